This is an optimization exercise on Yosys and OpenROAD, whose aim is small area, not a production implementation. RTL that was checked went through simulation tests only; none was proved equivalent to the original. Runs are listed by start time; runs that overlapped did not see each other's results, and the first one shown may already differ from the original design. Some runs may be left out. An edit can pass the tests and still lose a function that they never use. The RTL of runs 1 and 13 was laid out without a check of its function.

[design.v]
`timescale 1ns / 1ps
module xbip_dsp48_macro_0 (
    input wire                 CLK,
    input wire                 CE,
    input wire signed  [7:0]   A,
    input wire signed  [7:0]   B,
    input wire signed  [30:0]  C,
    output wire signed [31:0]  P
);
assign P = A * B + C;
endmodule
`timescale 1ns / 1ps
module MAC(
    input wire rstn_i,
    input wire clk_i,
    input wire dsp_enable_i,
    input wire dsp_valid_i,
    input wire signed [7:0] dsp_input_i,
    input wire signed [7:0] dsp_weight_i,
    output wire valid_o_d,
    output reg done_o,
    output wire signed [31:0] dsp_output_o
);
reg signed [30:0] partial_sum;     
reg signed [31:0] dsp_output;
wire signed [31:0] dsp_temp;
wire dsp_valid_o;
reg [1:0] dsp_valid_delay;
assign dsp_output_o = dsp_output;
assign dsp_valid_o = dsp_valid_delay[0];
assign valid_o_d = dsp_valid_delay[1];
always @(posedge clk_i or negedge rstn_i) begin
    if (!rstn_i) begin
        partial_sum <= 0;
    end else if (valid_o_d) begin
        partial_sum <= 0;
    end else begin
        partial_sum <= $signed ({dsp_temp[31],dsp_temp[29:0]});
    end 
end
always @(posedge clk_i or negedge rstn_i) begin
    if (!rstn_i) begin
        dsp_valid_delay <=0;
    end
    else begin
        dsp_valid_delay[0] <= dsp_valid_i;
        dsp_valid_delay[1] <= dsp_valid_delay[0];
    end
end
always @(posedge clk_i or negedge rstn_i) begin    
    if(!rstn_i) begin
        dsp_output <= 0;
        done_o <= 0;
    end
    else if (dsp_valid_o) begin
        dsp_output <= dsp_temp;
        done_o <= 1;
    end
    else begin
        dsp_output <=0;
        done_o <= 0;
    end
end 
xbip_dsp48_macro_0 DSP_for_MAC (
    .CLK(clk_i),              
    .CE(dsp_enable_i),        
    .A(dsp_input_i),          
    .B(dsp_weight_i),         
    .C(partial_sum),          
    .P(dsp_temp)              
);
endmodule
module Quantize
#(
    parameter WIDTH_INPUT       = 32, 
    parameter WIDTH_OUTPUT      = 8,
    parameter NUM_CALCULATE     = 8,
    parameter SCALIING_FACTOR   = 2408, 
    parameter QUANTIZE_BIT      = 8
)
(
    input wire                              clk_i,           
    input wire                              rstn_i,          
    input wire                              i_q_en,          
    input wire signed   [WIDTH_INPUT-1:0]   din_i,           
    output wire signed  [WIDTH_OUTPUT-1:0]  o_qout,          
    output wire                             o_qvalid,        
    output wire                             done_o           
);
    localparam LOCAL_COUNTER = $clog2(NUM_CALCULATE);  
    reg         [LOCAL_COUNTER-1:0] rCnt;                
    reg signed  [WIDTH_INPUT-1:0]   rScaled;             
    reg signed  [WIDTH_OUTPUT-1:0]  rClipped;            
    reg     rEn_delay;                                   
    reg     q_valid;                                     
    reg     q_done;                                      
    always @(posedge clk_i) begin
        if (!rstn_i) begin
            rEn_delay <= 0;                        
        end else begin
            rEn_delay <= i_q_en;                   
        end
    end
    always @(posedge clk_i or negedge rstn_i) begin
        if (!rstn_i) begin
            rScaled <= 0;                           
        end else if(din_i >= 0) begin
            rScaled <= (din_i + SCALIING_FACTOR / 2) / SCALIING_FACTOR;  
        end else begin
            rScaled <= (din_i - SCALIING_FACTOR / 2) / SCALIING_FACTOR;  
        end
    end
    always @(posedge clk_i) begin
        if (!rstn_i) begin
            q_valid <= 0;                          
            q_done  <= 0;                          
        end else if (rEn_delay) begin
            q_valid <= 1;                          
        end else if (rCnt == NUM_CALCULATE-2) begin
            q_done  <= 1;                           
        end else if (rCnt == NUM_CALCULATE-1) begin
            q_done  <= 0;                           
            q_valid <= 0;                          
        end
    end
    always @(posedge clk_i) begin
        if (!rstn_i) begin
            rCnt    <= 0;                              
        end else if(q_valid) begin
            rCnt <= rCnt + 1;                       
        end else begin
            rCnt <= 0;                              
        end
    end
    always @(posedge clk_i or negedge rstn_i) begin
        if (!rstn_i) begin
            rClipped <= 0;                          
        end else if (q_valid | rEn_delay) begin
            case(rScaled[QUANTIZE_BIT:QUANTIZE_BIT-1])
                2'b01:  begin
                    rClipped <= {(QUANTIZE_BIT-1){1'b1}};  
                end
                2'b10:  begin
                    rClipped <= {1'b1,{(QUANTIZE_BIT-1){1'b0}}};  
                end
                default:    begin
                    rClipped <= rScaled[QUANTIZE_BIT-1:0];  
                end
            endcase
        end else begin
            rClipped <= 0;                          
        end
    end    
    assign o_qvalid = q_valid;                     
    assign done_o   = q_done;                        
    assign o_qout   = rClipped;                      
endmodule
module Dequantize
#(
    parameter WIDTH_INPUT       = 32,
    parameter WIDTH_OUTPUT      = 32,
    parameter SCALIING_FACTOR_X = 2408,   
    parameter SCALIING_FACTOR_Y = 134,    
    parameter NUM_COUNTER_BIT   = 3,
    parameter NUM_CALCULATE     = 4
)
(
    input wire  clk_i,                               
    input wire  rstn_i,                              
    input wire signed   [WIDTH_INPUT-1:0]   din_i,   
    input wire  valid_i,                             
    output wire valid_o,                             
    output wire done_o,                              
    output wire signed  [WIDTH_OUTPUT-1:0]  dout_o   
);
    reg         [NUM_COUNTER_BIT-1:0]   rCnt;            
    reg signed  [WIDTH_OUTPUT-1:0]      rScaled;         
    reg         q_done;                                  
    reg [1:0]   valid_delay;                             
    always @(posedge clk_i or negedge rstn_i) begin
        if (!rstn_i) begin
            rScaled <= 0;
        end else begin
            rScaled <= din_i * SCALIING_FACTOR_X * SCALIING_FACTOR_Y; 
        end
    end
    always @(posedge clk_i or negedge rstn_i) begin
        if (!rstn_i) begin
            q_done <= 0;
        end else if (rCnt == NUM_CALCULATE-2) begin
            q_done <= 1;
        end else if (rCnt == NUM_CALCULATE-1) begin
            q_done <= 0;
        end
    end
    always @(posedge clk_i or negedge rstn_i) begin
        if (!rstn_i) begin
            rCnt <= 0;
        end else if (valid_o) begin
            rCnt <= rCnt + 1;
        end else begin
            rCnt <= 0;
        end
    end
    always @(posedge clk_i or negedge rstn_i) begin
        if (!rstn_i) begin
            valid_delay <= 0;
        end else begin
            valid_delay[0] <= valid_i;
            valid_delay[1] <= valid_delay[0];
        end
    end
    assign done_o = q_done;
    assign valid_o = valid_delay[1];
    assign dout_o = rScaled;
endmodule
module top(
    input wire                  clk_i,           
    input wire                  rstn_i,          
    input wire                  start_i,         
    input wire signed   [31:0]  vector_x_i,      
    input wire signed   [31:0]  quant_w_i,       
    output wire                 done_o,          
    output wire signed  [31:0]  dout_o           
);
wire quantize_done;                        
wire dequantize_done;                      
wire signed [7:0]   quantized_data;          
wire signed [31:0]  mac_out [3:0];           
reg signed  [31:0]  mac_o [3:0];             
wire valid;                                
wire mac_done;                             
wire [3:0] mac_done_w;                     
assign mac_done = mac_done_w[0];
reg q_valid;                               
reg [31:0] q_in;                           
Quantize #(
    .WIDTH_INPUT(32), 
    .WIDTH_OUTPUT(8),
    .NUM_CALCULATE(8),                     
    .SCALIING_FACTOR(2408),                
    .QUANTIZE_BIT(8) 
) quantize_inst (
    .clk_i(clk_i),                         
    .rstn_i(rstn_i),                       
    .i_q_en(start_i),                      
    .din_i(vector_x_i),                    
    .o_qout(quantized_data),               
    .o_qvalid(valid),                      
    .done_o(quantize_done)                 
);
genvar i;
generate 
    for (i = 0; i < 4; i = i + 1) begin : mac_gen
        MAC mymac(
            .clk_i(clk_i),                 
            .rstn_i(rstn_i),               
            .dsp_enable_i(valid),          
            .dsp_valid_i(quantize_done),   
            .dsp_input_i(quantized_data),  
            .dsp_weight_i(quant_w_i[32-1-8*i:32-8*(i+1)]),  
            .done_o(mac_done_w[i]),        
            .dsp_output_o(mac_out[i])      
        );
        always @(posedge clk_i or negedge rstn_i) begin
            if (!rstn_i) begin
                mac_o[i] <= 0;             
            end else if (mac_done) begin
                mac_o[i] <= mac_out[i];    
            end
        end
    end
endgenerate
Dequantize #(
    .WIDTH_INPUT(32),                      
    .WIDTH_OUTPUT(32), 
    .SCALIING_FACTOR_X(2408), 
    .SCALIING_FACTOR_Y(134),
    .NUM_COUNTER_BIT(3),                   
    .NUM_CALCULATE(4) 
) dequantize_inst (
    .clk_i(clk_i),                         
    .rstn_i(rstn_i),                       
    .din_i(q_in),                          
    .valid_i(q_valid),                     
    .done_o(dequantize_done),              
    .dout_o(dout_o)                        
);
reg [1:0] qCnt;                            
always @(posedge clk_i or negedge rstn_i) begin
    if (!rstn_i) begin
        qCnt <= 0;                         
    end else if (q_valid) begin
        qCnt <= qCnt + 1;                  
    end
end
always @(posedge clk_i or negedge rstn_i) begin
    if (!rstn_i) begin
        q_valid <= 0;                      
    end else if (mac_done) begin
        q_valid <= 1;                      
    end else if (qCnt == 3) begin
        q_valid <= 0;                      
    end
end
always @(posedge clk_i or negedge rstn_i) begin
    if (!rstn_i) begin
        q_in <= 0;                         
    end else if (q_valid) begin
        q_in <= mac_o[qCnt];               
    end else begin
        q_in <= 0;                         
    end
end
assign done_o = dequantize_done ? 1 : 0;   
endmodule
[run.sh]
#!/bin/bash
# synth_recipe.tcl (not shown) runs the flow's synth.tcl, then flattens the netlist and writes it again
# the make line also repeats each setting of config.mk as NAME=value (left out here)
make -C /OpenROAD-flow-scripts/flow DESIGN_CONFIG=/design/flow/config.mk WORK_HOME=/design/flow/orfs CLKGATE_MAP_FILE= SYNTH_SCRIPT=/design/flow/synth_recipe.tcl finish
[config.mk]
export PLATFORM = sky130hd
export DESIGN_NAME = top
export DESIGN_NICKNAME = top
export VERILOG_FILES = /design/flow/design.v
export SDC_FILE = /design/flow/constraint.sdc
export NUM_CORES = 4
export LEC_CHECK = 0
export CAP_MARGIN = 20
export CORE_MARGIN = 2
export CORE_UTILIZATION = 40
export SLEW_MARGIN = 20
[constraint.sdc]
create_clock -name core_clock -period 33.0 [get_ports {clk_i}]
set_input_delay 6.6000 -clock core_clock [delete_from_list [all_inputs] [get_ports {clk_i}]]
set_output_delay 6.6000 -clock core_clock [all_outputs]
set_load 0.01 [all_outputs]
==> metrics.md, run 1 <==
| Metric | Value |
|---|---|
| Vias in the first global route | `34830` |
| Maximum number of pins on one net before global-route repair | `158` |
| Cell mode on critical path | `a21oi_1` |
| Die Y | `341.3 µm` |
| Clock skew | `0.03388 ns` |
| WL final | `101.8 mm` |
| Synth top area cells | `dfrtp_1 23%, fa_1 14%, ha_1 12%` |
| Initial Util | `0.4039` |
| Cell taking the most area after synthesis | `dfrtp_1` |
| Initial DRC Count | `1976` |
| 1st-pass router iterations | `8` |
| Mapped Area | `45500 µm²` |
| Die W | `341.3 µm` |
| DP HPWL | `78.92 mm` |
| Total CTS buffers | `46` |
| CTS tree | `done` |
| Ys Warns | `6` |
| Hold Crit Depth | `0` |
| Final net count | `5696` |
| Max FO, Critical Path | `25` |
| Setup slack, reg-to-reg | `24.47 ns` |
| Post-synth ARST share | `0.9859` |
| Final hold vios | `0` |
| Syn Area/Cell | `9.354 µm²` |
| Hold Path Class | `register to register` |
| Status | `complete, no violations` |
| Critical Path Start Type | `input pin` |
| Critical Path Stages | `81` |
| Seq/Total Area, Yosys | `0.2337` |
| Period utilization | `0.9345` |
| H-tree levels | `2` |
| Slowest cell on crit path | `a311oi_4` |
| Row cnt | `123` |
| Pins Over Slew Limit | `0` |
| Clk buf depth | `3` |
| Data required, critical path | `33.46 ns` |
| Postcts setup bufs | `0` |
| Post-layout util | `0.4403` |
| Worst path bufs/invs | `4` |
| Top-area cell type share of the netlist area | `0.2310` |
| Post-synthesis register bit count | `426` |
| Clock latency on the worst-skew pair | `0.59 ns` |
| Synth unique cells | `144` |
| Arrival @ worst endpoint | `31.30 ns` |
| Slew margin rel. | `0.2710` |
| Initial antenna violation count | `0` |
| Cells after Synth | `4864` |
| Area growth, synth to finish | `9.029%` |
| Commonest non-fill, non-tap cells in the layout | `516 x inv_1, 441 x ha_1, 418 x dfrtp_1` |
| Primary FF master, synth | `dfrtp_1` |
| Vias | `34440` |
| Core Box Area | `112700 µm²` |
| GRT Residual Overflow | `0` |
| ANT nets after route | `0` |
| Post-DR vias/cell | `5.367` |
| Cells on worst reg2reg path | `40` |
| I/O Buffers | `95` |
| Max incr delay on CP | `0.61 ns` |
| Gr usage total | `0.1752` |
| Clk slew on worst S/H paths | `0.06 ns` |
| Drt drc | `0` |
| Final setup viols | `0` |
| Placer Congestion | `0.8650` |
| DIE AREA | `116500 µm²` |
| Fmax | `0.03243 GHz` |
| Setup Crit Path Kind | `input pin to register` |
| I/O pins | `100` |
| CTS sink count | `426` |
| DR WL/cell | `15.86 µm` |
| Minimum clock period | `30.84 ns` |
| Commonest non-fill, non-tap cell in the layout | `inv_1` |
| EDFF count, synth | `0` |
| CTS root buf | `clkbuf_16` |
| Setup TNS | `0 ns` |
| Share of layout cells above drive strength 1 | `0.07771` |
| First-pass GRT wire length | `172.3 mm` |
| Max Cap Violations | `0` |
| Worst Max-Slew Pin Slew | `1.094 ns` |
| Final-layout fill cell count | `10950` |
| RSZ-0062 raised after global routing | `no` |
| Critical path endpoint category | `register` |
| Top delay family on crit path | `compound AO/OA/AOI/OAI gates` |
## logic make-up after synthesis
kind of cell,count (synthesis),share of synthesized area
compound gates,1110,0.1733
fa+ha+maj,757,0.2584
buf+inv,686,0.05913
other cells,1,0.00008242
xor+xnor,383,0.07615
simple gates,1317,0.1546
flops,426,0.2337
mux,184,0.04469
## Yosys cell counts, types with 119 or more instances
cell        n
inv_1     516
ha_1      442
dfrtp_1   420
and2_1    318
fa_1      307
nand2_1   307
a21oi_1   306
xnor2_1   264
nor2_1    200
o21bai_1  159
mux2_2    130
o21ai_0   128
nor2b_1   124
clkbuf_1  119
## final cells by class
cell class,count,area [µm²],area share
multi-input cells,3755,32260,0.6503
flip-flops and latches,426,10640,0.2144
inverters,516,1937,0.03905
well taps,1500,1877,0.03784
clock buffers,64,1370,0.02762
repair buffers,135,1269,0.02558
clock inverters,20,256.5,0.005171
diodes,1,2.502,0.00005045
## through the flow
step                      hold WS, ns  area [µm²]  setup slack (ns)  cells
after detailed placement       0.3364       47920            0.9744   6332
after floorplan                0.3288       45510             6.447   4867
final                          0.3460       49600             2.162   6417
after global routing           0.3555       49600            0.1203   6416
after CTS                      0.3461       49540             1.494   6416
after global placement         0.3318       47920             1.611   6332
## worst paths after layout
path | endpoint | startpoint
hold / removal | mac_gen[3].mymac.dsp_valid_delay[0] | quantize_inst.q_done
setup reg to reg | dequantize_inst.rScaled[31] | q_in[3]
setup / recovery | quantize_inst.rScaled[8] | vector_x_i[31]
hold reg to reg | mac_gen[3].mymac.dsp_valid_delay[0] | quantize_inst.q_done
max in group asynchronous | mac_gen[2].mymac.partial_sum[8] | rstn_i
min in group asynchronous | dequantize_inst.rScaled[26] | rstn_i
## repair_timing
| item | in CTS | in global routing |
|---|---|---|
| resized for setup | 0 | 9 |
| endpoints found under the setup margin | 0 | 9 |
| hold buffers | 0 | 0 |
## layer usage
layer	GRT usage	routed length, µm	vias up
li1	-	-	16860
met1	0.2333	46380	16900
met2	0.3063	50010	553
met3	0.01667	3191	129
met4	0.04112	2205	0
met5	0	0	-
## flip-flops by register name (all words and copies together), names as in the netlist, 3 cells and up
signal	cells
mac_gen.mymac.dsp_output	112
mac_gen.mymac.partial_sum	112
mac_o	112
dequantize_inst.rScaled	28
q_in	28
quantize_inst.rScaled	9
quantize_inst.rClipped	8
dequantize_inst.rCnt	3
quantize_inst.rCnt	3
Power of run 1 is left out: the tool's default activity adds up to more than one toggle a clock period on the data nets, which glitch-free logic cannot reach.
==> inputs of run 2 (changes only) <==
==> design.v (replaced) <==
module FA (input wire a, input wire b, input wire c, output wire s, output wire co);
assign s = a ^ b ^ c;
assign co = (a & b) | (a & c) | (b & c);
endmodule
module HA (input wire a, input wire b, output wire s, output wire co);
assign s = a ^ b;
assign co = a & b;
endmodule
module XOR2 (input wire a, input wire b, output wire y);
assign y = a ^ b;
endmodule
module Quantize (
    input  wire [31:0] din_i,
    output wire [7:0]  q_o
);
wire [31:0] x = din_i;
wire [9:0] V;
wire [7:0] W;
wire [5:0] r43;
wire [2:0] tA, tB, t, u;
wire [3:0] tsum;
wire c;
wire [8:0] D, U73, s9;
wire q1s;
wire q1c;
wire q2s;
wire q2c;
wire q3s;
wire q3c;
wire q4s;
wire q4c;
wire q5s;
wire q5c;
wire q6s;
wire q6c;
wire q7s;
wire q7c;
wire q8s;
wire q8c;
wire q9;
wire q10;
wire q11s;
wire q11c;
wire q12s;
wire q12c;
wire q13s;
wire q13c;
wire q14;
wire q15;
wire q16s;
wire q16c;
wire q17s;
wire q17c;
wire q18s;
wire q18c;
wire q19;
wire q20;
wire q21s;
wire q21c;
wire q22s;
wire q22c;
wire q23s;
wire q23c;
wire q24;
wire q25;
wire q26s;
wire q26c;
wire q27s;
wire q27c;
wire q28s;
wire q28c;
wire q29;
wire q30;
wire q31s;
wire q31c;
wire q32;
wire q33;
wire q34s;
wire q34c;
wire q35;
wire q36;
wire q37s;
wire q37c;
wire q38s;
wire q38c;
wire q39s;
wire q39c;
wire q40s;
wire q40c;
wire q41;
wire q42;
wire q43s;
wire q43c;
wire q44s;
wire q44c;
wire q45s;
wire q45c;
wire q46s;
wire q46c;
wire q47s;
wire q47c;
wire q48s;
wire q48c;
wire q49s;
wire q49c;
wire q50s;
wire q50c;
wire q51s;
wire q51c;
wire q52s;
wire q52c;
wire q53s;
wire q53c;
wire q54s;
wire q54c;
wire q55s;
wire q55c;
wire q56s;
wire q56c;
wire q57s;
wire q57c;
wire q58s;
wire q58c;
wire q59s;
wire q59c;
wire q60s;
wire q60c;
wire q61s;
wire q61c;
wire q62s;
wire q62c;
wire q63s;
wire q63c;
wire q64s;
wire q64c;
wire q65s;
wire q65c;
wire q66s;
wire q66c;
wire q67s;
wire q67c;
wire q68s;
wire q68c;
wire q69s;
wire q69c;
wire q70s;
wire q70c;
wire q71s;
wire q71c;
wire q72s;
wire q72c;
wire q73s;
wire q73c;
wire q74s;
wire q74c;
wire q75;
wire q76;
wire q77s;
wire q77c;
wire q78s;
wire q78c;
wire q79s;
wire q79c;
wire q80s;
wire q80c;
wire q81s;
wire q81c;
wire q82;
wire q83;
wire q84;
wire q85;
wire q86;
wire q87s;
wire q87c;
wire q88s;
wire q88c;
wire q89s;
wire q89c;
wire q90s;
wire q90c;
wire q91s;
wire q91c;
wire q92s;
wire q92c;
wire q93s;
wire q93c;
wire q94s;
wire q94c;
wire q95s;
wire q95c;
wire q96s;
wire q96c;
wire q97s;
wire q97c;
wire q98s;
wire q98c;
wire q99s;
wire q99c;
wire q100s;
wire q100c;
wire q101s;
wire q101c;
wire q102s;
wire q102c;
wire q103s;
wire q103c;
wire q104;
wire q105;
wire q106;
wire q107;
wire q108;
wire q109;
wire q110;
wire q111;
wire q112;
wire q113;
FA uq1 (.a(x[10]), .b(x[24]), .c(x[31]), .s(q1s), .co(q1c));
FA uq2 (.a(x[3]), .b(x[17]), .c(~q1s), .s(q2s), .co(q2c));
FA uq3 (.a(x[11]), .b(x[25]), .c(q1c), .s(q3s), .co(q3c));
FA uq4 (.a(x[4]), .b(x[18]), .c(q2c), .s(q4s), .co(q4c));
FA uq5 (.a(~q3s), .b(q2s), .c(q4s), .s(q5s), .co(q5c));
FA uq6 (.a(x[12]), .b(x[26]), .c(q3c), .s(q6s), .co(q6c));
FA uq7 (.a(x[5]), .b(x[19]), .c(q4c), .s(q7s), .co(q7c));
FA uq8 (.a(q5c), .b(q7s), .c(q5s), .s(q8s), .co(q8c));
XOR2 uq9 (.a(q6s), .b(q8s), .y(q9));
assign q10 = ~q6s & q8s;
FA uq11 (.a(x[13]), .b(x[27]), .c(q6c), .s(q11s), .co(q11c));
FA uq12 (.a(x[6]), .b(x[20]), .c(q7c), .s(q12s), .co(q12c));
FA uq13 (.a(q12s), .b(q8c), .c(q10), .s(q13s), .co(q13c));
XOR2 uq14 (.a(q11s), .b(q13s), .y(q14));
assign q15 = ~q11s & q13s;
FA uq16 (.a(x[14]), .b(x[28]), .c(q11c), .s(q16s), .co(q16c));
FA uq17 (.a(x[7]), .b(x[21]), .c(q12c), .s(q17s), .co(q17c));
FA uq18 (.a(q17s), .b(q13c), .c(q15), .s(q18s), .co(q18c));
XOR2 uq19 (.a(q16s), .b(q18s), .y(q19));
assign q20 = ~q16s & q18s;
FA uq21 (.a(x[15]), .b(x[29]), .c(q16c), .s(q21s), .co(q21c));
FA uq22 (.a(x[8]), .b(x[22]), .c(q17c), .s(q22s), .co(q22c));
FA uq23 (.a(q22s), .b(q18c), .c(q20), .s(q23s), .co(q23c));
XOR2 uq24 (.a(q21s), .b(q23s), .y(q24));
assign q25 = ~q21s & q23s;
FA uq26 (.a(x[16]), .b(x[30]), .c(q21c), .s(q26s), .co(q26c));
FA uq27 (.a(x[9]), .b(x[23]), .c(q22c), .s(q27s), .co(q27c));
FA uq28 (.a(q27s), .b(q23c), .c(q25), .s(q28s), .co(q28c));
XOR2 uq29 (.a(q26s), .b(q28s), .y(q29));
assign q30 = ~q26s & q28s;
FA uq31 (.a(q27c), .b(q28c), .c(q30), .s(q31s), .co(q31c));
XOR2 uq32 (.a(q26c), .b(q31s), .y(q32));
assign q33 = ~q26c & q31s;
HA uq34 (.a(q31c), .b(q33), .s(q34s), .co(q34c));
assign V = {q34c, q34s, ~q32, ~q29, ~q24, ~q19, ~q14, ~q9, ~q5s, ~q2s};
XOR2 uq35 (.a(V[0]), .b(V[7]), .y(q35));
assign q36 = V[0] & ~V[7];
FA uq37 (.a(V[1]), .b(~V[8]), .c(q36), .s(q37s), .co(q37c));
FA uq38 (.a(V[2]), .b(~V[9]), .c(q37c), .s(q38s), .co(q38c));
FA uq39 (.a(V[3]), .b(q38c), .c(q38s), .s(q39s), .co(q39c));
HA uq40 (.a(V[4]), .b(q39c), .s(q40s), .co(q40c));
XOR2 uq41 (.a(V[5]), .b(q40c), .y(q41));
assign q42 = V[5] | q40c;
HA uq43 (.a(V[6]), .b(q42), .s(q43s), .co(q43c));
assign W = {q43c, q43s, ~q41, q40s, q39s, ~q38s, q37s, ~q35};
assign r43 = (W >= 8'd129) ? W - 8'd129 : (W >= 8'd86) ? W - 8'd86 : (W >= 8'd43) ? W - 8'd43 : W;
FA uq44 (.a(x[3]), .b(x[6]), .c(x[9]), .s(q44s), .co(q44c));
FA uq45 (.a(x[12]), .b(x[15]), .c(x[18]), .s(q45s), .co(q45c));
FA uq46 (.a(x[21]), .b(x[24]), .c(x[27]), .s(q46s), .co(q46c));
FA uq47 (.a(x[30]), .b(x[31]), .c(q44s), .s(q47s), .co(q47c));
FA uq48 (.a(q45s), .b(q46s), .c(q47s), .s(q48s), .co(q48c));
FA uq49 (.a(r43[0]), .b(r43[3]), .c(~q48s), .s(q49s), .co(q49c));
FA uq50 (.a(x[4]), .b(x[7]), .c(x[10]), .s(q50s), .co(q50c));
FA uq51 (.a(x[13]), .b(x[16]), .c(x[19]), .s(q51s), .co(q51c));
FA uq52 (.a(x[22]), .b(x[25]), .c(x[28]), .s(q52s), .co(q52c));
FA uq53 (.a(q44c), .b(q45c), .c(q46c), .s(q53s), .co(q53c));
FA uq54 (.a(q50s), .b(q51s), .c(q52s), .s(q54s), .co(q54c));
FA uq55 (.a(q47c), .b(q53s), .c(q54s), .s(q55s), .co(q55c));
FA uq56 (.a(r43[1]), .b(r43[4]), .c(q49c), .s(q56s), .co(q56c));
FA uq57 (.a(q48c), .b(q55s), .c(~q56s), .s(q57s), .co(q57c));
FA uq58 (.a(x[5]), .b(x[8]), .c(x[11]), .s(q58s), .co(q58c));
FA uq59 (.a(x[14]), .b(x[17]), .c(x[20]), .s(q59s), .co(q59c));
FA uq60 (.a(x[23]), .b(x[26]), .c(x[29]), .s(q60s), .co(q60c));
FA uq61 (.a(x[31]), .b(q50c), .c(q51c), .s(q61s), .co(q61c));
FA uq62 (.a(q52c), .b(q58s), .c(q59s), .s(q62s), .co(q62c));
FA uq63 (.a(q60s), .b(q53c), .c(q54c), .s(q63s), .co(q63c));
FA uq64 (.a(q61s), .b(q62s), .c(q55c), .s(q64s), .co(q64c));
FA uq65 (.a(r43[2]), .b(r43[5]), .c(q56c), .s(q65s), .co(q65c));
FA uq66 (.a(q63s), .b(q64s), .c(q57c), .s(q66s), .co(q66c));
FA uq67 (.a(q58c), .b(q59c), .c(q60c), .s(q67s), .co(q67c));
FA uq68 (.a(q61c), .b(q62c), .c(q67s), .s(q68s), .co(q68c));
FA uq69 (.a(q63c), .b(q68s), .c(q64c), .s(q69s), .co(q69c));
FA uq70 (.a(q49s), .b(~q69s), .c(q65c), .s(q70s), .co(q70c));
FA uq71 (.a(q67c), .b(q68c), .c(q69c), .s(q71s), .co(q71c));
FA uq72 (.a(q71s), .b(q57s), .c(~q70c), .s(q72s), .co(q72c));
FA uq73 (.a(q71c), .b(q66s), .c(q72c), .s(q73s), .co(q73c));
FA uq74 (.a(q66c), .b(~q70s), .c(q73c), .s(q74s), .co(q74c));
assign tA = {~q65s, q72s, q74s};
assign tB = {q73s, q74c, 1'b0};
assign tsum = tA + tB;
assign t = tsum % 4'd7;
assign c = (t >= 3'd4) | ((t == 3'd3) & ((r43 >= 6'd22) | ((r43 == 6'd21) & x[2] & (~x[31] | x[1] | x[0]))));
assign u = c ? t + 3'd1 : t;
XOR2 uq75 (.a(x[3]), .b(r43[0]), .y(q75));
assign q76 = x[3] | ~r43[0];
FA uq77 (.a(x[4]), .b(~r43[1]), .c(q76), .s(q77s), .co(q77c));
FA uq78 (.a(x[5]), .b(~r43[2]), .c(q77c), .s(q78s), .co(q78c));
FA uq79 (.a(x[6]), .b(~r43[3]), .c(q78c), .s(q79s), .co(q79c));
FA uq80 (.a(x[7]), .b(~r43[4]), .c(q79c), .s(q80s), .co(q80c));
FA uq81 (.a(x[8]), .b(~r43[5]), .c(q80c), .s(q81s), .co(q81c));
XOR2 uq82 (.a(x[9]), .b(q81c), .y(q82));
assign q83 = x[9] | q81c;
XOR2 uq84 (.a(x[10]), .b(q83), .y(q84));
assign q85 = x[10] | q83;
XOR2 uq86 (.a(x[11]), .b(q85), .y(q86));
assign D = {~q86, ~q84, ~q82, q81s, q80s, q79s, q78s, q77s, q75};
assign U73 = {{6{u[2]}}, u} * 9'd73;
HA uq87 (.a(U73[0]), .b(q75), .s(q87s), .co(q87c));
FA uq88 (.a(U73[1]), .b(q87c), .c(q77s), .s(q88s), .co(q88c));
FA uq89 (.a(U73[2]), .b(q75), .c(q78s), .s(q89s), .co(q89c));
HA uq90 (.a(q88c), .b(q89s), .s(q90s), .co(q90c));
FA uq91 (.a(U73[3]), .b(q77s), .c(q79s), .s(q91s), .co(q91c));
FA uq92 (.a(q89c), .b(q90c), .c(q91s), .s(q92s), .co(q92c));
FA uq93 (.a(U73[4]), .b(q78s), .c(q80s), .s(q93s), .co(q93c));
FA uq94 (.a(q91c), .b(q92c), .c(q93s), .s(q94s), .co(q94c));
FA uq95 (.a(U73[5]), .b(q75), .c(q79s), .s(q95s), .co(q95c));
FA uq96 (.a(q95s), .b(q81s), .c(q93c), .s(q96s), .co(q96c));
HA uq97 (.a(q94c), .b(q96s), .s(q97s), .co(q97c));
FA uq98 (.a(U73[6]), .b(q77s), .c(q80s), .s(q98s), .co(q98c));
FA uq99 (.a(q95c), .b(q98s), .c(q96c), .s(q99s), .co(q99c));
FA uq100 (.a(~q82), .b(q97c), .c(q99s), .s(q100s), .co(q100c));
FA uq101 (.a(U73[7]), .b(q75), .c(q78s), .s(q101s), .co(q101c));
FA uq102 (.a(q101s), .b(q81s), .c(q98c), .s(q102s), .co(q102c));
FA uq103 (.a(q102s), .b(q99c), .c(q100c), .s(q103s), .co(q103c));
XOR2 uq104 (.a(q84), .b(q103s), .y(q104));
assign q105 = ~q84 & q103s;
XOR2 uq106 (.a(U73[8]), .b(q77s), .y(q106));
XOR2 uq107 (.a(q106), .b(q79s), .y(q107));
XOR2 uq108 (.a(q107), .b(q101c), .y(q108));
XOR2 uq109 (.a(q108), .b(q82), .y(q109));
XOR2 uq110 (.a(q109), .b(q102c), .y(q110));
XOR2 uq111 (.a(q110), .b(q86), .y(q111));
XOR2 uq112 (.a(q111), .b(q103c), .y(q112));
XOR2 uq113 (.a(q112), .b(q105), .y(q113));
assign s9 = {q113, ~q104, q100s, q97s, q94s, q92s, q90s, q88s, q87s};
wire sat = s9[8] ^ s9[7];
wire [7:0] qn = {s9[8], sat ? {7{s9[7]}} : s9[6:0]};
wire wp = ~x[31] & (&x[30:11]) & (x[10:0] >= 11'd844);
wire wn = x[31] & ~(|x[30:11]) & (x[10:0] < 11'd1204);
wire [7:0] qw = x[31] ? ((x[10:0] >= 11'd852) ? 8'd164 : 8'd163) : ((x[10:0] > 11'd1196) ? 8'd93 : 8'd92);
assign q_o = (wp | wn) ? qw : qn;
endmodule
module top(
    input  wire         clk_i,
    input  wire         rstn_i,
    input  wire         start_i,
    input  wire [31:0]  vector_x_i,
    input  wire [31:0]  quant_w_i,
    output wire         done_o,
    output wire [31:0]  dout_o
);
reg [4:0] cnt;
always @(posedge clk_i or negedge rstn_i) begin
    if (!rstn_i)           cnt <= 5'd0;
    else if (cnt == 5'd0)  cnt <= {4'd0, start_i};
    else if (cnt == 5'd17) cnt <= 5'd0;
    else                   cnt <= cnt + 5'd1;
end
wire [7:0] q;
Quantize quantize_inst (.din_i(vector_x_i), .q_o(q));
wire qen = (cnt == 5'd0) ? start_i : (cnt <= 5'd8);
reg [7:0] q1, q2;
always @(posedge clk_i) begin
    q1 <= qen ? q : 8'd0;
    q2 <= q1;
end
wire clr = (cnt == 5'd2);
wire [7:0] w0 = quant_w_i[31:24], w1 = quant_w_i[23:16], w2 = quant_w_i[15:8], w3 = quant_w_i[7:0];
reg [18:0] acc0, acc1, acc2, acc3;
wire [18:0] a0 = clr ? 19'd134398 : acc0;
wire [18:0] v0 = acc0 ^ 19'd254;    
wire [18:0] a1 = clr ? 19'd101886 : acc1;
wire [18:0] v1 = acc1 ^ 19'd254;    
wire [18:0] a2 = clr ? 19'd69374 : acc2;
wire [18:0] v2 = acc2 ^ 19'd254;    
wire [18:0] a3 = clr ? 19'd36862 : acc3;
wire [18:0] v3 = acc3 ^ 19'd254;    
wire t1s;
wire t1c;
wire t2s;
wire t2c;
wire t3;
wire t4;
wire t5s;
wire t5c;
wire t6s;
wire t6c;
wire t7;
wire t8;
wire t9s;
wire t9c;
wire t10s;
wire t10c;
wire t11s;
wire t11c;
wire t12;
wire t13;
wire t14s;
wire t14c;
wire t15s;
wire t15c;
wire t16s;
wire t16c;
wire t17s;
wire t17c;
wire t18;
wire t19;
wire t20s;
wire t20c;
wire t21s;
wire t21c;
wire t22s;
wire t22c;
wire t23s;
wire t23c;
wire t24s;
wire t24c;
wire t25;
wire t26;
wire t27s;
wire t27c;
wire t28s;
wire t28c;
wire t29s;
wire t29c;
wire t30s;
wire t30c;
wire t31s;
wire t31c;
wire t32s;
wire t32c;
wire t33;
wire t34;
wire t35s;
wire t35c;
wire t36s;
wire t36c;
wire t37s;
wire t37c;
wire t38s;
wire t38c;
wire t39s;
wire t39c;
wire t40s;
wire t40c;
wire t41s;
wire t41c;
wire t42;
wire t43;
wire t44s;
wire t44c;
wire t45s;
wire t45c;
wire t46s;
wire t46c;
wire t47s;
wire t47c;
wire t48s;
wire t48c;
wire t49s;
wire t49c;
wire t50s;
wire t50c;
wire t51;
wire t52;
wire t53s;
wire t53c;
wire t54s;
wire t54c;
wire t55s;
wire t55c;
wire t56s;
wire t56c;
wire t57s;
wire t57c;
wire t58s;
wire t58c;
wire t59s;
wire t59c;
wire t60s;
wire t60c;
wire t61s;
wire t61c;
wire t62s;
wire t62c;
wire t63s;
wire t63c;
wire t64s;
wire t64c;
wire t65s;
wire t65c;
wire t66s;
wire t66c;
wire t67s;
wire t67c;
wire t68s;
wire t68c;
wire t69s;
wire t69c;
wire t70s;
wire t70c;
wire t71s;
wire t71c;
wire t72s;
wire t72c;
wire t73s;
wire t73c;
wire t74s;
wire t74c;
wire t75s;
wire t75c;
wire t76s;
wire t76c;
wire t77s;
wire t77c;
wire t78s;
wire t78c;
wire t79s;
wire t79c;
wire t80s;
wire t80c;
wire t81s;
wire t81c;
wire t82s;
wire t82c;
wire t83;
wire t84s;
wire t84c;
wire t85s;
wire t85c;
wire t86;
wire t87;
wire t88s;
wire t88c;
wire t89s;
wire t89c;
wire t90;
wire t91;
wire t92s;
wire t92c;
wire t93s;
wire t93c;
wire t94s;
wire t94c;
wire t95;
wire t96;
wire t97s;
wire t97c;
wire t98s;
wire t98c;
wire t99s;
wire t99c;
wire t100s;
wire t100c;
wire t101;
wire t102;
wire t103s;
wire t103c;
wire t104s;
wire t104c;
wire t105s;
wire t105c;
wire t106s;
wire t106c;
wire t107s;
wire t107c;
wire t108;
wire t109;
wire t110s;
wire t110c;
wire t111s;
wire t111c;
wire t112s;
wire t112c;
wire t113s;
wire t113c;
wire t114s;
wire t114c;
wire t115s;
wire t115c;
wire t116;
wire t117;
wire t118s;
wire t118c;
wire t119s;
wire t119c;
wire t120s;
wire t120c;
wire t121s;
wire t121c;
wire t122s;
wire t122c;
wire t123s;
wire t123c;
wire t124s;
wire t124c;
wire t125;
wire t126;
wire t127s;
wire t127c;
wire t128s;
wire t128c;
wire t129s;
wire t129c;
wire t130s;
wire t130c;
wire t131s;
wire t131c;
wire t132s;
wire t132c;
wire t133s;
wire t133c;
wire t134;
wire t135;
wire t136s;
wire t136c;
wire t137s;
wire t137c;
wire t138s;
wire t138c;
wire t139s;
wire t139c;
wire t140s;
wire t140c;
wire t141s;
wire t141c;
wire t142s;
wire t142c;
wire t143s;
wire t143c;
wire t144s;
wire t144c;
wire t145s;
wire t145c;
wire t146s;
wire t146c;
wire t147s;
wire t147c;
wire t148s;
wire t148c;
wire t149s;
wire t149c;
wire t150s;
wire t150c;
wire t151s;
wire t151c;
wire t152s;
wire t152c;
wire t153s;
wire t153c;
wire t154s;
wire t154c;
wire t155s;
wire t155c;
wire t156s;
wire t156c;
wire t157s;
wire t157c;
wire t158s;
wire t158c;
wire t159s;
wire t159c;
wire t160s;
wire t160c;
wire t161s;
wire t161c;
wire t162s;
wire t162c;
wire t163s;
wire t163c;
wire t164s;
wire t164c;
wire t165s;
wire t165c;
wire t166;
wire t167s;
wire t167c;
wire t168s;
wire t168c;
wire t169;
wire t170;
wire t171s;
wire t171c;
wire t172s;
wire t172c;
wire t173;
wire t174;
wire t175s;
wire t175c;
wire t176s;
wire t176c;
wire t177s;
wire t177c;
wire t178;
wire t179;
wire t180s;
wire t180c;
wire t181s;
wire t181c;
wire t182s;
wire t182c;
wire t183s;
wire t183c;
wire t184;
wire t185;
wire t186s;
wire t186c;
wire t187s;
wire t187c;
wire t188s;
wire t188c;
wire t189s;
wire t189c;
wire t190s;
wire t190c;
wire t191;
wire t192;
wire t193s;
wire t193c;
wire t194s;
wire t194c;
wire t195s;
wire t195c;
wire t196s;
wire t196c;
wire t197s;
wire t197c;
wire t198s;
wire t198c;
wire t199;
wire t200;
wire t201s;
wire t201c;
wire t202s;
wire t202c;
wire t203s;
wire t203c;
wire t204s;
wire t204c;
wire t205s;
wire t205c;
wire t206s;
wire t206c;
wire t207s;
wire t207c;
wire t208;
wire t209;
wire t210s;
wire t210c;
wire t211s;
wire t211c;
wire t212s;
wire t212c;
wire t213s;
wire t213c;
wire t214s;
wire t214c;
wire t215s;
wire t215c;
wire t216s;
wire t216c;
wire t217;
wire t218;
wire t219s;
wire t219c;
wire t220s;
wire t220c;
wire t221s;
wire t221c;
wire t222s;
wire t222c;
wire t223s;
wire t223c;
wire t224s;
wire t224c;
wire t225s;
wire t225c;
wire t226s;
wire t226c;
wire t227s;
wire t227c;
wire t228s;
wire t228c;
wire t229s;
wire t229c;
wire t230s;
wire t230c;
wire t231s;
wire t231c;
wire t232s;
wire t232c;
wire t233s;
wire t233c;
wire t234s;
wire t234c;
wire t235s;
wire t235c;
wire t236s;
wire t236c;
wire t237s;
wire t237c;
wire t238s;
wire t238c;
wire t239s;
wire t239c;
wire t240s;
wire t240c;
wire t241s;
wire t241c;
wire t242s;
wire t242c;
wire t243s;
wire t243c;
wire t244s;
wire t244c;
wire t245s;
wire t245c;
wire t246s;
wire t246c;
wire t247s;
wire t247c;
wire t248s;
wire t248c;
wire t249;
wire t250s;
wire t250c;
wire t251s;
wire t251c;
wire t252;
wire t253;
wire t254s;
wire t254c;
wire t255s;
wire t255c;
wire t256;
wire t257;
wire t258s;
wire t258c;
wire t259s;
wire t259c;
wire t260s;
wire t260c;
wire t261;
wire t262;
wire t263s;
wire t263c;
wire t264s;
wire t264c;
wire t265s;
wire t265c;
wire t266s;
wire t266c;
wire t267;
wire t268;
wire t269s;
wire t269c;
wire t270s;
wire t270c;
wire t271s;
wire t271c;
wire t272s;
wire t272c;
wire t273s;
wire t273c;
wire t274;
wire t275;
wire t276s;
wire t276c;
wire t277s;
wire t277c;
wire t278s;
wire t278c;
wire t279s;
wire t279c;
wire t280s;
wire t280c;
wire t281s;
wire t281c;
wire t282;
wire t283;
wire t284s;
wire t284c;
wire t285s;
wire t285c;
wire t286s;
wire t286c;
wire t287s;
wire t287c;
wire t288s;
wire t288c;
wire t289s;
wire t289c;
wire t290s;
wire t290c;
wire t291;
wire t292;
wire t293s;
wire t293c;
wire t294s;
wire t294c;
wire t295s;
wire t295c;
wire t296s;
wire t296c;
wire t297s;
wire t297c;
wire t298s;
wire t298c;
wire t299s;
wire t299c;
wire t300;
wire t301;
wire t302s;
wire t302c;
wire t303s;
wire t303c;
wire t304s;
wire t304c;
wire t305s;
wire t305c;
wire t306s;
wire t306c;
wire t307s;
wire t307c;
wire t308s;
wire t308c;
wire t309s;
wire t309c;
wire t310s;
wire t310c;
wire t311s;
wire t311c;
wire t312s;
wire t312c;
wire t313s;
wire t313c;
wire t314s;
wire t314c;
wire t315s;
wire t315c;
wire t316s;
wire t316c;
wire t317s;
wire t317c;
wire t318s;
wire t318c;
wire t319s;
wire t319c;
wire t320s;
wire t320c;
wire t321s;
wire t321c;
wire t322s;
wire t322c;
wire t323s;
wire t323c;
wire t324s;
wire t324c;
wire t325s;
wire t325c;
wire t326s;
wire t326c;
wire t327s;
wire t327c;
wire t328s;
wire t328c;
wire t329s;
wire t329c;
wire t330s;
wire t330c;
wire t331s;
wire t331c;
wire t332;
HA ut1 (.a((q2[0] & w0[0])), .b(a0[0]), .s(t1s), .co(t1c));
FA ut2 (.a(~(q2[0] & w0[1])), .b(~(q2[1] & w0[0])), .c(a0[1]), .s(t2s), .co(t2c));
XOR2 ut3 (.a(t1c), .b(t2s), .y(t3));
assign t4 = t1c & ~t2s;
FA ut5 (.a(~(q2[0] & w0[2])), .b(~(q2[1] & w0[1])), .c(~(q2[2] & w0[0])), .s(t5s), .co(t5c));
FA ut6 (.a(a0[2]), .b(t2c), .c(t5s), .s(t6s), .co(t6c));
XOR2 ut7 (.a(t4), .b(t6s), .y(t7));
assign t8 = t4 & ~t6s;
FA ut9 (.a(~(q2[0] & w0[3])), .b(~(q2[1] & w0[2])), .c(~(q2[2] & w0[1])), .s(t9s), .co(t9c));
FA ut10 (.a(~(q2[3] & w0[0])), .b(a0[3]), .c(t5c), .s(t10s), .co(t10c));
FA ut11 (.a(t9s), .b(t6c), .c(t10s), .s(t11s), .co(t11c));
XOR2 ut12 (.a(t8), .b(t11s), .y(t12));
assign t13 = t8 & ~t11s;
FA ut14 (.a(~(q2[0] & w0[4])), .b(~(q2[1] & w0[3])), .c(~(q2[2] & w0[2])), .s(t14s), .co(t14c));
FA ut15 (.a(~(q2[3] & w0[1])), .b(~(q2[4] & w0[0])), .c(a0[4]), .s(t15s), .co(t15c));
FA ut16 (.a(t9c), .b(t14s), .c(t15s), .s(t16s), .co(t16c));
FA ut17 (.a(t10c), .b(t16s), .c(t11c), .s(t17s), .co(t17c));
XOR2 ut18 (.a(t13), .b(t17s), .y(t18));
assign t19 = t13 & ~t17s;
FA ut20 (.a(~(q2[0] & w0[5])), .b(~(q2[1] & w0[4])), .c(~(q2[2] & w0[3])), .s(t20s), .co(t20c));
FA ut21 (.a(~(q2[3] & w0[2])), .b(~(q2[4] & w0[1])), .c(~(q2[5] & w0[0])), .s(t21s), .co(t21c));
FA ut22 (.a(a0[5]), .b(t14c), .c(t15c), .s(t22s), .co(t22c));
FA ut23 (.a(t20s), .b(t21s), .c(t16c), .s(t23s), .co(t23c));
FA ut24 (.a(t22s), .b(t23s), .c(t17c), .s(t24s), .co(t24c));
XOR2 ut25 (.a(t19), .b(t24s), .y(t25));
assign t26 = t19 & ~t24s;
FA ut27 (.a(~(q2[0] & w0[6])), .b(~(q2[1] & w0[5])), .c(~(q2[2] & w0[4])), .s(t27s), .co(t27c));
FA ut28 (.a(~(q2[3] & w0[3])), .b(~(q2[4] & w0[2])), .c(~(q2[5] & w0[1])), .s(t28s), .co(t28c));
FA ut29 (.a(~(q2[6] & w0[0])), .b(a0[6]), .c(t20c), .s(t29s), .co(t29c));
FA ut30 (.a(t21c), .b(t27s), .c(t28s), .s(t30s), .co(t30c));
FA ut31 (.a(t22c), .b(t29s), .c(t30s), .s(t31s), .co(t31c));
FA ut32 (.a(t23c), .b(t31s), .c(t24c), .s(t32s), .co(t32c));
XOR2 ut33 (.a(t26), .b(t32s), .y(t33));
assign t34 = t26 & ~t32s;
FA ut35 (.a(~(q2[1] & w0[6])), .b(~(q2[2] & w0[5])), .c(~(q2[3] & w0[4])), .s(t35s), .co(t35c));
FA ut36 (.a(~(q2[4] & w0[3])), .b(~(q2[5] & w0[2])), .c(~(q2[6] & w0[1])), .s(t36s), .co(t36c));
FA ut37 (.a(a0[7]), .b(t27c), .c(t28c), .s(t37s), .co(t37c));
FA ut38 (.a(t35s), .b(t36s), .c(t29c), .s(t38s), .co(t38c));
FA ut39 (.a(t30c), .b(t37s), .c(t38s), .s(t39s), .co(t39c));
FA ut40 (.a(t31c), .b(t39s), .c(t32c), .s(t40s), .co(t40c));
FA ut41 (.a(~(q2[0] & w0[7])), .b(~(q2[7] & w0[0])), .c(t34), .s(t41s), .co(t41c));
XOR2 ut42 (.a(t40s), .b(t41s), .y(t42));
assign t43 = ~t40s & t41s;
FA ut44 (.a(~(q2[1] & w0[7])), .b(~(q2[7] & w0[1])), .c(a0[8]), .s(t44s), .co(t44c));
FA ut45 (.a(~(q2[2] & w0[6])), .b(~(q2[3] & w0[5])), .c(~(q2[4] & w0[4])), .s(t45s), .co(t45c));
FA ut46 (.a(~(q2[5] & w0[3])), .b(~(q2[6] & w0[2])), .c(t35c), .s(t46s), .co(t46c));
FA ut47 (.a(t36c), .b(t45s), .c(t37c), .s(t47s), .co(t47c));
FA ut48 (.a(t46s), .b(t38c), .c(t47s), .s(t48s), .co(t48c));
FA ut49 (.a(t39c), .b(t48s), .c(t40c), .s(t49s), .co(t49c));
FA ut50 (.a(t44s), .b(t41c), .c(t43), .s(t50s), .co(t50c));
XOR2 ut51 (.a(t49s), .b(t50s), .y(t51));
assign t52 = ~t49s & t50s;
FA ut53 (.a(~(q2[2] & w0[7])), .b(~(q2[7] & w0[2])), .c(a0[9]), .s(t53s), .co(t53c));
FA ut54 (.a(~(q2[3] & w0[6])), .b(~(q2[4] & w0[5])), .c(~(q2[5] & w0[4])), .s(t54s), .co(t54c));
FA ut55 (.a(~(q2[6] & w0[3])), .b(t45c), .c(t54s), .s(t55s), .co(t55c));
FA ut56 (.a(t46c), .b(t55s), .c(t47c), .s(t56s), .co(t56c));
FA ut57 (.a(t48c), .b(t56s), .c(t49c), .s(t57s), .co(t57c));
FA ut58 (.a(t44c), .b(t53s), .c(t50c), .s(t58s), .co(t58c));
FA ut59 (.a(~t57s), .b(t52), .c(t58s), .s(t59s), .co(t59c));
FA ut60 (.a(~(q2[3] & w0[7])), .b(~(q2[7] & w0[3])), .c(a0[10]), .s(t60s), .co(t60c));
FA ut61 (.a(~(q2[4] & w0[6])), .b(~(q2[5] & w0[5])), .c(~(q2[6] & w0[4])), .s(t61s), .co(t61c));
FA ut62 (.a(t54c), .b(t61s), .c(t55c), .s(t62s), .co(t62c));
FA ut63 (.a(t62s), .b(t56c), .c(t57c), .s(t63s), .co(t63c));
FA ut64 (.a(t53c), .b(t60s), .c(t58c), .s(t64s), .co(t64c));
FA ut65 (.a(~t63s), .b(t59c), .c(t64s), .s(t65s), .co(t65c));
FA ut66 (.a(~(q2[4] & w0[7])), .b(~(q2[7] & w0[4])), .c(a0[11]), .s(t66s), .co(t66c));
FA ut67 (.a(~(q2[5] & w0[6])), .b(~(q2[6] & w0[5])), .c(t61c), .s(t67s), .co(t67c));
FA ut68 (.a(t67s), .b(t62c), .c(t63c), .s(t68s), .co(t68c));
FA ut69 (.a(t60c), .b(t66s), .c(t64c), .s(t69s), .co(t69c));
FA ut70 (.a(~t68s), .b(t65c), .c(t69s), .s(t70s), .co(t70c));
FA ut71 (.a(~(q2[5] & w0[7])), .b(~(q2[7] & w0[5])), .c(a0[12]), .s(t71s), .co(t71c));
FA ut72 (.a(~(q2[6] & w0[6])), .b(t67c), .c(t68c), .s(t72s), .co(t72c));
FA ut73 (.a(t66c), .b(t71s), .c(t69c), .s(t73s), .co(t73c));
FA ut74 (.a(~t72s), .b(t70c), .c(t73s), .s(t74s), .co(t74c));
FA ut75 (.a(~(q2[6] & w0[7])), .b(~(q2[7] & w0[6])), .c(a0[13]), .s(t75s), .co(t75c));
FA ut76 (.a(t71c), .b(t75s), .c(t73c), .s(t76s), .co(t76c));
FA ut77 (.a(~t72c), .b(t74c), .c(t76s), .s(t77s), .co(t77c));
FA ut78 (.a(a0[14]), .b(t75c), .c(t76c), .s(t78s), .co(t78c));
FA ut79 (.a((q2[7] & w0[7])), .b(t77c), .c(t78s), .s(t79s), .co(t79c));
FA ut80 (.a(a0[15]), .b(t78c), .c(t79c), .s(t80s), .co(t80c));
HA ut81 (.a(a0[16]), .b(t80c), .s(t81s), .co(t81c));
HA ut82 (.a(a0[17]), .b(t81c), .s(t82s), .co(t82c));
XOR2 ut83 (.a(a0[18]), .b(t82c), .y(t83));
HA ut84 (.a((q2[0] & w1[0])), .b(a1[0]), .s(t84s), .co(t84c));
FA ut85 (.a(~(q2[0] & w1[1])), .b(~(q2[1] & w1[0])), .c(a1[1]), .s(t85s), .co(t85c));
XOR2 ut86 (.a(t84c), .b(t85s), .y(t86));
assign t87 = t84c & ~t85s;
FA ut88 (.a(~(q2[0] & w1[2])), .b(~(q2[1] & w1[1])), .c(~(q2[2] & w1[0])), .s(t88s), .co(t88c));
FA ut89 (.a(a1[2]), .b(t85c), .c(t88s), .s(t89s), .co(t89c));
XOR2 ut90 (.a(t87), .b(t89s), .y(t90));
assign t91 = t87 & ~t89s;
FA ut92 (.a(~(q2[0] & w1[3])), .b(~(q2[1] & w1[2])), .c(~(q2[2] & w1[1])), .s(t92s), .co(t92c));
FA ut93 (.a(~(q2[3] & w1[0])), .b(a1[3]), .c(t88c), .s(t93s), .co(t93c));
FA ut94 (.a(t92s), .b(t89c), .c(t93s), .s(t94s), .co(t94c));
XOR2 ut95 (.a(t91), .b(t94s), .y(t95));
assign t96 = t91 & ~t94s;
FA ut97 (.a(~(q2[0] & w1[4])), .b(~(q2[1] & w1[3])), .c(~(q2[2] & w1[2])), .s(t97s), .co(t97c));
FA ut98 (.a(~(q2[3] & w1[1])), .b(~(q2[4] & w1[0])), .c(a1[4]), .s(t98s), .co(t98c));
FA ut99 (.a(t92c), .b(t97s), .c(t98s), .s(t99s), .co(t99c));
FA ut100 (.a(t93c), .b(t99s), .c(t94c), .s(t100s), .co(t100c));
XOR2 ut101 (.a(t96), .b(t100s), .y(t101));
assign t102 = t96 & ~t100s;
FA ut103 (.a(~(q2[0] & w1[5])), .b(~(q2[1] & w1[4])), .c(~(q2[2] & w1[3])), .s(t103s), .co(t103c));
FA ut104 (.a(~(q2[3] & w1[2])), .b(~(q2[4] & w1[1])), .c(~(q2[5] & w1[0])), .s(t104s), .co(t104c));
FA ut105 (.a(a1[5]), .b(t97c), .c(t98c), .s(t105s), .co(t105c));
FA ut106 (.a(t103s), .b(t104s), .c(t99c), .s(t106s), .co(t106c));
FA ut107 (.a(t105s), .b(t106s), .c(t100c), .s(t107s), .co(t107c));
XOR2 ut108 (.a(t102), .b(t107s), .y(t108));
assign t109 = t102 & ~t107s;
FA ut110 (.a(~(q2[0] & w1[6])), .b(~(q2[1] & w1[5])), .c(~(q2[2] & w1[4])), .s(t110s), .co(t110c));
FA ut111 (.a(~(q2[3] & w1[3])), .b(~(q2[4] & w1[2])), .c(~(q2[5] & w1[1])), .s(t111s), .co(t111c));
FA ut112 (.a(~(q2[6] & w1[0])), .b(a1[6]), .c(t103c), .s(t112s), .co(t112c));
FA ut113 (.a(t104c), .b(t110s), .c(t111s), .s(t113s), .co(t113c));
FA ut114 (.a(t105c), .b(t112s), .c(t113s), .s(t114s), .co(t114c));
FA ut115 (.a(t106c), .b(t114s), .c(t107c), .s(t115s), .co(t115c));
XOR2 ut116 (.a(t109), .b(t115s), .y(t116));
assign t117 = t109 & ~t115s;
FA ut118 (.a(~(q2[1] & w1[6])), .b(~(q2[2] & w1[5])), .c(~(q2[3] & w1[4])), .s(t118s), .co(t118c));
FA ut119 (.a(~(q2[4] & w1[3])), .b(~(q2[5] & w1[2])), .c(~(q2[6] & w1[1])), .s(t119s), .co(t119c));
FA ut120 (.a(a1[7]), .b(t110c), .c(t111c), .s(t120s), .co(t120c));
FA ut121 (.a(t118s), .b(t119s), .c(t112c), .s(t121s), .co(t121c));
FA ut122 (.a(t113c), .b(t120s), .c(t121s), .s(t122s), .co(t122c));
FA ut123 (.a(t114c), .b(t122s), .c(t115c), .s(t123s), .co(t123c));
FA ut124 (.a(~(q2[0] & w1[7])), .b(~(q2[7] & w1[0])), .c(t117), .s(t124s), .co(t124c));
XOR2 ut125 (.a(t123s), .b(t124s), .y(t125));
assign t126 = ~t123s & t124s;
FA ut127 (.a(~(q2[1] & w1[7])), .b(~(q2[7] & w1[1])), .c(a1[8]), .s(t127s), .co(t127c));
FA ut128 (.a(~(q2[2] & w1[6])), .b(~(q2[3] & w1[5])), .c(~(q2[4] & w1[4])), .s(t128s), .co(t128c));
FA ut129 (.a(~(q2[5] & w1[3])), .b(~(q2[6] & w1[2])), .c(t118c), .s(t129s), .co(t129c));
FA ut130 (.a(t119c), .b(t128s), .c(t120c), .s(t130s), .co(t130c));
FA ut131 (.a(t129s), .b(t121c), .c(t130s), .s(t131s), .co(t131c));
FA ut132 (.a(t122c), .b(t131s), .c(t123c), .s(t132s), .co(t132c));
FA ut133 (.a(t127s), .b(t124c), .c(t126), .s(t133s), .co(t133c));
XOR2 ut134 (.a(t132s), .b(t133s), .y(t134));
assign t135 = ~t132s & t133s;
FA ut136 (.a(~(q2[2] & w1[7])), .b(~(q2[7] & w1[2])), .c(a1[9]), .s(t136s), .co(t136c));
FA ut137 (.a(~(q2[3] & w1[6])), .b(~(q2[4] & w1[5])), .c(~(q2[5] & w1[4])), .s(t137s), .co(t137c));
FA ut138 (.a(~(q2[6] & w1[3])), .b(t128c), .c(t137s), .s(t138s), .co(t138c));
FA ut139 (.a(t129c), .b(t138s), .c(t130c), .s(t139s), .co(t139c));
FA ut140 (.a(t131c), .b(t139s), .c(t132c), .s(t140s), .co(t140c));
FA ut141 (.a(t127c), .b(t136s), .c(t133c), .s(t141s), .co(t141c));
FA ut142 (.a(~t140s), .b(t135), .c(t141s), .s(t142s), .co(t142c));
FA ut143 (.a(~(q2[3] & w1[7])), .b(~(q2[7] & w1[3])), .c(a1[10]), .s(t143s), .co(t143c));
FA ut144 (.a(~(q2[4] & w1[6])), .b(~(q2[5] & w1[5])), .c(~(q2[6] & w1[4])), .s(t144s), .co(t144c));
FA ut145 (.a(t137c), .b(t144s), .c(t138c), .s(t145s), .co(t145c));
FA ut146 (.a(t145s), .b(t139c), .c(t140c), .s(t146s), .co(t146c));
FA ut147 (.a(t136c), .b(t143s), .c(t141c), .s(t147s), .co(t147c));
FA ut148 (.a(~t146s), .b(t142c), .c(t147s), .s(t148s), .co(t148c));
FA ut149 (.a(~(q2[4] & w1[7])), .b(~(q2[7] & w1[4])), .c(a1[11]), .s(t149s), .co(t149c));
FA ut150 (.a(~(q2[5] & w1[6])), .b(~(q2[6] & w1[5])), .c(t144c), .s(t150s), .co(t150c));
FA ut151 (.a(t150s), .b(t145c), .c(t146c), .s(t151s), .co(t151c));
FA ut152 (.a(t143c), .b(t149s), .c(t147c), .s(t152s), .co(t152c));
FA ut153 (.a(~t151s), .b(t148c), .c(t152s), .s(t153s), .co(t153c));
FA ut154 (.a(~(q2[5] & w1[7])), .b(~(q2[7] & w1[5])), .c(a1[12]), .s(t154s), .co(t154c));
FA ut155 (.a(~(q2[6] & w1[6])), .b(t150c), .c(t151c), .s(t155s), .co(t155c));
FA ut156 (.a(t149c), .b(t154s), .c(t152c), .s(t156s), .co(t156c));
FA ut157 (.a(~t155s), .b(t153c), .c(t156s), .s(t157s), .co(t157c));
FA ut158 (.a(~(q2[6] & w1[7])), .b(~(q2[7] & w1[6])), .c(a1[13]), .s(t158s), .co(t158c));
FA ut159 (.a(t154c), .b(t158s), .c(t156c), .s(t159s), .co(t159c));
FA ut160 (.a(~t155c), .b(t157c), .c(t159s), .s(t160s), .co(t160c));
FA ut161 (.a(a1[14]), .b(t158c), .c(t159c), .s(t161s), .co(t161c));
FA ut162 (.a((q2[7] & w1[7])), .b(t160c), .c(t161s), .s(t162s), .co(t162c));
FA ut163 (.a(a1[15]), .b(t161c), .c(t162c), .s(t163s), .co(t163c));
HA ut164 (.a(a1[16]), .b(t163c), .s(t164s), .co(t164c));
HA ut165 (.a(a1[17]), .b(t164c), .s(t165s), .co(t165c));
XOR2 ut166 (.a(a1[18]), .b(t165c), .y(t166));
HA ut167 (.a((q2[0] & w2[0])), .b(a2[0]), .s(t167s), .co(t167c));
FA ut168 (.a(~(q2[0] & w2[1])), .b(~(q2[1] & w2[0])), .c(a2[1]), .s(t168s), .co(t168c));
XOR2 ut169 (.a(t167c), .b(t168s), .y(t169));
assign t170 = t167c & ~t168s;
FA ut171 (.a(~(q2[0] & w2[2])), .b(~(q2[1] & w2[1])), .c(~(q2[2] & w2[0])), .s(t171s), .co(t171c));
FA ut172 (.a(a2[2]), .b(t168c), .c(t171s), .s(t172s), .co(t172c));
XOR2 ut173 (.a(t170), .b(t172s), .y(t173));
assign t174 = t170 & ~t172s;
FA ut175 (.a(~(q2[0] & w2[3])), .b(~(q2[1] & w2[2])), .c(~(q2[2] & w2[1])), .s(t175s), .co(t175c));
FA ut176 (.a(~(q2[3] & w2[0])), .b(a2[3]), .c(t171c), .s(t176s), .co(t176c));
FA ut177 (.a(t175s), .b(t172c), .c(t176s), .s(t177s), .co(t177c));
XOR2 ut178 (.a(t174), .b(t177s), .y(t178));
assign t179 = t174 & ~t177s;
FA ut180 (.a(~(q2[0] & w2[4])), .b(~(q2[1] & w2[3])), .c(~(q2[2] & w2[2])), .s(t180s), .co(t180c));
FA ut181 (.a(~(q2[3] & w2[1])), .b(~(q2[4] & w2[0])), .c(a2[4]), .s(t181s), .co(t181c));
FA ut182 (.a(t175c), .b(t180s), .c(t181s), .s(t182s), .co(t182c));
FA ut183 (.a(t176c), .b(t182s), .c(t177c), .s(t183s), .co(t183c));
XOR2 ut184 (.a(t179), .b(t183s), .y(t184));
assign t185 = t179 & ~t183s;
FA ut186 (.a(~(q2[0] & w2[5])), .b(~(q2[1] & w2[4])), .c(~(q2[2] & w2[3])), .s(t186s), .co(t186c));
FA ut187 (.a(~(q2[3] & w2[2])), .b(~(q2[4] & w2[1])), .c(~(q2[5] & w2[0])), .s(t187s), .co(t187c));
FA ut188 (.a(a2[5]), .b(t180c), .c(t181c), .s(t188s), .co(t188c));
FA ut189 (.a(t186s), .b(t187s), .c(t182c), .s(t189s), .co(t189c));
FA ut190 (.a(t188s), .b(t189s), .c(t183c), .s(t190s), .co(t190c));
XOR2 ut191 (.a(t185), .b(t190s), .y(t191));
assign t192 = t185 & ~t190s;
FA ut193 (.a(~(q2[0] & w2[6])), .b(~(q2[1] & w2[5])), .c(~(q2[2] & w2[4])), .s(t193s), .co(t193c));
FA ut194 (.a(~(q2[3] & w2[3])), .b(~(q2[4] & w2[2])), .c(~(q2[5] & w2[1])), .s(t194s), .co(t194c));
FA ut195 (.a(~(q2[6] & w2[0])), .b(a2[6]), .c(t186c), .s(t195s), .co(t195c));
FA ut196 (.a(t187c), .b(t193s), .c(t194s), .s(t196s), .co(t196c));
FA ut197 (.a(t188c), .b(t195s), .c(t196s), .s(t197s), .co(t197c));
FA ut198 (.a(t189c), .b(t197s), .c(t190c), .s(t198s), .co(t198c));
XOR2 ut199 (.a(t192), .b(t198s), .y(t199));
assign t200 = t192 & ~t198s;
FA ut201 (.a(~(q2[1] & w2[6])), .b(~(q2[2] & w2[5])), .c(~(q2[3] & w2[4])), .s(t201s), .co(t201c));
FA ut202 (.a(~(q2[4] & w2[3])), .b(~(q2[5] & w2[2])), .c(~(q2[6] & w2[1])), .s(t202s), .co(t202c));
FA ut203 (.a(a2[7]), .b(t193c), .c(t194c), .s(t203s), .co(t203c));
FA ut204 (.a(t201s), .b(t202s), .c(t195c), .s(t204s), .co(t204c));
FA ut205 (.a(t196c), .b(t203s), .c(t204s), .s(t205s), .co(t205c));
FA ut206 (.a(t197c), .b(t205s), .c(t198c), .s(t206s), .co(t206c));
FA ut207 (.a(~(q2[0] & w2[7])), .b(~(q2[7] & w2[0])), .c(t200), .s(t207s), .co(t207c));
XOR2 ut208 (.a(t206s), .b(t207s), .y(t208));
assign t209 = ~t206s & t207s;
FA ut210 (.a(~(q2[1] & w2[7])), .b(~(q2[7] & w2[1])), .c(a2[8]), .s(t210s), .co(t210c));
FA ut211 (.a(~(q2[2] & w2[6])), .b(~(q2[3] & w2[5])), .c(~(q2[4] & w2[4])), .s(t211s), .co(t211c));
FA ut212 (.a(~(q2[5] & w2[3])), .b(~(q2[6] & w2[2])), .c(t201c), .s(t212s), .co(t212c));
FA ut213 (.a(t202c), .b(t211s), .c(t203c), .s(t213s), .co(t213c));
FA ut214 (.a(t212s), .b(t204c), .c(t213s), .s(t214s), .co(t214c));
FA ut215 (.a(t205c), .b(t214s), .c(t206c), .s(t215s), .co(t215c));
FA ut216 (.a(t210s), .b(t207c), .c(t209), .s(t216s), .co(t216c));
XOR2 ut217 (.a(t215s), .b(t216s), .y(t217));
assign t218 = ~t215s & t216s;
FA ut219 (.a(~(q2[2] & w2[7])), .b(~(q2[7] & w2[2])), .c(a2[9]), .s(t219s), .co(t219c));
FA ut220 (.a(~(q2[3] & w2[6])), .b(~(q2[4] & w2[5])), .c(~(q2[5] & w2[4])), .s(t220s), .co(t220c));
FA ut221 (.a(~(q2[6] & w2[3])), .b(t211c), .c(t220s), .s(t221s), .co(t221c));
FA ut222 (.a(t212c), .b(t221s), .c(t213c), .s(t222s), .co(t222c));
FA ut223 (.a(t214c), .b(t222s), .c(t215c), .s(t223s), .co(t223c));
FA ut224 (.a(t210c), .b(t219s), .c(t216c), .s(t224s), .co(t224c));
FA ut225 (.a(~t223s), .b(t218), .c(t224s), .s(t225s), .co(t225c));
FA ut226 (.a(~(q2[3] & w2[7])), .b(~(q2[7] & w2[3])), .c(a2[10]), .s(t226s), .co(t226c));
FA ut227 (.a(~(q2[4] & w2[6])), .b(~(q2[5] & w2[5])), .c(~(q2[6] & w2[4])), .s(t227s), .co(t227c));
FA ut228 (.a(t220c), .b(t227s), .c(t221c), .s(t228s), .co(t228c));
FA ut229 (.a(t228s), .b(t222c), .c(t223c), .s(t229s), .co(t229c));
FA ut230 (.a(t219c), .b(t226s), .c(t224c), .s(t230s), .co(t230c));
FA ut231 (.a(~t229s), .b(t225c), .c(t230s), .s(t231s), .co(t231c));
FA ut232 (.a(~(q2[4] & w2[7])), .b(~(q2[7] & w2[4])), .c(a2[11]), .s(t232s), .co(t232c));
FA ut233 (.a(~(q2[5] & w2[6])), .b(~(q2[6] & w2[5])), .c(t227c), .s(t233s), .co(t233c));
FA ut234 (.a(t233s), .b(t228c), .c(t229c), .s(t234s), .co(t234c));
FA ut235 (.a(t226c), .b(t232s), .c(t230c), .s(t235s), .co(t235c));
FA ut236 (.a(~t234s), .b(t231c), .c(t235s), .s(t236s), .co(t236c));
FA ut237 (.a(~(q2[5] & w2[7])), .b(~(q2[7] & w2[5])), .c(a2[12]), .s(t237s), .co(t237c));
FA ut238 (.a(~(q2[6] & w2[6])), .b(t233c), .c(t234c), .s(t238s), .co(t238c));
FA ut239 (.a(t232c), .b(t237s), .c(t235c), .s(t239s), .co(t239c));
FA ut240 (.a(~t238s), .b(t236c), .c(t239s), .s(t240s), .co(t240c));
FA ut241 (.a(~(q2[6] & w2[7])), .b(~(q2[7] & w2[6])), .c(a2[13]), .s(t241s), .co(t241c));
FA ut242 (.a(t237c), .b(t241s), .c(t239c), .s(t242s), .co(t242c));
FA ut243 (.a(~t238c), .b(t240c), .c(t242s), .s(t243s), .co(t243c));
FA ut244 (.a(a2[14]), .b(t241c), .c(t242c), .s(t244s), .co(t244c));
FA ut245 (.a((q2[7] & w2[7])), .b(t243c), .c(t244s), .s(t245s), .co(t245c));
FA ut246 (.a(a2[15]), .b(t244c), .c(t245c), .s(t246s), .co(t246c));
HA ut247 (.a(a2[16]), .b(t246c), .s(t247s), .co(t247c));
HA ut248 (.a(a2[17]), .b(t247c), .s(t248s), .co(t248c));
XOR2 ut249 (.a(a2[18]), .b(t248c), .y(t249));
HA ut250 (.a((q2[0] & w3[0])), .b(a3[0]), .s(t250s), .co(t250c));
FA ut251 (.a(~(q2[0] & w3[1])), .b(~(q2[1] & w3[0])), .c(a3[1]), .s(t251s), .co(t251c));
XOR2 ut252 (.a(t250c), .b(t251s), .y(t252));
assign t253 = t250c & ~t251s;
FA ut254 (.a(~(q2[0] & w3[2])), .b(~(q2[1] & w3[1])), .c(~(q2[2] & w3[0])), .s(t254s), .co(t254c));
FA ut255 (.a(a3[2]), .b(t251c), .c(t254s), .s(t255s), .co(t255c));
XOR2 ut256 (.a(t253), .b(t255s), .y(t256));
assign t257 = t253 & ~t255s;
FA ut258 (.a(~(q2[0] & w3[3])), .b(~(q2[1] & w3[2])), .c(~(q2[2] & w3[1])), .s(t258s), .co(t258c));
FA ut259 (.a(~(q2[3] & w3[0])), .b(a3[3]), .c(t254c), .s(t259s), .co(t259c));
FA ut260 (.a(t258s), .b(t255c), .c(t259s), .s(t260s), .co(t260c));
XOR2 ut261 (.a(t257), .b(t260s), .y(t261));
assign t262 = t257 & ~t260s;
FA ut263 (.a(~(q2[0] & w3[4])), .b(~(q2[1] & w3[3])), .c(~(q2[2] & w3[2])), .s(t263s), .co(t263c));
FA ut264 (.a(~(q2[3] & w3[1])), .b(~(q2[4] & w3[0])), .c(a3[4]), .s(t264s), .co(t264c));
FA ut265 (.a(t258c), .b(t263s), .c(t264s), .s(t265s), .co(t265c));
FA ut266 (.a(t259c), .b(t265s), .c(t260c), .s(t266s), .co(t266c));
XOR2 ut267 (.a(t262), .b(t266s), .y(t267));
assign t268 = t262 & ~t266s;
FA ut269 (.a(~(q2[0] & w3[5])), .b(~(q2[1] & w3[4])), .c(~(q2[2] & w3[3])), .s(t269s), .co(t269c));
FA ut270 (.a(~(q2[3] & w3[2])), .b(~(q2[4] & w3[1])), .c(~(q2[5] & w3[0])), .s(t270s), .co(t270c));
FA ut271 (.a(a3[5]), .b(t263c), .c(t264c), .s(t271s), .co(t271c));
FA ut272 (.a(t269s), .b(t270s), .c(t265c), .s(t272s), .co(t272c));
FA ut273 (.a(t271s), .b(t272s), .c(t266c), .s(t273s), .co(t273c));
XOR2 ut274 (.a(t268), .b(t273s), .y(t274));
assign t275 = t268 & ~t273s;
FA ut276 (.a(~(q2[0] & w3[6])), .b(~(q2[1] & w3[5])), .c(~(q2[2] & w3[4])), .s(t276s), .co(t276c));
FA ut277 (.a(~(q2[3] & w3[3])), .b(~(q2[4] & w3[2])), .c(~(q2[5] & w3[1])), .s(t277s), .co(t277c));
FA ut278 (.a(~(q2[6] & w3[0])), .b(a3[6]), .c(t269c), .s(t278s), .co(t278c));
FA ut279 (.a(t270c), .b(t276s), .c(t277s), .s(t279s), .co(t279c));
FA ut280 (.a(t271c), .b(t278s), .c(t279s), .s(t280s), .co(t280c));
FA ut281 (.a(t272c), .b(t280s), .c(t273c), .s(t281s), .co(t281c));
XOR2 ut282 (.a(t275), .b(t281s), .y(t282));
assign t283 = t275 & ~t281s;
FA ut284 (.a(~(q2[1] & w3[6])), .b(~(q2[2] & w3[5])), .c(~(q2[3] & w3[4])), .s(t284s), .co(t284c));
FA ut285 (.a(~(q2[4] & w3[3])), .b(~(q2[5] & w3[2])), .c(~(q2[6] & w3[1])), .s(t285s), .co(t285c));
FA ut286 (.a(a3[7]), .b(t276c), .c(t277c), .s(t286s), .co(t286c));
FA ut287 (.a(t284s), .b(t285s), .c(t278c), .s(t287s), .co(t287c));
FA ut288 (.a(t279c), .b(t286s), .c(t287s), .s(t288s), .co(t288c));
FA ut289 (.a(t280c), .b(t288s), .c(t281c), .s(t289s), .co(t289c));
FA ut290 (.a(~(q2[0] & w3[7])), .b(~(q2[7] & w3[0])), .c(t283), .s(t290s), .co(t290c));
XOR2 ut291 (.a(t289s), .b(t290s), .y(t291));
assign t292 = ~t289s & t290s;
FA ut293 (.a(~(q2[1] & w3[7])), .b(~(q2[7] & w3[1])), .c(a3[8]), .s(t293s), .co(t293c));
FA ut294 (.a(~(q2[2] & w3[6])), .b(~(q2[3] & w3[5])), .c(~(q2[4] & w3[4])), .s(t294s), .co(t294c));
FA ut295 (.a(~(q2[5] & w3[3])), .b(~(q2[6] & w3[2])), .c(t284c), .s(t295s), .co(t295c));
FA ut296 (.a(t285c), .b(t294s), .c(t286c), .s(t296s), .co(t296c));
FA ut297 (.a(t295s), .b(t287c), .c(t296s), .s(t297s), .co(t297c));
FA ut298 (.a(t288c), .b(t297s), .c(t289c), .s(t298s), .co(t298c));
FA ut299 (.a(t293s), .b(t290c), .c(t292), .s(t299s), .co(t299c));
XOR2 ut300 (.a(t298s), .b(t299s), .y(t300));
assign t301 = ~t298s & t299s;
FA ut302 (.a(~(q2[2] & w3[7])), .b(~(q2[7] & w3[2])), .c(a3[9]), .s(t302s), .co(t302c));
FA ut303 (.a(~(q2[3] & w3[6])), .b(~(q2[4] & w3[5])), .c(~(q2[5] & w3[4])), .s(t303s), .co(t303c));
FA ut304 (.a(~(q2[6] & w3[3])), .b(t294c), .c(t303s), .s(t304s), .co(t304c));
FA ut305 (.a(t295c), .b(t304s), .c(t296c), .s(t305s), .co(t305c));
FA ut306 (.a(t297c), .b(t305s), .c(t298c), .s(t306s), .co(t306c));
FA ut307 (.a(t293c), .b(t302s), .c(t299c), .s(t307s), .co(t307c));
FA ut308 (.a(~t306s), .b(t301), .c(t307s), .s(t308s), .co(t308c));
FA ut309 (.a(~(q2[3] & w3[7])), .b(~(q2[7] & w3[3])), .c(a3[10]), .s(t309s), .co(t309c));
FA ut310 (.a(~(q2[4] & w3[6])), .b(~(q2[5] & w3[5])), .c(~(q2[6] & w3[4])), .s(t310s), .co(t310c));
FA ut311 (.a(t303c), .b(t310s), .c(t304c), .s(t311s), .co(t311c));
FA ut312 (.a(t311s), .b(t305c), .c(t306c), .s(t312s), .co(t312c));
FA ut313 (.a(t302c), .b(t309s), .c(t307c), .s(t313s), .co(t313c));
FA ut314 (.a(~t312s), .b(t308c), .c(t313s), .s(t314s), .co(t314c));
FA ut315 (.a(~(q2[4] & w3[7])), .b(~(q2[7] & w3[4])), .c(a3[11]), .s(t315s), .co(t315c));
FA ut316 (.a(~(q2[5] & w3[6])), .b(~(q2[6] & w3[5])), .c(t310c), .s(t316s), .co(t316c));
FA ut317 (.a(t316s), .b(t311c), .c(t312c), .s(t317s), .co(t317c));
FA ut318 (.a(t309c), .b(t315s), .c(t313c), .s(t318s), .co(t318c));
FA ut319 (.a(~t317s), .b(t314c), .c(t318s), .s(t319s), .co(t319c));
FA ut320 (.a(~(q2[5] & w3[7])), .b(~(q2[7] & w3[5])), .c(a3[12]), .s(t320s), .co(t320c));
FA ut321 (.a(~(q2[6] & w3[6])), .b(t316c), .c(t317c), .s(t321s), .co(t321c));
FA ut322 (.a(t315c), .b(t320s), .c(t318c), .s(t322s), .co(t322c));
FA ut323 (.a(~t321s), .b(t319c), .c(t322s), .s(t323s), .co(t323c));
FA ut324 (.a(~(q2[6] & w3[7])), .b(~(q2[7] & w3[6])), .c(a3[13]), .s(t324s), .co(t324c));
FA ut325 (.a(t320c), .b(t324s), .c(t322c), .s(t325s), .co(t325c));
FA ut326 (.a(~t321c), .b(t323c), .c(t325s), .s(t326s), .co(t326c));
FA ut327 (.a(a3[14]), .b(t324c), .c(t325c), .s(t327s), .co(t327c));
FA ut328 (.a((q2[7] & w3[7])), .b(t326c), .c(t327s), .s(t328s), .co(t328c));
FA ut329 (.a(a3[15]), .b(t327c), .c(t328c), .s(t329s), .co(t329c));
HA ut330 (.a(a3[16]), .b(t329c), .s(t330s), .co(t330c));
HA ut331 (.a(a3[17]), .b(t330c), .s(t331s), .co(t331c));
XOR2 ut332 (.a(a3[18]), .b(t331c), .y(t332));
always @(posedge clk_i) acc0 <= {t83, t82s, t81s, t80s, t79s, t77s, t74s, t70s, t65s, t59s, ~t51, t42, t33, t25, t18, t12, t7, t3, t1s};
always @(posedge clk_i) acc1 <= {t166, t165s, t164s, t163s, t162s, t160s, t157s, t153s, t148s, t142s, ~t134, t125, t116, t108, t101, t95, t90, t86, t84s};
always @(posedge clk_i) acc2 <= {t249, t248s, t247s, t246s, t245s, t243s, t240s, t236s, t231s, t225s, ~t217, t208, t199, t191, t184, t178, t173, t169, t167s};
always @(posedge clk_i) acc3 <= {t332, t331s, t330s, t329s, t328s, t326s, t323s, t319s, t314s, t308s, ~t300, t291, t282, t274, t267, t261, t256, t252, t250s};
wire s0 = (cnt == 5'd14), s1 = (cnt == 5'd15), s2 = (cnt == 5'd16), s3 = (cnt == 5'd17);
wire [18:0] m = ({19{s0}} & v0) | ({19{s1}} & v1) | ({19{s2}} & v2) | ({19{s3}} & v3);
wire d1s;
wire d1c;
wire d2s;
wire d2c;
wire d3s;
wire d3c;
wire d4s;
wire d4c;
wire d5s;
wire d5c;
wire d6s;
wire d6c;
wire d7;
wire d8;
wire d9s;
wire d9c;
wire d10s;
wire d10c;
wire d11s;
wire d11c;
wire d12s;
wire d12c;
wire d13;
wire d14;
wire d15s;
wire d15c;
wire d16s;
wire d16c;
wire d17s;
wire d17c;
wire d18s;
wire d18c;
wire d19s;
wire d19c;
wire d20s;
wire d20c;
wire d21s;
wire d21c;
wire d22s;
wire d22c;
wire d23s;
wire d23c;
wire d24s;
wire d24c;
wire d25s;
wire d25c;
wire d26s;
wire d26c;
wire d27;
wire d28;
wire d29s;
wire d29c;
wire d30s;
wire d30c;
wire d31s;
wire d31c;
wire d32s;
wire d32c;
wire d33s;
wire d33c;
wire d34s;
wire d34c;
wire d35s;
wire d35c;
wire d36s;
wire d36c;
wire d37;
wire d38;
wire d39s;
wire d39c;
wire d40s;
wire d40c;
wire d41s;
wire d41c;
wire d42s;
wire d42c;
wire d43s;
wire d43c;
wire d44s;
wire d44c;
wire d45s;
wire d45c;
wire d46s;
wire d46c;
wire d47s;
wire d47c;
wire d48s;
wire d48c;
wire d49s;
wire d49c;
wire d50s;
wire d50c;
wire d51s;
wire d51c;
wire d52s;
wire d52c;
wire d53s;
wire d53c;
wire d54s;
wire d54c;
wire d55s;
wire d55c;
wire d56s;
wire d56c;
wire d57s;
wire d57c;
wire d58s;
wire d58c;
wire d59s;
wire d59c;
wire d60s;
wire d60c;
wire d61s;
wire d61c;
wire d62s;
wire d62c;
wire d63s;
wire d63c;
wire d64s;
wire d64c;
wire d65s;
wire d65c;
wire d66s;
wire d66c;
wire d67s;
wire d67c;
wire d68s;
wire d68c;
wire d69s;
wire d69c;
wire d70s;
wire d70c;
wire d71s;
wire d71c;
wire d72s;
wire d72c;
wire d73s;
wire d73c;
wire d74s;
wire d74c;
wire d75s;
wire d75c;
wire d76s;
wire d76c;
wire d77s;
wire d77c;
wire d78s;
wire d78c;
wire d79s;
wire d79c;
wire d80s;
wire d80c;
wire d81s;
wire d81c;
wire d82s;
wire d82c;
wire d83s;
wire d83c;
wire d84s;
wire d84c;
wire d85s;
wire d85c;
wire d86s;
wire d86c;
wire d87s;
wire d87c;
wire d88s;
wire d88c;
wire d89s;
wire d89c;
wire d90s;
wire d90c;
wire d91s;
wire d91c;
wire d92;
wire d93;
wire d94;
wire d95;
HA ud1 (.a(~m[1]), .b(~m[0]), .s(d1s), .co(d1c));
HA ud2 (.a(~m[2]), .b(d1c), .s(d2s), .co(d2c));
FA ud3 (.a(m[0]), .b(~m[3]), .c(d2c), .s(d3s), .co(d3c));
FA ud4 (.a(m[1]), .b(~m[4]), .c(d3c), .s(d4s), .co(d4c));
FA ud5 (.a(m[2]), .b(~m[5]), .c(d4c), .s(d5s), .co(d5c));
FA ud6 (.a(m[0]), .b(~m[3]), .c(m[6]), .s(d6s), .co(d6c));
XOR2 ud7 (.a(d6s), .b(d5c), .y(d7));
assign d8 = ~d6s | d5c;
FA ud9 (.a(m[1]), .b(~m[4]), .c(m[7]), .s(d9s), .co(d9c));
FA ud10 (.a(d6c), .b(d9s), .c(~d8), .s(d10s), .co(d10c));
FA ud11 (.a(m[0]), .b(m[2]), .c(~m[5]), .s(d11s), .co(d11c));
FA ud12 (.a(m[8]), .b(d9c), .c(d11s), .s(d12s), .co(d12c));
XOR2 ud13 (.a(d12s), .b(d10c), .y(d13));
assign d14 = ~d12s | ~d10c;
FA ud15 (.a(m[1]), .b(m[3]), .c(~m[6]), .s(d15s), .co(d15c));
FA ud16 (.a(m[9]), .b(d11c), .c(d15s), .s(d16s), .co(d16c));
FA ud17 (.a(d12c), .b(d16s), .c(~d14), .s(d17s), .co(d17c));
FA ud18 (.a(m[2]), .b(m[4]), .c(~m[7]), .s(d18s), .co(d18c));
FA ud19 (.a(m[10]), .b(d15c), .c(d18s), .s(d19s), .co(d19c));
FA ud20 (.a(d16c), .b(d19s), .c(d17c), .s(d20s), .co(d20c));
FA ud21 (.a(m[3]), .b(m[5]), .c(~m[8]), .s(d21s), .co(d21c));
FA ud22 (.a(m[11]), .b(d18c), .c(d21s), .s(d22s), .co(d22c));
FA ud23 (.a(d19c), .b(d22s), .c(d20c), .s(d23s), .co(d23c));
FA ud24 (.a(~m[0]), .b(m[4]), .c(m[6]), .s(d24s), .co(d24c));
FA ud25 (.a(~m[9]), .b(m[12]), .c(d21c), .s(d25s), .co(d25c));
FA ud26 (.a(d24s), .b(d22c), .c(d25s), .s(d26s), .co(d26c));
XOR2 ud27 (.a(d26s), .b(d23c), .y(d27));
assign d28 = ~d26s & ~d23c;
FA ud29 (.a(~m[1]), .b(m[5]), .c(m[7]), .s(d29s), .co(d29c));
FA ud30 (.a(~m[10]), .b(m[13]), .c(d24c), .s(d30s), .co(d30c));
FA ud31 (.a(d29s), .b(d25c), .c(d30s), .s(d31s), .co(d31c));
FA ud32 (.a(d26c), .b(d31s), .c(~d28), .s(d32s), .co(d32c));
FA ud33 (.a(~m[0]), .b(~m[2]), .c(m[6]), .s(d33s), .co(d33c));
FA ud34 (.a(m[8]), .b(~m[11]), .c(m[14]), .s(d34s), .co(d34c));
FA ud35 (.a(d29c), .b(d33s), .c(d34s), .s(d35s), .co(d35c));
FA ud36 (.a(d30c), .b(d35s), .c(d31c), .s(d36s), .co(d36c));
XOR2 ud37 (.a(d36s), .b(d32c), .y(d37));
assign d38 = ~d36s & ~d32c;
FA ud39 (.a(~m[1]), .b(~m[3]), .c(m[7]), .s(d39s), .co(d39c));
FA ud40 (.a(m[9]), .b(~m[12]), .c(m[15]), .s(d40s), .co(d40c));
FA ud41 (.a(d33c), .b(d34c), .c(d39s), .s(d41s), .co(d41c));
FA ud42 (.a(d40s), .b(d35c), .c(d41s), .s(d42s), .co(d42c));
FA ud43 (.a(d42s), .b(d36c), .c(~d38), .s(d43s), .co(d43c));
FA ud44 (.a(~m[2]), .b(~m[4]), .c(m[8]), .s(d44s), .co(d44c));
FA ud45 (.a(m[10]), .b(~m[13]), .c(m[16]), .s(d45s), .co(d45c));
FA ud46 (.a(d39c), .b(d40c), .c(d44s), .s(d46s), .co(d46c));
FA ud47 (.a(d45s), .b(d41c), .c(d46s), .s(d47s), .co(d47c));
FA ud48 (.a(d42c), .b(d47s), .c(d43c), .s(d48s), .co(d48c));
FA ud49 (.a(~m[3]), .b(~m[5]), .c(m[9]), .s(d49s), .co(d49c));
FA ud50 (.a(m[11]), .b(~m[14]), .c(m[17]), .s(d50s), .co(d50c));
FA ud51 (.a(d44c), .b(d45c), .c(d49s), .s(d51s), .co(d51c));
FA ud52 (.a(d50s), .b(d46c), .c(d51s), .s(d52s), .co(d52c));
FA ud53 (.a(d47c), .b(d52s), .c(d48c), .s(d53s), .co(d53c));
FA ud54 (.a(~m[4]), .b(~m[6]), .c(m[10]), .s(d54s), .co(d54c));
FA ud55 (.a(m[12]), .b(~m[15]), .c(~m[18]), .s(d55s), .co(d55c));
FA ud56 (.a(d49c), .b(d50c), .c(d54s), .s(d56s), .co(d56c));
FA ud57 (.a(d55s), .b(d51c), .c(d56s), .s(d57s), .co(d57c));
FA ud58 (.a(d52c), .b(d57s), .c(d53c), .s(d58s), .co(d58c));
FA ud59 (.a(~m[5]), .b(~m[7]), .c(m[11]), .s(d59s), .co(d59c));
FA ud60 (.a(m[13]), .b(~m[16]), .c(d54c), .s(d60s), .co(d60c));
FA ud61 (.a(d55c), .b(d59s), .c(d56c), .s(d61s), .co(d61c));
FA ud62 (.a(d60s), .b(d57c), .c(d61s), .s(d62s), .co(d62c));
FA ud63 (.a(d62s), .b(d58c), .c(d58s), .s(d63s), .co(d63c));
FA ud64 (.a(~m[6]), .b(~m[8]), .c(m[12]), .s(d64s), .co(d64c));
FA ud65 (.a(m[14]), .b(~m[17]), .c(d59c), .s(d65s), .co(d65c));
FA ud66 (.a(d64s), .b(d60c), .c(d65s), .s(d66s), .co(d66c));
FA ud67 (.a(d61c), .b(d66s), .c(d62c), .s(d67s), .co(d67c));
FA ud68 (.a(d67s), .b(d63c), .c(d63s), .s(d68s), .co(d68c));
FA ud69 (.a(~m[7]), .b(~m[9]), .c(m[13]), .s(d69s), .co(d69c));
FA ud70 (.a(m[15]), .b(m[18]), .c(d64c), .s(d70s), .co(d70c));
FA ud71 (.a(d69s), .b(d65c), .c(d70s), .s(d71s), .co(d71c));
FA ud72 (.a(d66c), .b(d71s), .c(d67c), .s(d72s), .co(d72c));
FA ud73 (.a(d72s), .b(d68c), .c(d68s), .s(d73s), .co(d73c));
FA ud74 (.a(~m[8]), .b(~m[10]), .c(m[14]), .s(d74s), .co(d74c));
FA ud75 (.a(m[16]), .b(d69c), .c(d74s), .s(d75s), .co(d75c));
FA ud76 (.a(d70c), .b(d75s), .c(d71c), .s(d76s), .co(d76c));
FA ud77 (.a(d76s), .b(d72c), .c(d73c), .s(d77s), .co(d77c));
FA ud78 (.a(~m[9]), .b(~m[11]), .c(m[15]), .s(d78s), .co(d78c));
FA ud79 (.a(m[17]), .b(d74c), .c(d78s), .s(d79s), .co(d79c));
FA ud80 (.a(d75c), .b(d79s), .c(d76c), .s(d80s), .co(d80c));
FA ud81 (.a(d80s), .b(d77c), .c(d77s), .s(d81s), .co(d81c));
FA ud82 (.a(~m[10]), .b(~m[12]), .c(m[16]), .s(d82s), .co(d82c));
FA ud83 (.a(~m[18]), .b(d78c), .c(d82s), .s(d83s), .co(d83c));
FA ud84 (.a(d79c), .b(d83s), .c(d80c), .s(d84s), .co(d84c));
FA ud85 (.a(d84s), .b(d81c), .c(d81s), .s(d85s), .co(d85c));
FA ud86 (.a(~m[11]), .b(~m[13]), .c(m[17]), .s(d86s), .co(d86c));
FA ud87 (.a(d82c), .b(d86s), .c(d83c), .s(d87s), .co(d87c));
FA ud88 (.a(d87s), .b(d84c), .c(d85c), .s(d88s), .co(d88c));
FA ud89 (.a(~m[12]), .b(~m[14]), .c(~m[18]), .s(d89s), .co(d89c));
FA ud90 (.a(d86c), .b(d89s), .c(d87c), .s(d90s), .co(d90c));
FA ud91 (.a(d90s), .b(d88c), .c(d88s), .s(d91s), .co(d91c));
XOR2 ud92 (.a(m[13]), .b(m[15]), .y(d92));
XOR2 ud93 (.a(d92), .b(d89c), .y(d93));
XOR2 ud94 (.a(d93), .b(d90c), .y(d94));
XOR2 ud95 (.a(d94), .b(d91c), .y(d95));
assign dout_o = {d95, ~d91s, d88s, ~d85s, d81s, d77s, ~d73s, d68s, d63s, d58s, ~d53s, ~d48s, ~d43s, d37, ~d32s, d27, ~d23s, ~d20s, ~d17s, ~d13, ~d10s, d7, d5s, d4s, d3s, d2s, d1s, m[0], 4'b0000};
assign done_o = s3;
endmodule
--- a/config.mk
+++ b/config.mk
@@ -9,3 +9,5 @@
 export CORE_MARGIN = 2
 export CORE_UTILIZATION = 40
 export SLEW_MARGIN = 20
+export SYNTH_HIERARCHICAL = 1
+export SYNTH_MINIMUM_KEEP_SIZE = 0
==> run 2 against run 1 <==
  * Utilization is 0.29 points higher
  * Routed wire length is 63% lower
  * Worst setup slack better by 3.3 ns
  * Final area is 65% lower
  * Flip-flop and latch count is 329 lower
  * Count of clock-buffer cells in the layout is 54 lower
  * Final cell count is 69% lower
  * Hold slack worse by 0.019 ns
  * Die area is 65% lower
  * Highest routed layer unchanged
==> metrics.md, run 2 <==
| Metric | Value |
|---|---|
| Fmax | `0.03628 GHz` |
| Initial antenna violation count | `0` |
| Cells after Synth | `1472` |
| EDFF count, synth | `0` |
| CTS tree | `done` |
| DIE AREA | `40900 µm²` |
| Vias | `10350` |
| Reg2reg end | `acc1[18]` |
| Core Box Area | `38740 µm²` |
| Post-Layout Cell Count | `2010` |
| Critical path endpoint category | `register` |
| Critical Path Start Type | `input pin` |
| Cell mode on critical path | `fa_1` |
| Count leader, synth | `fa_1` |
| Synth top area cells | `fa_1 52%, dfxtp_1 12%, nand2_1 6.8%` |
| Final-layout fill cell count | `3645` |
| Vias in the first global route | `11440` |
| Syn Area/Cell | `10.68 µm²` |
| Data required, critical path | `33.25 ns` |
| Final net count | `2006` |
| Post-synthesis register bit count | `97` |
| Placer Congestion | `0.9212` |
| Commonest non-fill, non-tap cell in the layout | `fa_1` |
| Setup slack, reg-to-reg | `23.22 ns` |
| Clock latency on the worst-skew pair | `0.36 ns` |
| Max incr delay on CP | `0.66 ns` |
| Share of layout cells above drive strength 1 | `0.06099` |
| Critical path startpoint | `vector_x_i[10]` |
| ANT nets after route | `0` |
| 1st-pass router iterations | `8` |
| Ys Warns | `7` |
| Area growth, synth to finish | `9.234%` |
| CTS Hold Bufs | `0` |
| Maximum number of pins on one net before global-route repair | `58` |
| Drt drc | `0` |
| Postcts setup bufs | `0` |
| Pins Over Slew Limit | `0` |
| Max FO, Critical Path | `13` |
| Crit path to | `q1[0]` |
| Arrival @ worst endpoint | `27.81 ns` |
| Die W | `202.2 µm` |
| Worst Max-Slew Pin Slew | `1.028 ns` |
| Max Cap Violations | `0` |
| Post-CTS sizing | `0` |
| Setup TNS | `0 ns` |
| GRT Residual Overflow | `0` |
| I/O Buffers | `95` |
| Slew margin rel. | `0.3093` |
| Mapped Area | `15720 µm²` |
| Initial Util | `0.4057` |
| Cell taking the most area after synthesis | `fa_1` |
| WL final | `37.46 mm` |
| Post-DR vias/cell | `5.149` |
| Commonest non-fill, non-tap cells in the layout | `409 x fa_1, 284 x nand2_1, 95 x clkdlybuf4s50_1` |
| Initial DRC Count | `607` |
| Final setup viols | `0` |
| Top-area cell type share of the netlist area | `0.5209` |
| Clk slew on worst S/H paths | `0.07 ns` |
| Minimum clock period | `27.56 ns` |
| Primary FF master, synth | `dfxtp_1` |
| Final hold vios | `0` |
| DR WL/cell | `18.64 µm` |
| I/O pins | `100` |
| Worst r2r src | `cnt[0]` |
| CTS root buf | `clkbuf_16` |
| Post-synth ARST share | `0.05155` |
| Commonest cells in the netlist | `409 x fa_1, 284 x nand2_1, 92 x dfxtp_1` |
| Hold Path Class | `register to register` |
| Seq/Total Area, Yosys | `0.1251` |
| Synth unique cells | `81` |
| Period utilization | `0.8352` |
| Status | `complete, no violations` |
| Clock skew | `0.01309 ns` |
| Row cnt | `72` |
| Slowest cell on crit path | `fa_1` |
| First-pass GRT wire length | `61.23 mm` |
| RSZ-0062 raised after global routing | `no` |
| Ant. Diodes | `0` |
| Gr usage total | `0.1912` |
| Setup Crit Path Kind | `input pin to register` |
| Clk buf depth | `2` |
| H-tree levels | `3` |
| Total CTS buffers | `9` |
| Die Y | `202.2 µm` |
| Cells on worst reg2reg path | `26` |
| DP HPWL | `30.35 mm` |
| CTS sink count | `97` |
| Dpl cells | `1994` |
-- run 2: cell count changes after synthesis, sizes merged, moves of 132 or more --
cell	change
o21ai	-163
inv	-422
xnor2	-261
ha	-399
and2	-286
mux2	-132
nor2	-162
a21oi	-308
o21bai	-155
dfrtp	-415
-- run 2: through the flow --
stage                     worst slack [ns]    util  hold slack, ns  instance area, µm²
final                                5.439  0.4432          0.3268               17170
after global routing                 4.125  0.4432          0.3331               17170
after CTS                            5.453  0.4432          0.3284               17170
after detailed placement             5.132  0.4359          0.3128               16880
after global placement               5.593  0.4359          0.3133               16880
after floorplan                      7.243       -          0.3096               15730
-- run 2: cell families after synthesis --
logic type      count (synthesis)  share of synthesized area
compound gates                 98                    0.04904
flops                          97                     0.1251
mux                             4                   0.002945
simple gates                  544                     0.1674
buf+inv                       197                    0.05509
xor+xnor                       73                    0.04116
fa+ha+maj                     458                     0.5590
other cells                     1                  0.0002386
-- run 2: cell type report --
cell class                 count  area [µm²]  area share
timing repair buffer         103        1011     0.05888
clock buffer                  10       229.0     0.01334
multi-input combinational   1181       12900      0.7512
clock inverter                 6       56.30    0.003279
tap                          518       648.1     0.03775
inverter                      95       359.1     0.02092
sequential                    97        1968      0.1146
-- run 2: worst max-delay path, delay by kind of cell --
family	cells	cell delay, ns
adders and majority gates	36	14.46
buffers and inverters	8	1.12
muxes	1	0.41
AOI/OAI and AO/OA	8	1.87
and+or+nand+nor	14	2.61
xor gates and xnor gates	2	0.72
-- run 2: modules after synthesis, one instance, submodules excluded --
module    flip-flops and latches  cells  area [µm²]  times used
Quantize                       0    252        1732           1
HA                             0      1       12.51          20
XOR2                           0      1       8.758          65
FA                             0      1       20.02         407
top                           97    728        5019           1
-- run 2: layer usage --
layer	GRT usage	vias to the layer above	routed length, µm
met3	0.03064	20	1824
met4	0.02815	0	369
met5	0	-	0
met1	0.2659	5453	16910
met2	0.3234	242	18350
li1	-	4634	-
-- run 2: how the worst min path moves through the flow --
stage | to | startpoint | cells after the start
floorplan | q2[0] | q1[0] | 0
global placement | q2[6] | q1[6] | 0
detailed placement | q2[4] | q1[4] | 0
CTS | q2[1] | q1[1] | 0
global route | q2[0] | q1[0] | 0
finish | q2[1] | q1[1] | 0
Power of run 2 is left out for the same reason.
==> inputs of run 3 (changes only) <==
==> design.v (replaced) <==
module FA (input wire a, input wire b, input wire c, output wire s, output wire co);
assign s = a ^ b ^ c;
assign co = (a & b) | (a & c) | (b & c);
endmodule
module HA (input wire a, input wire b, output wire s, output wire co);
assign s = a ^ b;
assign co = a & b;
endmodule
module XOR2 (input wire a, input wire b, output wire y);
assign y = a ^ b;
endmodule
module Quantize (
    input  wire [31:0] din_i,
    output wire [7:0]  q_o
);
wire [31:0] x = din_i;
wire e = x[2] & (~x[31] | x[1] | x[0]);
wire [9:0] V;
wire [7:0] W;
wire [1:0] m;
wire [2:0] tA, tB, tz;
wire [3:0] ts;
wire t7 = &tz;
wire [8:0] D, s9;
wire q1s;
wire q1c;
wire q2s;
wire q2c;
wire q3;
wire q4;
wire q5s;
wire q5c;
wire q6s;
wire q6c;
wire q7s;
wire q7c;
wire q8s;
wire q8c;
wire q9s;
wire q9c;
wire q10s;
wire q10c;
wire q11s;
wire q11c;
wire q12s;
wire q12c;
wire q13s;
wire q13c;
wire q14s;
wire q14c;
wire q15s;
wire q15c;
wire q16s;
wire q16c;
wire q17;
wire q18;
wire q19s;
wire q19c;
wire q20s;
wire q20c;
wire q21s;
wire q21c;
wire q22;
wire q23;
wire q24s;
wire q24c;
wire q25s;
wire q25c;
wire q26s;
wire q26c;
wire q27;
wire q28;
wire q29s;
wire q29c;
wire q30;
wire q31;
wire q32s;
wire q32c;
wire q33;
wire q34;
wire q35s;
wire q35c;
wire q36s;
wire q36c;
wire q37s;
wire q37c;
wire q38s;
wire q38c;
wire q39;
wire q40;
wire q41s;
wire q41c;
wire q42s;
wire q42c;
wire q43s;
wire q43c;
wire q44s;
wire q44c;
wire q45s;
wire q45c;
wire q46s;
wire q46c;
wire q47s;
wire q47c;
wire q48s;
wire q48c;
wire q49s;
wire q49c;
wire q50s;
wire q50c;
wire q51s;
wire q51c;
wire q52s;
wire q52c;
wire q53s;
wire q53c;
wire q54s;
wire q54c;
wire q55s;
wire q55c;
wire q56s;
wire q56c;
wire q57s;
wire q57c;
wire q58s;
wire q58c;
wire q59s;
wire q59c;
wire q60s;
wire q60c;
wire q61s;
wire q61c;
wire q62s;
wire q62c;
wire q63s;
wire q63c;
wire q64s;
wire q64c;
wire q65s;
wire q65c;
wire q66s;
wire q66c;
wire q67s;
wire q67c;
wire q68s;
wire q68c;
wire q69s;
wire q69c;
wire q70s;
wire q70c;
wire q71s;
wire q71c;
wire q72s;
wire q72c;
wire q73s;
wire q73c;
wire q74s;
wire q74c;
wire q75s;
wire q75c;
wire q76s;
wire q76c;
wire q77s;
wire q77c;
wire q78s;
wire q78c;
wire q79s;
wire q79c;
wire q80;
wire q81;
wire q82s;
wire q82c;
wire q83;
wire q84;
wire q85s;
wire q85c;
wire q86;
wire q87;
wire q88s;
wire q88c;
wire q89;
wire q90;
wire q91s;
wire q91c;
wire q92;
wire q93;
wire q94s;
wire q94c;
wire q95;
wire q96;
wire q97s;
wire q97c;
wire q98;
wire q99;
wire q100;
wire q101;
wire q102s;
wire q102c;
wire q103;
wire q104;
wire q105s;
wire q105c;
wire q106s;
wire q106c;
wire q107s;
wire q107c;
wire q108s;
wire q108c;
wire q109s;
wire q109c;
wire q110s;
wire q110c;
wire q111s;
wire q111c;
wire q112s;
wire q112c;
wire q113s;
wire q113c;
wire q114s;
wire q114c;
wire q115s;
wire q115c;
wire q116s;
wire q116c;
wire q117s;
wire q117c;
wire q118s;
wire q118c;
wire q119s;
wire q119c;
wire q120s;
wire q120c;
wire q121s;
wire q121c;
wire q122s;
wire q122c;
wire q123s;
wire q123c;
wire q124s;
wire q124c;
wire q125s;
wire q125c;
wire q126;
wire q127;
wire q128;
wire q129;
wire q130;
wire q131;
wire q132;
wire q133;
wire q134;
wire q135;
wire q136;
FA uq1 (.a(x[3]), .b(x[17]), .c(e), .s(q1s), .co(q1c));
FA uq2 (.a(x[10]), .b(x[24]), .c(x[31]), .s(q2s), .co(q2c));
XOR2 uq3 (.a(q1s), .b(q2s), .y(q3));
assign q4 = q1s & ~q2s;
FA uq5 (.a(x[4]), .b(x[18]), .c(q1c), .s(q5s), .co(q5c));
FA uq6 (.a(x[11]), .b(x[25]), .c(q2c), .s(q6s), .co(q6c));
FA uq7 (.a(q4), .b(q5s), .c(~q6s), .s(q7s), .co(q7c));
FA uq8 (.a(x[5]), .b(x[19]), .c(q5c), .s(q8s), .co(q8c));
FA uq9 (.a(x[12]), .b(x[26]), .c(q6c), .s(q9s), .co(q9c));
FA uq10 (.a(q7c), .b(q8s), .c(~q9s), .s(q10s), .co(q10c));
FA uq11 (.a(x[6]), .b(x[20]), .c(q8c), .s(q11s), .co(q11c));
FA uq12 (.a(x[13]), .b(x[27]), .c(q9c), .s(q12s), .co(q12c));
FA uq13 (.a(q10c), .b(q11s), .c(~q12s), .s(q13s), .co(q13c));
FA uq14 (.a(x[7]), .b(x[21]), .c(q11c), .s(q14s), .co(q14c));
FA uq15 (.a(x[14]), .b(x[28]), .c(q12c), .s(q15s), .co(q15c));
FA uq16 (.a(q13c), .b(q14s), .c(q13s), .s(q16s), .co(q16c));
XOR2 uq17 (.a(q15s), .b(q16s), .y(q17));
assign q18 = ~q15s | q16s;
FA uq19 (.a(x[8]), .b(x[22]), .c(q14c), .s(q19s), .co(q19c));
FA uq20 (.a(x[15]), .b(x[29]), .c(q15c), .s(q20s), .co(q20c));
FA uq21 (.a(q19s), .b(q16c), .c(q18), .s(q21s), .co(q21c));
XOR2 uq22 (.a(q20s), .b(q21s), .y(q22));
assign q23 = ~q20s & q21s;
FA uq24 (.a(x[9]), .b(x[23]), .c(q19c), .s(q24s), .co(q24c));
FA uq25 (.a(x[16]), .b(x[30]), .c(q20c), .s(q25s), .co(q25c));
FA uq26 (.a(q24s), .b(q21c), .c(q23), .s(q26s), .co(q26c));
XOR2 uq27 (.a(q25s), .b(q26s), .y(q27));
assign q28 = ~q25s & q26s;
FA uq29 (.a(q24c), .b(q26c), .c(q28), .s(q29s), .co(q29c));
XOR2 uq30 (.a(q25c), .b(q29s), .y(q30));
assign q31 = ~q25c & q29s;
HA uq32 (.a(q29c), .b(q31), .s(q32s), .co(q32c));
assign V = {q32c, q32s, ~q30, ~q27, ~q22, q17, ~q13s, q10s, q7s, ~q3};
XOR2 uq33 (.a(V[0]), .b(V[7]), .y(q33));
assign q34 = V[0] & ~V[7];
FA uq35 (.a(V[1]), .b(~V[8]), .c(q34), .s(q35s), .co(q35c));
FA uq36 (.a(V[2]), .b(~V[9]), .c(q35c), .s(q36s), .co(q36c));
FA uq37 (.a(V[3]), .b(q36c), .c(q36s), .s(q37s), .co(q37c));
HA uq38 (.a(V[4]), .b(q37c), .s(q38s), .co(q38c));
XOR2 uq39 (.a(V[5]), .b(q38c), .y(q39));
assign q40 = V[5] | q38c;
HA uq41 (.a(V[6]), .b(q40), .s(q41s), .co(q41c));
assign W = {q41c, q41s, ~q39, q38s, q37s, ~q36s, q35s, ~q33};
assign m = {W >= 8'd86, (W >= 8'd43 && W < 8'd86) || W >= 8'd129};
FA uq42 (.a(x[3]), .b(x[6]), .c(x[9]), .s(q42s), .co(q42c));
FA uq43 (.a(x[12]), .b(x[15]), .c(x[18]), .s(q43s), .co(q43c));
FA uq44 (.a(x[21]), .b(x[24]), .c(x[27]), .s(q44s), .co(q44c));
FA uq45 (.a(x[30]), .b(x[31]), .c(e), .s(q45s), .co(q45c));
FA uq46 (.a(q42s), .b(q43s), .c(q44s), .s(q46s), .co(q46c));
FA uq47 (.a(W[0]), .b(W[3]), .c(W[6]), .s(q47s), .co(q47c));
FA uq48 (.a(q45s), .b(q46s), .c(m[0]), .s(q48s), .co(q48c));
FA uq49 (.a(x[4]), .b(x[7]), .c(x[10]), .s(q49s), .co(q49c));
FA uq50 (.a(x[13]), .b(x[16]), .c(x[19]), .s(q50s), .co(q50c));
FA uq51 (.a(x[22]), .b(x[25]), .c(x[28]), .s(q51s), .co(q51c));
FA uq52 (.a(q42c), .b(q43c), .c(q44c), .s(q52s), .co(q52c));
FA uq53 (.a(q45c), .b(q49s), .c(q50s), .s(q53s), .co(q53c));
FA uq54 (.a(q51s), .b(q46c), .c(q52s), .s(q54s), .co(q54c));
FA uq55 (.a(W[1]), .b(W[4]), .c(W[7]), .s(q55s), .co(q55c));
FA uq56 (.a(q53s), .b(m[1]), .c(q54s), .s(q56s), .co(q56c));
FA uq57 (.a(q47c), .b(q55s), .c(~q48c), .s(q57s), .co(q57c));
FA uq58 (.a(x[5]), .b(x[8]), .c(x[11]), .s(q58s), .co(q58c));
FA uq59 (.a(x[14]), .b(x[17]), .c(x[20]), .s(q59s), .co(q59c));
FA uq60 (.a(x[23]), .b(x[26]), .c(x[29]), .s(q60s), .co(q60c));
FA uq61 (.a(x[31]), .b(q49c), .c(q50c), .s(q61s), .co(q61c));
FA uq62 (.a(q51c), .b(q58s), .c(q59s), .s(q62s), .co(q62c));
FA uq63 (.a(q60s), .b(q52c), .c(q53c), .s(q63s), .co(q63c));
FA uq64 (.a(q61s), .b(q62s), .c(q54c), .s(q64s), .co(q64c));
FA uq65 (.a(W[2]), .b(W[5]), .c(q55c), .s(q65s), .co(q65c));
FA uq66 (.a(q63s), .b(q56c), .c(q64s), .s(q66s), .co(q66c));
FA uq67 (.a(q65s), .b(q57c), .c(~q66s), .s(q67s), .co(q67c));
FA uq68 (.a(q58c), .b(q59c), .c(q60c), .s(q68s), .co(q68c));
FA uq69 (.a(q61c), .b(q62c), .c(q68s), .s(q69s), .co(q69c));
FA uq70 (.a(q63c), .b(q69s), .c(q64c), .s(q70s), .co(q70c));
FA uq71 (.a(q48s), .b(q66c), .c(q70s), .s(q71s), .co(q71c));
FA uq72 (.a(q47s), .b(q65c), .c(q67c), .s(q72s), .co(q72c));
FA uq73 (.a(q68c), .b(q69c), .c(q56s), .s(q73s), .co(q73c));
FA uq74 (.a(q70c), .b(q73s), .c(q71c), .s(q74s), .co(q74c));
FA uq75 (.a(q57s), .b(q72c), .c(~q74s), .s(q75s), .co(q75c));
FA uq76 (.a(q73c), .b(~q67s), .c(q74c), .s(q76s), .co(q76c));
FA uq77 (.a(q71s), .b(~q72s), .c(q76c), .s(q77s), .co(q77c));
assign tA = {~q75c, ~q75s, q77s};
assign tB = {q76s, q77c, 1'b0};
assign ts = tA + tB;
assign tz = ts[2:0] + ts[3];    
FA uq78 (.a(x[3]), .b(e), .c(~W[0]), .s(q78s), .co(q78c));
FA uq79 (.a(x[4]), .b(q78c), .c(q78s), .s(q79s), .co(q79c));
XOR2 uq80 (.a(W[1]), .b(q79s), .y(q80));
assign q81 = ~W[1] | q79s;
FA uq82 (.a(x[5]), .b(q79c), .c(q81), .s(q82s), .co(q82c));
XOR2 uq83 (.a(W[2]), .b(q82s), .y(q83));
assign q84 = ~W[2] | q82s;
FA uq85 (.a(x[6]), .b(q82c), .c(q84), .s(q85s), .co(q85c));
XOR2 uq86 (.a(W[3]), .b(q85s), .y(q86));
assign q87 = ~W[3] & q85s;
FA uq88 (.a(x[7]), .b(q85c), .c(q87), .s(q88s), .co(q88c));
XOR2 uq89 (.a(W[4]), .b(q88s), .y(q89));
assign q90 = ~W[4] | q88s;
FA uq91 (.a(x[8]), .b(q88c), .c(q90), .s(q91s), .co(q91c));
XOR2 uq92 (.a(W[5]), .b(q91s), .y(q92));
assign q93 = ~W[5] & q91s;
FA uq94 (.a(x[9]), .b(q91c), .c(q93), .s(q94s), .co(q94c));
XOR2 uq95 (.a(W[6]), .b(q94s), .y(q95));
assign q96 = ~W[6] & q94s;
FA uq97 (.a(x[10]), .b(q94c), .c(q96), .s(q97s), .co(q97c));
XOR2 uq98 (.a(W[7]), .b(q97s), .y(q98));
assign q99 = ~W[7] | q97s;
XOR2 uq100 (.a(x[11]), .b(q97c), .y(q100));
XOR2 uq101 (.a(q100), .b(q99), .y(q101));
assign D = {~q101, q98, ~q95, ~q92, q89, ~q86, q83, q80, ~q78s};
FA uq102 (.a(q78s), .b(m[0]), .c(~tz[0]), .s(q102s), .co(q102c));
XOR2 uq103 (.a(t7), .b(q102s), .y(q103));
assign q104 = t7 | ~q102s;
FA uq105 (.a(q80), .b(tz[1]), .c(q104), .s(q105s), .co(q105c));
FA uq106 (.a(m[1]), .b(q102c), .c(~q105s), .s(q106s), .co(q106c));
FA uq107 (.a(q83), .b(tz[2]), .c(q105c), .s(q107s), .co(q107c));
FA uq108 (.a(q78s), .b(q106c), .c(~q107s), .s(q108s), .co(q108c));
FA uq109 (.a(q80), .b(tz[0]), .c(q107c), .s(q109s), .co(q109c));
FA uq110 (.a(m[0]), .b(q86), .c(q108c), .s(q110s), .co(q110c));
FA uq111 (.a(~q109s), .b(q108s), .c(q110s), .s(q111s), .co(q111c));
FA uq112 (.a(q83), .b(tz[1]), .c(q89), .s(q112s), .co(q112c));
FA uq113 (.a(m[1]), .b(q110c), .c(q111c), .s(q113s), .co(q113c));
FA uq114 (.a(q109c), .b(q112s), .c(~q113s), .s(q114s), .co(q114c));
FA uq115 (.a(q78s), .b(q86), .c(q92), .s(q115s), .co(q115c));
FA uq116 (.a(tz[2]), .b(q112c), .c(q114c), .s(q116s), .co(q116c));
FA uq117 (.a(q115s), .b(q113c), .c(~q116s), .s(q117s), .co(q117c));
FA uq118 (.a(q80), .b(tz[0]), .c(q89), .s(q118s), .co(q118c));
FA uq119 (.a(m[0]), .b(q115c), .c(q95), .s(q119s), .co(q119c));
FA uq120 (.a(q119s), .b(q117c), .c(q117s), .s(q120s), .co(q120c));
FA uq121 (.a(q118s), .b(q116c), .c(~q120s), .s(q121s), .co(q121c));
FA uq122 (.a(q83), .b(tz[1]), .c(q118c), .s(q122s), .co(q122c));
FA uq123 (.a(q78s), .b(m[1]), .c(q92), .s(q123s), .co(q123c));
FA uq124 (.a(q123s), .b(q119c), .c(q120c), .s(q124s), .co(q124c));
FA uq125 (.a(q122s), .b(q98), .c(q121c), .s(q125s), .co(q125c));
XOR2 uq126 (.a(q124s), .b(q125s), .y(q126));
assign q127 = ~q124s & q125s;
XOR2 uq128 (.a(q80), .b(tz[2]), .y(q128));
XOR2 uq129 (.a(q128), .b(q86), .y(q129));
XOR2 uq130 (.a(q129), .b(q122c), .y(q130));
XOR2 uq131 (.a(q130), .b(q123c), .y(q131));
XOR2 uq132 (.a(q131), .b(q95), .y(q132));
XOR2 uq133 (.a(q132), .b(q101), .y(q133));
XOR2 uq134 (.a(q133), .b(q124c), .y(q134));
XOR2 uq135 (.a(q134), .b(q125c), .y(q135));
XOR2 uq136 (.a(q135), .b(q127), .y(q136));
assign s9 = {q136, ~q126, q121s, q117s, q114s, ~q111s, q108s, ~q106s, q103};
wire sat = s9[8] ^ s9[7];
wire [7:0] qn = {s9[8], sat ? {7{s9[7]}} : s9[6:0]};
wire wp = ~x[31] & (&x[30:11]) & (x[10:0] >= 11'd844);
wire wn = x[31] & ~(|x[30:11]) & (x[10:0] < 11'd1204);
wire [7:0] qw = x[31] ? ((x[10:0] >= 11'd852) ? 8'd164 : 8'd163) : ((x[10:0] > 11'd1196) ? 8'd93 : 8'd92);
assign q_o = (wp | wn) ? qw : qn;
endmodule
module top(
    input  wire         clk_i,
    input  wire         rstn_i,
    input  wire         start_i,
    input  wire [31:0]  vector_x_i,
    input  wire [31:0]  quant_w_i,
    output wire         done_o,
    output wire [31:0]  dout_o
);
reg [4:0] cnt;
always @(posedge clk_i or negedge rstn_i) begin
    if (!rstn_i)           cnt <= 5'd0;
    else if (cnt == 5'd0)  cnt <= {4'd0, start_i};
    else if (cnt == 5'd17) cnt <= 5'd0;
    else                   cnt <= cnt + 5'd1;
end
wire [7:0] q;
Quantize quantize_inst (.din_i(vector_x_i), .q_o(q));
wire qen = (cnt == 5'd0) ? start_i : (cnt <= 5'd8);
reg [7:0] q1, q2;
always @(posedge clk_i) begin
    q1 <= qen ? q : 8'd0;
    q2 <= q1;
end
wire clr = (cnt == 5'd2);
wire [7:0] w0 = quant_w_i[31:24], w1 = quant_w_i[23:16], w2 = quant_w_i[15:8], w3 = quant_w_i[7:0];
reg [18:0] acc0, acc1, acc2, acc3;
wire [8:0] qx = {q2, 1'b0};
wire bo0 = qx[1] ^ qx[0], bo1 = qx[3] ^ qx[2], bo2 = qx[5] ^ qx[4], bo3 = qx[7] ^ qx[6];
wire bt0 = (qx[2] & ~qx[1] & ~qx[0]) | (~qx[2] & qx[1] & qx[0]);
wire bt1 = (qx[4] & ~qx[3] & ~qx[2]) | (~qx[4] & qx[3] & qx[2]);
wire bt2 = (qx[6] & ~qx[5] & ~qx[4]) | (~qx[6] & qx[5] & qx[4]);
wire bt3 = (qx[8] & ~qx[7] & ~qx[6]) | (~qx[8] & qx[7] & qx[6]);
wire bn0 = qx[2] & ~(qx[1] & qx[0]), bn1 = qx[4] & ~(qx[3] & qx[2]);
wire bn2 = qx[6] & ~(qx[5] & qx[4]), bn3 = qx[8] & ~(qx[7] & qx[6]);
wire [18:0] a0 = clr ? 19'd272888 : acc0;
wire [18:0] v0 = acc0 ^ 19'd11768;    
wire [18:0] a1 = clr ? 19'd230136 : acc1;
wire [18:0] v1 = acc1 ^ 19'd11768;    
wire [18:0] a2 = clr ? 19'd227320 : acc2;
wire [18:0] v2 = acc2 ^ 19'd11768;    
wire [18:0] a3 = clr ? 19'd207096 : acc3;
wire [18:0] v3 = acc3 ^ 19'd11768;    
wire xw0_0_0;
wire xw0_0_1;
wire xw0_0_2;
wire xw0_0_3;
wire xw0_0_4;
wire xw0_0_5;
wire xw0_0_6;
wire xw0_0_7;
wire xw0_1_0;
wire xw0_1_1;
wire xw0_1_2;
wire xw0_1_3;
wire xw0_1_4;
wire xw0_1_5;
wire xw0_1_6;
wire xw0_1_7;
wire xw0_2_0;
wire xw0_2_1;
wire xw0_2_2;
wire xw0_2_3;
wire xw0_2_4;
wire xw0_2_5;
wire xw0_2_6;
wire xw0_2_7;
wire xw0_3_0;
wire xw0_3_1;
wire xw0_3_2;
wire xw0_3_3;
wire xw0_3_4;
wire xw0_3_5;
wire xw0_3_6;
wire xw0_3_7;
wire t1s;
wire t1c;
wire t2s;
wire t2c;
wire t3s;
wire t3c;
wire t4s;
wire t4c;
wire t5s;
wire t5c;
wire t6s;
wire t6c;
wire t7s;
wire t7c;
wire t8s;
wire t8c;
wire t9s;
wire t9c;
wire t10s;
wire t10c;
wire t11s;
wire t11c;
wire t12s;
wire t12c;
wire t13s;
wire t13c;
wire t14s;
wire t14c;
wire t15s;
wire t15c;
wire t16s;
wire t16c;
wire t17s;
wire t17c;
wire t18s;
wire t18c;
wire t19s;
wire t19c;
wire t20s;
wire t20c;
wire t21s;
wire t21c;
wire t22s;
wire t22c;
wire t23s;
wire t23c;
wire t24s;
wire t24c;
wire t25s;
wire t25c;
wire t26s;
wire t26c;
wire t27s;
wire t27c;
wire t28;
wire t29;
wire t30s;
wire t30c;
wire t31s;
wire t31c;
wire t32s;
wire t32c;
wire t33;
wire t34;
wire t35s;
wire t35c;
wire t36s;
wire t36c;
wire t37s;
wire t37c;
wire t38s;
wire t38c;
wire t39s;
wire t39c;
wire t40;
wire t41;
wire t42s;
wire t42c;
wire t43s;
wire t43c;
wire t44s;
wire t44c;
wire t45;
wire t46;
wire t47s;
wire t47c;
wire t48s;
wire t48c;
wire t49s;
wire t49c;
wire t50;
wire xw1_0_0;
wire xw1_0_1;
wire xw1_0_2;
wire xw1_0_3;
wire xw1_0_4;
wire xw1_0_5;
wire xw1_0_6;
wire xw1_0_7;
wire xw1_1_0;
wire xw1_1_1;
wire xw1_1_2;
wire xw1_1_3;
wire xw1_1_4;
wire xw1_1_5;
wire xw1_1_6;
wire xw1_1_7;
wire xw1_2_0;
wire xw1_2_1;
wire xw1_2_2;
wire xw1_2_3;
wire xw1_2_4;
wire xw1_2_5;
wire xw1_2_6;
wire xw1_2_7;
wire xw1_3_0;
wire xw1_3_1;
wire xw1_3_2;
wire xw1_3_3;
wire xw1_3_4;
wire xw1_3_5;
wire xw1_3_6;
wire xw1_3_7;
wire t51s;
wire t51c;
wire t52s;
wire t52c;
wire t53s;
wire t53c;
wire t54s;
wire t54c;
wire t55s;
wire t55c;
wire t56s;
wire t56c;
wire t57s;
wire t57c;
wire t58s;
wire t58c;
wire t59s;
wire t59c;
wire t60s;
wire t60c;
wire t61s;
wire t61c;
wire t62s;
wire t62c;
wire t63s;
wire t63c;
wire t64s;
wire t64c;
wire t65s;
wire t65c;
wire t66s;
wire t66c;
wire t67s;
wire t67c;
wire t68s;
wire t68c;
wire t69s;
wire t69c;
wire t70s;
wire t70c;
wire t71s;
wire t71c;
wire t72s;
wire t72c;
wire t73s;
wire t73c;
wire t74s;
wire t74c;
wire t75s;
wire t75c;
wire t76s;
wire t76c;
wire t77s;
wire t77c;
wire t78;
wire t79;
wire t80s;
wire t80c;
wire t81s;
wire t81c;
wire t82s;
wire t82c;
wire t83;
wire t84;
wire t85s;
wire t85c;
wire t86s;
wire t86c;
wire t87s;
wire t87c;
wire t88s;
wire t88c;
wire t89s;
wire t89c;
wire t90;
wire t91;
wire t92s;
wire t92c;
wire t93s;
wire t93c;
wire t94s;
wire t94c;
wire t95;
wire t96;
wire t97s;
wire t97c;
wire t98s;
wire t98c;
wire t99s;
wire t99c;
wire t100;
wire xw2_0_0;
wire xw2_0_1;
wire xw2_0_2;
wire xw2_0_3;
wire xw2_0_4;
wire xw2_0_5;
wire xw2_0_6;
wire xw2_0_7;
wire xw2_1_0;
wire xw2_1_1;
wire xw2_1_2;
wire xw2_1_3;
wire xw2_1_4;
wire xw2_1_5;
wire xw2_1_6;
wire xw2_1_7;
wire xw2_2_0;
wire xw2_2_1;
wire xw2_2_2;
wire xw2_2_3;
wire xw2_2_4;
wire xw2_2_5;
wire xw2_2_6;
wire xw2_2_7;
wire xw2_3_0;
wire xw2_3_1;
wire xw2_3_2;
wire xw2_3_3;
wire xw2_3_4;
wire xw2_3_5;
wire xw2_3_6;
wire xw2_3_7;
wire t101s;
wire t101c;
wire t102s;
wire t102c;
wire t103s;
wire t103c;
wire t104s;
wire t104c;
wire t105s;
wire t105c;
wire t106s;
wire t106c;
wire t107s;
wire t107c;
wire t108s;
wire t108c;
wire t109s;
wire t109c;
wire t110s;
wire t110c;
wire t111s;
wire t111c;
wire t112s;
wire t112c;
wire t113s;
wire t113c;
wire t114s;
wire t114c;
wire t115s;
wire t115c;
wire t116s;
wire t116c;
wire t117s;
wire t117c;
wire t118s;
wire t118c;
wire t119s;
wire t119c;
wire t120s;
wire t120c;
wire t121s;
wire t121c;
wire t122s;
wire t122c;
wire t123s;
wire t123c;
wire t124s;
wire t124c;
wire t125s;
wire t125c;
wire t126s;
wire t126c;
wire t127s;
wire t127c;
wire t128;
wire t129;
wire t130s;
wire t130c;
wire t131s;
wire t131c;
wire t132s;
wire t132c;
wire t133;
wire t134;
wire t135s;
wire t135c;
wire t136s;
wire t136c;
wire t137s;
wire t137c;
wire t138s;
wire t138c;
wire t139s;
wire t139c;
wire t140;
wire t141;
wire t142s;
wire t142c;
wire t143s;
wire t143c;
wire t144s;
wire t144c;
wire t145;
wire t146;
wire t147s;
wire t147c;
wire t148s;
wire t148c;
wire t149s;
wire t149c;
wire t150;
wire xw3_0_0;
wire xw3_0_1;
wire xw3_0_2;
wire xw3_0_3;
wire xw3_0_4;
wire xw3_0_5;
wire xw3_0_6;
wire xw3_0_7;
wire xw3_1_0;
wire xw3_1_1;
wire xw3_1_2;
wire xw3_1_3;
wire xw3_1_4;
wire xw3_1_5;
wire xw3_1_6;
wire xw3_1_7;
wire xw3_2_0;
wire xw3_2_1;
wire xw3_2_2;
wire xw3_2_3;
wire xw3_2_4;
wire xw3_2_5;
wire xw3_2_6;
wire xw3_2_7;
wire xw3_3_0;
wire xw3_3_1;
wire xw3_3_2;
wire xw3_3_3;
wire xw3_3_4;
wire xw3_3_5;
wire xw3_3_6;
wire xw3_3_7;
wire t151s;
wire t151c;
wire t152s;
wire t152c;
wire t153s;
wire t153c;
wire t154s;
wire t154c;
wire t155s;
wire t155c;
wire t156s;
wire t156c;
wire t157s;
wire t157c;
wire t158s;
wire t158c;
wire t159s;
wire t159c;
wire t160s;
wire t160c;
wire t161s;
wire t161c;
wire t162s;
wire t162c;
wire t163s;
wire t163c;
wire t164s;
wire t164c;
wire t165s;
wire t165c;
wire t166s;
wire t166c;
wire t167s;
wire t167c;
wire t168s;
wire t168c;
wire t169s;
wire t169c;
wire t170s;
wire t170c;
wire t171s;
wire t171c;
wire t172s;
wire t172c;
wire t173s;
wire t173c;
wire t174s;
wire t174c;
wire t175s;
wire t175c;
wire t176s;
wire t176c;
wire t177s;
wire t177c;
wire t178;
wire t179;
wire t180s;
wire t180c;
wire t181s;
wire t181c;
wire t182s;
wire t182c;
wire t183;
wire t184;
wire t185s;
wire t185c;
wire t186s;
wire t186c;
wire t187s;
wire t187c;
wire t188s;
wire t188c;
wire t189s;
wire t189c;
wire t190;
wire t191;
wire t192s;
wire t192c;
wire t193s;
wire t193c;
wire t194s;
wire t194c;
wire t195;
wire t196;
wire t197s;
wire t197c;
wire t198s;
wire t198c;
wire t199s;
wire t199c;
wire t200;
XOR2 uxw0_0_0 (.a(w0[0]), .b(bn0), .y(xw0_0_0));
XOR2 uxw0_0_1 (.a(w0[1]), .b(bn0), .y(xw0_0_1));
XOR2 uxw0_0_2 (.a(w0[2]), .b(bn0), .y(xw0_0_2));
XOR2 uxw0_0_3 (.a(w0[3]), .b(bn0), .y(xw0_0_3));
XOR2 uxw0_0_4 (.a(w0[4]), .b(bn0), .y(xw0_0_4));
XOR2 uxw0_0_5 (.a(w0[5]), .b(bn0), .y(xw0_0_5));
XOR2 uxw0_0_6 (.a(w0[6]), .b(bn0), .y(xw0_0_6));
XOR2 uxw0_0_7 (.a(w0[7]), .b(bn0), .y(xw0_0_7));
XOR2 uxw0_1_0 (.a(w0[0]), .b(bn1), .y(xw0_1_0));
XOR2 uxw0_1_1 (.a(w0[1]), .b(bn1), .y(xw0_1_1));
XOR2 uxw0_1_2 (.a(w0[2]), .b(bn1), .y(xw0_1_2));
XOR2 uxw0_1_3 (.a(w0[3]), .b(bn1), .y(xw0_1_3));
XOR2 uxw0_1_4 (.a(w0[4]), .b(bn1), .y(xw0_1_4));
XOR2 uxw0_1_5 (.a(w0[5]), .b(bn1), .y(xw0_1_5));
XOR2 uxw0_1_6 (.a(w0[6]), .b(bn1), .y(xw0_1_6));
XOR2 uxw0_1_7 (.a(w0[7]), .b(bn1), .y(xw0_1_7));
XOR2 uxw0_2_0 (.a(w0[0]), .b(bn2), .y(xw0_2_0));
XOR2 uxw0_2_1 (.a(w0[1]), .b(bn2), .y(xw0_2_1));
XOR2 uxw0_2_2 (.a(w0[2]), .b(bn2), .y(xw0_2_2));
XOR2 uxw0_2_3 (.a(w0[3]), .b(bn2), .y(xw0_2_3));
XOR2 uxw0_2_4 (.a(w0[4]), .b(bn2), .y(xw0_2_4));
XOR2 uxw0_2_5 (.a(w0[5]), .b(bn2), .y(xw0_2_5));
XOR2 uxw0_2_6 (.a(w0[6]), .b(bn2), .y(xw0_2_6));
XOR2 uxw0_2_7 (.a(w0[7]), .b(bn2), .y(xw0_2_7));
XOR2 uxw0_3_0 (.a(w0[0]), .b(bn3), .y(xw0_3_0));
XOR2 uxw0_3_1 (.a(w0[1]), .b(bn3), .y(xw0_3_1));
XOR2 uxw0_3_2 (.a(w0[2]), .b(bn3), .y(xw0_3_2));
XOR2 uxw0_3_3 (.a(w0[3]), .b(bn3), .y(xw0_3_3));
XOR2 uxw0_3_4 (.a(w0[4]), .b(bn3), .y(xw0_3_4));
XOR2 uxw0_3_5 (.a(w0[5]), .b(bn3), .y(xw0_3_5));
XOR2 uxw0_3_6 (.a(w0[6]), .b(bn3), .y(xw0_3_6));
XOR2 uxw0_3_7 (.a(w0[7]), .b(bn3), .y(xw0_3_7));
FA ut1 (.a(((bo0 & xw0_0_0) | (bt0 & bn0))), .b(bn0), .c(a0[0]), .s(t1s), .co(t1c));
FA ut2 (.a(((bo0 & xw0_0_1) | (bt0 & xw0_0_0))), .b(a0[1]), .c(t1c), .s(t2s), .co(t2c));
FA ut3 (.a(~((bo0 & xw0_0_2) | (bt0 & xw0_0_1))), .b(~((bo1 & xw0_1_0) | (bt1 & bn1))), .c(~a0[2]), .s(t3s), .co(t3c));
FA ut4 (.a(bn1), .b(~t3s), .c(t2c), .s(t4s), .co(t4c));
FA ut5 (.a(~((bo0 & xw0_0_3) | (bt0 & xw0_0_2))), .b(~((bo1 & xw0_1_1) | (bt1 & xw0_1_0))), .c(t3c), .s(t5s), .co(t5c));
FA ut6 (.a(a0[3]), .b(t5s), .c(~t4c), .s(t6s), .co(t6c));
FA ut7 (.a(~((bo0 & xw0_0_4) | (bt0 & xw0_0_3))), .b(~((bo1 & xw0_1_2) | (bt1 & xw0_1_1))), .c(~((bo2 & xw0_2_0) | (bt2 & bn2))), .s(t7s), .co(t7c));
FA ut8 (.a(t7s), .b(t5c), .c(t6c), .s(t8s), .co(t8c));
FA ut9 (.a(~bn2), .b(a0[4]), .c(t8s), .s(t9s), .co(t9c));
FA ut10 (.a(~((bo0 & xw0_0_5) | (bt0 & xw0_0_4))), .b(~((bo1 & xw0_1_3) | (bt1 & xw0_1_2))), .c(~((bo2 & xw0_2_1) | (bt2 & xw0_2_0))), .s(t10s), .co(t10c));
FA ut11 (.a(t7c), .b(t10s), .c(t8c), .s(t11s), .co(t11c));
FA ut12 (.a(a0[5]), .b(t9c), .c(t11s), .s(t12s), .co(t12c));
FA ut13 (.a(~((bo0 & xw0_0_6) | (bt0 & xw0_0_5))), .b(~((bo1 & xw0_1_4) | (bt1 & xw0_1_3))), .c(~((bo2 & xw0_2_2) | (bt2 & xw0_2_1))), .s(t13s), .co(t13c));
FA ut14 (.a(~((bo3 & xw0_3_0) | (bt3 & bn3))), .b(t10c), .c(t13s), .s(t14s), .co(t14c));
FA ut15 (.a(t14s), .b(t11c), .c(t12c), .s(t15s), .co(t15c));
FA ut16 (.a(~bn3), .b(a0[6]), .c(t15s), .s(t16s), .co(t16c));
FA ut17 (.a(~((bo0 & xw0_0_7) | (bt0 & xw0_0_6))), .b(~((bo1 & xw0_1_5) | (bt1 & xw0_1_4))), .c(~((bo2 & xw0_2_3) | (bt2 & xw0_2_2))), .s(t17s), .co(t17c));
FA ut18 (.a(~((bo3 & xw0_3_1) | (bt3 & xw0_3_0))), .b(t13c), .c(t17s), .s(t18s), .co(t18c));
FA ut19 (.a(t14c), .b(t18s), .c(t15c), .s(t19s), .co(t19c));
FA ut20 (.a(a0[7]), .b(t16c), .c(t19s), .s(t20s), .co(t20c));
FA ut21 (.a(((bo0 | bt0) & xw0_0_7)), .b(~((bo1 & xw0_1_6) | (bt1 & xw0_1_5))), .c(~((bo2 & xw0_2_4) | (bt2 & xw0_2_3))), .s(t21s), .co(t21c));
FA ut22 (.a(~((bo3 & xw0_3_2) | (bt3 & xw0_3_1))), .b(t17c), .c(t21s), .s(t22s), .co(t22c));
FA ut23 (.a(t18c), .b(t22s), .c(t19c), .s(t23s), .co(t23c));
FA ut24 (.a(a0[8]), .b(t20c), .c(t23s), .s(t24s), .co(t24c));
FA ut25 (.a(~((bo1 & xw0_1_7) | (bt1 & xw0_1_6))), .b(~((bo2 & xw0_2_5) | (bt2 & xw0_2_4))), .c(~((bo3 & xw0_3_3) | (bt3 & xw0_3_2))), .s(t25s), .co(t25c));
FA ut26 (.a(~a0[9]), .b(t21c), .c(t25s), .s(t26s), .co(t26c));
FA ut27 (.a(t22c), .b(t26s), .c(t23c), .s(t27s), .co(t27c));
XOR2 ut28 (.a(t24c), .b(t27s), .y(t28));
assign t29 = ~t24c & ~t27s;
FA ut30 (.a(((bo1 | bt1) & xw0_1_7)), .b(~((bo2 & xw0_2_6) | (bt2 & xw0_2_5))), .c(~((bo3 & xw0_3_4) | (bt3 & xw0_3_3))), .s(t30s), .co(t30c));
FA ut31 (.a(t25c), .b(t30s), .c(t26c), .s(t31s), .co(t31c));
FA ut32 (.a(a0[10]), .b(t31s), .c(t27c), .s(t32s), .co(t32c));
XOR2 ut33 (.a(t29), .b(t32s), .y(t33));
assign t34 = t29 & ~t32s;
FA ut35 (.a(~((bo2 & xw0_2_7) | (bt2 & xw0_2_6))), .b(~((bo3 & xw0_3_5) | (bt3 & xw0_3_4))), .c(t30c), .s(t35s), .co(t35c));
FA ut36 (.a(t35s), .b(t31c), .c(t32c), .s(t36s), .co(t36c));
FA ut37 (.a(a0[11]), .b(~t34), .c(t36s), .s(t37s), .co(t37c));
FA ut38 (.a(((bo2 | bt2) & xw0_2_7)), .b(~((bo3 & xw0_3_6) | (bt3 & xw0_3_5))), .c(~a0[12]), .s(t38s), .co(t38c));
FA ut39 (.a(t38s), .b(t35c), .c(t36c), .s(t39s), .co(t39c));
XOR2 ut40 (.a(t37c), .b(t39s), .y(t40));
assign t41 = ~t37c & ~t39s;
FA ut42 (.a(~((bo3 & xw0_3_7) | (bt3 & xw0_3_6))), .b(t38c), .c(t39c), .s(t42s), .co(t42c));
FA ut43 (.a(a0[13]), .b(~t41), .c(t42s), .s(t43s), .co(t43c));
FA ut44 (.a(((bo3 | bt3) & xw0_3_7)), .b(~a0[14]), .c(t42c), .s(t44s), .co(t44c));
XOR2 ut45 (.a(t43c), .b(t44s), .y(t45));
assign t46 = ~t43c & ~t44s;
FA ut47 (.a(a0[15]), .b(~t44c), .c(t46), .s(t47s), .co(t47c));
HA ut48 (.a(a0[16]), .b(t47c), .s(t48s), .co(t48c));
HA ut49 (.a(a0[17]), .b(t48c), .s(t49s), .co(t49c));
XOR2 ut50 (.a(a0[18]), .b(t49c), .y(t50));
XOR2 uxw1_0_0 (.a(w1[0]), .b(bn0), .y(xw1_0_0));
XOR2 uxw1_0_1 (.a(w1[1]), .b(bn0), .y(xw1_0_1));
XOR2 uxw1_0_2 (.a(w1[2]), .b(bn0), .y(xw1_0_2));
XOR2 uxw1_0_3 (.a(w1[3]), .b(bn0), .y(xw1_0_3));
XOR2 uxw1_0_4 (.a(w1[4]), .b(bn0), .y(xw1_0_4));
XOR2 uxw1_0_5 (.a(w1[5]), .b(bn0), .y(xw1_0_5));
XOR2 uxw1_0_6 (.a(w1[6]), .b(bn0), .y(xw1_0_6));
XOR2 uxw1_0_7 (.a(w1[7]), .b(bn0), .y(xw1_0_7));
XOR2 uxw1_1_0 (.a(w1[0]), .b(bn1), .y(xw1_1_0));
XOR2 uxw1_1_1 (.a(w1[1]), .b(bn1), .y(xw1_1_1));
XOR2 uxw1_1_2 (.a(w1[2]), .b(bn1), .y(xw1_1_2));
XOR2 uxw1_1_3 (.a(w1[3]), .b(bn1), .y(xw1_1_3));
XOR2 uxw1_1_4 (.a(w1[4]), .b(bn1), .y(xw1_1_4));
XOR2 uxw1_1_5 (.a(w1[5]), .b(bn1), .y(xw1_1_5));
XOR2 uxw1_1_6 (.a(w1[6]), .b(bn1), .y(xw1_1_6));
XOR2 uxw1_1_7 (.a(w1[7]), .b(bn1), .y(xw1_1_7));
XOR2 uxw1_2_0 (.a(w1[0]), .b(bn2), .y(xw1_2_0));
XOR2 uxw1_2_1 (.a(w1[1]), .b(bn2), .y(xw1_2_1));
XOR2 uxw1_2_2 (.a(w1[2]), .b(bn2), .y(xw1_2_2));
XOR2 uxw1_2_3 (.a(w1[3]), .b(bn2), .y(xw1_2_3));
XOR2 uxw1_2_4 (.a(w1[4]), .b(bn2), .y(xw1_2_4));
XOR2 uxw1_2_5 (.a(w1[5]), .b(bn2), .y(xw1_2_5));
XOR2 uxw1_2_6 (.a(w1[6]), .b(bn2), .y(xw1_2_6));
XOR2 uxw1_2_7 (.a(w1[7]), .b(bn2), .y(xw1_2_7));
XOR2 uxw1_3_0 (.a(w1[0]), .b(bn3), .y(xw1_3_0));
XOR2 uxw1_3_1 (.a(w1[1]), .b(bn3), .y(xw1_3_1));
XOR2 uxw1_3_2 (.a(w1[2]), .b(bn3), .y(xw1_3_2));
XOR2 uxw1_3_3 (.a(w1[3]), .b(bn3), .y(xw1_3_3));
XOR2 uxw1_3_4 (.a(w1[4]), .b(bn3), .y(xw1_3_4));
XOR2 uxw1_3_5 (.a(w1[5]), .b(bn3), .y(xw1_3_5));
XOR2 uxw1_3_6 (.a(w1[6]), .b(bn3), .y(xw1_3_6));
XOR2 uxw1_3_7 (.a(w1[7]), .b(bn3), .y(xw1_3_7));
FA ut51 (.a(((bo0 & xw1_0_0) | (bt0 & bn0))), .b(bn0), .c(a1[0]), .s(t51s), .co(t51c));
FA ut52 (.a(((bo0 & xw1_0_1) | (bt0 & xw1_0_0))), .b(a1[1]), .c(t51c), .s(t52s), .co(t52c));
FA ut53 (.a(~((bo0 & xw1_0_2) | (bt0 & xw1_0_1))), .b(~((bo1 & xw1_1_0) | (bt1 & bn1))), .c(~a1[2]), .s(t53s), .co(t53c));
FA ut54 (.a(bn1), .b(~t53s), .c(t52c), .s(t54s), .co(t54c));
FA ut55 (.a(~((bo0 & xw1_0_3) | (bt0 & xw1_0_2))), .b(~((bo1 & xw1_1_1) | (bt1 & xw1_1_0))), .c(t53c), .s(t55s), .co(t55c));
FA ut56 (.a(a1[3]), .b(t55s), .c(~t54c), .s(t56s), .co(t56c));
FA ut57 (.a(~((bo0 & xw1_0_4) | (bt0 & xw1_0_3))), .b(~((bo1 & xw1_1_2) | (bt1 & xw1_1_1))), .c(~((bo2 & xw1_2_0) | (bt2 & bn2))), .s(t57s), .co(t57c));
FA ut58 (.a(t57s), .b(t55c), .c(t56c), .s(t58s), .co(t58c));
FA ut59 (.a(~bn2), .b(a1[4]), .c(t58s), .s(t59s), .co(t59c));
FA ut60 (.a(~((bo0 & xw1_0_5) | (bt0 & xw1_0_4))), .b(~((bo1 & xw1_1_3) | (bt1 & xw1_1_2))), .c(~((bo2 & xw1_2_1) | (bt2 & xw1_2_0))), .s(t60s), .co(t60c));
FA ut61 (.a(t57c), .b(t60s), .c(t58c), .s(t61s), .co(t61c));
FA ut62 (.a(a1[5]), .b(t59c), .c(t61s), .s(t62s), .co(t62c));
FA ut63 (.a(~((bo0 & xw1_0_6) | (bt0 & xw1_0_5))), .b(~((bo1 & xw1_1_4) | (bt1 & xw1_1_3))), .c(~((bo2 & xw1_2_2) | (bt2 & xw1_2_1))), .s(t63s), .co(t63c));
FA ut64 (.a(~((bo3 & xw1_3_0) | (bt3 & bn3))), .b(t60c), .c(t63s), .s(t64s), .co(t64c));
FA ut65 (.a(t64s), .b(t61c), .c(t62c), .s(t65s), .co(t65c));
FA ut66 (.a(~bn3), .b(a1[6]), .c(t65s), .s(t66s), .co(t66c));
FA ut67 (.a(~((bo0 & xw1_0_7) | (bt0 & xw1_0_6))), .b(~((bo1 & xw1_1_5) | (bt1 & xw1_1_4))), .c(~((bo2 & xw1_2_3) | (bt2 & xw1_2_2))), .s(t67s), .co(t67c));
FA ut68 (.a(~((bo3 & xw1_3_1) | (bt3 & xw1_3_0))), .b(t63c), .c(t67s), .s(t68s), .co(t68c));
FA ut69 (.a(t64c), .b(t68s), .c(t65c), .s(t69s), .co(t69c));
FA ut70 (.a(a1[7]), .b(t66c), .c(t69s), .s(t70s), .co(t70c));
FA ut71 (.a(((bo0 | bt0) & xw1_0_7)), .b(~((bo1 & xw1_1_6) | (bt1 & xw1_1_5))), .c(~((bo2 & xw1_2_4) | (bt2 & xw1_2_3))), .s(t71s), .co(t71c));
FA ut72 (.a(~((bo3 & xw1_3_2) | (bt3 & xw1_3_1))), .b(t67c), .c(t71s), .s(t72s), .co(t72c));
FA ut73 (.a(t68c), .b(t72s), .c(t69c), .s(t73s), .co(t73c));
FA ut74 (.a(a1[8]), .b(t70c), .c(t73s), .s(t74s), .co(t74c));
FA ut75 (.a(~((bo1 & xw1_1_7) | (bt1 & xw1_1_6))), .b(~((bo2 & xw1_2_5) | (bt2 & xw1_2_4))), .c(~((bo3 & xw1_3_3) | (bt3 & xw1_3_2))), .s(t75s), .co(t75c));
FA ut76 (.a(~a1[9]), .b(t71c), .c(t75s), .s(t76s), .co(t76c));
FA ut77 (.a(t72c), .b(t76s), .c(t73c), .s(t77s), .co(t77c));
XOR2 ut78 (.a(t74c), .b(t77s), .y(t78));
assign t79 = ~t74c & ~t77s;
FA ut80 (.a(((bo1 | bt1) & xw1_1_7)), .b(~((bo2 & xw1_2_6) | (bt2 & xw1_2_5))), .c(~((bo3 & xw1_3_4) | (bt3 & xw1_3_3))), .s(t80s), .co(t80c));
FA ut81 (.a(t75c), .b(t80s), .c(t76c), .s(t81s), .co(t81c));
FA ut82 (.a(a1[10]), .b(t81s), .c(t77c), .s(t82s), .co(t82c));
XOR2 ut83 (.a(t79), .b(t82s), .y(t83));
assign t84 = t79 & ~t82s;
FA ut85 (.a(~((bo2 & xw1_2_7) | (bt2 & xw1_2_6))), .b(~((bo3 & xw1_3_5) | (bt3 & xw1_3_4))), .c(t80c), .s(t85s), .co(t85c));
FA ut86 (.a(t85s), .b(t81c), .c(t82c), .s(t86s), .co(t86c));
FA ut87 (.a(a1[11]), .b(~t84), .c(t86s), .s(t87s), .co(t87c));
FA ut88 (.a(((bo2 | bt2) & xw1_2_7)), .b(~((bo3 & xw1_3_6) | (bt3 & xw1_3_5))), .c(~a1[12]), .s(t88s), .co(t88c));
FA ut89 (.a(t88s), .b(t85c), .c(t86c), .s(t89s), .co(t89c));
XOR2 ut90 (.a(t87c), .b(t89s), .y(t90));
assign t91 = ~t87c & ~t89s;
FA ut92 (.a(~((bo3 & xw1_3_7) | (bt3 & xw1_3_6))), .b(t88c), .c(t89c), .s(t92s), .co(t92c));
FA ut93 (.a(a1[13]), .b(~t91), .c(t92s), .s(t93s), .co(t93c));
FA ut94 (.a(((bo3 | bt3) & xw1_3_7)), .b(~a1[14]), .c(t92c), .s(t94s), .co(t94c));
XOR2 ut95 (.a(t93c), .b(t94s), .y(t95));
assign t96 = ~t93c & ~t94s;
FA ut97 (.a(a1[15]), .b(~t94c), .c(t96), .s(t97s), .co(t97c));
HA ut98 (.a(a1[16]), .b(t97c), .s(t98s), .co(t98c));
HA ut99 (.a(a1[17]), .b(t98c), .s(t99s), .co(t99c));
XOR2 ut100 (.a(a1[18]), .b(t99c), .y(t100));
XOR2 uxw2_0_0 (.a(w2[0]), .b(bn0), .y(xw2_0_0));
XOR2 uxw2_0_1 (.a(w2[1]), .b(bn0), .y(xw2_0_1));
XOR2 uxw2_0_2 (.a(w2[2]), .b(bn0), .y(xw2_0_2));
XOR2 uxw2_0_3 (.a(w2[3]), .b(bn0), .y(xw2_0_3));
XOR2 uxw2_0_4 (.a(w2[4]), .b(bn0), .y(xw2_0_4));
XOR2 uxw2_0_5 (.a(w2[5]), .b(bn0), .y(xw2_0_5));
XOR2 uxw2_0_6 (.a(w2[6]), .b(bn0), .y(xw2_0_6));
XOR2 uxw2_0_7 (.a(w2[7]), .b(bn0), .y(xw2_0_7));
XOR2 uxw2_1_0 (.a(w2[0]), .b(bn1), .y(xw2_1_0));
XOR2 uxw2_1_1 (.a(w2[1]), .b(bn1), .y(xw2_1_1));
XOR2 uxw2_1_2 (.a(w2[2]), .b(bn1), .y(xw2_1_2));
XOR2 uxw2_1_3 (.a(w2[3]), .b(bn1), .y(xw2_1_3));
XOR2 uxw2_1_4 (.a(w2[4]), .b(bn1), .y(xw2_1_4));
XOR2 uxw2_1_5 (.a(w2[5]), .b(bn1), .y(xw2_1_5));
XOR2 uxw2_1_6 (.a(w2[6]), .b(bn1), .y(xw2_1_6));
XOR2 uxw2_1_7 (.a(w2[7]), .b(bn1), .y(xw2_1_7));
XOR2 uxw2_2_0 (.a(w2[0]), .b(bn2), .y(xw2_2_0));
XOR2 uxw2_2_1 (.a(w2[1]), .b(bn2), .y(xw2_2_1));
XOR2 uxw2_2_2 (.a(w2[2]), .b(bn2), .y(xw2_2_2));
XOR2 uxw2_2_3 (.a(w2[3]), .b(bn2), .y(xw2_2_3));
XOR2 uxw2_2_4 (.a(w2[4]), .b(bn2), .y(xw2_2_4));
XOR2 uxw2_2_5 (.a(w2[5]), .b(bn2), .y(xw2_2_5));
XOR2 uxw2_2_6 (.a(w2[6]), .b(bn2), .y(xw2_2_6));
XOR2 uxw2_2_7 (.a(w2[7]), .b(bn2), .y(xw2_2_7));
XOR2 uxw2_3_0 (.a(w2[0]), .b(bn3), .y(xw2_3_0));
XOR2 uxw2_3_1 (.a(w2[1]), .b(bn3), .y(xw2_3_1));
XOR2 uxw2_3_2 (.a(w2[2]), .b(bn3), .y(xw2_3_2));
XOR2 uxw2_3_3 (.a(w2[3]), .b(bn3), .y(xw2_3_3));
XOR2 uxw2_3_4 (.a(w2[4]), .b(bn3), .y(xw2_3_4));
XOR2 uxw2_3_5 (.a(w2[5]), .b(bn3), .y(xw2_3_5));
XOR2 uxw2_3_6 (.a(w2[6]), .b(bn3), .y(xw2_3_6));
XOR2 uxw2_3_7 (.a(w2[7]), .b(bn3), .y(xw2_3_7));
FA ut101 (.a(((bo0 & xw2_0_0) | (bt0 & bn0))), .b(bn0), .c(a2[0]), .s(t101s), .co(t101c));
FA ut102 (.a(((bo0 & xw2_0_1) | (bt0 & xw2_0_0))), .b(a2[1]), .c(t101c), .s(t102s), .co(t102c));
FA ut103 (.a(~((bo0 & xw2_0_2) | (bt0 & xw2_0_1))), .b(~((bo1 & xw2_1_0) | (bt1 & bn1))), .c(~a2[2]), .s(t103s), .co(t103c));
FA ut104 (.a(bn1), .b(~t103s), .c(t102c), .s(t104s), .co(t104c));
FA ut105 (.a(~((bo0 & xw2_0_3) | (bt0 & xw2_0_2))), .b(~((bo1 & xw2_1_1) | (bt1 & xw2_1_0))), .c(t103c), .s(t105s), .co(t105c));
FA ut106 (.a(a2[3]), .b(t105s), .c(~t104c), .s(t106s), .co(t106c));
FA ut107 (.a(~((bo0 & xw2_0_4) | (bt0 & xw2_0_3))), .b(~((bo1 & xw2_1_2) | (bt1 & xw2_1_1))), .c(~((bo2 & xw2_2_0) | (bt2 & bn2))), .s(t107s), .co(t107c));
FA ut108 (.a(t107s), .b(t105c), .c(t106c), .s(t108s), .co(t108c));
FA ut109 (.a(~bn2), .b(a2[4]), .c(t108s), .s(t109s), .co(t109c));
FA ut110 (.a(~((bo0 & xw2_0_5) | (bt0 & xw2_0_4))), .b(~((bo1 & xw2_1_3) | (bt1 & xw2_1_2))), .c(~((bo2 & xw2_2_1) | (bt2 & xw2_2_0))), .s(t110s), .co(t110c));
FA ut111 (.a(t107c), .b(t110s), .c(t108c), .s(t111s), .co(t111c));
FA ut112 (.a(a2[5]), .b(t109c), .c(t111s), .s(t112s), .co(t112c));
FA ut113 (.a(~((bo0 & xw2_0_6) | (bt0 & xw2_0_5))), .b(~((bo1 & xw2_1_4) | (bt1 & xw2_1_3))), .c(~((bo2 & xw2_2_2) | (bt2 & xw2_2_1))), .s(t113s), .co(t113c));
FA ut114 (.a(~((bo3 & xw2_3_0) | (bt3 & bn3))), .b(t110c), .c(t113s), .s(t114s), .co(t114c));
FA ut115 (.a(t114s), .b(t111c), .c(t112c), .s(t115s), .co(t115c));
FA ut116 (.a(~bn3), .b(a2[6]), .c(t115s), .s(t116s), .co(t116c));
FA ut117 (.a(~((bo0 & xw2_0_7) | (bt0 & xw2_0_6))), .b(~((bo1 & xw2_1_5) | (bt1 & xw2_1_4))), .c(~((bo2 & xw2_2_3) | (bt2 & xw2_2_2))), .s(t117s), .co(t117c));
FA ut118 (.a(~((bo3 & xw2_3_1) | (bt3 & xw2_3_0))), .b(t113c), .c(t117s), .s(t118s), .co(t118c));
FA ut119 (.a(t114c), .b(t118s), .c(t115c), .s(t119s), .co(t119c));
FA ut120 (.a(a2[7]), .b(t116c), .c(t119s), .s(t120s), .co(t120c));
FA ut121 (.a(((bo0 | bt0) & xw2_0_7)), .b(~((bo1 & xw2_1_6) | (bt1 & xw2_1_5))), .c(~((bo2 & xw2_2_4) | (bt2 & xw2_2_3))), .s(t121s), .co(t121c));
FA ut122 (.a(~((bo3 & xw2_3_2) | (bt3 & xw2_3_1))), .b(t117c), .c(t121s), .s(t122s), .co(t122c));
FA ut123 (.a(t118c), .b(t122s), .c(t119c), .s(t123s), .co(t123c));
FA ut124 (.a(a2[8]), .b(t120c), .c(t123s), .s(t124s), .co(t124c));
FA ut125 (.a(~((bo1 & xw2_1_7) | (bt1 & xw2_1_6))), .b(~((bo2 & xw2_2_5) | (bt2 & xw2_2_4))), .c(~((bo3 & xw2_3_3) | (bt3 & xw2_3_2))), .s(t125s), .co(t125c));
FA ut126 (.a(~a2[9]), .b(t121c), .c(t125s), .s(t126s), .co(t126c));
FA ut127 (.a(t122c), .b(t126s), .c(t123c), .s(t127s), .co(t127c));
XOR2 ut128 (.a(t124c), .b(t127s), .y(t128));
assign t129 = ~t124c & ~t127s;
FA ut130 (.a(((bo1 | bt1) & xw2_1_7)), .b(~((bo2 & xw2_2_6) | (bt2 & xw2_2_5))), .c(~((bo3 & xw2_3_4) | (bt3 & xw2_3_3))), .s(t130s), .co(t130c));
FA ut131 (.a(t125c), .b(t130s), .c(t126c), .s(t131s), .co(t131c));
FA ut132 (.a(a2[10]), .b(t131s), .c(t127c), .s(t132s), .co(t132c));
XOR2 ut133 (.a(t129), .b(t132s), .y(t133));
assign t134 = t129 & ~t132s;
FA ut135 (.a(~((bo2 & xw2_2_7) | (bt2 & xw2_2_6))), .b(~((bo3 & xw2_3_5) | (bt3 & xw2_3_4))), .c(t130c), .s(t135s), .co(t135c));
FA ut136 (.a(t135s), .b(t131c), .c(t132c), .s(t136s), .co(t136c));
FA ut137 (.a(a2[11]), .b(~t134), .c(t136s), .s(t137s), .co(t137c));
FA ut138 (.a(((bo2 | bt2) & xw2_2_7)), .b(~((bo3 & xw2_3_6) | (bt3 & xw2_3_5))), .c(~a2[12]), .s(t138s), .co(t138c));
FA ut139 (.a(t138s), .b(t135c), .c(t136c), .s(t139s), .co(t139c));
XOR2 ut140 (.a(t137c), .b(t139s), .y(t140));
assign t141 = ~t137c & ~t139s;
FA ut142 (.a(~((bo3 & xw2_3_7) | (bt3 & xw2_3_6))), .b(t138c), .c(t139c), .s(t142s), .co(t142c));
FA ut143 (.a(a2[13]), .b(~t141), .c(t142s), .s(t143s), .co(t143c));
FA ut144 (.a(((bo3 | bt3) & xw2_3_7)), .b(~a2[14]), .c(t142c), .s(t144s), .co(t144c));
XOR2 ut145 (.a(t143c), .b(t144s), .y(t145));
assign t146 = ~t143c & ~t144s;
FA ut147 (.a(a2[15]), .b(~t144c), .c(t146), .s(t147s), .co(t147c));
HA ut148 (.a(a2[16]), .b(t147c), .s(t148s), .co(t148c));
HA ut149 (.a(a2[17]), .b(t148c), .s(t149s), .co(t149c));
XOR2 ut150 (.a(a2[18]), .b(t149c), .y(t150));
XOR2 uxw3_0_0 (.a(w3[0]), .b(bn0), .y(xw3_0_0));
XOR2 uxw3_0_1 (.a(w3[1]), .b(bn0), .y(xw3_0_1));
XOR2 uxw3_0_2 (.a(w3[2]), .b(bn0), .y(xw3_0_2));
XOR2 uxw3_0_3 (.a(w3[3]), .b(bn0), .y(xw3_0_3));
XOR2 uxw3_0_4 (.a(w3[4]), .b(bn0), .y(xw3_0_4));
XOR2 uxw3_0_5 (.a(w3[5]), .b(bn0), .y(xw3_0_5));
XOR2 uxw3_0_6 (.a(w3[6]), .b(bn0), .y(xw3_0_6));
XOR2 uxw3_0_7 (.a(w3[7]), .b(bn0), .y(xw3_0_7));
XOR2 uxw3_1_0 (.a(w3[0]), .b(bn1), .y(xw3_1_0));
XOR2 uxw3_1_1 (.a(w3[1]), .b(bn1), .y(xw3_1_1));
XOR2 uxw3_1_2 (.a(w3[2]), .b(bn1), .y(xw3_1_2));
XOR2 uxw3_1_3 (.a(w3[3]), .b(bn1), .y(xw3_1_3));
XOR2 uxw3_1_4 (.a(w3[4]), .b(bn1), .y(xw3_1_4));
XOR2 uxw3_1_5 (.a(w3[5]), .b(bn1), .y(xw3_1_5));
XOR2 uxw3_1_6 (.a(w3[6]), .b(bn1), .y(xw3_1_6));
XOR2 uxw3_1_7 (.a(w3[7]), .b(bn1), .y(xw3_1_7));
XOR2 uxw3_2_0 (.a(w3[0]), .b(bn2), .y(xw3_2_0));
XOR2 uxw3_2_1 (.a(w3[1]), .b(bn2), .y(xw3_2_1));
XOR2 uxw3_2_2 (.a(w3[2]), .b(bn2), .y(xw3_2_2));
XOR2 uxw3_2_3 (.a(w3[3]), .b(bn2), .y(xw3_2_3));
XOR2 uxw3_2_4 (.a(w3[4]), .b(bn2), .y(xw3_2_4));
XOR2 uxw3_2_5 (.a(w3[5]), .b(bn2), .y(xw3_2_5));
XOR2 uxw3_2_6 (.a(w3[6]), .b(bn2), .y(xw3_2_6));
XOR2 uxw3_2_7 (.a(w3[7]), .b(bn2), .y(xw3_2_7));
XOR2 uxw3_3_0 (.a(w3[0]), .b(bn3), .y(xw3_3_0));
XOR2 uxw3_3_1 (.a(w3[1]), .b(bn3), .y(xw3_3_1));
XOR2 uxw3_3_2 (.a(w3[2]), .b(bn3), .y(xw3_3_2));
XOR2 uxw3_3_3 (.a(w3[3]), .b(bn3), .y(xw3_3_3));
XOR2 uxw3_3_4 (.a(w3[4]), .b(bn3), .y(xw3_3_4));
XOR2 uxw3_3_5 (.a(w3[5]), .b(bn3), .y(xw3_3_5));
XOR2 uxw3_3_6 (.a(w3[6]), .b(bn3), .y(xw3_3_6));
XOR2 uxw3_3_7 (.a(w3[7]), .b(bn3), .y(xw3_3_7));
FA ut151 (.a(((bo0 & xw3_0_0) | (bt0 & bn0))), .b(bn0), .c(a3[0]), .s(t151s), .co(t151c));
FA ut152 (.a(((bo0 & xw3_0_1) | (bt0 & xw3_0_0))), .b(a3[1]), .c(t151c), .s(t152s), .co(t152c));
FA ut153 (.a(~((bo0 & xw3_0_2) | (bt0 & xw3_0_1))), .b(~((bo1 & xw3_1_0) | (bt1 & bn1))), .c(~a3[2]), .s(t153s), .co(t153c));
FA ut154 (.a(bn1), .b(~t153s), .c(t152c), .s(t154s), .co(t154c));
FA ut155 (.a(~((bo0 & xw3_0_3) | (bt0 & xw3_0_2))), .b(~((bo1 & xw3_1_1) | (bt1 & xw3_1_0))), .c(t153c), .s(t155s), .co(t155c));
FA ut156 (.a(a3[3]), .b(t155s), .c(~t154c), .s(t156s), .co(t156c));
FA ut157 (.a(~((bo0 & xw3_0_4) | (bt0 & xw3_0_3))), .b(~((bo1 & xw3_1_2) | (bt1 & xw3_1_1))), .c(~((bo2 & xw3_2_0) | (bt2 & bn2))), .s(t157s), .co(t157c));
FA ut158 (.a(t157s), .b(t155c), .c(t156c), .s(t158s), .co(t158c));
FA ut159 (.a(~bn2), .b(a3[4]), .c(t158s), .s(t159s), .co(t159c));
FA ut160 (.a(~((bo0 & xw3_0_5) | (bt0 & xw3_0_4))), .b(~((bo1 & xw3_1_3) | (bt1 & xw3_1_2))), .c(~((bo2 & xw3_2_1) | (bt2 & xw3_2_0))), .s(t160s), .co(t160c));
FA ut161 (.a(t157c), .b(t160s), .c(t158c), .s(t161s), .co(t161c));
FA ut162 (.a(a3[5]), .b(t159c), .c(t161s), .s(t162s), .co(t162c));
FA ut163 (.a(~((bo0 & xw3_0_6) | (bt0 & xw3_0_5))), .b(~((bo1 & xw3_1_4) | (bt1 & xw3_1_3))), .c(~((bo2 & xw3_2_2) | (bt2 & xw3_2_1))), .s(t163s), .co(t163c));
FA ut164 (.a(~((bo3 & xw3_3_0) | (bt3 & bn3))), .b(t160c), .c(t163s), .s(t164s), .co(t164c));
FA ut165 (.a(t164s), .b(t161c), .c(t162c), .s(t165s), .co(t165c));
FA ut166 (.a(~bn3), .b(a3[6]), .c(t165s), .s(t166s), .co(t166c));
FA ut167 (.a(~((bo0 & xw3_0_7) | (bt0 & xw3_0_6))), .b(~((bo1 & xw3_1_5) | (bt1 & xw3_1_4))), .c(~((bo2 & xw3_2_3) | (bt2 & xw3_2_2))), .s(t167s), .co(t167c));
FA ut168 (.a(~((bo3 & xw3_3_1) | (bt3 & xw3_3_0))), .b(t163c), .c(t167s), .s(t168s), .co(t168c));
FA ut169 (.a(t164c), .b(t168s), .c(t165c), .s(t169s), .co(t169c));
FA ut170 (.a(a3[7]), .b(t166c), .c(t169s), .s(t170s), .co(t170c));
FA ut171 (.a(((bo0 | bt0) & xw3_0_7)), .b(~((bo1 & xw3_1_6) | (bt1 & xw3_1_5))), .c(~((bo2 & xw3_2_4) | (bt2 & xw3_2_3))), .s(t171s), .co(t171c));
FA ut172 (.a(~((bo3 & xw3_3_2) | (bt3 & xw3_3_1))), .b(t167c), .c(t171s), .s(t172s), .co(t172c));
FA ut173 (.a(t168c), .b(t172s), .c(t169c), .s(t173s), .co(t173c));
FA ut174 (.a(a3[8]), .b(t170c), .c(t173s), .s(t174s), .co(t174c));
FA ut175 (.a(~((bo1 & xw3_1_7) | (bt1 & xw3_1_6))), .b(~((bo2 & xw3_2_5) | (bt2 & xw3_2_4))), .c(~((bo3 & xw3_3_3) | (bt3 & xw3_3_2))), .s(t175s), .co(t175c));
FA ut176 (.a(~a3[9]), .b(t171c), .c(t175s), .s(t176s), .co(t176c));
FA ut177 (.a(t172c), .b(t176s), .c(t173c), .s(t177s), .co(t177c));
XOR2 ut178 (.a(t174c), .b(t177s), .y(t178));
assign t179 = ~t174c & ~t177s;
FA ut180 (.a(((bo1 | bt1) & xw3_1_7)), .b(~((bo2 & xw3_2_6) | (bt2 & xw3_2_5))), .c(~((bo3 & xw3_3_4) | (bt3 & xw3_3_3))), .s(t180s), .co(t180c));
FA ut181 (.a(t175c), .b(t180s), .c(t176c), .s(t181s), .co(t181c));
FA ut182 (.a(a3[10]), .b(t181s), .c(t177c), .s(t182s), .co(t182c));
XOR2 ut183 (.a(t179), .b(t182s), .y(t183));
assign t184 = t179 & ~t182s;
FA ut185 (.a(~((bo2 & xw3_2_7) | (bt2 & xw3_2_6))), .b(~((bo3 & xw3_3_5) | (bt3 & xw3_3_4))), .c(t180c), .s(t185s), .co(t185c));
FA ut186 (.a(t185s), .b(t181c), .c(t182c), .s(t186s), .co(t186c));
FA ut187 (.a(a3[11]), .b(~t184), .c(t186s), .s(t187s), .co(t187c));
FA ut188 (.a(((bo2 | bt2) & xw3_2_7)), .b(~((bo3 & xw3_3_6) | (bt3 & xw3_3_5))), .c(~a3[12]), .s(t188s), .co(t188c));
FA ut189 (.a(t188s), .b(t185c), .c(t186c), .s(t189s), .co(t189c));
XOR2 ut190 (.a(t187c), .b(t189s), .y(t190));
assign t191 = ~t187c & ~t189s;
FA ut192 (.a(~((bo3 & xw3_3_7) | (bt3 & xw3_3_6))), .b(t188c), .c(t189c), .s(t192s), .co(t192c));
FA ut193 (.a(a3[13]), .b(~t191), .c(t192s), .s(t193s), .co(t193c));
FA ut194 (.a(((bo3 | bt3) & xw3_3_7)), .b(~a3[14]), .c(t192c), .s(t194s), .co(t194c));
XOR2 ut195 (.a(t193c), .b(t194s), .y(t195));
assign t196 = ~t193c & ~t194s;
FA ut197 (.a(a3[15]), .b(~t194c), .c(t196), .s(t197s), .co(t197c));
HA ut198 (.a(a3[16]), .b(t197c), .s(t198s), .co(t198c));
HA ut199 (.a(a3[17]), .b(t198c), .s(t199s), .co(t199c));
XOR2 ut200 (.a(a3[18]), .b(t199c), .y(t200));
always @(posedge clk_i) acc0 <= {t50, t49s, t48s, t47s, t45, t43s, t40, t37s, t33, t28, t24s, t20s, t16s, t12s, t9s, t6s, t4s, t2s, t1s};
always @(posedge clk_i) acc1 <= {t100, t99s, t98s, t97s, t95, t93s, t90, t87s, t83, t78, t74s, t70s, t66s, t62s, t59s, t56s, t54s, t52s, t51s};
always @(posedge clk_i) acc2 <= {t150, t149s, t148s, t147s, t145, t143s, t140, t137s, t133, t128, t124s, t120s, t116s, t112s, t109s, t106s, t104s, t102s, t101s};
always @(posedge clk_i) acc3 <= {t200, t199s, t198s, t197s, t195, t193s, t190, t187s, t183, t178, t174s, t170s, t166s, t162s, t159s, t156s, t154s, t152s, t151s};
wire s0 = (cnt == 5'd14), s1 = (cnt == 5'd15), s2 = (cnt == 5'd16), s3 = (cnt == 5'd17);
wire [18:0] m = ({19{s0}} & v0) | ({19{s1}} & v1) | ({19{s2}} & v2) | ({19{s3}} & v3);
wire d1s;
wire d1c;
wire d2s;
wire d2c;
wire d3s;
wire d3c;
wire d4s;
wire d4c;
wire d5s;
wire d5c;
wire d6s;
wire d6c;
wire d7;
wire d8;
wire d9s;
wire d9c;
wire d10s;
wire d10c;
wire d11s;
wire d11c;
wire d12s;
wire d12c;
wire d13;
wire d14;
wire d15s;
wire d15c;
wire d16s;
wire d16c;
wire d17s;
wire d17c;
wire d18s;
wire d18c;
wire d19s;
wire d19c;
wire d20s;
wire d20c;
wire d21s;
wire d21c;
wire d22s;
wire d22c;
wire d23s;
wire d23c;
wire d24s;
wire d24c;
wire d25s;
wire d25c;
wire d26s;
wire d26c;
wire d27;
wire d28;
wire d29s;
wire d29c;
wire d30s;
wire d30c;
wire d31s;
wire d31c;
wire d32s;
wire d32c;
wire d33s;
wire d33c;
wire d34s;
wire d34c;
wire d35s;
wire d35c;
wire d36s;
wire d36c;
wire d37;
wire d38;
wire d39s;
wire d39c;
wire d40s;
wire d40c;
wire d41s;
wire d41c;
wire d42s;
wire d42c;
wire d43s;
wire d43c;
wire d44s;
wire d44c;
wire d45s;
wire d45c;
wire d46s;
wire d46c;
wire d47s;
wire d47c;
wire d48s;
wire d48c;
wire d49s;
wire d49c;
wire d50s;
wire d50c;
wire d51s;
wire d51c;
wire d52s;
wire d52c;
wire d53s;
wire d53c;
wire d54s;
wire d54c;
wire d55s;
wire d55c;
wire d56s;
wire d56c;
wire d57s;
wire d57c;
wire d58s;
wire d58c;
wire d59s;
wire d59c;
wire d60s;
wire d60c;
wire d61s;
wire d61c;
wire d62s;
wire d62c;
wire d63s;
wire d63c;
wire d64s;
wire d64c;
wire d65s;
wire d65c;
wire d66s;
wire d66c;
wire d67s;
wire d67c;
wire d68s;
wire d68c;
wire d69s;
wire d69c;
wire d70s;
wire d70c;
wire d71s;
wire d71c;
wire d72s;
wire d72c;
wire d73s;
wire d73c;
wire d74s;
wire d74c;
wire d75s;
wire d75c;
wire d76s;
wire d76c;
wire d77s;
wire d77c;
wire d78s;
wire d78c;
wire d79s;
wire d79c;
wire d80s;
wire d80c;
wire d81s;
wire d81c;
wire d82s;
wire d82c;
wire d83s;
wire d83c;
wire d84s;
wire d84c;
wire d85s;
wire d85c;
wire d86s;
wire d86c;
wire d87s;
wire d87c;
wire d88s;
wire d88c;
wire d89s;
wire d89c;
wire d90s;
wire d90c;
wire d91s;
wire d91c;
wire d92;
wire d93;
wire d94;
wire d95;
HA ud1 (.a(~m[1]), .b(~m[0]), .s(d1s), .co(d1c));
HA ud2 (.a(~m[2]), .b(d1c), .s(d2s), .co(d2c));
FA ud3 (.a(m[0]), .b(~m[3]), .c(d2c), .s(d3s), .co(d3c));
FA ud4 (.a(m[1]), .b(~m[4]), .c(d3c), .s(d4s), .co(d4c));
FA ud5 (.a(m[2]), .b(~m[5]), .c(d4c), .s(d5s), .co(d5c));
FA ud6 (.a(m[0]), .b(~m[3]), .c(m[6]), .s(d6s), .co(d6c));
XOR2 ud7 (.a(d6s), .b(d5c), .y(d7));
assign d8 = ~d6s | d5c;
FA ud9 (.a(m[1]), .b(~m[4]), .c(m[7]), .s(d9s), .co(d9c));
FA ud10 (.a(d6c), .b(d9s), .c(~d8), .s(d10s), .co(d10c));
FA ud11 (.a(m[0]), .b(m[2]), .c(~m[5]), .s(d11s), .co(d11c));
FA ud12 (.a(m[8]), .b(d9c), .c(d11s), .s(d12s), .co(d12c));
XOR2 ud13 (.a(d12s), .b(d10c), .y(d13));
assign d14 = ~d12s | ~d10c;
FA ud15 (.a(m[1]), .b(m[3]), .c(~m[6]), .s(d15s), .co(d15c));
FA ud16 (.a(m[9]), .b(d11c), .c(d15s), .s(d16s), .co(d16c));
FA ud17 (.a(d12c), .b(d16s), .c(~d14), .s(d17s), .co(d17c));
FA ud18 (.a(m[2]), .b(m[4]), .c(~m[7]), .s(d18s), .co(d18c));
FA ud19 (.a(m[10]), .b(d15c), .c(d18s), .s(d19s), .co(d19c));
FA ud20 (.a(d16c), .b(d19s), .c(d17c), .s(d20s), .co(d20c));
FA ud21 (.a(m[3]), .b(m[5]), .c(~m[8]), .s(d21s), .co(d21c));
FA ud22 (.a(m[11]), .b(d18c), .c(d21s), .s(d22s), .co(d22c));
FA ud23 (.a(d19c), .b(d22s), .c(d20c), .s(d23s), .co(d23c));
FA ud24 (.a(~m[0]), .b(m[4]), .c(m[6]), .s(d24s), .co(d24c));
FA ud25 (.a(~m[9]), .b(m[12]), .c(d21c), .s(d25s), .co(d25c));
FA ud26 (.a(d24s), .b(d22c), .c(d25s), .s(d26s), .co(d26c));
XOR2 ud27 (.a(d26s), .b(d23c), .y(d27));
assign d28 = ~d26s & ~d23c;
FA ud29 (.a(~m[1]), .b(m[5]), .c(m[7]), .s(d29s), .co(d29c));
FA ud30 (.a(~m[10]), .b(m[13]), .c(d24c), .s(d30s), .co(d30c));
FA ud31 (.a(d29s), .b(d25c), .c(d30s), .s(d31s), .co(d31c));
FA ud32 (.a(d26c), .b(d31s), .c(~d28), .s(d32s), .co(d32c));
FA ud33 (.a(~m[0]), .b(~m[2]), .c(m[6]), .s(d33s), .co(d33c));
FA ud34 (.a(m[8]), .b(~m[11]), .c(m[14]), .s(d34s), .co(d34c));
FA ud35 (.a(d29c), .b(d33s), .c(d34s), .s(d35s), .co(d35c));
FA ud36 (.a(d30c), .b(d35s), .c(d31c), .s(d36s), .co(d36c));
XOR2 ud37 (.a(d36s), .b(d32c), .y(d37));
assign d38 = ~d36s & ~d32c;
FA ud39 (.a(~m[1]), .b(~m[3]), .c(m[7]), .s(d39s), .co(d39c));
FA ud40 (.a(m[9]), .b(~m[12]), .c(m[15]), .s(d40s), .co(d40c));
FA ud41 (.a(d33c), .b(d34c), .c(d39s), .s(d41s), .co(d41c));
FA ud42 (.a(d40s), .b(d35c), .c(d41s), .s(d42s), .co(d42c));
FA ud43 (.a(d42s), .b(d36c), .c(~d38), .s(d43s), .co(d43c));
FA ud44 (.a(~m[2]), .b(~m[4]), .c(m[8]), .s(d44s), .co(d44c));
FA ud45 (.a(m[10]), .b(~m[13]), .c(m[16]), .s(d45s), .co(d45c));
FA ud46 (.a(d39c), .b(d40c), .c(d44s), .s(d46s), .co(d46c));
FA ud47 (.a(d45s), .b(d41c), .c(d46s), .s(d47s), .co(d47c));
FA ud48 (.a(d42c), .b(d47s), .c(d43c), .s(d48s), .co(d48c));
FA ud49 (.a(~m[3]), .b(~m[5]), .c(m[9]), .s(d49s), .co(d49c));
FA ud50 (.a(m[11]), .b(~m[14]), .c(m[17]), .s(d50s), .co(d50c));
FA ud51 (.a(d44c), .b(d45c), .c(d49s), .s(d51s), .co(d51c));
FA ud52 (.a(d50s), .b(d46c), .c(d51s), .s(d52s), .co(d52c));
FA ud53 (.a(d47c), .b(d52s), .c(d48c), .s(d53s), .co(d53c));
FA ud54 (.a(~m[4]), .b(~m[6]), .c(m[10]), .s(d54s), .co(d54c));
FA ud55 (.a(m[12]), .b(~m[15]), .c(~m[18]), .s(d55s), .co(d55c));
FA ud56 (.a(d49c), .b(d50c), .c(d54s), .s(d56s), .co(d56c));
FA ud57 (.a(d55s), .b(d51c), .c(d56s), .s(d57s), .co(d57c));
FA ud58 (.a(d52c), .b(d57s), .c(d53c), .s(d58s), .co(d58c));
FA ud59 (.a(~m[5]), .b(~m[7]), .c(m[11]), .s(d59s), .co(d59c));
FA ud60 (.a(m[13]), .b(~m[16]), .c(d54c), .s(d60s), .co(d60c));
FA ud61 (.a(d55c), .b(d59s), .c(d56c), .s(d61s), .co(d61c));
FA ud62 (.a(d60s), .b(d57c), .c(d61s), .s(d62s), .co(d62c));
FA ud63 (.a(d62s), .b(d58c), .c(d58s), .s(d63s), .co(d63c));
FA ud64 (.a(~m[6]), .b(~m[8]), .c(m[12]), .s(d64s), .co(d64c));
FA ud65 (.a(m[14]), .b(~m[17]), .c(d59c), .s(d65s), .co(d65c));
FA ud66 (.a(d64s), .b(d60c), .c(d65s), .s(d66s), .co(d66c));
FA ud67 (.a(d61c), .b(d66s), .c(d62c), .s(d67s), .co(d67c));
FA ud68 (.a(d67s), .b(d63c), .c(d63s), .s(d68s), .co(d68c));
FA ud69 (.a(~m[7]), .b(~m[9]), .c(m[13]), .s(d69s), .co(d69c));
FA ud70 (.a(m[15]), .b(m[18]), .c(d64c), .s(d70s), .co(d70c));
FA ud71 (.a(d69s), .b(d65c), .c(d70s), .s(d71s), .co(d71c));
FA ud72 (.a(d66c), .b(d71s), .c(d67c), .s(d72s), .co(d72c));
FA ud73 (.a(d72s), .b(d68c), .c(d68s), .s(d73s), .co(d73c));
FA ud74 (.a(~m[8]), .b(~m[10]), .c(m[14]), .s(d74s), .co(d74c));
FA ud75 (.a(m[16]), .b(d69c), .c(d74s), .s(d75s), .co(d75c));
FA ud76 (.a(d70c), .b(d75s), .c(d71c), .s(d76s), .co(d76c));
FA ud77 (.a(d76s), .b(d72c), .c(d73c), .s(d77s), .co(d77c));
FA ud78 (.a(~m[9]), .b(~m[11]), .c(m[15]), .s(d78s), .co(d78c));
FA ud79 (.a(m[17]), .b(d74c), .c(d78s), .s(d79s), .co(d79c));
FA ud80 (.a(d75c), .b(d79s), .c(d76c), .s(d80s), .co(d80c));
FA ud81 (.a(d80s), .b(d77c), .c(d77s), .s(d81s), .co(d81c));
FA ud82 (.a(~m[10]), .b(~m[12]), .c(m[16]), .s(d82s), .co(d82c));
FA ud83 (.a(~m[18]), .b(d78c), .c(d82s), .s(d83s), .co(d83c));
FA ud84 (.a(d79c), .b(d83s), .c(d80c), .s(d84s), .co(d84c));
FA ud85 (.a(d84s), .b(d81c), .c(d81s), .s(d85s), .co(d85c));
FA ud86 (.a(~m[11]), .b(~m[13]), .c(m[17]), .s(d86s), .co(d86c));
FA ud87 (.a(d82c), .b(d86s), .c(d83c), .s(d87s), .co(d87c));
FA ud88 (.a(d87s), .b(d84c), .c(d85c), .s(d88s), .co(d88c));
FA ud89 (.a(~m[12]), .b(~m[14]), .c(~m[18]), .s(d89s), .co(d89c));
FA ud90 (.a(d86c), .b(d89s), .c(d87c), .s(d90s), .co(d90c));
FA ud91 (.a(d90s), .b(d88c), .c(d88s), .s(d91s), .co(d91c));
XOR2 ud92 (.a(m[13]), .b(m[15]), .y(d92));
XOR2 ud93 (.a(d92), .b(d89c), .y(d93));
XOR2 ud94 (.a(d93), .b(d90c), .y(d94));
XOR2 ud95 (.a(d94), .b(d91c), .y(d95));
assign dout_o = {d95, ~d91s, d88s, ~d85s, d81s, d77s, ~d73s, d68s, d63s, d58s, ~d53s, ~d48s, ~d43s, d37, ~d32s, d27, ~d23s, ~d20s, ~d17s, ~d13, ~d10s, d7, d5s, d4s, d3s, d2s, d1s, m[0], 4'b0000};
assign done_o = s3;
endmodule
==> flow/run.sh (new file) <==
#!/bin/bash
# The standard layout (standard.sh, unchanged synthesis), with one difference:
# the port buffers that global placement inserts are buf_1 cells.
set -euo pipefail
bash standard.sh 'BUFFER_PORTS_ARGS=-buffer_cell sky130_fd_sc_hd__buf_1' finish > flow.log 2>&1
==> standard.sh (new file) <==
#!/bin/bash
# synth_recipe.tcl (not shown) runs the flow's synth.tcl, then flattens the netlist and writes it again
# the make line also repeats each setting of config.mk as NAME=value (left out here)
make -C /OpenROAD-flow-scripts/flow DESIGN_CONFIG=/design/flow/config.mk WORK_HOME=/design/flow/orfs CLKGATE_MAP_FILE= SYNTH_SCRIPT=/design/flow/synth_recipe.tcl "${@:-finish}"
removed: run.sh
==> run 3 against run 2 <==
  * Via count is 8.6% lower
  * Global-route usage is 0.20 points higher
  * Utilization is 0.62 points lower
  * Clock skew hardly changed
  * Sequential share of layout area is 1.6 points higher
  * Hold slack better by 0.0030 ns
  * Critical path depth is 7 lower
  * Highest routed layer unchanged
  * Synthesized area is 11% lower
==> metrics.md, run 3 <==
| Metric | Value |
|---|---|
| WL final | `34.12 mm` |
| Die W | `191.2 µm` |
| Max Cap Violations | `0` |
| Post-DR vias/cell | `5.407` |
| Hold Path Class | `register to register` |
| Placer Congestion | `0.8781` |
| Worst Max-Slew Pin Slew | `1.150 ns` |
| Critical Path Stages | `62` |
| Max incr delay on CP | `0.60 ns` |
| RSZ-0062 raised after global routing | `no` |
| CTS sink count | `97` |
| Cell mode on critical path | `fa_1` |
| DR WL/cell | `19.50 µm` |
| Max FO, Critical Path | `9` |
| Cells on worst reg2reg path | `25` |
| Die Y | `191.2 µm` |
| Initial antenna violation count | `0` |
| Critical Path Start Type | `input pin` |
| Cell taking the most area after synthesis | `fa_1` |
| Commonest cells in the netlist | `328 x fa_1, 183 x xor2_1, 108 x a22oi_1` |
| Clk slew on worst S/H paths | `0.08 ns` |
| Total CTS buffers | `9` |
| Data required, critical path | `33.24 ns` |
| Count leader, synth | `fa_1` |
| Core Box Area | `34540 µm²` |
| Slew margin rel. | `0.2316` |
| Cells after Synth | `1229` |
| Synth top area cells | `fa_1 47%, dfxtp_1 13%, xor2_1 11%` |
| Drt drc | `0` |
| Area growth, synth to finish | `7.694%` |
| Synth unique cells | `61` |
| GRT Residual Overflow | `0` |
| ANT nets after route | `0` |
| Post-synthesis register bit count | `97` |
| Gr usage total | `0.1933` |
| Status | `complete, no violations` |
| Period utilization | `0.7840` |
| Fmax | `0.03865 GHz` |
| Initial DRC Count | `676` |
| Setup TNS | `0 ns` |
| Arrival @ worst endpoint | `26.12 ns` |
| Final hold vios | `0` |
| CTS tree | `done` |
| Initial Util | `0.4058` |
| Postcts setup bufs | `0` |
| Vias in the first global route | `10240` |
| Minimum clock period | `25.87 ns` |
| Final setup viols | `0` |
| Hold_ws | `0.3298 ns` |
| Ys Warns | `7` |
| Setup Crit Path Kind | `input pin to register` |
| Post-synth ARST share | `0.05155` |
| Top-area cell type share of the netlist area | `0.4684` |
| Maximum number of pins on one net before global-route repair | `43` |
| CTS Hold Bufs | `0` |
| DIE AREA | `36560 µm²` |
| I/O Buffers | `95` |
| Pins Over Slew Limit | `0` |
| Primary FF master, synth | `dfxtp_1` |
| Final-layout fill cell count | `3355` |
| Clock latency on the worst-skew pair | `0.36 ns` |
| First-pass GRT wire length | `54.74 mm` |
| Top delay family on crit path | `adder cells` |
| Syn Area/Cell | `11.41 µm²` |
| Mapped Area | `14020 µm²` |
| I/O pins | `100` |
| Commonest non-fill, non-tap cell in the layout | `fa_1` |
| 1st-pass router iterations | `5` |
| Row cnt | `68` |
| Critical path endpoint category | `register` |
| CTS root buf | `clkbuf_16` |
| Slowest cell on crit path | `fa_1` |
| Hold Crit Depth | `0` |
| Vias | `9462` |
| Seq/Total Area, Yosys | `0.1403` |
| EDFF count, synth | `0` |
| Post-CTS sizing | `0` |
| DP HPWL | `28.21 mm` |
| Final net count | `1709` |
| Clk buf depth | `2` |
| H-tree levels | `3` |
| Worst path bufs/invs | `11` |
| Clock skew | `0.01297 ns` |
| Commonest non-fill, non-tap cells in the layout | `328 x fa_1, 183 x xor2_1, 108 x a22oi_1` |
| Share of layout cells above drive strength 1 | `0.04324` |
| Ant. Diodes | `0` |
[run 3: changes by cell type in the layout (fill, tap and decap cells not counted), sizes merged, moves of 35 or more]
| cell | delta |
|---|---|
| nand2 | -244 |
| xor2 | +115 |
| a22oi | +108 |
| buf | +104 |
| clkdlybuf4s50 | -95 |
| fa | -81 |
| or2 | -42 |
| nand2b | +35 |
[run 3: cells by family (layout without fill, tap and decap cells)]
kind of cell               count (synthesis)  after routing  share of synthesized area
AOI/OAI and AO/OA                        202            202                     0.1051
adders and majority gates                355            355                     0.4920
and+or+nand+nor                          255            255                     0.1017
DFF                                       97             97                     0.1403
buffers and inverters                    131            194                    0.04302
muxes                                      3              3                   0.002142
other                                      1              4                  0.0002675
xor gates and xnor gates                 185            185                     0.1156
[run 3: layer usage]
layer,share of wire,GRT usage
met4,0.015,0.03905
met2,0.49,0.3248
met5,0,0
met3,0.047,0.02130
met1,0.45,0.2712
[run 3: path summary, 6_finish.rpt]
kind | start | end | slack, ns
max | vector_x_i[31] | q1[5] | 7.13
min | q1[1] | q2[1] | 0.33
max reg2reg | q2[1] | acc1[18] | 23.31
min reg2reg | q1[1] | q2[1] | 0.33
max in group asynchronous | rstn_i | cnt[0] | 26.73
min in group asynchronous | rstn_i | cnt[2] | 6.07
[run 3: area by class of cell]
type | count | area (µm²) | area share
Tap cell | 455 | 569.3 | 0.03771
Clock inverter | 6 | 78.83 | 0.005221
Clock buffer | 10 | 239.0 | 0.01583
Multi-Input combinational cell | 1004 | 11510 | 0.7622
Timing Repair Buffer | 112 | 484.2 | 0.03207
Sequential cell | 97 | 1968 | 0.1304
Inverter | 66 | 250.2 | 0.01658
[run 3: modules after synthesis (local to each module, per instance)]
module | times used | cell area [µm²]
Quantize | 1 | 778.2
HA | 13 | 12.51
FA | 327 | 20.02
top | 1 | 4928
XOR2 | 183 | 8.758
[run 3: per-stage QoR]
| stage | area, µm² | instances | utilization | worst slack, ns |
|---|---|---|---|---|
| 2_1_floorplan | 14030 | 1232 | - | 8.023 |
| 3_3_place_gp | 14780 | 1734 | 0.4278 | 7.124 |
| 3_5_place_dp | 14780 | 1734 | 0.4278 | 6.635 |
| 4_1_cts | 15100 | 1750 | 0.4370 | 7.028 |
| 5_1_grt | 15100 | 1750 | 0.4370 | 6.277 |
| 6_report | 15100 | 1750 | 0.4370 | 7.127 |
Power of run 3 is left out for the same reason.
==> inputs of run 4 (changes only) <==
--- a/config.mk
+++ b/config.mk
@@ -8,6 +8,7 @@
 export CAP_MARGIN = 20
 export CORE_MARGIN = 2
 export CORE_UTILIZATION = 40
+export CTS_BUF_LIST = sky130_fd_sc_hd__clkbuf_8
 export SLEW_MARGIN = 20
 export SYNTH_HIERARCHICAL = 1
 export SYNTH_MINIMUM_KEEP_SIZE = 0
==> run 4 against run 3 <==
  * Still clean on timing, DRC and antenna
  * First-iteration DRC count down 2.1%
  * Hold slack better by 0.0043 ns
  * Critical path type unchanged
  * Sequential share of layout area up 0.088 points
  * Highest routed layer unchanged
  * Largest cell class unchanged
  * Via count down 0.21%
==> metrics.md, run 4 <==
| Metric | Value |
|---|---|
| Commonest cells in the netlist | `328 x fa_1, 183 x xor2_1, 108 x a22oi_1` |
| 1st-pass router iterations | `6` |
| Final hold vios | `0` |
| Synth unique cells | `61` |
| Xor-xnor portion of the synthesized cell area | `0.1156` |
| Setup slack, reg-to-reg | `23.32 ns` |
| Slew margin rel. | `0.2294` |
| Total CTS buffers | `9` |
| Final-layout fill cell count | `3367` |
| CTS tree | `done` |
| DR WL/cell | `19.49 µm` |
| Placer Congestion | `0.8781` |
| H-tree levels | `3` |
| Initial DRC Count | `662` |
| Cells after Synth | `1229` |
| Cell mode on critical path | `fa_1` |
| Max FO, Critical Path | `9` |
| Mapped Area | `14020 µm²` |
| Pins Over Slew Limit | `0` |
| Setup Crit Path Kind | `input pin to register` |
| First-pass GRT wire length | `54.83 mm` |
| Ys Warns | `7` |
| Cell taking the most area after synthesis | `fa_1` |
| Vias in the first global route | `10210` |
| Count leader, synth | `fa_1` |
| Status | `complete, no violations` |
| Max Cap Violations | `0` |
| I/O Buffers | `95` |
| EDFF count, synth | `0` |
| Top-area cell type share of the netlist area | `0.4684` |
| WL met3 | `1.717 mm` |
| Slowest cell on crit path | `fa_1` |
| Seq/Total Area, Yosys | `0.1403` |
| Die W | `191.2 µm` |
| Die Y | `191.2 µm` |
| Worst Max-Slew Pin Slew | `1.153 ns` |
| Post-CTS sizing | `0` |
| Gr usage total | `0.1935` |
| GRT Residual Overflow | `0` |
| Post-Route M1 WL | `15.22 mm` |
| Data required, critical path | `33.28 ns` |
| Max incr delay on CP | `0.60 ns` |
| Post-synthesis register bit count | `97` |
| Minimum clock period | `25.85 ns` |
| Final net count | `1709` |
| ANT nets after route | `0` |
| Commonest non-fill, non-tap cells in the layout | `328 x fa_1, 183 x xor2_1, 108 x a22oi_1` |
| Worst path bufs/invs | `11` |
| Initial Util | `0.4058` |
| Top delay family on crit path | `adder cells` |
| Row cnt | `68` |
| RSZ-0062 raised after global routing | `no` |
| Synth Area in Compound Gates | `0.1051` |
| Final setup viols | `0` |
| Clk buf depth | `2` |
| Clock latency on the worst-skew pair | `0.39 ns` |
| Multiplexer share of the synthesized area | `0.002142` |
| Synth Area in Simple Gates | `0.1017` |
| DP HPWL | `28.21 mm` |
| Commonest non-fill, non-tap cell in the layout | `fa_1` |
| Post-Synth Adder-Cell Area | `0.4920` |
| Core Box Area | `34540 µm²` |
| I/O pins | `100` |
| Syn Area/Cell | `11.41 µm²` |
| Post-synth ARST share | `0.05155` |
| Post-DR vias/cell | `5.395` |
| Highest metal used | `met4` |
| Arrival @ worst endpoint | `26.14 ns` |
| CTS sink count | `97` |
| Fmax | `0.03868 GHz` |
| Initial antenna violation count | `0` |
| Hold Path Class | `register to register` |
| Routed met2 length | `16.77 mm` |
| Drt drc | `0` |
| Maximum number of pins on one net before global-route repair | `43` |
| Period utilization | `0.7834` |
| Ant. Diodes | `0` |
| Critical Path Start Type | `input pin` |
| CTS root buf | `clkbuf_8` |
| Vias | `9442` |
| DIE AREA | `36560 µm²` |
| Postcts setup bufs | `0` |
| Setup TNS | `0 ns` |
| CTS Hold Bufs | `0` |
| Primary FF master, synth | `dfxtp_1` |
| WL final | `34.10 mm` |
| Clock skew | `0.01059 ns` |
| Clk slew on worst S/H paths | `0.10 ns` |
| Share of layout cells above drive strength 1 | `0.04324` |
| Area growth, synth to finish | `6.970%` |
| Synth top area cells | `fa_1 47%, dfxtp_1 13%, xor2_1 11%` |
| Critical path endpoint category | `register` |
| Main combinational cell family by area after synthesis | `adder cells` |
## run 4: stage by stage
stage	cells	cell area, µm²	utilization	setup WS [ns]	hold WS (ns)
2_1_floorplan	1232	14030	-	8.023	0.3096
6_report	1750	15000	0.4341	7.147	0.3341
4_1_cts	1750	15000	0.4341	7.076	0.3384
3_3_place_gp	1734	14780	0.4278	7.124	0.3111
5_1_grt	1750	15000	0.4341	6.326	0.3487
3_5_place_dp	1734	14780	0.4278	6.635	0.3150
## run 4: cell families (layout without fill, tap and decap cells)
family | count (synthesis) | in the layout
buffers and inverters | 131 | 194
and+or+nand+nor | 255 | 255
adders and majority gates | 355 | 355
other | 1 | 4
AOI/OAI and AO/OA | 202 | 202
xor gates and xnor gates | 185 | 185
muxes | 3 | 3
DFF | 97 | 97
## run 4: worst reg2reg max path: cells and delay by family (launching register included)
family	cells	cell delay (ns)
xor gates and xnor gates	1	0.15
and+or+nand+nor	3	1.10
DFF	1	0.32
AOI/OAI and AO/OA	1	0.16
buffers and inverters	1	0.31
adders and majority gates	19	7.53
## run 4: metal layers
layer / GRT usage / vias up
met5: 0 / -
met4: 0.03905 / 0
met3: 0.02111 / 32
met2: 0.3262 / 298
met1: 0.2707 / 4920
li1: - / 4192
## run 4: final cells by class
type                    count  area [µm²]  share of cell area
inverters                  66       250.2             0.01669
flip-flops and latches     97        1968              0.1312
repair buffers            112       484.2             0.03229
clock inverters             6       78.83            0.005257
clock buffers              10       137.6            0.009178
multi-input cells        1004       11510              0.7674
well taps                 455       569.3             0.03796
## run 4: modules after synthesis, one instance, submodules excluded
module,flip-flops and latches,cells inside,cell area [µm²],copies in the design
FA,0,1,20.02,327
HA,0,1,12.51,13
Quantize,0,129,778.2,1
XOR2,0,1,8.758,183
top,97,577,4928,1
## run 4: path summary, 6_finish.rpt
kind                                  to      startpoint  cells past startpoint
max in group asynchronous         cnt[4]          rstn_i                      1
worst max register to register  acc1[18]           q2[1]                     25
worst min-delay path               q2[1]           q1[1]                      0
worst max-delay path               q1[5]  vector_x_i[31]                     62
worst min register to register     q2[1]           q1[1]                      0
min in group asynchronous         cnt[3]          rstn_i                      1
Power of run 4 is left out for the same reason.
==> inputs of run 5 (changes only) <==
--- a/design.v
+++ b/design.v
@@ -15,13 +15,12 @@
 );
 wire [31:0] x = din_i;
 wire e = x[2] & (~x[31] | x[1] | x[0]);
-wire [9:0] V;
 wire [7:0] W;
 wire [1:0] m;
 wire [2:0] tA, tB, tz;
 wire [3:0] ts;
 wire t7 = &tz;
-wire [8:0] D, s9;
+wire [8:0] s9;
 wire q1s;
 wire q1c;
 wire q2s;
@@ -88,10 +87,8 @@
 wire q38c;
 wire q39;
 wire q40;
-wire q41s;
-wire q41c;
-wire q42s;
-wire q42c;
+wire q41;
+wire q42;
 wire q43s;
 wire q43c;
 wire q44s;
@@ -166,28 +163,30 @@
 wire q78c;
 wire q79s;
 wire q79c;
-wire q80;
+wire q80s;
+wire q80c;
 wire q81;
-wire q82s;
-wire q82c;
-wire q83;
+wire q82;
+wire q83s;
+wire q83c;
 wire q84;
-wire q85s;
-wire q85c;
-wire q86;
+wire q85;
+wire q86s;
+wire q86c;
 wire q87;
-wire q88s;
-wire q88c;
-wire q89;
+wire q88;
+wire q89s;
+wire q89c;
 wire q90;
-wire q91s;
-wire q91c;
-wire q92;
+wire q91;
+wire q92s;
+wire q92c;
 wire q93;
-wire q94s;
-wire q94c;
-wire q95;
-wire q96;
+wire q94;
+wire q95s;
+wire q95c;
+wire q96s;
+wire q96c;
 wire q97s;
 wire q97c;
 wire q98;
@@ -283,119 +282,117 @@
 XOR2 uq30 (.a(q25c), .b(q29s), .y(q30));
 assign q31 = ~q25c & q29s;
 HA uq32 (.a(q29c), .b(q31), .s(q32s), .co(q32c));
-assign V = {q32c, q32s, ~q30, ~q27, ~q22, q17, ~q13s, q10s, q7s, ~q3};
-XOR2 uq33 (.a(V[0]), .b(V[7]), .y(q33));
-assign q34 = V[0] & ~V[7];
-FA uq35 (.a(V[1]), .b(~V[8]), .c(q34), .s(q35s), .co(q35c));
-FA uq36 (.a(V[2]), .b(~V[9]), .c(q35c), .s(q36s), .co(q36c));
-FA uq37 (.a(V[3]), .b(q36c), .c(q36s), .s(q37s), .co(q37c));
-HA uq38 (.a(V[4]), .b(q37c), .s(q38s), .co(q38c));
-XOR2 uq39 (.a(V[5]), .b(q38c), .y(q39));
-assign q40 = V[5] | q38c;
-HA uq41 (.a(V[6]), .b(q40), .s(q41s), .co(q41c));
-assign W = {q41c, q41s, ~q39, q38s, q37s, ~q36s, q35s, ~q33};
+XOR2 uq33 (.a(q3), .b(q30), .y(q33));
+assign q34 = ~q3 & q30;
+FA uq35 (.a(q7s), .b(~q32s), .c(q34), .s(q35s), .co(q35c));
+FA uq36 (.a(q10s), .b(~q32c), .c(q35c), .s(q36s), .co(q36c));
+FA uq37 (.a(~q13s), .b(q36c), .c(q36s), .s(q37s), .co(q37c));
+HA uq38 (.a(q17), .b(q37c), .s(q38s), .co(q38c));
+XOR2 uq39 (.a(q22), .b(q38c), .y(q39));
+assign q40 = ~q22 | q38c;
+XOR2 uq41 (.a(q27), .b(q40), .y(q41));
+assign q42 = ~q27 & q40;
+assign W = {q42, ~q41, q39, q38s, q37s, ~q36s, q35s, ~q33};
 assign m = {W >= 8'd86, (W >= 8'd43 && W < 8'd86) || W >= 8'd129};
-FA uq42 (.a(x[3]), .b(x[6]), .c(x[9]), .s(q42s), .co(q42c));
-FA uq43 (.a(x[12]), .b(x[15]), .c(x[18]), .s(q43s), .co(q43c));
-FA uq44 (.a(x[21]), .b(x[24]), .c(x[27]), .s(q44s), .co(q44c));
-FA uq45 (.a(x[30]), .b(x[31]), .c(e), .s(q45s), .co(q45c));
-FA uq46 (.a(q42s), .b(q43s), .c(q44s), .s(q46s), .co(q46c));
-FA uq47 (.a(W[0]), .b(W[3]), .c(W[6]), .s(q47s), .co(q47c));
-FA uq48 (.a(q45s), .b(q46s), .c(m[0]), .s(q48s), .co(q48c));
-FA uq49 (.a(x[4]), .b(x[7]), .c(x[10]), .s(q49s), .co(q49c));
-FA uq50 (.a(x[13]), .b(x[16]), .c(x[19]), .s(q50s), .co(q50c));
-FA uq51 (.a(x[22]), .b(x[25]), .c(x[28]), .s(q51s), .co(q51c));
-FA uq52 (.a(q42c), .b(q43c), .c(q44c), .s(q52s), .co(q52c));
-FA uq53 (.a(q45c), .b(q49s), .c(q50s), .s(q53s), .co(q53c));
-FA uq54 (.a(q51s), .b(q46c), .c(q52s), .s(q54s), .co(q54c));
-FA uq55 (.a(W[1]), .b(W[4]), .c(W[7]), .s(q55s), .co(q55c));
-FA uq56 (.a(q53s), .b(m[1]), .c(q54s), .s(q56s), .co(q56c));
-FA uq57 (.a(q47c), .b(q55s), .c(~q48c), .s(q57s), .co(q57c));
-FA uq58 (.a(x[5]), .b(x[8]), .c(x[11]), .s(q58s), .co(q58c));
-FA uq59 (.a(x[14]), .b(x[17]), .c(x[20]), .s(q59s), .co(q59c));
-FA uq60 (.a(x[23]), .b(x[26]), .c(x[29]), .s(q60s), .co(q60c));
-FA uq61 (.a(x[31]), .b(q49c), .c(q50c), .s(q61s), .co(q61c));
-FA uq62 (.a(q51c), .b(q58s), .c(q59s), .s(q62s), .co(q62c));
-FA uq63 (.a(q60s), .b(q52c), .c(q53c), .s(q63s), .co(q63c));
-FA uq64 (.a(q61s), .b(q62s), .c(q54c), .s(q64s), .co(q64c));
-FA uq65 (.a(W[2]), .b(W[5]), .c(q55c), .s(q65s), .co(q65c));
-FA uq66 (.a(q63s), .b(q56c), .c(q64s), .s(q66s), .co(q66c));
-FA uq67 (.a(q65s), .b(q57c), .c(~q66s), .s(q67s), .co(q67c));
-FA uq68 (.a(q58c), .b(q59c), .c(q60c), .s(q68s), .co(q68c));
-FA uq69 (.a(q61c), .b(q62c), .c(q68s), .s(q69s), .co(q69c));
-FA uq70 (.a(q63c), .b(q69s), .c(q64c), .s(q70s), .co(q70c));
-FA uq71 (.a(q48s), .b(q66c), .c(q70s), .s(q71s), .co(q71c));
-FA uq72 (.a(q47s), .b(q65c), .c(q67c), .s(q72s), .co(q72c));
-FA uq73 (.a(q68c), .b(q69c), .c(q56s), .s(q73s), .co(q73c));
-FA uq74 (.a(q70c), .b(q73s), .c(q71c), .s(q74s), .co(q74c));
-FA uq75 (.a(q57s), .b(q72c), .c(~q74s), .s(q75s), .co(q75c));
-FA uq76 (.a(q73c), .b(~q67s), .c(q74c), .s(q76s), .co(q76c));
-FA uq77 (.a(q71s), .b(~q72s), .c(q76c), .s(q77s), .co(q77c));
-assign tA = {~q75c, ~q75s, q77s};
-assign tB = {q76s, q77c, 1'b0};
+FA uq43 (.a(x[3]), .b(x[6]), .c(x[9]), .s(q43s), .co(q43c));
+FA uq44 (.a(x[12]), .b(x[15]), .c(x[18]), .s(q44s), .co(q44c));
+FA uq45 (.a(x[21]), .b(x[24]), .c(x[27]), .s(q45s), .co(q45c));
+FA uq46 (.a(x[30]), .b(x[31]), .c(e), .s(q46s), .co(q46c));
+FA uq47 (.a(q43s), .b(q44s), .c(q45s), .s(q47s), .co(q47c));
+FA uq48 (.a(q46s), .b(q47s), .c(m[0]), .s(q48s), .co(q48c));
+FA uq49 (.a(q48s), .b(q33), .c(q41), .s(q49s), .co(q49c));
+FA uq50 (.a(x[4]), .b(x[7]), .c(x[10]), .s(q50s), .co(q50c));
+FA uq51 (.a(x[13]), .b(x[16]), .c(x[19]), .s(q51s), .co(q51c));
+FA uq52 (.a(x[22]), .b(x[25]), .c(x[28]), .s(q52s), .co(q52c));
+FA uq53 (.a(q43c), .b(q44c), .c(q45c), .s(q53s), .co(q53c));
+FA uq54 (.a(q46c), .b(q50s), .c(q51s), .s(q54s), .co(q54c));
+FA uq55 (.a(q52s), .b(q47c), .c(q53s), .s(q55s), .co(q55c));
+FA uq56 (.a(q54s), .b(m[1]), .c(q55s), .s(q56s), .co(q56c));
+FA uq57 (.a(q35s), .b(q38s), .c(q42), .s(q57s), .co(q57c));
+FA uq58 (.a(q48c), .b(q56s), .c(q49c), .s(q58s), .co(q58c));
+FA uq59 (.a(x[5]), .b(x[8]), .c(x[11]), .s(q59s), .co(q59c));
+FA uq60 (.a(x[14]), .b(x[17]), .c(x[20]), .s(q60s), .co(q60c));
+FA uq61 (.a(x[23]), .b(x[26]), .c(x[29]), .s(q61s), .co(q61c));
+FA uq62 (.a(x[31]), .b(q50c), .c(q51c), .s(q62s), .co(q62c));
+FA uq63 (.a(q52c), .b(q59s), .c(q60s), .s(q63s), .co(q63c));
+FA uq64 (.a(q61s), .b(q53c), .c(q54c), .s(q64s), .co(q64c));
+FA uq65 (.a(q62s), .b(q63s), .c(q55c), .s(q65s), .co(q65c));
+FA uq66 (.a(q64s), .b(q56c), .c(q65s), .s(q66s), .co(q66c));
+FA uq67 (.a(q66s), .b(q36s), .c(q58c), .s(q67s), .co(q67c));
+FA uq68 (.a(q39), .b(q57c), .c(~q67s), .s(q68s), .co(q68c));
+FA uq69 (.a(q59c), .b(q60c), .c(q61c), .s(q69s), .co(q69c));
+FA uq70 (.a(q62c), .b(q63c), .c(q69s), .s(q70s), .co(q70c));
+FA uq71 (.a(q64c), .b(q70s), .c(q65c), .s(q71s), .co(q71c));
+FA uq72 (.a(q66c), .b(q71s), .c(q49s), .s(q72s), .co(q72c));
+FA uq73 (.a(~q37s), .b(q72s), .c(q67c), .s(q73s), .co(q73c));
+FA uq74 (.a(q69c), .b(q70c), .c(q71c), .s(q74s), .co(q74c));
+FA uq75 (.a(q74s), .b(q58s), .c(q72c), .s(q75s), .co(q75c));
+FA uq76 (.a(~q57s), .b(q75s), .c(q73c), .s(q76s), .co(q76c));
+FA uq77 (.a(q74c), .b(q75c), .c(q76c), .s(q77s), .co(q77c));
+FA uq78 (.a(~q68c), .b(q73s), .c(q77c), .s(q78s), .co(q78c));
+assign tA = {~q68s, q76s, q78s};
+assign tB = {q77s, q78c, 1'b0};
 assign ts = tA + tB;
 assign tz = ts[2:0] + ts[3];    
-FA uq78 (.a(x[3]), .b(e), .c(~W[0]), .s(q78s), .co(q78c));
-FA uq79 (.a(x[4]), .b(q78c), .c(q78s), .s(q79s), .co(q79c));
-XOR2 uq80 (.a(W[1]), .b(q79s), .y(q80));
-assign q81 = ~W[1] | q79s;
-FA uq82 (.a(x[5]), .b(q79c), .c(q81), .s(q82s), .co(q82c));
-XOR2 uq83 (.a(W[2]), .b(q82s), .y(q83));
-assign q84 = ~W[2] | q82s;
-FA uq85 (.a(x[6]), .b(q82c), .c(q84), .s(q85s), .co(q85c));
-XOR2 uq86 (.a(W[3]), .b(q85s), .y(q86));
-assign q87 = ~W[3] & q85s;
-FA uq88 (.a(x[7]), .b(q85c), .c(q87), .s(q88s), .co(q88c));
-XOR2 uq89 (.a(W[4]), .b(q88s), .y(q89));
-assign q90 = ~W[4] | q88s;
-FA uq91 (.a(x[8]), .b(q88c), .c(q90), .s(q91s), .co(q91c));
-XOR2 uq92 (.a(W[5]), .b(q91s), .y(q92));
-assign q93 = ~W[5] & q91s;
-FA uq94 (.a(x[9]), .b(q91c), .c(q93), .s(q94s), .co(q94c));
-XOR2 uq95 (.a(W[6]), .b(q94s), .y(q95));
-assign q96 = ~W[6] & q94s;
-FA uq97 (.a(x[10]), .b(q94c), .c(q96), .s(q97s), .co(q97c));
-XOR2 uq98 (.a(W[7]), .b(q97s), .y(q98));
-assign q99 = ~W[7] | q97s;
+FA uq79 (.a(x[3]), .b(e), .c(q33), .s(q79s), .co(q79c));
+FA uq80 (.a(x[4]), .b(q79c), .c(q79s), .s(q80s), .co(q80c));
+XOR2 uq81 (.a(q35s), .b(q80s), .y(q81));
+assign q82 = ~q35s | q80s;
+FA uq83 (.a(x[5]), .b(q36s), .c(q80c), .s(q83s), .co(q83c));
+XOR2 uq84 (.a(q82), .b(q83s), .y(q84));
+assign q85 = q82 | q83s;
+FA uq86 (.a(x[6]), .b(q83c), .c(q85), .s(q86s), .co(q86c));
+XOR2 uq87 (.a(q37s), .b(q86s), .y(q87));
+assign q88 = ~q37s & q86s;
+FA uq89 (.a(x[7]), .b(q86c), .c(q88), .s(q89s), .co(q89c));
+XOR2 uq90 (.a(q38s), .b(q89s), .y(q90));
+assign q91 = ~q38s | q89s;
+FA uq92 (.a(x[8]), .b(q89c), .c(q91), .s(q92s), .co(q92c));
+XOR2 uq93 (.a(q39), .b(q92s), .y(q93));
+assign q94 = ~q39 & q92s;
+FA uq95 (.a(x[9]), .b(q41), .c(q92c), .s(q95s), .co(q95c));
+HA uq96 (.a(q94), .b(q95s), .s(q96s), .co(q96c));
+FA uq97 (.a(x[10]), .b(q95c), .c(q96c), .s(q97s), .co(q97c));
+XOR2 uq98 (.a(q42), .b(q97s), .y(q98));
+assign q99 = ~q42 | q97s;
 XOR2 uq100 (.a(x[11]), .b(q97c), .y(q100));
 XOR2 uq101 (.a(q100), .b(q99), .y(q101));
-assign D = {~q101, q98, ~q95, ~q92, q89, ~q86, q83, q80, ~q78s};
-FA uq102 (.a(q78s), .b(m[0]), .c(~tz[0]), .s(q102s), .co(q102c));
-XOR2 uq103 (.a(t7), .b(q102s), .y(q103));
-assign q104 = t7 | ~q102s;
-FA uq105 (.a(q80), .b(tz[1]), .c(q104), .s(q105s), .co(q105c));
-FA uq106 (.a(m[1]), .b(q102c), .c(~q105s), .s(q106s), .co(q106c));
-FA uq107 (.a(q83), .b(tz[2]), .c(q105c), .s(q107s), .co(q107c));
-FA uq108 (.a(q78s), .b(q106c), .c(~q107s), .s(q108s), .co(q108c));
-FA uq109 (.a(q80), .b(tz[0]), .c(q107c), .s(q109s), .co(q109c));
-FA uq110 (.a(m[0]), .b(q86), .c(q108c), .s(q110s), .co(q110c));
+FA uq102 (.a(~m[0]), .b(tz[0]), .c(t7), .s(q102s), .co(q102c));
+XOR2 uq103 (.a(q102s), .b(q79s), .y(q103));
+assign q104 = q102s | ~q79s;
+FA uq105 (.a(tz[1]), .b(q102c), .c(q104), .s(q105s), .co(q105c));
+FA uq106 (.a(~m[1]), .b(q81), .c(q105s), .s(q106s), .co(q106c));
+FA uq107 (.a(tz[2]), .b(q105c), .c(q106c), .s(q107s), .co(q107c));
+FA uq108 (.a(q79s), .b(q84), .c(~q107s), .s(q108s), .co(q108c));
+FA uq109 (.a(tz[0]), .b(q81), .c(q107c), .s(q109s), .co(q109c));
+FA uq110 (.a(m[0]), .b(q87), .c(q108c), .s(q110s), .co(q110c));
 FA uq111 (.a(~q109s), .b(q108s), .c(q110s), .s(q111s), .co(q111c));
-FA uq112 (.a(q83), .b(tz[1]), .c(q89), .s(q112s), .co(q112c));
-FA uq113 (.a(m[1]), .b(q110c), .c(q111c), .s(q113s), .co(q113c));
-FA uq114 (.a(q109c), .b(q112s), .c(~q113s), .s(q114s), .co(q114c));
-FA uq115 (.a(q78s), .b(q86), .c(q92), .s(q115s), .co(q115c));
-FA uq116 (.a(tz[2]), .b(q112c), .c(q114c), .s(q116s), .co(q116c));
-FA uq117 (.a(q115s), .b(q113c), .c(~q116s), .s(q117s), .co(q117c));
-FA uq118 (.a(q80), .b(tz[0]), .c(q89), .s(q118s), .co(q118c));
-FA uq119 (.a(m[0]), .b(q115c), .c(q95), .s(q119s), .co(q119c));
-FA uq120 (.a(q119s), .b(q117c), .c(q117s), .s(q120s), .co(q120c));
-FA uq121 (.a(q118s), .b(q116c), .c(~q120s), .s(q121s), .co(q121c));
-FA uq122 (.a(q83), .b(tz[1]), .c(q118c), .s(q122s), .co(q122c));
-FA uq123 (.a(q78s), .b(m[1]), .c(q92), .s(q123s), .co(q123c));
-FA uq124 (.a(q123s), .b(q119c), .c(q120c), .s(q124s), .co(q124c));
-FA uq125 (.a(q122s), .b(q98), .c(q121c), .s(q125s), .co(q125c));
-XOR2 uq126 (.a(q124s), .b(q125s), .y(q126));
-assign q127 = ~q124s & q125s;
-XOR2 uq128 (.a(q80), .b(tz[2]), .y(q128));
-XOR2 uq129 (.a(q128), .b(q86), .y(q129));
-XOR2 uq130 (.a(q129), .b(q122c), .y(q130));
-XOR2 uq131 (.a(q130), .b(q123c), .y(q131));
-XOR2 uq132 (.a(q131), .b(q95), .y(q132));
+FA uq112 (.a(m[1]), .b(q84), .c(q110c), .s(q112s), .co(q112c));
+FA uq113 (.a(tz[1]), .b(q109c), .c(q90), .s(q113s), .co(q113c));
+FA uq114 (.a(q111c), .b(q112s), .c(~q113s), .s(q114s), .co(q114c));
+FA uq115 (.a(q79s), .b(q87), .c(q112c), .s(q115s), .co(q115c));
+FA uq116 (.a(q115s), .b(q93), .c(q114c), .s(q116s), .co(q116c));
+FA uq117 (.a(tz[2]), .b(q113c), .c(~q116s), .s(q117s), .co(q117c));
+FA uq118 (.a(tz[0]), .b(q81), .c(q90), .s(q118s), .co(q118c));
+FA uq119 (.a(m[0]), .b(q115c), .c(q116c), .s(q119s), .co(q119c));
+FA uq120 (.a(q118s), .b(q96s), .c(q117c), .s(q120s), .co(q120c));
+FA uq121 (.a(~q119s), .b(q117s), .c(q120s), .s(q121s), .co(q121c));
+FA uq122 (.a(m[1]), .b(q79s), .c(q84), .s(q122s), .co(q122c));
+FA uq123 (.a(q122s), .b(q93), .c(q119c), .s(q123s), .co(q123c));
+FA uq124 (.a(tz[1]), .b(q118c), .c(q98), .s(q124s), .co(q124c));
+FA uq125 (.a(q120c), .b(q124s), .c(q121c), .s(q125s), .co(q125c));
+XOR2 uq126 (.a(q123s), .b(q125s), .y(q126));
+assign q127 = ~q123s & q125s;
+XOR2 uq128 (.a(tz[2]), .b(q81), .y(q128));
+XOR2 uq129 (.a(q128), .b(q122c), .y(q129));
+XOR2 uq130 (.a(q129), .b(q87), .y(q130));
+XOR2 uq131 (.a(q130), .b(q96s), .y(q131));
+XOR2 uq132 (.a(q131), .b(q123c), .y(q132));
 XOR2 uq133 (.a(q132), .b(q101), .y(q133));
 XOR2 uq134 (.a(q133), .b(q124c), .y(q134));
 XOR2 uq135 (.a(q134), .b(q125c), .y(q135));
 XOR2 uq136 (.a(q135), .b(q127), .y(q136));
-assign s9 = {q136, ~q126, q121s, q117s, q114s, ~q111s, q108s, ~q106s, q103};
+assign s9 = {~q136, ~q126, q121s, ~q117s, ~q114s, ~q111s, q108s, q106s, q103};
 wire sat = s9[8] ^ s9[7];
 wire [7:0] qn = {s9[8], sat ? {7{s9[7]}} : s9[6:0]};
 wire wp = ~x[31] & (&x[30:11]) & (x[10:0] >= 11'd844);
--- a/config.mk
+++ b/config.mk
@@ -8,7 +8,7 @@
 export CAP_MARGIN = 20
 export CORE_MARGIN = 2
 export CORE_UTILIZATION = 40
-export CTS_BUF_LIST = sky130_fd_sc_hd__clkbuf_8
+export CTS_BUF_LIST = sky130_fd_sc_hd__clkbuf_4 sky130_fd_sc_hd__clkbuf_8
 export SLEW_MARGIN = 20
 export SYNTH_HIERARCHICAL = 1
 export SYNTH_MINIMUM_KEEP_SIZE = 0
==> run 5 against run 4 <==
  * Still clean
  * Non-clock buffer count down 3
  * Utilization down 0.18 points
  * Sequential share of layout area up 0.055 points
  * Synthesized area about the same
==> metrics.md, run 5 <==
| Metric | Value |
|---|---|
| Status | `complete, no violations` |
| Fmax | `0.03651 GHz` |
| Core Box Area | `34540 µm²` |
| Initial DRC Count | `654` |
| Worst Max-Slew Pin Slew | `1.002 ns` |
| 1st-pass router iterations | `5` |
| Initial Util | `0.4057` |
| Final hold vios | `0` |
| CTS tree | `done` |
| DP HPWL | `28.69 mm` |
| FF/Latch Area | `1968 µm²` |
| Slew margin rel. | `0.3268` |
| Post-synthesis register bit count | `97` |
| Cell mode on critical path | `fa_1` |
| Synth Area in Compound Gates | `0.1058` |
| WL final | `34.65 mm` |
| Clk slew on worst S/H paths | `0.09 ns` |
| Cells after Synth | `1218` |
| Hold Path Class | `register to register` |
| Setup TNS | `0 ns` |
| Minimum clock period | `27.39 ns` |
| Total CTS buffers | `9` |
| Placer Congestion | `0.8926` |
| Synth top area cells | `fa_1 47%, dfxtp_1 13%, xor2_1 11%` |
| Commonest cells in the netlist | `328 x fa_1, 183 x xor2_1, 108 x a22oi_1` |
| Critical path endpoint category | `register` |
| Drt drc | `0` |
| Arrival @ worst endpoint | `27.73 ns` |
| Max incr delay on CP | `0.59 ns` |
| Ant. Diodes | `0` |
| Pins Over Slew Limit | `0` |
| Primary FF master, synth | `dfxtp_1` |
| Critical Path Start Type | `input pin` |
| Area growth, synth to finish | `6.563%` |
| Die Y | `191.2 µm` |
| Xor-xnor portion of the synthesized cell area | `0.1156` |
| CTS sink count | `97` |
| ANT nets after route | `0` |
| Post-Synth Adder-Cell Area | `0.4929` |
| Data required, critical path | `33.34 ns` |
| Final net count | `1695` |
| Final setup viols | `0` |
| Max FO, Critical Path | `7` |
| Vias | `9311` |
| Multiplexer share of the synthesized area | `0.003571` |
| Post-DR vias/cell | `5.363` |
| Max Cap Violations | `0` |
| Post-synth ARST share | `0.05155` |
| Period utilization | `0.8301` |
| Count leader, synth | `fa_1` |
| Postcts setup bufs | `0` |
| Top-area cell type share of the netlist area | `0.4686` |
| Cell taking the most area after synthesis | `fa_1` |
| Final-layout fill cell count | `3351` |
| I/O Buffers | `95` |
| EDFF count, synth | `0` |
| Gr usage total | `0.1968` |
| CTS root buf | `clkbuf_8` |
| Post-CTS sizing | `0` |
| Ys Warns | `7` |
| Setup Crit Path Kind | `input pin to register` |
| DR WL/cell | `19.96 µm` |
| Clk buf depth | `2` |
| Vias in the first global route | `10060` |
| Area of the multi-input gates | `11540 µm²` |
| CTS Hold Bufs | `0` |
| Initial antenna violation count | `1` |
| Setup slack, reg-to-reg | `23.34 ns` |
| DIE AREA | `36550 µm²` |
| Commonest non-fill, non-tap cell in the layout | `fa_1` |
| Commonest non-fill, non-tap cells in the layout | `328 x fa_1, 183 x xor2_1, 108 x a22oi_1` |
| First-pass GRT wire length | `55.41 mm` |
| Maximum number of pins on one net before global-route repair | `50` |
| Syn Area/Cell | `11.51 µm²` |
| GRT Residual Overflow | `0` |
| Synth unique cells | `64` |
| Row cnt | `68` |
| Mapped Area | `14010 µm²` |
| Clock skew | `0.01682 ns` |
| RSZ-0062 raised after global routing | `no` |
| Share of layout cells above drive strength 1 | `0.04606` |
| Seq/Total Area, Yosys | `0.1404` |
| Synth Area in Simple Gates | `0.1007` |
| H-tree levels | `3` |
| Die W | `191.2 µm` |
| Main combinational cell family by area after synthesis | `adder cells` |
| Clock latency on the worst-skew pair | `0.40 ns` |
| I/O pins | `100` |
| Slowest cell on crit path | `fa_1` |
-- run 5: worst paths after layout --
kind | start | endpoint | cells past startpoint
setup / recovery | vector_x_i[31] | q1[3] | 66
hold / removal | q1[1] | q2[1] | 0
setup reg to reg | q2[1] | acc3[18] | 26
hold reg to reg | q1[1] | q2[1] | 0
max in group asynchronous | rstn_i | cnt[2] | 1
min in group asynchronous | rstn_i | cnt[3] | 1
-- run 5: modules after synthesis, one instance, submodules excluded --
module	area (µm²)	copies in the design	flops+latches
Quantize	772.0	1	0
XOR2	8.758	183	0
HA	12.51	13	0
FA	20.02	327	0
top	4930	1	97
-- run 5: through the flow --
stage	hold slack [ns]	cell area (µm²)	std cells	utilization	setup WS, ns
2_1_floorplan	0.3096	14020	1221	-	6.643
3_5_place_dp	0.3127	14750	1720	0.4270	5.092
6_report	0.3320	14930	1736	0.4323	5.608
3_3_place_gp	0.3135	14750	1720	0.4270	5.502
5_1_grt	0.3437	14930	1736	0.4323	4.476
4_1_cts	0.3322	14920	1736	0.4320	5.533
-- run 5: logic make-up (layout without fill, tap and decap cells) --
kind of cell / after synthesis / after routing
fa+ha+maj: 356 / 356
simple gates: 254 / 254
compound gates: 199 / 199
xor+xnor: 185 / 185
buf+inv: 122 / 182
flops: 97 / 97
mux: 4 / 4
other cells: 1 / 4
-- run 5: layout make-up --
cell class / instances / area share
multi-input cells: 1002 / 0.7730
inverters: 57 / 0.01450
repair buffers: 109 / 0.03092
well taps: 455 / 0.03812
clock buffers: 10 / 0.008798
clock inverters: 6 / 0.002849
flip-flops and latches: 97 / 0.1318
-- run 5: worst max-delay path, delay by kind of cell --
kind	cells	cell delay (ns)
and+or+nand+nor	10	1.81
adders and majority gates	40	16.18
AOI/OAI and AO/OA	5	0.97
buffers and inverters	8	0.80
xor gates and xnor gates	3	1.36
-- run 5: per-layer routing --
layer	up-vias	GRT usage	share of wire
met5	-	0	0.00029
met2	298	0.3232	0.48
met1	4830	0.2766	0.45
met3	42	0.02791	0.057
li1	4139	-	-
met4	2	0.04527	0.016
Power of run 5 is left out for the same reason.
==> inputs of run 6 (changes only) <==
--- a/config.mk
+++ b/config.mk
@@ -8,7 +8,7 @@
 export CAP_MARGIN = 20
 export CORE_MARGIN = 2
 export CORE_UTILIZATION = 40
-export CTS_BUF_LIST = sky130_fd_sc_hd__clkbuf_4 sky130_fd_sc_hd__clkbuf_8
+export CTS_BUF_LIST = sky130_fd_sc_hd__clkbuf_8
 export SLEW_MARGIN = 20
 export SYNTH_HIERARCHICAL = 1
 export SYNTH_MINIMUM_KEEP_SIZE = 0
==> run 6 against run 5 <==
  * Critical path depth unchanged
  * Register-to-register slack is essentially flat
  * Flip-flop and latch count unchanged
  * Final cell count unchanged
  * First-iteration DRC count up 7.2%
  * Hold slack lost 0.00073 ns
  * Worst setup slack improved by 0.012 ns
  * Sequential share of layout area about the same
  * Via count decreased by 0.37%
  * Non-clock buffer count unchanged
==> metrics.md, run 6 <==
| Metric | Value |
|---|---|
| Critical path endpoint category | `register` |
| Reg2reg end | `acc3[18]` |
| Cells on worst reg2reg path | `26` |
| Seq/Total Area, Yosys | `0.1404` |
| Syn Area/Cell | `11.51 µm²` |
| Commonest non-fill, non-tap cells in the layout | `328 x fa_1, 183 x xor2_1, 108 x a22oi_1` |
| Area growth, synth to finish | `6.536%` |
| Mapped Area | `14010 µm²` |
| Die Y | `191.2 µm` |
| 1st-pass router iterations | `5` |
| Post-CTS sizing | `0` |
| CTS root buf | `clkbuf_8` |
| Vias in the first global route | `10050` |
| Hold Path Class | `register to register` |
| Arrival @ worst endpoint | `27.72 ns` |
| Status | `complete, no violations` |
| Final-layout fill cell count | `3352` |
| Worst Max-Slew Pin Slew | `0.9765 ns` |
| Final hold vios | `0` |
| Clock latency on the worst-skew pair | `0.40 ns` |
| Pins Over Slew Limit | `0` |
| Final setup viols | `0` |
| Clk buf depth | `2` |
| EDFF count, synth | `0` |
| DIE AREA | `36550 µm²` |
| Maximum number of pins on one net before global-route repair | `50` |
| Setup Crit Path Kind | `input pin to register` |
| Share of layout cells above drive strength 1 | `0.04528` |
| Post-synthesis register bit count | `97` |
| DP HPWL | `28.69 mm` |
| Cell mode on critical path | `fa_1` |
| GRT Residual Overflow | `0` |
| Setup slack, reg-to-reg | `23.33 ns` |
| Synth top area cells | `fa_1 47%, dfxtp_1 13%, xor2_1 11%` |
| Hold path start | `q1[1]` |
| Top-area cell type share of the netlist area | `0.4686` |
| Synth unique cells | `64` |
| Setup TNS | `0 ns` |
| Commonest non-fill, non-tap cell in the layout | `fa_1` |
| Count leader, synth | `fa_1` |
| I/O pins | `100` |
| Crit path to | `q1[3]` |
| Cell taking the most area after synthesis | `fa_1` |
| RSZ-0062 raised after global routing | `no` |
| WL final | `34.58 mm` |
| Max Cap Violations | `0` |
| Initial antenna violation count | `1` |
| I/O Buffers | `95` |
| Gr usage total | `0.1967` |
| Die W | `191.2 µm` |
| Clock skew | `0.01419 ns` |
| CTS sink count | `97` |
| Fmax | `0.03652 GHz` |
| Post-synth ARST share | `0.05155` |
| Ant. Diodes | `0` |
| Placer Congestion | `0.8926` |
| Initial Util | `0.4057` |
| Minimum clock period | `27.38 ns` |
| First-pass GRT wire length | `55.37 mm` |
| Total CTS buffers | `9` |
| Critical path startpoint | `vector_x_i[31]` |
| Commonest cells in the netlist | `328 x fa_1, 183 x xor2_1, 108 x a22oi_1` |
| Hold Crit Depth | `0` |
| Primary FF master, synth | `dfxtp_1` |
| Data required, critical path | `33.34 ns` |
| Worst r2r src | `q2[1]` |
| Core Box Area | `34540 µm²` |
| Slew margin rel. | `0.3440` |
| Ys Warns | `7` |
| Cells after Synth | `1218` |
| Max FO, Critical Path | `7` |
| Row cnt | `68` |
| FF/Latch Area | `1968 µm²` |
| Post-DR vias/cell | `5.344` |
| H-tree levels | `3` |
| Initial DRC Count | `701` |
| DR WL/cell | `19.92 µm` |
| ANT nets after route | `0` |
| Max incr delay on CP | `0.59 ns` |
| Vias | `9277` |
| Area of the multi-input gates | `11540 µm²` |
| Clk slew on worst S/H paths | `0.09 ns` |
| Period utilization | `0.8297` |
| Final net count | `1695` |
| CTS tree | `done` |
| Postcts setup bufs | `0` |
| Slowest cell on crit path | `fa_1` |
| Critical Path Start Type | `input pin` |
| CTS Hold Bufs | `0` |
| Drt drc | `0` |
[run 6: cell type report]
cell class / instances / share of cell area
sequential: 97 / 0.1318
multi-input combinational: 1002 / 0.7732
tap: 455 / 0.03813
clock buffer: 9 / 0.008297
clock inverter: 7 / 0.003101
inverter: 57 / 0.01450
timing repair buffer: 109 / 0.03093
[run 6: per-module statistics from Yosys (local to each module, per instance)]
module | cell area (µm²) | times used | cells
top | 4930 | 1 | 577
Quantize | 772.0 | 1 | 118
FA | 20.02 | 327 | 1
HA | 12.51 | 13 | 1
XOR2 | 8.758 | 183 | 1
[run 6: worst max-delay path, delay by kind of cell]
kind | cells | cell delay [ns]
adders and majority gates | 40 | 16.18
buffers and inverters | 8 | 0.80
xor gates and xnor gates | 3 | 1.35
AOI/OAI and AO/OA | 5 | 0.97
and+or+nand+nor | 10 | 1.79
[run 6: how the worst min path moves through the flow]
stage                        to  slack (ns)
final                     q2[1]        0.33
after detailed placement  q2[1]        0.31
after global placement    q2[1]        0.31
after CTS                 q2[1]        0.33
after global routing      q2[1]        0.34
after floorplan           q2[0]        0.31
[run 6: logic make-up after synthesis]
logic type                 Yosys count  synth area share
xor gates and xnor gates           185            0.1156
DFF                                 97            0.1404
muxes                                4          0.003572
buffers and inverters              122           0.04080
adders and majority gates          356            0.4929
and+or+nand+nor                    254            0.1007
AOI/OAI and AO/OA                  199            0.1058
other                                1         0.0002676
[run 6: metal layers]
metal	global-route usage	vias up	wire [µm]
met5	0	-	10
met4	0.04527	2	557
met3	0.02791	36	1944
met2	0.3229	294	16480
met1	0.2764	4806	15590
li1	-	4139	-
[run 6: through the flow]
stage | utilization | std cells | hold WS [ns] | setup WS [ns] | area (µm²)
2_1_floorplan | - | 1221 | 0.3096 | 6.643 | 14020
3_3_place_gp | 0.4270 | 1720 | 0.3135 | 5.502 | 14750
3_5_place_dp | 0.4270 | 1720 | 0.3127 | 5.092 | 14750
4_1_cts | 0.4319 | 1736 | 0.3322 | 5.533 | 14920
5_1_grt | 0.4322 | 1736 | 0.3437 | 4.476 | 14930
6_report | 0.4322 | 1736 | 0.3313 | 5.620 | 14930
Power of run 6 is left out for the same reason.
==> inputs of run 7 (changes only) <==
==> flow/run.sh (replaced) <==
#!/bin/bash
# The standard layout (standard.sh, unchanged synthesis), with two differences:
# the port buffers that global placement inserts are buf_1 cells, and the buffers
# that synthesis (abc) inserted are taken out at floorplan (repair_design puts back
# whatever slew and capacitance need).
set -euo pipefail
bash standard.sh 'BUFFER_PORTS_ARGS=-buffer_cell sky130_fd_sc_hd__buf_1' REMOVE_ABC_BUFFERS=1 finish > flow.log 2>&1
--- a/config.mk
+++ b/config.mk
@@ -8,7 +8,7 @@
 export CAP_MARGIN = 20
 export CORE_MARGIN = 2
 export CORE_UTILIZATION = 40
-export CTS_BUF_LIST = sky130_fd_sc_hd__clkbuf_8
+export CTS_BUF_LIST = sky130_fd_sc_hd__clkbuf_4 sky130_fd_sc_hd__clkbuf_8
 export SLEW_MARGIN = 20
 export SYNTH_HIERARCHICAL = 1
 export SYNTH_MINIMUM_KEEP_SIZE = 0
==> run 7 against run 6 <==
  * Utilization is 0.12 points higher
  * Register-to-register slack improved by 0.04 ns
  * Fmax is 0.75% lower
  * Routed wire length down 3.5%
  * Hold slack got worse by 0.0053 ns
  * Final area grew 0.29%
  * Critical path type unchanged
  * Final cell count rose by 0.12%
  * Flip-flop and latch count did not move
  * Die area did not move
  * Worst setup slack worse by 0.21 ns
  * Critical path depth unchanged
  * Global-route usage is 0.54 points lower
==> metrics.md, run 7 <==
| Metric | Value |
|---|---|
| Cell taking the most area after synthesis | `fa_1` |
| Minimum clock period | `27.59 ns` |
| Commonest non-fill, non-tap cell in the layout | `fa_1` |
| Area growth, synth to finish | `6.840%` |
| Syn Area/Cell | `11.51 µm²` |
| Final hold vios | `0` |
| First-pass GRT wire length | `54.19 mm` |
| H-tree levels | `3` |
| Seq/Total Area, Yosys | `0.1404` |
| Initial antenna violation count | `0` |
| Final net count | `1696` |
| Cells after Synth | `1218` |
| ANT nets after route | `0` |
| Core Box Area | `34540 µm²` |
| Clock skew | `0.01449 ns` |
| Slew margin rel. | `0.2800` |
| Postcts setup bufs | `0` |
| Die Y | `191.2 µm` |
| Setup Crit Path Kind | `input pin to register` |
| Worst Max-Slew Pin Slew | `1.072 ns` |
| Max incr delay on CP | `0.59 ns` |
| Share of layout cells above drive strength 1 | `0.04602` |
| Cell mode on critical path | `fa_1` |
| Final setup viols | `0` |
| Vias | `9286` |
| Synth top area cells | `fa_1 47%, dfxtp_1 13%, xor2_1 11%` |
| Post-CTS sizing | `0` |
| I/O Buffers | `95` |
| CTS tree | `done` |
| Clk slew on worst S/H paths | `0.11 ns` |
| Post-synthesis register bit count | `97` |
| Max Cap Violations | `0` |
| Critical path endpoint category | `register` |
| Fmax | `0.03625 GHz` |
| Gr usage total | `0.1913` |
| Total CTS buffers | `9` |
| Data required, critical path | `33.32 ns` |
| Max FO, Critical Path | `7` |
| Post-synth ARST share | `0.05155` |
| Arrival @ worst endpoint | `27.91 ns` |
| Slowest cell on crit path | `fa_1` |
| Die W | `191.2 µm` |
| Status | `complete, no violations` |
| Synth unique cells | `64` |
| Primary FF master, synth | `dfxtp_1` |
| Clock latency on the worst-skew pair | `0.38 ns` |
| CTS sink count | `97` |
| Post-DR vias/cell | `5.343` |
| Row cnt | `68` |
| Placer Congestion | `0.8901` |
| Initial DRC Count | `662` |
| Vias in the first global route | `10230` |
| Pins Over Slew Limit | `0` |
| CTS Hold Bufs | `0` |
| Period utilization | `0.8359` |
| Commonest non-fill, non-tap cells in the layout | `328 x fa_1, 183 x xor2_1, 108 x a22oi_1` |
| DIE AREA | `36550 µm²` |
| RSZ-0062 raised after global routing | `no` |
| Clk buf depth | `2` |
| Count leader, synth | `fa_1` |
| Hold Path Class | `register to register` |
| Commonest cells in the netlist | `328 x fa_1, 183 x xor2_1, 108 x a22oi_1` |
| Maximum number of pins on one net before global-route repair | `43` |
| Post-layout util | `0.4334` |
| Drt drc | `0` |
| Mapped Area | `14010 µm²` |
| DR WL/cell | `19.19 µm` |
| Setup TNS | `0 ns` |
| I/O pins | `100` |
| Critical Path Start Type | `input pin` |
| Initial Util | `0.4057` |
| EDFF count, synth | `0` |
| GRT Residual Overflow | `0` |
| Ys Warns | `7` |
| CTS root buf | `clkbuf_8` |
| Top-area cell type share of the netlist area | `0.4686` |
| 1st-pass router iterations | `8` |
| DP HPWL | `27.38 mm` |
| WL final | `33.36 mm` |
[run 7: worst max-delay path: cells and delay by family]
| kind | cells | cell delay [ns] |
|---|---|---|
| xor gates and xnor gates | 3 | 1.36 |
| AOI/OAI and AO/OA | 5 | 1.02 |
| and+or+nand+nor | 10 | 1.85 |
| adders and majority gates | 40 | 16.24 |
| buffers and inverters | 8 | 0.83 |
[run 7: through the flow]
step | std cells | setup slack (ns) | cell area [µm²] | hold slack, ns
floorplan | 1156 | 6.643 | 13670 | 0.3096
global placement | 1721 | 5.642 | 14760 | 0.3132
detailed placement | 1721 | 4.995 | 14760 | 0.3121
CTS | 1737 | 5.415 | 14960 | 0.3278
global route | 1737 | 4.426 | 14970 | 0.3308
finish | 1738 | 5.414 | 14970 | 0.3260
[run 7: logic make-up after synthesis]
logic type,synth area share
AO/OA/AOI/OAI,0.1058
XOR/XNOR,0.1156
adder cells (fa/ha/maj),0.4929
flip-flops,0.1404
buffers and inverters,0.04080
multiplexers,0.003572
other,0.0002676
AND/OR/NAND/NOR,0.1007
[run 7: final timing paths]
check                          startpoint       end  slack [ns]  depth (start not counted)
max in group asynchronous          rstn_i    cnt[4]       26.76                          1
hold reg to reg                     q1[3]     q2[3]        0.33                          0
hold / removal                      q1[3]     q2[3]        0.33                          0
setup / recovery           vector_x_i[31]     q1[4]        5.41                         66
min in group asynchronous          rstn_i    cnt[1]        6.04                          1
setup reg to reg                    q2[1]  acc0[18]       23.37                         26
[run 7: per-layer routing]
layer	GRT usage	wire length [µm]
met1	0.2678	15170
met2	0.3229	16230
met3	0.01652	1398
met4	0.04497	551
met5	0	0
[run 7: cell type report]
| type | instances | area [µm²] |
|---|---|---|
| well taps | 455 | 569.3 |
| multi-input cells | 1002 | 11540 |
| inverters | 57 | 216.5 |
| diodes | 1 | 2.502 |
| clock buffers | 9 | 123.9 |
| clock inverters | 7 | 83.83 |
| flip-flops and latches | 97 | 1968 |
| fillers | 3355 | 19570 |
| repair buffers | 110 | 469.2 |
[run 7: modules after synthesis (local to each module, per instance)]
module	flops+latches	cells inside	copies in the design
HA	0	1	13
Quantize	0	118	1
top	97	577	1
FA	0	1	327
XOR2	0	1	183
Power of run 7 is left out for the same reason.
==> inputs of run 8 (changes only) <==
--- a/design.v
+++ b/design.v
@@ -11,6 +11,7 @@
 endmodule
 module Quantize (
     input  wire [31:0] din_i,
+    input  wire        en_i,      
     output wire [7:0]  q_o
 );
 wire [31:0] x = din_i;
@@ -398,7 +399,7 @@
 wire wp = ~x[31] & (&x[30:11]) & (x[10:0] >= 11'd844);
 wire wn = x[31] & ~(|x[30:11]) & (x[10:0] < 11'd1204);
 wire [7:0] qw = x[31] ? ((x[10:0] >= 11'd852) ? 8'd164 : 8'd163) : ((x[10:0] > 11'd1196) ? 8'd93 : 8'd92);
-assign q_o = (wp | wn) ? qw : qn;
+assign q_o = ~en_i ? 8'd0 : (wp | wn) ? qw : qn;
 endmodule
 module top(
     input  wire         clk_i,
@@ -417,11 +418,11 @@
     else                   cnt <= cnt + 5'd1;
 end
 wire [7:0] q;
-Quantize quantize_inst (.din_i(vector_x_i), .q_o(q));
 wire qen = (cnt == 5'd0) ? start_i : (cnt <= 5'd8);
+Quantize quantize_inst (.din_i(vector_x_i), .en_i(qen), .q_o(q));
 reg [7:0] q1, q2;
 always @(posedge clk_i) begin
-    q1 <= qen ? q : 8'd0;
+    q1 <= q;
     q2 <= q1;
 end
 wire clr = (cnt == 5'd2);
@@ -1281,8 +1282,10 @@
 wire d5c;
 wire d6s;
 wire d6c;
-wire d7;
-wire d8;
+wire d7s;
+wire d7c;
+wire d8s;
+wire d8c;
 wire d9s;
 wire d9c;
 wire d10s;
@@ -1291,12 +1294,13 @@
 wire d11c;
 wire d12s;
 wire d12c;
-wire d13;
-wire d14;
+wire d13s;
+wire d13c;
+wire d14s;
+wire d14c;
 wire d15s;
 wire d15c;
-wire d16s;
-wire d16c;
+wire d16;
 wire d17s;
 wire d17c;
 wire d18s;
@@ -1317,8 +1321,10 @@
 wire d25c;
 wire d26s;
 wire d26c;
-wire d27;
-wire d28;
+wire d27s;
+wire d27c;
+wire d28s;
+wire d28c;
 wire d29s;
 wire d29c;
 wire d30s;
@@ -1333,10 +1339,10 @@
 wire d34c;
 wire d35s;
 wire d35c;
-wire d36s;
-wire d36c;
+wire d36;
 wire d37;
-wire d38;
+wire d38s;
+wire d38c;
 wire d39s;
 wire d39c;
 wire d40s;
@@ -1347,10 +1353,8 @@
 wire d42c;
 wire d43s;
 wire d43c;
-wire d44s;
-wire d44c;
-wire d45s;
-wire d45c;
+wire d44;
+wire d45;
 wire d46s;
 wire d46c;
 wire d47s;
@@ -1417,10 +1421,8 @@
 wire d77c;
 wire d78s;
 wire d78c;
-wire d79s;
-wire d79c;
-wire d80s;
-wire d80c;
+wire d79;
+wire d80;
 wire d81s;
 wire d81c;
 wire d82s;
@@ -1439,109 +1441,104 @@
 wire d88c;
 wire d89s;
 wire d89c;
-wire d90s;
-wire d90c;
-wire d91s;
-wire d91c;
-wire d92;
+wire d90;
+wire d91;
+wire d92s;
+wire d92c;
 wire d93;
-wire d94;
-wire d95;
-HA ud1 (.a(~m[1]), .b(~m[0]), .s(d1s), .co(d1c));
-HA ud2 (.a(~m[2]), .b(d1c), .s(d2s), .co(d2c));
-FA ud3 (.a(m[0]), .b(~m[3]), .c(d2c), .s(d3s), .co(d3c));
-FA ud4 (.a(m[1]), .b(~m[4]), .c(d3c), .s(d4s), .co(d4c));
-FA ud5 (.a(m[2]), .b(~m[5]), .c(d4c), .s(d5s), .co(d5c));
-FA ud6 (.a(m[0]), .b(~m[3]), .c(m[6]), .s(d6s), .co(d6c));
-XOR2 ud7 (.a(d6s), .b(d5c), .y(d7));
-assign d8 = ~d6s | d5c;
-FA ud9 (.a(m[1]), .b(~m[4]), .c(m[7]), .s(d9s), .co(d9c));
-FA ud10 (.a(d6c), .b(d9s), .c(~d8), .s(d10s), .co(d10c));
-FA ud11 (.a(m[0]), .b(m[2]), .c(~m[5]), .s(d11s), .co(d11c));
-FA ud12 (.a(m[8]), .b(d9c), .c(d11s), .s(d12s), .co(d12c));
-XOR2 ud13 (.a(d12s), .b(d10c), .y(d13));
-assign d14 = ~d12s | ~d10c;
-FA ud15 (.a(m[1]), .b(m[3]), .c(~m[6]), .s(d15s), .co(d15c));
-FA ud16 (.a(m[9]), .b(d11c), .c(d15s), .s(d16s), .co(d16c));
-FA ud17 (.a(d12c), .b(d16s), .c(~d14), .s(d17s), .co(d17c));
-FA ud18 (.a(m[2]), .b(m[4]), .c(~m[7]), .s(d18s), .co(d18c));
-FA ud19 (.a(m[10]), .b(d15c), .c(d18s), .s(d19s), .co(d19c));
-FA ud20 (.a(d16c), .b(d19s), .c(d17c), .s(d20s), .co(d20c));
-FA ud21 (.a(m[3]), .b(m[5]), .c(~m[8]), .s(d21s), .co(d21c));
-FA ud22 (.a(m[11]), .b(d18c), .c(d21s), .s(d22s), .co(d22c));
-FA ud23 (.a(d19c), .b(d22s), .c(d20c), .s(d23s), .co(d23c));
-FA ud24 (.a(~m[0]), .b(m[4]), .c(m[6]), .s(d24s), .co(d24c));
-FA ud25 (.a(~m[9]), .b(m[12]), .c(d21c), .s(d25s), .co(d25c));
-FA ud26 (.a(d24s), .b(d22c), .c(d25s), .s(d26s), .co(d26c));
-XOR2 ud27 (.a(d26s), .b(d23c), .y(d27));
-assign d28 = ~d26s & ~d23c;
-FA ud29 (.a(~m[1]), .b(m[5]), .c(m[7]), .s(d29s), .co(d29c));
-FA ud30 (.a(~m[10]), .b(m[13]), .c(d24c), .s(d30s), .co(d30c));
-FA ud31 (.a(d29s), .b(d25c), .c(d30s), .s(d31s), .co(d31c));
-FA ud32 (.a(d26c), .b(d31s), .c(~d28), .s(d32s), .co(d32c));
-FA ud33 (.a(~m[0]), .b(~m[2]), .c(m[6]), .s(d33s), .co(d33c));
-FA ud34 (.a(m[8]), .b(~m[11]), .c(m[14]), .s(d34s), .co(d34c));
-FA ud35 (.a(d29c), .b(d33s), .c(d34s), .s(d35s), .co(d35c));
-FA ud36 (.a(d30c), .b(d35s), .c(d31c), .s(d36s), .co(d36c));
-XOR2 ud37 (.a(d36s), .b(d32c), .y(d37));
-assign d38 = ~d36s & ~d32c;
-FA ud39 (.a(~m[1]), .b(~m[3]), .c(m[7]), .s(d39s), .co(d39c));
-FA ud40 (.a(m[9]), .b(~m[12]), .c(m[15]), .s(d40s), .co(d40c));
-FA ud41 (.a(d33c), .b(d34c), .c(d39s), .s(d41s), .co(d41c));
-FA ud42 (.a(d40s), .b(d35c), .c(d41s), .s(d42s), .co(d42c));
-FA ud43 (.a(d42s), .b(d36c), .c(~d38), .s(d43s), .co(d43c));
-FA ud44 (.a(~m[2]), .b(~m[4]), .c(m[8]), .s(d44s), .co(d44c));
-FA ud45 (.a(m[10]), .b(~m[13]), .c(m[16]), .s(d45s), .co(d45c));
-FA ud46 (.a(d39c), .b(d40c), .c(d44s), .s(d46s), .co(d46c));
-FA ud47 (.a(d45s), .b(d41c), .c(d46s), .s(d47s), .co(d47c));
-FA ud48 (.a(d42c), .b(d47s), .c(d43c), .s(d48s), .co(d48c));
-FA ud49 (.a(~m[3]), .b(~m[5]), .c(m[9]), .s(d49s), .co(d49c));
-FA ud50 (.a(m[11]), .b(~m[14]), .c(m[17]), .s(d50s), .co(d50c));
-FA ud51 (.a(d44c), .b(d45c), .c(d49s), .s(d51s), .co(d51c));
-FA ud52 (.a(d50s), .b(d46c), .c(d51s), .s(d52s), .co(d52c));
-FA ud53 (.a(d47c), .b(d52s), .c(d48c), .s(d53s), .co(d53c));
-FA ud54 (.a(~m[4]), .b(~m[6]), .c(m[10]), .s(d54s), .co(d54c));
-FA ud55 (.a(m[12]), .b(~m[15]), .c(~m[18]), .s(d55s), .co(d55c));
-FA ud56 (.a(d49c), .b(d50c), .c(d54s), .s(d56s), .co(d56c));
-FA ud57 (.a(d55s), .b(d51c), .c(d56s), .s(d57s), .co(d57c));
-FA ud58 (.a(d52c), .b(d57s), .c(d53c), .s(d58s), .co(d58c));
-FA ud59 (.a(~m[5]), .b(~m[7]), .c(m[11]), .s(d59s), .co(d59c));
-FA ud60 (.a(m[13]), .b(~m[16]), .c(d54c), .s(d60s), .co(d60c));
-FA ud61 (.a(d55c), .b(d59s), .c(d56c), .s(d61s), .co(d61c));
-FA ud62 (.a(d60s), .b(d57c), .c(d61s), .s(d62s), .co(d62c));
-FA ud63 (.a(d62s), .b(d58c), .c(d58s), .s(d63s), .co(d63c));
-FA ud64 (.a(~m[6]), .b(~m[8]), .c(m[12]), .s(d64s), .co(d64c));
-FA ud65 (.a(m[14]), .b(~m[17]), .c(d59c), .s(d65s), .co(d65c));
-FA ud66 (.a(d64s), .b(d60c), .c(d65s), .s(d66s), .co(d66c));
-FA ud67 (.a(d61c), .b(d66s), .c(d62c), .s(d67s), .co(d67c));
-FA ud68 (.a(d67s), .b(d63c), .c(d63s), .s(d68s), .co(d68c));
-FA ud69 (.a(~m[7]), .b(~m[9]), .c(m[13]), .s(d69s), .co(d69c));
-FA ud70 (.a(m[15]), .b(m[18]), .c(d64c), .s(d70s), .co(d70c));
-FA ud71 (.a(d69s), .b(d65c), .c(d70s), .s(d71s), .co(d71c));
-FA ud72 (.a(d66c), .b(d71s), .c(d67c), .s(d72s), .co(d72c));
-FA ud73 (.a(d72s), .b(d68c), .c(d68s), .s(d73s), .co(d73c));
-FA ud74 (.a(~m[8]), .b(~m[10]), .c(m[14]), .s(d74s), .co(d74c));
-FA ud75 (.a(m[16]), .b(d69c), .c(d74s), .s(d75s), .co(d75c));
-FA ud76 (.a(d70c), .b(d75s), .c(d71c), .s(d76s), .co(d76c));
-FA ud77 (.a(d76s), .b(d72c), .c(d73c), .s(d77s), .co(d77c));
-FA ud78 (.a(~m[9]), .b(~m[11]), .c(m[15]), .s(d78s), .co(d78c));
-FA ud79 (.a(m[17]), .b(d74c), .c(d78s), .s(d79s), .co(d79c));
-FA ud80 (.a(d75c), .b(d79s), .c(d76c), .s(d80s), .co(d80c));
-FA ud81 (.a(d80s), .b(d77c), .c(d77s), .s(d81s), .co(d81c));
-FA ud82 (.a(~m[10]), .b(~m[12]), .c(m[16]), .s(d82s), .co(d82c));
-FA ud83 (.a(~m[18]), .b(d78c), .c(d82s), .s(d83s), .co(d83c));
-FA ud84 (.a(d79c), .b(d83s), .c(d80c), .s(d84s), .co(d84c));
-FA ud85 (.a(d84s), .b(d81c), .c(d81s), .s(d85s), .co(d85c));
-FA ud86 (.a(~m[11]), .b(~m[13]), .c(m[17]), .s(d86s), .co(d86c));
-FA ud87 (.a(d82c), .b(d86s), .c(d83c), .s(d87s), .co(d87c));
-FA ud88 (.a(d87s), .b(d84c), .c(d85c), .s(d88s), .co(d88c));
-FA ud89 (.a(~m[12]), .b(~m[14]), .c(~m[18]), .s(d89s), .co(d89c));
-FA ud90 (.a(d86c), .b(d89s), .c(d87c), .s(d90s), .co(d90c));
-FA ud91 (.a(d90s), .b(d88c), .c(d88s), .s(d91s), .co(d91c));
-XOR2 ud92 (.a(m[13]), .b(m[15]), .y(d92));
-XOR2 ud93 (.a(d92), .b(d89c), .y(d93));
-XOR2 ud94 (.a(d93), .b(d90c), .y(d94));
-XOR2 ud95 (.a(d94), .b(d91c), .y(d95));
-assign dout_o = {d95, ~d91s, d88s, ~d85s, d81s, d77s, ~d73s, d68s, d63s, d58s, ~d53s, ~d48s, ~d43s, d37, ~d32s, d27, ~d23s, ~d20s, ~d17s, ~d13, ~d10s, d7, d5s, d4s, d3s, d2s, d1s, m[0], 4'b0000};
+HA ud1 (.a(m[0]), .b(~m[6]), .s(d1s), .co(d1c));
+FA ud2 (.a(m[1]), .b(~m[7]), .c(d1c), .s(d2s), .co(d2c));
+FA ud3 (.a(m[2]), .b(~m[8]), .c(d2c), .s(d3s), .co(d3c));
+FA ud4 (.a(m[3]), .b(~m[9]), .c(d3c), .s(d4s), .co(d4c));
+FA ud5 (.a(m[4]), .b(~m[10]), .c(d4c), .s(d5s), .co(d5c));
+FA ud6 (.a(m[5]), .b(~m[11]), .c(d5c), .s(d6s), .co(d6c));
+FA ud7 (.a(m[6]), .b(~m[12]), .c(d6c), .s(d7s), .co(d7c));
+FA ud8 (.a(m[7]), .b(~m[13]), .c(d7c), .s(d8s), .co(d8c));
+FA ud9 (.a(m[8]), .b(~m[14]), .c(d8c), .s(d9s), .co(d9c));
+FA ud10 (.a(m[9]), .b(~m[15]), .c(d9c), .s(d10s), .co(d10c));
+FA ud11 (.a(m[10]), .b(~m[16]), .c(d10c), .s(d11s), .co(d11c));
+FA ud12 (.a(m[11]), .b(~m[17]), .c(d11c), .s(d12s), .co(d12c));
+FA ud13 (.a(m[12]), .b(m[18]), .c(d12c), .s(d13s), .co(d13c));
+HA ud14 (.a(m[13]), .b(d13c), .s(d14s), .co(d14c));
+HA ud15 (.a(m[14]), .b(d14c), .s(d15s), .co(d15c));
+XOR2 ud16 (.a(m[15]), .b(d15c), .y(d16));
+HA ud17 (.a(~m[2]), .b(~m[0]), .s(d17s), .co(d17c));
+FA ud18 (.a(~m[3]), .b(~m[1]), .c(d17c), .s(d18s), .co(d18c));
+FA ud19 (.a(~m[4]), .b(~m[2]), .c(d18c), .s(d19s), .co(d19c));
+FA ud20 (.a(~m[5]), .b(~m[3]), .c(d19c), .s(d20s), .co(d20c));
+FA ud21 (.a(~m[4]), .b(d1s), .c(d20c), .s(d21s), .co(d21c));
+FA ud22 (.a(~m[5]), .b(d2s), .c(d21c), .s(d22s), .co(d22c));
+FA ud23 (.a(d1s), .b(d3s), .c(d22c), .s(d23s), .co(d23c));
+FA ud24 (.a(d2s), .b(d4s), .c(d23c), .s(d24s), .co(d24c));
+FA ud25 (.a(d3s), .b(d5s), .c(d24c), .s(d25s), .co(d25c));
+FA ud26 (.a(d4s), .b(d6s), .c(d25c), .s(d26s), .co(d26c));
+FA ud27 (.a(d5s), .b(d7s), .c(d26c), .s(d27s), .co(d27c));
+FA ud28 (.a(d6s), .b(d8s), .c(d27c), .s(d28s), .co(d28c));
+FA ud29 (.a(d7s), .b(d9s), .c(d28c), .s(d29s), .co(d29c));
+FA ud30 (.a(d8s), .b(d10s), .c(d29c), .s(d30s), .co(d30c));
+FA ud31 (.a(d9s), .b(d11s), .c(d30c), .s(d31s), .co(d31c));
+FA ud32 (.a(d10s), .b(d12s), .c(d31c), .s(d32s), .co(d32c));
+FA ud33 (.a(d11s), .b(d13s), .c(d32c), .s(d33s), .co(d33c));
+FA ud34 (.a(d12s), .b(d14s), .c(d33c), .s(d34s), .co(d34c));
+FA ud35 (.a(d13s), .b(d15s), .c(d34c), .s(d35s), .co(d35c));
+XOR2 ud36 (.a(d14s), .b(d16), .y(d36));
+XOR2 ud37 (.a(d36), .b(d35c), .y(d37));
+HA ud38 (.a(~m[1]), .b(~m[0]), .s(d38s), .co(d38c));
+HA ud39 (.a(~m[2]), .b(d38c), .s(d39s), .co(d39c));
+FA ud40 (.a(m[0]), .b(~m[3]), .c(d39c), .s(d40s), .co(d40c));
+FA ud41 (.a(m[1]), .b(~m[4]), .c(d40c), .s(d41s), .co(d41c));
+FA ud42 (.a(m[2]), .b(~m[5]), .c(d41c), .s(d42s), .co(d42c));
+FA ud43 (.a(~m[0]), .b(m[3]), .c(~m[6]), .s(d43s), .co(d43c));
+XOR2 ud44 (.a(d43s), .b(d42c), .y(d44));
+assign d45 = d43s | d42c;
+FA ud46 (.a(~m[1]), .b(m[4]), .c(~m[7]), .s(d46s), .co(d46c));
+FA ud47 (.a(d43c), .b(d46s), .c(d45), .s(d47s), .co(d47c));
+FA ud48 (.a(m[5]), .b(~m[8]), .c(d17s), .s(d48s), .co(d48c));
+FA ud49 (.a(d46c), .b(d48s), .c(d47c), .s(d49s), .co(d49c));
+FA ud50 (.a(m[6]), .b(~m[9]), .c(d48c), .s(d50s), .co(d50c));
+FA ud51 (.a(d18s), .b(d50s), .c(d49c), .s(d51s), .co(d51c));
+HA ud52 (.a(d49s), .b(d51s), .s(d52s), .co(d52c));
+FA ud53 (.a(m[7]), .b(~m[10]), .c(d50c), .s(d53s), .co(d53c));
+FA ud54 (.a(d19s), .b(d53s), .c(d51c), .s(d54s), .co(d54c));
+HA ud55 (.a(d52c), .b(d54s), .s(d55s), .co(d55c));
+FA ud56 (.a(m[8]), .b(~m[11]), .c(d53c), .s(d56s), .co(d56c));
+FA ud57 (.a(d20s), .b(d56s), .c(d54c), .s(d57s), .co(d57c));
+HA ud58 (.a(d55c), .b(d57s), .s(d58s), .co(d58c));
+FA ud59 (.a(m[9]), .b(~m[12]), .c(d56c), .s(d59s), .co(d59c));
+FA ud60 (.a(d21s), .b(d59s), .c(d57c), .s(d60s), .co(d60c));
+HA ud61 (.a(d58c), .b(d60s), .s(d61s), .co(d61c));
+FA ud62 (.a(m[10]), .b(~m[13]), .c(d59c), .s(d62s), .co(d62c));
+FA ud63 (.a(d22s), .b(d62s), .c(d60c), .s(d63s), .co(d63c));
+HA ud64 (.a(d61c), .b(d63s), .s(d64s), .co(d64c));
+FA ud65 (.a(m[11]), .b(~m[14]), .c(d62c), .s(d65s), .co(d65c));
+FA ud66 (.a(d23s), .b(d65s), .c(d63c), .s(d66s), .co(d66c));
+HA ud67 (.a(d64c), .b(d66s), .s(d67s), .co(d67c));
+FA ud68 (.a(m[12]), .b(~m[15]), .c(d65c), .s(d68s), .co(d68c));
+FA ud69 (.a(d24s), .b(d68s), .c(d66c), .s(d69s), .co(d69c));
+HA ud70 (.a(d67c), .b(d69s), .s(d70s), .co(d70c));
+FA ud71 (.a(m[13]), .b(~m[16]), .c(d68c), .s(d71s), .co(d71c));
+FA ud72 (.a(d25s), .b(d71s), .c(d69c), .s(d72s), .co(d72c));
+HA ud73 (.a(d70c), .b(d72s), .s(d73s), .co(d73c));
+FA ud74 (.a(m[14]), .b(~m[17]), .c(d71c), .s(d74s), .co(d74c));
+FA ud75 (.a(d26s), .b(d74s), .c(d72c), .s(d75s), .co(d75c));
+HA ud76 (.a(d73c), .b(d75s), .s(d76s), .co(d76c));
+FA ud77 (.a(m[15]), .b(m[18]), .c(d74c), .s(d77s), .co(d77c));
+FA ud78 (.a(d27s), .b(d77s), .c(d75c), .s(d78s), .co(d78c));
+XOR2 ud79 (.a(d76c), .b(d78s), .y(d79));
+assign d80 = d76c | d78s;
+FA ud81 (.a(m[16]), .b(d77c), .c(d28s), .s(d81s), .co(d81c));
+FA ud82 (.a(d81s), .b(d78c), .c(d80), .s(d82s), .co(d82c));
+FA ud83 (.a(m[17]), .b(d29s), .c(d81c), .s(d83s), .co(d83c));
+FA ud84 (.a(d83s), .b(d82c), .c(d82s), .s(d84s), .co(d84c));
+FA ud85 (.a(~m[18]), .b(d30s), .c(d83c), .s(d85s), .co(d85c));
+FA ud86 (.a(d85s), .b(d84c), .c(d84s), .s(d86s), .co(d86c));
+FA ud87 (.a(d31s), .b(d85c), .c(d86c), .s(d87s), .co(d87c));
+FA ud88 (.a(d32s), .b(d87c), .c(d87s), .s(d88s), .co(d88c));
+FA ud89 (.a(d33s), .b(d88c), .c(d88s), .s(d89s), .co(d89c));
+XOR2 ud90 (.a(d34s), .b(d89c), .y(d90));
+assign d91 = d34s | d89c;
+HA ud92 (.a(d35s), .b(d91), .s(d92s), .co(d92c));
+XOR2 ud93 (.a(d37), .b(d92c), .y(d93));
+assign dout_o = {~d93, d92s, ~d90, d89s, ~d88s, ~d87s, d86s, ~d84s, ~d82s, ~d79, d76s, d73s, d70s, d67s, d64s, d61s, d58s, d55s, d52s, ~d49s, d47s, ~d44, d42s, d41s, d40s, d39s, d38s, m[0], 4'b0000};
 assign done_o = s3;
 endmodule
==> flow/run.sh (replaced) <==
#!/bin/bash
# The standard layout (standard.sh, unchanged synthesis), with one difference:
# the port buffers that global placement inserts are buf_1 cells.
set -euo pipefail
bash standard.sh 'BUFFER_PORTS_ARGS=-buffer_cell sky130_fd_sc_hd__buf_1' finish > flow.log 2>&1
==> run 8 against run 7 <==
  * Final area shrank 1.4%
  * Count of clock-buffer cells in the layout is the same
  * Highest routed layer unchanged
  * Fmax grew 0.81%
  * Final cell count shrank 0.46%
  * Worst setup slack gained 0.22 ns
  * Clock skew grew 0.0055 ns
  * Critical path depth shrank 1
  * Routed wire length shrank 0.44%
  * Via count shrank 0.24%
  * First-iteration DRC count shrank 0.30%
==> metrics.md, run 8 <==
| Metric | Value |
|---|---|
| Vias | `9264` |
| Area growth, synth to finish | `6.859%` |
| Row cnt | `68` |
| Commonest non-fill, non-tap cells in the layout | `314 x fa_1, 182 x xor2_1, 108 x a22oi_1` |
| H-tree levels | `3` |
| Postcts setup bufs | `0` |
| DIE AREA | `36030 µm²` |
| Pins Over Slew Limit | `0` |
| Initial antenna violation count | `0` |
| Post-DR vias/cell | `5.355` |
| Setup Crit Path Kind | `input pin to register` |
| Vias in the first global route | `10030` |
| Mapped Area | `13810 µm²` |
| Commonest cells in the netlist | `314 x fa_1, 182 x xor2_1, 108 x a22oi_1` |
| Initial DRC Count | `660` |
| Maximum number of pins on one net before global-route repair | `43` |
| Count leader, synth | `fa_1` |
| Arrival @ worst endpoint | `27.69 ns` |
| RSZ-0062 raised after global routing | `no` |
| Max Cap Violations | `0` |
| WL final | `33.21 mm` |
| Commonest non-fill, non-tap cell in the layout | `fa_1` |
| GRT Residual Overflow | `0` |
| Core Box Area | `34290 µm²` |
| Primary FF master, synth | `dfxtp_1` |
| Gr usage total | `0.1914` |
| Drt drc | `0` |
| Ys Warns | `7` |
| I/O Buffers | `95` |
| Minimum clock period | `27.36 ns` |
| Setup TNS | `0 ns` |
| Post-synth ARST share | `0.05155` |
| Data required, critical path | `33.33 ns` |
| Post-CTS sizing | `0` |
| Slowest cell on crit path | `fa_1` |
| Clock latency on the worst-skew pair | `0.40 ns` |
| EDFF count, synth | `0` |
| Syn Area/Cell | `11.38 µm²` |
| Share of layout cells above drive strength 1 | `0.04314` |
| Placer Congestion | `0.8720` |
| DR WL/cell | `19.19 µm` |
| Top-area cell type share of the netlist area | `0.4552` |
| Post-layout util | `0.4304` |
| Hold Path Class | `register to register` |
| Hold_ws | `0.3335 ns` |
| Clk slew on worst S/H paths | `0.11 ns` |
| Ant. Diodes | `0` |
| Seq/Total Area, Yosys | `0.1424` |
| Die W | `189.8 µm` |
| Max incr delay on CP | `0.59 ns` |
| CTS Hold Bufs | `0` |
| Initial Util | `0.4028` |
| Fmax | `0.03655 GHz` |
| Post-synthesis register bit count | `97` |
| Cell mode on critical path | `fa_1` |
| DP HPWL | `27.26 mm` |
| Critical Path Start Type | `input pin` |
| ANT nets after route | `0` |
| Clk buf depth | `2` |
| Die Y | `189.8 µm` |
| Total CTS buffers | `9` |
| Synth unique cells | `58` |
| Cell taking the most area after synthesis | `fa_1` |
| Worst Max-Slew Pin Slew | `1.072 ns` |
| Final net count | `1689` |
| Period utilization | `0.8292` |
| Synth top area cells | `fa_1 46%, dfxtp_1 13%, xor2_1 12%` |
| I/O pins | `100` |
| Final setup viols | `0` |
| 1st-pass router iterations | `5` |
| Final hold vios | `0` |
| Status | `complete, no violations` |
| Critical path endpoint category | `register` |
| Slew margin rel. | `0.2836` |
| CTS tree | `done` |
| CTS root buf | `clkbuf_8` |
| Clock skew | `0.01995 ns` |
| Cells after Synth | `1214` |
| First-pass GRT wire length | `53.88 mm` |
| Max FO, Critical Path | `8` |
| CTS sink count | `97` |
-- run 8: cell types whose count changed in the layout (fill, tap and decap cells not counted), sizes merged, moves of 4 or more --
| cell | before | now |
|---|---|---|
| a21o | 4 | 8 |
| and2 | 44 | 36 |
| fa | 328 | 314 |
| ha | 24 | 38 |
| nand3 | 4 | 8 |
-- run 8: path summary, 6_finish.rpt --
check                               startpoint  endpoint  slack [ns]  depth (start not counted)
max in group asynchronous               rstn_i    cnt[2]       26.75                          1
worst max register to register           q2[1]  acc1[18]       22.77                         26
worst min register to register           q1[1]     q2[1]        0.33                          0
worst max-delay path            vector_x_i[31]     q1[4]        5.64                         65
worst min-delay path                     q1[1]     q2[1]        0.33                          0
min in group asynchronous               rstn_i    cnt[4]        6.04                          1
-- run 8: layout make-up --
cell class                 instances  area, µm²
clock buffer                       9      123.9
clock inverter                     7      86.33
fill                            3278      19530
inverter                          56      210.2
multi-input combinational        996      11330
sequential                        97       1968
tap                              455      569.3
timing repair buffer             110      469.2
-- run 8: cells by family (layout without fill, tap and decap cells) --
kind of cell	count (synthesis)	count (layout)	synth area share
simple gates	246	246	0.09704
fa+ha+maj	355	355	0.4918
xor+xnor	184	184	0.1167
mux	2	2	0.001450
compound gates	205	205	0.1085
other cells	1	4	0.0002716
buf+inv	124	182	0.04177
flops	97	97	0.1424
-- run 8: critical path: cells and delay by family --
kind,cells,cell delay (ns)
adder cells (fa/ha/maj),40,16.32
AND/OR/NAND/NOR,8,1.48
XOR/XNOR,3,1.24
AO/OA/AOI/OAI,5,1.10
buffers and inverters,9,0.96
-- run 8: layer usage --
layer / GRT usage / share of wire / up-vias
met5: 0 / 0 / -
met4: 0.04979 / 0.015 / 0
met3: 0.02730 / 0.056 / 43
met2: 0.3147 / 0.48 / 277
met1: 0.2672 / 0.45 / 4799
li1: - / - / 4145
-- run 8: Yosys stat by module (local to each module, per instance) --
module / cell area, µm² / cells inside
FA: 20.02 / 1
HA: 12.51 / 1
Quantize: 747.0 / 124
XOR2: 8.758 / 1
top: 4865 / 568
-- run 8: stage by stage --
stage / setup slack, ns / instance area [µm²] / cells
2_1_floorplan: 6.780 / 13820 / 1217
6_report: 5.637 / 14760 / 1730
4_1_cts: 5.611 / 14760 / 1730
3_5_place_dp: 5.171 / 14550 / 1714
5_1_grt: 4.581 / 14760 / 1730
3_3_place_gp: 5.623 / 14550 / 1714
Power of run 8 is left out for the same reason.
==> inputs of run 9 (changes only) <==
==> flow/run.sh (replaced) <==
#!/bin/bash
# The standard layout (standard.sh, unchanged synthesis), with two differences:
# the port buffers that global placement inserts are buf_1 cells, and clock tree
# synthesis adds no dummy loads.
set -euo pipefail
bash standard.sh 'BUFFER_PORTS_ARGS=-buffer_cell sky130_fd_sc_hd__buf_1' \
  'CTS_ARGS=-sink_clustering_enable -repair_clock_nets -buf_list {sky130_fd_sc_hd__clkbuf_4 sky130_fd_sc_hd__clkbuf_8} -dont_use_dummy_load' \
  finish > flow.log 2>&1
==> run 9 against run 8 <==
  * Register-to-register slack got worse by 0.07 ns
  * Critical endpoint unchanged
  * Final area is 0.57% lower
  * Synthesized cell count unchanged
  * Clock skew increased by 0.015 ns
  * Flip-flop and latch count unchanged
  * Count of clock-buffer cells in the layout did not move
  * Final cell count fell by 0.35%
  * Highest routed layer unchanged
  * Routed wire length decreased by 0.25%
  * Fmax about the same
  * Largest cell class unchanged
  * Synthesized area unchanged
==> metrics.md, run 9 <==
| Metric | Value |
|---|---|
| Status | `complete, no violations` |
| Vias | `9279` |
| Initial Util | `0.4028` |
| Final hold vios | `0` |
| Initial antenna violation count | `0` |
| FF/Latch Area | `1968 µm²` |
| I/O Buffers | `95` |
| Postcts setup bufs | `0` |
| Synth top area cells | `fa_1 46%, dfxtp_1 13%, xor2_1 12%` |
| EDFF count, synth | `0` |
| Cells after Synth | `1214` |
| Vias in the first global route | `10040` |
| Synth unique cells | `58` |
| Area of the multi-input gates | `11330 µm²` |
| Core Box Area | `34290 µm²` |
| Data required, critical path | `33.33 ns` |
| Seq/Total Area, Yosys | `0.1424` |
| Clk buf depth | `2` |
| Top-area cell type share of the netlist area | `0.4552` |
| Area growth, synth to finish | `6.252%` |
| Clock skew | `0.03520 ns` |
| CTS tree | `done` |
| Final-layout fill cell count | `3281` |
| Primary FF master, synth | `dfxtp_1` |
| Max FO, Critical Path | `8` |
| GRT Residual Overflow | `0` |
| Final net count | `1689` |
| Worst Max-Slew Pin Slew | `1.149 ns` |
| H-tree levels | `3` |
| DIE AREA | `36030 µm²` |
| DR WL/cell | `19.21 µm` |
| First-pass GRT wire length | `53.88 mm` |
| Final setup viols | `0` |
| Setup slack, reg-to-reg | `22.70 ns` |
| CTS Hold Bufs | `0` |
| Arrival @ worst endpoint | `27.70 ns` |
| Max Cap Violations | `0` |
| Placer Congestion | `0.8720` |
| Gr usage total | `0.1912` |
| Fmax | `0.03653 GHz` |
| Setup TNS | `0 ns` |
| Post-synthesis register bit count | `97` |
| Die W | `189.8 µm` |
| Hold Path Class | `register to register` |
| WL final | `33.13 mm` |
| Mapped Area | `13810 µm²` |
| I/O pins | `100` |
| Total CTS buffers | `9` |
| Critical path endpoint category | `register` |
| Cell mode on critical path | `fa_1` |
| Clk slew on worst S/H paths | `0.11 ns` |
| Clock latency on the worst-skew pair | `0.39 ns` |
| Drt drc | `0` |
| CTS sink count | `97` |
| Row cnt | `68` |
| Count leader, synth | `fa_1` |
| RSZ-0062 raised after global routing | `no` |
| Commonest non-fill, non-tap cells in the layout | `314 x fa_1, 182 x xor2_1, 108 x a22oi_1` |
| Slowest cell on crit path | `fa_1` |
| Commonest non-fill, non-tap cell in the layout | `fa_1` |
| Commonest cells in the netlist | `314 x fa_1, 182 x xor2_1, 108 x a22oi_1` |
| ANT nets after route | `0` |
| Share of layout cells above drive strength 1 | `0.03785` |
| Post-CTS sizing | `0` |
| DP HPWL | `27.26 mm` |
| Post-DR vias/cell | `5.382` |
| Post-synth ARST share | `0.05155` |
| Cell taking the most area after synthesis | `fa_1` |
| Critical Path Start Type | `input pin` |
| 1st-pass router iterations | `5` |
| Slew margin rel. | `0.2326` |
| Maximum number of pins on one net before global-route repair | `43` |
| Pins Over Slew Limit | `0` |
| CTS root buf | `clkbuf_8` |
| Ys Warns | `7` |
| Minimum clock period | `27.37 ns` |
| Setup Crit Path Kind | `input pin to register` |
| Syn Area/Cell | `11.38 µm²` |
| Max incr delay on CP | `0.59 ns` |
| Period utilization | `0.8295` |
| Initial DRC Count | `593` |
| Die Y | `189.8 µm` |
-- run 9: routing by layer --
layer | vias to the layer above | routed length (µm) | global-route usage
met5 | - | 0 | 0
met4 | 0 | 563 | 0.04621
met3 | 49 | 1794 | 0.02841
met2 | 310 | 15670 | 0.3143
met1 | 4789 | 15100 | 0.2677
li1 | 4131 | - | -
-- run 9: modules after synthesis (local to each module, per instance) --
module | copies in the design | cells
top | 1 | 568
Quantize | 1 | 124
FA | 313 | 1
HA | 27 | 1
XOR2 | 182 | 1
-- run 9: worst max-delay path, delay by kind of cell --
kind	cells	cell delay (ns)
fa+ha+maj	40	16.33
simple gates	8	1.48
xor+xnor	3	1.24
compound gates	5	1.09
buf+inv	9	0.96
-- run 9: final timing paths --
path                       cells past startpoint      startpoint       end
hold / removal                                 0           q1[7]     q2[7]
min in group asynchronous                      1          rstn_i    cnt[4]
setup reg to reg                              26           q2[1]  acc1[18]
hold reg to reg                                0           q1[7]     q2[7]
max in group asynchronous                      1          rstn_i    cnt[2]
setup / recovery                              65  vector_x_i[31]     q1[4]
-- run 9: logic make-up after synthesis --
logic type,count (synthesis),share of synthesized area
buf+inv,124,0.04177
simple gates,246,0.09704
mux,2,0.001450
xor+xnor,184,0.1167
other cells,1,0.0002716
flops,97,0.1424
compound gates,205,0.1085
fa+ha+maj,355,0.4918
-- run 9: final cells by class --
class / instances / area share
well taps: 455 / 0.03880
clock buffers: 9 / 0.008442
multi-input cells: 996 / 0.7721
flip-flops and latches: 97 / 0.1341
diodes: 1 / 0.0001705
inverters: 56 / 0.01433
repair buffers: 110 / 0.03198
-- run 9: stage by stage --
step	utilization	area, µm²	worst slack, ns	std cells	hold slack [ns]
finish	0.4279	14670	5.626	1724	0.3331
global route	0.4279	14670	4.562	1723	0.3411
CTS	0.4279	14670	5.610	1723	0.3363
detailed placement	0.4242	14550	5.171	1714	0.3157
global placement	0.4242	14550	5.623	1714	0.3144
floorplan	-	13820	6.780	1217	0.3096
Power of run 9 is left out for the same reason.
==> inputs of run 10 (changes only) <==
--- a/config.mk
+++ b/config.mk
@@ -7,8 +7,8 @@
 export LEC_CHECK = 0
 export CAP_MARGIN = 20
 export CORE_MARGIN = 2
-export CORE_UTILIZATION = 40
-export CTS_BUF_LIST = sky130_fd_sc_hd__clkbuf_4 sky130_fd_sc_hd__clkbuf_8
+export CORE_UTILIZATION = 65
+export PLACE_DENSITY = 0.75
 export SLEW_MARGIN = 20
 export SYNTH_HIERARCHICAL = 1
 export SYNTH_MINIMUM_KEEP_SIZE = 0
==> run 10 against run 9 <==
  * Synthesized area did not move
  * Critical path depth did not move
  * Still clean on timing, DRC and antenna
  * Worst setup slack got worse by 0.014 ns
  * Critical endpoint is now q1[3]
  * First-iteration DRC count rose by 23%
  * Largest cell class unchanged
  * Count of clock-buffer cells in the layout did not move
  * Final area fell by 1.6%
  * Final cell count fell by 10%
  * Non-clock buffer count did not move
  * Synthesized cell count did not move
  * Fmax barely moved
==> metrics.md, run 10 <==
| Metric | Value |
|---|---|
| Hold path start | `q1[1]` |
| Max incr delay on CP | `0.60 ns` |
| Total CTS buffers | `9` |
| Cells after Synth | `1214` |
| Setup slack, reg-to-reg | `22.93 ns` |
| ANT nets after route | `0` |
| Postcts setup bufs | `0` |
| Clk slew on worst S/H paths | `0.10 ns` |
| Final hold vios | `0` |
| Post-DR vias/cell | `6.084` |
| Critical path startpoint | `vector_x_i[31]` |
| Clock skew | `0.02466 ns` |
| Post-synthesis register bit count | `97` |
| Drt drc | `0` |
| Top-area cell type share of the netlist area | `0.4552` |
| First-pass GRT wire length | `50.66 mm` |
| Count leader, synth | `fa_1` |
| Post-CTS sizing | `0` |
| Seq/Total Area, Yosys | `0.1424` |
| Reg2reg end | `acc0[18]` |
| CTS tree | `done` |
| EDFF count, synth | `0` |
| Critical Path Start Type | `input pin` |
| I/O Buffers | `95` |
| Vias in the first global route | `9968` |
| Setup Crit Path Kind | `input pin to register` |
| GRT Residual Overflow | `0` |
| Final setup viols | `0` |
| Primary FF master, synth | `dfxtp_1` |
| Initial antenna violation count | `0` |
| DIE AREA | `22430 µm²` |
| DP HPWL | `25.73 mm` |
| Data required, critical path | `33.31 ns` |
| Hold Crit Depth | `0` |
| Hold Path Class | `register to register` |
| 1st-pass router iterations | `5` |
| Cells on worst reg2reg path | `26` |
| Commonest non-fill, non-tap cell in the layout | `fa_1` |
| Period utilization | `0.8300` |
| Placer Congestion | `0.9179` |
| Pins Over Slew Limit | `0` |
| H-tree levels | `3` |
| Ys Warns | `7` |
| Worst Max-Slew Pin Slew | `0.8180 ns` |
| Ant. Diodes | `0` |
| CTS Hold Bufs | `0` |
| CTS root buf | `clkbuf_8` |
| Synth top area cells | `fa_1 46%, dfxtp_1 13%, xor2_1 12%` |
| Final-layout fill cell count | `1632` |
| Fmax | `0.03651 GHz` |
| Initial DRC Count | `732` |
| Synth unique cells | `58` |
| Max FO, Critical Path | `8` |
| DR WL/cell | `20.30 µm` |
| Clock latency on the worst-skew pair | `0.38 ns` |
| Arrival @ worst endpoint | `27.70 ns` |
| Share of layout cells above drive strength 1 | `0.03785` |
| Setup TNS | `0 ns` |
| Mapped Area | `13810 µm²` |
| Syn Area/Cell | `11.38 µm²` |
| Maximum number of pins on one net before global-route repair | `50` |
| Slew margin rel. | `0.4535` |
| RSZ-0062 raised after global routing | `no` |
| Cell mode on critical path | `fa_1` |
| Top delay family on crit path | `adder cells` |
| FF/Latch Area | `1968 µm²` |
| CTS sink count | `97` |
| Vias | `9387` |
| Status | `complete, no violations` |
| Critical path endpoint category | `register` |
| Worst r2r src | `q2[1]` |
| Core Box Area | `20960 µm²` |
| Minimum clock period | `27.39 ns` |
| Commonest non-fill, non-tap cells in the layout | `314 x fa_1, 182 x xor2_1, 108 x a22oi_1` |
| Cell taking the most area after synthesis | `fa_1` |
| Max Cap Violations | `0` |
| Final net count | `1689` |
| Die W | `149.8 µm` |
| Die Y | `149.8 µm` |
| Slowest cell on crit path | `fa_1` |
| Worst path bufs/invs | `9` |
| Area of the multi-input gates | `11330 µm²` |
| Initial Util | `0.6590` |
| Commonest cells in the netlist | `314 x fa_1, 182 x xor2_1, 108 x a22oi_1` |
| WHS Endpoint | `q2[1]` |
| Area growth, synth to finish | `4.585%` |
| Clk buf depth | `2` |
| I/O pins | `100` |
| Row cnt | `53` |
| Gr usage total | `0.2967` |
| WL final | `31.33 mm` |
| Post-synth ARST share | `0.05155` |
run 10: cell count changes in the layout (fill, tap and decap cells not counted):
cell	change
buf_2	+1
buf_4	-1
diode_2	-1
run 10: worst max path at each step:
| stage | end | cells after the start |
|---|---|---|
| 2_1_floorplan | q1[3] | 65 |
| 3_5_place_dp | q1[3] | 65 |
| 5_1_grt | q1[3] | 65 |
| 6_report | q1[3] | 65 |
| 3_3_place_gp | q1[3] | 65 |
| 4_1_cts | q1[3] | 65 |
run 10: per-stage QoR:
step | worst slack [ns] | area (µm²) | hold slack (ns) | utilization | std cells
final | 5.612 | 14440 | 0.3323 | 0.6892 | 1543
after global routing | 4.588 | 14440 | 0.3397 | 0.6892 | 1543
after CTS | 5.657 | 14440 | 0.3341 | 0.6890 | 1542
after detailed placement | 5.246 | 14310 | 0.3145 | 0.6831 | 1533
after global placement | 5.698 | 14310 | 0.3132 | 0.6831 | 1533
after floorplan | 6.780 | 13820 | 0.3096 | - | 1217
run 10: Yosys stat by module, one instance, submodules excluded:
module,flip-flops and latches,cells,area [µm²]
top,97,568,4865
XOR2,0,1,8.758
FA,0,1,20.02
Quantize,0,124,747.0
HA,0,1,12.51
run 10: final cells by class:
| type | instances | area share |
|---|---|---|
| clock buffer | 9 | 0.008577 |
| inverter | 56 | 0.01455 |
| tap | 275 | 0.02382 |
| sequential | 97 | 0.1363 |
| multi-input combinational | 996 | 0.7845 |
| timing repair buffer | 110 | 0.03231 |
run 10: cell families (layout without fill, tap and decap cells):
group	after synthesis	after routing	synth area share
flip-flops	97	97	0.1424
XOR/XNOR	184	184	0.1167
other	1	4	0.0002716
adder cells (fa/ha/maj)	355	355	0.4918
buffers and inverters	124	175	0.04177
AND/OR/NAND/NOR	246	246	0.09704
AO/OA/AOI/OAI	205	205	0.1085
multiplexers	2	2	0.001450
run 10: routing by layer:
metal	global-route usage	wire length [µm]	vias up
met5	0	0	-
met4	0.07547	586	0
met3	0.04909	2308	47
met2	0.4874	15070	415
met1	0.4179	13360	4776
li1	-	-	4149
Power of run 10 is left out for the same reason.
==> inputs of run 11 (changes only) <==
==> flow/run.sh (replaced) <==
#!/bin/bash
# The standard layout (standard.sh, unchanged synthesis), with three differences:
# the port buffers that global placement inserts are buf_1 cells, cells on paths with
# slack to spare are sized down after global placement (flow/recover.tcl), and clock
# tree synthesis adds no dummy loads.
set -euo pipefail
bash standard.sh 'BUFFER_PORTS_ARGS=-buffer_cell sky130_fd_sc_hd__buf_1' \
  "POST_GLOBAL_PLACE_TCL=$PWD/flow/recover.tcl" \
  'CTS_ARGS=-sink_clustering_enable -repair_clock_nets -buf_list {sky130_fd_sc_hd__clkbuf_4 sky130_fd_sc_hd__clkbuf_8} -dont_use_dummy_load' \
  finish > flow.log 2>&1
==> flow/recover.tcl (new file) <==
# After global placement: size down cells on paths with slack to spare
# (repair_timing's power recovery), before repair_design and detailed placement.
repair_timing -recover_power 100 -verbose
--- a/config.mk
+++ b/config.mk
@@ -7,8 +7,8 @@
 export LEC_CHECK = 0
 export CAP_MARGIN = 20
 export CORE_MARGIN = 2
-export CORE_UTILIZATION = 65
-export PLACE_DENSITY = 0.75
+export CORE_UTILIZATION = 40
+export CTS_BUF_LIST = sky130_fd_sc_hd__clkbuf_4 sky130_fd_sc_hd__clkbuf_8
 export SLEW_MARGIN = 20
 export SYNTH_HIERARCHICAL = 1
 export SYNTH_MINIMUM_KEEP_SIZE = 0
==> run 11 against run 10 <==
  * Still clean on timing, DRC and antenna
  * Hold slack got worse by 0.025 ns
  * Sequential share of layout area decreased by 0.21 points
  * Utilization decreased by 26 points
  * Routed wire length increased by 5.8%
  * Flip-flop and latch count unchanged
  * Final cell count increased by 12%
  * Synthesized cell count unchanged
  * Global-route usage decreased by 11 points
  * First-iteration DRC count decreased by 2.2%
  * Register-to-register slack got worse by 0.16 ns
  * Critical path type unchanged
  * Largest cell class unchanged
==> metrics.md, run 11 <==
| Metric | Value |
|---|---|
| Critical path endpoint category | `register` |
| Maximum number of pins on one net before global-route repair | `43` |
| DP HPWL | `27.26 mm` |
| Die Y | `189.8 µm` |
| Primary FF master, synth | `dfxtp_1` |
| Setup slack, reg-to-reg | `22.77 ns` |
| DR WL/cell | `19.23 µm` |
| First-pass GRT wire length | `54.15 mm` |
| H-tree levels | `3` |
| Max Cap Violations | `0` |
| Clock latency on the worst-skew pair | `0.38 ns` |
| Synth top area cells | `fa_1 46%, dfxtp_1 13%, xor2_1 12%` |
| ANT nets after route | `0` |
| Post-CTS sizing | `0` |
| Initial DRC Count | `716` |
| Post-Layout Cell Count | `1724` |
| Critical Path Start Type | `input pin` |
| Seq/Total Area, Yosys | `0.1424` |
| Count leader, synth | `fa_1` |
| Clock skew | `0.03154 ns` |
| Fmax | `0.03651 GHz` |
| Slowest cell on crit path | `fa_1` |
| DIE AREA | `36030 µm²` |
| Dpl cells | `1714` |
| Clk slew on worst S/H paths | `0.10 ns` |
| Hold path start | `q1[2]` |
| I/O pins | `100` |
| CTS sink count | `97` |
| Max incr delay on CP | `0.60 ns` |
| Final hold vios | `0` |
| Cells on worst reg2reg path | `26` |
| Total CTS buffers | `9` |
| Minimum clock period | `27.39 ns` |
| WL final | `33.15 mm` |
| CTS tree | `done` |
| Gr usage total | `0.1917` |
| Area growth, synth to finish | `6.215%` |
| Worst Max-Slew Pin Slew | `1.083 ns` |
| Period utilization | `0.8300` |
| Share of layout cells above drive strength 1 | `0.03628` |
| Initial Util | `0.4028` |
| Post-synthesis register bit count | `97` |
| Setup TNS | `0 ns` |
| Setup Crit Path Kind | `input pin to register` |
| Core Box Area | `34290 µm²` |
| Cell taking the most area after synthesis | `fa_1` |
| Slew margin rel. | `0.2762` |
| Mapped Area | `13810 µm²` |
| Final net count | `1689` |
| Post-synth ARST share | `0.05155` |
| Cell mode on critical path | `fa_1` |
| Post-layout util | `0.4278` |
| RSZ-0062 raised after global routing | `no` |
| GRT Residual Overflow | `0` |
| Hold Path Class | `register to register` |
| Arrival @ worst endpoint | `27.71 ns` |
| Top-area cell type share of the netlist area | `0.4552` |
| Vias | `9283` |
| Vias in the first global route | `10000` |
| EDFF count, synth | `0` |
| Clk buf depth | `2` |
| Worst r2r src | `q2[1]` |
| Row cnt | `68` |
| Status | `complete, no violations` |
| 1st-pass router iterations | `6` |
| Ys Warns | `7` |
| Final setup viols | `0` |
| Data required, critical path | `33.32 ns` |
| Postcts setup bufs | `0` |
| Cells after Synth | `1214` |
| Hold Crit Depth | `0` |
| Drt drc | `0` |
| Max FO, Critical Path | `8` |
| I/O Buffers | `95` |
| CTS root buf | `clkbuf_8` |
| DP Area | `14540 µm²` |
| Initial antenna violation count | `0` |
| Commonest cells in the netlist | `314 x fa_1, 182 x xor2_1, 108 x a22oi_1` |
| WHS Endpoint | `q2[2]` |
| Syn Area/Cell | `11.38 µm²` |
| Commonest non-fill, non-tap cells in the layout | `314 x fa_1, 182 x xor2_1, 108 x a22oi_1` |
| Commonest non-fill, non-tap cell in the layout | `fa_1` |
| Post-DR vias/cell | `5.385` |
| Final instance area | `14670 µm²` |
| Pins Over Slew Limit | `0` |
| Synth unique cells | `58` |
| Die W | `189.8 µm` |
| Reg2reg end | `acc1[18]` |
| CTS Hold Bufs | `0` |
run 11: final cells by class:
| cell class | instances | area, µm² |
|---|---|---|
| Sequential cell | 97 | 1968 |
| Clock buffer | 9 | 123.9 |
| Fill cell | 3285 | 19620 |
| Inverter | 56 | 210.2 |
| Antenna cell | 1 | 2.502 |
| Tap cell | 455 | 569.3 |
| Multi-Input combinational cell | 996 | 11320 |
| Timing Repair Buffer | 110 | 469.2 |
run 11: kinds of logic (layout without fill, tap and decap cells):
| group | Yosys count | after routing | synth area share |
|---|---|---|---|
| AOI/OAI and AO/OA | 205 | 205 | 0.1085 |
| xor gates and xnor gates | 184 | 184 | 0.1167 |
| adders and majority gates | 355 | 355 | 0.4918 |
| buffers and inverters | 124 | 175 | 0.04177 |
| DFF | 97 | 97 | 0.1424 |
| muxes | 2 | 2 | 0.001450 |
| other | 1 | 5 | 0.0002716 |
| and+or+nand+nor | 246 | 246 | 0.09704 |
run 11: worst max-delay path by stage:
stage,start,end,slack [ns],depth (start not counted)
2_1_floorplan,vector_x_i[0],q1[3],6.78,65
3_3_place_gp,vector_x_i[31],q1[4],5.62,65
3_5_place_dp,vector_x_i[31],q1[4],5.16,65
4_1_cts,vector_x_i[31],q1[4],5.61,65
5_1_grt,vector_x_i[31],q1[1],4.49,66
6_report,vector_x_i[31],q1[5],5.61,65
run 11: layer usage:
layer	share of wire	wire, µm	GRT usage
met1	0.45	15060	0.2739
met2	0.47	15570	0.3143
met3	0.059	1941	0.02324
met4	0.017	580	0.04264
met5	0	0	0
run 11: modules after synthesis, one instance, submodules excluded:
module | copies in the design | cell area, µm²
FA | 313 | 20.02
HA | 27 | 12.51
Quantize | 1 | 747.0
XOR2 | 182 | 8.758
top | 1 | 4865
run 11: critical path: cells and delay by family:
kind	cells	cell delay (ns)
AOI/OAI and AO/OA	5	1.14
xor gates and xnor gates	3	1.24
and+or+nand+nor	8	1.46
adders and majority gates	40	16.32
buffers and inverters	9	0.95
run 11: metrics by stage:
stage / hold slack, ns / worst slack [ns]
final: 0.3078 / 5.610
after global routing: 0.3262 / 4.491
after CTS: 0.3090 / 5.609
after detailed placement: 0.3184 / 5.160
after global placement: 0.3144 / 5.623
after floorplan: 0.3096 / 6.780
Power of run 11 is left out for the same reason.
==> inputs of run 12 (changes only) <==
--- a/design.v
+++ b/design.v
@@ -9,6 +9,9 @@
 module XOR2 (input wire a, input wire b, output wire y);
 assign y = a ^ b;
 endmodule
+module XNOR2 (input wire a, input wire b, output wire y);
+assign y = ~(a ^ b);
+endmodule
 module Quantize (
     input  wire [31:0] din_i,
     input  wire        en_i,      
@@ -18,9 +21,8 @@
 wire e = x[2] & (~x[31] | x[1] | x[0]);
 wire [7:0] W;
 wire [1:0] m;
-wire [2:0] tA, tB, tz;
+wire [2:0] tA, tB, v;
 wire [3:0] ts;
-wire t7 = &tz;
 wire [8:0] s9;
 wire q1s;
 wire q1c;
@@ -90,10 +92,8 @@
 wire q40;
 wire q41;
 wire q42;
-wire q43s;
-wire q43c;
-wire q44s;
-wire q44c;
+wire q43;
+wire q44;
 wire q45s;
 wire q45c;
 wire q46s;
@@ -102,10 +102,8 @@
 wire q47c;
 wire q48s;
 wire q48c;
-wire q49s;
-wire q49c;
-wire q50s;
-wire q50c;
+wire q49;
+wire q50;
 wire q51s;
 wire q51c;
 wire q52s;
@@ -166,48 +164,59 @@
 wire q79c;
 wire q80s;
 wire q80c;
-wire q81;
-wire q82;
+wire q81s;
+wire q81c;
+wire q82s;
+wire q82c;
 wire q83s;
 wire q83c;
-wire q84;
-wire q85;
+wire q84s;
+wire q84c;
+wire q85s;
+wire q85c;
 wire q86s;
 wire q86c;
-wire q87;
-wire q88;
+wire q87s;
+wire q87c;
+wire q88s;
+wire q88c;
 wire q89s;
 wire q89c;
 wire q90;
-wire q91;
+wire q91s;
+wire q91c;
 wire q92s;
 wire q92c;
-wire q93;
-wire q94;
+wire q93s;
+wire q93c;
+wire q94s;
+wire q94c;
 wire q95s;
 wire q95c;
 wire q96s;
 wire q96c;
-wire q97s;
-wire q97c;
+wire q97;
 wire q98;
-wire q99;
-wire q100;
-wire q101;
+wire q99s;
+wire q99c;
+wire q100s;
+wire q100c;
+wire q101s;
+wire q101c;
 wire q102s;
 wire q102c;
-wire q103;
-wire q104;
+wire q103s;
+wire q103c;
+wire q104s;
+wire q104c;
 wire q105s;
 wire q105c;
 wire q106s;
 wire q106c;
 wire q107s;
 wire q107c;
-wire q108s;
-wire q108c;
-wire q109s;
-wire q109c;
+wire q108;
+wire q109;
 wire q110s;
 wire q110c;
 wire q111s;
@@ -216,41 +225,15 @@
 wire q112c;
 wire q113s;
 wire q113c;
-wire q114s;
-wire q114c;
-wire q115s;
-wire q115c;
-wire q116s;
-wire q116c;
-wire q117s;
-wire q117c;
-wire q118s;
-wire q118c;
-wire q119s;
-wire q119c;
-wire q120s;
-wire q120c;
-wire q121s;
-wire q121c;
-wire q122s;
-wire q122c;
-wire q123s;
-wire q123c;
-wire q124s;
-wire q124c;
-wire q125s;
-wire q125c;
-wire q126;
-wire q127;
-wire q128;
-wire q129;
-wire q130;
-wire q131;
-wire q132;
-wire q133;
-wire q134;
-wire q135;
-wire q136;
+wire q114;
+wire q115;
+wire q116;
+wire q117;
+wire q118;
+wire q119;
+wire q120;
+wire q121;
+wire q122;
 FA uq1 (.a(x[3]), .b(x[17]), .c(e), .s(q1s), .co(q1c));
 FA uq2 (.a(x[10]), .b(x[24]), .c(x[31]), .s(q2s), .co(q2c));
 XOR2 uq3 (.a(q1s), .b(q2s), .y(q3));
@@ -295,105 +278,91 @@
 assign q42 = ~q27 & q40;
 assign W = {q42, ~q41, q39, q38s, q37s, ~q36s, q35s, ~q33};
 assign m = {W >= 8'd86, (W >= 8'd43 && W < 8'd86) || W >= 8'd129};
-FA uq43 (.a(x[3]), .b(x[6]), .c(x[9]), .s(q43s), .co(q43c));
-FA uq44 (.a(x[12]), .b(x[15]), .c(x[18]), .s(q44s), .co(q44c));
-FA uq45 (.a(x[21]), .b(x[24]), .c(x[27]), .s(q45s), .co(q45c));
-FA uq46 (.a(x[30]), .b(x[31]), .c(e), .s(q46s), .co(q46c));
-FA uq47 (.a(q43s), .b(q44s), .c(q45s), .s(q47s), .co(q47c));
-FA uq48 (.a(q46s), .b(q47s), .c(m[0]), .s(q48s), .co(q48c));
-FA uq49 (.a(q48s), .b(q33), .c(q41), .s(q49s), .co(q49c));
-FA uq50 (.a(x[4]), .b(x[7]), .c(x[10]), .s(q50s), .co(q50c));
-FA uq51 (.a(x[13]), .b(x[16]), .c(x[19]), .s(q51s), .co(q51c));
-FA uq52 (.a(x[22]), .b(x[25]), .c(x[28]), .s(q52s), .co(q52c));
-FA uq53 (.a(q43c), .b(q44c), .c(q45c), .s(q53s), .co(q53c));
-FA uq54 (.a(q46c), .b(q50s), .c(q51s), .s(q54s), .co(q54c));
-FA uq55 (.a(q52s), .b(q47c), .c(q53s), .s(q55s), .co(q55c));
-FA uq56 (.a(q54s), .b(m[1]), .c(q55s), .s(q56s), .co(q56c));
-FA uq57 (.a(q35s), .b(q38s), .c(q42), .s(q57s), .co(q57c));
-FA uq58 (.a(q48c), .b(q56s), .c(q49c), .s(q58s), .co(q58c));
-FA uq59 (.a(x[5]), .b(x[8]), .c(x[11]), .s(q59s), .co(q59c));
-FA uq60 (.a(x[14]), .b(x[17]), .c(x[20]), .s(q60s), .co(q60c));
-FA uq61 (.a(x[23]), .b(x[26]), .c(x[29]), .s(q61s), .co(q61c));
-FA uq62 (.a(x[31]), .b(q50c), .c(q51c), .s(q62s), .co(q62c));
-FA uq63 (.a(q52c), .b(q59s), .c(q60s), .s(q63s), .co(q63c));
-FA uq64 (.a(q61s), .b(q53c), .c(q54c), .s(q64s), .co(q64c));
-FA uq65 (.a(q62s), .b(q63s), .c(q55c), .s(q65s), .co(q65c));
-FA uq66 (.a(q64s), .b(q56c), .c(q65s), .s(q66s), .co(q66c));
-FA uq67 (.a(q66s), .b(q36s), .c(q58c), .s(q67s), .co(q67c));
-FA uq68 (.a(q39), .b(q57c), .c(~q67s), .s(q68s), .co(q68c));
-FA uq69 (.a(q59c), .b(q60c), .c(q61c), .s(q69s), .co(q69c));
-FA uq70 (.a(q62c), .b(q63c), .c(q69s), .s(q70s), .co(q70c));
-FA uq71 (.a(q64c), .b(q70s), .c(q65c), .s(q71s), .co(q71c));
-FA uq72 (.a(q66c), .b(q71s), .c(q49s), .s(q72s), .co(q72c));
-FA uq73 (.a(~q37s), .b(q72s), .c(q67c), .s(q73s), .co(q73c));
-FA uq74 (.a(q69c), .b(q70c), .c(q71c), .s(q74s), .co(q74c));
-FA uq75 (.a(q74s), .b(q58s), .c(q72c), .s(q75s), .co(q75c));
-FA uq76 (.a(~q57s), .b(q75s), .c(q73c), .s(q76s), .co(q76c));
-FA uq77 (.a(q74c), .b(q75c), .c(q76c), .s(q77s), .co(q77c));
-FA uq78 (.a(~q68c), .b(q73s), .c(q77c), .s(q78s), .co(q78c));
-assign tA = {~q68s, q76s, q78s};
-assign tB = {q77s, q78c, 1'b0};
+XOR2 uq43 (.a(m[0]), .b(q33), .y(q43));
+assign q44 = m[0] & ~q33;
+FA uq45 (.a(m[1]), .b(q44), .c(q35s), .s(q45s), .co(q45c));
+FA uq46 (.a(m[0]), .b(~q36s), .c(q45c), .s(q46s), .co(q46c));
+FA uq47 (.a(m[1]), .b(q46c), .c(q37s), .s(q47s), .co(q47c));
+FA uq48 (.a(m[0]), .b(q38s), .c(q47c), .s(q48s), .co(q48c));
+XOR2 uq49 (.a(m[1]), .b(q39), .y(q49));
+XOR2 uq50 (.a(q49), .b(q48c), .y(q50));
+FA uq51 (.a(x[3]), .b(x[6]), .c(x[9]), .s(q51s), .co(q51c));
+FA uq52 (.a(x[12]), .b(x[15]), .c(x[18]), .s(q52s), .co(q52c));
+FA uq53 (.a(x[21]), .b(x[24]), .c(x[27]), .s(q53s), .co(q53c));
+FA uq54 (.a(x[30]), .b(x[31]), .c(e), .s(q54s), .co(q54c));
+FA uq55 (.a(q51s), .b(q52s), .c(q53s), .s(q55s), .co(q55c));
+FA uq56 (.a(q54s), .b(q55s), .c(q43), .s(q56s), .co(q56c));
+FA uq57 (.a(x[4]), .b(x[7]), .c(x[10]), .s(q57s), .co(q57c));
+FA uq58 (.a(x[13]), .b(x[16]), .c(x[19]), .s(q58s), .co(q58c));
+FA uq59 (.a(x[22]), .b(x[25]), .c(x[28]), .s(q59s), .co(q59c));
+FA uq60 (.a(q51c), .b(q52c), .c(q53c), .s(q60s), .co(q60c));
+FA uq61 (.a(q54c), .b(q57s), .c(q58s), .s(q61s), .co(q61c));
+FA uq62 (.a(q59s), .b(q55c), .c(q60s), .s(q62s), .co(q62c));
+FA uq63 (.a(q61s), .b(q62s), .c(q56c), .s(q63s), .co(q63c));
+FA uq64 (.a(q45s), .b(~q63s), .c(q48s), .s(q64s), .co(q64c));
+FA uq65 (.a(x[5]), .b(x[8]), .c(x[11]), .s(q65s), .co(q65c));
+FA uq66 (.a(x[14]), .b(x[17]), .c(x[20]), .s(q66s), .co(q66c));
+FA uq67 (.a(x[23]), .b(x[26]), .c(x[29]), .s(q67s), .co(q67c));
+FA uq68 (.a(x[31]), .b(q57c), .c(q58c), .s(q68s), .co(q68c));
+FA uq69 (.a(q59c), .b(q65s), .c(q66s), .s(q69s), .co(q69c));
+FA uq70 (.a(q67s), .b(q60c), .c(q61c), .s(q70s), .co(q70c));
+FA uq71 (.a(q68s), .b(q69s), .c(q62c), .s(q71s), .co(q71c));
+FA uq72 (.a(q70s), .b(q71s), .c(q63c), .s(q72s), .co(q72c));
+FA uq73 (.a(q46s), .b(q50), .c(q64c), .s(q73s), .co(q73c));
+FA uq74 (.a(q65c), .b(q66c), .c(q67c), .s(q74s), .co(q74c));
+FA uq75 (.a(q68c), .b(q69c), .c(q74s), .s(q75s), .co(q75c));
+FA uq76 (.a(q70c), .b(q75s), .c(q71c), .s(q76s), .co(q76c));
+FA uq77 (.a(q76s), .b(q56s), .c(q72c), .s(q77s), .co(q77c));
+FA uq78 (.a(q47s), .b(~q77s), .c(q73c), .s(q78s), .co(q78c));
+FA uq79 (.a(q74c), .b(q75c), .c(q76c), .s(q79s), .co(q79c));
+FA uq80 (.a(q79s), .b(q77c), .c(~q64s), .s(q80s), .co(q80c));
+FA uq81 (.a(q79c), .b(q72s), .c(q80c), .s(q81s), .co(q81c));
+assign tA = {~q73s, ~q78c, ~q78s};
+assign tB = {q81s, q80s, q81c};
 assign ts = tA + tB;
-assign tz = ts[2:0] + ts[3];    
-FA uq79 (.a(x[3]), .b(e), .c(q33), .s(q79s), .co(q79c));
-FA uq80 (.a(x[4]), .b(q79c), .c(q79s), .s(q80s), .co(q80c));
-XOR2 uq81 (.a(q35s), .b(q80s), .y(q81));
-assign q82 = ~q35s | q80s;
-FA uq83 (.a(x[5]), .b(q36s), .c(q80c), .s(q83s), .co(q83c));
-XOR2 uq84 (.a(q82), .b(q83s), .y(q84));
-assign q85 = q82 | q83s;
-FA uq86 (.a(x[6]), .b(q83c), .c(q85), .s(q86s), .co(q86c));
-XOR2 uq87 (.a(q37s), .b(q86s), .y(q87));
-assign q88 = ~q37s & q86s;
-FA uq89 (.a(x[7]), .b(q86c), .c(q88), .s(q89s), .co(q89c));
-XOR2 uq90 (.a(q38s), .b(q89s), .y(q90));
-assign q91 = ~q38s | q89s;
-FA uq92 (.a(x[8]), .b(q89c), .c(q91), .s(q92s), .co(q92c));
-XOR2 uq93 (.a(q39), .b(q92s), .y(q93));
-assign q94 = ~q39 & q92s;
-FA uq95 (.a(x[9]), .b(q41), .c(q92c), .s(q95s), .co(q95c));
-HA uq96 (.a(q94), .b(q95s), .s(q96s), .co(q96c));
-FA uq97 (.a(x[10]), .b(q95c), .c(q96c), .s(q97s), .co(q97c));
-XOR2 uq98 (.a(q42), .b(q97s), .y(q98));
-assign q99 = ~q42 | q97s;
-XOR2 uq100 (.a(x[11]), .b(q97c), .y(q100));
-XOR2 uq101 (.a(q100), .b(q99), .y(q101));
-FA uq102 (.a(~m[0]), .b(tz[0]), .c(t7), .s(q102s), .co(q102c));
-XOR2 uq103 (.a(q102s), .b(q79s), .y(q103));
-assign q104 = q102s | ~q79s;
-FA uq105 (.a(tz[1]), .b(q102c), .c(q104), .s(q105s), .co(q105c));
-FA uq106 (.a(~m[1]), .b(q81), .c(q105s), .s(q106s), .co(q106c));
-FA uq107 (.a(tz[2]), .b(q105c), .c(q106c), .s(q107s), .co(q107c));
-FA uq108 (.a(q79s), .b(q84), .c(~q107s), .s(q108s), .co(q108c));
-FA uq109 (.a(tz[0]), .b(q81), .c(q107c), .s(q109s), .co(q109c));
-FA uq110 (.a(m[0]), .b(q87), .c(q108c), .s(q110s), .co(q110c));
-FA uq111 (.a(~q109s), .b(q108s), .c(q110s), .s(q111s), .co(q111c));
-FA uq112 (.a(m[1]), .b(q84), .c(q110c), .s(q112s), .co(q112c));
-FA uq113 (.a(tz[1]), .b(q109c), .c(q90), .s(q113s), .co(q113c));
-FA uq114 (.a(q111c), .b(q112s), .c(~q113s), .s(q114s), .co(q114c));
-FA uq115 (.a(q79s), .b(q87), .c(q112c), .s(q115s), .co(q115c));
-FA uq116 (.a(q115s), .b(q93), .c(q114c), .s(q116s), .co(q116c));
-FA uq117 (.a(tz[2]), .b(q113c), .c(~q116s), .s(q117s), .co(q117c));
-FA uq118 (.a(tz[0]), .b(q81), .c(q90), .s(q118s), .co(q118c));
-FA uq119 (.a(m[0]), .b(q115c), .c(q116c), .s(q119s), .co(q119c));
-FA uq120 (.a(q118s), .b(q96s), .c(q117c), .s(q120s), .co(q120c));
-FA uq121 (.a(~q119s), .b(q117s), .c(q120s), .s(q121s), .co(q121c));
-FA uq122 (.a(m[1]), .b(q79s), .c(q84), .s(q122s), .co(q122c));
-FA uq123 (.a(q122s), .b(q93), .c(q119c), .s(q123s), .co(q123c));
-FA uq124 (.a(tz[1]), .b(q118c), .c(q98), .s(q124s), .co(q124c));
-FA uq125 (.a(q120c), .b(q124s), .c(q121c), .s(q125s), .co(q125c));
-XOR2 uq126 (.a(q123s), .b(q125s), .y(q126));
-assign q127 = ~q123s & q125s;
-XOR2 uq128 (.a(tz[2]), .b(q81), .y(q128));
-XOR2 uq129 (.a(q128), .b(q122c), .y(q129));
-XOR2 uq130 (.a(q129), .b(q87), .y(q130));
-XOR2 uq131 (.a(q130), .b(q96s), .y(q131));
-XOR2 uq132 (.a(q131), .b(q123c), .y(q132));
-XOR2 uq133 (.a(q132), .b(q101), .y(q133));
-XOR2 uq134 (.a(q133), .b(q124c), .y(q134));
-XOR2 uq135 (.a(q134), .b(q125c), .y(q135));
-XOR2 uq136 (.a(q135), .b(q127), .y(q136));
-assign s9 = {~q136, ~q126, q121s, ~q117s, ~q114s, ~q111s, q108s, q106s, q103};
+assign v = ts[2:0] + ts[3];    
+FA uq82 (.a(x[3]), .b(e), .c(q43), .s(q82s), .co(q82c));
+FA uq83 (.a(x[4]), .b(q82c), .c(~q45s), .s(q83s), .co(q83c));
+FA uq84 (.a(x[5]), .b(~q46s), .c(q83c), .s(q84s), .co(q84c));
+FA uq85 (.a(x[6]), .b(q84c), .c(~q47s), .s(q85s), .co(q85c));
+FA uq86 (.a(x[7]), .b(~q48s), .c(q85c), .s(q86s), .co(q86c));
+FA uq87 (.a(x[8]), .b(~q50), .c(q86c), .s(q87s), .co(q87c));
+HA uq88 (.a(x[9]), .b(q87c), .s(q88s), .co(q88c));
+HA uq89 (.a(x[10]), .b(q88c), .s(q89s), .co(q89c));
+XOR2 uq90 (.a(x[11]), .b(q89c), .y(q90));
+FA uq91 (.a(v[0]), .b(v[2]), .c(q82s), .s(q91s), .co(q91c));
+FA uq92 (.a(v[1]), .b(q91c), .c(q83s), .s(q92s), .co(q92c));
+FA uq93 (.a(v[2]), .b(q82s), .c(q84s), .s(q93s), .co(q93c));
+FA uq94 (.a(q92c), .b(q92s), .c(q93s), .s(q94s), .co(q94c));
+FA uq95 (.a(v[0]), .b(q83s), .c(q93c), .s(q95s), .co(q95c));
+FA uq96 (.a(q85s), .b(q94c), .c(q95s), .s(q96s), .co(q96c));
+XOR2 uq97 (.a(q94s), .b(q96s), .y(q97));
+assign q98 = q94s | q96s;
+FA uq99 (.a(v[1]), .b(q84s), .c(q95c), .s(q99s), .co(q99c));
+FA uq100 (.a(q86s), .b(q96c), .c(q99s), .s(q100s), .co(q100c));
+HA uq101 (.a(q98), .b(q100s), .s(q101s), .co(q101c));
+FA uq102 (.a(v[2]), .b(q82s), .c(q85s), .s(q102s), .co(q102c));
+FA uq103 (.a(q102s), .b(q99c), .c(q87s), .s(q103s), .co(q103c));
+FA uq104 (.a(q100c), .b(q103s), .c(q101c), .s(q104s), .co(q104c));
+FA uq105 (.a(v[0]), .b(q83s), .c(q86s), .s(q105s), .co(q105c));
+FA uq106 (.a(q102c), .b(q88s), .c(q105s), .s(q106s), .co(q106c));
+FA uq107 (.a(q103c), .b(q106s), .c(q104c), .s(q107s), .co(q107c));
+XOR2 uq108 (.a(q104s), .b(q107s), .y(q108));
+assign q109 = q104s | q107s;
+FA uq110 (.a(v[1]), .b(q82s), .c(q84s), .s(q110s), .co(q110c));
+FA uq111 (.a(q110s), .b(q87s), .c(q105c), .s(q111s), .co(q111c));
+FA uq112 (.a(q89s), .b(q106c), .c(q111s), .s(q112s), .co(q112c));
+FA uq113 (.a(q112s), .b(q107c), .c(q109), .s(q113s), .co(q113c));
+XOR2 uq114 (.a(v[2]), .b(q83s), .y(q114));
+XOR2 uq115 (.a(q114), .b(q110c), .y(q115));
+XOR2 uq116 (.a(q115), .b(q85s), .y(q116));
+XOR2 uq117 (.a(q116), .b(q88s), .y(q117));
+XOR2 uq118 (.a(q117), .b(q111c), .y(q118));
+XOR2 uq119 (.a(q118), .b(q90), .y(q119));
+XOR2 uq120 (.a(q119), .b(q112c), .y(q120));
+XOR2 uq121 (.a(q120), .b(q113c), .y(q121));
+XOR2 uq122 (.a(q121), .b(q113s), .y(q122));
+assign s9 = {q122, ~q113s, ~q108, ~q104s, q101s, ~q97, ~q94s, ~q92s, q91s};
 wire sat = s9[8] ^ s9[7];
 wire [7:0] qn = {s9[8], sat ? {7{s9[7]}} : s9[6:0]};
 wire wp = ~x[31] & (&x[30:11]) & (x[10:0] >= 11'd844);
==> flow/run.sh (replaced) <==
#!/bin/bash
# The standard layout (standard.sh, unchanged synthesis), with two differences:
# the port buffers that global placement inserts are buf_1 cells, and clock tree
# synthesis adds no dummy loads.
set -euo pipefail
bash standard.sh 'BUFFER_PORTS_ARGS=-buffer_cell sky130_fd_sc_hd__buf_1' \
  'CTS_ARGS=-sink_clustering_enable -repair_clock_nets -buf_list {sky130_fd_sc_hd__clkbuf_4 sky130_fd_sc_hd__clkbuf_8} -dont_use_dummy_load' \
  finish > flow.log 2>&1
removed: flow/recover.tcl
==> run 12 against run 11 <==
  * Still clean on timing, DRC and antenna
  * Non-clock buffer count grew 1
  * Final cell count shrank 1.0%
  * Flip-flop and latch count is the same
  * Via count shrank 0.87%
  * Utilization grew 0.49 points
  * Sequential share of layout area grew 0.11 points
  * Synthesized area shrank 0.94%
  * Global-route usage grew 0.32 points
  * Synthesized cell count shrank 0.91%
  * Final area shrank 0.84%
  * Clock skew grew 0.0033 ns
  * Critical endpoint unchanged
==> metrics.md, run 12 <==
| Metric | Value |
|---|---|
| Status | `complete, no violations` |
| Vias | `9202` |
| Worst Max-Slew Pin Slew | `1.236 ns` |
| Die W | `188.9 µm` |
| Arrival @ worst endpoint | `24.97 ns` |
| Placer Congestion | `0.8664` |
| Die Y | `188.9 µm` |
| Setup TNS | `0 ns` |
| Syn Area/Cell | `11.37 µm²` |
| Data required, critical path | `33.29 ns` |
| Share of layout cells above drive strength 1 | `0.04061` |
| Clk buf depth | `2` |
| Synth Area in Simple Gates | `0.09641` |
| Global routing usage on met3 | `0.02799` |
| Max Cap Violations | `0` |
| Final hold vios | `0` |
| Post-CTS sizing | `0` |
| Clock skew | `0.03486 ns` |
| 1st-pass router iterations | `5` |
| EDFF count, synth | `0` |
| Mapped Area | `13680 µm²` |
| Critical Path Start Type | `input pin` |
| Top delay family on crit path | `adder cells` |
| Top-area cell type share of the netlist area | `0.4493` |
| Maximum number of pins on one net before global-route repair | `44` |
| CTS sink count | `97` |
| I/O Buffers | `95` |
| Cell mode on critical path | `fa_1` |
| Initial DRC Count | `635` |
| Pins Over Slew Limit | `0` |
| Max incr delay on CP | `0.72 ns` |
| CTS Hold Bufs | `0` |
| Fmax | `0.04051 GHz` |
| Commonest cells in the netlist | `307 x fa_1, 178 x xor2_1, 108 x a22oi_1` |
| Period utilization | `0.7480` |
| Critical path endpoint category | `register` |
| GRT Residual Overflow | `0` |
| Worst path bufs/invs | `4` |
| I/O pins | `100` |
| Final setup viols | `0` |
| Clock latency on the worst-skew pair | `0.38 ns` |
| Final net count | `1674` |
| Vias in the first global route | `9981` |
| Minimum clock period | `24.68 ns` |
| Xor-xnor portion of the synthesized cell area | `0.1159` |
| Postcts setup bufs | `0` |
| ANT nets after route | `0` |
| Synth top area cells | `fa_1 45%, dfxtp_1 13%, xor2_1 11%` |
| Post-synth ARST share | `0.05155` |
| Cells after Synth | `1203` |
| Clk slew on worst S/H paths | `0.10 ns` |
| H-tree levels | `3` |
| Met1 Resource Use GR | `0.2808` |
| Area growth, synth to finish | `6.329%` |
| Main combinational cell family by area after synthesis | `adder cells` |
| CTS root buf | `clkbuf_8` |
| Post-DR vias/cell | `5.394` |
| Post-synthesis register bit count | `97` |
| Hold Path Class | `register to register` |
| Drt drc | `0` |
| Slowest cell on crit path | `fa_1` |
| Met2 Use GR | `0.3138` |
| WL final | `33.43 mm` |
| Multiplexer share of the synthesized area | `0.002927` |
| DR WL/cell | `19.59 µm` |
| CTS tree | `done` |
| First-pass GRT wire length | `54.68 mm` |
| RSZ-0062 raised after global routing | `no` |
| Commonest non-fill, non-tap cells in the layout | `307 x fa_1, 178 x xor2_1, 108 x a22oi_1` |
| Synth unique cells | `58` |
| DIE AREA | `35690 µm²` |
| Post-Synth Adder-Cell Area | `0.4899` |
| Slew margin rel. | `0.1694` |
| Primary FF master, synth | `dfxtp_1` |
| Total CTS buffers | `9` |
| DP HPWL | `27.19 mm` |
| Gr usage total | `0.1949` |
| Initial Util | `0.4069` |
| Cell taking the most area after synthesis | `fa_1` |
| Setup Crit Path Kind | `input pin to register` |
| Synth Area in Compound Gates | `0.1089` |
| Commonest non-fill, non-tap cell in the layout | `fa_1` |
| Seq/Total Area, Yosys | `0.1438` |
| Ys Warns | `7` |
| Count leader, synth | `fa_1` |
| Initial antenna violation count | `1` |
| Max FO, Critical Path | `12` |
| Row cnt | `67` |
| Top Usage Layer GRT | `met2` |
| Core Box Area | `33620 µm²` |
[run 12: kinds of logic (layout without fill, tap and decap cells)]
family	after synthesis	after routing
AND/OR/NAND/NOR	242	242
XOR/XNOR	181	181
multiplexers	4	4
other	1	6
AO/OA/AOI/OAI	203	203
flip-flops	97	97
adder cells (fa/ha/maj)	352	352
buffers and inverters	123	173
[run 12: routing by layer]
| metal | vias to the layer above | routed length, µm |
|---|---|---|
| li1 | 4118 | - |
| met1 | 4773 | 15770 |
| met2 | 283 | 15410 |
| met3 | 28 | 1759 |
| met4 | 0 | 481 |
| met5 | - | 0 |
[run 12: final cells by class]
cell class,count,area [µm²]
diodes,2,5.005
multi-input cells,986,11210
inverters,53,198.9
repair buffers,111,476.7
flip-flops and latches,97,1968
fillers,3210,19070
clock buffers,9,123.9
well taps,448,560.5
[run 12: Yosys stat by module (local to each module, per instance)]
module,copies in the design,flip-flops and latches,cells inside
Quantize,1,0,122
FA,306,0,1
XOR2,178,0,1
HA,29,0,1
top,1,97,568
[run 12: final timing paths]
kind | start | endpoint | slack (ns) | cells after the start
setup / recovery | vector_x_i[31] | q1[5] | 8.32 | 57
min in group asynchronous | rstn_i | cnt[3] | 6.04 | 1
setup reg to reg | q2[1] | acc3[18] | 23.23 | 27
hold reg to reg | q1[2] | q2[2] | 0.34 | 0
max in group asynchronous | rstn_i | cnt[4] | 26.72 | 1
hold / removal | q1[2] | q2[2] | 0.34 | 0
[run 12: metrics by stage]
stage               setup WS, ns  std cells  utilization  instance area (µm²)  hold slack (ns)
finish                     8.317       1706       0.4327                14550           0.3356
global route               7.439       1705       0.4326                14540           0.3418
global placement           8.309       1695       0.4287                14410           0.3135
floorplan                  9.416       1206            -                13690           0.3096
CTS                        8.228       1704       0.4324                14530           0.3384
detailed placement         7.813       1695       0.4287                14410           0.3128
Power of run 12 is left out for the same reason.
==> inputs of run 13 (changes only) <==
--- a/design.v
+++ b/design.v
@@ -23,6 +23,7 @@
 wire [1:0] m;
 wire [2:0] tA, tB, v;
 wire [3:0] ts;
+wire v6 = v[2] & v[1];
 wire [8:0] s9;
 wire q1s;
 wire q1c;
@@ -182,29 +183,27 @@
 wire q88c;
 wire q89s;
 wire q89c;
-wire q90;
-wire q91s;
-wire q91c;
+wire q90s;
+wire q90c;
+wire q91;
 wire q92s;
 wire q92c;
 wire q93s;
 wire q93c;
 wire q94s;
 wire q94c;
-wire q95s;
-wire q95c;
-wire q96s;
-wire q96c;
-wire q97;
-wire q98;
+wire q95;
+wire q96;
+wire q97s;
+wire q97c;
+wire q98s;
+wire q98c;
 wire q99s;
 wire q99c;
 wire q100s;
 wire q100c;
-wire q101s;
-wire q101c;
-wire q102s;
-wire q102c;
+wire q101;
+wire q102;
 wire q103s;
 wire q103c;
 wire q104s;
@@ -215,16 +214,17 @@
 wire q106c;
 wire q107s;
 wire q107c;
-wire q108;
-wire q109;
+wire q108s;
+wire q108c;
+wire q109s;
+wire q109c;
 wire q110s;
 wire q110c;
 wire q111s;
 wire q111c;
 wire q112s;
 wire q112c;
-wire q113s;
-wire q113c;
+wire q113;
 wire q114;
 wire q115;
 wire q116;
@@ -232,8 +232,6 @@
 wire q118;
 wire q119;
 wire q120;
-wire q121;
-wire q122;
 FA uq1 (.a(x[3]), .b(x[17]), .c(e), .s(q1s), .co(q1c));
 FA uq2 (.a(x[10]), .b(x[24]), .c(x[31]), .s(q2s), .co(q2c));
 XOR2 uq3 (.a(q1s), .b(q2s), .y(q3));
@@ -289,80 +287,78 @@
 FA uq51 (.a(x[3]), .b(x[6]), .c(x[9]), .s(q51s), .co(q51c));
 FA uq52 (.a(x[12]), .b(x[15]), .c(x[18]), .s(q52s), .co(q52c));
 FA uq53 (.a(x[21]), .b(x[24]), .c(x[27]), .s(q53s), .co(q53c));
-FA uq54 (.a(x[30]), .b(x[31]), .c(e), .s(q54s), .co(q54c));
-FA uq55 (.a(q51s), .b(q52s), .c(q53s), .s(q55s), .co(q55c));
-FA uq56 (.a(q54s), .b(q55s), .c(q43), .s(q56s), .co(q56c));
+FA uq54 (.a(x[30]), .b(e), .c(q51s), .s(q54s), .co(q54c));
+FA uq55 (.a(q52s), .b(q53s), .c(q54s), .s(q55s), .co(q55c));
+FA uq56 (.a(q55s), .b(q43), .c(~q47s), .s(q56s), .co(q56c));
 FA uq57 (.a(x[4]), .b(x[7]), .c(x[10]), .s(q57s), .co(q57c));
 FA uq58 (.a(x[13]), .b(x[16]), .c(x[19]), .s(q58s), .co(q58c));
 FA uq59 (.a(x[22]), .b(x[25]), .c(x[28]), .s(q59s), .co(q59c));
 FA uq60 (.a(q51c), .b(q52c), .c(q53c), .s(q60s), .co(q60c));
-FA uq61 (.a(q54c), .b(q57s), .c(q58s), .s(q61s), .co(q61c));
-FA uq62 (.a(q59s), .b(q55c), .c(q60s), .s(q62s), .co(q62c));
-FA uq63 (.a(q61s), .b(q62s), .c(q56c), .s(q63s), .co(q63c));
-FA uq64 (.a(q45s), .b(~q63s), .c(q48s), .s(q64s), .co(q64c));
+FA uq61 (.a(q57s), .b(q58s), .c(q59s), .s(q61s), .co(q61c));
+FA uq62 (.a(q54c), .b(q60s), .c(q61s), .s(q62s), .co(q62c));
+FA uq63 (.a(x[31]), .b(q45s), .c(q48s), .s(q63s), .co(q63c));
+FA uq64 (.a(q55c), .b(q62s), .c(q56c), .s(q64s), .co(q64c));
 FA uq65 (.a(x[5]), .b(x[8]), .c(x[11]), .s(q65s), .co(q65c));
 FA uq66 (.a(x[14]), .b(x[17]), .c(x[20]), .s(q66s), .co(q66c));
 FA uq67 (.a(x[23]), .b(x[26]), .c(x[29]), .s(q67s), .co(q67c));
-FA uq68 (.a(x[31]), .b(q57c), .c(q58c), .s(q68s), .co(q68c));
-FA uq69 (.a(q59c), .b(q65s), .c(q66s), .s(q69s), .co(q69c));
-FA uq70 (.a(q67s), .b(q60c), .c(q61c), .s(q70s), .co(q70c));
-FA uq71 (.a(q68s), .b(q69s), .c(q62c), .s(q71s), .co(q71c));
-FA uq72 (.a(q70s), .b(q71s), .c(q63c), .s(q72s), .co(q72c));
-FA uq73 (.a(q46s), .b(q50), .c(q64c), .s(q73s), .co(q73c));
+FA uq68 (.a(q57c), .b(q58c), .c(q59c), .s(q68s), .co(q68c));
+FA uq69 (.a(q65s), .b(q66s), .c(q67s), .s(q69s), .co(q69c));
+FA uq70 (.a(q60c), .b(q61c), .c(q68s), .s(q70s), .co(q70c));
+FA uq71 (.a(q69s), .b(q62c), .c(q70s), .s(q71s), .co(q71c));
+FA uq72 (.a(q46s), .b(q50), .c(q63c), .s(q72s), .co(q72c));
+FA uq73 (.a(q71s), .b(q64c), .c(~q72s), .s(q73s), .co(q73c));
 FA uq74 (.a(q65c), .b(q66c), .c(q67c), .s(q74s), .co(q74c));
 FA uq75 (.a(q68c), .b(q69c), .c(q74s), .s(q75s), .co(q75c));
 FA uq76 (.a(q70c), .b(q75s), .c(q71c), .s(q76s), .co(q76c));
-FA uq77 (.a(q76s), .b(q56s), .c(q72c), .s(q77s), .co(q77c));
-FA uq78 (.a(q47s), .b(~q77s), .c(q73c), .s(q78s), .co(q78c));
-FA uq79 (.a(q74c), .b(q75c), .c(q76c), .s(q79s), .co(q79c));
-FA uq80 (.a(q79s), .b(q77c), .c(~q64s), .s(q80s), .co(q80c));
-FA uq81 (.a(q79c), .b(q72s), .c(q80c), .s(q81s), .co(q81c));
-assign tA = {~q73s, ~q78c, ~q78s};
-assign tB = {q81s, q80s, q81c};
+FA uq77 (.a(q76s), .b(q56s), .c(q73c), .s(q77s), .co(q77c));
+FA uq78 (.a(q74c), .b(q75c), .c(q76c), .s(q78s), .co(q78c));
+FA uq79 (.a(q78s), .b(q64s), .c(q77c), .s(q79s), .co(q79c));
+FA uq80 (.a(q78c), .b(q73s), .c(q79c), .s(q80s), .co(q80c));
+FA uq81 (.a(~q72c), .b(q77s), .c(q80c), .s(q81s), .co(q81c));
+FA uq82 (.a(~q63s), .b(q79s), .c(q81c), .s(q82s), .co(q82c));
+assign tA = {q80s, q82s, q81s};
+assign tB = {q82c, 1'b0, 1'b0};
 assign ts = tA + tB;
 assign v = ts[2:0] + ts[3];    
-FA uq82 (.a(x[3]), .b(e), .c(q43), .s(q82s), .co(q82c));
-FA uq83 (.a(x[4]), .b(q82c), .c(~q45s), .s(q83s), .co(q83c));
-FA uq84 (.a(x[5]), .b(~q46s), .c(q83c), .s(q84s), .co(q84c));
-FA uq85 (.a(x[6]), .b(q84c), .c(~q47s), .s(q85s), .co(q85c));
-FA uq86 (.a(x[7]), .b(~q48s), .c(q85c), .s(q86s), .co(q86c));
-FA uq87 (.a(x[8]), .b(~q50), .c(q86c), .s(q87s), .co(q87c));
-HA uq88 (.a(x[9]), .b(q87c), .s(q88s), .co(q88c));
-HA uq89 (.a(x[10]), .b(q88c), .s(q89s), .co(q89c));
-XOR2 uq90 (.a(x[11]), .b(q89c), .y(q90));
-FA uq91 (.a(v[0]), .b(v[2]), .c(q82s), .s(q91s), .co(q91c));
-FA uq92 (.a(v[1]), .b(q91c), .c(q83s), .s(q92s), .co(q92c));
-FA uq93 (.a(v[2]), .b(q82s), .c(q84s), .s(q93s), .co(q93c));
-FA uq94 (.a(q92c), .b(q92s), .c(q93s), .s(q94s), .co(q94c));
-FA uq95 (.a(v[0]), .b(q83s), .c(q93c), .s(q95s), .co(q95c));
-FA uq96 (.a(q85s), .b(q94c), .c(q95s), .s(q96s), .co(q96c));
-XOR2 uq97 (.a(q94s), .b(q96s), .y(q97));
-assign q98 = q94s | q96s;
-FA uq99 (.a(v[1]), .b(q84s), .c(q95c), .s(q99s), .co(q99c));
-FA uq100 (.a(q86s), .b(q96c), .c(q99s), .s(q100s), .co(q100c));
-HA uq101 (.a(q98), .b(q100s), .s(q101s), .co(q101c));
-FA uq102 (.a(v[2]), .b(q82s), .c(q85s), .s(q102s), .co(q102c));
-FA uq103 (.a(q102s), .b(q99c), .c(q87s), .s(q103s), .co(q103c));
-FA uq104 (.a(q100c), .b(q103s), .c(q101c), .s(q104s), .co(q104c));
-FA uq105 (.a(v[0]), .b(q83s), .c(q86s), .s(q105s), .co(q105c));
-FA uq106 (.a(q102c), .b(q88s), .c(q105s), .s(q106s), .co(q106c));
-FA uq107 (.a(q103c), .b(q106s), .c(q104c), .s(q107s), .co(q107c));
-XOR2 uq108 (.a(q104s), .b(q107s), .y(q108));
-assign q109 = q104s | q107s;
-FA uq110 (.a(v[1]), .b(q82s), .c(q84s), .s(q110s), .co(q110c));
-FA uq111 (.a(q110s), .b(q87s), .c(q105c), .s(q111s), .co(q111c));
-FA uq112 (.a(q89s), .b(q106c), .c(q111s), .s(q112s), .co(q112c));
-FA uq113 (.a(q112s), .b(q107c), .c(q109), .s(q113s), .co(q113c));
-XOR2 uq114 (.a(v[2]), .b(q83s), .y(q114));
-XOR2 uq115 (.a(q114), .b(q110c), .y(q115));
-XOR2 uq116 (.a(q115), .b(q85s), .y(q116));
-XOR2 uq117 (.a(q116), .b(q88s), .y(q117));
-XOR2 uq118 (.a(q117), .b(q111c), .y(q118));
-XOR2 uq119 (.a(q118), .b(q90), .y(q119));
+FA uq83 (.a(x[3]), .b(e), .c(q43), .s(q83s), .co(q83c));
+FA uq84 (.a(x[4]), .b(q83c), .c(~q45s), .s(q84s), .co(q84c));
+FA uq85 (.a(x[5]), .b(~q46s), .c(q84c), .s(q85s), .co(q85c));
+FA uq86 (.a(x[6]), .b(q85c), .c(~q47s), .s(q86s), .co(q86c));
+FA uq87 (.a(x[7]), .b(~q48s), .c(q86c), .s(q87s), .co(q87c));
+FA uq88 (.a(x[8]), .b(~q50), .c(q87c), .s(q88s), .co(q88c));
+HA uq89 (.a(x[9]), .b(q88c), .s(q89s), .co(q89c));
+HA uq90 (.a(x[10]), .b(q89c), .s(q90s), .co(q90c));
+XOR2 uq91 (.a(x[11]), .b(q90c), .y(q91));
+FA uq92 (.a(v[0]), .b(v6), .c(q83s), .s(q92s), .co(q92c));
+FA uq93 (.a(v[1]), .b(q92c), .c(q84s), .s(q93s), .co(q93c));
+FA uq94 (.a(v[2]), .b(q83s), .c(q85s), .s(q94s), .co(q94c));
+XOR2 uq95 (.a(q93c), .b(q94s), .y(q95));
+assign q96 = q93c | q94s;
+FA uq97 (.a(v[0]), .b(q84s), .c(q94c), .s(q97s), .co(q97c));
+FA uq98 (.a(q86s), .b(q96), .c(q97s), .s(q98s), .co(q98c));
+FA uq99 (.a(v[1]), .b(q85s), .c(q97c), .s(q99s), .co(q99c));
+FA uq100 (.a(q87s), .b(q98c), .c(q99s), .s(q100s), .co(q100c));
+XOR2 uq101 (.a(q98s), .b(q100s), .y(q101));
+assign q102 = q98s | q100s;
+FA uq103 (.a(v[2]), .b(q83s), .c(q86s), .s(q103s), .co(q103c));
+FA uq104 (.a(q103s), .b(q99c), .c(q88s), .s(q104s), .co(q104c));
+FA uq105 (.a(q100c), .b(q104s), .c(q102), .s(q105s), .co(q105c));
+FA uq106 (.a(v[0]), .b(q84s), .c(q87s), .s(q106s), .co(q106c));
+FA uq107 (.a(q103c), .b(q89s), .c(q106s), .s(q107s), .co(q107c));
+FA uq108 (.a(q104c), .b(q107s), .c(q105c), .s(q108s), .co(q108c));
+FA uq109 (.a(v[1]), .b(q83s), .c(q85s), .s(q109s), .co(q109c));
+FA uq110 (.a(q109s), .b(q88s), .c(q106c), .s(q110s), .co(q110c));
+FA uq111 (.a(q90s), .b(q107c), .c(q110s), .s(q111s), .co(q111c));
+FA uq112 (.a(q111s), .b(q108c), .c(q108s), .s(q112s), .co(q112c));
+XOR2 uq113 (.a(v[2]), .b(q84s), .y(q113));
+XOR2 uq114 (.a(q113), .b(q109c), .y(q114));
+XOR2 uq115 (.a(q114), .b(q86s), .y(q115));
+XOR2 uq116 (.a(q115), .b(q89s), .y(q116));
+XOR2 uq117 (.a(q116), .b(q110c), .y(q117));
+XOR2 uq118 (.a(q117), .b(q91), .y(q118));
+XOR2 uq119 (.a(q118), .b(q111c), .y(q119));
 XOR2 uq120 (.a(q119), .b(q112c), .y(q120));
-XOR2 uq121 (.a(q120), .b(q113c), .y(q121));
-XOR2 uq122 (.a(q121), .b(q113s), .y(q122));
-assign s9 = {q122, ~q113s, ~q108, ~q104s, q101s, ~q97, ~q94s, ~q92s, q91s};
+assign s9 = {q120, q112s, ~q108s, q105s, ~q101, ~q98s, ~q95, q93s, q92s};
 wire sat = s9[8] ^ s9[7];
 wire [7:0] qn = {s9[8], sat ? {7{s9[7]}} : s9[6:0]};
 wire wp = ~x[31] & (&x[30:11]) & (x[10:0] >= 11'd844);
==> run 13 against run 12 <==
  * Worst setup slack worse by 1.2 ns
  * Synthesized cell count down 1.0%
  * Hold slack worse by 0.0012 ns
  * Register-to-register slack better by 0.11 ns
  * Still clean
==> metrics.md, run 13 <==
| Metric | Value |
|---|---|
| CTS Hold Bufs | `0` |
| WL final | `32.44 mm` |
| Die Y | `188.3 µm` |
| Clk buf depth | `2` |
| Postcts setup bufs | `0` |
| Post-synthesis register bit count | `97` |
| Fmax | `0.03864 GHz` |
| Commonest non-fill, non-tap cell in the layout | `fa_1` |
| Worst Max-Slew Pin Slew | `1.086 ns` |
| Max incr delay on CP | `0.59 ns` |
| EDFF count, synth | `0` |
| Period utilization | `0.7843` |
| Minimum clock period | `25.88 ns` |
| Slowest cell on crit path | `fa_1` |
| 1st-pass router iterations | `6` |
| Cell taking the most area after synthesis | `fa_1` |
| ANT nets after route | `0` |
| Final hold vios | `0` |
| WL met3 | `1.196 mm` |
| Critical Path Start Type | `input pin` |
| Drt drc | `0` |
| CTS sink count | `97` |
| Core Box Area | `33530 µm²` |
| DR WL/cell | `19.16 µm` |
| Highest metal used | `met4` |
| Critical path endpoint category | `register` |
| DIE AREA | `35470 µm²` |
| Setup TNS | `0 ns` |
| I/O pins | `100` |
| Final net count | `1658` |
| Commonest non-fill, non-tap cells in the layout | `306 x fa_1, 178 x xor2_1, 108 x a22oi_1` |
| Top-area cell type share of the netlist area | `0.4507` |
| Die W | `188.3 µm` |
| RSZ-0062 raised after global routing | `no` |
| Max Cap Violations | `0` |
| Vias | `8966` |
| GRT Residual Overflow | `0` |
| Clk slew on worst S/H paths | `0.11 ns` |
| Dpl cells | `1683` |
| Clock latency on the worst-skew pair | `0.39 ns` |
| Initial antenna violation count | `0` |
| Post-layout util | `0.4309` |
| Share of layout cells above drive strength 1 | `0.04100` |
| H-tree levels | `3` |
| Pins Over Slew Limit | `0` |
| Post-Route M1 WL | `15.44 mm` |
| Primary FF master, synth | `dfxtp_1` |
| Row cnt | `67` |
| Slew margin rel. | `0.2707` |
| CTS root buf | `clkbuf_8` |
| Ys Warns | `7` |
| Post-Layout Cell Count | `1693` |
| Arrival @ worst endpoint | `26.18 ns` |
| Data required, critical path | `33.29 ns` |
| Routed met2 length | `15.27 mm` |
| Synth top area cells | `fa_1 45%, dfxtp_1 14%, xor2_1 11%` |
| Maximum number of pins on one net before global-route repair | `54` |
| Clock skew | `0.03792 ns` |
| CTS tree | `done` |
| Cells after Synth | `1191` |
| Placer Congestion | `0.8820` |
| DP HPWL | `26.91 mm` |
| Status | `complete, no violations` |
| Count leader, synth | `fa_1` |
| Final setup viols | `0` |
| Vias in the first global route | `9629` |
| Post-CTS sizing | `0` |
| Initial Util | `0.4053` |
| Gr usage total | `0.1884` |
| Syn Area/Cell | `11.41 µm²` |
| Hold Path Class | `register to register` |
| Post-synth ARST share | `0.05155` |
| Seq/Total Area, Yosys | `0.1447` |
| Setup Crit Path Kind | `input pin to register` |
| Commonest cells in the netlist | `306 x fa_1, 178 x xor2_1, 108 x a22oi_1` |
| Max FO, Critical Path | `10` |
| Area growth, synth to finish | `6.316%` |
| I/O Buffers | `95` |
| Total CTS buffers | `9` |
| Cell mode on critical path | `fa_1` |
| Post-DR vias/cell | `5.296` |
| Initial DRC Count | `697` |
| First-pass GRT wire length | `52.51 mm` |
| Synth unique cells | `61` |
| Mapped Area | `13590 µm²` |
==> run 13: path summary, 6_finish.rpt <==
path | endpoint | cells past startpoint | start | slack (ns)
setup / recovery | q1[5] | 59 | vector_x_i[31] | 7.12
hold / removal | q2[3] | 0 | q1[3] | 0.33
setup reg to reg | acc3[18] | 27 | q2[1] | 23.34
hold reg to reg | q2[3] | 0 | q1[3] | 0.33
max in group asynchronous | cnt[4] | 1 | rstn_i | 26.71
min in group asynchronous | cnt[3] | 1 | rstn_i | 6.05
==> run 13: cells by family after synthesis <==
family | synth area share
simple gates | 0.09823
other cells | 0.0002759
fa+ha+maj | 0.4889
xor+xnor | 0.1154
mux | 0.002946
flops | 0.1447
compound gates | 0.1093
buf+inv | 0.04032
==> run 13: Yosys stat by module, one instance, submodules excluded <==
module,flip-flops and latches,cells,cell area [µm²],times used
FA,0,1,20.02,306
Quantize,0,112,701.9,1
top,97,568,4862,1
XOR2,0,1,8.758,177
HA,0,1,12.51,28
==> run 13: metrics by stage <==
step	hold slack (ns)	cell area, µm²	worst slack [ns]
after detailed placement	0.3121	14320	6.643
final	0.3343	14450	7.118
after floorplan	0.3096	13600	8.217
after CTS	0.3361	14440	7.113
after global routing	0.3375	14450	6.262
after global placement	0.3113	14320	7.165
==> run 13: area by class of cell <==
class                      instances  area [µm²]
timing repair buffer             110       469.2
multi-input combinational        981       11150
tap                              448       560.5
fill                            3236       19080
clock buffer                       9       123.9
sequential                        97        1968
inverter                          47       176.4
antenna                            1       2.502
==> run 13: critical path: cells and delay by family <==
family                   cells  cell delay [ns]
XOR/XNOR                     3             1.07
buffers and inverters        5             0.69
AND/OR/NAND/NOR             10             1.81
AO/OA/AOI/OAI                4             1.02
adder cells (fa/ha/maj)     37            14.94
==> run 13: metal layers <==
metal / global-route usage / vias up
li1: - / 4078
met1: 0.2724 / 4581
met2: 0.3090 / 264
met3: 0.01714 / 43
met4: 0.04297 / 0
met5: 0 / -
Power of run 13 is left out for the same reason.
==> inputs of run 14 (changes only) <==
--- a/design.v
+++ b/design.v
@@ -55,20 +55,22 @@
 wire q15c;
 wire q16s;
 wire q16c;
-wire q17;
-wire q18;
+wire q17s;
+wire q17c;
+wire q18s;
+wire q18c;
 wire q19s;
 wire q19c;
 wire q20s;
 wire q20c;
 wire q21s;
 wire q21c;
-wire q22;
-wire q23;
-wire q24s;
-wire q24c;
-wire q25s;
-wire q25c;
+wire q22s;
+wire q22c;
+wire q23s;
+wire q23c;
+wire q24;
+wire q25;
 wire q26s;
 wire q26c;
 wire q27;
@@ -79,22 +81,26 @@
 wire q31;
 wire q32s;
 wire q32c;
-wire q33;
+wire q33s;
+wire q33c;
 wire q34;
-wire q35s;
-wire q35c;
+wire q35;
 wire q36s;
 wire q36c;
 wire q37s;
 wire q37c;
 wire q38s;
 wire q38c;
-wire q39;
+wire q39s;
+wire q39c;
 wire q40;
 wire q41;
-wire q42;
-wire q43;
-wire q44;
+wire q42s;
+wire q42c;
+wire q43s;
+wire q43c;
+wire q44s;
+wire q44c;
 wire q45s;
 wire q45c;
 wire q46s;
@@ -103,8 +109,10 @@
 wire q47c;
 wire q48s;
 wire q48c;
-wire q49;
-wire q50;
+wire q49s;
+wire q49c;
+wire q50s;
+wire q50c;
 wire q51s;
 wire q51c;
 wire q52s;
@@ -167,33 +175,31 @@
 wire q80c;
 wire q81s;
 wire q81c;
-wire q82s;
-wire q82c;
+wire q82;
 wire q83s;
 wire q83c;
 wire q84s;
 wire q84c;
 wire q85s;
 wire q85c;
-wire q86s;
-wire q86c;
-wire q87s;
-wire q87c;
+wire q86;
+wire q87;
 wire q88s;
 wire q88c;
 wire q89s;
 wire q89c;
 wire q90s;
 wire q90c;
-wire q91;
-wire q92s;
-wire q92c;
-wire q93s;
-wire q93c;
+wire q91s;
+wire q91c;
+wire q92;
+wire q93;
 wire q94s;
 wire q94c;
-wire q95;
-wire q96;
+wire q95s;
+wire q95c;
+wire q96s;
+wire q96c;
 wire q97s;
 wire q97c;
 wire q98s;
@@ -202,36 +208,20 @@
 wire q99c;
 wire q100s;
 wire q100c;
-wire q101;
-wire q102;
+wire q101s;
+wire q101c;
+wire q102s;
+wire q102c;
 wire q103s;
 wire q103c;
-wire q104s;
-wire q104c;
-wire q105s;
-wire q105c;
-wire q106s;
-wire q106c;
-wire q107s;
-wire q107c;
-wire q108s;
-wire q108c;
-wire q109s;
-wire q109c;
-wire q110s;
-wire q110c;
-wire q111s;
-wire q111c;
-wire q112s;
-wire q112c;
-wire q113;
-wire q114;
-wire q115;
-wire q116;
-wire q117;
-wire q118;
-wire q119;
-wire q120;
+wire q104;
+wire q105;
+wire q106;
+wire q107;
+wire q108;
+wire q109;
+wire q110;
+wire q111;
 FA uq1 (.a(x[3]), .b(x[17]), .c(e), .s(q1s), .co(q1c));
 FA uq2 (.a(x[10]), .b(x[24]), .c(x[31]), .s(q2s), .co(q2c));
 XOR2 uq3 (.a(q1s), .b(q2s), .y(q3));
@@ -247,118 +237,109 @@
 FA uq13 (.a(q10c), .b(q11s), .c(~q12s), .s(q13s), .co(q13c));
 FA uq14 (.a(x[7]), .b(x[21]), .c(q11c), .s(q14s), .co(q14c));
 FA uq15 (.a(x[14]), .b(x[28]), .c(q12c), .s(q15s), .co(q15c));
-FA uq16 (.a(q13c), .b(q14s), .c(q13s), .s(q16s), .co(q16c));
-XOR2 uq17 (.a(q15s), .b(q16s), .y(q17));
-assign q18 = ~q15s | q16s;
-FA uq19 (.a(x[8]), .b(x[22]), .c(q14c), .s(q19s), .co(q19c));
-FA uq20 (.a(x[15]), .b(x[29]), .c(q15c), .s(q20s), .co(q20c));
-FA uq21 (.a(q19s), .b(q16c), .c(q18), .s(q21s), .co(q21c));
-XOR2 uq22 (.a(q20s), .b(q21s), .y(q22));
-assign q23 = ~q20s & q21s;
-FA uq24 (.a(x[9]), .b(x[23]), .c(q19c), .s(q24s), .co(q24c));
-FA uq25 (.a(x[16]), .b(x[30]), .c(q20c), .s(q25s), .co(q25c));
-FA uq26 (.a(q24s), .b(q21c), .c(q23), .s(q26s), .co(q26c));
-XOR2 uq27 (.a(q25s), .b(q26s), .y(q27));
-assign q28 = ~q25s & q26s;
-FA uq29 (.a(q24c), .b(q26c), .c(q28), .s(q29s), .co(q29c));
-XOR2 uq30 (.a(q25c), .b(q29s), .y(q30));
-assign q31 = ~q25c & q29s;
-HA uq32 (.a(q29c), .b(q31), .s(q32s), .co(q32c));
-XOR2 uq33 (.a(q3), .b(q30), .y(q33));
-assign q34 = ~q3 & q30;
-FA uq35 (.a(q7s), .b(~q32s), .c(q34), .s(q35s), .co(q35c));
-FA uq36 (.a(q10s), .b(~q32c), .c(q35c), .s(q36s), .co(q36c));
-FA uq37 (.a(~q13s), .b(q36c), .c(q36s), .s(q37s), .co(q37c));
-HA uq38 (.a(q17), .b(q37c), .s(q38s), .co(q38c));
-XOR2 uq39 (.a(q22), .b(q38c), .y(q39));
-assign q40 = ~q22 | q38c;
-XOR2 uq41 (.a(q27), .b(q40), .y(q41));
-assign q42 = ~q27 & q40;
-assign W = {q42, ~q41, q39, q38s, q37s, ~q36s, q35s, ~q33};
+FA uq16 (.a(q13c), .b(q14s), .c(~q15s), .s(q16s), .co(q16c));
+FA uq17 (.a(x[8]), .b(x[22]), .c(q14c), .s(q17s), .co(q17c));
+FA uq18 (.a(x[15]), .b(x[29]), .c(q15c), .s(q18s), .co(q18c));
+FA uq19 (.a(q16c), .b(q17s), .c(~q18s), .s(q19s), .co(q19c));
+FA uq20 (.a(x[9]), .b(x[23]), .c(q17c), .s(q20s), .co(q20c));
+FA uq21 (.a(x[16]), .b(x[30]), .c(q18c), .s(q21s), .co(q21c));
+FA uq22 (.a(q19c), .b(q20s), .c(~q21s), .s(q22s), .co(q22c));
+FA uq23 (.a(q20c), .b(~q21c), .c(q22c), .s(q23s), .co(q23c));
+XOR2 uq24 (.a(q3), .b(q23s), .y(q24));
+assign q25 = ~q3 | ~q23s;
+FA uq26 (.a(q7s), .b(~q23c), .c(q25), .s(q26s), .co(q26c));
+XOR2 uq27 (.a(q10s), .b(q26c), .y(q27));
+assign q28 = q10s | q26c;
+HA uq29 (.a(q13s), .b(q28), .s(q29s), .co(q29c));
+XOR2 uq30 (.a(q16s), .b(q29c), .y(q30));
+assign q31 = q16s | q29c;
+HA uq32 (.a(q19s), .b(q31), .s(q32s), .co(q32c));
+HA uq33 (.a(q22s), .b(q32c), .s(q33s), .co(q33c));
+assign W = {q33c, q33s, q32s, ~q30, q29s, ~q27, q26s, ~q24};
 assign m = {W >= 8'd86, (W >= 8'd43 && W < 8'd86) || W >= 8'd129};
-XOR2 uq43 (.a(m[0]), .b(q33), .y(q43));
-assign q44 = m[0] & ~q33;
-FA uq45 (.a(m[1]), .b(q44), .c(q35s), .s(q45s), .co(q45c));
-FA uq46 (.a(m[0]), .b(~q36s), .c(q45c), .s(q46s), .co(q46c));
-FA uq47 (.a(m[1]), .b(q46c), .c(q37s), .s(q47s), .co(q47c));
-FA uq48 (.a(m[0]), .b(q38s), .c(q47c), .s(q48s), .co(q48c));
-XOR2 uq49 (.a(m[1]), .b(q39), .y(q49));
-XOR2 uq50 (.a(q49), .b(q48c), .y(q50));
-FA uq51 (.a(x[3]), .b(x[6]), .c(x[9]), .s(q51s), .co(q51c));
-FA uq52 (.a(x[12]), .b(x[15]), .c(x[18]), .s(q52s), .co(q52c));
-FA uq53 (.a(x[21]), .b(x[24]), .c(x[27]), .s(q53s), .co(q53c));
-FA uq54 (.a(x[30]), .b(e), .c(q51s), .s(q54s), .co(q54c));
-FA uq55 (.a(q52s), .b(q53s), .c(q54s), .s(q55s), .co(q55c));
-FA uq56 (.a(q55s), .b(q43), .c(~q47s), .s(q56s), .co(q56c));
-FA uq57 (.a(x[4]), .b(x[7]), .c(x[10]), .s(q57s), .co(q57c));
-FA uq58 (.a(x[13]), .b(x[16]), .c(x[19]), .s(q58s), .co(q58c));
-FA uq59 (.a(x[22]), .b(x[25]), .c(x[28]), .s(q59s), .co(q59c));
-FA uq60 (.a(q51c), .b(q52c), .c(q53c), .s(q60s), .co(q60c));
-FA uq61 (.a(q57s), .b(q58s), .c(q59s), .s(q61s), .co(q61c));
-FA uq62 (.a(q54c), .b(q60s), .c(q61s), .s(q62s), .co(q62c));
-FA uq63 (.a(x[31]), .b(q45s), .c(q48s), .s(q63s), .co(q63c));
-FA uq64 (.a(q55c), .b(q62s), .c(q56c), .s(q64s), .co(q64c));
-FA uq65 (.a(x[5]), .b(x[8]), .c(x[11]), .s(q65s), .co(q65c));
-FA uq66 (.a(x[14]), .b(x[17]), .c(x[20]), .s(q66s), .co(q66c));
-FA uq67 (.a(x[23]), .b(x[26]), .c(x[29]), .s(q67s), .co(q67c));
-FA uq68 (.a(q57c), .b(q58c), .c(q59c), .s(q68s), .co(q68c));
-FA uq69 (.a(q65s), .b(q66s), .c(q67s), .s(q69s), .co(q69c));
-FA uq70 (.a(q60c), .b(q61c), .c(q68s), .s(q70s), .co(q70c));
-FA uq71 (.a(q69s), .b(q62c), .c(q70s), .s(q71s), .co(q71c));
-FA uq72 (.a(q46s), .b(q50), .c(q63c), .s(q72s), .co(q72c));
-FA uq73 (.a(q71s), .b(q64c), .c(~q72s), .s(q73s), .co(q73c));
-FA uq74 (.a(q65c), .b(q66c), .c(q67c), .s(q74s), .co(q74c));
-FA uq75 (.a(q68c), .b(q69c), .c(q74s), .s(q75s), .co(q75c));
-FA uq76 (.a(q70c), .b(q75s), .c(q71c), .s(q76s), .co(q76c));
-FA uq77 (.a(q76s), .b(q56s), .c(q73c), .s(q77s), .co(q77c));
-FA uq78 (.a(q74c), .b(q75c), .c(q76c), .s(q78s), .co(q78c));
-FA uq79 (.a(q78s), .b(q64s), .c(q77c), .s(q79s), .co(q79c));
-FA uq80 (.a(q78c), .b(q73s), .c(q79c), .s(q80s), .co(q80c));
-FA uq81 (.a(~q72c), .b(q77s), .c(q80c), .s(q81s), .co(q81c));
-FA uq82 (.a(~q63s), .b(q79s), .c(q81c), .s(q82s), .co(q82c));
-assign tA = {q80s, q82s, q81s};
-assign tB = {q82c, 1'b0, 1'b0};
+XOR2 uq34 (.a(m[0]), .b(q24), .y(q34));
+assign q35 = m[0] & ~q24;
+FA uq36 (.a(m[1]), .b(q35), .c(q26s), .s(q36s), .co(q36c));
+FA uq37 (.a(m[0]), .b(~q27), .c(q36c), .s(q37s), .co(q37c));
+FA uq38 (.a(m[1]), .b(q29s), .c(q37c), .s(q38s), .co(q38c));
+FA uq39 (.a(m[0]), .b(~q30), .c(q38c), .s(q39s), .co(q39c));
+XOR2 uq40 (.a(m[1]), .b(q32s), .y(q40));
+XOR2 uq41 (.a(q40), .b(q39c), .y(q41));
+FA uq42 (.a(x[3]), .b(x[6]), .c(x[9]), .s(q42s), .co(q42c));
+FA uq43 (.a(x[12]), .b(x[15]), .c(x[18]), .s(q43s), .co(q43c));
+FA uq44 (.a(x[21]), .b(x[24]), .c(x[27]), .s(q44s), .co(q44c));
+FA uq45 (.a(x[30]), .b(e), .c(q42s), .s(q45s), .co(q45c));
+FA uq46 (.a(q43s), .b(q44s), .c(q45s), .s(q46s), .co(q46c));
+FA uq47 (.a(q46s), .b(q34), .c(~q38s), .s(q47s), .co(q47c));
+FA uq48 (.a(x[4]), .b(x[7]), .c(x[10]), .s(q48s), .co(q48c));
+FA uq49 (.a(x[13]), .b(x[16]), .c(x[19]), .s(q49s), .co(q49c));
+FA uq50 (.a(x[22]), .b(x[25]), .c(x[28]), .s(q50s), .co(q50c));
+FA uq51 (.a(q42c), .b(q43c), .c(q44c), .s(q51s), .co(q51c));
+FA uq52 (.a(q48s), .b(q49s), .c(q50s), .s(q52s), .co(q52c));
+FA uq53 (.a(q45c), .b(q51s), .c(q52s), .s(q53s), .co(q53c));
+FA uq54 (.a(x[31]), .b(q36s), .c(q39s), .s(q54s), .co(q54c));
+FA uq55 (.a(q46c), .b(q53s), .c(q47c), .s(q55s), .co(q55c));
+FA uq56 (.a(x[5]), .b(x[8]), .c(x[11]), .s(q56s), .co(q56c));
+FA uq57 (.a(x[14]), .b(x[17]), .c(x[20]), .s(q57s), .co(q57c));
+FA uq58 (.a(x[23]), .b(x[26]), .c(x[29]), .s(q58s), .co(q58c));
+FA uq59 (.a(q48c), .b(q49c), .c(q50c), .s(q59s), .co(q59c));
+FA uq60 (.a(q56s), .b(q57s), .c(q58s), .s(q60s), .co(q60c));
+FA uq61 (.a(q51c), .b(q52c), .c(q59s), .s(q61s), .co(q61c));
+FA uq62 (.a(q60s), .b(q53c), .c(q61s), .s(q62s), .co(q62c));
+FA uq63 (.a(q37s), .b(q41), .c(q54c), .s(q63s), .co(q63c));
+FA uq64 (.a(q62s), .b(q55c), .c(~q63s), .s(q64s), .co(q64c));
+FA uq65 (.a(q56c), .b(q57c), .c(q58c), .s(q65s), .co(q65c));
+FA uq66 (.a(q59c), .b(q60c), .c(q65s), .s(q66s), .co(q66c));
+FA uq67 (.a(q61c), .b(q66s), .c(q62c), .s(q67s), .co(q67c));
+FA uq68 (.a(q67s), .b(q47s), .c(q64c), .s(q68s), .co(q68c));
+FA uq69 (.a(q65c), .b(q66c), .c(q67c), .s(q69s), .co(q69c));
+FA uq70 (.a(q69s), .b(q55s), .c(q68c), .s(q70s), .co(q70c));
+FA uq71 (.a(q69c), .b(q64s), .c(q70c), .s(q71s), .co(q71c));
+FA uq72 (.a(~q63c), .b(q68s), .c(q71c), .s(q72s), .co(q72c));
+FA uq73 (.a(~q54s), .b(q70s), .c(q72c), .s(q73s), .co(q73c));
+assign tA = {q71s, q73s, q72s};
+assign tB = {q73c, 1'b0, 1'b0};
 assign ts = tA + tB;
 assign v = ts[2:0] + ts[3];    
-FA uq83 (.a(x[3]), .b(e), .c(q43), .s(q83s), .co(q83c));
-FA uq84 (.a(x[4]), .b(q83c), .c(~q45s), .s(q84s), .co(q84c));
-FA uq85 (.a(x[5]), .b(~q46s), .c(q84c), .s(q85s), .co(q85c));
-FA uq86 (.a(x[6]), .b(q85c), .c(~q47s), .s(q86s), .co(q86c));
-FA uq87 (.a(x[7]), .b(~q48s), .c(q86c), .s(q87s), .co(q87c));
-FA uq88 (.a(x[8]), .b(~q50), .c(q87c), .s(q88s), .co(q88c));
-HA uq89 (.a(x[9]), .b(q88c), .s(q89s), .co(q89c));
-HA uq90 (.a(x[10]), .b(q89c), .s(q90s), .co(q90c));
-XOR2 uq91 (.a(x[11]), .b(q90c), .y(q91));
-FA uq92 (.a(v[0]), .b(v6), .c(q83s), .s(q92s), .co(q92c));
-FA uq93 (.a(v[1]), .b(q92c), .c(q84s), .s(q93s), .co(q93c));
-FA uq94 (.a(v[2]), .b(q83s), .c(q85s), .s(q94s), .co(q94c));
-XOR2 uq95 (.a(q93c), .b(q94s), .y(q95));
-assign q96 = q93c | q94s;
-FA uq97 (.a(v[0]), .b(q84s), .c(q94c), .s(q97s), .co(q97c));
-FA uq98 (.a(q86s), .b(q96), .c(q97s), .s(q98s), .co(q98c));
-FA uq99 (.a(v[1]), .b(q85s), .c(q97c), .s(q99s), .co(q99c));
-FA uq100 (.a(q87s), .b(q98c), .c(q99s), .s(q100s), .co(q100c));
-XOR2 uq101 (.a(q98s), .b(q100s), .y(q101));
-assign q102 = q98s | q100s;
-FA uq103 (.a(v[2]), .b(q83s), .c(q86s), .s(q103s), .co(q103c));
-FA uq104 (.a(q103s), .b(q99c), .c(q88s), .s(q104s), .co(q104c));
-FA uq105 (.a(q100c), .b(q104s), .c(q102), .s(q105s), .co(q105c));
-FA uq106 (.a(v[0]), .b(q84s), .c(q87s), .s(q106s), .co(q106c));
-FA uq107 (.a(q103c), .b(q89s), .c(q106s), .s(q107s), .co(q107c));
-FA uq108 (.a(q104c), .b(q107s), .c(q105c), .s(q108s), .co(q108c));
-FA uq109 (.a(v[1]), .b(q83s), .c(q85s), .s(q109s), .co(q109c));
-FA uq110 (.a(q109s), .b(q88s), .c(q106c), .s(q110s), .co(q110c));
-FA uq111 (.a(q90s), .b(q107c), .c(q110s), .s(q111s), .co(q111c));
-FA uq112 (.a(q111s), .b(q108c), .c(q108s), .s(q112s), .co(q112c));
-XOR2 uq113 (.a(v[2]), .b(q84s), .y(q113));
-XOR2 uq114 (.a(q113), .b(q109c), .y(q114));
-XOR2 uq115 (.a(q114), .b(q86s), .y(q115));
-XOR2 uq116 (.a(q115), .b(q89s), .y(q116));
-XOR2 uq117 (.a(q116), .b(q110c), .y(q117));
-XOR2 uq118 (.a(q117), .b(q91), .y(q118));
-XOR2 uq119 (.a(q118), .b(q111c), .y(q119));
-XOR2 uq120 (.a(q119), .b(q112c), .y(q120));
-assign s9 = {q120, q112s, ~q108s, q105s, ~q101, ~q98s, ~q95, q93s, q92s};
+FA uq74 (.a(x[3]), .b(e), .c(q34), .s(q74s), .co(q74c));
+FA uq75 (.a(x[4]), .b(q74c), .c(~q36s), .s(q75s), .co(q75c));
+FA uq76 (.a(x[5]), .b(~q37s), .c(q75c), .s(q76s), .co(q76c));
+FA uq77 (.a(x[6]), .b(~q38s), .c(q76c), .s(q77s), .co(q77c));
+FA uq78 (.a(x[7]), .b(~q39s), .c(q77c), .s(q78s), .co(q78c));
+FA uq79 (.a(x[8]), .b(~q41), .c(q78c), .s(q79s), .co(q79c));
+HA uq80 (.a(x[9]), .b(q79c), .s(q80s), .co(q80c));
+HA uq81 (.a(x[10]), .b(q80c), .s(q81s), .co(q81c));
+XOR2 uq82 (.a(x[11]), .b(q81c), .y(q82));
+FA uq83 (.a(v[0]), .b(v6), .c(q74s), .s(q83s), .co(q83c));
+FA uq84 (.a(v[1]), .b(q83c), .c(q75s), .s(q84s), .co(q84c));
+FA uq85 (.a(v[2]), .b(q74s), .c(q76s), .s(q85s), .co(q85c));
+XOR2 uq86 (.a(q84c), .b(q85s), .y(q86));
+assign q87 = q84c | q85s;
+FA uq88 (.a(v[0]), .b(q75s), .c(q77s), .s(q88s), .co(q88c));
+FA uq89 (.a(q85c), .b(q87), .c(q88s), .s(q89s), .co(q89c));
+FA uq90 (.a(v[1]), .b(q76s), .c(q78s), .s(q90s), .co(q90c));
+FA uq91 (.a(q88c), .b(q89c), .c(q90s), .s(q91s), .co(q91c));
+XOR2 uq92 (.a(q89s), .b(q91s), .y(q92));
+assign q93 = q89s | q91s;
+FA uq94 (.a(v[2]), .b(q74s), .c(q77s), .s(q94s), .co(q94c));
+FA uq95 (.a(q94s), .b(q79s), .c(q90c), .s(q95s), .co(q95c));
+FA uq96 (.a(q91c), .b(q95s), .c(q93), .s(q96s), .co(q96c));
+FA uq97 (.a(v[0]), .b(q75s), .c(q78s), .s(q97s), .co(q97c));
+FA uq98 (.a(q94c), .b(q80s), .c(q97s), .s(q98s), .co(q98c));
+FA uq99 (.a(q95c), .b(q98s), .c(q96c), .s(q99s), .co(q99c));
+FA uq100 (.a(v[1]), .b(q74s), .c(q76s), .s(q100s), .co(q100c));
+FA uq101 (.a(q100s), .b(q79s), .c(q97c), .s(q101s), .co(q101c));
+FA uq102 (.a(q81s), .b(q98c), .c(q101s), .s(q102s), .co(q102c));
+FA uq103 (.a(q102s), .b(q99c), .c(q99s), .s(q103s), .co(q103c));
+XOR2 uq104 (.a(v[2]), .b(q75s), .y(q104));
+XOR2 uq105 (.a(q104), .b(q77s), .y(q105));
+XOR2 uq106 (.a(q105), .b(q100c), .y(q106));
+XOR2 uq107 (.a(q106), .b(q80s), .y(q107));
+XOR2 uq108 (.a(q107), .b(q101c), .y(q108));
+XOR2 uq109 (.a(q108), .b(q82), .y(q109));
+XOR2 uq110 (.a(q109), .b(q102c), .y(q110));
+XOR2 uq111 (.a(q110), .b(q103c), .y(q111));
+assign s9 = {q111, q103s, ~q99s, q96s, ~q92, ~q89s, ~q86, q84s, q83s};
 wire sat = s9[8] ^ s9[7];
 wire [7:0] qn = {s9[8], sat ? {7{s9[7]}} : s9[6:0]};
 wire wp = ~x[31] & (&x[30:11]) & (x[10:0] >= 11'd844);
==> run 14 against run 13 <==
  * Final cell count is 0.41% lower
  * Global-route usage is 0.18 points higher
  * Synthesized area is 0.46% lower
  * Sequential share of layout area is 0.069 points higher
  * Critical path type unchanged
==> metrics.md, run 14 <==
| Metric | Value |
|---|---|
| WL met3 | `1.681 mm` |
| Primary FF master, synth | `dfxtp_1` |
| Final instance area | `14380 µm²` |
| Post-layout util | `0.4298` |
| Seq/Total Area, Yosys | `0.1454` |
| Initial Util | `0.4044` |
| Clk slew on worst S/H paths | `0.08 ns` |
| DP HPWL | `26.86 mm` |
| Top delay family on crit path | `adder cells` |
| Setup Crit Path Kind | `input pin to register` |
| Ant. Diodes | `0` |
| GRT Residual Overflow | `0` |
| EDFF count, synth | `0` |
| CTS tree | `done` |
| Synth unique cells | `63` |
| WL final | `32.44 mm` |
| Final-layout fill cell count | `3206` |
| Top-area cell type share of the netlist area | `0.4499` |
| Clk buf depth | `2` |
| Fmax | `0.04072 GHz` |
| Slowest cell on crit path | `fa_1` |
| Final hold vios | `0` |
| Clock latency on the worst-skew pair | `0.39 ns` |
| Syn Area/Cell | `11.41 µm²` |
| Final setup viols | `0` |
| Critical Path Start Type | `input pin` |
| Worst Max-Slew Pin Slew | `1.072 ns` |
| Initial antenna violation count | `0` |
| Vias | `8988` |
| Postcts setup bufs | `0` |
| Share of layout cells above drive strength 1 | `0.04443` |
| Highest metal used | `met4` |
| Routed met2 length | `14.75 mm` |
| Post-synthesis register bit count | `97` |
| Cells after Synth | `1186` |
| Final net count | `1651` |
| Slew margin rel. | `0.2799` |
| Worst path bufs/invs | `4` |
| Cell taking the most area after synthesis | `fa_1` |
| Maximum number of pins on one net before global-route repair | `44` |
| Mapped Area | `13530 µm²` |
| Cell mode on critical path | `fa_1` |
| H-tree levels | `3` |
| CTS root buf | `clkbuf_8` |
| CTS sink count | `97` |
| Dpl cells | `1677` |
| Placer Congestion | `0.9237` |
| DIE AREA | `35310 µm²` |
| Clock skew | `0.02511 ns` |
| Status | `complete, no violations` |
| Post-Route M1 WL | `15.62 mm` |
| 1st-pass router iterations | `8` |
| First-pass GRT wire length | `52.45 mm` |
| Synth top area cells | `fa_1 45%, dfxtp_1 14%, xor2_1 11%` |
| Hold Path Class | `register to register` |
| Post-DR vias/cell | `5.331` |
| ANT nets after route | `0` |
| Count leader, synth | `fa_1` |
| Commonest cells in the netlist | `304 x fa_1, 174 x xor2_1, 108 x a22oi_1` |
| Row cnt | `67` |
| Vias in the first global route | `9555` |
| Initial DRC Count | `750` |
| Max FO, Critical Path | `10` |
| Total CTS buffers | `9` |
| Die Y | `187.9 µm` |
| Pins Over Slew Limit | `0` |
| DR WL/cell | `19.24 µm` |
| Core Box Area | `33450 µm²` |
| Post-CTS sizing | `0` |
| Gr usage total | `0.1902` |
| Ys Warns | `7` |
| Area growth, synth to finish | `6.271%` |
| Data required, critical path | `33.28 ns` |
| Post-synth ARST share | `0.05155` |
| CTS Hold Bufs | `0` |
| Period utilization | `0.7442` |
| DP Area | `14250 µm²` |
| I/O pins | `100` |
| Minimum clock period | `24.56 ns` |
| RSZ-0062 raised after global routing | `no` |
| I/O Buffers | `95` |
| Critical path endpoint category | `register` |
| Max incr delay on CP | `0.57 ns` |
| Max Cap Violations | `0` |
| Setup TNS | `0 ns` |
| Post-Layout Cell Count | `1686` |
| Die W | `187.9 µm` |
| Drt drc | `0` |
| Commonest non-fill, non-tap cells in the layout | `304 x fa_1, 174 x xor2_1, 108 x a22oi_1` |
| Commonest non-fill, non-tap cell in the layout | `fa_1` |
| Arrival @ worst endpoint | `24.84 ns` |
-- run 14: cell types whose count changed after synthesis, moves of 3 or more --
cell      previous run  this run
xor2_1             178       174
nand2b_1            42        39
a21boi_1             0         4
nor2b_1             18        14
inv_1               45        48
-- run 14: final cells by class --
class / instances / area [µm²] / share of cell area
flip-flops and latches: 97 / 1968 / 0.1369
repair buffers: 109 / 461.7 / 0.03211
clock buffers: 9 / 123.9 / 0.008616
well taps: 448 / 560.5 / 0.03899
multi-input cells: 972 / 11070 / 0.7701
inverters: 51 / 191.4 / 0.01332
-- run 14: cell families after synthesis --
kind of cell,after synthesis,share of synthesized area
AOI/OAI and AO/OA,199,0.1098
xor gates and xnor gates,175,0.1133
adders and majority gates,347,0.4891
buffers and inverters,120,0.04162
DFF,97,0.1454
muxes,4,0.002960
other,1,0.0002772
and+or+nand+nor,243,0.09758
-- run 14: final timing paths --
check | start | end | slack [ns] | depth (start not counted)
max | vector_x_i[31] | q1[5] | 8.44 | 54
min | q1[6] | q2[6] | 0.33 | 0
max reg2reg | q2[1] | acc3[18] | 22.71 | 26
min reg2reg | q1[6] | q2[6] | 0.33 | 0
max in group asynchronous | rstn_i | cnt[4] | 26.72 | 1
min in group asynchronous | rstn_i | cnt[2] | 6.05 | 1
-- run 14: through the flow --
step                      setup slack, ns  hold slack [ns]
after global placement              8.485           0.3126
after global routing                7.596           0.3401
after floorplan                     9.491           0.3096
after detailed placement            7.980           0.3121
final                               8.441           0.3321
after CTS                           8.429           0.3335
-- run 14: layer usage --
| metal | global-route usage | up-vias |
|---|---|---|
| met4 | 0.03786 | 0 |
| met3 | 0.02545 | 29 |
| met1 | 0.2795 | 4649 |
| met5 | 0 | - |
| met2 | 0.3026 | 261 |
| li1 | - | 4049 |
-- run 14: modules after synthesis (local to each module, per instance) --
module,area [µm²],cells
top,4862,568
Quantize,701.9,112
FA,20.02,1
HA,12.51,1
XOR2,8.758,1
Power of run 14 is left out for the same reason.

-- re-timing with driven ports --
How much do the figures lean on ideal ports? The routed layouts below were timed once more, with nothing changed but the port constraints. Step 1 assumes that a clkbuf_16 drives the clock port and a buf_2 every other input. Step 2 adds t to the input delays and takes it off the output delays; t is the mean of the earliest and latest rising clock arrival at the registers after step 1. Input paths then give back, and output paths get back, about the clock's delay inside the block. Three values: no drivers, after step 1, after step 2; two values: the first two.
run	shift t [ns]	setup WS [ns]	worst setup path at the end	latest minus earliest clock arrival (ns)
run 1	0.637	2.162 / 2.199 / 1.562	input to register	0.034 / 0.034
run 2	0.402	5.439 / 5.465 / 5.063	input to register	0.013 / 0.013
run 3	0.390	7.127 / 7.143 / 6.753	input to register	0.013 / 0.013
run 4	0.416	7.147 / 7.158 / 6.742	input to register	0.011 / 0.011
run 5	0.432	5.608 / 5.626 / 5.193	input to register	0.017 / 0.017
run 6	0.432	5.620 / 5.638 / 5.206	input to register	0.014 / 0.014
run 7	0.418	5.414 / 5.421 / 5.003	input to register	0.015 / 0.014
run 8	0.426	5.637 / 5.655 / 5.229	input to register	0.020 / 0.020
run 9	0.411	5.626 / 5.644 / 5.233	input to register	0.036 / 0.036
run 10	0.406	5.612 / 5.626 / 5.220	input to register	0.025 / 0.024
run 11	0.402	5.610 / 5.621 / 5.219	input to register	0.031 / 0.032
run 12	0.406	8.317 / 8.334 / 7.928	input to register	0.035 / 0.035
run 13	0.408	7.118 / 7.136 / 6.727	input to register	0.038 / 0.037
run 14	0.415	8.441 / 8.460 / 8.044	input to register	0.025 / 0.025
After both steps setup and hold are still met in every run listed. The setup slack of run 1, which loses most, moves by +0.037 ns with the drivers and by -0.600 ns with both steps.
